This design comes from an exercise in tuning for small area and a short achievable clock period on the open sky130 flow, not from production work.
At most, simulation tests tie the RTL to the original design; equivalence was not proved.
Order is by start time. A run may have started before the one above it ended, and the first run may already hold edits.
Not every run is shown, and edits may drop behaviour that the tests do not exercise.
The RTL of runs 3 to 6, 8, 11, 15, 17 to 22, 28 and 29 was laid out without a check of its function.
Power is estimated from default activity; no workload was simulated.

[flow/config.mk]
export PLATFORM = sky130hd
export DESIGN_NAME = add_jump_cpu
export DESIGN_NICKNAME = add_jump_cpu
export VERILOG_FILES = /design/flow/design.v
export SDC_FILE = /design/flow/constraint.sdc
export NUM_CORES = 4
export LEC_CHECK = 0
export CAP_MARGIN = 20
export CORE_MARGIN = 2
export CORE_UTILIZATION = 40
export SLEW_MARGIN = 20
[flow/constraint.sdc]
create_clock -name core_clock -period 5.5 [get_ports {clk}]
set_input_delay 1.1000 -clock core_clock [delete_from_list [all_inputs] [get_ports {clk}]]
set_output_delay 1.1000 -clock core_clock [all_outputs]
set_load 0.01 [all_outputs]
[flow/design.v]
module adder_nbits
#(
    parameter bits = 16
)
(
    input [(bits-1):0] a,
    input [(bits-1):0] b,
    input c_i,
    output [(bits - 1):0] s,
    output c_o
);
   wire [bits:0] temp;
   assign temp = a + b + c_i;
   assign s = temp [(bits-1):0];
   assign c_o = temp[bits];
endmodule
module mux_2x1_nbits #(                    
    parameter bits = 2
)
(
    input [0:0] sel,		 
    input [(bits - 1):0] xin_0,
    input [(bits - 1):0] xin_1,
    output reg [(bits - 1):0] xout
);
    always @ (*) begin
        case (sel)
            1'h0: xout = xin_0;
            1'h1: xout = xin_1;
            default:
                xout = 'h0;
        endcase
    end
endmodule
module mux_4x1_nbits #(
						parameter bits = 16
				)
			(
			input [bits - 1:0]x0,x1,x2,x3,
			input s0,s1,
			output [bits - 1:0]out
			);
	wire [bits-1:0]z1,z2;     
	mux_2x1_nbits #(
				.bits(16))
	instance01 (
				.sel(s0),
				.xin_0(x0),
				.xin_1(x1),
				.xout(z1)
				);
	mux_2x1_nbits #(
				.bits(16))
	instance02 (
				.sel(s0),
				.xin_0(x2),
				.xin_1(x3),
				.xout(z2)
				);
	mux_2x1_nbits #(
				.bits(16))
	instance03 (
				.sel(s1),
				.xin_0(z1),
				.xin_1(z2),
				.xout(out)
				)	;
endmodule				
module demux_nbits
#(
    parameter bits = 2,
    parameter otherwise = 0 
)
(
    output [(bits-1):0] out_0,
    output [(bits-1):0] out_1,
    output [(bits-1):0] out_2,
    output [(bits-1):0] out_3,
    input [1:0] sel,
    input [(bits-1):0] in
);
    assign out_0 = (sel == 2'h0)? in : otherwise;
    assign out_1 = (sel == 2'h1)? in : otherwise;
    assign out_2 = (sel == 2'h2)? in : otherwise;
    assign out_3 = (sel == 2'h3)? in : otherwise;
endmodule
module decoder_1x4 (
    output out_0,
    output out_1,
    output out_2,
    output out_3,
    input [1:0] sel
);
    assign out_0 = (sel == 2'h0)? 1'b1 : 1'b0;
    assign out_1 = (sel == 2'h1)? 1'b1 : 1'b0;
    assign out_2 = (sel == 2'h2)? 1'b1 : 1'b0;
    assign out_3 = (sel == 2'h3)? 1'b1 : 1'b0;
endmodule
module decoder3 (      
    output dout_0,
    output dout_1,
    output dout_2,
    output dout_3,
    output dout_4,
    output dout_5,
    output dout_6,
    output dout_7,
    input [2:0] sel
);
    assign dout_0 = (sel == 3'h0)? 1'b1 : 1'b0;
    assign dout_1 = (sel == 3'h1)? 1'b1 : 1'b0;
    assign dout_2 = (sel == 3'h2)? 1'b1 : 1'b0;
    assign dout_3 = (sel == 3'h3)? 1'b1 : 1'b0;
    assign dout_4 = (sel == 3'h4)? 1'b1 : 1'b0;
    assign dout_5 = (sel == 3'h5)? 1'b1 : 1'b0;
    assign dout_6 = (sel == 3'h6)? 1'b1 : 1'b0;
    assign dout_7 = (sel == 3'h7)? 1'b1 : 1'b0;
endmodule
module dff #(
    parameter bits = 1
)
(
    input c,
    input rst,
    input en,
    input [(bits - 1):0]d,
    output [(bits - 1):0]q
);
    reg [(bits - 1):0] state;    
    assign q = state;
    always @ (posedge c) begin
        if (rst)
            state <= 'h0;
        else if (en)
            state <= d;
   end
endmodule
module priorityencoder3 (
    input  in0, in1, in2, in3, in4, in5, in6, in7,
    output reg [2:0] num,
    output           any
);
    assign any = in0 | in1 | in2 | in3 | in4 | in5 | in6 | in7;
    always @(*) begin
        casex ({in7,in6,in5,in4,in3,in2,in1,in0})
            8'b1xxxxxxx: num = 3'd7;
            8'b01xxxxxx: num = 3'd6;
            8'b001xxxxx: num = 3'd5;
            8'b0001xxxx: num = 3'd4;
            8'b00001xxx: num = 3'd3;
            8'b000001xx: num = 3'd2;
            8'b0000001x: num = 3'd1;
            8'b00000001: num = 3'd0;
            default:     num = 3'd0;  
        endcase
    end
endmodule
module assembler (
  input        prog,
  input [15:0] value,
  input [1:0]  dest,
  input [1:0]  src,
  input        asm_add,
  input        asm_jump,
  output [31:0] inst,
  output        store_clk
);
  wire [2:0] opcode;
  wire any;
  priorityencoder3 priorityencoder3_i0 (
    .in0(asm_add),    
    .in1(1'b0),       
    .in2(1'b0),       
    .in3(1'b0),       
    .in4(1'b0),       
    .in5(1'b0),       
    .in6(1'b0),       
    .in7(asm_jump),   
    .num(opcode),
    .any(any)
  );
  assign inst[15:0]  = value;
  assign inst[17:16] = dest;
  assign inst[19:18] = 2'b0;
  assign inst[21:20] = src;
  assign inst[23:22] = 2'b0;
  assign inst[26:24] = opcode;
  assign inst[31:27] = 5'b0;
  assign store_clk = (any & prog);
endmodule
module eeprom   
    (   input c,  
        input str,     
	input ld,    
        input [31:0] d_in,     
        input [3:0] a,   
        output [31:0] d     
    );
reg [31:0] rom[0:15];
always@(posedge c)
begin
    if(str)     
        rom[a] <= d_in;
end
assign d = ld ? rom[a] : 32'b0;
endmodule
module counter_with_preset #(              
    parameter bits = 4,
    parameter maxvalue = 15
)
(
    input c,
    input rst,
    input ce,
    input en,
    input clr,
    input dir,
    input [(bits-1):0] in,
    input ld,
    output [(bits-1):0] out,
    output ovf
);
    reg [(bits-1):0] count;
    function automatic [(bits-1):0] maxval (input [(bits-1):0] maxv);
        if (maxv == 0)
            maxval = (1 << bits) - 1;
        else
            maxval = maxv;
    endfunction
    assign out = count;
assign ovf = ((count == maxval(maxvalue) & dir == 1'b0)
                | (count == 'b0 & dir == 1'b1))? en : 1'b0;
    always @ (posedge c) begin
        if (rst == 1'b1)
            count <= 'h0;
        else if (ce == 1'b0)
            count <= count;
        else if (clr == 1'b1)
            count <= 'h0;
        else if (ld == 1'b1)
            count <= in;
        else if (en == 1'b1) begin
            if (dir == 1'b0) begin
                if (count == maxval(maxvalue))
                    count <= 'h0;
                else
                    count <= count + 1'b1;
            end
            else begin
		   if (count == 'h0)
                    count <= maxval(maxvalue);
                else
                    count <= count - 1;
            end
        end
    end
endmodule
module decoder (
  input d_prog,
  input [31:0] bypass,
  input [31:0] d_inst,
  output [15:0] d_a,
  output [1:0] d_rs,
  output [1:0] d_rd,
  output d_jump,
  output d_add,
  output [2:0]  iw2_dbg    
);
  wire [31:0] iw1;              
  wire [2:0] iw2;
  mux_2x1_nbits #(
    .bits(32)
  )
  mux_2x1_nbits_i0 (
    .sel( d_prog ),
    .xin_0( d_inst ),
    .xin_1( bypass ),
    .xout( iw1 )
  );
  assign d_a = iw1[15:0];
  assign d_rd = iw1[17:16];
  assign d_rs = iw1[21:20];
  assign iw2 = iw1[26:24];
  assign iw2_dbg = iw2;    
  decoder3 decoder3_i1 (
    .sel( iw2 ),
    .dout_0( d_add ),           
    .dout_7( d_jump )
  );
endmodule
module execute (                 
  input [15:0] exe_a,
  input [15:0] exe_b,
  input exe_add,
  output [15:0] exe_result
);
  wire [15:0] sum;              
  adder_nbits #(
    .bits(16)
  )
  adder_nbits_i0 (
    .a( exe_a ),
    .b( exe_b ),
    .c_i( 1'b0 ),
    .s( sum )
  );
  mux_2x1_nbits #(
    .bits(16)
  )
  mux_2x1_nbits_i0 (
    .sel( exe_add ),
    .xin_0( exe_b ),
    .xin_1( sum ),
    .xout( exe_result )
  );
endmodule
module regfile(
  input [1:0] rs,
  input [1:0] rd,
  input [15:0] result,
  input clk,
  input rst,
  input we,
  output [15:0] o_b,
  output [15:0] o_r0,
  output [15:0] o_r1,
  output [15:0] o_r2,
  output [15:0] o_r3
);
  wire [15:0] dx0;
  wire [15:0] dx1;
  wire [15:0] dx2;
  wire [15:0] dx3;
  wire d0; 
  wire d1;
  wire d2;
  wire d3;
 wire [15:0] r0_temp;
 wire [15:0] r1_temp;
 wire [15:0] r2_temp;
 wire [15:0] r3_temp;
  demux_nbits #(
    .bits(16),
    .otherwise(0)
  )
  demux_bus0 (
    .sel( rd ),
    .in( result ),
    .out_0( dx0 ),
    .out_1( dx1 ),
    .out_2( dx2 ),
    .out_3( dx3 )
  );
  decoder_1x4 enabler_regs (      
    .sel( rd ),
    .out_0( d0 ),
    .out_1( d1 ),
    .out_2( d2 ),
    .out_3( d3 )
  );
  dff #(
    .bits(16)
  )
  dff_reg_bus0 (
    .d( dx0 ),
    .c( clk ),
    .rst( rst ),
    .en( d0 & we ),
    .q( r0_temp )
  );
  dff #(
    .bits(16)
  )
  dff_reg_bus1 (
    .d( dx1 ),
    .c( clk ),
    .rst( rst ),
    .en( d1 & we ),
    .q( r1_temp )
  );
  dff #(
    .bits(16)
  )
  dff_reg_bus2 (
    .d( dx2 ),
    .c( clk ),
    .rst( rst ),
    .en( d2 & we ),
    .q( r2_temp )
  );
  dff #(
    .bits(16)
  )
  dff_reg_bus3 (
    .d( dx3 ),
    .c( clk ),
    .rst( rst ),
    .en( d3 & we ),
    .q( r3_temp )
  );
  mux_4x1_nbits #(
    .bits(16)
  )
  mux_4x1_nbits_i6 (
    .s0(rs[0] ),
    .s1(rs[1]),
    .x0( r0_temp ),
    .x1( r1_temp ),
    .x2( r2_temp ),
    .x3( r3_temp ),
    .out( o_b )
  );
  assign o_r0 = r0_temp;
  assign o_r1 = r1_temp;
  assign o_r2 = r2_temp;
  assign o_r3 = r3_temp;
endmodule
module add_jump_cpu (
    input               clk,
    input               rst,
    input        [15:0] value,
    input        [1:0]  dest,
    input        [1:0]  src,
    input               add,
    input               jump,
    input               prog,
    input               advance,
    output   [3:0]  pc,
    output   [15:0] o_b,
    output   [15:0] o_r0,
    output   [15:0] o_r1,
    output   [15:0] o_r2,
    output   [15:0] o_r3,
    output   [31:0] w2_dbg,
    output    asm_store_clk_dbg
);
    wire [31:0] asm_inst;
    wire        asm_store_clk;
    wire [31:0] mem_data;
    wire [3:0]  pc_internal;
    wire [15:0] dec_imm;
    wire [1:0]  dec_rs;
    wire [1:0]  dec_rd;
    wire        dec_jump;
    wire        dec_add;
    wire [15:0] exe_result;
    wire [15:0] exe_b;
    wire clk_regfile = clk;
    assembler u_assembler (
        .prog     (prog),
        .value    (value),
        .dest     (dest),
        .src      (src),
        .asm_add  (add),
        .asm_jump (jump),
        .inst     (asm_inst),
        .store_clk(asm_store_clk)
    );
    assign w2_dbg = asm_inst;   
    assign asm_store_clk_dbg = asm_store_clk;
    eeprom u_eeprom (
        .c    (clk),
        .str  (asm_store_clk),
        .ld   (1'b1),
        .d_in (asm_inst),         
        .a    (pc_internal),      
        .d    (mem_data)          
    );
    counter_with_preset #(.bits(4)) u_pc (
        .c    (clk),
        .rst  (rst),
        .ce   (advance),
        .en   (1'b1),
        .dir  (1'b0),
        .in   (dec_imm[3:0]),
        .ld   (dec_jump),
        .clr  (1'b0),
        .out  (pc_internal)
    );
    assign pc = pc_internal;
    decoder u_decoder (
        .d_prog (prog),
        .bypass (asm_inst),     
        .d_inst (mem_data),     
        .d_a    (dec_imm),
        .d_rs   (dec_rs),
        .d_rd   (dec_rd),
        .d_jump (dec_jump),
        .d_add  (dec_add)
    );
    execute u_execute (
        .exe_a      (dec_imm),
        .exe_b      (exe_b),
        .exe_add    (dec_add),
        .exe_result (exe_result)
    );
    regfile u_regfile (
        .rs     (dec_rs),
        .rd     (dec_rd),
        .result (exe_result),
        .clk    (clk_regfile),
        .rst    (rst),
        .we     (advance),
        .o_b    (o_b),
        .o_r0   (o_r0),
        .o_r1   (o_r1),
        .o_r2   (o_r2),
        .o_r3   (o_r3)
    );
    assign exe_b = o_b;
endmodule
[flow/run.sh]
#!/bin/bash
# synth_recipe.tcl (not shown) runs the flow's synth.tcl, then flattens the netlist and writes it again
# the make line also repeats each setting of config.mk as NAME=value (left out here)
make -C /OpenROAD-flow-scripts/flow DESIGN_CONFIG=/design/flow/config.mk WORK_HOME=/design/flow/orfs CLKGATE_MAP_FILE= SYNTH_SCRIPT=/design/flow/synth_recipe.tcl finish
==> results by group, run 1 <==
Logic synthesis
  – Post-synth EDFFs: 336
  – Number of synthesized register bits: 408
  – Yosys top cell by area: edfxtp_1
  – Top cells by count, synth: 336 x edfxtp_1, 104 x nand2_1, 93 x mux4_2
  – Synthesized cell area: 17800 sq um
  – Yosys top cell area share: 0.567
  – Register area share after synthesis: 0.649
  – Asr flop ratio synth: 0
  – Cell with the most instances after synthesis: edfxtp_1
  – Netlist cell types: 77
  – Mean Syn Cell Area: 15.1 sq um
  – Count of synthesis-stage warnings from yosys: 6
  – Synth area leaders: edfxtp_1 57%, mux4_2 12%, dfxtp_1 8.1%
  – Mapped Cells: 1181
  – Ys flop type: edfxtp_1

Global route
  – Pin count of the biggest net entering global routing: 73
  – First-pass GRT wire length: 69400 microns
  – Initial antenna violation count: 1
  – Vias in the first global route: 10800
  – Remaining Overflow, GRT: 0
  – GRT Util Overall: 0.200

Worst setup path
  – Slowest stage delay, CP: 0.55 ns
  – Setup CP Type: reg2reg
  – Worst Path Required: 5.99 ns
  – Worst Setup End Kind: flop
  – Startpoint types: flop
  – Critical path depth in cells: 18
  – Critical path fanouts, max: 12
  – WP data arrival: 5.54 ns
  – CP bufs+invs: 3
  – CP top delay family: compound AO/OA/AOI/OAI gates
  – CP cell instances: mux4_2 -> mux2_2 -> and2_1 -> nor2_1 -> buf_4 -> buf_4 -> nand2_1 -> and3_1 -> a31oi_1 -> ha_1 -> buf_4 -> and3_1 -> a2111oi_0 -> nor2_1 -> and2_1 -> a221oi_1 -> nand3_1 -> a311oi_1
  – Crit-path most repeated cell: buf_4
  – Reg2reg path depth: 18
  – Crit path max-delay cell type: dfxtp_2

Floorplan
  – Die Span Y: 215 microns
  – Core area: 44000 sq um
  – Chip Width: 215 microns
  – Initial Utilization: 0.404
  – Num ports: 143
  – Die ar.: 46200 sq um
  – Rows: 77

Cells and area
  – Area grow syn2layout: 20.1%
  – Layout cells sized above 1: 0.198
  – NumNets Final: 1396
  – Core Util, Final: 0.485
  – Antenna fix cells: 0
  – Non-Filler Instances: 1979

CTS
  – H-tree depth: 2
  – Clock transition at path regs: 0.06 ns
  – # resized after CTS: 0
  – Setup Buffers After CTS: 0
  – Clock Sink Count: 408
  – Total CTS buffers: 43
  – CTS tree: done
  – CTS root buf: clkbuf_16
  – Worst-Skew Late Latency: 0.58 ns
  – # hold bufs at CTS: 0
  – Maximum root-to-sink buffer count: 3

Timing
  – Worst Skew: 0.0188 ns
  – RSZ-0062 raised after global routing: false
  – Final Slew Violations: 0
  – Final min period: 5.06 ns
  – Setup slack after layout: 0.444 ns
  – Part of the cycle the worst path needs: 0.919
  – Setup TNS Final: 0 ns
  – Final hold viol count: 0
  – # setup viols final: 0
  – Slew @ Worst Pin: 0.844 ns
  – Fmax: 198 MHz
  – Worst slew margin: 0.437

Route
  – Drt first pass iters: 5
  – Wire per inst: 23.4 microns
  – Drt drc: 0
  – Initial DRC Count: 913
  – Post-route ant nets: 0
  – Post-DR vias/cell: 5.57
  – Final WL: 46200 microns
  – Vias: 11000

Placement
  – Buffers on Ports: 133
  – Worst slack, placed: 0.0645 ns
  – Placed Cells: 1901
  – Hpwl dp: 30100 microns
  – Routability cong.: 0.898

Power
  – Pwr dens: 365 nW/um^2
  – Maximum VDD drop: 238 uV
  – Leak: 7.11 nW
  – Overall power: 7.79 mW

Hold path
  – Worst hold path class: reg2reg
  – WHS Path Cells: 2

Outcome
  – Status: no timing/DRC/antenna violations

Run
  – Max-cap violations: 0
[registers in the layout (all words and copies together) (netlist names), named ones only]
signal	cells
u_eeprom.rom	336
u_pc.count	4
u_regfile.dff_reg_bus1.state	16
u_regfile.dff_reg_bus3.state	16
u_regfile.dff_reg_bus0.state	16
u_regfile.dff_reg_bus2.state	16
[routing by layer]
metal	vias to the layer above	share of wire	GRT usage
li1	4965	-	-
met1	5515	0.44	0.274
met2	465	0.47	0.320
met3	79	0.070	0.0372
met4	2	0.027	0.0706
met5	-	0.00024	0
[tightest hold or removal path, delay by kind of cell, from the launching register on]
| family | cells | cell delay, ns |
|---|---|---|
| AO/OA/AOI/OAI | 1 | 0.06 |
| flip-flops | 1 | 0.33 |
| AND/OR/NAND/NOR | 1 | 0.06 |
[cell families (layout without fill, tap and decap cells)]
| kind of cell | Yosys count | in the layout | synth area share |
|---|---|---|---|
| other cells | 1 | 9 | 0.000211 |
| buf+inv | 114 | 312 | 0.0332 |
| fa+ha+maj | 19 | 19 | 0.0134 |
| simple gates | 310 | 310 | 0.0828 |
| flops | 408 | 408 | 0.649 |
| xor+xnor | 8 | 8 | 0.00394 |
| compound gates | 198 | 198 | 0.0820 |
| mux | 123 | 123 | 0.136 |
[report_power, final]
group / switching [mW] / internal [mW] / leakage, nW
sequential: 0.0869 / 3.44 / 3.62
combinational: 0.834 / 0.667 / 2.83
clock: 1.19 / 1.58 / 0.656
[final timing paths]
path | startpoint | end | slack, ns
min | u_regfile.dff_reg_bus2.state[9]$_SDFFE_PP0P_ | u_regfile.dff_reg_bus2.state[9]$_SDFFE_PP0P_ | 0.50
max | flop | u_regfile.dff_reg_bus1.state[15]$_SDFFE_PP0P_ | 0.44
min reg2reg | u_regfile.dff_reg_bus2.state[9]$_SDFFE_PP0P_ | u_regfile.dff_reg_bus2.state[9]$_SDFFE_PP0P_ | 0.50
max reg2reg | flop | u_regfile.dff_reg_bus1.state[15]$_SDFFE_PP0P_ | 0.44
[cell type report]
type                       instances  area (sq um)
clock buffer                      50          1100
clock inverter                    28           223
fill                            3822         22700
inverter                          15          56.3
multi-input combinational        667          5690
sequential                       408         11500
tap                              592           741
timing repair buffer             219          2000
[stage by stage]
step | hold WS [ns] | instance area (sq um)
after global placement | 0.492 | 20000
after detailed placement | 0.494 | 20000
after global routing | 0.517 | 21400
after CTS | 0.502 | 21400
after floorplan | 0.503 | 17800
final | 0.499 | 21400
[placed cells by master, fill, tap and decap left out, types with 7 or more instances in the layout]
master	synthesis	final
nand2b_1	7	7
nor3_1	9	9
clkbuf_1	47	7
conb_1	1	9
dfxtp_1	72	68
o22ai_1	8	8
clkdlybuf4s50_1	0	132
mux2i_1	25	25
edfxtp_1	336	336
a21oi_1	18	18
nand3_1	17	17
o21ai_0	23	23
nor2_1	86	84
a31oi_1	18	18
a211oi_1	55	55
clkinv_1	0	9
and2_1	27	27
ha_1	15	15
a21o_1	12	12
and3_1	25	25
inv_1	15	15
buf_4	36	84
mux4_2	93	93
clkbuf_16	0	43
nand2_1	104	104
clkinv_2	0	12
==> inputs of run 2 (changes only) <==
==> flow/design.v (replaced) <==
module add_jump_cpu (
    input               clk,
    input               rst,
    input        [15:0] value,
    input        [1:0]  dest,
    input        [1:0]  src,
    input               add,
    input               jump,
    input               prog,
    input               advance,
    output   [3:0]  pc,
    output   [15:0] o_b,
    output   [15:0] o_r0,
    output   [15:0] o_r1,
    output   [15:0] o_r2,
    output   [15:0] o_r3,
    output   [31:0] w2_dbg,
    output          asm_store_clk_dbg
);
    reg  [3:0]  pc_r;
    reg  [15:0] r0, r1, r2, r3;
    reg  [20:0] mem [0:15];
    wire        store = prog & (add | jump);
    wire [20:0] asm_inst = {jump, src, dest, value};
    assign w2_dbg = {5'b0, {3{jump}}, 2'b0, src, 2'b0, dest, value};
    assign asm_store_clk_dbg = store;
    always @(posedge clk)
        if (store)
            mem[pc_r] <= asm_inst;
    wire [20:0] cur = prog ? asm_inst : mem[pc_r];
    wire        c_jump = cur[20];
    wire [1:0]  c_rs   = cur[19:18];
    wire [1:0]  c_rd   = cur[17:16];
    wire [15:0] c_imm  = cur[15:0];
    reg [15:0] b;
    always @(*)
        case (c_rs)
            2'd0: b = r0;
            2'd1: b = r1;
            2'd2: b = r2;
            default: b = r3;
        endcase
    wire [15:0] result = b + (c_imm & {16{~c_jump}});
    always @(posedge clk) begin
        if (rst) begin
            r0 <= 16'h0; r1 <= 16'h0; r2 <= 16'h0; r3 <= 16'h0;
        end else if (advance) begin
            case (c_rd)
                2'd0: r0 <= result;
                2'd1: r1 <= result;
                2'd2: r2 <= result;
                default: r3 <= result;
            endcase
        end
    end
    always @(posedge clk) begin
        if (rst)
            pc_r <= 4'h0;
        else if (advance)
            pc_r <= c_jump ? c_imm[3:0] : pc_r + 4'h1;
    end
    assign pc   = pc_r;
    assign o_b  = b;
    assign o_r0 = r0;
    assign o_r1 = r1;
    assign o_r2 = r2;
    assign o_r3 = r3;
endmodule
==> run 2 against run 1 <==
Effect of this change:
- critical path depth down 8
- wire length is 12% lower
- count of clock-buffer cells in the layout grew 1
- first-iteration DRC count decreased by 3.2%
- setup slack better by 0.028 ns
- core utilization decreased by 0.28 points
- fmax up 0.55%
- critical path type is now reg2out
- largest cell class unchanged
==> results by group, run 2 <==
Cells and area
  – Area grow syn2layout: 19.8%
  – Number of flip-flops in the largest register: 336 (unchanged)
  – Layout cells sized above 1: 0.216 (+0.0177)
  – Commonest non-fill, non-tap cell in the layout: edfxtp_1
  – Final instance area: 20600 sq um (-3.4%)
  – Non-Filler Instances: 1764 (-11%)
  – Commonest non-fill, non-tap cells in the layout: 336 x edfxtp_1, 132 x clkdlybuf4s50_1, 109 x mux2i_1, 100 x nor2_1, 90 x mux4_2
  – NumNets Final: 1230 (-12%)
  – Core Util, Final: 0.482 (-0.00279)
  – Antenna fix cells: 0 (unchanged)
  – Biggest register: mem

Power
  – Combinational share of power: 0.180 (-0.013)
  – Maximum VDD drop: 199 uV (-16%)
  – Sequential Power Share: 0.457 (+0.005)
  – P_sw: 2.01 mW (-4.6%)
  – Leak: 6.92 nW (-2.7%)
  – Clk network pwr share: 0.363 (+0.008)
  – Internal Power: 5.74 mW (+0.92%)
  – Sw frac: 0.260 (-0.0110)
  – Pwr dens: 376 nW/um^2 (+2.9%)
  – Overall power: 7.75 mW (-0.58%)

Run
  – Max-cap violations: 0 (unchanged)

Global route
  – Remaining Overflow, GRT: 0 (unchanged)
  – Initial antenna violation count: 0 (-1)
  – GRT Util Overall: 0.187 (-0.0132)
  – Vias in the first global route: 9583 (-11%)
  – Pin count of the biggest net entering global routing: 41 (-44%)
  – First-pass GRT wire length: 61700 microns (-11%)

Hold path
  – HP Start: r3[1]$_SDFFE_PP0P_
  – Worst Hold Path EP: r3[1]$_SDFFE_PP0P_
  – Worst hold path class: reg2reg
  – WHS Path Cells: 2 (unchanged)

Timing
  – Slew @ Worst Pin: 0.874 ns (+0.0295 ns)
  – Setup TNS Final: 0 ns (unchanged)
  – RSZ-0062 raised after global routing: false
  – Fmax: 199 MHz (+0.55%)
  – Final Slew Violations: 0 (unchanged)
  – Hold Slack: 0.515 ns (+0.0156 ns)
  – Part of the cycle the worst path needs: 0.914 (-0.00503)
  – Final min period: 5.03 ns (-0.0276 ns)
  – Setup slack after layout: 0.472 ns (+0.0276 ns)
  – Final hold viol count: 0 (unchanged)
  – # setup viols final: 0 (unchanged)
  – Worst Skew: 0.0110 ns (-0.00781 ns)
  – Worst slew margin: 0.417 (-0.0203)

Route
  – Post-DR vias/cell: 5.40 (-3.0%)
  – Vias: 9532 (-14%)
  – Final WL: 40900 microns (-12%)
  – Wire per inst: 23.2 microns (-0.83%)
  – Drt first pass iters: 5 (unchanged)
  – Post-route ant nets: 0 (unchanged)
  – Initial DRC Count: 884 (-3.2%)
  – Drt drc: 0 (unchanged)

Logic synthesis
  – Post-synth EDFFs: 336 (unchanged)
  – Netlist cell types: 59 (-23%)
  – Number of synthesized register bits: 408 (unchanged)
  – Ys flop type: edfxtp_1
  – Synth area leaders: edfxtp_1 59%, mux4_2 12%, dfxtp_1 8.4%
  – Asr flop ratio synth: 0 (unchanged)
  – Top cells by count, synth: 336 x edfxtp_1, 112 x nor2_1, 109 x mux2i_1
  – Cell with the most instances after synthesis: edfxtp_1
  – Yosys top cell by area: edfxtp_1
  – Synthesized cell area: 17200 sq um (-3.2%)
  – Count of synthesis-stage warnings from yosys: 1 (-5)
  – Yosys top cell area share: 0.586 (+0.0185)
  – Mean Syn Cell Area: 16.8 sq um (+12%)
  – Register area share after synthesis: 0.670 (+0.0212)
  – Mapped Cells: 1025 (-13%)

Floorplan
  – Core area: 42800 sq um (-2.8%)
  – Initial Utilization: 0.402 (-0.00145)
  – Die Span Y: 211 microns (-1.6%)
  – Die ar.: 44700 sq um (-3.1%)
  – Rows: 76 (-1.3%)
  – Num ports: 143 (unchanged)
  – Chip Width: 211 microns (-1.6%)

Worst setup path
  – Critical path fanouts, max: 23 (+11)
  – Crit path max-delay cell type: clkdlybuf4s50_1
  – Reg2reg path depth: 16 (-2)
  – Worst Setup End Kind: output port
  – Setup CP Type: reg2out
  – CP cell instances: mux4_2 -> mux2i_1 -> o221ai_2 -> o21ai_4 -> buf_12 -> buf_4 -> mux2_2 -> nor2_1 -> a21oi_1 -> clkdlybuf4s50_1
  – WP data arrival: 3.93 ns (-1.61 ns)
  – Worst r2r dst: r3[15]$_SDFFE_PP0P_
  – Slowest stage delay, CP: 0.62 ns (+0.07 ns)
  – R2r setup slk: 0.50 ns (+0.06 ns)
  – Worst Path Required: 4.40 ns (-1.59 ns)
  – Startpoint types: flop

Placement
  – Worst slack, placed: 0.202 ns (+0.138 ns)
  – Routability cong.: 0.838 (-6.6%)
  – Dpl cell area: 19300 sq um (-3.7%)
  – Buffers on Ports: 133 (unchanged)
  – Hpwl dp: 26100 microns (-13%)
  – Placed Cells: 1685 (-11%)

CTS
  – CTS root buf: clkbuf_16
  – # hold bufs at CTS: 0 (unchanged)
  – Setup Buffers After CTS: 0 (unchanged)
  – Maximum root-to-sink buffer count: 3 (unchanged)
  – Total CTS buffers: 43 (unchanged)
  – Clock transition at path regs: 0.06 ns (about the same)
  – Clock Sink Count: 408 (unchanged)
  – # resized after CTS: 0 (unchanged)
  – Worst-Skew Late Latency: 0.56 ns (-0.02 ns)
  – CTS tree: done
  – H-tree depth: 2 (unchanged)

Outcome
  – Status: no timing/DRC/antenna violations
==> run 2: cell types whose count changed in the layout (fill, tap and decap cells not counted), sizes merged, moves of 11 or more <==
cell / previous run / this run
a211oi: 55 / 12
a21oi: 18 / 37
a31oi: 18 / 1
and2: 27 / 1
and3: 25 / 2
buf: 87 / 59
mux2: 4 / 17
mux2i: 25 / 109
nand2: 105 / 20
nand3: 17 / 6
nor2: 86 / 113
==> run 2: cell families after synthesis <==
group / Yosys count / synth area share
buffers and inverters: 100 / 0.0355
XOR/XNOR: 10 / 0.00603
adder cells (fa/ha/maj): 20 / 0.0150
flip-flops: 408 / 0.670
AO/OA/AOI/OAI: 93 / 0.0366
AND/OR/NAND/NOR: 177 / 0.0449
other: 1 / 0.000218
multiplexers: 216 / 0.192
==> run 2: critical path, delay by kind of cell, from the launching register on <==
kind | cells | cell delay (ns)
mux | 3 | 1.03
buf+inv | 3 | 1.04
compound gates | 3 | 0.64
simple gates | 1 | 0.03
flops | 1 | 0.60
==> run 2: area by class of cell <==
cell class,count,area [sq um]
clock buffers,51,1110
clock inverters,28,248
fillers,3632,22200
inverters,15,56.3
multi-input cells,525,5170
flip-flops and latches,408,11500
well taps,546,683
repair buffers,191,1840
==> run 2: how the worst max path moves through the flow <==
stage | startpoint | endpoint | cells past startpoint
after floorplan | flop | r3[15]$_SDFFE_PP0P_ | 17
after global routing | flop | r3[15]$_SDFFE_PP0P_ | 18
after detailed placement | prog | r3[15]$_SDFFE_PP0P_ | 15
final | flop | o_b[11] | 10
after CTS | flop | o_b[11] | 10
after global placement | prog | r3[15]$_SDFFE_PP0P_ | 16
==> run 2: power groups by stage <==
stage / Sequential [mW] / Combinational (mW) / Clock (mW)
6_report: 3.54 / 1.40 / 2.81
5_1_grt: 3.55 / 1.52 / 3.00
4_1_cts: 3.54 / 1.41 / 2.88
3_5_place_dp: 3.60 / 1.40 / 0
3_3_place_gp: 3.60 / 1.39 / 0
2_1_floorplan: 3.59 / 0.893 / 0
==> run 2: metal layers <==
layer | vias to the layer above | track usage | part of all wire | wire (microns)
li1 | 4286 | - | - | -
met1 | 4865 | 0.270 | 0.46 | 18800
met2 | 334 | 0.291 | 0.46 | 18800
met3 | 47 | 0.0355 | 0.061 | 2500
met4 | 0 | 0.0481 | 0.018 | 734
met5 | - | 0 | 0 | 0
==> inputs of run 3 (changes only) <==
--- a/flow/design.v
+++ b/flow/design.v
@@ -1,2 +1,46 @@
+module adder_nbits (
+    input  [15:0] a,
+    input  [15:0] b,
+    output [15:0] s
+);
+    wire [15:0] g0 = a & b;
+    wire [15:0] p0 = a ^ b;
+    wire [15:0] g1, p1;
+    wire [15:0] g2, p2;
+    wire [15:0] g3, p3;
+    wire [15:0] g4;
+    genvar i;
+    generate
+        for (i = 0; i < 16; i = i + 1) begin : pfx
+            if (i % 2 == 1) begin : l1c
+                assign g1[i] = g0[i] | (p0[i] & g0[i-1]);
+                assign p1[i] = p0[i] & p0[i-1];
+            end else begin : l1p
+                assign g1[i] = g0[i];
+                assign p1[i] = p0[i];
+            end
+            if (i % 4 >= 2) begin : l2c
+                assign g2[i] = g1[i] | (p1[i] & g1[(i/4)*4+1]);
+                assign p2[i] = p1[i] & p1[(i/4)*4+1];
+            end else begin : l2p
+                assign g2[i] = g1[i];
+                assign p2[i] = p1[i];
+            end
+            if (i % 8 >= 4) begin : l3c
+                assign g3[i] = g2[i] | (p2[i] & g2[(i/8)*8+3]);
+                assign p3[i] = p2[i] & p2[(i/8)*8+3];
+            end else begin : l3p
+                assign g3[i] = g2[i];
+                assign p3[i] = p2[i];
+            end
+            if (i >= 8) begin : l4c
+                assign g4[i] = g3[i] | (p3[i] & g3[7]);
+            end else begin : l4p
+                assign g4[i] = g3[i];
+            end
+        end
+    endgenerate
+    assign s = p0 ^ {g4[14:0], 1'b0};
+endmodule
 module add_jump_cpu (
     input               clk,
@@ -21,12 +65,10 @@
     reg  [15:0] r0, r1, r2, r3;
     reg  [20:0] mem [0:15];
+    reg  [20:0] ir;
     wire        store = prog & (add | jump);
     wire [20:0] asm_inst = {jump, src, dest, value};
     assign w2_dbg = {5'b0, {3{jump}}, 2'b0, src, 2'b0, dest, value};
     assign asm_store_clk_dbg = store;
-    always @(posedge clk)
-        if (store)
-            mem[pc_r] <= asm_inst;
-    wire [20:0] cur = prog ? asm_inst : mem[pc_r];
+    wire [20:0] cur = prog ? asm_inst : ir;
     wire        c_jump = cur[20];
     wire [1:0]  c_rs   = cur[19:18];
@@ -41,5 +83,10 @@
             default: b = r3;
         endcase
-    wire [15:0] result = b + (c_imm & {16{~c_jump}});
+    wire [15:0] result;
+    adder_nbits u_add (
+        .a (b),
+        .b (c_imm & {16{~c_jump}}),
+        .s (result)
+    );
     always @(posedge clk) begin
         if (rst) begin
@@ -54,10 +101,14 @@
         end
     end
-    always @(posedge clk) begin
-        if (rst)
-            pc_r <= 4'h0;
-        else if (advance)
-            pc_r <= c_jump ? c_imm[3:0] : pc_r + 4'h1;
-    end
+    wire [3:0] pc_next = rst     ? 4'h0 :
+                         advance ? (c_jump ? c_imm[3:0] : pc_r + 4'h1) :
+                                   pc_r;
+    always @(posedge clk)
+        pc_r <= pc_next;
+    always @(posedge clk)
+        if (store)
+            mem[pc_r] <= asm_inst;
+    always @(posedge clk)
+        ir <= (store && pc_next == pc_r) ? asm_inst : mem[pc_next];
     assign pc   = pc_r;
     assign o_b  = b;
==> run 3 against run 2 <==
Effect of this change:
- final area down 0.20%
- clock power about the same
- worst hold slack worse by 0.0032 ns
- critical path type is now reg2reg
- synthesized area down 0.32%
- total power down 0.53%
- global-route usage up 0.064 points
- sequential cell count down 4
- first-iteration DRC count down 8.8%
- still clean
- largest cell class unchanged
- sequential power down 1%
- count of clock-buffer cells in the layout up 1
==> results by group, run 3 <==
Route
  – Wire per inst: 23.7 microns (+2.2%)
  – Drt first pass iters: 5 (unchanged)
  – Initial DRC Count: 806 (-8.8%)
  – Drt drc: 0 (unchanged)
  – Vias: 9325 (-2.2%)
  – Post-DR vias/cell: 5.37 (-0.59%)
  – Final WL: 41100 microns (+0.55%)
  – Post-route ant nets: 0 (unchanged)

Timing
  – Fmax: 197 MHz (-1.0%)
  – Final min period: 5.08 ns (+0.0531 ns)
  – Final hold viol count: 0 (unchanged)
  – Slew @ Worst Pin: 0.794 ns (-0.0798 ns)
  – RSZ-0062 raised after global routing: false
  – Worst slew margin: 0.470 (+0.0532)
  – Final Slew Violations: 0 (unchanged)
  – Worst Skew: 0.0134 ns (+0.00239 ns)
  – Setup TNS Final: 0 ns (unchanged)
  – # setup viols final: 0 (unchanged)
  – Part of the cycle the worst path needs: 0.924 (+0.00965)

Global route
  – GRT Util Overall: 0.187 (+0.000639)
  – Initial antenna violation count: 0 (unchanged)
  – Pin count of the biggest net entering global routing: 66 (+61%)
  – Vias in the first global route: 9434 (-1.6%)
  – Remaining Overflow, GRT: 0 (unchanged)
  – First-pass GRT wire length: 61300 microns (-0.55%)

CTS
  – Clock transition at path regs: 0.06 ns (about the same)
  – Clock Sink Count: 404 (-0.98%)
  – H-tree depth: 2 (unchanged)
  – Maximum root-to-sink buffer count: 3 (unchanged)
  – CTS root buf: clkbuf_16
  – Total CTS buffers: 44 (+2.3%)
  – Worst-Skew Late Latency: 0.56 ns (about the same)
  – # hold bufs at CTS: 0 (unchanged)
  – CTS tree: done
  – Setup Buffers After CTS: 0 (unchanged)
  – # resized after CTS: 0 (unchanged)

Cells and area
  – Number of flip-flops in the largest register: 336 (unchanged)
  – Final instance area: 20600 sq um (-0.20%)
  – Layout fillers: 3538 (-2.6%)
  – Antenna fix cells: 0 (unchanged)
  – Layout cells sized above 1: 0.223 (+0.00713)
  – Area grow syn2layout: 20.0%
  – Core Util, Final: 0.489 (+0.00654)
  – Commonest non-fill, non-tap cell in the layout: edfxtp_1
  – NumNets Final: 1211 (-1.5%)
  – Biggest register: mem
  – Commonest non-fill, non-tap cells in the layout: 336 x edfxtp_1, 131 x clkdlybuf4s50_1, 102 x nor2_1, 99 x mux2i_1, 84 x mux4_2

Worst setup path
  – Worst Path Required: 5.91 ns (+1.51 ns)
  – Setup CP Type: reg2reg
  – Slowest stage delay, CP: 0.62 ns (about the same)
  – Critical path fanouts, max: 28 (+22%)
  – RR Startpoint: pc_r[0]$_SDFFE_PP0P_
  – Crit path max-delay cell type: dfxtp_4
  – WP data arrival: 5.49 ns (+1.56 ns)
  – Startpoint types: flop
  – Beginning of the critical path: pc_r[0]$_SDFFE_PP0P_
  – CP cell instances: buf_12 -> buf_12 -> mux4_2 -> mux4_2 -> mux2i_1 -> nor2_1 -> ha_1 -> a21o_1 -> a221o_1 -> a21oi_1 -> o22ai_1 -> o41ai_1 -> xnor3_2 -> mux2i_1 -> nor2_1
  – Worst Setup End Kind: flop

Logic synthesis
  – Ys flop type: edfxtp_1
  – Number of synthesized register bits: 404 (-0.98%)
  – Synthesized cell area: 17200 sq um (-0.32%)
  – Mean Syn Cell Area: 17.3 sq um (+3.0%)
  – Mapped Cells: 992 (-3.2%)
  – Cell with the most instances after synthesis: edfxtp_1
  – Post-synth EDFFs: 336 (unchanged)
  – Synth area leaders: edfxtp_1 59%, mux4_2 11%, dfxtp_1 7.9%
  – Top cells by count, synth: 336 x edfxtp_1, 115 x nor2_1, 99 x mux2i_1
  – Yosys top cell area share: 0.588 (+0.00188)
  – Asr flop ratio synth: 0 (unchanged)
  – Count of synthesis-stage warnings from yosys: 1 (unchanged)
  – Register area share after synthesis: 0.667 (-0.00252)
  – Yosys top cell by area: edfxtp_1
  – Netlist cell types: 68 (+15%)

Power
  – Leak: 6.98 nW (+0.91%)
  – Maximum VDD drop: 192 uV (-3.5%)
  – Pwr dens: 374 nW/um^2 (-0.33%)
  – Overall power: 7.71 mW (-0.53%)

Floorplan
  – Rows: 75 (-1.3%)
  – Core area: 42100 sq um (-1.5%)
  – Initial Utilization: 0.407 (+0.00497)
  – Num ports: 143 (unchanged)
  – Die ar.: 44600 sq um (-0.32%)
  – Chip Width: 211 microns (-0.16%)
  – Die Span Y: 211 microns (-0.16%)

Placement
  – Dpl cell area: 19200 sq um (-0.34%)
  – Routability cong.: 0.813 (-3.0%)
  – Hpwl dp: 26200 microns (+0.37%)
  – Buffers on Ports: 133 (unchanged)

Run
  – Max-cap violations: 0 (unchanged)

Hold path
  – Worst hold path class: reg2reg
  – HP Start: r0[2]$_SDFFE_PP0P_

Outcome
  – Status: no timing/DRC/antenna violations
## run 3: changes by cell type in the layout (fill, tap and decap cells not counted), moves of 4 or more
cell and delta:
a21oi_1 -14, or2_2 -4, a211oi_1 -4, mux4_2 -6, dfxtp_1 -5, buf_4 +11, mux4_1 +9, mux2i_1 -10
o21ai_0 -5, nand3b_1 -5, a221oi_1 +4
## run 3: cells by family after synthesis
kind of cell	share of synthesized area
XOR/XNOR	0.00547
adder cells (fa/ha/maj)	0.0178
buffers and inverters	0.0399
AND/OR/NAND/NOR	0.0438
multiplexers	0.193
flip-flops	0.667
AO/OA/AOI/OAI	0.0328
other	0.000218
## run 3: layout make-up
type	count	area [sq um]	share of cell area
timing repair buffer	202	1910	0.0930
tap	539	674	0.0327
clock buffer	52	1130	0.0549
multi-input combinational	498	5110	0.248
clock inverter	28	246	0.0120
sequential	404	11500	0.556
inverter	13	53.8	0.00261
## run 3: final timing paths
kind                    endpoint  cells past startpoint  slack, ns
max          r2[15]$_SDFFE_PP0P_                     15       0.42
min           r0[2]$_SDFFE_PP0P_                      2       0.51
max reg2reg  r2[15]$_SDFFE_PP0P_                     15       0.42
min reg2reg   r0[2]$_SDFFE_PP0P_                      2       0.51
## run 3: power by group
part | switching (mW) | leakage, nW | total (mW) | internal [mW]
clock | 1.17 | 0.669 | 2.82 | 1.66
sequential | 0.0864 | 3.59 | 3.50 | 3.42
combinational | 0.712 | 2.73 | 1.38 | 0.671
## run 3: worst max-delay path: cells and delay by family, from the launching register on
family | cells | cell delay (ns)
multiplexers | 4 | 1.43
AO/OA/AOI/OAI | 5 | 1.35
XOR/XNOR | 1 | 0.50
buffers and inverters | 2 | 0.50
flip-flops | 1 | 0.62
AND/OR/NAND/NOR | 2 | 0.13
adder cells (fa/ha/maj) | 1 | 0.34
## run 3: metal layers
layer / wire length (microns) / part of all wire / track usage
met2: 19500 / 0.47 / 0.297
met5: 0 / 0 / 0
met3: 2510 / 0.061 / 0.0361
met1: 18200 / 0.44 / 0.262
met4: 898 / 0.022 / 0.0578
## run 3: stage by stage
stage | hold slack [ns] | std cells | worst slack [ns]
6_report | 0.511 | 1736 | 0.419
2_1_floorplan | 0.488 | 1000 | 0.619
5_1_grt | 0.529 | 1736 | 0.0995
4_1_cts | 0.513 | 1736 | 0.362
3_5_place_dp | 0.505 | 1656 | 0.221
3_3_place_gp | 0.500 | 1656 | 0.234
==> inputs of run 4 (changes only) <==
--- a/flow/config.mk
+++ b/flow/config.mk
@@ -6,6 +6,8 @@
 export NUM_CORES = 4
 export LEC_CHECK = 0
+export ABC_CLOCK_PERIOD_IN_PS = 3000
 export CAP_MARGIN = 20
 export CORE_MARGIN = 2
-export CORE_UTILIZATION = 40
+export CORE_UTILIZATION = 55
+export SETUP_SLACK_MARGIN = 2.4
 export SLEW_MARGIN = 20
==> run 4 against run 3 <==
Effect of this change:
- worst hold slack worse by 0.012 ns
- largest power group unchanged
- count of clock-buffer cells in the layout down 4
- critical path type is now reg2out
- sequential share of layout area down 3.7 points
- synthesized cell count unchanged
- sequential cell count unchanged
- wire length up 7.7%
- register-to-register slack better by 0.69 ns
==> results by group, run 4 <==
Outcome
  – Status: no timing/DRC/antenna violations

Timing
  – Worst slew margin: 0.446 (-0.0245)
  – Final Slew Violations: 0 (unchanged)
  – Final hold viol count: 0 (unchanged)
  – Worst Skew: 0.0122 ns (-0.00122 ns)
  – RSZ-0062 raised after global routing: true
  – # setup viols final: 0 (unchanged)
  – Final min period: 4.45 ns (-0.629 ns)
  – Fmax: 225 MHz (+14%)
  – Part of the cycle the worst path needs: 0.809 (-0.114)
  – Setup TNS Final: 0 ns (unchanged)
  – Slew @ Worst Pin: 0.831 ns (+0.0367 ns)

Power
  – Overall power: 8.23 mW (+6.7%)
  – Leak: 7.63 nW (+9.3%)
  – Pwr dens: 373 nW/um^2 (-0.42%)
  – Maximum VDD drop: 305 uV (+59%)

CTS
  – Clock transition at path regs: 0.06 ns (about the same)
  – # hold bufs at CTS: 0 (unchanged)
  – CTS tree: done
  – Clock Sink Count: 404 (unchanged)
  – Total CTS buffers: 42 (-4.5%)
  – Worst-Skew Late Latency: 0.54 ns (-0.02 ns)
  – H-tree depth: 2 (unchanged)
  – CTS root buf: clkbuf_16
  – Maximum root-to-sink buffer count: 3 (unchanged)

Logic synthesis
  – Synth area leaders: edfxtp_1 59%, mux4_2 11%, dfxtp_1 7.9%
  – Register area share after synthesis: 0.667 (unchanged)
  – Top cells by count, synth: 336 x edfxtp_1, 115 x nor2_1, 99 x mux2i_1
  – Asr flop ratio synth: 0 (unchanged)
  – Synthesized cell area: 17200 sq um (unchanged)
  – Netlist cell types: 68 (unchanged)
  – Ys flop type: edfxtp_1
  – Post-synth EDFFs: 336 (unchanged)
  – Cell with the most instances after synthesis: edfxtp_1
  – Yosys top cell by area: edfxtp_1
  – Mean Syn Cell Area: 17.3 sq um (unchanged)
  – Count of synthesis-stage warnings from yosys: 1 (unchanged)
  – Number of synthesized register bits: 404 (unchanged)
  – Mapped Cells: 992 (unchanged)
  – Yosys top cell area share: 0.588 (unchanged)

Global route
  – First-pass GRT wire length: 65200 microns (+6.4%)
  – Pin count of the biggest net entering global routing: 66 (unchanged)
  – Remaining Overflow, GRT: 0 (unchanged)
  – Vias in the first global route: 10000 (+6.3%)
  – Initial antenna violation count: 0 (unchanged)
  – GRT Util Overall: 0.270 (+0.0832)

Placement
  – Placed Cells: 1491 (-10%)
  – Routability cong.: 0.846 (+4.0%)
  – Hpwl dp: 25200 microns (-3.8%)
  – Dpl cell area: 19100 sq um (-0.48%)
  – Buffers on Ports: 133 (unchanged)

Worst setup path
  – Worst Path Required: 4.40 ns (-1.51 ns)
  – Crit path max-delay cell type: mux4_2
  – Setup CP Type: reg2out
  – Startpoint types: flop
  – Critical path fanouts, max: 6 (-79%)
  – Slowest stage delay, CP: 0.51 ns (-0.11 ns)
  – Worst Setup End Kind: output port
  – Crit-path most repeated cell: buf_6
  – WP data arrival: 3.35 ns (-2.14 ns)
  – CP cell instances: buf_12 -> mux4_2 -> mux2_4 -> a221oi_4 -> buf_6 -> nor2_4 -> buf_6 -> buf_6 -> a21oi_4 -> buf_6 -> buf_6 -> buf_6

Route
  – Wire per inst: 26.6 microns (+12%)
  – Vias: 10000 (+7.7%)
  – Final WL: 44200 microns (+7.7%)
  – Post-DR vias/cell: 6.04 (+12%)
  – Initial DRC Count: 867 (+7.6%)
  – Drt drc: 0 (unchanged)
  – Drt first pass iters: 5 (unchanged)
  – Post-route ant nets: 0 (unchanged)

Cells and area
  – Layout cells sized above 1: 0.376 (+0.153)
  – Area grow syn2layout: 28.6%
  – Final instance area: 22100 sq um (+7.2%)
  – Non-Filler Instances: 1664 (-4.1%)
  – Antenna fix cells: 0 (unchanged)
  – Commonest non-fill, non-tap cells in the layout: 336 x edfxtp_1, 91 x mux2i_1, 88 x mux4_2, 87 x clkdlybuf4s50_1, 83 x buf_4
  – Biggest register: mem
  – Commonest non-fill, non-tap cell in the layout: edfxtp_1
  – Number of flip-flops in the largest register: 336 (unchanged)
  – NumNets Final: 1288 (+6.4%)

Run
  – Max-cap violations: 0 (unchanged)

Floorplan
  – Rows: 64 (-15%)
  – Chip Width: 181 microns (-14%)
  – Core area: 30700 sq um (-27%)
  – Initial Utilization: 0.560 (+0.152)
  – Num ports: 143 (unchanged)
  – Die ar.: 32600 sq um (-27%)
  – Die Span Y: 181 microns (-14%)

Hold path
  – Worst hold path class: reg2reg
## run 4: layer usage
metal / up-vias / wire length [microns] / track usage / part of all wire
met4: 0 / 1000 / 0.0648 / 0.023
li1: 4358 / - / - / -
met5: - / 0 / 0 / 0
met3: 79 / 3140 / 0.0453 / 0.071
met1: 5192 / 18700 / 0.392 / 0.42
met2: 414 / 21400 / 0.435 / 0.48
## run 4: area by class of cell
| class | instances | area [sq um] |
|---|---|---|
| sequential | 404 | 11500 |
| inverter | 13 | 56.3 |
| clock buffer | 48 | 1090 |
| fill | 1911 | 8600 |
| tap | 396 | 495 |
| multi-input combinational | 502 | 5980 |
| clock inverter | 24 | 256 |
| timing repair buffer | 277 | 2730 |
## run 4: critical path, delay by kind of cell (launching register included)
family / cells / cell delay [ns]
compound gates: 2 / 0.59
mux: 2 / 0.81
flops: 1 / 0.45
simple gates: 1 / 0.06
buf+inv: 7 / 0.90
## run 4: kinds of logic after synthesis
family	count (synthesis)	synth area share
AOI/OAI and AO/OA	73	0.0328
xor gates and xnor gates	9	0.00547
adders and majority gates	22	0.0178
buffers and inverters	98	0.0399
DFF	404	0.667
muxes	209	0.193
other	1	0.000218
and+or+nand+nor	176	0.0438
## run 4: power breakdown
group          total, mW  leakage, nW  switching (mW)  internal (mW)
sequential          3.50         3.59          0.0820           3.41
combinational       1.94         3.40           0.967          0.976
clock               2.79        0.651            1.16           1.62
total               8.23         7.63            2.21           6.01
## run 4: final timing paths
check / from / slack (ns) / cells past startpoint / end
min: r0[14]$_SDFFE_PP0P_ / 0.50 / 2 / r0[14]$_SDFFE_PP0P_
min reg2reg: r0[14]$_SDFFE_PP0P_ / 0.50 / 2 / r0[14]$_SDFFE_PP0P_
max reg2reg: pc_r[0]$_SDFFE_PP0P_ / 1.11 / 19 / r2[14]$_SDFFE_PP0P_
max: pc_r[0]$_SDFFE_PP0P_ / 1.05 / 12 / o_b[1]
## run 4: through the flow
step | hold slack, ns | util | setup slack [ns]
2_1_floorplan | 0.488 | - | 1.12
3_3_place_gp | 0.477 | 0.624 | 0.365
3_5_place_dp | 0.487 | 0.624 | 0.303
4_1_cts | 0.494 | 0.704 | 1.02
5_1_grt | 0.533 | 0.720 | 0.979
6_report | 0.500 | 0.720 | 1.05
## run 4: what timing repair did
| action | CTS | global route |
|---|---|---|
| setup endpoints to repair | 175 | 88 |
| pin swaps | 45 | 40 |
| resized for setup | 240 | 81 |
| cloned | 4 | 1 |
| buffers inserted | 74 | 22 |
==> inputs of run 5 (changes only) <==
--- a/flow/design.v
+++ b/flow/design.v
@@ -106,9 +106,16 @@
     always @(posedge clk)
         pc_r <= pc_next;
+    genvar w;
+    generate
+        for (w = 0; w < 16; w = w + 1) begin : word
+            always @(posedge clk)
+                if (store && pc_r == w)
+                    mem[w] <= asm_inst;
+        end
+    endgenerate
+    wire        hit = store && (pc_next == pc_r);
+    wire [20:0] mem_next = mem[pc_next];
     always @(posedge clk)
-        if (store)
-            mem[pc_r] <= asm_inst;
-    always @(posedge clk)
-        ir <= (store && pc_next == pc_r) ? asm_inst : mem[pc_next];
+        ir <= hit ? asm_inst : mem_next;
     assign pc   = pc_r;
     assign o_b  = b;
==> flow/flow/run.sh (new file) <==
#!/bin/bash
# Standard ORFS layout with two changes: ports are buffered with a plain
# buf_1 instead of the delay cell buffer_ports picks, and adders are left as
# plain gates for ABC (no half/full adder cell extraction), so ABC can build a
# fast carry tree.
set -euo pipefail
bash standard.sh finish \
    "BUFFER_PORTS_ARGS=-buffer_cell sky130_fd_sc_hd__buf_1" \
    ADDER_MAP_FILE= > standard_flow.log 2>&1
==> flow/standard.sh (new file) <==
#!/bin/bash
# synth_recipe.tcl (not shown) runs the flow's synth.tcl, then flattens the netlist and writes it again
# the make line also repeats each setting of config.mk as NAME=value (left out here)
make -C /OpenROAD-flow-scripts/flow DESIGN_CONFIG=/design/flow/config.mk WORK_HOME=/design/flow/orfs CLKGATE_MAP_FILE= SYNTH_SCRIPT=/design/flow/synth_recipe.tcl "${@:-finish}"
--- a/flow/config.mk
+++ b/flow/config.mk
@@ -6,5 +6,4 @@
 export NUM_CORES = 4
 export LEC_CHECK = 0
-export ABC_CLOCK_PERIOD_IN_PS = 3000
 export CAP_MARGIN = 20
 export CORE_MARGIN = 2
removed: flow/run.sh
==> run 5 against run 4 <==
Effect of this change:
- still clean
- via count grew 34%
- die area up 2.0%
- synthesized area rose by 2.1%
- clock skew grew 0.013 ns
- total power rose by 21%
==> results by group, run 5 <==
Outcome
  – Status: no timing/DRC/antenna violations

CTS
  – CTS root buf: clkbuf_16
  – Clock transition at path regs: 0.06 ns (about the same)
  – H-tree depth: 2 (unchanged)
  – Clock Sink Count: 425 (+5.2%)
  – Maximum root-to-sink buffer count: 3 (unchanged)
  – Worst-Skew Late Latency: 0.58 ns (+0.04 ns)
  – # hold bufs at CTS: 0 (unchanged)
  – Total CTS buffers: 45 (+7.1%)
  – CTS tree: done

Global route
  – Vias in the first global route: 12500 (+24%)
  – First-pass GRT wire length: 80500 microns (+23%)
  – Remaining Overflow, GRT: 0 (unchanged)
  – Initial antenna violation count: 0 (unchanged)
  – Pin count of the biggest net entering global routing: 49 (-26%)
  – GRT Util Overall: 0.332 (+0.0620)

Logic synthesis
  – Synthesized cell area: 17500 sq um (+2.1%)
  – Cell with the most instances after synthesis: edfxtp_1
  – Register area share after synthesis: 0.678 (+0.0105)
  – Top cells by count, synth: 336 x edfxtp_1, 135 x nand2_1, 90 x nor2_1
  – Mapped Cells: 1342 (+35%)
  – Ys flop type: edfxtp_1
  – Yosys top cell area share: 0.576 (-0.0119)
  – Yosys top cell by area: edfxtp_1
  – Post-synth EDFFs: 336 (unchanged)
  – Mean Syn Cell Area: 13.1 sq um (-25%)
  – Synth area leaders: edfxtp_1 58%, dfxtp_1 10%, a22oi_1 3.6%
  – Asr flop ratio synth: 0 (unchanged)
  – Netlist cell types: 76 (+12%)
  – Number of synthesized register bits: 425 (+5.2%)
  – Count of synthesis-stage warnings from yosys: 2 (+1)

Run
  – Max-cap violations: 0 (unchanged)

Floorplan
  – Die ar.: 33300 sq um (+2.0%)
  – Rows: 65 (+1.6%)
  – Initial Utilization: 0.557 (-0.00306)
  – Core area: 31500 sq um (+2.6%)
  – Chip Width: 182 microns (+1.0%)
  – Num ports: 143 (unchanged)
  – Die Span Y: 182 microns (+1.0%)

Worst setup path
  – Slowest stage delay, CP: 0.43 ns (-0.08 ns)
  – Setup CP Type: in2reg
  – Beginning of the critical path: prog
  – CP cell instances: clkbuf_16 -> buf_4 -> buf_4 -> nand2_1 -> o32a_1 -> a311oi_2 -> maj3_2 -> o21ba_4 -> maj3_2 -> maj3_2 -> maj3_4 -> xnor2_4 -> nand2_1 -> a21oi_1
  – Crit-path most repeated cell: maj3_2
  – Worst Path Required: 5.99 ns (+1.59 ns)
  – Critical path fanouts, max: 8 (+2)
  – CP bufs+invs: 3 (-4)
  – Crit path max-delay cell type: maj3_4
  – RR Startpoint: ir[18]$_DFF_P_
  – Worst Setup End Kind: flop
  – CP top delay family: adder cells
  – Startpoint types: input port
  – WP data arrival: 4.20 ns (+0.85 ns)

Cells and area
  – Commonest non-fill, non-tap cells in the layout: 336 x edfxtp_1, 141 x buf_4, 117 x nand2_1, 111 x buf_1, 87 x dfxtp_1
  – Area grow syn2layout: 33.6%
  – Layout fillers: 2003 (+4.8%)
  – Non-Filler Instances: 2069 (+24%)
  – Antenna fix cells: 0 (unchanged)
  – Biggest register: mem
  – Layout cells sized above 1: 0.319 (-0.0576)
  – Top flop regs: mem: 336 flops, ir: 21 flops
  – Commonest non-fill, non-tap cell in the layout: edfxtp_1
  – NumNets Final: 1656 (+29%)
  – Number of flip-flops in the largest register: 336 (unchanged)

Timing
  – Worst Skew: 0.0252 ns (+0.0130 ns)
  – Final hold viol count: 0 (unchanged)
  – Setup slack after layout: 1.80 ns (+0.747 ns)
  – Part of the cycle the worst path needs: 0.674 (-0.136)
  – # setup viols final: 0 (unchanged)
  – Final Slew Violations: 0 (unchanged)
  – RSZ-0062 raised after global routing: true
  – Slew @ Worst Pin: 1.13 ns (+0.303 ns)
  – Worst slew margin: 0.244 (-0.201)
  – Setup TNS Final: 0 ns (unchanged)
  – Final min period: 3.70 ns (-0.747 ns)
  – Fmax: 270 MHz (+20%)

Route
  – Post-route ant nets: 0 (unchanged)
  – Drt first pass iters: 5 (unchanged)
  – Drt drc: 0 (unchanged)
  – Initial DRC Count: 1816 (+110%)
  – Wire per inst: 29.4 microns (+11%)
  – Final WL: 60900 microns (+38%)
  – Post-DR vias/cell: 6.51 (+7.9%)
  – Vias: 13500 (+34%)

Power
  – Overall power: 9.94 mW (+21%)
  – Leak: 7.88 nW (+3.2%)
  – Pwr dens: 425 nW/um^2 (+14%)
  – Maximum VDD drop: 356 uV (+17%)

Placement
  – Routability cong.: 0.890 (+5.2%)
  – Hpwl dp: 32200 microns (+28%)
  – Worst slack, placed: 0.732 ns (+0.429 ns)
  – Placed Cells: 1835 (+23%)
  – Buffers on Ports: 133 (unchanged)

Hold path
  – Worst hold path class: reg2reg
  – HP Start: r2[10]$_SDFFE_PP0P_
run 5: cell count changes in the layout (fill, tap and decap cells not counted), sizes merged, moves of 25 or more:
cell / change
mux4: -93
nand2: +113
nand3: +25
a22oi: +80
buf: +174
clkdlybuf4s50: -87
nor2: -28
mux2i: -75
nand4: +34
a221oi: +29
a22o: +41
a21oi: +33
run 5: layout make-up:
type | instances | area, sq um | share of cell area
Sequential cell | 425 | 11900 | 0.507
Multi-Input combinational cell | 792 | 6530 | 0.279
Timing Repair Buffer | 351 | 2900 | 0.124
Clock buffer | 55 | 1230 | 0.0524
Tap cell | 402 | 503 | 0.0215
Clock inverter | 29 | 317 | 0.0135
Inverter | 15 | 58.8 | 0.00251
run 5: kinds of logic after synthesis:
family,synth area share
DFF,0.678
and+or+nand+nor,0.0981
AOI/OAI and AO/OA,0.145
buffers and inverters,0.0400
muxes,0.0206
xor gates and xnor gates,0.0144
adders and majority gates,0.00436
other,0.000214
run 5: final timing paths:
path	slack, ns	endpoint	cells after the start
worst min-delay path	0.48	r2[10]$_SDFFE_PP0P_	2
worst min register to register	0.48	r2[10]$_SDFFE_PP0P_	2
worst max-delay path	1.80	r1[6]$_SDFFE_PP0P_	14
worst max register to register	2.02	r1[6]$_SDFFE_PP0P_	11
run 5: power breakdown:
| group | leakage (nW) | total [mW] | switching, mW | internal, mW |
|---|---|---|---|---|
| Sequential | 3.76 | 3.89 | 0.203 | 3.68 |
| Combinational | 3.36 | 2.88 | 1.65 | 1.23 |
| Clock | 0.758 | 3.17 | 1.29 | 1.88 |
| Total | 7.88 | 9.94 | 3.15 | 6.79 |
run 5: what timing repair did:
item,in CTS,in global routing
gates resized for setup,139,190
pin swaps,48,87
buffers inserted,68,68
setup endpoints to repair,95,85
cloned,3,11
run 5: per-layer routing:
layer	wire length [microns]	GRT usage	share of wire
met1	23400	0.461	0.38
met2	27900	0.519	0.46
met3	6230	0.0611	0.10
met4	3270	0.143	0.054
met5	0	0	0
run 5: stage by stage:
stage	instance area [sq um]	hold WS, ns	util
after floorplan	18000	0.489	-
after global placement	18900	0.465	0.602
after detailed placement	18900	0.467	0.602
after CTS	21700	0.477	0.691
after global routing	23400	0.497	0.744
final	23400	0.482	0.744
run 5: tightest hold or removal path: stages, from the launching register on:
cell and delay (ns):
dfxtp_1 0.32, nand2_1 0.06, a21oi_1 0.06
==> inputs of run 6 (changes only) <==
==> flow/flow/run.sh (replaced) <==
#!/bin/bash
# Standard ORFS layout with two changes: ports are buffered with a plain
# buf_2 instead of the delay cell buffer_ports picks, and adders are left as
# plain gates for ABC (no half/full adder cell extraction), so ABC can build a
# fast carry tree.
set -euo pipefail
bash standard.sh finish \
    "BUFFER_PORTS_ARGS=-buffer_cell sky130_fd_sc_hd__buf_2" \
    ADDER_MAP_FILE= > standard_flow.log 2>&1
==> run 6 against run 5 <==
Effect of this change:
- worst hold slack got worse by 0.013 ns
- sequential power about the same
- count of clock-buffer cells in the layout increased by 11
- first-iteration DRC count decreased by 17%
- non-clock buffer count decreased by 20
- register-to-register slack improved by 0.19 ns
- critical path type is now in2out
- clock power decreased by 11%
- synthesized area unchanged
- still clean
==> results by group, run 6 <==
CTS
  – CTS tree: done
  – Clock transition at path regs: 0.06 ns (about the same)
  – CTS root buf: clkbuf_16
  – Worst-Skew Late Latency: 0.54 ns (-0.04 ns)
  – Maximum root-to-sink buffer count: 3 (unchanged)
  – H-tree depth: 2 (unchanged)
  – Total CTS buffers: 44 (-2.2%)
  – Clock Sink Count: 425 (unchanged)
  – # hold bufs at CTS: 0 (unchanged)

Cells and area
  – Commonest non-fill, non-tap cell in the layout: edfxtp_1
  – NumNets Final: 1636 (-1.2%)
  – Layout cells sized above 1: 0.371 (+0.0527)
  – Number of flip-flops in the largest register: 336 (unchanged)
  – Area grow syn2layout: 31.7%
  – Antenna fix cells: 0 (unchanged)
  – Biggest register: mem
  – Top flop regs: mem: 336 flops, ir: 21 flops
  – Commonest non-fill, non-tap cells in the layout: 336 x edfxtp_1, 126 x buf_2, 122 x buf_4, 121 x nand2_1, 86 x dfxtp_1

Route
  – Post-route ant nets: 0 (unchanged)
  – Wire per inst: 28.4 microns (-3.6%)
  – Final WL: 58000 microns (-4.7%)
  – Post-DR vias/cell: 6.50 (-0.27%)
  – Drt first pass iters: 6 (+1)
  – Vias: 13300 (-1.4%)
  – Drt drc: 0 (unchanged)
  – Initial DRC Count: 1504 (-17%)

Power
  – Pwr dens: 409 nW/um^2 (-3.8%)
  – Leak: 8.11 nW (+3.0%)
  – Maximum VDD drop: 334 uV (-6.1%)

Hold path
  – HP Start: r0[11]$_SDFFE_PP0P_
  – Worst hold path class: reg2reg

Floorplan
  – Die Span Y: 182 microns (unchanged)
  – Initial Utilization: 0.557 (unchanged)
  – Die ar.: 33300 sq um (unchanged)
  – Chip Width: 182 microns (unchanged)
  – Core area: 31500 sq um (unchanged)
  – Num ports: 143 (unchanged)
  – Rows: 65 (unchanged)

Placement
  – Buffers on Ports: 133 (unchanged)
  – Routability cong.: 0.864 (-2.9%)
  – Hpwl dp: 31700 microns (-1.4%)
  – Worst slack, placed: 0.754 ns (+0.0215 ns)

Timing
  – Final min period: 3.60 ns (-0.105 ns)
  – Part of the cycle the worst path needs: 0.655 (-0.0190)
  – Slew @ Worst Pin: 1.11 ns (-0.0238 ns)
  – Worst slew margin: 0.258 (+0.0141)
  – # setup viols final: 0 (unchanged)
  – Final Slew Violations: 0 (unchanged)
  – Worst Skew: 0.0147 ns (-0.0105 ns)
  – Fmax: 278 MHz (+2.9%)
  – Final hold viol count: 0 (unchanged)
  – RSZ-0062 raised after global routing: true
  – Hold Slack: 0.469 ns (-0.0130 ns)
  – Setup slack after layout: 1.90 ns (+0.105 ns)
  – Setup TNS Final: 0 ns (unchanged)

Logic synthesis
  – Post-synth EDFFs: 336 (unchanged)
  – Synth area leaders: edfxtp_1 58%, dfxtp_1 10%, a22oi_1 3.6%
  – Number of synthesized register bits: 425 (unchanged)
  – Register area share after synthesis: 0.678 (unchanged)
  – Ys flop type: edfxtp_1
  – Synthesized cell area: 17500 sq um (unchanged)
  – Yosys top cell area share: 0.576 (unchanged)
  – Mapped Cells: 1342 (unchanged)
  – Count of synthesis-stage warnings from yosys: 2 (unchanged)
  – Netlist cell types: 76 (unchanged)
  – Yosys top cell by area: edfxtp_1
  – Mean Syn Cell Area: 13.1 sq um (unchanged)
  – Top cells by count, synth: 336 x edfxtp_1, 135 x nand2_1, 90 x nor2_1
  – Asr flop ratio synth: 0 (unchanged)
  – Cell with the most instances after synthesis: edfxtp_1

Global route
  – Vias in the first global route: 12500 (+0.27%)
  – Initial antenna violation count: 0 (unchanged)
  – Remaining Overflow, GRT: 0 (unchanged)
  – First-pass GRT wire length: 82400 microns (+2.4%)
  – GRT Util Overall: 0.340 (+0.00748)
  – Pin count of the biggest net entering global routing: 65 (+33%)

Worst setup path
  – Critical path fanouts, max: 9 (+1)
  – Worst Setup End Kind: output port
  – Beginning of the critical path: prog
  – Startpoint types: input port
  – WP data arrival: 2.50 ns (-1.70 ns)
  – Setup CP Type: in2out
  – RR Startpoint: ir[19]$_DFF_P_
  – Worst Path Required: 4.40 ns (-1.59 ns)

Run
  – Max-cap violations: 0 (unchanged)

Outcome
  – Status: no timing/DRC/antenna violations
[run 6: cell counts after synthesis]
No cell type changed its count.
[run 6: cell type report]
class | instances | area, sq um
clock buffer | 66 | 1250
clock inverter | 13 | 104
fill | 2089 | 8400
inverter | 15 | 72.6
multi-input combinational | 793 | 6440
sequential | 425 | 11900
tap | 402 | 503
timing repair buffer | 331 | 2830
[run 6: what timing repair did]
action,CTS,global route
pin swaps,88,82
setup buffers,101,37
endpoints found under the hold margin,0,0
resized for setup,194,97
setup endpoints to repair,87,86
cloned,8,3
[run 6: logic make-up (layout without fill, tap and decap cells)]
kind of cell | Yosys count | after routing | synth area share
XOR/XNOR | 28 | 28 | 0.0144
AO/OA/AOI/OAI | 348 | 348 | 0.145
other | 1 | 9 | 0.000214
AND/OR/NAND/NOR | 369 | 370 | 0.0981
flip-flops | 425 | 425 | 0.678
adder cells (fa/ha/maj) | 7 | 7 | 0.00436
buffers and inverters | 134 | 425 | 0.0400
multiplexers | 30 | 31 | 0.0206
[run 6: where the power goes]
part | total [mW] | switching, mW | internal (mW) | leakage (nW)
sequential | 3.89 | 0.208 | 3.69 | 3.76
clock | 2.82 | 1.20 | 1.62 | 0.659
combinational | 2.72 | 1.55 | 1.16 | 3.69
[run 6: worst max-delay path, stage by stage]
cell	delay (ns)
buf_12	0.12
buf_12	0.14
mux2i_4	0.29
buf_4	0.17
buf_12	0.14
mux2i_4	0.25
mux2i_4	0.14
buf_6	0.15
[run 6: worst paths after layout]
check / slack [ns] / endpoint / depth (start not counted)
worst min-delay path: 0.47 / r0[11]$_SDFFE_PP0P_ / 2
worst max-delay path: 1.90 / o_b[8] / 8
worst max register to register: 2.21 / r2[13]$_SDFFE_PP0P_ / 14
worst min register to register: 0.47 / r0[11]$_SDFFE_PP0P_ / 2
[run 6: through the flow]
stage	util	cells	area (sq um)	total power, mW
floorplan	-	1350	18000	5.15
finish	0.733	2045	23100	9.43
global placement	0.603	1817	19000	5.77
CTS	0.707	2005	22200	9.10
detailed placement	0.603	1817	19000	5.80
global route	0.733	2045	23100	9.72
[run 6: routing by layer]
layer	wire [microns]	track usage	up-vias	part of all wire
li1	-	-	5715	-
met1	23000	0.468	6665	0.40
met2	27700	0.561	767	0.48
met3	5150	0.0471	139	0.089
met4	2110	0.118	0	0.036
met5	0	0	-	0
==> inputs of run 7 (changes only) <==
--- a/flow/design.v
+++ b/flow/design.v
@@ -72,15 +72,17 @@
     wire [20:0] cur = prog ? asm_inst : ir;
     wire        c_jump = cur[20];
-    wire [1:0]  c_rs   = cur[19:18];
     wire [1:0]  c_rd   = cur[17:16];
     wire [15:0] c_imm  = cur[15:0];
-    reg [15:0] b;
-    always @(*)
-        case (c_rs)
-            2'd0: b = r0;
-            2'd1: b = r1;
-            2'd2: b = r2;
-            default: b = r3;
+    function [15:0] rsel(input [1:0] a, input [15:0] x0, x1, x2, x3);
+        case (a)
+            2'd0: rsel = x0;
+            2'd1: rsel = x1;
+            2'd2: rsel = x2;
+            default: rsel = x3;
         endcase
+    endfunction
+    wire [15:0] b_src = rsel(src, r0, r1, r2, r3);
+    wire [15:0] b_ir  = rsel(ir[19:18], r0, r1, r2, r3);
+    wire [15:0] b     = prog ? b_src : b_ir;
     wire [15:0] result;
     adder_nbits u_add (
==> flow/flow/run.sh (replaced) <==
#!/bin/bash
# Standard ORFS layout with three changes: ports are buffered with a plain
# buf_2 instead of the delay cell buffer_ports picks; adders are left as plain
# gates for ABC (no half/full adder cell extraction), so ABC can build a fast
# carry tree; and the clock tree uses clkbuf_8 leaves over larger clusters,
# without dummy loads.
set -euo pipefail
bash standard.sh finish \
    "BUFFER_PORTS_ARGS=-buffer_cell sky130_fd_sc_hd__buf_2" \
    ADDER_MAP_FILE= \
    "CTS_ARGS=-sink_clustering_enable -repair_clock_nets -dont_use_dummy_load -buf_list sky130_fd_sc_hd__clkbuf_8 -sink_clustering_size 16 -sink_clustering_max_diameter 60" \
    > standard_flow.log 2>&1
--- a/flow/config.mk
+++ b/flow/config.mk
@@ -8,5 +8,5 @@
 export CAP_MARGIN = 20
 export CORE_MARGIN = 2
-export CORE_UTILIZATION = 55
-export SETUP_SLACK_MARGIN = 2.4
+export CORE_UTILIZATION = 60
+export SETUP_SLACK_MARGIN = 2.3
 export SLEW_MARGIN = 20
==> run 7 against run 6 <==
Effect of this change:
- synthesized area increased by 2.0%
- highest routed layer unchanged
- total power decreased by 11%
- largest power group unchanged
- largest cell class unchanged
- clock power decreased by 45%
- die area decreased by 6.3%
- critical endpoint is now o_b[0]
==> results by group, run 7 <==
Outcome
  – Status: no timing/DRC/antenna violations

Logic synthesis
  – Post-synth EDFFs: 336 (unchanged)
  – Cell with the most instances after synthesis: edfxtp_1
  – Asr flop ratio synth: 0 (unchanged)
  – Mean Syn Cell Area: 13.2 sq um (+1.0%)
  – Netlist cell types: 89 (+17%)
  – Ys flop type: edfxtp_1
  – Yosys top cell by area: edfxtp_1
  – Count of synthesis-stage warnings from yosys: 2 (unchanged)
  – Yosys top cell area share: 0.565 (-0.0114)
  – Synth area leaders: edfxtp_1 56%, dfxtp_1 10%, a22oi_1 2.9%
  – Synthesized cell area: 17900 sq um (+2.0%)
  – Mapped Cells: 1355 (+0.97%)
  – Top cells by count, synth: 336 x edfxtp_1, 125 x nor2_1, 113 x nand2_1
  – Register area share after synthesis: 0.664 (-0.0134)
  – Number of synthesized register bits: 425 (unchanged)

Timing
  – Setup TNS Final: 0 ns (unchanged)
  – RSZ-0062 raised after global routing: true
  – Worst Skew: 0.0715 ns (+0.0568 ns)
  – Fmax: 282 MHz (+1.7%)
  – Final min period: 3.54 ns (-0.0596 ns)
  – Final Slew Violations: 0 (unchanged)
  – Final hold viol count: 0 (unchanged)
  – # setup viols final: 0 (unchanged)
  – Worst slew margin: 0.198 (-0.0601)
  – Slew @ Worst Pin: 1.19 ns (+0.0848 ns)
  – Hold Slack: 0.488 ns (+0.0191 ns)
  – Part of the cycle the worst path needs: 0.644 (-0.0108)

Hold path
  – Worst hold path class: reg2reg

Worst setup path
  – Worst Setup End Kind: output port
  – CP cell instances: buf_16 -> buf_12 -> mux2i_4 -> o22ai_2 -> a211o_1 -> buf_4 -> buf_4 -> buf_6
  – Worst Path Required: 4.40 ns (about the same)
  – Critical path fanouts, max: 7 (-2)
  – CP top delay family: buffers and inverters
  – Startpoint types: input port
  – CP bufs+invs: 5 (unchanged)
  – WP data arrival: 2.44 ns (-0.06 ns)
  – Setup CP Type: in2out
  – Slowest stage delay, CP: 0.32 ns (+0.03 ns)
  – Crit-path most repeated cell: buf_4
  – Crit path max-delay cell type: a211o_1

CTS
  – Total CTS buffers: 35 (-20%)
  – Clock transition at path regs: 0.07 ns (about the same)
  – Worst-Skew Late Latency: 0.58 ns (+0.04 ns)
  – CTS tree: done
  – H-tree depth: 2 (unchanged)
  – CTS root buf: clkbuf_8
  – Maximum root-to-sink buffer count: 3 (unchanged)
  – Clock Sink Count: 425 (unchanged)

Run
  – Max-cap violations: 0 (unchanged)

Cells and area
  – Commonest non-fill, non-tap cells in the layout: 336 x edfxtp_1, 125 x buf_4, 122 x buf_2, 107 x nand2_1, 88 x nor2_1
  – NumNets Final: 1629 (-0.43%)
  – Area grow syn2layout: 25.3%
  – Number of flip-flops in the largest register: 336 (unchanged)
  – Biggest register: mem
  – Top flop regs: mem: 336 flops, ir: 21 flops
  – Final instance area: 22400 sq um (-3.0%)
  – Layout fillers: 1849 (-11%)
  – Antenna fix cells: 0 (unchanged)
  – Layout cells sized above 1: 0.366 (-0.00525)
  – Commonest non-fill, non-tap cell in the layout: edfxtp_1

Route
  – Initial DRC Count: 1895 (+26%)
  – Post-route ant nets: 0 (unchanged)
  – Vias: 13600 (+2.6%)
  – Drt drc: 0 (unchanged)
  – Final WL: 59300 microns (+2.3%)
  – Post-DR vias/cell: 6.85 (+5.4%)
  – Drt first pass iters: 6 (unchanged)
  – Wire per inst: 29.8 microns (+5.0%)

Placement
  – Hpwl dp: 33500 microns (+5.6%)
  – Routability cong.: 0.836 (-3.3%)
  – Dpl cell area: 19400 sq um (+2.1%)
  – Buffers on Ports: 133 (unchanged)

Power
  – Pwr dens: 376 nW/um^2 (-8.0%)
  – Leak: 7.86 nW (-3.1%)
  – Maximum VDD drop: 241 uV (-28%)

Floorplan
  – Die ar.: 31200 sq um (-6.3%)
  – Die Span Y: 177 microns (-3.2%)
  – Core area: 29500 sq um (-6.3%)
  – Rows: 63 (-3.1%)
  – Num ports: 143 (unchanged)
  – Initial Utilization: 0.606 (+0.0496)
  – Chip Width: 177 microns (-3.2%)

Global route
  – First-pass GRT wire length: 82900 microns (+0.53%)
  – Pin count of the biggest net entering global routing: 74 (+14%)
  – Remaining Overflow, GRT: 0 (unchanged)
  – Initial antenna violation count: 0 (unchanged)
  – GRT Util Overall: 0.368 (+0.0279)
  – Vias in the first global route: 12400 (-1.2%)
run 7: cell types whose count changed after synthesis, moves of 13 or more:
cell      before  now
a21oi_1       57   71
o221ai_1       1   27
mux2i_1       19   39
nand2_1      135  113
mux2_2         4   21
a22oi_1       83   68
nor2_1        90  125
a22o_1        41    7
a31oi_1       15    2
buf_2         32   18
nand4_1       35    6
run 7: routing by layer:
layer | GRT usage | up-vias | part of all wire | routed length, microns
li1 | - | 5703 | - | -
met5 | 0 | - | 0 | 0
met2 | 0.566 | 1014 | 0.45 | 27000
met4 | 0.112 | 0 | 0.035 | 2080
met1 | 0.536 | 6744 | 0.39 | 22900
met3 | 0.0711 | 173 | 0.12 | 7320
run 7: stage by stage:
step | power, mW | std cells | worst slack (ns) | util
after floorplan | 5.38 | 1363 | 1.82 | -
after global placement | 6.00 | 1822 | 0.846 | 0.657
after detailed placement | 6.03 | 1822 | 0.744 | 0.657
after CTS | 8.00 | 1927 | 2.10 | 0.724
after global routing | 8.66 | 1991 | 1.88 | 0.759
final | 8.41 | 1991 | 1.96 | 0.759
run 7: path summary, 6_finish.rpt:
kind                                    startpoint  cells past startpoint  slack [ns]                   to
worst max-delay path                        src[0]                      8        1.96               o_b[0]
worst min-delay path            r0[4]$_SDFFE_PP0P_                      2        0.49   r0[4]$_SDFFE_PP0P_
worst max register to register      ir[19]$_DFF_P_                     14        2.08  r3[15]$_SDFFE_PP0P_
worst min register to register  r0[4]$_SDFFE_PP0P_                      2        0.49   r0[4]$_SDFFE_PP0P_
run 7: worst reg2reg max path: stages (launching register included):
cell and delay [ns]:
dfxtp_4 0.46, buf_6 0.21, nand3b_1 0.20, and2_4 0.25, buf_12 0.15, a2bb2oi_4 0.16
xnor2_2 0.18, nor4_4 0.27, o211ai_2 0.18, buf_4 0.19, a31oi_4 0.17, o31ai_4 0.11
maj3_2 0.36, xnor2_4 0.24, a211oi_2 0.11
run 7: logic make-up after synthesis:
family,after synthesis,share of synthesized area
buffers and inverters,141,0.0418
other,1,0.000210
AO/OA/AOI/OAI,360,0.153
XOR/XNOR,31,0.0160
multiplexers,63,0.0389
AND/OR/NAND/NOR,331,0.0841
adder cells (fa/ha/maj),3,0.00182
flip-flops,425,0.664
run 7: cell type report:
class / count / area [sq um] / area share
flip-flops and latches: 425 / 11900 / 0.531
multi-input cells: 801 / 6730 / 0.301
repair buffers: 312 / 2650 / 0.118
well taps: 390 / 488 / 0.0218
clock buffers: 35 / 482 / 0.0215
inverters: 27 / 146 / 0.00654
repair inverters: 1 / 8.76 / 0.000391
run 7: power by group:
group	switching (mW)	internal, mW
combinational	1.70	1.24
clock	0.975	0.574
sequential	0.225	3.69
run 7: timing repair:
item,4_1_cts,5_1_grt
hold buffers,0,0
resized for setup,160,85
setup endpoints to repair,181,77
buffers inserted,62,58
pin swaps,74,68
cloned,8,6
==> inputs of run 8 (changes only) <==
--- a/flow/design.v
+++ b/flow/design.v
@@ -4,42 +4,76 @@
     output [15:0] s
 );
-    wire [15:0] g0 = a & b;
-    wire [15:0] p0 = a ^ b;
-    wire [15:0] g1, p1;
-    wire [15:0] g2, p2;
-    wire [15:0] g3, p3;
-    wire [15:0] g4;
+    wire [15:0] x;
+    wire [15:0] g0n, t0n, g1, t1, g2n, t2n, g3, t3, g4n;
     genvar i;
     generate
-        for (i = 0; i < 16; i = i + 1) begin : pfx
-            if (i % 2 == 1) begin : l1c
-                assign g1[i] = g0[i] | (p0[i] & g0[i-1]);
-                assign p1[i] = p0[i] & p0[i-1];
+        for (i = 0; i < 16; i = i + 1) begin : bits
+            aj_pg u_pg (.a(a[i]), .b(b[i]), .gn(g0n[i]), .tn(t0n[i]), .x(x[i]));
+            if (i >= 1) begin : l1
+                aj_oai_gt u (.gh_n(g0n[i]), .th_n(t0n[i]), .gl_n(g0n[i-1]), .tl_n(t0n[i-1]),
+                             .g(g1[i]), .t(t1[i]));
             end else begin : l1p
-                assign g1[i] = g0[i];
-                assign p1[i] = p0[i];
+                aj_inv u (.a(g0n[i]), .y(g1[i]));
+                assign t1[i] = 1'b0;
             end
-            if (i % 4 >= 2) begin : l2c
-                assign g2[i] = g1[i] | (p1[i] & g1[(i/4)*4+1]);
-                assign p2[i] = p1[i] & p1[(i/4)*4+1];
+            if (i >= 3) begin : l2
+                aj_aoi_gt u (.gh(g1[i]), .th(t1[i]), .gl(g1[i-2]), .tl(t1[i-2]),
+                             .g_n(g2n[i]), .t_n(t2n[i]));
+            end else if (i >= 2) begin : l2g
+                aj_aoi_g u (.gh(g1[i]), .th(t1[i]), .gl(g1[i-2]), .g_n(g2n[i]));
+                assign t2n[i] = 1'b1;
             end else begin : l2p
-                assign g2[i] = g1[i];
-                assign p2[i] = p1[i];
+                aj_inv u (.a(g1[i]), .y(g2n[i]));
+                assign t2n[i] = 1'b1;
             end
-            if (i % 8 >= 4) begin : l3c
-                assign g3[i] = g2[i] | (p2[i] & g2[(i/8)*8+3]);
-                assign p3[i] = p2[i] & p2[(i/8)*8+3];
+            if (i >= 7) begin : l3
+                aj_oai_gt u (.gh_n(g2n[i]), .th_n(t2n[i]), .gl_n(g2n[i-4]), .tl_n(t2n[i-4]),
+                             .g(g3[i]), .t(t3[i]));
+            end else if (i >= 4) begin : l3g
+                aj_oai_g u (.gh_n(g2n[i]), .th_n(t2n[i]), .gl_n(g2n[i-4]), .g(g3[i]));
+                assign t3[i] = 1'b0;
             end else begin : l3p
-                assign g3[i] = g2[i];
-                assign p3[i] = p2[i];
+                aj_inv u (.a(g2n[i]), .y(g3[i]));
+                assign t3[i] = 1'b0;
             end
-            if (i >= 8) begin : l4c
-                assign g4[i] = g3[i] | (p3[i] & g3[7]);
-            end else begin : l4p
-                assign g4[i] = g3[i];
+            if (i >= 8 && i < 15) begin : l4g
+                aj_aoi_g u (.gh(g3[i]), .th(t3[i]), .gl(g3[i-8]), .g_n(g4n[i]));
+            end else if (i < 8) begin : l4p
+                aj_inv u (.a(g3[i]), .y(g4n[i]));
+            end else begin : l4x
+                assign g4n[i] = 1'b1;
+            end
+            if (i == 0) begin : s0
+                assign s[i] = x[i];
+            end else begin : sn
+                aj_xnor u (.a(x[i]), .b(g4n[i-1]), .y(s[i]));
             end
         end
     endgenerate
-    assign s = p0 ^ {g4[14:0], 1'b0};
+endmodule
+module aj_pg (input a, input b, output gn, output tn, output x);
+    assign gn = ~(a & b);
+    assign tn = ~(a | b);
+    assign x  = a ^ b;
+endmodule
+module aj_oai_gt (input gh_n, input th_n, input gl_n, input tl_n, output g, output t);
+    assign g = ~(gh_n & (th_n | gl_n));
+    assign t = ~(th_n | tl_n);
+endmodule
+module aj_oai_g (input gh_n, input th_n, input gl_n, output g);
+    assign g = ~(gh_n & (th_n | gl_n));
+endmodule
+module aj_aoi_gt (input gh, input th, input gl, input tl, output g_n, output t_n);
+    assign g_n = ~(gh | (th & gl));
+    assign t_n = ~(th & tl);
+endmodule
+module aj_aoi_g (input gh, input th, input gl, output g_n);
+    assign g_n = ~(gh | (th & gl));
+endmodule
+module aj_inv (input a, output y);
+    assign y = ~a;
+endmodule
+module aj_xnor (input a, input b, output y);
+    assign y = ~(a ^ b);
 endmodule
 module add_jump_cpu (
--- a/flow/config.mk
+++ b/flow/config.mk
@@ -11,2 +11,3 @@
 export SETUP_SLACK_MARGIN = 2.3
 export SLEW_MARGIN = 20
+export SYNTH_HIERARCHICAL = 1
==> run 8 against run 7 <==
Effect of this change:
- final cell count up 2.1%
- register-to-register slack gained 0.27 ns
- via count is 0.56% higher
- wire length decreased by 5.1%
- still clean on timing, DRC and antenna
- core utilization shrank 4.8 points
- largest power group unchanged
- sequential share of layout area up 1.3 points
- clock skew down 0.0030 ns
- critical path depth did not move
- die area grew 5.2%
- count of clock-buffer cells in the layout grew 3
- fmax rose by 9.8%
- critical endpoint is now o_b[10]
==> results by group, run 8 <==
Cells and area
  – Core Util, Final: 0.711 (-0.0485)
  – Biggest register: mem
  – Number of flip-flops in the largest register: 336 (unchanged)
  – Commonest non-fill, non-tap cells in the layout: 336 x edfxtp_1, 138 x nor2_1, 120 x buf_2, 115 x mux2i_1, 86 x dfxtp_1
  – Layout fillers: 2154 (+16%)
  – Commonest non-fill, non-tap cell in the layout: edfxtp_1
  – NumNets Final: 1664 (+2.1%)
  – Top flop regs: mem: 336 flops, ir: 21 flops
  – Non-Filler Instances: 2032 (+2.1%)
  – Layout cells sized above 1: 0.297 (-0.0690)
  – Area grow syn2layout: 16.1%
  – Antenna fix cells: 0 (unchanged)

Global route
  – Pin count of the biggest net entering global routing: 70 (-5.4%)
  – Initial antenna violation count: 0 (unchanged)
  – Vias in the first global route: 13000 (+4.9%)
  – GRT Util Overall: 0.337 (-0.0304)
  – Remaining Overflow, GRT: 0 (unchanged)
  – First-pass GRT wire length: 82400 microns (-0.62%)

Worst setup path
  – R2r setup slk: 2.35 ns (+0.27 ns)
  – Worst r2r dst: ir[16]$_DFF_P_
  – RR Startpoint: pc_r[2]$_DFF_P_
  – Critical path fanouts, max: 8 (+1)
  – Startpoint types: input port
  – Setup CP Type: in2out
  – WP data arrival: 2.12 ns (-0.32 ns)
  – Worst Path Required: 4.40 ns (about the same)
  – Worst Setup End Kind: output port
  – Reg2reg path depth: 9 (-5)

CTS
  – Total CTS buffers: 38 (+8.6%)
  – Maximum root-to-sink buffer count: 3 (unchanged)
  – CTS tree: done
  – Clock transition at path regs: 0.10 ns (+0.03 ns)
  – Clock Sink Count: 425 (unchanged)
  – CTS root buf: clkbuf_8
  – # hold bufs at CTS: 0 (unchanged)
  – Worst-Skew Late Latency: 0.58 ns (about the same)
  – H-tree depth: 2 (unchanged)

Power
  – Overall power: 8.78 mW (+4.4%)
  – Clk network pwr share: 0.182 (-0.002)
  – Pwr dens: 402 nW/um^2 (+6.9%)
  – Combinational share of power: 0.372 (+0.022)
  – Leak: 8.26 nW (+5.1%)
  – Maximum VDD drop: 224 uV (-6.8%)
  – P_sw: 3.17 mW (+9.2%)
  – Sw frac: 0.361 (+0.0159)
  – Sequential Power Share: 0.447 (-0.019)
  – Internal Power: 5.61 mW (+1.9%)

Timing
  – Worst Skew: 0.0685 ns (-0.00297 ns)
  – Slew @ Worst Pin: 1.09 ns (-0.108 ns)
  – Final Slew Violations: 0 (unchanged)
  – Setup TNS Final: 0 ns (unchanged)
  – # setup viols final: 0 (unchanged)
  – RSZ-0062 raised after global routing: true
  – Final min period: 3.22 ns (-0.317 ns)
  – Fmax: 310 MHz (+9.8%)
  – Final hold viol count: 0 (unchanged)
  – Setup slack after layout: 2.28 ns (+0.317 ns)
  – Worst slew margin: 0.273 (+0.0749)
  – Part of the cycle the worst path needs: 0.586 (-0.0577)

Floorplan
  – Die Span Y: 181 microns (+2.6%)
  – Initial Utilization: 0.612 (+0.00612)
  – Die ar.: 32800 sq um (+5.2%)
  – Rows: 64 (+1.6%)
  – Core area: 30700 sq um (+4.3%)
  – Num ports: 143 (unchanged)
  – Chip Width: 181 microns (+2.6%)

Placement
  – Routability cong.: 0.909 (+8.8%)
  – Hpwl dp: 35500 microns (+5.8%)
  – Worst slack, placed: 0.970 ns (+0.226 ns)
  – Placed Cells: 1935 (+6.2%)
  – Buffers on Ports: 133 (unchanged)

Route
  – Initial DRC Count: 1819 (-4.0%)
  – Drt drc: 0 (unchanged)
  – Wire per inst: 27.7 microns (-7.0%)
  – Post-DR vias/cell: 6.75 (-1.5%)
  – Final WL: 56300 microns (-5.1%)
  – Vias: 13700 (+0.56%)
  – Drt first pass iters: 8 (+2)
  – Post-route ant nets: 0 (unchanged)

Logic synthesis
  – Mean Syn Cell Area: 12.9 sq um (-2.1%)
  – Count of synthesis-stage warnings from yosys: 8 (+6)
  – Mapped Cells: 1458 (+7.6%)
  – Synthesized cell area: 18800 sq um (+5.4%)

Run
  – Max-cap violations: 0 (unchanged)

Hold path
  – HP Start: mem[0][7]$_DFFE_PP_
  – WHS Path Cells: 2 (unchanged)
  – Worst hold path class: reg2reg
  – Worst Hold Path EP: ir[7]$_DFF_P_

Outcome
  – Status: no timing/DRC/antenna violations
==> run 8: critical path, stage by stage <==
cell,delay [ns]
buf_16,0.12
buf_12,0.13
nor2_4,0.10
a31oi_4,0.05
buf_6,0.14
buf_12,0.14
o21a_4,0.22
buf_6,0.11
==> run 8: metrics by stage <==
step	hold WS, ns	cell area [sq um]
global placement	0.493	20100
CTS	0.512	21400
finish	0.505	21900
floorplan	0.480	19200
detailed placement	0.502	20100
global route	0.530	21900
==> run 8: power by group through the flow <==
stage	registers, mW	clock network, mW	logic, mW
global route	3.94	1.73	3.46
floorplan	3.93	0	1.91
finish	3.92	1.60	3.26
CTS	3.90	1.60	3.05
detailed placement	3.97	0	2.77
global placement	3.96	0	2.73
==> run 8: what timing repair did <==
action | 4_1_cts | 5_1_grt
setup endpoints to repair | 155 | 60
gates resized for setup | 91 | 76
setup buffers | 43 | 8
pin swaps | 19 | 17
cloned | 8 | 0
==> run 8: layout make-up <==
cell class / count / area [sq um] / share of cell area
multi-input cells: 904 / 7020 / 0.321
repair buffers: 239 / 1820 / 0.0834
clock buffers: 38 / 523 / 0.0239
inverters: 30 / 115 / 0.00527
well taps: 396 / 495 / 0.0227
flip-flops and latches: 425 / 11900 / 0.544
==> run 8: metal layers <==
| metal | routed length [microns] | track usage | vias to the layer above |
|---|---|---|---|
| met3 | 5800 | 0.0681 | 150 |
| met5 | 0 | 0 | - |
| met1 | 21300 | 0.448 | 6746 |
| met2 | 27100 | 0.550 | 877 |
| li1 | - | - | 5937 |
| met4 | 2080 | 0.137 | 0 |
==> run 8: how the worst max path moves through the flow <==
stage | from | to
after global routing | src[0] | o_b[0]
after detailed placement | prog | ir[1]$_DFF_P_
after floorplan | jump | ir[17]$_DFF_P_
final | prog | o_b[10]
after global placement | prog | ir[3]$_DFF_P_
after CTS | src[0] | o_b[4]
==> inputs of run 9 (changes only) <==
==> flow/design.v: back to that of run 7 <==
--- a/flow/config.mk
+++ b/flow/config.mk
@@ -9,5 +9,4 @@
 export CORE_MARGIN = 2
 export CORE_UTILIZATION = 60
-export SETUP_SLACK_MARGIN = 2.3
+export SETUP_SLACK_MARGIN = 2.0
 export SLEW_MARGIN = 20
-export SYNTH_HIERARCHICAL = 1
==> run 9 against run 8 <==
Effect of this change:
- sequential cell count stayed put
- sequential share of layout area is 3.5 points higher
- worst hold slack worse by 0.019 ns
- clock skew is 0.012 ns lower
- fmax is 10% lower
- largest power group unchanged
- via count is 8.4% lower
==> results by group, run 9 <==
Worst setup path
  – Setup CP Type: in2reg
  – WP data arrival: 4.03 ns (+1.91 ns)
  – Worst Setup End Kind: flop
  – Startpoint types: input port
  – Worst Path Required: 5.94 ns (+1.54 ns)
  – Critical path fanouts, max: 13 (+5)

Timing
  – Worst slew margin: 0.329 (+0.0562)
  – RSZ-0062 raised after global routing: true
  – Final Slew Violations: 0 (unchanged)
  – # setup viols final: 0 (unchanged)
  – Part of the cycle the worst path needs: 0.653 (+0.0671)
  – Setup TNS Final: 0 ns (unchanged)
  – Final min period: 3.59 ns (+0.369 ns)
  – Slew @ Worst Pin: 0.999 ns (-0.0875 ns)
  – Final hold viol count: 0 (unchanged)
  – Hold Slack: 0.485 ns (-0.0193 ns)
  – Worst Skew: 0.0562 ns (-0.0124 ns)
  – Fmax: 278 MHz (-10%)
  – Setup slack after layout: 1.91 ns (-0.369 ns)

Logic synthesis
  – Register area share after synthesis: 0.664
  – Netlist cell types: 89
  – Number of synthesized register bits: 425
  – Mapped Cells: 1355 (-7.1%)
  – Yosys top cell area share: 0.565
  – Asr flop ratio synth: 0
  – Synthesized cell area: 17900 sq um (-5.1%)
  – Top cells by count, synth: 336 x edfxtp_1, 125 x nor2_1, 113 x nand2_1
  – Count of synthesis-stage warnings from yosys: 2 (-6)
  – Yosys top cell by area: edfxtp_1
  – Cell with the most instances after synthesis: edfxtp_1
  – Synth area leaders: edfxtp_1 56%, dfxtp_1 10%, a22oi_1 2.9%
  – Mean Syn Cell Area: 13.2 sq um (+2.1%)
  – Post-synth EDFFs: 336
  – Ys flop type: edfxtp_1

Global route
  – Vias in the first global route: 11700 (-9.5%)
  – Pin count of the biggest net entering global routing: 72 (+2.9%)
  – GRT Util Overall: 0.334 (-0.00330)
  – Initial antenna violation count: 1 (+1)
  – Remaining Overflow, GRT: 0 (unchanged)
  – First-pass GRT wire length: 75900 microns (-7.9%)

Power
  – Sequential Power Share: 0.501 (+0.054)
  – Clk network pwr share: 0.199 (+0.017)
  – Maximum VDD drop: 223 uV (-0.48%)
  – Pwr dens: 379 nW/um^2 (-5.7%)
  – Internal Power: 5.20 mW (-7.4%)
  – Combinational share of power: 0.300 (-0.072)
  – Leak: 7.18 nW (-13%)
  – Sw frac: 0.331 (-0.0296)
  – P_sw: 2.58 mW (-19%)

Cells and area
  – Antenna fix cells: 0 (unchanged)
  – Layout cells sized above 1: 0.280 (-0.0169)
  – Final instance area: 20500 sq um (-6.1%)
  – Layout fillers: 2161 (+0.32%)
  – NumNets Final: 1559 (-6.3%)
  – Number of flip-flops in the largest register: 336 (unchanged)
  – Sequential Area: 11900 sq um (about the same)
  – Area of the multi-input gates: 5890 sq um (-16%)
  – Top flop regs: mem: 336 flops, ir: 21 flops
  – Commonest non-fill, non-tap cells in the layout: 336 x edfxtp_1, 128 x buf_2, 110 x nand2_1, 104 x buf_4, 100 x nor2_1
  – Biggest register: mem
  – Area grow syn2layout: 14.8%
  – Commonest non-fill, non-tap cell in the layout: edfxtp_1

Route
  – Wire per inst: 27.4 microns (-1.2%)
  – Drt drc: 0 (unchanged)
  – Vias: 12600 (-8.4%)
  – Post-DR vias/cell: 6.53 (-3.2%)
  – Final WL: 52600 microns (-6.6%)
  – Post-route ant nets: 0 (unchanged)
  – Drt first pass iters: 5 (-3)
  – Initial DRC Count: 1689 (-7.1%)

CTS
  – Maximum root-to-sink buffer count: 3 (unchanged)
  – Clock Sink Count: 425 (unchanged)
  – Clock transition at path regs: 0.07 ns (-0.03 ns)
  – H-tree depth: 2 (unchanged)
  – Worst-Skew Late Latency: 0.58 ns (about the same)
  – CTS tree: done
  – CTS root buf: clkbuf_8
  – Total CTS buffers: 36 (-5.3%)
  – # hold bufs at CTS: 0 (unchanged)

Floorplan
  – Core area: 29500 sq um (-4.1%)
  – Die Span Y: 177 microns (-2.5%)
  – Num ports: 143 (unchanged)
  – Rows: 63 (-1.6%)
  – Chip Width: 177 microns (-2.5%)
  – Initial Utilization: 0.606 (-0.00612)
  – Die ar.: 31200 sq um (-5.0%)

Placement
  – Dpl cell area: 19000 sq um (-5.2%)
  – Buffers on Ports: 133 (unchanged)
  – Hpwl dp: 32800 microns (-7.5%)
  – Worst slack, placed: 0.704 ns (-0.267 ns)
  – Routability cong.: 0.865 (-4.8%)

Outcome
  – Status: no timing/DRC/antenna violations

Hold path
  – Worst hold path class: reg2reg

Run
  – Max-cap violations: 0 (unchanged)
[run 9: power by group through the flow]
stage          Sequential, mW  Combinational [mW]  Clock (mW)
6_report                 3.89                2.33        1.55
5_1_grt                  3.91                2.49        1.67
4_1_cts                  3.88                2.11        1.57
3_5_place_dp             3.95                1.97           0
3_3_place_gp             3.95                1.94           0
2_1_floorplan            3.89                1.33           0
[run 9: cell type report]
type / count / area share
clock buffers: 36 / 0.0242
repair buffers: 246 / 0.0810
inverters: 27 / 0.00525
multi-input cells: 797 / 0.287
flip-flops and latches: 425 / 0.579
well taps: 390 / 0.0238
[run 9: cell families (layout without fill, tap and decap cells)]
| kind of cell | Yosys count | in the layout | share of synthesized area |
|---|---|---|---|
| AO/OA/AOI/OAI | 360 | 360 | 0.153 |
| XOR/XNOR | 31 | 31 | 0.0160 |
| adder cells (fa/ha/maj) | 3 | 3 | 0.00182 |
| buffers and inverters | 141 | 309 | 0.0418 |
| flip-flops | 425 | 425 | 0.664 |
| multiplexers | 63 | 63 | 0.0389 |
| other | 1 | 9 | 0.000210 |
| AND/OR/NAND/NOR | 331 | 331 | 0.0841 |
[run 9: worst max-delay path: stages]
cell       delay (ns)
buf_16           0.13
buf_12           0.14
nand3b_1         0.23
and2_4           0.24
buf_4            0.13
a2bb2oi_2        0.17
a32oi_2          0.27
a221oi_4         0.11
o21ai_1          0.25
nand2_1          0.17
a211oi_2         0.35
a21oi_1          0.16
xor2_2           0.17
buf_4            0.17
o31ai_1          0.23
[run 9: through the flow]
step | utilization | power [mW] | instances
after global placement | 0.646 | 5.89 | 1836
after global routing | 0.696 | 8.07 | 1921
final | 0.696 | 7.77 | 1921
after CTS | 0.676 | 7.55 | 1890
after floorplan | - | 5.22 | 1363
after detailed placement | 0.646 | 5.91 | 1836
[run 9: repair_timing]
action | CTS | global route
gates resized for setup | 58 | 57
gates cloned | 0 | 1
endpoints found under the setup margin | 91 | 56
buffers inserted | 18 | 30
pin swaps | 12 | 16
[run 9: worst paths after layout]
path / startpoint / end / slack, ns / depth (start not counted)
max: prog / r2[11]$_SDFFE_PP0P_ / 1.91 / 15
min reg2reg: r1[2]$_SDFFE_PP0P_ / r1[2]$_SDFFE_PP0P_ / 0.49 / 2
min: r1[2]$_SDFFE_PP0P_ / r1[2]$_SDFFE_PP0P_ / 0.49 / 2
max reg2reg: ir[19]$_DFF_P_ / r2[11]$_SDFFE_PP0P_ / 2.02 / 14
[run 9: per-layer routing]
| metal | vias to the layer above | GRT usage | routed length [microns] |
|---|---|---|---|
| li1 | 5529 | - | - |
| met1 | 6140 | 0.458 | 20400 |
| met2 | 756 | 0.527 | 24500 |
| met4 | 0 | 0.143 | 2200 |
| met3 | 127 | 0.0644 | 5510 |
| met5 | - | 0 | 0 |
==> inputs of run 10 (changes only) <==
==> flow/design.v (replaced) <==
module adder_nbits (
    input  [15:0] a,
    input  [15:0] b,
    output [15:0] s
);
    wire [15:0] x;
    wire [15:0] g0n, t0n, g1, t1, g2n, t2n, g3, t3, g4n;
    genvar i;
    generate
        for (i = 0; i < 16; i = i + 1) begin : bits
            aj_pg u_pg (.a(a[i]), .b(b[i]), .gn(g0n[i]), .tn(t0n[i]), .x(x[i]));
            if (i >= 1) begin : l1
                aj_oai_gt u (.gh_n(g0n[i]), .th_n(t0n[i]), .gl_n(g0n[i-1]), .tl_n(t0n[i-1]),
                             .g(g1[i]), .t(t1[i]));
            end else begin : l1p
                aj_inv u (.a(g0n[i]), .y(g1[i]));
                assign t1[i] = 1'b0;
            end
            if (i >= 3) begin : l2
                aj_aoi_gt u (.gh(g1[i]), .th(t1[i]), .gl(g1[i-2]), .tl(t1[i-2]),
                             .g_n(g2n[i]), .t_n(t2n[i]));
            end else if (i >= 2) begin : l2g
                aj_aoi_g u (.gh(g1[i]), .th(t1[i]), .gl(g1[i-2]), .g_n(g2n[i]));
                assign t2n[i] = 1'b1;
            end else begin : l2p
                aj_inv u (.a(g1[i]), .y(g2n[i]));
                assign t2n[i] = 1'b1;
            end
            if (i >= 7) begin : l3
                aj_oai_gt u (.gh_n(g2n[i]), .th_n(t2n[i]), .gl_n(g2n[i-4]), .tl_n(t2n[i-4]),
                             .g(g3[i]), .t(t3[i]));
            end else if (i >= 4) begin : l3g
                aj_oai_g u (.gh_n(g2n[i]), .th_n(t2n[i]), .gl_n(g2n[i-4]), .g(g3[i]));
                assign t3[i] = 1'b0;
            end else begin : l3p
                aj_inv u (.a(g2n[i]), .y(g3[i]));
                assign t3[i] = 1'b0;
            end
            if (i >= 8 && i < 15) begin : l4g
                aj_aoi_g u (.gh(g3[i]), .th(t3[i]), .gl(g3[i-8]), .g_n(g4n[i]));
            end else if (i < 8) begin : l4p
                aj_inv u (.a(g3[i]), .y(g4n[i]));
            end else begin : l4x
                assign g4n[i] = 1'b1;
            end
            if (i == 0) begin : s0
                assign s[i] = x[i];
            end else begin : sn
                aj_xnor u (.a(x[i]), .b(g4n[i-1]), .y(s[i]));
            end
        end
    endgenerate
endmodule
module aj_pg (input a, input b, output gn, output tn, output x);
    assign gn = ~(a & b);
    assign tn = ~(a | b);
    assign x  = a ^ b;
endmodule
module aj_oai_gt (input gh_n, input th_n, input gl_n, input tl_n, output g, output t);
    assign g = ~(gh_n & (th_n | gl_n));
    assign t = ~(th_n | tl_n);
endmodule
module aj_oai_g (input gh_n, input th_n, input gl_n, output g);
    assign g = ~(gh_n & (th_n | gl_n));
endmodule
module aj_aoi_gt (input gh, input th, input gl, input tl, output g_n, output t_n);
    assign g_n = ~(gh | (th & gl));
    assign t_n = ~(th & tl);
endmodule
module aj_aoi_g (input gh, input th, input gl, output g_n);
    assign g_n = ~(gh | (th & gl));
endmodule
module aj_inv (input a, output y);
    assign y = ~a;
endmodule
module aj_xnor (input a, input b, output y);
    assign y = ~(a ^ b);
endmodule
module aj_ao4 (
    input  [3:0] s,
    input  [3:0] d,
    output       y
);
    assign y = |(s & d);
endmodule
module aj_ao16 (
    input  [15:0] s,
    input  [15:0] d,
    output        y
);
    assign y = |(s & d);
endmodule
module add_jump_cpu (
    input               clk,
    input               rst,
    input        [15:0] value,
    input        [1:0]  dest,
    input        [1:0]  src,
    input               add,
    input               jump,
    input               prog,
    input               advance,
    output   [3:0]  pc,
    output   [15:0] o_b,
    output   [15:0] o_r0,
    output   [15:0] o_r1,
    output   [15:0] o_r2,
    output   [15:0] o_r3,
    output   [31:0] w2_dbg,
    output          asm_store_clk_dbg
);
    reg  [3:0]  pc_r;
    reg  [15:0] r0, r1, r2, r3;
    reg  [20:0] mem [0:15];
    reg  [20:0] ir;
    wire        store = prog & (add | jump);
    wire [20:0] asm_inst = {jump, src, dest, value};
    assign w2_dbg = {5'b0, {3{jump}}, 2'b0, src, 2'b0, dest, value};
    assign asm_store_clk_dbg = store;
    wire [20:0] cur = prog ? asm_inst : ir;
    wire        c_jump = cur[20];
    wire [1:0]  c_rd   = cur[17:16];
    wire [15:0] c_imm  = cur[15:0];
    wire [1:0] c_rs = prog ? src : ir[19:18];
    wire [3:0] rsel = {c_rs == 2'd3, c_rs == 2'd2, c_rs == 2'd1, c_rs == 2'd0};
    wire [15:0] b;
    genvar j;
    generate
        for (j = 0; j < 16; j = j + 1) begin : rd_b
            aj_ao4 u (.s(rsel), .d({r3[j], r2[j], r1[j], r0[j]}), .y(b[j]));
        end
    endgenerate
    wire [15:0] result;
    adder_nbits u_add (
        .a (b),
        .b (c_imm & {16{~c_jump}}),
        .s (result)
    );
    always @(posedge clk) begin
        if (rst) begin
            r0 <= 16'h0; r1 <= 16'h0; r2 <= 16'h0; r3 <= 16'h0;
        end else if (advance) begin
            case (c_rd)
                2'd0: r0 <= result;
                2'd1: r1 <= result;
                2'd2: r2 <= result;
                default: r3 <= result;
            endcase
        end
    end
    wire [3:0] pc_next = rst     ? 4'h0 :
                         advance ? (c_jump ? c_imm[3:0] : pc_r + 4'h1) :
                                   pc_r;
    always @(posedge clk)
        pc_r <= pc_next;
    wire [15:0] oh_pc  = 16'h1 << pc_r;
    wire [15:0] oh_pc1 = {oh_pc[14:0], oh_pc[15]};
    wire [15:0] oh_jmp = 16'h1 << c_imm[3:0];
    wire [15:0] oh_next = rst     ? 16'h1 :
                          advance ? (c_jump ? oh_jmp : oh_pc1) :
                                    oh_pc;
    genvar w;
    generate
        for (w = 0; w < 16; w = w + 1) begin : word
            always @(posedge clk)
                if (store && oh_pc[w])
                    mem[w] <= asm_inst;
        end
    endgenerate
    wire        hit = store && (pc_next == pc_r);
    wire [20:0] mem_next;
    genvar k;
    generate
        for (k = 0; k < 21; k = k + 1) begin : rd_ir
            aj_ao16 u (.s(oh_next),
                       .d({mem[15][k], mem[14][k], mem[13][k], mem[12][k],
                           mem[11][k], mem[10][k], mem[9][k],  mem[8][k],
                           mem[7][k],  mem[6][k],  mem[5][k],  mem[4][k],
                           mem[3][k],  mem[2][k],  mem[1][k],  mem[0][k]}),
                       .y(mem_next[k]));
        end
    endgenerate
    always @(posedge clk)
        ir <= hit ? asm_inst : mem_next;
    assign pc   = pc_r;
    assign o_b  = b;
    assign o_r0 = r0;
    assign o_r1 = r1;
    assign o_r2 = r2;
    assign o_r3 = r3;
endmodule
--- a/flow/config.mk
+++ b/flow/config.mk
@@ -9,4 +9,5 @@
 export CORE_MARGIN = 2
 export CORE_UTILIZATION = 60
-export SETUP_SLACK_MARGIN = 2.0
+export SETUP_SLACK_MARGIN = 2.6
 export SLEW_MARGIN = 20
+export SYNTH_HIERARCHICAL = 1
==> run 10 against run 9 <==
Effect of this change:
- still clean
- critical path depth is 1 lower
- register-to-register slack better by 0.45 ns
- final area is 13% higher
- sequential power is 6.2% lower
- wire length is 1.7% higher
- count of clock-buffer cells in the layout is 1 lower
- first-iteration DRC count is 22% lower
- combinational power is 42% lower
- core utilization is 8.5 points higher
- sequential share of layout area is 6.7 points lower
- largest cell class unchanged
- largest power group unchanged
==> results by group, run 10 <==
Outcome
  – Status: no timing/DRC/antenna violations

Worst setup path
  – WP data arrival: 3.74 ns (-0.29 ns)
  – Slowest stage delay, CP: 0.41 ns (+0.06 ns)
  – Setup CP Type: in2reg
  – Critical path fanouts, max: 6 (-7)
  – CP bufs+invs: 5 (+1)
  – CP top delay family: compound AO/OA/AOI/OAI gates
  – Crit path max-delay cell type: a221oi_4
  – CP cell instances: buf_16 -> buf_12 -> buf_6 -> buf_4 -> mux2_4 -> nand2_4 -> nor2_4 -> a221oi_4 -> nor3_4 -> buf_8 -> a22o_1 -> a221oi_2 -> nand4_1 -> mux2_4
  – Worst Setup End Kind: flop
  – Worst Path Required: 5.95 ns (about the same)
  – RR Startpoint: pc_r[0]$_DFF_P_
  – Crit-path most repeated cell: mux2_4
  – Startpoint types: input port
  – Beginning of the critical path: prog

Global route
  – GRT Util Overall: 0.333 (-0.00123)
  – Vias in the first global route: 12100 (+3.4%)
  – Pin count of the biggest net entering global routing: 61 (-15%)
  – Remaining Overflow, GRT: 0 (unchanged)
  – First-pass GRT wire length: 76700 microns (+1.1%)
  – Initial antenna violation count: 0 (-1)

Logic synthesis
  – Mapped Cells: 1249 (-7.8%)
  – Mean Syn Cell Area: 14.5 sq um (+10%)
  – Count of synthesis-stage warnings from yosys: 8 (+6)
  – Synthesized cell area: 18200 sq um (+1.6%)

CTS
  – Clock transition at path regs: 0.09 ns (+0.02 ns)
  – CTS tree: done
  – Worst-Skew Late Latency: 0.56 ns (-0.02 ns)
  – H-tree depth: 2 (unchanged)
  – Maximum root-to-sink buffer count: 3 (unchanged)
  – CTS root buf: clkbuf_8
  – Total CTS buffers: 35 (-2.8%)
  – Clock Sink Count: 425 (unchanged)

Cells and area
  – Area grow syn2layout: 27.8%
  – Number of flip-flops in the largest register: 336 (unchanged)
  – Layout fillers: 1657 (-23%)
  – Commonest non-fill, non-tap cells in the layout: 336 x edfxtp_1, 110 x buf_2, 102 x nor2_1, 86 x dfxtp_1, 83 x a22o_1
  – Biggest register: mem
  – Final instance area: 23200 sq um (+13%)
  – Top flop regs: mem: 336 flops, ir: 21 flops
  – Layout cells sized above 1: 0.456 (+0.176)
  – Area of the multi-input gates: 7400 sq um (+26%)
  – Commonest non-fill, non-tap cell in the layout: edfxtp_1
  – NumNets Final: 1542 (-1.1%)
  – Antenna fix cells: 0 (unchanged)
  – Sequential Area: 11900 sq um (about the same)

Hold path
  – HP Start: r3[13]$_SDFFE_PP0P_
  – Worst hold path class: reg2reg

Power
  – Maximum VDD drop: 224 uV (+0.36%)
  – Overall power: 6.51 mW (-16%)
  – Pwr dens: 281 nW/um^2 (-26%)
  – Leak: 8.58 nW (+20%)

Floorplan
  – Die Span Y: 178 microns (+0.77%)
  – Die ar.: 31700 sq um (+1.6%)
  – Num ports: 143 (unchanged)
  – Core area: 29700 sq um (+0.80%)
  – Initial Utilization: 0.611 (+0.00473)
  – Rows: 63 (unchanged)
  – Chip Width: 178 microns (+0.77%)

Timing
  – Worst slew margin: 0.253 (-0.0760)
  – Fmax: 304 MHz (+9.2%)
  – Final hold viol count: 0 (unchanged)
  – Setup TNS Final: 0 ns (unchanged)
  – Final min period: 3.29 ns (-0.303 ns)
  – Part of the cycle the worst path needs: 0.598 (-0.0550)
  – Hold Slack: 0.536 ns (+0.0510 ns)
  – Slew @ Worst Pin: 1.12 ns (+0.118 ns)
  – Setup slack after layout: 2.21 ns (+0.303 ns)
  – RSZ-0062 raised after global routing: true
  – Worst Skew: 0.0462 ns (-0.0100 ns)
  – # setup viols final: 0 (unchanged)
  – Final Slew Violations: 0 (unchanged)

Route
  – Initial DRC Count: 1319 (-22%)
  – Drt drc: 0 (unchanged)
  – Drt first pass iters: 5 (unchanged)
  – Post-DR vias/cell: 6.64 (+1.7%)
  – Post-route ant nets: 0 (unchanged)
  – Vias: 12600 (+0.76%)
  – Wire per inst: 28.1 microns (+2.6%)
  – Final WL: 53500 microns (+1.7%)

Placement
  – Hpwl dp: 28000 microns (-15%)
  – Dpl cell area: 19800 sq um (+4.2%)
  – Buffers on Ports: 133 (unchanged)
  – Worst slack, placed: 1.03 ns (+0.329 ns)
  – Routability cong.: 0.866 (+0.13%)

Run
  – Max-cap violations: 0 (unchanged)
==> run 10: cell count changes in the layout (fill, tap and decap cells not counted), sizes merged, moves of 23 or more <==
cell | before | now
buf | 244 | 287
a21oi | 72 | 30
mux2i | 39 | 80
nor2 | 125 | 152
a221oi | 28 | 93
o22ai | 26 | 3
a22o | 8 | 86
nand2 | 113 | 61
a211oi | 34 | 10
o221ai | 30 | 0
a22oi | 71 | 35
==> run 10: tightest hold or removal path, delay by kind of cell (launching register included) <==
kind          cells  cell delay, ns
mux               1            0.08
simple gates      1            0.07
flops             1            0.35
==> run 10: through the flow <==
| step | std cells | utilization |
|---|---|---|
| global route | 1904 | 0.781 |
| global placement | 1749 | 0.666 |
| floorplan | 1257 | - |
| detailed placement | 1752 | 0.668 |
| CTS | 1886 | 0.754 |
| finish | 1904 | 0.781 |
==> run 10: final cells by class <==
cell class	count	area share
flip-flops and latches	425	0.512
multi-input cells	739	0.319
repair buffers	292	0.124
well taps	390	0.0210
clock buffers	35	0.0208
inverters	23	0.00383
==> run 10: report_power, final <==
| part | internal [mW] | switching, mW | leakage, nW |
|---|---|---|---|
| registers | 3.56 | 0.0880 | 3.76 |
| clock network | 0.573 | 0.927 | 0.252 |
| logic | 0.593 | 0.772 | 4.57 |
==> run 10: final timing paths <==
check	endpoint	cells after the start	slack [ns]
max	ir[6]$_DFF_P_	14	2.21
min	r3[13]$_SDFFE_PP0P_	2	0.54
max reg2reg	ir[20]$_DFF_P_	11	2.47
min reg2reg	r3[13]$_SDFFE_PP0P_	2	0.54
==> run 10: repair_timing <==
action	in CTS	in global routing
pin swaps	76	95
setup buffers	84	15
hold buffers	0	0
resized for setup	204	115
endpoints found under the setup margin	102	90
gates cloned	15	3
==> run 10: per-layer routing <==
| metal | up-vias | global-route usage | part of all wire |
|---|---|---|---|
| met1 | 6346 | 0.457 | 0.39 |
| met3 | 162 | 0.0542 | 0.091 |
| met5 | - | 0 | 0 |
| li1 | 5417 | - | - |
| met2 | 723 | 0.540 | 0.48 |
| met4 | 0 | 0.121 | 0.043 |
==> inputs of run 11 (changes only) <==
--- a/flow/design.v
+++ b/flow/design.v
@@ -84,4 +84,7 @@
     assign y = |(s & d);
 endmodule
+module aj_or4 (input [3:0] a, output y);
+    assign y = |a;
+endmodule
 module aj_ao16 (
     input  [15:0] s,
@@ -89,5 +92,12 @@
     output        y
 );
-    assign y = |(s & d);
+    wire [3:0] q;
+    genvar i;
+    generate
+        for (i = 0; i < 4; i = i + 1) begin : quad
+            aj_ao4 u (.s(s[4*i+3:4*i]), .d(d[4*i+3:4*i]), .y(q[i]));
+        end
+    endgenerate
+    aj_or4 u_o (.a(q), .y(y));
 endmodule
 module add_jump_cpu (
@@ -137,15 +147,12 @@
         .s (result)
     );
+    wire [15:0] wdata = result & {16{~rst}};
+    wire [3:0]  r_en  = {4{rst}} |
+                        ({4{advance}} & {c_rd == 2'd3, c_rd == 2'd2, c_rd == 2'd1, c_rd == 2'd0});
     always @(posedge clk) begin
-        if (rst) begin
-            r0 <= 16'h0; r1 <= 16'h0; r2 <= 16'h0; r3 <= 16'h0;
-        end else if (advance) begin
-            case (c_rd)
-                2'd0: r0 <= result;
-                2'd1: r1 <= result;
-                2'd2: r2 <= result;
-                default: r3 <= result;
-            endcase
-        end
+        if (r_en[0]) r0 <= wdata;
+        if (r_en[1]) r1 <= wdata;
+        if (r_en[2]) r2 <= wdata;
+        if (r_en[3]) r3 <= wdata;
     end
     wire [3:0] pc_next = rst     ? 4'h0 :
--- a/flow/config.mk
+++ b/flow/config.mk
@@ -9,5 +9,5 @@
 export CORE_MARGIN = 2
 export CORE_UTILIZATION = 60
-export SETUP_SLACK_MARGIN = 2.6
+export SETUP_SLACK_MARGIN = 2.3
 export SLEW_MARGIN = 20
 export SYNTH_HIERARCHICAL = 1
==> run 11 against run 10 <==
Effect of this change:
- still clean
- sequential power up 8.5%
- critical path depth down 5
- count of clock-buffer cells in the layout down 4
- final area down 10%
- final cell count down 5.1%
- clock power down 7%
- synthesized area down 3.7%
- largest cell class unchanged
- largest power group unchanged
==> results by group, run 11 <==
Worst setup path
  – CP bufs+invs: 5 (unchanged)
  – R2r setup slk: 2.38 ns (-0.09 ns)
  – Worst Path Required: 4.40 ns (-1.55 ns)
  – RR Startpoint: pc_r[1]$_DFF_P_
  – WP data arrival: 2.28 ns (-1.46 ns)
  – Worst Setup End Kind: output port
  – CP top delay family: buffers and inverters
  – Critical path fanouts, max: 7 (+1)
  – Beginning of the critical path: prog
  – Slowest stage delay, CP: 0.23 ns (-0.18 ns)
  – Crit path max-delay cell type: o22ai_4
  – CP cell instances: buf_16 -> buf_12 -> nand2b_4 -> o22ai_4 -> buf_12 -> buf_16 -> a22oi_2 -> nand2_2 -> buf_6
  – Startpoint types: input port
  – Setup CP Type: in2out

Cells and area
  – Number of flip-flops in the largest register: 336 (unchanged)
  – Area grow syn2layout: 19.3%
  – Biggest register: mem
  – Layout cells sized above 1: 0.348 (-0.108)
  – NumNets Final: 1450 (-6.0%)
  – Antenna fix cells: 0 (unchanged)
  – Commonest non-fill, non-tap cells in the layout: 400 x edfxtp_1, 181 x a22oi_1, 116 x buf_2, 113 x nand2_1, 75 x buf_4
  – Commonest non-fill, non-tap cell in the layout: edfxtp_1
  – Top flop regs: mem: 336 flops, ir: 21 flops

Timing
  – Worst Skew: 0.0408 ns (-0.00533 ns)
  – Slew @ Worst Pin: 0.931 ns (-0.186 ns)
  – Setup TNS Final: 0 ns (unchanged)
  – Final Slew Violations: 0 (unchanged)
  – Final hold viol count: 0 (unchanged)
  – RSZ-0062 raised after global routing: true
  – Setup slack after layout: 2.12 ns (-0.0918 ns)
  – # setup viols final: 0 (unchanged)
  – Fmax: 296 MHz (-2.7%)
  – Final min period: 3.38 ns (+0.0918 ns)
  – Part of the cycle the worst path needs: 0.615 (+0.0167)
  – Worst slew margin: 0.378 (+0.124)

Floorplan
  – Rows: 62 (-1.6%)
  – Die ar.: 30500 sq um (-3.6%)
  – Die Span Y: 175 microns (-1.8%)
  – Num ports: 143 (unchanged)
  – Core area: 28700 sq um (-3.4%)
  – Initial Utilization: 0.609 (-0.00159)
  – Chip Width: 175 microns (-1.8%)

CTS
  – Total CTS buffers: 31 (-11%)
  – CTS tree: done
  – H-tree depth: 1 (-1)
  – Maximum root-to-sink buffer count: 3 (unchanged)
  – # hold bufs at CTS: 0 (unchanged)
  – Clock Sink Count: 425 (unchanged)
  – Clock transition at path regs: 0.09 ns (about the same)
  – CTS root buf: clkbuf_8
  – Worst-Skew Late Latency: 0.62 ns (+0.06 ns)

Placement
  – Worst slack, placed: 0.997 ns (-0.0358 ns)
  – Hpwl dp: 26500 microns (-5.5%)
  – Buffers on Ports: 133 (unchanged)
  – Routability cong.: 0.896 (+3.4%)

Logic synthesis
  – Mapped Cells: 1203 (-3.7%)
  – Count of synthesis-stage warnings from yosys: 8 (unchanged)
  – Mean Syn Cell Area: 14.5 sq um (about the same)
  – Synthesized cell area: 17500 sq um (-3.7%)

Route
  – Post-route ant nets: 0 (unchanged)
  – Wire per inst: 25.9 microns (-7.7%)
  – Post-DR vias/cell: 6.35 (-4.4%)
  – Drt drc: 0 (unchanged)
  – Drt first pass iters: 5 (unchanged)
  – Initial DRC Count: 1115 (-15%)
  – Vias: 11500 (-9.3%)
  – Final WL: 46800 microns (-12%)

Hold path
  – Worst hold path class: reg2reg
  – HP Start: pc_r[2]$_DFF_P_

Power
  – Leak: 7.45 nW (-13%)
  – Maximum VDD drop: 235 uV (+4.8%)
  – Pwr dens: 349 nW/um^2 (+24%)

Global route
  – First-pass GRT wire length: 68400 microns (-11%)
  – Remaining Overflow, GRT: 0 (unchanged)
  – Pin count of the biggest net entering global routing: 32 (-48%)
  – GRT Util Overall: 0.301 (-0.0317)
  – Vias in the first global route: 11100 (-8.3%)
  – Initial antenna violation count: 0 (unchanged)

Run
  – Max-cap violations: 0 (unchanged)

Outcome
  – Status: no timing/DRC/antenna violations
[run 11: metrics by stage]
stage	instance area, sq um	utilization	hold WS [ns]	total power [mW]	std cells
2_1_floorplan	18000	-	0.611	5.05	1211
3_5_place_dp	19100	0.666	0.495	5.56	1705
4_1_cts	20500	0.714	0.511	7.17	1794
5_1_grt	20900	0.727	0.528	7.56	1806
3_3_place_gp	19100	0.665	0.488	5.54	1703
6_report	20900	0.727	0.504	7.29	1806
[run 11: worst paths after layout]
check / to / cells after the start
worst max-delay path: o_b[6] / 9
worst min-delay path: pc_r[2]$_DFF_P_ / 2
worst max register to register: ir[19]$_DFF_P_ / 8
worst min register to register: pc_r[2]$_DFF_P_ / 2
[run 11: repair_timing]
action | CTS | global route
endpoints found under the setup margin | 98 | 93
cloned | 7 | 3
pin swaps | 33 | 22
gates resized for setup | 73 | 62
buffers inserted | 51 | 9
[run 11: power breakdown]
group | switching [mW] | leakage, nW | internal, mW | total [mW]
registers | 0.130 | 3.90 | 3.83 | 3.96
clock network | 0.896 | 0.223 | 0.501 | 1.40
logic | 1.11 | 3.32 | 0.824 | 1.94
[run 11: worst reg2reg max path: cells and delay by family, from the launching register on]
kind | cells | cell delay [ns]
simple gates | 6 | 1.81
mux | 1 | 0.28
flops | 1 | 0.70
compound gates | 1 | 0.23
[run 11: metal layers]
metal | global-route usage | up-vias | part of all wire
met5 | 0 | - | 0
met4 | 0.123 | 0 | 0.047
met3 | 0.0426 | 121 | 0.082
met2 | 0.508 | 595 | 0.48
met1 | 0.398 | 5666 | 0.39
li1 | - | 5087 | -
[run 11: cell type report]
class	count	area, sq um
multi-input combinational	713	5630
timing repair buffer	231	1730
fill	1844	7840
inverter	22	86.3
sequential	425	12500
tap	384	480
clock buffer	31	427
==> inputs of run 12 (changes only) <==
--- a/flow/design.v
+++ b/flow/design.v
@@ -84,7 +84,4 @@
     assign y = |(s & d);
 endmodule
-module aj_or4 (input [3:0] a, output y);
-    assign y = |a;
-endmodule
 module aj_ao16 (
     input  [15:0] s,
@@ -92,12 +89,5 @@
     output        y
 );
-    wire [3:0] q;
-    genvar i;
-    generate
-        for (i = 0; i < 4; i = i + 1) begin : quad
-            aj_ao4 u (.s(s[4*i+3:4*i]), .d(d[4*i+3:4*i]), .y(q[i]));
-        end
-    endgenerate
-    aj_or4 u_o (.a(q), .y(y));
+    assign y = |(s & d);
 endmodule
 module add_jump_cpu (
@@ -147,12 +137,15 @@
         .s (result)
     );
-    wire [15:0] wdata = result & {16{~rst}};
-    wire [3:0]  r_en  = {4{rst}} |
-                        ({4{advance}} & {c_rd == 2'd3, c_rd == 2'd2, c_rd == 2'd1, c_rd == 2'd0});
     always @(posedge clk) begin
-        if (r_en[0]) r0 <= wdata;
-        if (r_en[1]) r1 <= wdata;
-        if (r_en[2]) r2 <= wdata;
-        if (r_en[3]) r3 <= wdata;
+        if (rst) begin
+            r0 <= 16'h0; r1 <= 16'h0; r2 <= 16'h0; r3 <= 16'h0;
+        end else if (advance) begin
+            case (c_rd)
+                2'd0: r0 <= result;
+                2'd1: r1 <= result;
+                2'd2: r2 <= result;
+                default: r3 <= result;
+            endcase
+        end
     end
     wire [3:0] pc_next = rst     ? 4'h0 :
--- a/flow/config.mk
+++ b/flow/config.mk
@@ -9,5 +9,5 @@
 export CORE_MARGIN = 2
 export CORE_UTILIZATION = 60
-export SETUP_SLACK_MARGIN = 2.3
+export SETUP_SLACK_MARGIN = 2.0
 export SLEW_MARGIN = 20
 export SYNTH_HIERARCHICAL = 1
==> run 12 against run 11 <==
Effect of this change:
- die area rose by 3.7%
- critical path type is now in2reg
- sequential share of layout area fell by 2.4 points
- wire length fell by 1.4%
- synthesized cell count rose by 3.8%
- clock power rose by 7%
- critical endpoint is now ir[0]$_DFF_P_
- setup slack got worse by 0.041 ns
- sequential power decreased by 8.1%
- combinational power fell by 49%
- critical path depth grew 1
- final area shrank 1.2%
- global-route usage decreased by 1.0 points
- sequential cell count unchanged
==> results by group, run 12 <==
Outcome
  – Status: no timing/DRC/antenna violations

Worst setup path
  – Crit path max-delay cell type: a221oi_4
  – Critical path fanouts, max: 30 (+23)
  – Worst Path Required: 5.95 ns (+1.55 ns)
  – Reg2reg path depth: 9 (+1)
  – Startpoint types: input port
  – Setup CP Type: in2reg
  – RR Startpoint: pc_r[3]$_DFF_P_
  – Worst r2r dst: ir[0]$_DFF_P_
  – Slowest stage delay, CP: 0.55 ns (+0.32 ns)
  – WP data arrival: 3.88 ns (+1.60 ns)
  – R2r setup slk: 2.20 ns (-0.18 ns)
  – Worst Setup End Kind: flop
  – CP cell instances: buf_12 -> buf_4 -> nor2_1 -> a32o_1 -> a221oi_4 -> nor3_4 -> a22o_1 -> a221oi_2 -> nand4_1 -> mux2_4

CTS
  – CTS tree: done
  – Maximum root-to-sink buffer count: 3 (unchanged)
  – H-tree depth: 2 (+1)
  – # hold bufs at CTS: 0 (unchanged)
  – Clock Sink Count: 425 (unchanged)
  – CTS root buf: clkbuf_8
  – Worst-Skew Late Latency: 0.56 ns (-0.06 ns)
  – Clock transition at path regs: 0.09 ns (about the same)
  – Total CTS buffers: 34 (+9.7%)

Timing
  – Hold Slack: 0.523 ns (+0.0187 ns)
  – Setup TNS Final: 0 ns (unchanged)
  – Final hold viol count: 0 (unchanged)
  – Slew @ Worst Pin: 1.06 ns (+0.126 ns)
  – Fmax: 292 MHz (-1.2%)
  – RSZ-0062 raised after global routing: false
  – Worst slew margin: 0.294 (-0.0840)
  – # setup viols final: 0 (unchanged)
  – Worst Skew: 0.0541 ns (+0.0132 ns)
  – Final Slew Violations: 0 (unchanged)
  – Part of the cycle the worst path needs: 0.622 (+0.00749)
  – Final min period: 3.42 ns (+0.0412 ns)

Placement
  – Routability cong.: 0.897 (+0.18%)
  – Buffers on Ports: 133 (unchanged)
  – Hpwl dp: 28000 microns (+5.7%)

Hold path
  – HP Start: r1[14]$_SDFFE_PP0P_
  – Worst Hold Path EP: r1[14]$_SDFFE_PP0P_
  – WHS Path Cells: 2 (unchanged)
  – Worst hold path class: reg2reg

Cells and area
  – NumNets Final: 1435 (-1.0%)
  – Number of flip-flops in the largest register: 336 (unchanged)
  – Commonest non-fill, non-tap cell in the layout: edfxtp_1
  – Commonest non-fill, non-tap cells in the layout: 336 x edfxtp_1, 129 x buf_2, 124 x nor2_1, 87 x a221oi_2, 87 x dfxtp_1
  – Layout cells sized above 1: 0.351 (+0.00300)
  – Core Util, Final: 0.693 (-0.0334)
  – Top flop regs: mem: 336 flops, ir: 21 flops
  – Area grow syn2layout: 13.5%
  – Biggest register: mem

Route
  – Initial DRC Count: 1001 (-10%)
  – Vias: 11500 (+0.51%)
  – Post-route ant nets: 0 (unchanged)
  – Drt first pass iters: 6 (+1)
  – Drt drc: 0 (unchanged)
  – Final WL: 46200 microns (-1.4%)
  – Post-DR vias/cell: 6.41 (+0.96%)
  – Wire per inst: 25.7 microns (-0.95%)

Logic synthesis
  – Mean Syn Cell Area: 14.5 sq um (about the same)
  – Synthesized cell area: 18200 sq um (+3.8%)
  – Count of synthesis-stage warnings from yosys: 8 (unchanged)
  – Mapped Cells: 1249 (+3.8%)

Floorplan
  – Die Span Y: 178 microns (+1.8%)
  – Chip Width: 178 microns (+1.8%)
  – Core area: 29700 sq um (+3.5%)
  – Initial Utilization: 0.611 (+0.00159)
  – Rows: 63 (+1.6%)
  – Num ports: 143 (unchanged)
  – Die ar.: 31700 sq um (+3.7%)

Global route
  – GRT Util Overall: 0.291 (-0.0102)
  – Vias in the first global route: 11000 (-1.3%)
  – Remaining Overflow, GRT: 0 (unchanged)
  – Initial antenna violation count: 1 (+1)
  – Pin count of the biggest net entering global routing: 69 (+120%)
  – First-pass GRT wire length: 67500 microns (-1.4%)

Power
  – Maximum VDD drop: 226 uV (-3.8%)
  – Leak: 7.66 nW (+2.8%)
  – Pwr dens: 298 nW/um^2 (-15%)

Run
  – Max-cap violations: 0 (unchanged)
==> run 12: repair_timing <==
action / CTS / global route
endpoints found under the hold margin: 0 / 0
gates cloned: 0 / 1
pin swaps: 4 / 2
gates resized for setup: 9 / 14
setup endpoints to repair: 97 / 36
setup buffers: 4 / 7
==> run 12: worst max-delay path by stage <==
stage                     start              endpoint  slack, ns  depth (start not counted)
after CTS                  prog                o_b[3]       2.01                          7
after global routing       prog         ir[0]$_DFF_P_       2.02                         11
after detailed placement   prog        ir[12]$_DFF_P_       1.03                         11
after global placement     prog        ir[12]$_DFF_P_       1.07                         11
after floorplan            prog  mem[12][0]$_DFFE_PP_       1.52                          4
final                      prog         ir[0]$_DFF_P_       2.08                         10
==> run 12: final cells by class <==
class                   instances  area (sq um)
fillers                      2080          9110
clock buffers                  34           468
repair buffers                185          1140
diodes                          1          2.50
flip-flops and latches        425         11900
multi-input cells             740          6540
inverters                      23          86.3
well taps                     390           488
==> run 12: where the power goes <==
group	switching [mW]	internal, mW	total (mW)
combinational	0.620	0.378	0.998
sequential	0.0797	3.56	3.64
clock	0.938	0.558	1.50
==> run 12: stage by stage <==
stage               worst slack [ns]  total power [mW]  cells  instance area, sq um
floorplan                       1.52              4.37   1257                 18800
global placement                1.07              4.65   1751                 19900
finish                          2.08              6.13   1798                 20600
detailed placement              1.03              4.66   1751                 19900
CTS                             2.01              6.14   1789                 20500
global route                    2.02              6.34   1798                 20600
==> run 12: worst max-delay path, delay by kind of cell <==
kind / cells / cell delay [ns]
simple gates: 3 / 0.47
mux: 1 / 0.28
compound gates: 4 / 1.45
buf+inv: 2 / 0.53
==> run 12: routing by layer <==
layer,GRT usage,vias to the layer above,part of all wire
met5,0,-,0
met4,0.0891,0,0.031
met3,0.0491,85,0.074
met1,0.389,5755,0.40
li1,-,5204,-
met2,0.491,484,0.49
==> inputs of run 13 (changes only) <==
--- a/flow/config.mk
+++ b/flow/config.mk
@@ -9,5 +9,5 @@
 export CORE_MARGIN = 2
 export CORE_UTILIZATION = 60
-export SETUP_SLACK_MARGIN = 2.0
+export SETUP_SLACK_MARGIN = 2.3
 export SLEW_MARGIN = 20
 export SYNTH_HIERARCHICAL = 1
==> run 13 against run 12 <==
Effect of this change:
- sequential share of layout area shrank 1.5 points
- global-route usage grew 0.48 points
- clock skew grew 0.0053 ns
- largest cell class unchanged
- count of clock-buffer cells in the layout is the same
- fmax grew 5.5%
- non-clock buffer count grew 25
- worst hold slack gained 0.015 ns
- final area grew 2.7%
- combinational power grew 6%
- register-to-register slack gained 0.22 ns
==> results by group, run 13 <==
Cells and area
  – Layout cells sized above 1: 0.379 (+0.0284)
  – Final instance area: 21200 sq um (+2.7%)
  – Core Util, Final: 0.712 (+0.0184)
  – Area grow syn2layout: 16.5%
  – Sequential Area: 11900 sq um (about the same)
  – Number of flip-flops in the largest register: 336 (unchanged)
  – Commonest non-fill, non-tap cells in the layout: 336 x edfxtp_1, 135 x nor2_1, 117 x buf_2, 91 x a221oi_2
  – Top flop regs: mem: 336 flops, ir: 21 flops
  – Area of the multi-input gates: 6680 sq um (+2.1%)
  – Commonest non-fill, non-tap cell in the layout: edfxtp_1
  – Layout fillers: 2024 (-2.7%)
  – Antenna fix cells: 0 (-1)
  – Biggest register: mem
  – NumNets Final: 1459 (+1.7%)
  – Non-Filler Instances: 1821 (+1.3%)

Worst setup path
  – Setup CP Type: in2out
  – CP cell instances: buf_16 -> nand2_8 -> o32ai_4 -> buf_6 -> buf_12 -> a22oi_2 -> nand2_2 -> buf_6
  – WP data arrival: 2.14 ns (-1.74 ns)
  – CP bufs+invs: 4 (+2)
  – Startpoint types: input port
  – Slowest stage delay, CP: 0.20 ns (-0.35 ns)
  – Critical path fanouts, max: 8 (-73%)
  – Crit path max-delay cell type: a22oi_2
  – Worst Setup End Kind: output port
  – CP top delay family: buffers and inverters
  – Crit-path most repeated cell: buf_6
  – Worst Path Required: 4.40 ns (-1.55 ns)

Timing
  – Setup TNS Final: 0 ns (unchanged)
  – RSZ-0062 raised after global routing: true
  – Final min period: 3.24 ns (-0.179 ns)
  – Slew @ Worst Pin: 1.12 ns (+0.0583 ns)
  – Worst Skew: 0.0594 ns (+0.00532 ns)
  – Hold Slack: 0.537 ns (+0.0145 ns)
  – Final hold viol count: 0 (unchanged)
  – Final Slew Violations: 0 (unchanged)
  – Worst slew margin: 0.255 (-0.0389)
  – # setup viols final: 0 (unchanged)
  – Part of the cycle the worst path needs: 0.590 (-0.0326)
  – Setup slack after layout: 2.26 ns (+0.179 ns)
  – Fmax: 308 MHz (+5.5%)

Floorplan
  – Chip Width: 178 microns (unchanged)
  – Die ar.: 31700 sq um (unchanged)
  – Initial Utilization: 0.611 (unchanged)
  – Die Span Y: 178 microns (unchanged)
  – Rows: 63 (unchanged)
  – Core area: 29700 sq um (unchanged)
  – Num ports: 143 (unchanged)

Route
  – Post-DR vias/cell: 6.47 (+0.95%)
  – Vias: 11800 (+2.2%)
  – Wire per inst: 26.2 microns (+2.0%)
  – Initial DRC Count: 1129 (+13%)
  – Drt first pass iters: 5 (-1)
  – Post-route ant nets: 0 (unchanged)
  – Final WL: 47700 microns (+3.3%)
  – Drt drc: 0 (unchanged)

Power
  – Sequential Power Share: 0.587 (-0.006)
  – Sw frac: 0.269 (+0.00165)
  – Maximum VDD drop: 297 uV (+32%)
  – Leak: 7.87 nW (+2.8%)
  – Overall power: 6.20 mW (+1.1%)
  – Clk network pwr share: 0.243 (about the same)
  – Pwr dens: 293 nW/um^2 (-1.5%)
  – Internal Power: 4.53 mW (+0.84%)
  – Combinational share of power: 0.170 (+0.007)
  – P_sw: 1.67 mW (+1.7%)

Placement
  – Hpwl dp: 27100 microns (-3.1%)
  – Routability cong.: 0.876 (-2.4%)
  – Worst slack, placed: 1.20 ns (+0.175 ns)
  – Buffers on Ports: 133 (unchanged)
  – Dpl cell area: 19900 sq um (-0.12%)
  – Placed Cells: 1751 (unchanged)

Global route
  – Pin count of the biggest net entering global routing: 61 (-12%)
  – Remaining Overflow, GRT: 0 (unchanged)
  – GRT Util Overall: 0.296 (+0.00479)
  – First-pass GRT wire length: 68600 microns (+1.6%)
  – Vias in the first global route: 11200 (+1.7%)
  – Initial antenna violation count: 0 (-1)

CTS
  – Total CTS buffers: 34 (unchanged)
  – Clock Sink Count: 425 (unchanged)
  – CTS root buf: clkbuf_8
  – Clock transition at path regs: 0.08 ns (about the same)
  – Maximum root-to-sink buffer count: 3 (unchanged)
  – # hold bufs at CTS: 0 (unchanged)
  – CTS tree: done
  – Worst-Skew Late Latency: 0.57 ns (about the same)
  – H-tree depth: 2 (unchanged)

Hold path
  – Worst hold path class: reg2reg

Logic synthesis
  – Mapped Cells: 1249 (unchanged)
  – Count of synthesis-stage warnings from yosys: 8 (unchanged)
  – Synthesized cell area: 18200 sq um (unchanged)
  – Mean Syn Cell Area: 14.5 sq um (unchanged)

Run
  – Max-cap violations: 0 (unchanged)

Outcome
  – Status: no timing/DRC/antenna violations
==> run 13: worst reg2reg max path: cells and delay by family, from the launching register on <==
family	cells	cell delay (ns)
AND/OR/NAND/NOR	5	0.91
AO/OA/AOI/OAI	3	0.90
multiplexers	1	0.28
flip-flops	1	0.65
buffers and inverters	1	0.26
==> run 13: power groups by stage <==
stage | registers, mW | clock network [mW] | logic [mW]
global placement | 3.70 | 0 | 0.934
CTS | 3.63 | 1.54 | 1.02
global route | 3.65 | 1.64 | 1.13
floorplan | 3.69 | 0 | 0.660
finish | 3.64 | 1.51 | 1.06
detailed placement | 3.70 | 0 | 0.947
==> run 13: path summary, 6_finish.rpt <==
path                 startpoint                  to  slack [ns]  depth (start not counted)
max                        prog              o_b[9]        2.26                          8
min          r0[7]$_SDFFE_PP0P_  r0[7]$_SDFFE_PP0P_        0.54                          2
max reg2reg     pc_r[0]$_DFF_P_      ir[14]$_DFF_P_        2.42                         10
min reg2reg  r0[7]$_SDFFE_PP0P_  r0[7]$_SDFFE_PP0P_        0.54                          2
==> run 13: timing repair <==
item | in CTS | in global routing
setup buffers | 23 | 7
setup endpoints to repair | 98 | 60
pin swaps | 10 | 13
resized for setup | 55 | 40
cloned | 2 | 4
==> run 13: routing by layer <==
metal	vias up	track usage	routed length [microns]
li1	5250	-	-
met1	5853	0.418	19700
met2	590	0.474	22500
met3	93	0.0506	4050
met4	0	0.0878	1410
met5	-	0	0
==> run 13: final cells by class <==
cell class                      instances  share of cell area
Sequential cell                       425               0.561
Multi-Input combinational cell        739               0.316
Timing Repair Buffer                  210              0.0735
Tap cell                              390              0.0231
Clock buffer                           34              0.0221
Inverter                               23             0.00408
==> inputs of run 14 (changes only) <==
==> flow/flow/run.sh (replaced) <==
#!/bin/bash
# Standard ORFS layout with three changes: ports are buffered with a plain
# buf_1 instead of the delay cell buffer_ports picks; adders are left as plain
# gates for ABC (no half/full adder cell extraction), so ABC can build a fast
# carry tree; and the clock tree uses clkbuf_8 leaves over larger clusters,
# without dummy loads.
set -euo pipefail
bash standard.sh finish \
    "BUFFER_PORTS_ARGS=-buffer_cell sky130_fd_sc_hd__buf_1" \
    ADDER_MAP_FILE= \
    "CTS_ARGS=-sink_clustering_enable -repair_clock_nets -dont_use_dummy_load -buf_list sky130_fd_sc_hd__clkbuf_8 -sink_clustering_size 16 -sink_clustering_max_diameter 60" \
    > standard_flow.log 2>&1
==> run 14 against run 13 <==
Effect of this change:
- final cell count increased by 2.0%
- largest cell class unchanged
- synthesized area unchanged
- register-to-register slack about the same
- global-route usage increased by 1.3 points
==> results by group, run 14 <==
Hold path
  – Worst hold path class: reg2reg
  – Worst Hold Path EP: r1[5]$_SDFFE_PP0P_
  – WHS Path Cells: 2 (unchanged)
  – HP Start: r1[5]$_SDFFE_PP0P_

Route
  – Drt first pass iters: 5 (unchanged)
  – Post-route ant nets: 0 (unchanged)
  – Drt drc: 0 (unchanged)
  – Vias: 12000 (+1.5%)
  – Initial DRC Count: 1254 (+11%)
  – Final WL: 48900 microns (+2.4%)
  – Post-DR vias/cell: 6.44 (-0.57%)
  – Wire per inst: 26.3 microns (+0.40%)

Worst setup path
  – Worst Setup End Kind: output port
  – R2r setup slk: 2.41 ns (about the same)
  – Reg2reg path depth: 10 (unchanged)
  – Slowest stage delay, CP: 0.15 ns (-0.05 ns)
  – Worst r2r dst: ir[14]$_DFF_P_
  – CP top delay family: buffers and inverters
  – Startpoint types: input port
  – CP bufs+invs: 8 (+4)
  – WP data arrival: 2.34 ns (+0.20 ns)
  – Critical path fanouts, max: 8 (unchanged)
  – Setup CP Type: in2out
  – Crit-path most repeated cell: buf_6
  – CP cell instances: buf_8 -> buf_6 -> buf_6 -> buf_6 -> o32ai_4 -> buf_6 -> buf_12 -> buf_6 -> a22oi_2 -> nand2_2 -> buf_6
  – Crit path max-delay cell type: o32ai_4
  – RR Startpoint: pc_r[0]$_DFF_P_
  – Worst Path Required: 4.40 ns (about the same)

Power
  – Pwr dens: 291 nW/um^2 (-0.71%)
  – Leak: 7.67 nW (-2.5%)
  – Maximum VDD drop: 256 uV (-14%)

Floorplan
  – Chip Width: 178 microns (unchanged)
  – Initial Utilization: 0.611 (unchanged)
  – Core area: 29700 sq um (unchanged)
  – Die Span Y: 178 microns (unchanged)
  – Rows: 63 (unchanged)
  – Num ports: 143 (unchanged)
  – Die ar.: 31700 sq um (unchanged)

CTS
  – Total CTS buffers: 34 (unchanged)
  – Clock transition at path regs: 0.05 ns (-0.03 ns)
  – CTS tree: done
  – Maximum root-to-sink buffer count: 3 (unchanged)
  – CTS root buf: clkbuf_8
  – H-tree depth: 2 (unchanged)
  – Worst-Skew Late Latency: 0.57 ns (about the same)
  – Clock Sink Count: 425 (unchanged)

Cells and area
  – Core Util, Final: 0.722 (+0.00994)
  – Area grow syn2layout: 18.1%
  – Number of flip-flops in the largest register: 336 (unchanged)
  – Layout cells sized above 1: 0.328 (-0.0511)
  – Antenna fix cells: 0 (unchanged)
  – Non-Filler Instances: 1858 (+2.0%)
  – Top flop regs: mem: 336 flops, ir: 21 flops
  – Commonest non-fill, non-tap cells in the layout: 336 x edfxtp_1, 128 x nor2_1, 110 x buf_1, 92 x a221oi_2
  – NumNets Final: 1496 (+2.5%)
  – Commonest non-fill, non-tap cell in the layout: edfxtp_1
  – Biggest register: mem
  – Layout fillers: 1932 (-4.5%)

Run
  – Max-cap violations: 0 (unchanged)

Timing
  – # setup viols final: 0 (unchanged)
  – Setup slack after layout: 2.06 ns (-0.199 ns)
  – Slew @ Worst Pin: 1.11 ns (-0.00871 ns)
  – Part of the cycle the worst path needs: 0.626 (+0.0362)
  – Worst slew margin: 0.261 (+0.00582)
  – Final Slew Violations: 0 (unchanged)
  – RSZ-0062 raised after global routing: true
  – Hold Slack: 0.547 ns (+0.00964 ns)
  – Final hold viol count: 0 (unchanged)
  – Final min period: 3.44 ns (+0.199 ns)
  – Worst Skew: 0.0958 ns (+0.0364 ns)
  – Setup TNS Final: 0 ns (unchanged)
  – Fmax: 290 MHz (-5.8%)

Logic synthesis
  – Synthesized cell area: 18200 sq um (unchanged)
  – Mean Syn Cell Area: 14.5 sq um (unchanged)
  – Mapped Cells: 1249 (unchanged)
  – Count of synthesis-stage warnings from yosys: 8 (unchanged)

Placement
  – Routability cong.: 0.889 (+1.5%)
  – Buffers on Ports: 133 (unchanged)
  – Hpwl dp: 27900 microns (+2.9%)
  – Worst slack, placed: 1.06 ns (-0.136 ns)
  – Placed Cells: 1766 (+0.86%)

Global route
  – First-pass GRT wire length: 71000 microns (+3.6%)
  – GRT Util Overall: 0.309 (+0.0128)
  – Initial antenna violation count: 0 (unchanged)
  – Remaining Overflow, GRT: 0 (unchanged)
  – Vias in the first global route: 11400 (+2.1%)
  – Pin count of the biggest net entering global routing: 63 (+3.3%)

Outcome
  – Status: no timing/DRC/antenna violations
run 14: worst max-delay path by stage:
stage          startpoint              to  slack, ns  depth (start not counted)
2_1_floorplan        prog          o_b[1]       1.83                          8
3_3_place_gp         prog  ir[13]$_DFF_P_       1.15                         11
3_5_place_dp         prog  ir[13]$_DFF_P_       1.06                         11
4_1_cts            src[0]         o_b[10]       2.08                         10
5_1_grt            src[0]          o_b[0]       2.03                         11
6_report           src[0]          o_b[2]       2.06                         11
run 14: report_power, final:
part | internal [mW] | switching [mW]
clock | 0.557 | 0.938
sequential | 3.56 | 0.0825
combinational | 0.443 | 0.661
run 14: what timing repair did:
action | in CTS | in global routing
cloned | 6 | 0
buffers inserted | 45 | 7
gates resized for setup | 99 | 50
setup endpoints to repair | 98 | 64
pin swaps | 30 | 27
hold buffers | 0 | 0
run 14: worst register-to-register path: cells and delay by family, from the launching register on:
family | cells | cell delay [ns]
mux | 1 | 0.28
buf+inv | 1 | 0.27
flops | 1 | 0.62
compound gates | 3 | 0.94
simple gates | 5 | 0.93
run 14: metrics by stage:
| step | cell area (sq um) | power, mW |
|---|---|---|
| after floorplan | 18700 | 4.35 |
| after global placement | 19800 | 4.63 |
| after detailed placement | 19800 | 4.65 |
| after CTS | 21200 | 6.23 |
| after global routing | 21400 | 6.46 |
| final | 21400 | 6.24 |
run 14: layout make-up:
class	count	area, sq um	area share
flip-flops and latches	425	11900	0.554
clock buffers	34	468	0.0218
inverters	23	96.3	0.00449
well taps	390	488	0.0228
repair buffers	247	1760	0.0819
multi-input cells	739	6760	0.315
run 14: layer usage:
| metal | vias up | share of wire | GRT usage |
|---|---|---|---|
| li1 | 5324 | - | - |
| met1 | 5975 | 0.40 | 0.420 |
| met2 | 556 | 0.48 | 0.500 |
| met3 | 102 | 0.084 | 0.0585 |
| met4 | 0 | 0.036 | 0.110 |
| met5 | - | 0 | 0 |
==> inputs of run 15 (changes only) <==
--- a/flow/design.v
+++ b/flow/design.v
@@ -137,15 +137,12 @@
         .s (result)
     );
+    wire [15:0] wdata = result & {16{~rst}};
+    wire [3:0]  r_en  = {4{rst}} |
+                        ({4{advance}} & {c_rd == 2'd3, c_rd == 2'd2, c_rd == 2'd1, c_rd == 2'd0});
     always @(posedge clk) begin
-        if (rst) begin
-            r0 <= 16'h0; r1 <= 16'h0; r2 <= 16'h0; r3 <= 16'h0;
-        end else if (advance) begin
-            case (c_rd)
-                2'd0: r0 <= result;
-                2'd1: r1 <= result;
-                2'd2: r2 <= result;
-                default: r3 <= result;
-            endcase
-        end
+        if (r_en[0]) r0 <= wdata;
+        if (r_en[1]) r1 <= wdata;
+        if (r_en[2]) r2 <= wdata;
+        if (r_en[3]) r3 <= wdata;
     end
     wire [3:0] pc_next = rst     ? 4'h0 :
==> flow/flow/run.sh (replaced) <==
#!/bin/bash
# Standard ORFS layout with three changes: ports are buffered with a plain
# buf_2 instead of the delay cell buffer_ports picks; adders are left as plain
# gates for ABC (no half/full adder cell extraction), so ABC can build a fast
# carry tree; and the clock tree uses clkbuf_8 leaves over larger clusters,
# without dummy loads.
set -euo pipefail
bash standard.sh finish \
    "BUFFER_PORTS_ARGS=-buffer_cell sky130_fd_sc_hd__buf_2" \
    ADDER_MAP_FILE= \
    "CTS_ARGS=-sink_clustering_enable -repair_clock_nets -dont_use_dummy_load -buf_list sky130_fd_sc_hd__clkbuf_8 -sink_clustering_size 16 -sink_clustering_max_diameter 60" \
    > standard_flow.log 2>&1
==> run 15 against run 14 <==
Effect of this change:
- highest routed layer unchanged
- clock skew fell by 0.042 ns
- sequential share of layout area rose by 4.2 points
- core utilization is 0.91 points lower
- non-clock buffer count fell by 5
- critical endpoint is now o_b[15]
- final area fell by 2.0%
- critical path depth decreased by 3
- via count is 6.5% lower
- sequential cell count stayed put
- global-route usage down 1.7 points
- total power grew 18%
- first-iteration DRC count shrank 16%
==> results by group, run 15 <==
Outcome
  – Status: no timing/DRC/antenna violations

Cells and area
  – Sequential Area: 12500 sq um (+5.4%)
  – Layout fillers: 1951 (+0.98%)
  – Core Util, Final: 0.713 (-0.00911)
  – Commonest non-fill, non-tap cell in the layout: edfxtp_1
  – Top flop regs: mem: 336 flops, ir: 21 flops
  – Commonest non-fill, non-tap cells in the layout: 400 x edfxtp_1, 112 x buf_2, 90 x a221oi_2, 89 x buf_4, 84 x a22o_1
  – Area of the multi-input gates: 5620 sq um (-17%)
  – Antenna fix cells: 0 (unchanged)
  – Non-Filler Instances: 1736 (-6.6%)
  – NumNets Final: 1374 (-8.2%)
  – Number of flip-flops in the largest register: 336 (unchanged)
  – Layout cells sized above 1: 0.412 (+0.0840)
  – Biggest register: mem
  – Area grow syn2layout: 17.5%

Worst setup path
  – R2r setup slk: 2.47 ns (+0.06 ns)
  – CP cell instances: buf_12 -> nand2b_4 -> buf_6 -> o22ai_4 -> buf_12 -> a22oi_2 -> nand2_2 -> buf_2
  – CP bufs+invs: 4 (-4)
  – Worst Path Required: 4.40 ns (about the same)
  – Crit-path most repeated cell: buf_12
  – WP data arrival: 2.24 ns (-0.10 ns)
  – Setup CP Type: in2out
  – Startpoint types: input port
  – Slowest stage delay, CP: 0.24 ns (+0.09 ns)
  – Worst Setup End Kind: output port
  – CP top delay family: buffers and inverters
  – Critical path fanouts, max: 8 (unchanged)
  – Crit path max-delay cell type: o22ai_4

CTS
  – Total CTS buffers: 34 (unchanged)
  – Maximum root-to-sink buffer count: 3 (unchanged)
  – H-tree depth: 2 (unchanged)
  – Clock transition at path regs: 0.10 ns (+0.05 ns)
  – Clock Sink Count: 425 (unchanged)
  – # hold bufs at CTS: 0 (unchanged)
  – Worst-Skew Late Latency: 0.55 ns (-0.02 ns)
  – CTS root buf: clkbuf_8
  – CTS tree: done

Logic synthesis
  – Mapped Cells: 1119 (-10%)
  – Synthesized cell area: 17900 sq um (-1.5%)
  – Count of synthesis-stage warnings from yosys: 8 (unchanged)
  – Mean Syn Cell Area: 16.0 sq um (+9.9%)

Global route
  – GRT met3 Usage: 0.0432 (-0.0153)
  – Pin count of the biggest net entering global routing: 32 (-49%)
  – Met2 Resource Use GR: 0.472 (-0.0283)
  – Initial antenna violation count: 0 (unchanged)
  – First-pass GRT wire length: 66200 microns (-6.8%)
  – Top Usage Layer GRT: met2
  – Remaining Overflow, GRT: 0 (unchanged)
  – GRT Util Overall: 0.292 (-0.0167)
  – Vias in the first global route: 10500 (-7.9%)
  – Met1 global-route usage: 0.421 (+0.00176)

Timing
  – Worst Skew: 0.0541 ns (-0.0417 ns)
  – Part of the cycle the worst path needs: 0.607 (-0.0189)
  – Fmax: 300 MHz (+3.1%)
  – # setup viols final: 0 (unchanged)
  – Setup TNS Final: 0 ns (unchanged)
  – Final Slew Violations: 0 (unchanged)
  – RSZ-0062 raised after global routing: true
  – Worst slew margin: 0.400 (+0.139)
  – Slew @ Worst Pin: 0.897 ns (-0.209 ns)
  – Final hold viol count: 0 (unchanged)
  – Final min period: 3.34 ns (-0.104 ns)

Route
  – Wire per inst: 26.7 microns (+1.5%)
  – Initial DRC Count: 1055 (-16%)
  – Drt drc: 0 (unchanged)
  – Final WL: 46300 microns (-5.1%)
  – Drt first pass iters: 5 (unchanged)
  – Post-route ant nets: 0 (unchanged)
  – Post-DR vias/cell: 6.44 (+0.11%)
  – Vias: 11200 (-6.5%)

Placement
  – Placed Cells: 1630 (-7.7%)
  – Buffers on Ports: 133 (unchanged)
  – Hpwl dp: 26000 microns (-6.7%)
  – Routability cong.: 0.868 (-2.3%)

Power
  – Overall power: 7.35 mW (+18%)
  – Leak: 7.34 nW (-4.3%)
  – Maximum VDD drop: 237 uV (-7.4%)
  – Pwr dens: 350 nW/um^2 (+20%)

Floorplan
  – Num ports: 143 (unchanged)
  – Chip Width: 177 microns (-0.73%)
  – Die ar.: 31200 sq um (-1.5%)
  – Initial Utilization: 0.607 (-0.00431)
  – Rows: 63 (unchanged)
  – Die Span Y: 177 microns (-0.73%)
  – Core area: 29500 sq um (-0.80%)

Hold path
  – Worst hold path class: reg2reg

Run
  – Max-cap violations: 0 (unchanged)
==> run 15: changes by cell type in the layout (fill, tap and decap cells not counted), sizes merged, moves of 3 or more <==
cell    before  now
nand3        4    9
nor2b        2   19
mux2i       80   17
dfxtp       89   25
buf        241  237
o21ai       35   40
edfxtp     336  400
nor3        22   18
nand2       61   58
nor2       152   92
==> run 15: report_power, final <==
part	switching, mW	internal, mW	total (mW)
sequential	0.137	3.83	3.96
combinational	1.06	0.845	1.91
clock	0.915	0.557	1.47
total	2.12	5.23	7.35
==> run 15: worst register-to-register path: stages (launching register included) <==
cell      delay [ns]
dfxtp_1         0.30
buf_4           0.27
nand2b_1        0.43
or2_2           0.26
o21ai_1         0.09
a31oi_2         0.53
nor2_4          0.25
a221oi_2        0.44
nand4_1         0.13
mux2_4          0.26
==> run 15: worst paths after layout <==
| kind | startpoint | end | cells after the start |
|---|---|---|---|
| setup / recovery | src[1] | o_b[15] | 8 |
| hold / removal | mem[10][11]$_DFFE_PP_ | ir[11]$_DFF_P_ | 3 |
| setup reg to reg | pc_r[3]$_DFF_P_ | ir[12]$_DFF_P_ | 9 |
| hold reg to reg | mem[10][11]$_DFFE_PP_ | ir[11]$_DFF_P_ | 3 |
==> run 15: layout make-up <==
type | count | area share
well taps | 390 | 0.0232
repair buffers | 242 | 0.0875
clock buffers | 34 | 0.0223
multi-input cells | 623 | 0.267
flip-flops and latches | 425 | 0.596
inverters | 22 | 0.00411
==> run 15: metrics by stage <==
stage	instance area, sq um	hold WS (ns)	setup slack [ns]
after global placement	19400	0.585	1.35
after detailed placement	19400	0.594	1.29
after global routing	21000	0.601	2.14
after CTS	20700	0.586	2.18
after floorplan	18300	0.556	1.95
final	21000	0.580	2.16
==> run 15: metal layers <==
| metal | vias to the layer above | part of all wire |
|---|---|---|
| met2 | 527 | 0.48 |
| met3 | 72 | 0.082 |
| met5 | - | 0 |
| li1 | 4942 | - |
| met4 | 0 | 0.023 |
| met1 | 5643 | 0.41 |
==> run 15: what timing repair did <==
action	CTS	global route
gates cloned	3	3
endpoints found under the hold margin	0	0
buffers inserted	50	16
endpoints found under the setup margin	98	66
pin swaps	27	17
gates resized for setup	64	32
==> inputs of run 16 (changes only) <==
--- a/flow/design.v
+++ b/flow/design.v
@@ -137,12 +137,15 @@
         .s (result)
     );
-    wire [15:0] wdata = result & {16{~rst}};
-    wire [3:0]  r_en  = {4{rst}} |
-                        ({4{advance}} & {c_rd == 2'd3, c_rd == 2'd2, c_rd == 2'd1, c_rd == 2'd0});
     always @(posedge clk) begin
-        if (r_en[0]) r0 <= wdata;
-        if (r_en[1]) r1 <= wdata;
-        if (r_en[2]) r2 <= wdata;
-        if (r_en[3]) r3 <= wdata;
+        if (rst) begin
+            r0 <= 16'h0; r1 <= 16'h0; r2 <= 16'h0; r3 <= 16'h0;
+        end else if (advance) begin
+            case (c_rd)
+                2'd0: r0 <= result;
+                2'd1: r1 <= result;
+                2'd2: r2 <= result;
+                default: r3 <= result;
+            endcase
+        end
     end
     wire [3:0] pc_next = rst     ? 4'h0 :
--- a/flow/config.mk
+++ b/flow/config.mk
@@ -8,5 +8,5 @@
 export CAP_MARGIN = 20
 export CORE_MARGIN = 2
-export CORE_UTILIZATION = 60
+export CORE_UTILIZATION = 70
 export SETUP_SLACK_MARGIN = 2.3
 export SLEW_MARGIN = 20
==> run 16 against run 15 <==
Effect of this change:
- still clean on timing, DRC and antenna
- via count is 10% higher
- core utilization is 11 points higher
- sequential share of layout area is 2.6 points lower
- sequential cell count stayed put
- critical path type unchanged
- highest routed layer unchanged
==> results by group, run 16 <==
Worst setup path
  – Worst Setup End Kind: output port
  – Crit-path most repeated cell: buf_12
  – CP cell instances: buf_12 -> nand2b_4 -> o32ai_4 -> buf_12 -> a22oi_1 -> nand2_1 -> buf_2
  – WP data arrival: 2.14 ns (-0.10 ns)
  – Slowest stage delay, CP: 0.20 ns (-0.04 ns)
  – Critical path fanouts, max: 20 (+12)
  – Setup CP Type: in2out
  – Crit path max-delay cell type: a22oi_1
  – Worst Path Required: 4.40 ns (about the same)
  – Startpoint types: input port

Timing
  – Final Slew Violations: 0 (unchanged)
  – Final hold viol count: 0 (unchanged)
  – Setup TNS Final: 0 ns (unchanged)
  – Hold Slack: 0.534 ns (-0.0463 ns)
  – # setup viols final: 0 (unchanged)
  – Worst Skew: 0.0998 ns (+0.0457 ns)
  – Final min period: 3.24 ns (-0.0991 ns)
  – Worst slew margin: 0.292 (-0.108)
  – Part of the cycle the worst path needs: 0.589 (-0.0180)
  – Fmax: 309 MHz (+3.1%)
  – RSZ-0062 raised after global routing: true
  – Setup slack after layout: 2.26 ns (+0.0991 ns)
  – Slew @ Worst Pin: 1.06 ns (+0.162 ns)

Power
  – Pwr dens: 293 nW/um^2 (-16%)
  – Combinational share of power: 0.173 (-0.087)
  – Sw frac: 0.270 (-0.0178)
  – Sequential Power Share: 0.596 (+0.056)
  – Leak: 7.76 nW (+5.8%)
  – Maximum VDD drop: 291 uV (+23%)
  – Clk network pwr share: 0.231 (+0.031)
  – P_sw: 1.65 mW (-22%)
  – Internal Power: 4.46 mW (-15%)

Floorplan
  – Core area: 25300 sq um (-14%)
  – Initial Utilization: 0.717 (+0.110)
  – Die Span Y: 165 microns (-6.6%)
  – Chip Width: 165 microns (-6.6%)
  – Die ar.: 27200 sq um (-13%)
  – Num ports: 143 (unchanged)
  – Rows: 58 (-7.9%)

Cells and area
  – Top flop regs: mem: 336 flops, ir: 21 flops
  – Area grow syn2layout: 14.9%
  – Commonest non-fill, non-tap cells in the layout: 336 x edfxtp_1, 129 x nor2_1, 126 x buf_2, 88 x a221oi_2
  – NumNets Final: 1450 (+5.5%)
  – Non-Filler Instances: 1752 (+0.92%)
  – Number of flip-flops in the largest register: 336 (unchanged)
  – Layout cells sized above 1: 0.373 (-0.0396)
  – Antenna fix cells: 0 (unchanged)
  – Core Util, Final: 0.823 (+0.111)
  – Layout fillers: 1335 (-32%)
  – Commonest non-fill, non-tap cell in the layout: edfxtp_1
  – Biggest register: mem

Global route
  – First-pass GRT wire length: 72300 microns (+9.2%)
  – Initial antenna violation count: 0 (unchanged)
  – GRT Util Overall: 0.364 (+0.0723)
  – Vias in the first global route: 11600 (+11%)
  – Pin count of the biggest net entering global routing: 52 (+63%)
  – Remaining Overflow, GRT: 0 (unchanged)

Logic synthesis
  – Mean Syn Cell Area: 14.5 sq um (-9.0%)
  – Synthesized cell area: 18200 sq um (+1.5%)
  – Mapped Cells: 1249 (+12%)
  – Count of synthesis-stage warnings from yosys: 8 (unchanged)

CTS
  – Total CTS buffers: 31 (-8.8%)
  – Maximum root-to-sink buffer count: 3 (unchanged)
  – Clock transition at path regs: 0.09 ns (about the same)
  – Clock Sink Count: 425 (unchanged)
  – CTS tree: done
  – CTS root buf: clkbuf_8
  – H-tree depth: 1 (-1)
  – Worst-Skew Late Latency: 0.65 ns (+0.10 ns)

Route
  – Post-DR vias/cell: 7.03 (+9.1%)
  – Vias: 12300 (+10%)
  – Drt first pass iters: 6 (+1)
  – Initial DRC Count: 1690 (+60%)
  – Wire per inst: 28.2 microns (+5.6%)
  – Drt drc: 0 (unchanged)
  – Post-route ant nets: 0 (unchanged)
  – Final WL: 49400 microns (+6.6%)

Placement
  – Placed Cells: 1693 (+3.9%)
  – Worst slack, placed: 1.13 ns (-0.163 ns)
  – Buffers on Ports: 133 (unchanged)
  – Hpwl dp: 30500 microns (+17%)
  – Routability cong.: 0.915 (+5.3%)

Run
  – Max-cap violations: 0 (unchanged)

Hold path
  – Worst hold path class: reg2reg

Outcome
  – Status: no timing/DRC/antenna violations
## run 16: cell count changes in the layout (fill, tap and decap cells not counted), moves of 14 or more
cell	previous run	this run
buf_4	89	61
edfxtp_1	400	336
buf_6	25	3
xnor2_1	15	0
nor2_1	60	129
dfxtp_1	25	86
xnor2_2	0	15
mux2i_1	14	77
buf_2	112	126
## run 16: cell type report
cell class	instances	area (sq um)	share of cell area
repair buffers	202	1330	0.0639
clock buffers	31	427	0.0205
well taps	330	413	0.0198
inverters	23	86.3	0.00414
multi-input cells	741	6720	0.322
flip-flops and latches	425	11900	0.569
## run 16: power groups by stage
stage / clock network (mW) / registers, mW / logic (mW)
finish: 1.41 / 3.64 / 1.06
detailed placement: 0 / 3.71 / 0.961
floorplan: 0 / 3.69 / 0.660
global placement: 0 / 3.70 / 0.936
global route: 1.52 / 3.65 / 1.12
CTS: 1.41 / 3.64 / 1.02
## run 16: final timing paths
check                      from            endpoint  slack, ns  depth (start not counted)
max reg2reg     pc_r[1]$_DFF_P_      ir[16]$_DFF_P_       2.33                          8
min reg2reg  r2[9]$_SDFFE_PP0P_  r2[9]$_SDFFE_PP0P_       0.53                          2
max                      src[1]             o_b[15]       2.26                          7
min          r2[9]$_SDFFE_PP0P_  r2[9]$_SDFFE_PP0P_       0.53                          2
## run 16: metal layers
metal	wire length, microns	vias up	GRT usage
met2	23500	878	0.592
met3	5530	167	0.0737
met1	17900	6032	0.486
met4	2380	0	0.151
met5	0	-	0
li1	-	5236	-
## run 16: per-stage QoR
| step | area (sq um) | total power [mW] |
|---|---|---|
| 3_5_place_dp | 19800 | 4.67 |
| 5_1_grt | 20900 | 6.28 |
| 2_1_floorplan | 18700 | 4.35 |
| 3_3_place_gp | 19800 | 4.64 |
| 4_1_cts | 20700 | 6.08 |
| 6_report | 20900 | 6.11 |
## run 16: worst max-delay path: cells and delay by family
kind,cells,cell delay (ns)
AOI/OAI and AO/OA,2,0.29
buffers and inverters,3,0.46
and+or+nand+nor,2,0.27
## run 16: repair_timing
action / in CTS / in global routing
resized for setup: 48 / 31
gates cloned: 2 / 0
endpoints found under the setup margin: 94 / 67
pin swaps: 18 / 4
buffers inserted: 24 / 2
hold buffers: 0 / 0
==> inputs of run 17 (changes only) <==
--- a/flow/design.v
+++ b/flow/design.v
@@ -90,4 +90,54 @@
 );
     assign y = |(s & d);
+endmodule
+module aj_ob5 (
+    input  [3:0] s,
+    input  [3:0] d,
+    input        np,
+    input        bi,
+    output       y
+);
+    assign y = |(s & d) | (np & bi);
+endmodule
+module aj_srcdec (
+    input        prog,
+    input  [1:0] src,
+    output [3:0] s,
+    output       np
+);
+    assign s  = {4{prog}} & {src == 2'd3, src == 2'd2, src == 2'd1, src == 2'd0};
+    assign np = ~prog;
+endmodule
+module aj_pcctl (
+    input  rst,
+    input  advance,
+    input  prog,
+    input  jump,
+    input  ir_jump,
+    output j,
+    output q,
+    output h
+);
+    wire cj = prog ? jump : ir_jump;
+    assign j = ~rst & advance & cj;
+    assign q = ~rst & advance & ~cj;
+    assign h = ~rst & ~advance;
+endmodule
+module aj_ohn (
+    input  j, a,
+    input  q, b,
+    input  h, c,
+    output y
+);
+    assign y = (j & a) | (q & b) | (h & c);
+endmodule
+module aj_ohn0 (
+    input  j, a,
+    input  q, b,
+    input  h, c,
+    input  z,
+    output y
+);
+    assign y = (j & a) | (q & b) | (h & c) | z;
 endmodule
 module add_jump_cpu (
@@ -122,11 +172,18 @@
     wire [1:0]  c_rd   = cur[17:16];
     wire [15:0] c_imm  = cur[15:0];
-    wire [1:0] c_rs = prog ? src : ir[19:18];
-    wire [3:0] rsel = {c_rs == 2'd3, c_rs == 2'd2, c_rs == 2'd1, c_rs == 2'd0};
+    wire [3:0]  irsel = {ir[19:18] == 2'd3, ir[19:18] == 2'd2,
+                         ir[19:18] == 2'd1, ir[19:18] == 2'd0};
+    wire [15:0] b_ir;
     wire [15:0] b;
+    wire [3:0]  ssel_lo, ssel_hi;
+    wire        np_lo, np_hi;
+    aj_srcdec u_sdec_lo (.prog(prog), .src(src), .s(ssel_lo), .np(np_lo));
+    aj_srcdec u_sdec_hi (.prog(prog), .src(src), .s(ssel_hi), .np(np_hi));
     genvar j;
     generate
         for (j = 0; j < 16; j = j + 1) begin : rd_b
-            aj_ao4 u (.s(rsel), .d({r3[j], r2[j], r1[j], r0[j]}), .y(b[j]));
+            aj_ao4 u_ir (.s(irsel), .d({r3[j], r2[j], r1[j], r0[j]}), .y(b_ir[j]));
+            aj_ob5 u_b  (.s(j < 8 ? ssel_lo : ssel_hi), .d({r3[j], r2[j], r1[j], r0[j]}),
+                         .np(j < 8 ? np_lo : np_hi), .bi(b_ir[j]), .y(b[j]));
         end
     endgenerate
@@ -157,7 +214,17 @@
     wire [15:0] oh_pc1 = {oh_pc[14:0], oh_pc[15]};
     wire [15:0] oh_jmp = 16'h1 << c_imm[3:0];
-    wire [15:0] oh_next = rst     ? 16'h1 :
-                          advance ? (c_jump ? oh_jmp : oh_pc1) :
-                                    oh_pc;
+    wire        nx_j, nx_q, nx_h;
+    wire [15:0] oh_next;
+    aj_pcctl u_pcctl (.rst(rst), .advance(advance), .prog(prog), .jump(jump),
+                      .ir_jump(ir[20]), .j(nx_j), .q(nx_q), .h(nx_h));
+    aj_ohn0 u_nxt0 (.j(nx_j), .a(oh_jmp[0]), .q(nx_q), .b(oh_pc1[0]),
+                    .h(nx_h), .c(oh_pc[0]), .z(rst), .y(oh_next[0]));
+    genvar n;
+    generate
+        for (n = 1; n < 16; n = n + 1) begin : nxt
+            aj_ohn u (.j(nx_j), .a(oh_jmp[n]), .q(nx_q), .b(oh_pc1[n]),
+                      .h(nx_h), .c(oh_pc[n]), .y(oh_next[n]));
+        end
+    endgenerate
     genvar w;
     generate
--- a/flow/config.mk
+++ b/flow/config.mk
@@ -8,5 +8,5 @@
 export CAP_MARGIN = 20
 export CORE_MARGIN = 2
-export CORE_UTILIZATION = 70
+export CORE_UTILIZATION = 60
 export SETUP_SLACK_MARGIN = 2.3
 export SLEW_MARGIN = 20
==> run 17 against run 16 <==
Effect of this change:
- clock power about the same
- critical path depth stayed put
- worst hold slack better by 0.023 ns
- die area up 18%
- synthesized area is 1.9% higher
- setup slack got worse by 0.12 ns
- highest routed layer unchanged
==> results by group, run 17 <==
Outcome
  – Status: no timing/DRC/antenna violations

Worst setup path
  – Worst Setup End Kind: output port
  – WP data arrival: 2.26 ns (+0.12 ns)
  – Startpoint types: input port
  – Setup CP Type: in2out
  – Critical path fanouts, max: 7 (-65%)
  – Worst Path Required: 4.40 ns (about the same)
  – Crit path max-delay cell type: a222oi_1
  – Slowest stage delay, CP: 0.35 ns (+0.15 ns)
  – CP cell instances: buf_16 -> buf_12 -> nor3b_4 -> buf_6 -> a222oi_1 -> nand2_1 -> buf_2

Floorplan
  – Rows: 64 (+10%)
  – Num ports: 143 (unchanged)
  – Chip Width: 180 microns (+8.8%)
  – Die ar.: 32200 sq um (+18%)
  – Initial Utilization: 0.606 (-0.111)
  – Core area: 30500 sq um (+20%)
  – Die Span Y: 180 microns (+8.8%)

Cells and area
  – Biggest register: mem
  – Layout cells sized above 1: 0.334 (-0.0389)
  – Core Util, Final: 0.687 (-0.137)
  – Antenna fix cells: 0 (unchanged)
  – Area grow syn2layout: 13.2%
  – Commonest non-fill, non-tap cells in the layout: 336 x edfxtp_1, 138 x nor2_1, 128 x buf_2, 87 x dfxtp_1
  – Non-Filler Instances: 1870 (+6.7%)
  – Final instance area: 20900 sq um (+0.44%)
  – Layout fillers: 2164 (+62%)
  – Commonest non-fill, non-tap cell in the layout: edfxtp_1
  – NumNets Final: 1502 (+3.6%)
  – Number of flip-flops in the largest register: 336 (unchanged)
  – Top flop regs: mem: 336 flops, ir: 21 flops

Power
  – Pwr dens: 304 nW/um^2 (+3.6%)
  – Maximum VDD drop: 255 uV (-12%)
  – Combinational share of power: 0.195 (+0.022)
  – Clk network pwr share: 0.224 (-0.007)
  – Leak: 8.04 nW (+3.6%)
  – P_sw: 1.77 mW (+7.2%)
  – Sw frac: 0.279 (+0.00835)
  – Internal Power: 4.59 mW (+2.8%)
  – Sequential Power Share: 0.582 (-0.014)

CTS
  – Worst-Skew Late Latency: 0.64 ns (about the same)
  – CTS tree: done
  – H-tree depth: 1 (unchanged)
  – CTS root buf: clkbuf_8
  – Clock Sink Count: 425 (unchanged)
  – Maximum root-to-sink buffer count: 3 (unchanged)
  – Clock transition at path regs: 0.09 ns (about the same)
  – Total CTS buffers: 31 (unchanged)

Hold path
  – Worst hold path class: reg2reg

Timing
  – Final Slew Violations: 0 (unchanged)
  – Slew @ Worst Pin: 1.08 ns (+0.0205 ns)
  – Worst slew margin: 0.278 (-0.0137)
  – Setup TNS Final: 0 ns (unchanged)
  – Fmax: 298 MHz (-3.5%)
  – Part of the cycle the worst path needs: 0.611 (+0.0215)
  – Worst Skew: 0.0564 ns (-0.0434 ns)
  – RSZ-0062 raised after global routing: true
  – Final min period: 3.36 ns (+0.118 ns)
  – # setup viols final: 0 (unchanged)
  – Setup slack after layout: 2.14 ns (-0.118 ns)
  – Final hold viol count: 0 (unchanged)

Placement
  – Hpwl dp: 28600 microns (-6.3%)
  – Routability cong.: 0.909 (-0.59%)
  – Worst slack, placed: 1.17 ns (+0.0384 ns)
  – Placed Cells: 1794 (+6.0%)
  – Dpl cell area: 19600 sq um (-0.96%)
  – Buffers on Ports: 133 (unchanged)

Global route
  – Initial antenna violation count: 0 (unchanged)
  – Remaining Overflow, GRT: 0 (unchanged)
  – Pin count of the biggest net entering global routing: 70 (+35%)
  – First-pass GRT wire length: 72400 microns (+0.19%)
  – GRT Util Overall: 0.298 (-0.0668)
  – Vias in the first global route: 11500 (-1.1%)

Logic synthesis
  – Synthesized cell area: 18500 sq um (+1.9%)
  – Count of synthesis-stage warnings from yosys: 8 (unchanged)
  – Mean Syn Cell Area: 14.3 sq um (-1.3%)
  – Mapped Cells: 1289 (+3.2%)

Route
  – Post-route ant nets: 0 (unchanged)
  – Final WL: 49900 microns (+1.1%)
  – Drt first pass iters: 7 (+1)
  – Drt drc: 0 (unchanged)
  – Post-DR vias/cell: 6.58 (-6.4%)
  – Initial DRC Count: 1514 (-10%)
  – Vias: 12300 (-0.065%)
  – Wire per inst: 26.7 microns (-5.3%)

Run
  – Max-cap violations: 0 (unchanged)
## run 17: cell types whose count changed in the layout (fill, tap and decap cells not counted), sizes merged, moves of 4 or more
| cell | change |
|---|---|
| bufinv | +11 |
| nor4 | -6 |
| and3 | +4 |
| or2 | +4 |
| a22oi | +16 |
| and3b | +5 |
| a221oi | -9 |
| a211oi | -8 |
| nor3 | -16 |
| nand2 | +20 |
| nor2 | +10 |
| a222oi | +31 |
| nand2b | -5 |
## run 17: metal layers
layer	vias up	track usage	part of all wire
met5	-	0	0
met4	0	0.0927	0.031
met1	6166	0.416	0.41
met2	606	0.482	0.48
li1	5429	-	-
met3	104	0.0504	0.079
## run 17: area by class of cell
type / instances / area [sq um] / area share
clock buffer: 31 / 427 / 0.0204
inverter: 35 / 287 / 0.0137
multi-input combinational: 778 / 6500 / 0.310
sequential: 425 / 11900 / 0.567
tap: 396 / 495 / 0.0237
timing repair buffer: 203 / 1340 / 0.0642
timing repair inverter: 2 / 13.8 / 0.000657
## run 17: final timing paths
| kind | to | cells after the start | from | slack (ns) |
|---|---|---|---|---|
| worst max-delay path | o_b[10] | 7 | prog | 2.14 |
| worst min-delay path | r1[12]$_SDFFE_PP0P_ | 2 | r1[12]$_SDFFE_PP0P_ | 0.56 |
| worst max register to register | r3[13]$_SDFFE_PP0P_ | 16 | ir[19]$_DFF_P_ | 2.54 |
| worst min register to register | r1[12]$_SDFFE_PP0P_ | 2 | r1[12]$_SDFFE_PP0P_ | 0.56 |
## run 17: through the flow
stage | power [mW] | hold slack, ns
after floorplan | 4.50 | 0.561
after global placement | 4.83 | 0.528
after detailed placement | 4.85 | 0.541
after global routing | 6.59 | 0.585
final | 6.36 | 0.557
after CTS | 6.26 | 0.555
## run 17: worst max-delay path: cells and delay by family
kind / cells / cell delay [ns]
compound gates: 1 / 0.35
simple gates: 2 / 0.27
buf+inv: 4 / 0.54
## run 17: power by group through the flow
stage | Combinational [mW] | Sequential (mW) | Clock (mW)
6_report | 1.24 | 3.70 | 1.42
5_1_grt | 1.31 | 3.71 | 1.56
4_1_cts | 1.13 | 3.69 | 1.45
3_5_place_dp | 1.09 | 3.76 | 0
3_3_place_gp | 1.08 | 3.76 | 0
2_1_floorplan | 0.760 | 3.74 | 0
## run 17: repair_timing
item                       CTS  global route
setup endpoints to repair   94            77
gates cloned                 2             4
pin swaps                   27            41
hold buffers                 0             0
setup buffers               32             7
resized for setup           40            92
==> inputs of run 18 (changes only) <==
--- a/flow/design.v
+++ b/flow/design.v
@@ -91,4 +91,16 @@
     assign y = |(s & d);
 endmodule
+module aj_aoi22 (input a0, input b0, input a1, input b1, output y);
+    assign y = ~((a0 & b0) | (a1 & b1));
+endmodule
+module aj_aoi221 (input a0, input b0, input a1, input b1, input c, output y);
+    assign y = ~((a0 & b0) | (a1 & b1) | c);
+endmodule
+module aj_nand2 (input a, input b, output y);
+    assign y = ~(a & b);
+endmodule
+module aj_and2 (input a, input b, output y);
+    assign y = a & b;
+endmodule
 module aj_ob5 (
     input  [3:0] s,
@@ -98,5 +110,9 @@
     output       y
 );
-    assign y = |(s & d) | (np & bi);
+    wire x0, x1, nb;
+    aj_and2   u_nb (.a(np), .b(bi), .y(nb));
+    aj_aoi22  u_x0 (.a0(s[0]), .b0(d[0]), .a1(s[1]), .b1(d[1]), .y(x0));
+    aj_aoi221 u_x1 (.a0(s[2]), .b0(d[2]), .a1(s[3]), .b1(d[3]), .c(nb), .y(x1));
+    aj_nand2  u_y  (.a(x0), .b(x1), .y(y));
 endmodule
 module aj_srcdec (
==> run 18 against run 17 <==
Effect of this change:
- still clean
- synthesized area is 1.4% higher
- worst hold slack gained 0.012 ns
- combinational power about the same
- non-clock buffer count shrank 7
- critical path depth did not move
- largest cell class unchanged
==> results by group, run 18 <==
Timing
  – # setup viols final: 0 (unchanged)
  – Setup TNS Final: 0 ns (unchanged)
  – Final min period: 3.33 ns (-0.0277 ns)
  – Part of the cycle the worst path needs: 0.605 (-0.00504)
  – Final hold viol count: 0 (unchanged)
  – Worst slew margin: 0.264 (-0.0143)
  – Fmax: 300 MHz (+0.83%)
  – Hold Slack: 0.569 ns (+0.0119 ns)
  – Slew @ Worst Pin: 1.10 ns (+0.0213 ns)
  – Worst Skew: 0.0968 ns (+0.0404 ns)
  – RSZ-0062 raised after global routing: true
  – Final Slew Violations: 0 (unchanged)

Floorplan
  – Initial Utilization: 0.612 (+0.00532)
  – Chip Width: 181 microns (+0.68%)
  – Num ports: 143 (unchanged)
  – Rows: 64 (unchanged)
  – Die Span Y: 181 microns (+0.68%)
  – Core area: 30700 sq um (+0.52%)
  – Die ar.: 32700 sq um (+1.4%)

Hold path
  – Worst hold path class: reg2reg
  – WHS Path Cells: 2 (unchanged)

Route
  – Initial DRC Count: 1210 (-20%)
  – Vias: 12300 (+0.35%)
  – Drt first pass iters: 5 (-2)
  – Wire per inst: 26.3 microns (-1.4%)
  – Drt drc: 0 (unchanged)
  – Post-route ant nets: 0 (unchanged)
  – Final WL: 49500 microns (-0.84%)
  – Post-DR vias/cell: 6.56 (-0.24%)

Outcome
  – Status: no timing/DRC/antenna violations

Global route
  – Vias in the first global route: 11700 (+1.2%)
  – Pin count of the biggest net entering global routing: 60 (-14%)
  – First-pass GRT wire length: 73000 microns (+0.76%)
  – Initial antenna violation count: 0 (unchanged)
  – Remaining Overflow, GRT: 0 (unchanged)
  – GRT Util Overall: 0.297 (about the same)

Power
  – Sw frac: 0.276 (-0.00228)
  – Clk network pwr share: 0.235 (+0.011)
  – Sequential Power Share: 0.575 (-0.007)
  – Maximum VDD drop: 256 uV (+0.43%)
  – Combinational share of power: 0.189 (-0.006)
  – P_sw: 1.77 mW (+0.19%)
  – Internal Power: 4.65 mW (+1.3%)
  – Pwr dens: 303 nW/um^2 (about the same)
  – Leak: 8.09 nW (+0.60%)

CTS
  – Maximum root-to-sink buffer count: 3 (unchanged)
  – Worst-Skew Late Latency: 0.58 ns (-0.06 ns)
  – Clock transition at path regs: 0.07 ns (-0.02 ns)
  – Clock Sink Count: 425 (unchanged)
  – H-tree depth: 2 (+1)
  – CTS tree: done
  – Total CTS buffers: 35 (+13%)
  – CTS root buf: clkbuf_8

Cells and area
  – Commonest non-fill, non-tap cells in the layout: 336 x edfxtp_1, 136 x nor2_1, 120 x buf_2, 96 x a221oi_2, 87 x dfxtp_1
  – Non-Filler Instances: 1881 (+0.59%)
  – Number of flip-flops in the largest register: 336 (unchanged)
  – Top flop regs: mem: 336 flops, ir: 21 flops
  – Area grow syn2layout: 12.9%
  – Antenna fix cells: 0 (unchanged)
  – Layout cells sized above 1: 0.348 (+0.0144)
  – NumNets Final: 1513 (+0.73%)
  – Biggest register: mem
  – Layout fillers: 2174 (+0.46%)
  – Commonest non-fill, non-tap cell in the layout: edfxtp_1
  – Final instance area: 21200 sq um (+1.1%)

Worst setup path
  – Worst Path Required: 4.40 ns (about the same)
  – Reg2reg path depth: 16 (unchanged)
  – WP data arrival: 2.23 ns (-0.03 ns)
  – Setup CP Type: in2out
  – Worst Setup End Kind: output port
  – Startpoint types: input port
  – Critical path fanouts, max: 8 (+1)

Logic synthesis
  – Synthesized cell area: 18800 sq um (+1.4%)
  – Mean Syn Cell Area: 14.4 sq um (+0.16%)
  – Mapped Cells: 1305 (+1.2%)
  – Count of synthesis-stage warnings from yosys: 8 (unchanged)

Placement
  – Buffers on Ports: 133 (unchanged)
  – Placed Cells: 1814 (+1.1%)
  – Hpwl dp: 30000 microns (+4.8%)
  – Routability cong.: 1.00 (+10%)
  – Dpl cell area: 19900 sq um (+1.7%)

Run
  – Max-cap violations: 0 (unchanged)
run 18: area by class of cell:
class                   instances  area [sq um]  area share
clock buffers                  35           482      0.0227
inverters                      35           289      0.0136
multi-input cells             794          6720       0.317
flip-flops and latches        425         11900       0.561
well taps                     396           495      0.0234
repair buffers                196          1320      0.0623
run 18: final timing paths:
| check | from | to | slack (ns) |
|---|---|---|---|
| max | prog | o_b[8] | 2.17 |
| min reg2reg | r3[10]$_SDFFE_PP0P_ | r3[10]$_SDFFE_PP0P_ | 0.57 |
| min | r3[10]$_SDFFE_PP0P_ | r3[10]$_SDFFE_PP0P_ | 0.57 |
| max reg2reg | ir[19]$_DFF_P_ | r0[13]$_SDFFE_PP0P_ | 2.50 |
run 18: routing by layer:
layer | vias to the layer above | routed length (microns) | track usage
li1 | 5457 | - | -
met2 | 573 | 24100 | 0.490
met4 | 0 | 1810 | 0.112
met5 | - | 0 | 0
met1 | 6196 | 20000 | 0.407
met3 | 122 | 3540 | 0.0383
run 18: critical path, cell delays in order:
cell,delay [ns]
buf_16,0.10
buf_12,0.12
clkinvlp_4,0.22
and2_4,0.24
a221oi_2,0.18
nand2_1,0.10
buf_2,0.16
run 18: power by group through the flow:
stage | Sequential, mW | Combinational [mW] | Clock, mW
after floorplan | 3.74 | 0.770 | 0
after detailed placement | 3.76 | 1.11 | 0
after CTS | 3.69 | 1.16 | 1.54
final | 3.69 | 1.22 | 1.51
after global placement | 3.76 | 1.10 | 0
after global routing | 3.71 | 1.29 | 1.64
run 18: repair_timing:
| item | in CTS | in global routing |
|---|---|---|
| buffers inserted | 23 | 8 |
| gates resized for setup | 57 | 70 |
| gates cloned | 0 | 1 |
| pin swaps | 28 | 31 |
| endpoints found under the setup margin | 98 | 75 |
| hold buffers | 0 | 0 |
run 18: stage by stage:
step                      total power [mW]  utilization  setup WS [ns]
after floorplan                       4.51            -           2.11
after global placement                4.85        0.650           1.25
after detailed placement              4.87        0.650           1.24
after CTS                             6.39        0.678           2.21
after global routing                  6.64        0.691           2.12
final                                 6.42        0.691           2.17
==> inputs of run 19 (changes only) <==
--- a/flow/design.v
+++ b/flow/design.v
@@ -84,4 +84,14 @@
     assign y = |(s & d);
 endmodule
+module aj_ao8 (
+    input  [7:0] s,
+    input  [7:0] d,
+    output       y
+);
+    assign y = |(s & d);
+endmodule
+module aj_or2 (input a, input b, output y);
+    assign y = a | b;
+endmodule
 module aj_ao16 (
     input  [15:0] s,
@@ -89,5 +99,8 @@
     output        y
 );
-    assign y = |(s & d);
+    wire lo, hi;
+    aj_ao8 u_lo (.s(s[7:0]),  .d(d[7:0]),  .y(lo));
+    aj_ao8 u_hi (.s(s[15:8]), .d(d[15:8]), .y(hi));
+    aj_or2 u_y  (.a(lo), .b(hi), .y(y));
 endmodule
 module aj_aoi22 (input a0, input b0, input a1, input b1, output y);
@@ -140,4 +153,10 @@
     assign h = ~rst & ~advance;
 endmodule
+module aj_nand3 (input a, input b, input c, output y);
+    assign y = ~(a & b & c);
+endmodule
+module aj_nand4 (input a, input b, input c, input d, output y);
+    assign y = ~(a & b & c & d);
+endmodule
 module aj_ohn (
     input  j, a,
@@ -146,5 +165,9 @@
     output y
 );
-    assign y = (j & a) | (q & b) | (h & c);
+    wire x0, x1, x2;
+    aj_nand2 u0 (.a(j), .b(a), .y(x0));
+    aj_nand2 u1 (.a(q), .b(b), .y(x1));
+    aj_nand2 u2 (.a(h), .b(c), .y(x2));
+    aj_nand3 u3 (.a(x0), .b(x1), .c(x2), .y(y));
 endmodule
 module aj_ohn0 (
@@ -155,5 +178,10 @@
     output y
 );
-    assign y = (j & a) | (q & b) | (h & c) | z;
+    wire x0, x1, x2, zn;
+    aj_nand2 u0 (.a(j), .b(a), .y(x0));
+    aj_nand2 u1 (.a(q), .b(b), .y(x1));
+    aj_nand2 u2 (.a(h), .b(c), .y(x2));
+    aj_nand2 u3 (.a(z), .b(z), .y(zn));
+    aj_nand4 u4 (.a(x0), .b(x1), .c(x2), .d(zn), .y(y));
 endmodule
 module add_jump_cpu (
==> run 19 against run 18 <==
Effect of this change:
- still clean on timing, DRC and antenna
- sequential cell count did not move
- count of clock-buffer cells in the layout did not move
- clock power barely moved
- via count rose by 2.4%
- worst hold slack got worse by 0.0014 ns
- synthesized area fell by 2.3%
- final area fell by 0.93%
- fmax rose by 0.60%
- global-route usage rose by 1.7 points
- clock skew fell by 0.0038 ns
- first-iteration DRC count rose by 5.7%
- die area fell by 2.2%
- highest routed layer unchanged
==> results by group, run 19 <==
Outcome
  – Status: no timing/DRC/antenna violations

Power
  – Maximum VDD drop: 259 uV (+1.2%)
  – Leak: 7.87 nW (-2.7%)
  – Overall power: 6.53 mW (+1.7%)
  – Pwr dens: 311 nW/um^2 (+2.7%)

CTS
  – Total CTS buffers: 35 (unchanged)
  – Clock transition at path regs: 0.08 ns (about the same)
  – H-tree depth: 2 (unchanged)
  – Maximum root-to-sink buffer count: 3 (unchanged)
  – Clock Sink Count: 425 (unchanged)
  – CTS root buf: clkbuf_8
  – CTS tree: done
  – Worst-Skew Late Latency: 0.59 ns (about the same)

Route
  – Wire per inst: 25.8 microns (-2.0%)
  – Final WL: 50500 microns (+2.1%)
  – Post-route ant nets: 0 (unchanged)
  – Initial DRC Count: 1279 (+5.7%)
  – Drt first pass iters: 5 (unchanged)
  – Vias: 12600 (+2.4%)
  – Post-DR vias/cell: 6.45 (-1.7%)
  – Drt drc: 0 (unchanged)

Worst setup path
  – R2r setup slk: 2.45 ns (-0.05 ns)
  – Beginning of the critical path: prog
  – Reg2reg path depth: 17 (+1)
  – Slowest stage delay, CP: 0.40 ns (+0.16 ns)
  – Setup crit end: ir[2]$_DFF_P_
  – Worst Setup End Kind: flop
  – RR Startpoint: ir[19]$_DFF_P_
  – Worst r2r dst: r2[13]$_SDFFE_PP0P_
  – Crit path max-delay cell type: and3b_1
  – Startpoint types: input port
  – CP cell instances: buf_16 -> buf_4 -> mux2i_1 -> and3b_1 -> nand2_1 -> nand3_4 -> a22oi_1 -> nand4_1 -> or2_1 -> mux2_4
  – Setup CP Type: in2reg
  – Worst Path Required: 5.93 ns (+1.53 ns)
  – WP data arrival: 3.74 ns (+1.51 ns)
  – Critical path fanouts, max: 21 (+13)

Timing
  – Final Slew Violations: 0 (unchanged)
  – RSZ-0062 raised after global routing: true
  – Final hold viol count: 0 (unchanged)
  – Fmax: 302 MHz (+0.60%)
  – # setup viols final: 0 (unchanged)
  – Worst Skew: 0.0930 ns (-0.00380 ns)
  – Final min period: 3.31 ns (-0.0199 ns)
  – Setup TNS Final: 0 ns (unchanged)
  – Part of the cycle the worst path needs: 0.602 (-0.00362)
  – Worst slew margin: 0.239 (-0.0255)
  – Slew @ Worst Pin: 1.14 ns (+0.0382 ns)

Run
  – Max-cap violations: 0 (unchanged)

Floorplan
  – Die Span Y: 179 microns (-1.1%)
  – Core area: 29900 sq um (-2.6%)
  – Num ports: 143 (unchanged)
  – Chip Width: 179 microns (-1.1%)
  – Initial Utilization: 0.613 (+0.00186)
  – Rows: 63 (-1.6%)
  – Die ar.: 32000 sq um (-2.2%)

Global route
  – GRT Util Overall: 0.315 (+0.0172)
  – Initial antenna violation count: 0 (unchanged)
  – Vias in the first global route: 11900 (+2.4%)
  – First-pass GRT wire length: 73800 microns (+1.1%)
  – Pin count of the biggest net entering global routing: 74 (+23%)
  – Remaining Overflow, GRT: 0 (unchanged)

Hold path
  – Worst hold path class: reg2reg

Placement
  – Placed Cells: 1881 (+3.7%)
  – Routability cong.: 0.937 (-6.5%)
  – Buffers on Ports: 133 (unchanged)
  – Hpwl dp: 29900 microns (-0.30%)

Cells and area
  – NumNets Final: 1597 (+5.6%)
  – Top flop regs: mem: 336 flops, ir: 21 flops
  – Area of the multi-input gates: 6630 sq um (-1.4%)
  – Layout fillers: 2096 (-3.6%)
  – Core Util, Final: 0.702 (+0.0118)
  – Commonest non-fill, non-tap cell in the layout: edfxtp_1
  – Number of flip-flops in the largest register: 336 (unchanged)
  – Commonest non-fill, non-tap cells in the layout: 336 x edfxtp_1, 196 x a22oi_1, 128 x nor2_1, 115 x buf_2, 109 x nand2_1
  – Sequential Area: 11900 sq um (about the same)
  – Biggest register: mem
  – Area grow syn2layout: 14.5%
  – Layout cells sized above 1: 0.292 (-0.0562)
  – Non-Filler Instances: 1960 (+4.2%)

Logic synthesis
  – Count of synthesis-stage warnings from yosys: 8 (unchanged)
  – Mapped Cells: 1379 (+5.7%)
  – Synthesized cell area: 18300 sq um (-2.3%)
  – Mean Syn Cell Area: 13.3 sq um (-7.5%)
==> run 19: cell type report <==
| class | count | area share |
|---|---|---|
| inverter | 20 | 0.00376 |
| antenna | 1 | 0.000119 |
| sequential | 425 | 0.566 |
| multi-input combinational | 886 | 0.316 |
| tap | 390 | 0.0233 |
| timing repair buffer | 203 | 0.0681 |
| clock buffer | 35 | 0.0230 |
==> run 19: per-layer routing <==
metal,GRT usage,up-vias,wire (microns)
met2,0.504,632,23800
met1,0.448,6295,20900
met3,0.0558,96,4560
met4,0.0854,0,1300
met5,0,-,0
li1,-,5624,-
==> run 19: timing repair <==
item / in CTS / in global routing
resized for setup: 79 / 56
pin swaps: 33 / 21
setup endpoints to repair: 98 / 82
hold buffers: 0 / 0
buffers inserted: 24 / 13
hold endpoints to repair: 0 / 0
gates cloned: 3 / 2
==> run 19: worst min path at each step <==
stage,startpoint,to,depth (start not counted)
after floorplan,r1[10]$_SDFFE_PP0P_,r1[10]$_SDFFE_PP0P_,2
after global routing,r0[11]$_SDFFE_PP0P_,r0[11]$_SDFFE_PP0P_,2
final,r2[10]$_SDFFE_PP0P_,r2[10]$_SDFFE_PP0P_,2
after CTS,r3[14]$_SDFFE_PP0P_,r3[14]$_SDFFE_PP0P_,2
after detailed placement,r2[10]$_SDFFE_PP0P_,r2[10]$_SDFFE_PP0P_,2
after global placement,r2[7]$_SDFFE_PP0P_,r2[7]$_SDFFE_PP0P_,2
==> run 19: report_power, final <==
group / leakage [nW] / internal (mW) / switching [mW]
clock network: 0.252 / 0.572 / 0.941
registers: 3.76 / 3.60 / 0.116
logic: 3.86 / 0.516 / 0.792
total: 7.87 / 4.68 / 1.85
==> run 19: critical path, delay by kind of cell <==
kind | cells | cell delay, ns
and+or+nand+nor | 5 | 1.53
muxes | 2 | 0.41
buffers and inverters | 2 | 0.36
AOI/OAI and AO/OA | 1 | 0.31
==> run 19: through the flow <==
step	instance area, sq um	hold WS, ns	setup WS (ns)
global placement	19500	0.545	1.03
CTS	20600	0.570	2.15
detailed placement	19500	0.555	0.957
global route	21000	0.595	2.15
finish	21000	0.568	2.19
floorplan	18500	0.571	2.12
==> inputs of run 20 (changes only) <==
--- a/flow/design.v
+++ b/flow/design.v
@@ -116,13 +116,19 @@
     assign y = a & b;
 endmodule
+module aj_nor2 (input a, input b, output y);
+    assign y = ~(a | b);
+endmodule
+module aj_inv1 (input a, output y);
+    assign y = ~a;
+endmodule
 module aj_ob5 (
     input  [3:0] s,
     input  [3:0] d,
-    input        np,
-    input        bi,
+    input        p,
+    input        bin,
     output       y
 );
     wire x0, x1, nb;
-    aj_and2   u_nb (.a(np), .b(bi), .y(nb));
+    aj_nor2   u_nb (.a(p), .b(bin), .y(nb));
     aj_aoi22  u_x0 (.a0(s[0]), .b0(d[0]), .a1(s[1]), .b1(d[1]), .y(x0));
     aj_aoi221 u_x1 (.a0(s[2]), .b0(d[2]), .a1(s[3]), .b1(d[3]), .c(nb), .y(x1));
@@ -132,9 +138,7 @@
     input        prog,
     input  [1:0] src,
-    output [3:0] s,
-    output       np
+    output [3:0] s
 );
-    assign s  = {4{prog}} & {src == 2'd3, src == 2'd2, src == 2'd1, src == 2'd0};
-    assign np = ~prog;
+    assign s = {4{prog}} & {src == 2'd3, src == 2'd2, src == 2'd1, src == 2'd0};
 endmodule
 module aj_pcctl (
@@ -221,13 +225,14 @@
     wire [15:0] b;
     wire [3:0]  ssel_lo, ssel_hi;
-    wire        np_lo, np_hi;
-    aj_srcdec u_sdec_lo (.prog(prog), .src(src), .s(ssel_lo), .np(np_lo));
-    aj_srcdec u_sdec_hi (.prog(prog), .src(src), .s(ssel_hi), .np(np_hi));
+    wire [15:0] b_irn;
+    aj_srcdec u_sdec_lo (.prog(prog), .src(src), .s(ssel_lo));
+    aj_srcdec u_sdec_hi (.prog(prog), .src(src), .s(ssel_hi));
     genvar j;
     generate
         for (j = 0; j < 16; j = j + 1) begin : rd_b
             aj_ao4 u_ir (.s(irsel), .d({r3[j], r2[j], r1[j], r0[j]}), .y(b_ir[j]));
+            aj_inv1 u_irn (.a(b_ir[j]), .y(b_irn[j]));
             aj_ob5 u_b  (.s(j < 8 ? ssel_lo : ssel_hi), .d({r3[j], r2[j], r1[j], r0[j]}),
-                         .np(j < 8 ? np_lo : np_hi), .bi(b_ir[j]), .y(b[j]));
+                         .p(prog), .bin(b_irn[j]), .y(b[j]));
         end
     endgenerate
==> run 20 against run 19 <==
Effect of this change:
- non-clock buffer count rose by 1
- die area about the same
- sequential cell count unchanged
- critical path depth fell by 3
- worst hold slack got worse by 0.0012 ns
- final cell count grew 0.97%
- sequential power barely moved
- largest power group unchanged
==> results by group, run 20 <==
Cells and area
  – Area grow syn2layout: 14.0%
  – Commonest non-fill, non-tap cells in the layout: 336 x edfxtp_1, 202 x a22oi_1, 158 x nor2_1, 114 x buf_2, 112 x nand2_1
  – Top flop regs: mem: 336 flops, ir: 21 flops
  – NumNets Final: 1611 (+0.88%)
  – Number of flip-flops in the largest register: 336 (unchanged)
  – Layout cells sized above 1: 0.272 (-0.0203)
  – Non-Filler Instances: 1979 (+0.97%)
  – Commonest non-fill, non-tap cell in the layout: edfxtp_1
  – Antenna fix cells: 0 (-1)
  – Biggest register: mem
  – Core Util, Final: 0.689 (-0.0134)

Timing
  – Fmax: 296 MHz (-2.0%)
  – Final Slew Violations: 0 (unchanged)
  – Slew @ Worst Pin: 1.16 ns (+0.0206 ns)
  – Final min period: 3.38 ns (+0.0689 ns)
  – Worst Skew: 0.0721 ns (-0.0210 ns)
  – Final hold viol count: 0 (unchanged)
  – RSZ-0062 raised after global routing: true
  – Setup TNS Final: 0 ns (unchanged)
  – # setup viols final: 0 (unchanged)
  – Worst slew margin: 0.225 (-0.0138)
  – Part of the cycle the worst path needs: 0.614 (+0.0125)

Worst setup path
  – Reg2reg path depth: 9 (-8)
  – RR Startpoint: pc_r[2]$_DFF_P_
  – Critical path fanouts, max: 8 (-62%)
  – Crit-path most repeated cell: buf_12
  – Startpoint types: input port
  – Slowest stage delay, CP: 0.31 ns (-0.09 ns)
  – CP top delay family: buffers and inverters
  – CP bufs+invs: 4 (+2)
  – Setup CP Type: in2out
  – R2r setup slk: 2.52 ns (+0.07 ns)
  – Worst Setup End Kind: output port
  – Crit path max-delay cell type: a221oi_2
  – Worst r2r dst: ir[3]$_DFF_P_
  – CP cell instances: buf_12 -> buf_12 -> buf_12 -> and3b_4 -> a221oi_2 -> nand2_2 -> buf_6
  – WP data arrival: 2.28 ns (-1.46 ns)
  – Worst Path Required: 4.40 ns (-1.53 ns)

Power
  – Leak: 7.85 nW (-0.29%)
  – Maximum VDD drop: 276 uV (+6.5%)
  – Pwr dens: 313 nW/um^2 (+0.68%)

Global route
  – Remaining Overflow, GRT: 0 (unchanged)
  – Met1 global-route usage: 0.452 (+0.00409)
  – Vias in the first global route: 11700 (-1.7%)
  – GRT met3 Usage: 0.0549 (-0.000848)
  – GRT Util Overall: 0.311 (-0.00348)
  – Initial antenna violation count: 0 (unchanged)
  – Top Usage Layer GRT: met2
  – First-pass GRT wire length: 73100 microns (-0.93%)
  – Met2 Resource Use GR: 0.482 (-0.0218)
  – Pin count of the biggest net entering global routing: 71 (-4.1%)

Hold path
  – Worst Hold Path EP: r1[13]$_SDFFE_PP0P_
  – HP Start: r1[13]$_SDFFE_PP0P_
  – WHS Path Cells: 2 (unchanged)
  – Worst hold path class: reg2reg

Logic synthesis
  – Synthesized cell area: 18300 sq um (about the same)
  – Mapped Cells: 1393 (+1.0%)
  – Mean Syn Cell Area: 13.2 sq um (-0.94%)
  – Count of synthesis-stage warnings from yosys: 8 (unchanged)

Placement
  – Buffers on Ports: 133 (unchanged)
  – Routability cong.: 0.919 (-1.9%)
  – Hpwl dp: 31600 microns (+5.8%)
  – Placed Cells: 1907 (+1.4%)

CTS
  – Clock transition at path regs: 0.06 ns (-0.02 ns)
  – Worst-Skew Late Latency: 0.58 ns (about the same)
  – Total CTS buffers: 38 (+8.6%)
  – # hold bufs at CTS: 0 (unchanged)
  – CTS root buf: clkbuf_8
  – CTS tree: done
  – H-tree depth: 2 (unchanged)
  – Maximum root-to-sink buffer count: 3 (unchanged)
  – Clock Sink Count: 425 (unchanged)

Floorplan
  – Chip Width: 179 microns (about the same)
  – Die Span Y: 179 microns (about the same)
  – Core area: 30300 sq um (+1.6%)
  – Num ports: 143 (unchanged)
  – Rows: 64 (+1.6%)
  – Die ar.: 32000 sq um (about the same)
  – Initial Utilization: 0.604 (-0.00917)

Run
  – Max-cap violations: 0 (unchanged)

Route
  – Post-DR vias/cell: 6.39 (-0.96%)
  – Vias: 12600 (unchanged)
  – Final WL: 50000 microns (-1.1%)
  – Initial DRC Count: 1264 (-1.2%)
  – Drt drc: 0 (unchanged)
  – Drt first pass iters: 7 (+2)
  – Wire per inst: 25.3 microns (-2.0%)
  – Post-route ant nets: 0 (unchanged)

Outcome
  – Status: no timing/DRC/antenna violations
run 20: cell type report:
class	count	area [sq um]
fillers	2209	9440
flip-flops and latches	425	11900
clock buffers	38	523
well taps	396	495
repair buffers	204	1500
inverters	34	128
multi-input cells	882	6380
run 20: report_power, final:
group / switching [mW] / internal (mW) / total (mW) / leakage (nW)
clock network: 0.972 / 0.619 / 1.59 / 0.273
registers: 0.112 / 3.60 / 3.71 / 3.76
logic: 0.756 / 0.497 / 1.25 / 3.82
run 20: routing by layer:
metal  vias to the layer above  part of all wire  wire length, microns
li1                       5637                 -                     -
met1                      6282              0.42                 21200
met2                       630              0.46                 22900
met3                        98             0.087                  4370
met4                         0             0.030                  1500
met5                         -                 0                     0
run 20: worst max path at each step:
stage	startpoint	to	slack, ns	depth (start not counted)
after floorplan	prog	mem[11][0]$_DFFE_PP_	2.12	4
after CTS	prog	o_b[15]	2.08	7
after global routing	prog	o_b[8]	2.09	7
after detailed placement	jump	ir[18]$_DFF_P_	1.12	10
final	prog	o_b[9]	2.12	7
after global placement	prog	ir[18]$_DFF_P_	1.17	12
run 20: through the flow:
| stage | worst slack, ns | instance area (sq um) | hold slack (ns) | total power [mW] |
|---|---|---|---|---|
| finish | 2.12 | 20900 | 0.566 | 6.55 |
| global route | 2.09 | 20900 | 0.586 | 6.78 |
| CTS | 2.08 | 20700 | 0.564 | 6.53 |
| detailed placement | 1.12 | 19600 | 0.553 | 4.90 |
| global placement | 1.17 | 19600 | 0.548 | 4.89 |
| floorplan | 2.12 | 18500 | 0.571 | 4.52 |
run 20: worst reg2reg max path, stage by stage (launching register included):
cell	delay, ns
dfxtp_1	0.64
nand2b_1	0.41
nor2_1	0.13
nand2_1	0.15
nand3_4	0.24
buf_4	0.28
a22oi_1	0.25
nand4_1	0.22
or2_1	0.28
mux2_4	0.26
run 20: timing repair:
action | CTS | global route
buffers inserted | 27 | 6
pin swaps | 19 | 14
gates resized for setup | 61 | 38
gates cloned | 1 | 0
setup endpoints to repair | 98 | 77
==> inputs of run 21 (changes only) <==
--- a/flow/design.v
+++ b/flow/design.v
@@ -263,15 +263,20 @@
     wire [15:0] oh_pc1 = {oh_pc[14:0], oh_pc[15]};
     wire [15:0] oh_jmp = 16'h1 << c_imm[3:0];
-    wire        nx_j, nx_q, nx_h;
+    wire [3:0]  nx_j, nx_q, nx_h;
     wire [15:0] oh_next;
-    aj_pcctl u_pcctl (.rst(rst), .advance(advance), .prog(prog), .jump(jump),
-                      .ir_jump(ir[20]), .j(nx_j), .q(nx_q), .h(nx_h));
-    aj_ohn0 u_nxt0 (.j(nx_j), .a(oh_jmp[0]), .q(nx_q), .b(oh_pc1[0]),
-                    .h(nx_h), .c(oh_pc[0]), .z(rst), .y(oh_next[0]));
+    genvar c;
+    generate
+        for (c = 0; c < 4; c = c + 1) begin : nctl
+            aj_pcctl u (.rst(rst), .advance(advance), .prog(prog), .jump(jump),
+                        .ir_jump(ir[20]), .j(nx_j[c]), .q(nx_q[c]), .h(nx_h[c]));
+        end
+    endgenerate
+    aj_ohn0 u_nxt0 (.j(nx_j[0]), .a(oh_jmp[0]), .q(nx_q[0]), .b(oh_pc1[0]),
+                    .h(nx_h[0]), .c(oh_pc[0]), .z(rst), .y(oh_next[0]));
     genvar n;
     generate
         for (n = 1; n < 16; n = n + 1) begin : nxt
-            aj_ohn u (.j(nx_j), .a(oh_jmp[n]), .q(nx_q), .b(oh_pc1[n]),
-                      .h(nx_h), .c(oh_pc[n]), .y(oh_next[n]));
+            aj_ohn u (.j(nx_j[n/4]), .a(oh_jmp[n]), .q(nx_q[n/4]), .b(oh_pc1[n]),
+                      .h(nx_h[n/4]), .c(oh_pc[n]), .y(oh_next[n]));
         end
     endgenerate
==> run 21 against run 20 <==
Effect of this change:
- still clean on timing, DRC and antenna
- clock power decreased by 3%
- sequential share of layout area fell by 0.88 points
- non-clock buffer count rose by 15
- fmax increased by 0.28%
- critical endpoint is now o_b[3]
- largest power group unchanged
- highest routed layer unchanged
==> results by group, run 21 <==
Cells and area
  – Area grow syn2layout: 15.3%
  – Biggest register: mem
  – Commonest non-fill, non-tap cell in the layout: edfxtp_1
  – Number of flip-flops in the largest register: 336 (unchanged)
  – NumNets Final: 1639 (+1.7%)
  – Layout cells sized above 1: 0.289 (+0.0176)
  – Top flop regs: mem: 336 flops, ir: 21 flops
  – Commonest non-fill, non-tap cells in the layout: 336 x edfxtp_1, 202 x a22oi_1, 148 x nor2_1, 113 x buf_2, 110 x nand2_1
  – Antenna fix cells: 0 (unchanged)
  – Non-Filler Instances: 2007 (+1.4%)
  – Layout fillers: 2145 (-2.9%)

Worst setup path
  – Setup crit end: o_b[3]
  – Slowest stage delay, CP: 0.26 ns (-0.05 ns)
  – Crit path max-delay cell type: a221oi_2
  – Reg2reg path depth: 8 (-1)
  – Worst r2r dst: ir[15]$_DFF_P_
  – Setup CP Type: in2out
  – Startpoint types: input port
  – WP data arrival: 2.27 ns (about the same)
  – R2r setup slk: 2.56 ns (+0.04 ns)
  – CP bufs+invs: 4 (unchanged)
  – Critical path fanouts, max: 8 (unchanged)
  – CP cell instances: buf_12 -> buf_12 -> buf_16 -> and3_4 -> a221oi_2 -> nand2_1 -> buf_6
  – CP top delay family: buffers and inverters
  – Worst Setup End Kind: output port
  – RR Startpoint: pc_r[1]$_DFF_P_
  – Critical path depth in cells: 7 (unchanged)
  – Worst Path Required: 4.40 ns (about the same)
  – Beginning of the critical path: prog
  – Crit-path most repeated cell: buf_12

Floorplan
  – Chip Width: 179 microns (+0.24%)
  – Die Span Y: 179 microns (+0.24%)
  – Initial Utilization: 0.606 (+0.00137)
  – Num ports: 143 (unchanged)
  – Die ar.: 32100 sq um (+0.48%)
  – Core area: 30400 sq um (+0.26%)
  – Rows: 64 (unchanged)

Route
  – Post-DR vias/cell: 6.50 (+1.7%)
  – Drt first pass iters: 5 (-2)
  – Drt drc: 0 (unchanged)
  – Vias: 13000 (+3.1%)
  – Initial DRC Count: 1509 (+19%)
  – Post-route ant nets: 0 (unchanged)
  – Wire per inst: 26.9 microns (+6.6%)
  – Final WL: 54000 microns (+8.1%)

Outcome
  – Status: no timing/DRC/antenna violations

Logic synthesis
  – Synthesized cell area: 18400 sq um (+0.49%)
  – Count of synthesis-stage warnings from yosys: 8 (unchanged)
  – Mean Syn Cell Area: 13.1 sq um (-0.37%)
  – Mapped Cells: 1405 (+0.86%)

CTS
  – CTS root buf: clkbuf_8
  – H-tree depth: 2 (unchanged)
  – Worst-Skew Late Latency: 0.58 ns (about the same)
  – CTS tree: done
  – Maximum root-to-sink buffer count: 3 (unchanged)
  – Clock transition at path regs: 0.07 ns (about the same)
  – Clock Sink Count: 425 (unchanged)
  – Total CTS buffers: 36 (-5.3%)

Global route
  – Remaining Overflow, GRT: 0 (unchanged)
  – Pin count of the biggest net entering global routing: 75 (+5.6%)
  – First-pass GRT wire length: 76300 microns (+4.4%)
  – Vias in the first global route: 12200 (+3.9%)
  – Initial antenna violation count: 0 (unchanged)
  – GRT Util Overall: 0.327 (+0.0156)

Timing
  – Part of the cycle the worst path needs: 0.613 (-0.00171)
  – Final min period: 3.37 ns (-0.00943 ns)
  – # setup viols final: 0 (unchanged)
  – Slew @ Worst Pin: 0.862 ns (-0.298 ns)
  – Fmax: 297 MHz (+0.28%)
  – Worst slew margin: 0.425 (+0.200)
  – Final Slew Violations: 0 (unchanged)
  – Setup TNS Final: 0 ns (unchanged)
  – Setup slack after layout: 2.13 ns (+0.00943 ns)
  – RSZ-0062 raised after global routing: true
  – Final hold viol count: 0 (unchanged)
  – Worst Skew: 0.0795 ns (+0.00749 ns)

Placement
  – Buffers on Ports: 133 (unchanged)
  – Routability cong.: 0.918 (-0.18%)
  – Placed Cells: 1918 (+0.58%)
  – Worst slack, placed: 0.954 ns (-0.163 ns)
  – Hpwl dp: 32500 microns (+2.8%)

Power
  – Pwr dens: 312 nW/um^2 (-0.52%)
  – Leak: 8.02 nW (+2.2%)
  – Maximum VDD drop: 260 uV (-5.9%)
  – Overall power: 6.62 mW (+1.1%)

Hold path
  – WHS Path Cells: 2 (unchanged)
  – Worst hold path class: reg2reg

Run
  – Max-cap violations: 0 (unchanged)
run 21: changes by cell type in the layout (fill, tap and decap cells not counted), sizes merged, moves of 3 or more:
cell	previous run	this run
nor2	178	181
mux2i	82	85
and3b	6	9
buf	203	216
nor3b	5	8
run 21: metal layers:
metal / part of all wire / up-vias / global-route usage
met5: 0 / - / 0
met1: 0.40 / 6523 / 0.466
met3: 0.094 / 80 / 0.0469
met4: 0.022 / 0 / 0.0753
met2: 0.48 / 717 / 0.535
li1: - / 5719 / -
run 21: through the flow:
step                      area [sq um]  utilization  hold WS, ns
after floorplan                  18600            -        0.571
after global placement           19600        0.645        0.547
after detailed placement         19600        0.646        0.551
after CTS                        20900        0.686        0.564
after global routing             21200        0.698        0.586
final                            21200        0.698        0.565
run 21: final cells by class:
type                    count  area (sq um)  share of cell area
flip-flops and latches    425         11900               0.559
multi-input cells         897          6600               0.311
repair buffers            219          1650              0.0775
clock buffers              36           495              0.0233
well taps                 396           495              0.0233
inverters                  34           128             0.00601
run 21: worst min-delay path by stage:
stage / from / to / slack, ns
floorplan: r1[10]$_SDFFE_PP0P_ / r1[10]$_SDFFE_PP0P_ / 0.57
global placement: r2[3]$_SDFFE_PP0P_ / r2[3]$_SDFFE_PP0P_ / 0.55
detailed placement: r3[14]$_SDFFE_PP0P_ / r3[14]$_SDFFE_PP0P_ / 0.55
CTS: r3[14]$_SDFFE_PP0P_ / r3[14]$_SDFFE_PP0P_ / 0.56
global route: r3[14]$_SDFFE_PP0P_ / r3[14]$_SDFFE_PP0P_ / 0.59
finish: r3[14]$_SDFFE_PP0P_ / r3[14]$_SDFFE_PP0P_ / 0.57
run 21: worst reg2reg max path, cell delays in order (launching register included):
cell	delay (ns)
dfxtp_1	0.71
nand2b_1	0.38
nor2_1	0.11
nand2_1	0.31
nand3_2	0.37
a22oi_1	0.29
nand4_1	0.11
or2_1	0.24
mux2_4	0.26
run 21: what timing repair did:
action | CTS | global route
hold buffers | 0 | 0
endpoints found under the setup margin | 98 | 67
buffers inserted | 33 | 14
cloned | 3 | 3
resized for setup | 84 | 46
pin swaps | 35 | 21
run 21: power breakdown:
part / internal [mW] / switching [mW] / leakage (nW)
combinational: 0.550 / 0.815 / 4.01
sequential: 3.60 / 0.115 / 3.76
clock: 0.588 / 0.957 / 0.259
==> inputs of run 22 (changes only) <==
--- a/flow/design.v
+++ b/flow/design.v
@@ -263,20 +263,15 @@
     wire [15:0] oh_pc1 = {oh_pc[14:0], oh_pc[15]};
     wire [15:0] oh_jmp = 16'h1 << c_imm[3:0];
-    wire [3:0]  nx_j, nx_q, nx_h;
+    wire        nx_j, nx_q, nx_h;
     wire [15:0] oh_next;
-    genvar c;
-    generate
-        for (c = 0; c < 4; c = c + 1) begin : nctl
-            aj_pcctl u (.rst(rst), .advance(advance), .prog(prog), .jump(jump),
-                        .ir_jump(ir[20]), .j(nx_j[c]), .q(nx_q[c]), .h(nx_h[c]));
-        end
-    endgenerate
-    aj_ohn0 u_nxt0 (.j(nx_j[0]), .a(oh_jmp[0]), .q(nx_q[0]), .b(oh_pc1[0]),
-                    .h(nx_h[0]), .c(oh_pc[0]), .z(rst), .y(oh_next[0]));
+    aj_pcctl u_pcctl (.rst(rst), .advance(advance), .prog(prog), .jump(jump),
+                      .ir_jump(ir[20]), .j(nx_j), .q(nx_q), .h(nx_h));
+    aj_ohn0 u_nxt0 (.j(nx_j), .a(oh_jmp[0]), .q(nx_q), .b(oh_pc1[0]),
+                    .h(nx_h), .c(oh_pc[0]), .z(rst), .y(oh_next[0]));
     genvar n;
     generate
         for (n = 1; n < 16; n = n + 1) begin : nxt
-            aj_ohn u (.j(nx_j[n/4]), .a(oh_jmp[n]), .q(nx_q[n/4]), .b(oh_pc1[n]),
-                      .h(nx_h[n/4]), .c(oh_pc[n]), .y(oh_next[n]));
+            aj_ohn u (.j(nx_j), .a(oh_jmp[n]), .q(nx_q), .b(oh_pc1[n]),
+                      .h(nx_h), .c(oh_pc[n]), .y(oh_next[n]));
         end
     endgenerate
--- a/flow/flow/run.sh
+++ b/flow/flow/run.sh
@@ -8,5 +8,5 @@
 bash standard.sh finish \
     "BUFFER_PORTS_ARGS=-buffer_cell sky130_fd_sc_hd__buf_2" \
-    ADDER_MAP_FILE= \
+    ADDER_MAP_FILE= MATCH_CELL_FOOTPRINT=0 \
     "CTS_ARGS=-sink_clustering_enable -repair_clock_nets -dont_use_dummy_load -buf_list sky130_fd_sc_hd__clkbuf_8 -sink_clustering_size 16 -sink_clustering_max_diameter 60" \
     > standard_flow.log 2>&1
==> run 22 against run 21 <==
Effect of this change:
- final area fell by 1.5%
- sequential cell count did not move
- setup slack better by 0.034 ns
- non-clock buffer count down 13
- synthesized cell count decreased by 0.85%
- sequential share of layout area increased by 0.86 points
- global-route usage shrank 1.2 points
- via count is 2.8% lower
- synthesized area decreased by 0.49%
- final cell count is 1.4% lower
- register-to-register slack worse by 0.05 ns
- count of clock-buffer cells in the layout is 1 lower
==> results by group, run 22 <==
Hold path
  – Worst hold path class: reg2reg
  – WHS Path Cells: 2 (unchanged)
  – HP Start: r1[14]$_SDFFE_PP0P_

Floorplan
  – Initial Utilization: 0.604 (-0.00137)
  – Core area: 30300 sq um (-0.26%)
  – Die Span Y: 179 microns (-0.24%)
  – Rows: 64 (unchanged)
  – Chip Width: 179 microns (-0.24%)
  – Num ports: 143 (unchanged)
  – Die ar.: 32000 sq um (-0.48%)

Worst setup path
  – Setup CP Type: in2out
  – RR Startpoint: ir[19]$_DFF_P_
  – Critical path fanouts, max: 8 (unchanged)
  – Reg2reg path depth: 17 (+9)
  – WP data arrival: 2.24 ns (-0.03 ns)
  – Slowest stage delay, CP: 0.31 ns (+0.05 ns)
  – Startpoint types: input port
  – Worst Path Required: 4.40 ns (about the same)
  – Worst r2r dst: r2[9]$_SDFFE_PP0P_
  – R2r setup slk: 2.51 ns (-0.05 ns)
  – Setup crit end: o_b[7]
  – Beginning of the critical path: prog
  – CP cell instances: buf_16 -> buf_12 -> and3b_2 -> a221oi_2 -> nand2_1 -> buf_6
  – Crit path max-delay cell type: a221oi_2
  – Worst Setup End Kind: output port

Global route
  – GRT Util Overall: 0.315 (-0.0115)
  – Remaining Overflow, GRT: 0 (unchanged)
  – Vias in the first global route: 12100 (-0.59%)
  – Initial antenna violation count: 1 (+1)
  – First-pass GRT wire length: 74300 microns (-2.6%)
  – Pin count of the biggest net entering global routing: 65 (-13%)

Route
  – Post-route ant nets: 0 (unchanged)
  – Final WL: 51000 microns (-5.6%)
  – Vias: 12700 (-2.8%)
  – Post-DR vias/cell: 6.40 (-1.4%)
  – Initial DRC Count: 1210 (-20%)
  – Wire per inst: 25.8 microns (-4.2%)
  – Drt first pass iters: 6 (+1)
  – Drt drc: 0 (unchanged)

Power
  – Sw frac: 0.285 (-0.000400)
  – Combinational share of power: 0.200 (-0.006)
  – Maximum VDD drop: 236 uV (-9.3%)
  – Leak: 7.83 nW (-2.4%)
  – Clk network pwr share: 0.235 (+0.002)
  – Pwr dens: 313 nW/um^2 (+0.37%)
  – Internal Power: 4.68 mW (-1.1%)
  – Sequential Power Share: 0.565 (+0.005)
  – P_sw: 1.86 mW (-1.3%)

Placement
  – Buffers on Ports: 133 (unchanged)
  – Routability cong.: 0.918 (about the same)
  – Hpwl dp: 30300 microns (-6.7%)

Logic synthesis
  – Mean Syn Cell Area: 13.2 sq um (+0.37%)
  – Synthesized cell area: 18300 sq um (-0.49%)
  – Count of synthesis-stage warnings from yosys: 8 (unchanged)
  – Mapped Cells: 1393 (-0.85%)

Cells and area
  – Commonest non-fill, non-tap cells in the layout: 336 x edfxtp_1, 201 x a22oi_1, 149 x nor2_1, 114 x buf_2, 110 x nand2_1
  – Number of flip-flops in the largest register: 336 (unchanged)
  – Area grow syn2layout: 14.1%
  – Antenna fix cells: 0 (unchanged)
  – Biggest register: mem
  – Top flop regs: mem: 336 flops, ir: 21 flops
  – Commonest non-fill, non-tap cell in the layout: edfxtp_1
  – Layout fillers: 2184 (+1.8%)
  – Layout cells sized above 1: 0.276 (-0.0132)
  – NumNets Final: 1611 (-1.7%)

CTS
  – CTS tree: done
  – Total CTS buffers: 35 (-2.8%)
  – # hold bufs at CTS: 0 (unchanged)
  – CTS root buf: clkbuf_8
  – Maximum root-to-sink buffer count: 3 (unchanged)
  – Clock Sink Count: 425 (unchanged)
  – H-tree depth: 2 (unchanged)
  – Clock transition at path regs: 0.08 ns (about the same)
  – Worst-Skew Late Latency: 0.57 ns (about the same)

Timing
  – RSZ-0062 raised after global routing: true
  – Hold Slack: 0.573 ns (+0.00752 ns)
  – Final hold viol count: 0 (unchanged)
  – Worst Skew: 0.0766 ns (-0.00293 ns)
  – Worst slew margin: 0.238 (-0.187)
  – Slew @ Worst Pin: 1.14 ns (+0.278 ns)
  – Final Slew Violations: 0 (unchanged)
  – Fmax: 300 MHz (+1.0%)
  – # setup viols final: 0 (unchanged)
  – Part of the cycle the worst path needs: 0.607 (-0.00612)
  – Setup TNS Final: 0 ns (unchanged)
  – Final min period: 3.34 ns (-0.0337 ns)

Run
  – Max-cap violations: 0 (unchanged)

Outcome
  – Status: no timing/DRC/antenna violations
==> run 22: worst min-delay path by stage <==
stage	slack [ns]	endpoint
after floorplan	0.57	r1[10]$_SDFFE_PP0P_
after global placement	0.55	r1[14]$_SDFFE_PP0P_
after detailed placement	0.56	r1[9]$_SDFFE_PP0P_
after CTS	0.57	r3[11]$_SDFFE_PP0P_
after global routing	0.60	r1[8]$_SDFFE_PP0P_
final	0.57	r1[14]$_SDFFE_PP0P_
==> run 22: per-stage QoR <==
stage | cells | setup WS (ns) | area [sq um] | power, mW | util
finish | 1979 | 2.16 | 20900 | 6.55 | 0.689
global route | 1979 | 2.15 | 20900 | 6.78 | 0.689
CTS | 1973 | 2.20 | 20700 | 6.50 | 0.681
detailed placement | 1903 | 1.02 | 19500 | 4.91 | 0.643
global placement | 1903 | 1.08 | 19500 | 4.89 | 0.643
floorplan | 1401 | 2.12 | 18500 | 4.52 | -
==> run 22: power groups by stage <==
stage               Sequential (mW)  Clock, mW  Combinational, mW
finish                         3.70       1.54               1.31
detailed placement             3.77          0               1.14
CTS                            3.70       1.56               1.24
global placement               3.76          0               1.13
floorplan                      3.75          0              0.767
global route                   3.71       1.66               1.40
==> run 22: final cells by class <==
| class | instances | area [sq um] | area share |
|---|---|---|---|
| Sequential cell | 425 | 11900 | 0.568 |
| Clock buffer | 35 | 482 | 0.0230 |
| Timing Repair Buffer | 206 | 1520 | 0.0725 |
| Inverter | 34 | 128 | 0.00610 |
| Tap cell | 396 | 495 | 0.0237 |
| Multi-Input combinational cell | 883 | 6420 | 0.307 |
==> run 22: worst max-delay path: cells and delay by family <==
| kind | cells | cell delay [ns] |
|---|---|---|
| buf+inv | 3 | 0.39 |
| compound gates | 1 | 0.31 |
| simple gates | 2 | 0.43 |
==> run 22: timing repair <==
action / 4_1_cts / 5_1_grt
setup buffers: 33 / 4
gates resized for setup: 75 / 42
pin swaps: 33 / 17
gates cloned: 2 / 2
setup endpoints to repair: 98 / 78
==> run 22: layer usage <==
layer  global-route usage  routed length (microns)  up-vias
met5                    0                        7        -
met4                0.106                     1580        2
li1                     -                        -     5639
met3               0.0454                     4110      101
met1                0.450                    21200     6313
met2                0.500                    24200      619
==> inputs of run 23 (changes only) <==
==> flow/design.v: back to that of run 10 <==
==> run 23 against run 22 <==
Effect of this change:
- still clean on timing, DRC and antenna
- via count fell by 8.1%
- total power is 6.2% lower
- register-to-register slack worse by 0.11 ns
- fmax rose by 1.9%
- first-iteration DRC count fell by 11%
- final cell count fell by 9.0%
- final area fell by 0.90%
- critical path depth unchanged
- combinational power shrank 24%
==> results by group, run 23 <==
Outcome
  – Status: no timing/DRC/antenna violations

Logic synthesis
  – Mapped Cells: 1249 (-10%)
  – Count of synthesis-stage warnings from yosys: 8 (unchanged)
  – Mean Syn Cell Area: 14.5 sq um (+10%)
  – Synthesized cell area: 18200 sq um (-0.99%)

Global route
  – Remaining Overflow, GRT: 0 (unchanged)
  – Pin count of the biggest net entering global routing: 61 (-6.2%)
  – Initial antenna violation count: 0 (-1)
  – First-pass GRT wire length: 68100 microns (-8.3%)
  – GRT Util Overall: 0.294 (-0.0217)
  – Vias in the first global route: 11100 (-8.6%)

Floorplan
  – Rows: 63 (-1.6%)
  – Die Span Y: 178 microns (-0.48%)
  – Chip Width: 178 microns (-0.48%)
  – Initial Utilization: 0.611 (+0.00674)
  – Core area: 29700 sq um (-2.1%)
  – Die ar.: 31700 sq um (-0.97%)
  – Num ports: 143 (unchanged)

Timing
  – # setup viols final: 0 (unchanged)
  – Worst slew margin: 0.267 (+0.0284)
  – RSZ-0062 raised after global routing: true
  – Part of the cycle the worst path needs: 0.595 (-0.0111)
  – Final hold viol count: 0 (unchanged)
  – Final Slew Violations: 0 (unchanged)
  – Final min period: 3.27 ns (-0.0613 ns)
  – Setup TNS Final: 0 ns (unchanged)
  – Fmax: 305 MHz (+1.9%)
  – Worst Skew: 0.0555 ns (-0.0211 ns)
  – Hold Slack: 0.528 ns (-0.0447 ns)
  – Setup slack after layout: 2.23 ns (+0.0613 ns)
  – Slew @ Worst Pin: 1.10 ns (-0.0425 ns)

CTS
  – Clock Sink Count: 425 (unchanged)
  – Total CTS buffers: 34 (-2.9%)
  – Maximum root-to-sink buffer count: 3 (unchanged)
  – Worst-Skew Late Latency: 0.57 ns (about the same)
  – Clock transition at path regs: 0.08 ns (about the same)
  – H-tree depth: 2 (unchanged)
  – CTS root buf: clkbuf_8
  – CTS tree: done

Power
  – Sw frac: 0.267 (-0.0174)
  – Combinational share of power: 0.163 (-0.037)
  – Pwr dens: 296 nW/um^2 (-5.4%)
  – Internal Power: 4.50 mW (-3.9%)
  – Sequential Power Share: 0.592 (+0.027)
  – P_sw: 1.64 mW (-12%)
  – Leak: 7.69 nW (-1.7%)
  – Clk network pwr share: 0.245 (+0.010)
  – Maximum VDD drop: 297 uV (+26%)

Route
  – Wire per inst: 25.9 microns (+0.34%)
  – Post-route ant nets: 0 (unchanged)
  – Drt first pass iters: 7 (+1)
  – Vias: 11700 (-8.1%)
  – Drt drc: 0 (unchanged)
  – Initial DRC Count: 1082 (-11%)
  – Post-DR vias/cell: 6.47 (+1.1%)
  – Final WL: 46600 microns (-8.7%)

Worst setup path
  – Setup CP Type: in2out
  – Critical path fanouts, max: 15 (+7)
  – Worst Path Required: 4.40 ns (about the same)
  – Worst Setup End Kind: output port
  – Startpoint types: input port
  – WP data arrival: 2.17 ns (-0.07 ns)

Cells and area
  – Number of flip-flops in the largest register: 336 (unchanged)
  – Layout cells sized above 1: 0.359 (+0.0828)
  – Top flop regs: mem: 336 flops, ir: 21 flops
  – Commonest non-fill, non-tap cells in the layout: 336 x edfxtp_1, 136 x nor2_1, 124 x buf_2, 88 x a221oi_2, 87 x dfxtp_1
  – NumNets Final: 1438 (-11%)
  – Area grow syn2layout: 14.2% (about the same)
  – Core Util, Final: 0.698 (+0.00834)
  – Biggest register: mem
  – Antenna fix cells: 0 (unchanged)
  – Final instance area: 20700 sq um (-0.90%)
  – Layout fillers: 2072 (-5.1%)
  – Commonest non-fill, non-tap cell in the layout: edfxtp_1

Placement
  – Worst slack, placed: 1.20 ns (+0.180 ns)
  – Hpwl dp: 27100 microns (-11%)
  – Routability cong.: 0.876 (-4.6%)
  – Dpl cell area: 19900 sq um (+1.8%)
  – Buffers on Ports: 133 (unchanged)

Hold path
  – Worst hold path class: reg2reg

Run
  – Max-cap violations: 0 (unchanged)
==> run 23: worst paths after layout <==
kind,from,endpoint,slack [ns],cells after the start
hold reg to reg,r2[14]$_SDFFE_PP0P_,r2[14]$_SDFFE_PP0P_,0.53,2
setup reg to reg,pc_r[0]$_DFF_P_,ir[14]$_DFF_P_,2.40,10
setup / recovery,prog,o_b[1],2.23,6
hold / removal,r2[14]$_SDFFE_PP0P_,r2[14]$_SDFFE_PP0P_,0.53,2
==> run 23: critical path, cell delays in order <==
cell and delay [ns]:
buf_16 0.14, o32ai_4 0.33, buf_12 0.21, a22oi_2 0.10
nand2_2 0.13, buf_2 0.14
==> run 23: area by class of cell <==
cell class	instances	area (sq um)	area share
sequential	425	11900	0.573
multi-input combinational	739	6590	0.318
timing repair buffer	189	1230	0.0591
tap	390	488	0.0235
clock buffer	34	468	0.0226
inverter	23	86.3	0.00416
==> run 23: layer usage <==
metal / vias to the layer above / track usage / wire length (microns)
met2: 514 / 0.473 / 22100
met4: 0 / 0.0813 / 1250
li1: 5216 / - / -
met3: 89 / 0.0493 / 3600
met1: 5833 / 0.416 / 19600
met5: - / 0 / 0
==> run 23: what timing repair did <==
| item | CTS | global route |
|---|---|---|
| hold buffers | 0 | 0 |
| pin swaps | 9 | 0 |
| gates resized for setup | 43 | 19 |
| cloned | 1 | 0 |
| setup buffers | 14 | 0 |
| hold endpoints to repair | 0 | 0 |
| setup endpoints to repair | 98 | 39 |
==> run 23: metrics by stage <==
step,power (mW),cells
after floorplan,4.35,1257
after global placement,4.63,1750
after detailed placement,4.65,1751
after CTS,6.16,1800
after global routing,6.36,1800
final,6.14,1800
==> run 23: power by group through the flow <==
| stage | Combinational [mW] | Sequential [mW] | Clock [mW] |
|---|---|---|---|
| 2_1_floorplan | 0.660 | 3.69 | 0 |
| 3_3_place_gp | 0.934 | 3.70 | 0 |
| 3_5_place_dp | 0.947 | 3.70 | 0 |
| 4_1_cts | 0.990 | 3.63 | 1.54 |
| 5_1_grt | 1.07 | 3.64 | 1.64 |
| 6_report | 1.00 | 3.64 | 1.50 |
==> inputs of run 24 (changes only) <==
--- a/flow/design.v
+++ b/flow/design.v
@@ -84,4 +84,14 @@
     assign y = |(s & d);
 endmodule
+module aj_ao8 (
+    input  [7:0] s,
+    input  [7:0] d,
+    output       y
+);
+    assign y = |(s & d);
+endmodule
+module aj_or2 (input a, input b, output y);
+    assign y = a | b;
+endmodule
 module aj_ao16 (
     input  [15:0] s,
@@ -89,5 +99,95 @@
     output        y
 );
-    assign y = |(s & d);
+    wire lo, hi;
+    aj_ao8 u_lo (.s(s[7:0]),  .d(d[7:0]),  .y(lo));
+    aj_ao8 u_hi (.s(s[15:8]), .d(d[15:8]), .y(hi));
+    aj_or2 u_y  (.a(lo), .b(hi), .y(y));
+endmodule
+module aj_aoi22 (input a0, input b0, input a1, input b1, output y);
+    assign y = ~((a0 & b0) | (a1 & b1));
+endmodule
+module aj_aoi221 (input a0, input b0, input a1, input b1, input c, output y);
+    assign y = ~((a0 & b0) | (a1 & b1) | c);
+endmodule
+module aj_nand2 (input a, input b, output y);
+    assign y = ~(a & b);
+endmodule
+module aj_and2 (input a, input b, output y);
+    assign y = a & b;
+endmodule
+module aj_nor2 (input a, input b, output y);
+    assign y = ~(a | b);
+endmodule
+module aj_inv1 (input a, output y);
+    assign y = ~a;
+endmodule
+module aj_ob5 (
+    input  [3:0] s,
+    input  [3:0] d,
+    input        np,
+    input        bi,
+    output       y
+);
+    wire x0, x1, x2;
+    aj_aoi22 u_x0 (.a0(s[0]), .b0(d[0]), .a1(s[1]), .b1(d[1]), .y(x0));
+    aj_aoi22 u_x1 (.a0(s[2]), .b0(d[2]), .a1(s[3]), .b1(d[3]), .y(x1));
+    aj_nand2 u_x2 (.a(np), .b(bi), .y(x2));
+    aj_nand3 u_y  (.a(x0), .b(x1), .c(x2), .y(y));
+endmodule
+module aj_srcdec (
+    input        prog,
+    input  [1:0] src,
+    output [3:0] s,
+    output       np
+);
+    assign s  = {4{prog}} & {src == 2'd3, src == 2'd2, src == 2'd1, src == 2'd0};
+    assign np = ~prog;
+endmodule
+module aj_pcctl (
+    input  rst,
+    input  advance,
+    input  prog,
+    input  jump,
+    input  ir_jump,
+    output j,
+    output q,
+    output h
+);
+    wire cj = prog ? jump : ir_jump;
+    assign j = ~rst & advance & cj;
+    assign q = ~rst & advance & ~cj;
+    assign h = ~rst & ~advance;
+endmodule
+module aj_nand3 (input a, input b, input c, output y);
+    assign y = ~(a & b & c);
+endmodule
+module aj_nand4 (input a, input b, input c, input d, output y);
+    assign y = ~(a & b & c & d);
+endmodule
+module aj_ohn (
+    input  j, a,
+    input  q, b,
+    input  h, c,
+    output y
+);
+    wire x0, x1, x2;
+    aj_nand2 u0 (.a(j), .b(a), .y(x0));
+    aj_nand2 u1 (.a(q), .b(b), .y(x1));
+    aj_nand2 u2 (.a(h), .b(c), .y(x2));
+    aj_nand3 u3 (.a(x0), .b(x1), .c(x2), .y(y));
+endmodule
+module aj_ohn0 (
+    input  j, a,
+    input  q, b,
+    input  h, c,
+    input  z,
+    output y
+);
+    wire x0, x1, x2, zn;
+    aj_nand2 u0 (.a(j), .b(a), .y(x0));
+    aj_nand2 u1 (.a(q), .b(b), .y(x1));
+    aj_nand2 u2 (.a(h), .b(c), .y(x2));
+    aj_nand2 u3 (.a(z), .b(z), .y(zn));
+    aj_nand4 u4 (.a(x0), .b(x1), .c(x2), .d(zn), .y(y));
 endmodule
 module add_jump_cpu (
@@ -122,11 +222,18 @@
     wire [1:0]  c_rd   = cur[17:16];
     wire [15:0] c_imm  = cur[15:0];
-    wire [1:0] c_rs = prog ? src : ir[19:18];
-    wire [3:0] rsel = {c_rs == 2'd3, c_rs == 2'd2, c_rs == 2'd1, c_rs == 2'd0};
+    wire [3:0]  irsel = {ir[19:18] == 2'd3, ir[19:18] == 2'd2,
+                         ir[19:18] == 2'd1, ir[19:18] == 2'd0};
+    wire [15:0] b_ir;
     wire [15:0] b;
+    wire [3:0]  ssel_lo, ssel_hi;
+    wire        np_lo, np_hi;
+    aj_srcdec u_sdec_lo (.prog(prog), .src(src), .s(ssel_lo), .np(np_lo));
+    aj_srcdec u_sdec_hi (.prog(prog), .src(src), .s(ssel_hi), .np(np_hi));
     genvar j;
     generate
         for (j = 0; j < 16; j = j + 1) begin : rd_b
-            aj_ao4 u (.s(rsel), .d({r3[j], r2[j], r1[j], r0[j]}), .y(b[j]));
+            aj_ao4 u_ir (.s(irsel), .d({r3[j], r2[j], r1[j], r0[j]}), .y(b_ir[j]));
+            aj_ob5 u_b  (.s(j < 8 ? ssel_lo : ssel_hi), .d({r3[j], r2[j], r1[j], r0[j]}),
+                         .np(j < 8 ? np_lo : np_hi), .bi(b_ir[j]), .y(b[j]));
         end
     endgenerate
@@ -157,7 +264,22 @@
     wire [15:0] oh_pc1 = {oh_pc[14:0], oh_pc[15]};
     wire [15:0] oh_jmp = 16'h1 << c_imm[3:0];
-    wire [15:0] oh_next = rst     ? 16'h1 :
-                          advance ? (c_jump ? oh_jmp : oh_pc1) :
-                                    oh_pc;
+    wire [3:0]  nx_j, nx_q, nx_h;
+    wire [15:0] oh_next;
+    genvar c;
+    generate
+        for (c = 0; c < 4; c = c + 1) begin : nctl
+            aj_pcctl u (.rst(rst), .advance(advance), .prog(prog), .jump(jump),
+                        .ir_jump(ir[20]), .j(nx_j[c]), .q(nx_q[c]), .h(nx_h[c]));
+        end
+    endgenerate
+    aj_ohn0 u_nxt0 (.j(nx_j[0]), .a(oh_jmp[0]), .q(nx_q[0]), .b(oh_pc1[0]),
+                    .h(nx_h[0]), .c(oh_pc[0]), .z(rst), .y(oh_next[0]));
+    genvar n;
+    generate
+        for (n = 1; n < 16; n = n + 1) begin : nxt
+            aj_ohn u (.j(nx_j[n/4]), .a(oh_jmp[n]), .q(nx_q[n/4]), .b(oh_pc1[n]),
+                      .h(nx_h[n/4]), .c(oh_pc[n]), .y(oh_next[n]));
+        end
+    endgenerate
     genvar w;
     generate
==> run 24 against run 23 <==
Effect of this change:
- sequential power increased by 2%
- register-to-register slack improved by 0.14 ns
- worst hold slack gained 0.043 ns
- clock skew rose by 0.018 ns
- final cell count is 9.4% higher
- total power increased by 5.5%
- critical path type unchanged
- clock power about the same
- die area is 1.1% higher
- core utilization down 1.2 points
- global-route usage grew 2.3 points
- first-iteration DRC count up 22%
- sequential share of layout area fell by 0.19 points
==> results by group, run 24 <==
Route
  – Drt first pass iters: 5 (-2)
  – Wire per inst: 25.9 microns (+0.15%)
  – Final WL: 51000 microns (+9.6%)
  – Drt drc: 0 (unchanged)
  – Vias: 12600 (+8.4%)
  – Post-route ant nets: 0 (unchanged)
  – Post-DR vias/cell: 6.41 (-0.91%)
  – Initial DRC Count: 1323 (+22%)

Placement
  – Worst slack, placed: 0.954 ns (-0.246 ns)
  – Routability cong.: 0.949 (+8.4%)
  – Buffers on Ports: 133 (unchanged)
  – Hpwl dp: 30100 microns (+11%)

Floorplan
  – Num ports: 143 (unchanged)
  – Die Span Y: 179 microns (+0.53%)
  – Rows: 64 (+1.6%)
  – Die ar.: 32000 sq um (+1.1%)
  – Core area: 30300 sq um (+2.1%)
  – Initial Utilization: 0.605 (-0.00616)
  – Chip Width: 179 microns (+0.53%)

CTS
  – Clock Sink Count: 425 (unchanged)
  – # hold bufs at CTS: 0 (unchanged)
  – Worst-Skew Late Latency: 0.57 ns (about the same)
  – CTS tree: done
  – H-tree depth: 2 (unchanged)
  – Clock transition at path regs: 0.09 ns (about the same)
  – Maximum root-to-sink buffer count: 3 (unchanged)
  – CTS root buf: clkbuf_8
  – Total CTS buffers: 35 (+2.9%)

Worst setup path
  – Crit path max-delay cell type: and3_4
  – WP data arrival: 2.17 ns (about the same)
  – CP bufs+invs: 4 (+1)
  – Worst Path Required: 4.40 ns (about the same)
  – Crit-path most repeated cell: buf_16
  – Worst Setup End Kind: output port
  – CP top delay family: buffers and inverters
  – Slowest stage delay, CP: 0.24 ns (-0.09 ns)
  – CP cell instances: buf_16 -> buf_12 -> buf_16 -> and3_4 -> a22oi_2 -> nand3_2 -> buf_6
  – Setup CP Type: in2out
  – Startpoint types: input port
  – Critical path fanouts, max: 8 (-7)

Cells and area
  – Layout fillers: 2207 (+6.5%)
  – Antenna fix cells: 0 (unchanged)
  – Layout cells sized above 1: 0.273 (-0.0855)
  – Biggest register: mem
  – Number of flip-flops in the largest register: 336 (unchanged)
  – Area grow syn2layout: 13.3%
  – Commonest non-fill, non-tap cells in the layout: 336 x edfxtp_1, 201 x a22oi_1, 139 x nor2_1, 125 x nand2_1, 114 x buf_2
  – Commonest non-fill, non-tap cell in the layout: edfxtp_1
  – Top flop regs: mem: 336 flops, ir: 21 flops
  – NumNets Final: 1601 (+11%)

Timing
  – Fmax: 306 MHz (about the same)
  – Worst slew margin: 0.493 (+0.226)
  – Final Slew Violations: 0 (unchanged)
  – Setup slack after layout: 2.23 ns (+0.00317 ns)
  – Worst Skew: 0.0737 ns (+0.0182 ns)
  – Setup TNS Final: 0 ns (unchanged)
  – Part of the cycle the worst path needs: 0.595 (about the same)
  – Final hold viol count: 0 (unchanged)
  – # setup viols final: 0 (unchanged)
  – RSZ-0062 raised after global routing: true
  – Final min period: 3.27 ns (-0.00317 ns)
  – Slew @ Worst Pin: 0.760 ns (-0.337 ns)

Run
  – Max-cap violations: 0 (unchanged)

Global route
  – Remaining Overflow, GRT: 0 (unchanged)
  – Pin count of the biggest net entering global routing: 75 (+23%)
  – GRT Util Overall: 0.316 (+0.0227)
  – First-pass GRT wire length: 74200 microns (+8.9%)
  – Vias in the first global route: 12100 (+8.9%)
  – Initial antenna violation count: 1 (+1)

Outcome
  – Status: no timing/DRC/antenna violations

Hold path
  – Worst hold path class: reg2reg

Logic synthesis
  – Mapped Cells: 1391 (+11%)
  – Synthesized cell area: 18400 sq um (+1.1%)
  – Mean Syn Cell Area: 13.2 sq um (-9.2%)
  – Count of synthesis-stage warnings from yosys: 8 (unchanged)

Power
  – Leak: 7.85 nW (+2.0%)
  – Pwr dens: 311 nW/um^2 (+5.2%)
  – Maximum VDD drop: 231 uV (-22%)
==> run 24: repair_timing <==
| action | CTS | global route |
|---|---|---|
| pin swaps | 29 | 27 |
| endpoints found under the setup margin | 98 | 72 |
| resized for setup | 74 | 20 |
| gates cloned | 2 | 2 |
| buffers inserted | 24 | 8 |
==> run 24: worst min-delay path, stage by stage (launching register included) <==
cell	delay [ns]
dfxtp_1	0.35
mux2i_1	0.14
nor2_1	0.05
==> run 24: layout make-up <==
| cell class | instances | area [sq um] | area share |
|---|---|---|---|
| clock buffers | 35 | 482 | 0.0232 |
| inverters | 20 | 75.1 | 0.00361 |
| multi-input cells | 896 | 6470 | 0.311 |
| flip-flops and latches | 425 | 11900 | 0.571 |
| well taps | 396 | 495 | 0.0238 |
| repair buffers | 197 | 1410 | 0.0676 |
==> run 24: metrics by stage <==
step	total power [mW]	hold WS, ns	util	instance area (sq um)	cells
2_1_floorplan	4.52	0.571	-	18500	1399
5_1_grt	6.70	0.597	0.685	20800	1969
4_1_cts	6.44	0.569	0.679	20600	1959
6_report	6.48	0.571	0.685	20800	1969
3_3_place_gp	4.89	0.547	0.644	19500	1898
3_5_place_dp	4.91	0.555	0.644	19500	1898
==> run 24: final timing paths <==
check                             end                 from  slack [ns]  cells past startpoint
setup / recovery               o_b[7]                 prog        2.23                      7
setup reg to reg        ir[3]$_DFF_P_      pc_r[1]$_DFF_P_        2.54                      8
hold reg to reg   r3[10]$_SDFFE_PP0P_  r3[10]$_SDFFE_PP0P_        0.57                      2
hold / removal    r3[10]$_SDFFE_PP0P_  r3[10]$_SDFFE_PP0P_        0.57                      2
==> run 24: layer usage <==
layer | vias to the layer above | global-route usage | share of wire
li1 | 5632 | - | -
met1 | 6279 | 0.437 | 0.41
met2 | 631 | 0.514 | 0.48
met3 | 86 | 0.0632 | 0.092
met4 | 2 | 0.0888 | 0.026
met5 | - | 0 | 0.00022
==> run 24: report_power, final <==
part | total [mW] | leakage [nW] | internal [mW] | switching [mW]
Clock | 1.51 | 0.252 | 0.573 | 0.940
Sequential | 3.71 | 3.76 | 3.60 | 0.112
Combinational | 1.26 | 3.84 | 0.490 | 0.766
Total | 6.48 | 7.85 | 4.66 | 1.82
==> inputs of run 25 (changes only) <==
--- a/flow/design.v
+++ b/flow/design.v
@@ -191,4 +191,7 @@
     aj_nand4 u4 (.a(x0), .b(x1), .c(x2), .d(zn), .y(y));
 endmodule
+module aj_ao22 (input a0, input b0, input a1, input b1, output y);
+    assign y = (a0 & b0) | (a1 & b1);
+endmodule
 module add_jump_cpu (
     input               clk,
@@ -238,8 +241,17 @@
         end
     endgenerate
+    wire        imm_v  = prog & ~jump;
+    wire        imm_i  = ~prog & ~ir[20];
+    wire [15:0] add_imm;
+    genvar m;
+    generate
+        for (m = 0; m < 16; m = m + 1) begin : aimm
+            aj_ao22 u (.a0(imm_v), .b0(value[m]), .a1(imm_i), .b1(ir[m]), .y(add_imm[m]));
+        end
+    endgenerate
     wire [15:0] result;
     adder_nbits u_add (
         .a (b),
-        .b (c_imm & {16{~c_jump}}),
+        .b (add_imm),
         .s (result)
     );
==> run 25 against run 24 <==
Effect of this change:
- still clean on timing, DRC and antenna
- via count shrank 0.52%
- die area shrank 0.81%
- sequential cell count is the same
- clock power is essentially flat
- core utilization grew 0.45 points
- final cell count shrank 1.4%
- non-clock buffer count shrank 2
- sequential share of layout area grew 0.68 points
- final area shrank 1.2%
- fmax grew 1.9%
- critical endpoint is now o_b[15]
- largest power group unchanged
==> results by group, run 25 <==
Outcome
  – Status: no timing/DRC/antenna violations

Worst setup path
  – Worst r2r dst: ir[4]$_DFF_P_
  – Critical path fanouts, max: 26 (+18)
  – Worst Path Required: 4.40 ns (about the same)
  – R2r setup slk: 2.55 ns (about the same)
  – Startpoint types: input port
  – Beginning of the critical path: src[0]
  – Setup CP Type: in2out
  – Worst Setup End Kind: output port
  – Reg2reg path depth: 8 (unchanged)
  – RR Startpoint: pc_r[0]$_DFF_P_
  – WP data arrival: 2.11 ns (-0.06 ns)

Timing
  – # setup viols final: 0 (unchanged)
  – Fmax: 311 MHz (+1.9%)
  – Part of the cycle the worst path needs: 0.584 (-0.0109)
  – Setup TNS Final: 0 ns (unchanged)
  – Worst Skew: 0.0863 ns (+0.0127 ns)
  – Final min period: 3.21 ns (-0.0600 ns)
  – Slew @ Worst Pin: 1.15 ns (+0.386 ns)
  – RSZ-0062 raised after global routing: false
  – Hold Slack: 0.568 ns (-0.00308 ns)
  – Final Slew Violations: 0 (unchanged)
  – Final hold viol count: 0 (unchanged)
  – Worst slew margin: 0.234 (-0.259)

Placement
  – Buffers on Ports: 133 (unchanged)
  – Routability cong.: 0.867 (-8.7%)
  – Hpwl dp: 30600 microns (+1.8%)

Cells and area
  – Layout cells sized above 1: 0.260 (-0.0137)
  – Core Util, Final: 0.690 (+0.00449)
  – Commonest non-fill, non-tap cell in the layout: edfxtp_1
  – Layout fillers: 2141 (-3.0%)
  – Top flop regs: mem: 336 flops, ir: 21 flops
  – Number of flip-flops in the largest register: 336 (unchanged)
  – Area grow syn2layout: 12.9%
  – Commonest non-fill, non-tap cells in the layout: 336 x edfxtp_1, 200 x a22oi_1, 136 x nor2_1, 129 x buf_2, 128 x nand2_1
  – NumNets Final: 1580 (-1.3%)
  – Biggest register: mem
  – Antenna fix cells: 0 (unchanged)

Global route
  – GRT Util Overall: 0.313 (-0.00373)
  – Vias in the first global route: 12000 (-0.95%)
  – Pin count of the biggest net entering global routing: 71 (-5.3%)
  – Remaining Overflow, GRT: 0 (unchanged)
  – First-pass GRT wire length: 73200 microns (-1.4%)
  – Initial antenna violation count: 0 (-1)

Route
  – Vias: 12600 (-0.52%)
  – Post-route ant nets: 0 (unchanged)
  – Wire per inst: 25.8 microns (-0.63%)
  – Post-DR vias/cell: 6.47 (+0.86%)
  – M1 wire length: 21200 microns (+2.5%)
  – Met3 wire length: 4000 microns (-14%)
  – WL met2: 23200 microns (-4.5%)
  – Final WL: 50000 microns (-2.0%)
  – Initial DRC Count: 1428 (+7.9%)
  – Max Used Layer: met4
  – Drt drc: 0 (unchanged)
  – Drt first pass iters: 5 (unchanged)

CTS
  – Worst-Skew Late Latency: 0.56 ns (about the same)
  – Total CTS buffers: 35 (unchanged)
  – H-tree depth: 2 (unchanged)
  – Clock transition at path regs: 0.06 ns (-0.03 ns)
  – # hold bufs at CTS: 0 (unchanged)
  – CTS tree: done
  – Maximum root-to-sink buffer count: 3 (unchanged)
  – CTS root buf: clkbuf_8
  – Clock Sink Count: 425 (unchanged)

Logic synthesis
  – Count of synthesis-stage warnings from yosys: 8 (unchanged)
  – Mean Syn Cell Area: 13.3 sq um (+0.70%)
  – Mapped Cells: 1370 (-1.5%)
  – Synthesized cell area: 18200 sq um (-0.82%)

Floorplan
  – Die Span Y: 178 microns (-0.41%)
  – Rows: 63 (-1.6%)
  – Die ar.: 31700 sq um (-0.81%)
  – Core area: 29800 sq um (-1.8%)
  – Initial Utilization: 0.611 (+0.00614)
  – Chip Width: 178 microns (-0.41%)
  – Num ports: 143 (unchanged)

Power
  – Leak: 7.78 nW (-0.91%)
  – Overall power: 6.42 mW (-0.94%)
  – Pwr dens: 312 nW/um^2 (+0.24%)
  – Maximum VDD drop: 225 uV (-2.8%)

Hold path
  – Worst Hold Path EP: r3[12]$_SDFFE_PP0P_
  – Worst hold path class: reg2reg
  – HP Start: r3[12]$_SDFFE_PP0P_
  – WHS Path Cells: 2 (unchanged)

Run
  – Max-cap violations: 0 (unchanged)
==> run 25: where the power goes <==
group          switching (mW)  leakage [nW]  internal [mW]
clock network           0.938         0.252          0.573
registers               0.118          3.76           3.60
logic                   0.722          3.77          0.468
==> run 25: worst max path at each step <==
stage / endpoint
finish: o_b[15]
floorplan: mem[11][0]$_DFFE_PP_
CTS: o_b[13]
global route: ir[1]$_DFF_P_
global placement: r2[6]$_SDFFE_PP0P_
detailed placement: r3[6]$_SDFFE_PP0P_
==> run 25: cell type report <==
cell class	count	area, sq um	area share
Sequential cell	425	11900	0.578
Multi-Input combinational cell	878	6340	0.309
Timing Repair Buffer	195	1300	0.0632
Tap cell	390	488	0.0237
Clock buffer	35	482	0.0234
Inverter	19	71.3	0.00347
==> run 25: timing repair <==
item                       CTS  global route
gates cloned                 0             2
buffers inserted            17            13
gates resized for setup     51            22
setup endpoints to repair  155            83
pin swaps                   10            11
==> run 25: layer usage <==
metal  vias to the layer above  GRT usage
met2                       601      0.497
met5                         -          0
met3                       108     0.0407
met1                      6262      0.450
li1                       5593          -
met4                         0      0.105
==> run 25: stage by stage <==
step	instances	setup WS, ns	area, sq um
after CTS	1927	2.25	20300
after detailed placement	1875	1.07	19400
after floorplan	1378	2.12	18300
after global routing	1942	2.29	20600
final	1942	2.29	20600
after global placement	1875	1.14	19400
==> run 25: critical path: stages <==
cell     delay [ns]
buf_12         0.15
and3b_4        0.29
a22oi_2        0.24
nand3_2        0.14
buf_2          0.17
==> inputs of run 26 (changes only) <==
--- a/flow/design.v
+++ b/flow/design.v
@@ -94,7 +94,12 @@
     assign y = a | b;
 endmodule
+module aj_byp (input l, input h, input hit, input a, output y);
+    assign y = hit ? a : (l | h);
+endmodule
 module aj_ao16 (
     input  [15:0] s,
     input  [15:0] d,
+    input         hit,
+    input         a,
     output        y
 );
@@ -102,5 +107,5 @@
     aj_ao8 u_lo (.s(s[7:0]),  .d(d[7:0]),  .y(lo));
     aj_ao8 u_hi (.s(s[15:8]), .d(d[15:8]), .y(hi));
-    aj_or2 u_y  (.a(lo), .b(hi), .y(y));
+    aj_byp u_y  (.l(lo), .h(hi), .hit(hit), .a(a), .y(y));
 endmodule
 module aj_aoi22 (input a0, input b0, input a1, input b1, output y);
@@ -285,6 +290,9 @@
         end
     endgenerate
+    wire [15:0] oh_next2;
     aj_ohn0 u_nxt0 (.j(nx_j[0]), .a(oh_jmp[0]), .q(nx_q[0]), .b(oh_pc1[0]),
                     .h(nx_h[0]), .c(oh_pc[0]), .z(rst), .y(oh_next[0]));
+    aj_ohn0 u_nxt0b (.j(nx_j[0]), .a(oh_jmp[0]), .q(nx_q[0]), .b(oh_pc1[0]),
+                     .h(nx_h[0]), .c(oh_pc[0]), .z(rst), .y(oh_next2[0]));
     genvar n;
     generate
@@ -292,4 +300,6 @@
             aj_ohn u (.j(nx_j[n/4]), .a(oh_jmp[n]), .q(nx_q[n/4]), .b(oh_pc1[n]),
                       .h(nx_h[n/4]), .c(oh_pc[n]), .y(oh_next[n]));
+            aj_ohn u2 (.j(nx_j[n/4]), .a(oh_jmp[n]), .q(nx_q[n/4]), .b(oh_pc1[n]),
+                       .h(nx_h[n/4]), .c(oh_pc[n]), .y(oh_next2[n]));
         end
     endgenerate
@@ -307,5 +317,5 @@
     generate
         for (k = 0; k < 21; k = k + 1) begin : rd_ir
-            aj_ao16 u (.s(oh_next),
+            aj_ao16 u (.s(k < 11 ? oh_next : oh_next2), .hit(hit), .a(asm_inst[k]),
                        .d({mem[15][k], mem[14][k], mem[13][k], mem[12][k],
                            mem[11][k], mem[10][k], mem[9][k],  mem[8][k],
@@ -316,5 +326,5 @@
     endgenerate
     always @(posedge clk)
-        ir <= hit ? asm_inst : mem_next;
+        ir <= mem_next;
     assign pc   = pc_r;
     assign o_b  = b;
==> run 26 against run 25 <==
Effect of this change:
- still clean
- combinational power fell by 12%
- sequential power fell by 1%
- core utilization fell by 0.51 points
- register-to-register slack got worse by 0.04 ns
- first-iteration DRC count fell by 15%
- clock power barely moved
- final cell count rose by 3.9%
- largest cell class unchanged
==> results by group, run 26 <==
Outcome
  – Status: no timing/DRC/antenna violations

Timing
  – Setup TNS Final: 0 ns (unchanged)
  – Final hold viol count: 0 (unchanged)
  – Worst slew margin: 0.466 (+0.232)
  – # setup viols final: 0 (unchanged)
  – RSZ-0062 raised after global routing: false
  – Part of the cycle the worst path needs: 0.575 (-0.00904)
  – Final Slew Violations: 0 (unchanged)
  – Final min period: 3.16 ns (-0.0497 ns)
  – Slew @ Worst Pin: 0.800 ns (-0.346 ns)
  – Fmax: 316 MHz (+1.6%)
  – Worst Skew: 0.0586 ns (-0.0278 ns)

Cells and area
  – Commonest non-fill, non-tap cells in the layout: 336 x edfxtp_1, 202 x a22oi_1, 192 x nand2_1, 157 x nor2_1, 128 x buf_2
  – Commonest non-fill, non-tap cell in the layout: edfxtp_1
  – Core Util, Final: 0.685 (-0.00513)
  – NumNets Final: 1655 (+4.7%)
  – Number of flip-flops in the largest register: 336 (unchanged)
  – Area grow syn2layout: 11.6%
  – Final instance area: 20500 sq um (-0.48%)
  – Layout fillers: 2231 (+4.2%)
  – Top flop regs: mem: 336 flops, ir: 21 flops
  – Layout cells sized above 1: 0.224 (-0.0353)
  – Biggest register: mem

Worst setup path
  – CP bufs+invs: 2 (unchanged)
  – CP top delay family: simple AND/OR/NAND/NOR gates
  – Worst Path Required: 4.40 ns (about the same)
  – Slowest stage delay, CP: 0.30 ns (about the same)
  – Crit path max-delay cell type: and3b_2
  – R2r setup slk: 2.51 ns (-0.04 ns)
  – Startpoint types: input port
  – Critical path fanouts, max: 13 (-50%)
  – Worst Setup End Kind: output port
  – Setup CP Type: in2out
  – WP data arrival: 2.06 ns (-0.05 ns)
  – RR Startpoint: pc_r[0]$_DFF_P_
  – Worst r2r dst: ir[1]$_DFF_P_
  – Reg2reg path depth: 8 (unchanged)
  – CP cell instances: buf_16 -> and3b_2 -> a22oi_2 -> nand3_2 -> buf_6

Logic synthesis
  – Count of synthesis-stage warnings from yosys: 8 (unchanged)
  – Mapped Cells: 1459 (+6.5%)
  – Mean Syn Cell Area: 12.6 sq um (-5.5%)
  – Synthesized cell area: 18300 sq um (+0.69%)

Hold path
  – HP Start: r3[11]$_SDFFE_PP0P_
  – Worst Hold Path EP: r3[11]$_SDFFE_PP0P_
  – Worst hold path class: reg2reg
  – WHS Path Cells: 2 (unchanged)

Power
  – Overall power: 6.23 mW (-2.8%)
  – Leak: 7.64 nW (-1.7%)
  – Pwr dens: 305 nW/um^2 (-2.4%)
  – Maximum VDD drop: 261 uV (+16%)

Route
  – Drt drc: 0 (unchanged)
  – Post-DR vias/cell: 6.39 (-1.2%)
  – Post-route ant nets: 0 (unchanged)
  – Vias: 12900 (+2.7%)
  – Wire per inst: 23.8 microns (-7.5%)
  – Initial DRC Count: 1211 (-15%)
  – Drt first pass iters: 5 (unchanged)
  – Final WL: 48100 microns (-3.8%)

Placement
  – Buffers on Ports: 133 (unchanged)
  – Routability cong.: 0.930 (+7.2%)
  – Dpl cell area: 19400 sq um (about the same)
  – Hpwl dp: 30900 microns (+0.97%)

CTS
  – Clock Sink Count: 425 (unchanged)
  – Total CTS buffers: 35 (unchanged)
  – Clock transition at path regs: 0.06 ns (about the same)
  – Maximum root-to-sink buffer count: 3 (unchanged)
  – H-tree depth: 2 (unchanged)
  – CTS tree: done
  – Worst-Skew Late Latency: 0.57 ns (about the same)
  – CTS root buf: clkbuf_8
  – # hold bufs at CTS: 0 (unchanged)

Floorplan
  – Num ports: 143 (unchanged)
  – Core area: 29900 sq um (+0.26%)
  – Die Span Y: 179 microns (+0.34%)
  – Rows: 63 (unchanged)
  – Die ar.: 32000 sq um (+0.67%)
  – Chip Width: 179 microns (+0.34%)
  – Initial Utilization: 0.614 (+0.00258)

Global route
  – Remaining Overflow, GRT: 0 (unchanged)
  – Initial antenna violation count: 1 (+1)
  – Vias in the first global route: 12200 (+2.0%)
  – First-pass GRT wire length: 71200 microns (-2.6%)
  – GRT Util Overall: 0.299 (-0.0139)
  – Pin count of the biggest net entering global routing: 70 (-1.4%)

Run
  – Max-cap violations: 0 (unchanged)
## run 26: how the worst max path moves through the flow
stage	start	to	slack, ns	cells after the start
final	src[1]	o_b[4]	2.34	5
after global routing	jump	r3[14]$_SDFFE_PP0P_	2.29	12
after CTS	jump	r2[14]$_SDFFE_PP0P_	2.22	12
after detailed placement	prog	r1[13]$_SDFFE_PP0P_	0.92	12
after global placement	prog	r3[13]$_SDFFE_PP0P_	1.05	12
after floorplan	prog	mem[11][0]$_DFFE_PP_	2.19	3
## run 26: repair_timing
action,4_1_cts,5_1_grt
gates resized for setup,43,27
endpoints found under the setup margin,109,79
gates cloned,0,4
buffers inserted,10,9
pin swaps,8,9
## run 26: final cells by class
cell class / instances / area [sq um] / share of cell area
timing repair buffer: 179 / 1180 / 0.0576
sequential: 425 / 11900 / 0.580
inverter: 26 / 97.6 / 0.00477
clock buffer: 35 / 482 / 0.0236
multi-input combinational: 962 / 6340 / 0.310
tap: 390 / 488 / 0.0239
antenna: 1 / 2.50 / 0.000122
## run 26: worst min-delay path, cell delays in order (launching register included)
cell and delay (ns):
dfxtp_1 0.34, mux2i_1 0.14, nor2_1 0.05
## run 26: per-stage QoR
step	worst slack [ns]	cells	hold slack (ns)
final	2.34	2018	0.566
after global routing	2.29	2018	0.583
after CTS	2.22	2003	0.569
after detailed placement	0.924	1958	0.556
after global placement	1.05	1958	0.544
after floorplan	2.19	1467	0.571
## run 26: report_power, final
group	total (mW)	internal [mW]	switching, mW
clock	1.51	0.573	0.932
combinational	1.05	0.346	0.702
sequential	3.68	3.58	0.0967
total	6.23	4.50	1.73
## run 26: per-layer routing
| layer | wire length (microns) | up-vias | part of all wire | GRT usage |
|---|---|---|---|---|
| met5 | 0 | - | 0 | 0 |
| met4 | 1310 | 0 | 0.027 | 0.101 |
| met3 | 4120 | 100 | 0.086 | 0.0492 |
| met2 | 23300 | 625 | 0.48 | 0.493 |
| met1 | 19400 | 6318 | 0.40 | 0.405 |
| li1 | - | 5856 | - | - |
==> inputs of run 27 (changes only) <==
--- a/flow/config.mk
+++ b/flow/config.mk
@@ -9,5 +9,5 @@
 export CORE_MARGIN = 2
 export CORE_UTILIZATION = 60
-export SETUP_SLACK_MARGIN = 2.3
+export SETUP_SLACK_MARGIN = 2.5
 export SLEW_MARGIN = 20
 export SYNTH_HIERARCHICAL = 1
==> run 27 against run 26 <==
Effect of this change:
- first-iteration DRC count increased by 19%
- still clean
- register-to-register slack better by 0.15 ns
- wire length rose by 0.21%
- via count rose by 1.0%
- combinational power increased by 5%
- total power grew 1.2%
- critical path depth up 1
- largest power group unchanged
- sequential share of layout area shrank 1.2 points
- sequential cell count unchanged
- largest cell class unchanged
- final area increased by 2.1%
- final cell count increased by 0.79%
==> results by group, run 27 <==
Outcome
  – Status: no timing/DRC/antenna violations

Hold path
  – WHS Path Cells: 2 (unchanged)
  – Worst Hold Path EP: r2[12]$_SDFFE_PP0P_
  – Worst hold path class: reg2reg
  – HP Start: r2[12]$_SDFFE_PP0P_

Route
  – Wire per inst: 23.7 microns (-0.58%)
  – Drt drc: 0 (unchanged)
  – Final WL: 48200 microns (+0.21%)
  – Drt first pass iters: 6 (+1)
  – Vias: 13000 (+1.0%)
  – Initial DRC Count: 1444 (+19%)
  – Post-route ant nets: 0 (unchanged)
  – Post-DR vias/cell: 6.41 (+0.25%)

Cells and area
  – Biggest register: mem
  – Number of flip-flops in the largest register: 336 (unchanged)
  – Layout fillers: 2113 (-5.3%)
  – NumNets Final: 1672 (+1.0%)
  – Antenna fix cells: 0 (-1)
  – Top flop regs: mem: 336 flops, ir: 21 flops
  – Commonest non-fill, non-tap cell in the layout: edfxtp_1
  – Commonest non-fill, non-tap cells in the layout: 336 x edfxtp_1, 201 x a22oi_1, 195 x nand2_1, 157 x nor2_1, 113 x buf_2
  – Final instance area: 20900 sq um (+2.1%)
  – Area grow syn2layout: 13.9%
  – Layout cells sized above 1: 0.243 (+0.0190)

Worst setup path
  – Worst Setup End Kind: output port
  – Setup CP Type: in2out
  – Slowest stage delay, CP: 0.24 ns (-0.06 ns)
  – WP data arrival: 2.02 ns (-0.04 ns)
  – Worst r2r dst: r0[15]$_SDFFE_PP0P_
  – RR Startpoint: ir[18]$_DFF_P_
  – Crit path max-delay cell type: a22oi_2
  – Startpoint types: input port
  – Critical path fanouts, max: 7 (-6)
  – CP bufs+invs: 3 (+1)
  – CP cell instances: buf_16 -> nor3b_4 -> buf_4 -> a22oi_2 -> nand3_2 -> buf_6
  – R2r setup slk: 2.66 ns (+0.15 ns)
  – CP top delay family: buffers and inverters
  – Worst Path Required: 4.40 ns (about the same)
  – Reg2reg path depth: 14 (+6)

CTS
  – Clock transition at path regs: 0.07 ns (about the same)
  – H-tree depth: 2 (unchanged)
  – CTS root buf: clkbuf_8
  – CTS tree: done
  – # hold bufs at CTS: 0 (unchanged)
  – Maximum root-to-sink buffer count: 3 (unchanged)
  – Clock Sink Count: 425 (unchanged)
  – Total CTS buffers: 36 (+2.9%)
  – Worst-Skew Late Latency: 0.57 ns (about the same)

Power
  – Sequential Power Share: 0.583 (-0.007)
  – Combinational share of power: 0.175 (+0.007)
  – Clk network pwr share: 0.242 (about the same)
  – Sw frac: 0.278 (+0.000649)
  – Maximum VDD drop: 265 uV (+1.6%)
  – P_sw: 1.75 mW (+1.4%)
  – Pwr dens: 302 nW/um^2 (-0.93%)
  – Leak: 7.89 nW (+3.3%)
  – Internal Power: 4.55 mW (+1.1%)

Global route
  – Pin count of the biggest net entering global routing: 75 (+7.1%)
  – Remaining Overflow, GRT: 0 (unchanged)
  – Initial antenna violation count: 0 (-1)
  – GRT Util Overall: 0.299 (+0.000696)
  – Vias in the first global route: 12200 (+0.066%)
  – First-pass GRT wire length: 71800 microns (+0.85%)

Logic synthesis
  – Mean Syn Cell Area: 12.6 sq um (unchanged)
  – Count of synthesis-stage warnings from yosys: 8 (unchanged)
  – Synthesized cell area: 18300 sq um (unchanged)
  – Mapped Cells: 1459 (unchanged)

Placement
  – Hpwl dp: 30900 microns (about the same)
  – Buffers on Ports: 133 (unchanged)
  – Dpl cell area: 19400 sq um (about the same)
  – Routability cong.: 0.973 (+4.6%)

Timing
  – RSZ-0062 raised after global routing: true
  – Fmax: 320 MHz (+1.2%)
  – Final Slew Violations: 0 (unchanged)
  – Final min period: 3.12 ns (-0.0382 ns)
  – Part of the cycle the worst path needs: 0.568 (-0.00695)
  – Final hold viol count: 0 (unchanged)
  – Worst Skew: 0.0526 ns (-0.00599 ns)
  – # setup viols final: 0 (unchanged)
  – Setup TNS Final: 0 ns (unchanged)
  – Worst slew margin: 0.241 (-0.224)
  – Slew @ Worst Pin: 1.14 ns (+0.335 ns)

Floorplan
  – Die Span Y: 179 microns (unchanged)
  – Initial Utilization: 0.614 (unchanged)
  – Die ar.: 32000 sq um (unchanged)
  – Num ports: 143 (unchanged)
  – Chip Width: 179 microns (unchanged)
  – Rows: 63 (unchanged)
  – Core area: 29900 sq um (unchanged)

Run
  – Max-cap violations: 0 (unchanged)
run 27: repair_timing:
| item | in CTS | in global routing |
|---|---|---|
| gates resized for setup | 70 | 43 |
| setup buffers | 29 | 4 |
| cloned | 7 | 2 |
| pin swaps | 40 | 27 |
| setup endpoints to repair | 140 | 79 |
run 27: power by group through the flow:
stage               logic (mW)  registers [mW]  clock network (mW)
floorplan                0.627            3.73                   0
global placement         0.956            3.74                   0
detailed placement       0.970            3.75                   0
CTS                       1.04            3.67                1.55
global route              1.18            3.69                1.64
finish                    1.10            3.68                1.52
run 27: area by class of cell:
class | instances | area, sq um | share of cell area
Multi-Input combinational cell | 964 | 6480 | 0.311
Timing Repair Buffer | 193 | 1450 | 0.0693
Tap cell | 390 | 488 | 0.0234
Inverter | 26 | 97.6 | 0.00467
Sequential cell | 425 | 11900 | 0.568
Clock buffer | 36 | 495 | 0.0237
run 27: worst max-delay path by stage:
stage	start	end	cells after the start
after floorplan	prog	mem[11][0]$_DFFE_PP_	3
after global placement	prog	r1[14]$_SDFFE_PP0P_	12
after detailed placement	prog	r3[13]$_SDFFE_PP0P_	12
after CTS	src[1]	o_b[2]	5
after global routing	prog	o_b[6]	6
final	prog	o_b[6]	6
run 27: metal layers:
metal | part of all wire | vias up | GRT usage
met1 | 0.42 | 6409 | 0.430
li1 | - | 5899 | -
met3 | 0.080 | 93 | 0.0333
met5 | 0 | - | 0
met4 | 0.027 | 0 | 0.0857
met2 | 0.48 | 633 | 0.487
run 27: worst min-delay path, delay by kind of cell, from the launching register on:
| kind | cells | cell delay (ns) |
|---|---|---|
| flops | 1 | 0.35 |
| mux | 1 | 0.14 |
| simple gates | 1 | 0.05 |
run 27: per-stage QoR:
stage           util  power, mW  instances  setup slack, ns  hold WS [ns]
2_1_floorplan      -       4.36       1467             2.19         0.571
3_3_place_gp   0.648       4.70       1955             1.29         0.546
3_5_place_dp   0.648       4.72       1955             1.21         0.554
4_1_cts        0.689       6.27       2027             2.40         0.568
5_1_grt        0.699       6.52       2034             2.37         0.590
6_report       0.699       6.31       2034             2.38         0.573
==> inputs of run 28 (changes only) <==
--- a/flow/design.v
+++ b/flow/design.v
@@ -261,15 +261,12 @@
         .s (result)
     );
+    wire [15:0] wdata = result & {16{~rst}};
+    wire [3:0]  r_en  = {4{rst}} |
+                        ({4{advance}} & {c_rd == 2'd3, c_rd == 2'd2, c_rd == 2'd1, c_rd == 2'd0});
     always @(posedge clk) begin
-        if (rst) begin
-            r0 <= 16'h0; r1 <= 16'h0; r2 <= 16'h0; r3 <= 16'h0;
-        end else if (advance) begin
-            case (c_rd)
-                2'd0: r0 <= result;
-                2'd1: r1 <= result;
-                2'd2: r2 <= result;
-                default: r3 <= result;
-            endcase
-        end
+        if (r_en[0]) r0 <= wdata;
+        if (r_en[1]) r1 <= wdata;
+        if (r_en[2]) r2 <= wdata;
+        if (r_en[3]) r3 <= wdata;
     end
     wire [3:0] pc_next = rst     ? 4'h0 :
--- a/flow/config.mk
+++ b/flow/config.mk
@@ -9,5 +9,5 @@
 export CORE_MARGIN = 2
 export CORE_UTILIZATION = 60
-export SETUP_SLACK_MARGIN = 2.5
+export SETUP_SLACK_MARGIN = 2.3
 export SLEW_MARGIN = 20
 export SYNTH_HIERARCHICAL = 1
==> run 28 against run 27 <==
Effect of this change:
- first-iteration DRC count shrank 0.90%
- non-clock buffer count shrank 3
- register-to-register slack lost 0.16 ns
- worst hold slack gained 0.054 ns
- combinational power grew 89%
- synthesized cell count shrank 8.8%
==> results by group, run 28 <==
CTS
  – CTS tree: done
  – H-tree depth: 2 (unchanged)
  – Clock transition at path regs: 0.09 ns (+0.02 ns)
  – Maximum root-to-sink buffer count: 3 (unchanged)
  – Worst-Skew Late Latency: 0.56 ns (about the same)
  – Total CTS buffers: 34 (-5.6%)
  – # hold bufs at CTS: 0 (unchanged)
  – CTS root buf: clkbuf_8
  – Clock Sink Count: 425 (unchanged)

Cells and area
  – NumNets Final: 1547 (-7.5%)
  – Commonest non-fill, non-tap cell in the layout: edfxtp_1
  – Layout cells sized above 1: 0.241 (-0.00236)
  – Top flop regs: mem: 336 flops, ir: 21 flops
  – Number of flip-flops in the largest register: 336 (unchanged)
  – Biggest register: mem
  – Area grow syn2layout: 12.5%
  – Antenna fix cells: 0 (unchanged)
  – Commonest non-fill, non-tap cells in the layout: 400 x edfxtp_1, 202 x nand2_1, 200 x a22oi_1, 120 x buf_2, 93 x nor2_1

Worst setup path
  – Worst Setup End Kind: output port
  – Worst Path Required: 4.40 ns (about the same)
  – Critical path fanouts, max: 8 (+1)
  – Setup CP Type: in2out
  – Startpoint types: input port
  – WP data arrival: 2.18 ns (+0.16 ns)

Power
  – Sw frac: 0.317 (+0.0382)
  – Overall power: 7.71 mW (+22%)
  – P_sw: 2.44 mW (+39%)
  – Internal Power: 5.27 mW (+16%)
  – Leak: 7.05 nW (-11%)
  – Pwr dens: 379 nW/um^2 (+26%)
  – Clk network pwr share: 0.191 (-0.051)
  – Combinational share of power: 0.269 (+0.094)
  – Sequential Power Share: 0.540 (-0.043)
  – Maximum VDD drop: 311 uV (+18%)

Placement
  – Buffers on Ports: 133 (unchanged)
  – Routability cong.: 0.970 (-0.26%)
  – Hpwl dp: 31400 microns (+1.3%)

Outcome
  – Status: no timing/DRC/antenna violations

Run
  – Max-cap violations: 0 (unchanged)

Global route
  – Remaining Overflow, GRT: 0 (unchanged)
  – Vias in the first global route: 11600 (-5.0%)
  – GRT Util Overall: 0.300 (+0.000881)
  – First-pass GRT wire length: 69800 microns (-2.8%)
  – Pin count of the biggest net entering global routing: 41 (-45%)
  – Initial antenna violation count: 1 (+1)

Route
  – Wire per inst: 24.6 microns (+4.0%)
  – Max Used Layer: met5
  – WL met2: 21900 microns (-4.4%)
  – Met3 wire length: 4350 microns (+13%)
  – Post-DR vias/cell: 6.41 (+0.11%)
  – Drt drc: 0 (unchanged)
  – Vias: 12200 (-6.0%)
  – Post-route ant nets: 0 (unchanged)
  – Initial DRC Count: 1431 (-0.90%)
  – Drt first pass iters: 5 (-1)
  – Final WL: 47100 microns (-2.4%)
  – M1 wire length: 19800 microns (-1.6%)

Floorplan
  – Core area: 29600 sq um (-0.79%)
  – Rows: 63 (unchanged)
  – Die Span Y: 178 microns (-0.67%)
  – Die ar.: 31500 sq um (-1.3%)
  – Num ports: 143 (unchanged)
  – Initial Utilization: 0.610 (-0.00355)
  – Chip Width: 178 microns (-0.67%)

Timing
  – Final Slew Violations: 0 (unchanged)
  – # setup viols final: 0 (unchanged)
  – Fmax: 305 MHz (-4.7%)
  – Setup TNS Final: 0 ns (unchanged)
  – Slew @ Worst Pin: 0.830 ns (-0.306 ns)
  – RSZ-0062 raised after global routing: true
  – Hold Slack: 0.627 ns (+0.0539 ns)
  – Final min period: 3.28 ns (+0.155 ns)
  – Part of the cycle the worst path needs: 0.596 (+0.0282)
  – Worst Skew: 0.0486 ns (-0.00401 ns)
  – Worst slew margin: 0.446 (+0.204)
  – Final hold viol count: 0 (unchanged)

Logic synthesis
  – Synthesized cell area: 18100 sq um (-1.4%)
  – Mean Syn Cell Area: 13.6 sq um (+8.2%)
  – Count of synthesis-stage warnings from yosys: 8 (unchanged)
  – Mapped Cells: 1330 (-8.8%)

Hold path
  – Worst hold path class: reg2reg
## run 28: repair_timing
action	in CTS	in global routing
setup buffers	18	11
endpoints found under the setup margin	132	98
resized for setup	54	24
pin swaps	21	20
hold endpoints to repair	0	0
cloned	1	0
## run 28: power groups by stage
stage	Clock (mW)	Sequential [mW]	Combinational (mW)
global placement	0	4.22	1.88
detailed placement	0	4.23	1.89
global route	1.61	4.19	2.26
finish	1.47	4.16	2.08
floorplan	0	4.24	1.14
CTS	1.50	4.15	2.00
## run 28: cell type report
cell class	count	area, sq um
clock buffers	34	468
inverters	21	78.8
fillers	2091	9300
repair buffers	190	1260
multi-input cells	849	5530
well taps	390	488
flip-flops and latches	425	12500
## run 28: metal layers
metal  GRT usage  vias to the layer above
met5           0                        -
met4      0.0738                        2
met2       0.474                      595
met3      0.0484                       75
met1       0.441                     6063
li1            -                     5511
## run 28: worst max-delay path, cell delays in order
cell	delay, ns
buf_12	0.11
buf_12	0.11
and3b_2	0.30
buf_6	0.15
a22oi_2	0.17
nand3_2	0.10
buf_6	0.13
## run 28: worst paths after layout
check                       start             end  slack, ns  depth (start not counted)
max                          prog         o_b[15]       2.22                          7
min          mem[14][0]$_DFFE_PP_   ir[0]$_DFF_P_       0.63                          4
min reg2reg  mem[14][0]$_DFFE_PP_   ir[0]$_DFF_P_       0.63                          4
max reg2reg       pc_r[2]$_DFF_P_  ir[15]$_DFF_P_       2.50                          8
## run 28: through the flow
| stage | cell area, sq um | instances | setup slack, ns | utilization |
|---|---|---|---|---|
| finish | 20300 | 1909 | 2.22 | 0.686 |
| detailed placement | 19300 | 1845 | 1.46 | 0.650 |
| global route | 20300 | 1909 | 2.18 | 0.686 |
| CTS | 20100 | 1898 | 2.24 | 0.679 |
| global placement | 19300 | 1845 | 1.40 | 0.650 |
| floorplan | 18200 | 1338 | 1.85 | - |
==> inputs of run 29 (changes only) <==
--- a/flow/design.v
+++ b/flow/design.v
@@ -234,14 +234,18 @@
     wire [15:0] b_ir;
     wire [15:0] b;
-    wire [3:0]  ssel_lo, ssel_hi;
-    wire        np_lo, np_hi;
-    aj_srcdec u_sdec_lo (.prog(prog), .src(src), .s(ssel_lo), .np(np_lo));
-    aj_srcdec u_sdec_hi (.prog(prog), .src(src), .s(ssel_hi), .np(np_hi));
+    wire [3:0]  ssel [0:3];
+    wire [3:0]  np;
+    genvar q;
+    generate
+        for (q = 0; q < 4; q = q + 1) begin : sdec
+            aj_srcdec u (.prog(prog), .src(src), .s(ssel[q]), .np(np[q]));
+        end
+    endgenerate
     genvar j;
     generate
         for (j = 0; j < 16; j = j + 1) begin : rd_b
             aj_ao4 u_ir (.s(irsel), .d({r3[j], r2[j], r1[j], r0[j]}), .y(b_ir[j]));
-            aj_ob5 u_b  (.s(j < 8 ? ssel_lo : ssel_hi), .d({r3[j], r2[j], r1[j], r0[j]}),
-                         .np(j < 8 ? np_lo : np_hi), .bi(b_ir[j]), .y(b[j]));
+            aj_ob5 u_b  (.s(ssel[j/4]), .d({r3[j], r2[j], r1[j], r0[j]}),
+                         .np(np[j/4]), .bi(b_ir[j]), .y(b[j]));
         end
     endgenerate
@@ -261,12 +265,15 @@
         .s (result)
     );
-    wire [15:0] wdata = result & {16{~rst}};
-    wire [3:0]  r_en  = {4{rst}} |
-                        ({4{advance}} & {c_rd == 2'd3, c_rd == 2'd2, c_rd == 2'd1, c_rd == 2'd0});
     always @(posedge clk) begin
-        if (r_en[0]) r0 <= wdata;
-        if (r_en[1]) r1 <= wdata;
-        if (r_en[2]) r2 <= wdata;
-        if (r_en[3]) r3 <= wdata;
+        if (rst) begin
+            r0 <= 16'h0; r1 <= 16'h0; r2 <= 16'h0; r3 <= 16'h0;
+        end else if (advance) begin
+            case (c_rd)
+                2'd0: r0 <= result;
+                2'd1: r1 <= result;
+                2'd2: r2 <= result;
+                default: r3 <= result;
+            endcase
+        end
     end
     wire [3:0] pc_next = rst     ? 4'h0 :
==> run 29 against run 28 <==
Effect of this change:
- still clean
- non-clock buffer count grew 5
- final cell count is 7.3% higher
- count of clock-buffer cells in the layout rose by 1
- critical path depth shrank 1
- sequential share of layout area shrank 3.9 points
- core utilization down 0.94 points
- global-route usage shrank 0.85 points
- synthesized area grew 1.8%
- total power decreased by 19%
- register-to-register slack better by 0.15 ns
- highest routed layer is now met4
==> results by group, run 29 <==
Outcome
  – Status: no timing/DRC/antenna violations

Floorplan
  – Rows: 64 (+1.6%)
  – Core area: 30400 sq um (+2.7%)
  – Initial Utilization: 0.605 (-0.00491)
  – Die Span Y: 179 microns (+0.90%)
  – Die ar.: 32100 sq um (+1.8%)
  – Chip Width: 179 microns (+0.90%)
  – Num ports: 143 (unchanged)

Global route
  – Pin count of the biggest net entering global routing: 75 (+83%)
  – First-pass GRT wire length: 70000 microns (+0.31%)
  – GRT Util Overall: 0.292 (-0.00851)
  – Remaining Overflow, GRT: 0 (unchanged)
  – Vias in the first global route: 11800 (+2.0%)
  – Initial antenna violation count: 0 (-1)

Placement
  – Buffers on Ports: 133 (unchanged)
  – Hpwl dp: 31500 microns (+0.46%)
  – Placed Cells: 1974 (+7.0%)
  – Routability cong.: 0.937 (-3.4%)

Worst setup path
  – Critical path fanouts, max: 47 (+39)
  – Setup CP Type: in2out
  – Worst Setup End Kind: output port
  – CP cell instances: buf_16 -> nor3b_4 -> buf_4 -> a22oi_2 -> nand3_2 -> buf_6
  – Startpoint types: input port
  – Slowest stage delay, CP: 0.19 ns (-0.11 ns)
  – RR Startpoint: ir[18]$_DFF_P_
  – Worst Path Required: 4.40 ns (about the same)
  – Beginning of the critical path: prog
  – WP data arrival: 2.10 ns (-0.08 ns)
  – Crit path max-delay cell type: a22oi_2

Timing
  – RSZ-0062 raised after global routing: false
  – Final hold viol count: 0 (unchanged)
  – Fmax: 313 MHz (+2.6%)
  – Final Slew Violations: 0 (unchanged)
  – Final min period: 3.20 ns (-0.0832 ns)
  – Worst slew margin: 0.237 (-0.209)
  – Worst Skew: 0.0385 ns (-0.0101 ns)
  – Slew @ Worst Pin: 1.14 ns (+0.313 ns)
  – # setup viols final: 0 (unchanged)
  – Setup TNS Final: 0 ns (unchanged)
  – Part of the cycle the worst path needs: 0.581 (-0.0151)

CTS
  – H-tree depth: 2 (unchanged)
  – CTS root buf: clkbuf_8
  – CTS tree: done
  – Total CTS buffers: 35 (+2.9%)
  – Maximum root-to-sink buffer count: 3 (unchanged)
  – Clock Sink Count: 425 (unchanged)
  – Clock transition at path regs: 0.07 ns (-0.02 ns)
  – Worst-Skew Late Latency: 0.55 ns (about the same)
  – # hold bufs at CTS: 0 (unchanged)

Cells and area
  – Number of flip-flops in the largest register: 336 (unchanged)
  – Non-Filler Instances: 2049 (+7.3%)
  – Commonest non-fill, non-tap cells in the layout: 336 x edfxtp_1, 202 x a22oi_1, 195 x nand2_1, 160 x nor2_1, 127 x buf_2
  – Commonest non-fill, non-tap cell in the layout: edfxtp_1
  – Antenna fix cells: 0 (unchanged)
  – Area grow syn2layout: 11.8%
  – Top flop regs: mem: 336 flops, ir: 21 flops
  – NumNets Final: 1681 (+8.7%)
  – Layout cells sized above 1: 0.225 (-0.0159)
  – Biggest register: mem

Route
  – Vias: 12900 (+5.6%)
  – Post-route ant nets: 0 (unchanged)
  – Drt first pass iters: 5 (unchanged)
  – Post-DR vias/cell: 6.31 (-1.6%)
  – Wire per inst: 23.1 microns (-6.3%)
  – Drt drc: 0 (unchanged)
  – Final WL: 47300 microns (+0.57%)
  – Initial DRC Count: 1055 (-26%)

Power
  – Maximum VDD drop: 308 uV (-1.1%)
  – Pwr dens: 303 nW/um^2 (-20%)
  – Leak: 7.74 nW (+9.7%)

Logic synthesis
  – Count of synthesis-stage warnings from yosys: 9 (+1)
  – Mapped Cells: 1469 (+10%)
  – Synthesized cell area: 18400 sq um (+1.8%)
  – Mean Syn Cell Area: 12.5 sq um (-7.8%)

Hold path
  – Worst hold path class: reg2reg
  – HP Start: r2[10]$_SDFFE_PP0P_

Run
  – Max-cap violations: 0 (unchanged)
run 29: worst max-delay path, delay by kind of cell:
family,cells,cell delay (ns)
buffers and inverters,3,0.45
and+or+nand+nor,2,0.33
AOI/OAI and AO/OA,1,0.19
run 29: final cells by class:
type	count	area, sq um
Clock buffer	35	482
Sequential cell	425	11900
Timing Repair Buffer	195	1290
Fill cell	2279	9840
Tap cell	396	495
Multi-Input combinational cell	970	6350
Inverter	28	105
run 29: path summary, 6_finish.rpt:
check	end	slack, ns	depth (start not counted)
worst min-delay path	r2[10]$_SDFFE_PP0P_	0.57	2
worst min register to register	r2[10]$_SDFFE_PP0P_	0.57	2
worst max register to register	r2[15]$_SDFFE_PP0P_	2.65	15
worst max-delay path	o_b[1]	2.30	6
run 29: power by group:
part / internal (mW) / switching, mW / total, mW
registers: 3.58 / 0.0996 / 3.68
clock network: 0.573 / 0.935 / 1.51
logic: 0.354 / 0.700 / 1.05
total: 4.51 / 1.73 / 6.24
run 29: routing by layer:
| layer | up-vias | wire [microns] | part of all wire | global-route usage |
|---|---|---|---|---|
| met5 | - | 0 | 0 | 0 |
| met4 | 0 | 955 | 0.020 | 0.0685 |
| met3 | 74 | 3450 | 0.073 | 0.0411 |
| met2 | 496 | 23000 | 0.49 | 0.477 |
| met1 | 6433 | 19900 | 0.42 | 0.417 |
| li1 | 5927 | - | - | - |
run 29: what timing repair did:
| item | 4_1_cts | 5_1_grt |
|---|---|---|
| buffers inserted | 11 | 25 |
| gates resized for setup | 47 | 15 |
| hold endpoints to repair | 0 | 0 |
| endpoints found under the setup margin | 120 | 57 |
| pin swaps | 6 | 20 |
| cloned | 1 | 1 |
run 29: stage by stage:
| step | instance area, sq um | hold slack (ns) | total power [mW] | util | setup WS [ns] |
|---|---|---|---|---|---|
| detailed placement | 19500 | 0.550 | 4.73 | 0.640 | 1.10 |
| finish | 20600 | 0.569 | 6.24 | 0.677 | 2.30 |
| global placement | 19500 | 0.543 | 4.71 | 0.640 | 1.19 |
| floorplan | 18400 | 0.571 | 4.35 | - | 2.19 |
| global route | 20600 | 0.586 | 6.48 | 0.677 | 2.29 |
| CTS | 20200 | 0.563 | 6.22 | 0.665 | 2.25 |
==> inputs of run 30 (changes only) <==
--- a/flow/design.v
+++ b/flow/design.v
@@ -234,18 +234,14 @@
     wire [15:0] b_ir;
     wire [15:0] b;
-    wire [3:0]  ssel [0:3];
-    wire [3:0]  np;
-    genvar q;
-    generate
-        for (q = 0; q < 4; q = q + 1) begin : sdec
-            aj_srcdec u (.prog(prog), .src(src), .s(ssel[q]), .np(np[q]));
-        end
-    endgenerate
+    wire [3:0]  ssel_lo, ssel_hi;
+    wire        np_lo, np_hi;
+    aj_srcdec u_sdec_lo (.prog(prog), .src(src), .s(ssel_lo), .np(np_lo));
+    aj_srcdec u_sdec_hi (.prog(prog), .src(src), .s(ssel_hi), .np(np_hi));
     genvar j;
     generate
         for (j = 0; j < 16; j = j + 1) begin : rd_b
             aj_ao4 u_ir (.s(irsel), .d({r3[j], r2[j], r1[j], r0[j]}), .y(b_ir[j]));
-            aj_ob5 u_b  (.s(ssel[j/4]), .d({r3[j], r2[j], r1[j], r0[j]}),
-                         .np(np[j/4]), .bi(b_ir[j]), .y(b[j]));
+            aj_ob5 u_b  (.s(j < 8 ? ssel_lo : ssel_hi), .d({r3[j], r2[j], r1[j], r0[j]}),
+                         .np(j < 8 ? np_lo : np_hi), .bi(b_ir[j]), .y(b[j]));
         end
     endgenerate
==> flow/flow/run.sh (replaced) <==
#!/bin/bash
# Standard ORFS layout with three changes: ports are buffered with a plain
# buf_2 instead of the delay cell buffer_ports picks; adders are left as plain
# gates for ABC (no half/full adder cell extraction), so ABC can build a fast
# carry tree; and the clock tree uses clkbuf_16 leaves over larger clusters,
# without dummy loads.
set -euo pipefail
bash standard.sh finish \
    "BUFFER_PORTS_ARGS=-buffer_cell sky130_fd_sc_hd__buf_2" \
    ADDER_MAP_FILE= MATCH_CELL_FOOTPRINT=0 \
    "CTS_ARGS=-sink_clustering_enable -repair_clock_nets -dont_use_dummy_load -buf_list sky130_fd_sc_hd__clkbuf_16 -sink_clustering_size 28 -sink_clustering_max_diameter 80" \
    > standard_flow.log 2>&1
==> run 30 against run 29 <==
Effect of this change:
- count of clock-buffer cells in the layout down 13
- register-to-register slack worse by 0.13 ns
- combinational power about the same
- synthesized cell count is 0.68% lower
- sequential share of layout area up 0.098 points
- largest power group unchanged
==> results by group, run 30 <==
Power
  – Sequential Power Share: 0.575 (-0.015)
  – Leak: 7.68 nW (-0.70%)
  – Maximum VDD drop: 303 uV (-1.6%)
  – Combinational share of power: 0.165 (-0.004)
  – Internal Power: 4.65 mW (+3.1%)
  – Pwr dens: 311 nW/um^2 (+2.6%)
  – Overall power: 6.39 mW (+2.4%)
  – Clk network pwr share: 0.260 (+0.018)
  – Sw frac: 0.273 (-0.00466)
  – P_sw: 1.75 mW (+0.68%)

Run
  – Max-cap violations: 0 (unchanged)

Logic synthesis
  – Count of synthesis-stage warnings from yosys: 8 (-1)
  – Mapped Cells: 1459 (-0.68%)
  – Synthesized cell area: 18300 sq um (-0.45%)
  – Mean Syn Cell Area: 12.6 sq um (+0.23%)

Floorplan
  – Initial Utilization: 0.614 (+0.00846)
  – Die Span Y: 179 microns (-0.22%)
  – Chip Width: 179 microns (-0.22%)
  – Die ar.: 32000 sq um (-0.44%)
  – Core area: 29900 sq um (-1.8%)
  – Rows: 63 (-1.6%)
  – Num ports: 143 (unchanged)

Worst setup path
  – Worst Path Required: 4.40 ns (about the same)
  – Startpoint types: input port
  – Slowest stage delay, CP: 0.31 ns (+0.12 ns)
  – CP cell instances: buf_16 -> and3b_2 -> a22oi_2 -> nand3_2 -> buf_6
  – Crit path max-delay cell type: and3b_2
  – Worst r2r dst: ir[1]$_DFF_P_
  – Worst Setup End Kind: output port
  – Critical path fanouts, max: 9 (-81%)
  – Reg2reg path depth: 8 (-7)
  – RR Startpoint: pc_r[0]$_DFF_P_
  – R2r setup slk: 2.52 ns (-0.13 ns)
  – Setup CP Type: in2out
  – WP data arrival: 2.06 ns (-0.04 ns)

Route
  – Post-DR vias/cell: 6.45 (+2.1%)
  – Initial DRC Count: 1251 (+19%)
  – Final WL: 48200 microns (+1.7%)
  – Post-route ant nets: 0 (unchanged)
  – Vias: 12900 (+0.093%)
  – Wire per inst: 24.0 microns (+3.8%)
  – Drt drc: 0 (unchanged)
  – Drt first pass iters: 6 (+1)

Placement
  – Routability cong.: 0.930 (-0.78%)
  – Buffers on Ports: 133 (unchanged)
  – Placed Cells: 1958 (-0.81%)
  – Hpwl dp: 30900 microns (-1.8%)

Global route
  – GRT Util Overall: 0.297 (+0.00567)
  – First-pass GRT wire length: 71100 microns (+1.6%)
  – Pin count of the biggest net entering global routing: 70 (-6.7%)
  – Initial antenna violation count: 1 (+1)
  – Vias in the first global route: 12100 (+2.0%)
  – Remaining Overflow, GRT: 0 (unchanged)

Timing
  – # setup viols final: 0 (unchanged)
  – Slew @ Worst Pin: 0.822 ns (-0.321 ns)
  – Final Slew Violations: 0 (unchanged)
  – Final min period: 3.16 ns (-0.0334 ns)
  – RSZ-0062 raised after global routing: true
  – Worst slew margin: 0.452 (+0.215)
  – Worst Skew: 0.0441 ns (+0.00556 ns)
  – Fmax: 316 MHz (+1.1%)
  – Part of the cycle the worst path needs: 0.575 (-0.00608)
  – Setup TNS Final: 0 ns (unchanged)
  – Final hold viol count: 0 (unchanged)

CTS
  – CTS root buf: clkbuf_16
  – # hold bufs at CTS: 0 (unchanged)
  – Worst-Skew Late Latency: 0.57 ns (+0.02 ns)
  – Clock transition at path regs: 0.06 ns (about the same)
  – H-tree depth: 1 (-1)
  – Clock Sink Count: 425 (unchanged)
  – CTS tree: done
  – Maximum root-to-sink buffer count: 3 (unchanged)
  – Total CTS buffers: 22 (-37%)

Cells and area
  – Layout cells sized above 1: 0.218 (-0.00674)
  – Commonest non-fill, non-tap cells in the layout: 336 x edfxtp_1, 202 x a22oi_1, 193 x nand2_1, 158 x nor2_1, 128 x buf_2
  – Number of flip-flops in the largest register: 336 (unchanged)
  – Area of the multi-input gates: 6340 sq um (-0.18%)
  – Commonest non-fill, non-tap cell in the layout: edfxtp_1
  – Top flop regs: mem: 336 flops, ir: 21 flops
  – Area grow syn2layout: 12.2%
  – NumNets Final: 1645 (-2.1%)
  – Sequential Area: 11900 sq um (unchanged)
  – Layout fillers: 2213 (-2.9%)
  – Biggest register: mem
  – Non-Filler Instances: 2008 (-2.0%)

Hold path
  – Worst hold path class: reg2reg
  – WHS Path Cells: 2 (unchanged)
  – HP Start: r2[5]$_SDFFE_PP0P_
  – Worst Hold Path EP: r2[5]$_SDFFE_PP0P_

Outcome
  – Status: no timing/DRC/antenna violations
run 30: worst max-delay path by stage:
stage,start,endpoint,cells past startpoint
floorplan,prog,mem[11][0]$_DFFE_PP_,3
global placement,prog,r3[13]$_SDFFE_PP0P_,12
detailed placement,prog,r1[13]$_SDFFE_PP0P_,12
CTS,jump,r1[13]$_SDFFE_PP0P_,12
global route,jump,r0[6]$_SDFFE_PP0P_,12
finish,src[0],o_b[4],5
run 30: power groups by stage:
stage,registers (mW),logic [mW],clock network (mW)
after floorplan,3.73,0.624,0
after global placement,3.75,0.957,0
after detailed placement,3.75,0.967,0
after CTS,3.68,0.991,1.69
after global routing,3.69,1.14,1.78
final,3.68,1.05,1.66
run 30: per-stage QoR:
step / hold WS, ns / instance area, sq um / worst slack [ns] / utilization
4_1_cts: 0.572 / 20200 / 2.21 / 0.676
3_3_place_gp: 0.544 / 19400 / 1.05 / 0.649
2_1_floorplan: 0.571 / 18400 / 2.19 / -
3_5_place_dp: 0.556 / 19400 / 0.924 / 0.649
6_report: 0.568 / 20600 / 2.34 / 0.688
5_1_grt: 0.591 / 20600 / 2.26 / 0.688
run 30: timing repair:
action,4_1_cts,5_1_grt
gates cloned,0,4
pin swaps,9,5
setup buffers,10,11
setup endpoints to repair,109,80
resized for setup,43,26
run 30: per-layer routing:
metal  routed length, microns  track usage
met3                     3710       0.0373
met4                     1530       0.0955
met5                        0            0
met2                    23400        0.499
met1                    19600        0.407
run 30: critical path, delay by kind of cell:
family	cells	cell delay, ns
AOI/OAI and AO/OA	1	0.21
buffers and inverters	2	0.28
and+or+nand+nor	2	0.47
run 30: cell type report:
type,count,area share
Antenna cell,1,0.000122
Sequential cell,425,0.578
Clock buffer,22,0.0268
Tap cell,390,0.0237
Inverter,26,0.00475
Timing Repair Buffer,182,0.0587
Multi-Input combinational cell,962,0.308

-- separate check: timing with driven ports --
How much do the figures lean on ideal ports? The routed layouts below were timed once more, with nothing changed but the port constraints. Step 1 assumes that a clkbuf_16 drives the clock port and a buf_2 every other input. Step 2 also shifts input and output timing later by t, the mid clock arrival at the registers, as if the neighbouring blocks saw the same clock. a / b / c = no drivers / after step 1 / after step 2; a / b = the first two.
| run | t (ns) | setup WS [ns] | worst setup path after step 2 | pins driven straight from the clock port |
|---|---|---|---|---|
| run 1 | 0.631 | 0.444 / 0.411 / -0.004 | input to register | 1 |
| run 2 | 0.611 | 0.472 / 0.420 / 0.210 | input to register | 1 |
| run 3 | 0.607 | 0.419 / 0.419 / 0.215 | input to register | 1 |
| run 4 | 0.583 | 1.048 / 0.996 / 0.657 | input to register | 1 |
| run 5 | 0.619 | 1.795 / 1.759 / 1.187 | input to register | 1 |
| run 6 | 0.593 | 1.900 / 1.831 / 1.323 | input to register | 1 |
| run 7 | 0.591 | 1.959 / 1.748 / 1.205 | input to register | 1 |
| run 8 | 0.593 | 2.277 / 2.139 / 1.638 | input to register | 1 |
| run 9 | 0.599 | 1.908 / 1.850 / 1.250 | input to register | 1 |
| run 10 | 0.579 | 2.210 / 2.154 / 1.575 | input to register | 1 |
| run 11 | 0.653 | 2.119 / 2.000 / 1.533 | input to register | 1 |
| run 12 | 0.585 | 2.077 / 2.013 / 1.480 | input to register | 1 |
| run 13 | 0.593 | 2.257 / 2.140 / 1.663 | input to register | 1 |
| run 14 | 0.573 | 2.057 / 1.989 / 1.640 | input to register | 1 |
| run 15 | 0.573 | 2.162 / 2.052 / 1.565 | input to register | 1 |
| run 16 | 0.642 | 2.261 / 2.140 / 1.560 | input to register | 1 |
| run 17 | 0.662 | 2.142 / 2.078 / 1.651 | input to register | 1 |
| run 18 | 0.591 | 2.170 / 2.081 / 1.720 | input to register | 1 |
| run 19 | 0.585 | 2.190 / 2.113 / 1.564 | input to register | 1 |
| run 20 | 0.589 | 2.121 / 2.074 / 1.586 | input to register | 1 |
| run 21 | 0.588 | 2.130 / 2.082 / 1.764 | input to register | 1 |
| run 22 | 0.584 | 2.164 / 2.069 / 1.676 | input to register | 1 |
| run 23 | 0.590 | 2.225 / 2.099 / 1.698 | input to register | 1 |
| run 24 | 0.585 | 2.228 / 2.160 / 1.651 | input to register | 1 |
| run 25 | 0.564 | 2.288 / 2.221 / 1.738 | input to register | 1 |
| run 26 | 0.595 | 2.338 / 2.112 / 1.680 | input to register | 1 |
| run 27 | 0.593 | 2.376 / 2.174 / 1.824 | input to register | 1 |
| run 28 | 0.584 | 2.221 / 2.172 / 1.805 | input to register | 1 |
| run 29 | 0.581 | 2.304 / 2.128 / 1.739 | input to register | 1 |
| run 30 | 0.595 | 2.338 / 2.129 / 1.742 | input to register | 1 |
Met with ideal ports but missed after step 2: setup timing in run 1. For run 7, which loses most, drivers alone change the setup slack by -0.211 ns; drivers and shift together by -0.754 ns.
